This design comes from an exercise in tuning for small area, a short achievable clock period and few clock cycles on the open sky130 flow, not from production work. RTL that was checked went through simulation tests only; none was proved equivalent to the original. Order is by start time. A run may have started before the one above it ended, and the first run may already hold edits. The series may have gaps, and a smaller design here may also do less where the tests do not look. For runs 4 to 7, 16, 20 to 22, 24, 27, 28 and 31, only the layout was checked, not whether the RTL still works. Power is estimated from default activity; no workload was simulated.

File: flow/run.sh
#!/bin/bash
# synth_recipe.tcl (not shown) runs the flow's synth.tcl, then flattens the netlist and writes it again
# the make line also repeats each setting of config.mk as NAME=value (left out here)
make -C /OpenROAD-flow-scripts/flow DESIGN_CONFIG=/design/flow/config.mk WORK_HOME=/design/flow/orfs CLKGATE_MAP_FILE= SYNTH_SCRIPT=/design/flow/synth_recipe.tcl finish
File: flow/design.v
module sdram_controller (
        input   clk,
        input   rst,
        output  sdram_cle,
        output  sdram_cs,
        output  sdram_cas,
        output  sdram_ras,
        output  sdram_we,
        output  sdram_dqm,
        output  [1:0]  sdram_ba,
        output  [12:0] sdram_a,
        input   [31:0] sdram_dqi,
        output  [31:0] sdram_dqo,
        input   [22:0] user_addr,
        input   rw,                  
        input   [31:0] data_in,
        output  [31:0] data_out,
        output  busy,
        input   in_valid,
        output  out_valid
    );
    localparam [9:0] REF_TH = 10'd780;
    localparam [2:0] C_NOP = 3'b111,
                     C_ACT = 3'b011,
                     C_RD  = 3'b101,
                     C_WR  = 3'b100,
                     C_PRE = 3'b010,
                     C_REF = 3'b001;
    reg  [2:0]  cmd_q;
    reg  [12:0] a_q;
    reg  [1:0]  ba_q;
    reg         req_valid;
    reg         req_rw;
    reg  [1:0]  req_b;
    reg  [12:0] req_row;
    reg  [5:0]  req_col;
    reg  [31:0] req_data;
    reg         req_hit;         
    reg  [12:0] row0, row1, row2, row3;
    reg  [3:0]  open;
    reg  [2:0]  v0, v1, v2, v3;
    reg         act_last;        
    reg  [1:0]  rd_v;            
    reg  [9:0]  rcnt;            
    reg  [1:0]  rdp;             
    assign sdram_cle = 1'b1;
    assign sdram_cs  = 1'b0;
    assign sdram_ras = cmd_q[2];
    assign sdram_cas = cmd_q[1];
    assign sdram_we  = cmd_q[0];
    assign sdram_dqm = 1'b0;
    assign sdram_ba  = ba_q;
    assign sdram_a   = a_q;
    assign sdram_dqo = req_data;
    assign out_valid = rdp[1];
    assign data_out  = sdram_dqi;
    wire col_q = cmd_q[2] & ~cmd_q[1];
    wire busy_w = req_valid & ~col_q;
    assign busy = busy_w;
    wire acc = in_valid & ~busy_w;
    wire [1:0]  in_b   = user_addr[9:8];
    wire [12:0] in_row = user_addr[22:10];
    wire [5:0]  in_col = user_addr[7:2];
    wire [3:0] zero  = {v3 == 3'd0, v2 == 3'd0, v1 == 3'd0, v0 == 3'd0};
    wire [3:0] colok = {v3 <= 3'd2, v2 <= 3'd2, v1 <= 3'd2, v0 <= 3'd2};
    wire [3:0] rmatch = {row3 == in_row, row2 == in_row, row1 == in_row, row0 == in_row};
    wire in_open  = open[in_b];
    wire in_hit   = in_open & rmatch[in_b];
    wire in_zero  = zero[in_b];
    wire        xv    = acc | busy_w;
    wire        x_rw  = acc ? rw     : req_rw;
    wire [1:0]  x_b   = acc ? in_b   : req_b;
    wire [12:0] x_row = acc ? in_row : req_row;
    wire [5:0]  x_col = acc ? in_col : req_col;
    wire        x_hit = acc ? in_hit : req_hit;
    wire        x_open  = open[x_b];
    wire        x_zero  = zero[x_b];
    wire        x_colok = colok[x_b];
    wire rp = (rcnt >= REF_TH);
    wire any_open = |open;
    wire all_zero = &zero;
    wire pre_ok_all = &(zero | ~open);
    wire do_col   = ~rp & xv & x_hit & x_colok & (~x_rw | (rd_v == 2'd0));
    wire do_pre_x = ~rp & xv & ~x_hit & x_open & x_zero;
    wire do_act_x = ~rp & xv & ~x_open & x_zero & ~act_last;
    wire x_any = do_col | do_pre_x | do_act_x;
    wire pk = ~rp & busy_w & in_valid & (in_b != req_b) & ~in_hit & ~x_any;
    wire do_pre_y = pk & in_open & in_zero;
    wire do_act_y = pk & ~in_open & in_zero & ~act_last;
    wire do_preall = rp & any_open & pre_ok_all;
    wire do_ref    = rp & ~any_open & all_zero;
    wire do_act = do_act_x | do_act_y;
    wire do_pre = do_pre_x | do_pre_y;
    wire tgt_y  = do_act_y | do_pre_y;
    wire [1:0]  t_b   = tgt_y ? in_b : x_b;
    wire [12:0] t_row = tgt_y ? in_row : x_row;
    reg [2:0]  cmd_d;
    reg [12:0] a_d;
    always @* begin
        cmd_d = C_NOP;
        a_d = 13'd0;
        if (do_col) begin
            cmd_d = x_rw ? C_WR : C_RD;
            a_d = {7'd0, x_col};
        end else if (do_act) begin
            cmd_d = C_ACT;
            a_d = t_row;
        end else if (do_pre) begin
            cmd_d = C_PRE;
        end else if (do_preall) begin
            cmd_d = C_PRE;
            a_d[10] = 1'b1;
        end else if (do_ref) begin
            cmd_d = C_REF;
        end
    end
    function [2:0] vnext;
        input [2:0] v;
        input act, pre, wr, rf;
        reg [2:0] dec;
        begin
            dec = (v == 3'd0) ? 3'd0 : v - 3'd1;
            if (act)
                vnext = 3'd4;
            else if (pre)
                vnext = 3'd2;
            else if (rf)
                vnext = 3'd6;
            else if (wr && dec == 3'd0)
                vnext = 3'd1;
            else
                vnext = dec;
        end
    endfunction
    wire [3:0] tsel = 4'b0001 << t_b;
    wire [3:0] act_k = {4{do_act}} & tsel;
    wire [3:0] pre_k = ({4{do_pre}} & tsel) | {4{do_preall}};
    wire [3:0] wr_k  = {4{do_col & x_rw}} & tsel;
    always @(posedge clk) begin
        if (rst) begin
            cmd_q <= C_NOP;
            req_valid <= 1'b0;
            open <= 4'd0;
            v0 <= 3'd0; v1 <= 3'd0; v2 <= 3'd0; v3 <= 3'd0;
            act_last <= 1'b0;
            rd_v <= 2'd0;
            rcnt <= 10'd0;
            rdp <= 2'd0;
        end else begin
            cmd_q <= cmd_d;
            req_valid <= xv;
            open <= (open | act_k) & ~pre_k;
            v0 <= vnext(v0, act_k[0], pre_k[0], wr_k[0], do_ref);
            v1 <= vnext(v1, act_k[1], pre_k[1], wr_k[1], do_ref);
            v2 <= vnext(v2, act_k[2], pre_k[2], wr_k[2], do_ref);
            v3 <= vnext(v3, act_k[3], pre_k[3], wr_k[3], do_ref);
            act_last <= do_act;
            rd_v <= (do_col & ~x_rw) ? 2'd2 : (rd_v == 2'd0) ? 2'd0 : rd_v - 2'd1;
            rcnt <= do_ref ? 10'd0 : rcnt + 10'd1;
            rdp <= {rdp[0], cmd_q == C_RD};
        end
        a_q <= a_d;
        ba_q <= t_b;
        req_hit <= (x_hit & ~do_preall) | do_act_x;
        if (acc) begin
            req_rw <= rw;
            req_b <= in_b;
            req_row <= in_row;
            req_col <= in_col;
            req_data <= data_in;
        end
        if (act_k[0]) row0 <= t_row;
        if (act_k[1]) row1 <= t_row;
        if (act_k[2]) row2 <= t_row;
        if (act_k[3]) row3 <= t_row;
    end
endmodule
File: flow/config.mk
export PLATFORM = sky130hd
export DESIGN_NAME = sdram_controller
export DESIGN_NICKNAME = sdram_controller
export VERILOG_FILES = /design/flow/design.v
export SDC_FILE = /design/flow/constraint.sdc
export NUM_CORES = 4
export LEC_CHECK = 0
export CAP_MARGIN = 20
export CORE_MARGIN = 2
export CORE_UTILIZATION = 40
export SLEW_MARGIN = 20
File: flow/constraint.sdc
create_clock -name core_clock -period 5.0 [get_ports {clk}]
set_input_delay 1.0000 -clock core_clock [delete_from_list [all_inputs] [get_ports {clk}]]
set_output_delay 1.0000 -clock core_clock [all_outputs]
set_load 0.01 [all_outputs]
==> impl_metrics.csv, run 1 <==
group,metric,value,unit
sta,timing.fmax,0.2222,GHz
synthesis,synthArstFlopShare,0,%
floorplanning,dieArea,18680,um2
flow_run,maxCapViolations,0,
sta,slew_headroom,46.73,%
synthesis,ys_types,67,
setup_path,crit_arrival,4610,ps
floorplanning,io_pins,178,
setup_path,critPathRequiredTime,5110,ps
setup_path,path_class,"input port to register",
drt,via_per_inst,5.187,
placed_design,port_buffers,108,
sta,rsz0062_at_grt,"no",
synthesis,synthFlopType,"edfxtp_1",
cts,ctsHoldBuffers,0,
finish,layout-drive-gt1-share,12.36,%
floorplanning,initial_core_util,40.85,%
sta,hold_violations,0,
synthesis,synth_top_family_by_area,"simple AND/OR/NAND/NOR gates",
cts,cts_root_buf,"clkbuf_16",
cts,clk_pin_slew,60,ps
worst_hold_path,hold_path_class,"register to register",
placed_design,gp_congestion,0.8705,
floorplanning,fp.dieH,136.7,um
setup_path,rr_startpoint,"open[3]",
synthesis,synth.area.mux_share,4.140,%
drt,ant_nets,0,
sta,finalClockSkew,7.701,ps
sta,setup_violations,0,
finish,ff_latch_area,3984,um2
drt,via_count,4777,
synthesis,synth_edf_count,84,
floorplanning,die_width,136.7,um
drt,routedWlPerCell,18.02,um
cts,cts_buffers,17,
sta,finalCritPeriodShare,90.01,%
power,powerDensity,471.0,nW/um2
setup_path,crit_slowest_cell,"a211oi_2",
drt,drt_iter0_markers,325,
sta,period_minus_slack,4500,ps
floorplanning,rows,48,
setup_path,slowest_delay,700,ps
setup_path,critPathBufInv,4,
sta,worst_pin_slew,797.5,ps
sta,finalMaxSlewViolations,0,
cts,cts_setup_buffers,0,
synthesis,synth_xor_xnor_area_share,7.711,%
cts,cts_tree,"done",
global_routing,track_usage,17.91,%
finish,fillers,1517,
global_routing,gr-total-overflow,0,
synthesis,yosys_register_bits,157,
setup_path,crit_chain,"clkdlybuf4s50_1 -> mux4_2 -> inv_1 -> a2111oi_4 -> a211oi_2 -> o21ai_4 -> o41ai_2 -> o21ai_1 -> inv_1 -> buf_4",
finish,multi_input_area,2541,um2
synthesis,syn_avg_cell_area,11.68,um2
finish,syn_to_final_growth,23.99,%
setup_path,worst_setup_path_start_kind,"input port",
synthesis,ys_seq_area_share,56.57,%
power,p_leak,3.347,nW
global_routing,grt_pass1_wl,25210,um
synthesis,synth_compound_area_share,10.63,%
drt,drc,0,
drt,drt-pass1-iter-count,5,
synthesis,yosys.area_share.simple,11.64,%
finish,finalNetCount,784,
setup_path,startpoint,"user_addr[8]",
sta,finalSetupTns,0,ps
floorplanning,coreArea,17240,um2
cts,clk_path_buf_depth,2,
placed_design,dp.cells,889,
cts,htreeDepth,4,
synthesis,synthAdderAreaFrac,1.777,%
cts,clock-sinks,157,
cts,ctsResizeCount,0,
finish,instances_no_fill,921,
setup_path,crit_fanout,13,
synthesis,yosys_warnings,1,
global_routing,grt_max_degree,39,
global_routing,grt_antenna_before_repair,0,
finish,antennaDiodeCount,0,
power,peakVddDrop,255.9,uV
placed_design,hpwlAfterDp,11770,um
worst_hold_path,min-delay-start,"rdp[0]",
setup_path,cp-end-kind,"register",
setup_path,crit_top_cell,"inv_1",
drt,wirelength,16600,um
synthesis,netlist_instances,603,
synthesis,syn-cell-area,7042,um2
global_routing,grt_pass1_vias,4855,
setup_path,cp_top_family,"compound AO/OA/AOI/OAI gates",
outcome,status,"finished clean",
cts,clock_latency,420,ps
sta,fin_hold_ws,443.0,ps
==> per-layer routing <==
metal  track usage, %  part of all wire (%)  vias up
li1                 -                     -     2261
met1            21.80                    42     2311
met2            30.42                    50      164
met3            5.037                   6.5       41
met4            6.192                   1.7        0
met5                0                     0        -
==> worst reg2reg max path: cells and delay by family (launching register included) <==
kind | cells | cell delay, ps
mux | 1 | 590
compound gates | 5 | 1860
flops | 1 | 340
buf+inv | 3 | 610
==> cells in the mapped netlist (all sizes together) (8+ instances only) <==
| master | instances | area [um2] |
|---|---|---|
| buf | 53 | 384.1 |
| nand2 | 80 | 300.3 |
| edfxtp | 84 | 2522 |
| dfxtp | 73 | 1461 |
| nor4 | 10 | 62.56 |
| xnor2 | 28 | 245.2 |
| o211ai | 8 | 65.06 |
| xor2 | 34 | 297.8 |
| o21ai | 22 | 125.1 |
| mux2 | 16 | 206.5 |
| nand4 | 8 | 50.05 |
| o22ai | 8 | 50.05 |
| clkbuf | 9 | 33.78 |
| nor2 | 25 | 93.84 |
| nor3 | 8 | 40.04 |
| ha | 10 | 125.1 |
| inv | 27 | 101.4 |
==> area by class of cell <==
cell class / instances / area share (%)
Timing Repair Buffer: 122 / 13.87
Clock inverter: 15 / 2.092
Tap cell: 225 / 3.224
Multi-Input combinational cell: 357 / 29.11
Sequential cell: 157 / 45.63
Inverter: 28 / 1.204
Clock buffer: 17 / 4.872
==> state kept, by name, indices dropped and copies added, names as in the netlist, 3 cells and up <==
name / count
cmd_q: 3
rcnt: 10
v2: 3
req_row: 13
row2: 13
open: 4
row3: 13
v0: 3
row1: 13
req_col: 6
v1: 3
v3: 3
a_q: 13
req_data: 32
row0: 13
==> power breakdown <==
part           internal [mW]  switching [mW]  leakage, nW
sequential              1.62          0.0857         1.39
combinational          0.465           0.597         1.66
clock                  0.794           0.546        0.300
total                   2.88            1.23         3.35
==> stage by stage <==
step	cell area, um2	setup WS, ps	power [mW]	util, %
after CTS	8728	482.1	4.140	50.64
final	8731	499.5	4.112	50.65
after detailed placement	8120	35.77	2.796	47.11
after floorplan	7046	1204	2.386	-
after global routing	8731	354.6	4.303	50.65
after global placement	8120	77.32	2.770	47.11
==> cells in the final DEF (no fill, tap or decap), types with 5 or more instances in the layout <==
| cell | Yosys | final |
|---|---|---|
| o31ai_1 | 5 | 5 |
| o21ai_0 | 16 | 16 |
| dfxtp_1 | 73 | 73 |
| nand3_1 | 5 | 5 |
| clkdlybuf4s50_1 | 0 | 108 |
| inv_1 | 25 | 25 |
| a211oi_1 | 6 | 6 |
| o22ai_1 | 8 | 8 |
| mux2_4 | 7 | 7 |
| xnor2_1 | 28 | 28 |
| mux2_2 | 9 | 9 |
| a22o_1 | 6 | 6 |
| nand2_1 | 80 | 80 |
| nor3_1 | 8 | 8 |
| a21oi_1 | 5 | 5 |
| and2_1 | 7 | 7 |
| clkbuf_16 | 0 | 17 |
| buf_4 | 36 | 12 |
| nor2_1 | 25 | 24 |
| nand4_1 | 8 | 8 |
| ha_1 | 10 | 10 |
| nor4_1 | 10 | 10 |
| o211ai_1 | 7 | 7 |
| xor2_1 | 34 | 34 |
| edfxtp_1 | 84 | 84 |
==> kinds of logic (layout without fill, tap and decap cells) <==
logic type / count (synthesis) / in the layout
xor gates and xnor gates: 62 / 62
buffers and inverters: 90 / 182
other: 2 / 3
DFF: 157 / 157
and+or+nand+nor: 169 / 169
muxes: 22 / 22
AOI/OAI and AO/OA: 91 / 91
adders and majority gates: 10 / 10
==> path summary, 6_finish.rpt <==
kind	endpoint	slack (ps)	depth (start not counted)
setup / recovery	row0[6]	500	10
hold / removal	rdp[1]	440	1
setup reg to reg	row0[6]	1270	9
hold reg to reg	rdp[1]	440	1
Testbench counts, summed over its fixed seeds: cycles 76,139.
==> run 2: changes to the inputs <==
--- a/flow/config.mk
+++ b/flow/config.mk
@@ -8,4 +8,5 @@
 export CAP_MARGIN = 20
 export CORE_MARGIN = 2
 export CORE_UTILIZATION = 40
+export SETUP_SLACK_MARGIN = 2.2
 export SLEW_MARGIN = 20
==> run 2 against run 1 <==
Critical path type unchanged. Total power up 13%. Final area up 15%. Largest power group unchanged. Synthesized area unchanged. Synthesized cell count unchanged. Clock skew up 0.84 ps. Combinational power up 58%. Clock power down 5%. Critical path depth up 4. Core utilization up 7.7 points. Via count up 9.8%. Still clean.
==> impl_metrics.csv, run 2 <==
group,metric,value,unit
finish,regMostFlops,"req_data",
sta,finalMaxSlewViolations,0,
placed_design,placed_area,8168,um2
cts,clk_path_buf_depth,2,
floorplanning,coreArea,17240,um2
synthesis,yosysMostFrequentCell,"edfxtp_1",
finish,final_common_cell,"clkdlybuf4s50_1",
finish,multi_input_area,3127,um2
cts,clock_latency,440,ps
global_routing,grt_max_degree,24,
sta,setup_violations,0,
global_routing,gr-total-overflow,0,
finish,syn_to_final_growth,42.84,%
placed_design,port_buffers,108,
sta,hold_violations,0,
worst_hold_path,hold_path_class,"register to register",
setup_path,crit_arrival,3830,ps
sta,worst_pin_slew,844.9,ps
placed_design,hpwlAfterDp,12060,um
floorplanning,io_pins,178,
global_routing,grt_pass1_wl,28170,um
power,p_leak,3.921,nW
setup_path,rr_startpoint,"rcnt[7]",
floorplanning,rows,48,
global_routing,grt_pass1_vias,5122,
synthesis,yosys_warnings,1,
synthesis,ys_seq_area_share,56.57,%
finish,largest_reg_flops,32,
sta,layout_setup_ws,1514,ps
placed_design,dpl_worst_slack,409.1,ps
setup_path,r2r_setup_slack,1680,ps
setup_path,crit_fanout,6,
synthesis,syn_avg_cell_area,11.68,um2
cts,htreeDepth,4,
worst_hold_path,min-delay-start,"rdp[0]",
floorplanning,dieArea,18680,um2
drt,wirelength,19630,um
sta,finalCritPeriodShare,69.72,%
sta,period_minus_slack,3486,ps
finish,fillers,1357,
synthesis,syn-cell-area,7042,um2
sta,finalClockSkew,8.539,ps
synthesis,netlist.area_leader.share,35.82,%
setup_path,path_class,"input port to register",
drt,drc,0,
power,peakVddDrop,287.7,uV
synthesis,yosys_register_bits,157,
cts,ctsHoldBuffers,0,
finish,fin_area,10060,um2
outcome,status,"finished clean",
sta,slew_headroom,43.50,%
setup_path,reg2reg_to,"v1[0]",
cts,clk_pin_slew,70,ps
setup_path,critPathRequiredTime,5340,ps
synthesis,netlist_instances,603,
worst_hold_path,holdPathStages,1,
synthesis,synth_commonest_cells,"84 x edfxtp_1, 80 x nand2_1, 73 x dfxtp_1",
setup_path,cp-end-kind,"register",
synthesis,synth_top_area_cell,"edfxtp_1",
drt,routedWlPerCell,19.80,um
drt,drt_iter0_markers,429,
floorplanning,fp.dieH,136.7,um
sta,timing.fmax,0.2869,GHz
setup_path,startpoint,"user_addr[14]",
placed_design,gp_congestion,0.8787,
cts,cts_root_buf,"clkbuf_16",
synthesis,ys_types,67,
flow_run,maxCapViolations,0,
finish,instances_no_fill,991,
worst_hold_path,whs_endpoint,"rdp[1]",
global_routing,grt_antenna_before_repair,0,
placed_design,dp.cells,884,
drt,drt-pass1-iter-count,4,
finish,ff_latch_area,3984,um2
sta,finalSetupTns,0,ps
drt,via_per_inst,5.293,
setup_path,reg2regPathDepth,9,
finish,fin_util,58.36,%
drt,via_count,5245,
finish,final_cell_mix,"92 x clkdlybuf4s50_1, 84 x edfxtp_1, 77 x nand2_1",
cts,cts_tree,"done",
synthesis,synthFlopType,"edfxtp_1",
synthesis,synthTopCellsByArea,"edfxtp_1 36%, dfxtp_1 21%, nand2_1 4.3%",
finish,finalNetCount,854,
setup_path,worst_setup_path_start_kind,"input port",
drt,ant_nets,0,
sta,rsz0062_at_grt,"yes",
power,powerDensity,463.9,nW/um2
synthesis,synthArstFlopShare,0,%
finish,layout-drive-gt1-share,31.20,%
floorplanning,initial_core_util,40.85,%
cts,clock-sinks,157,
cts,cts_buffers,17,
finish,antennaDiodeCount,0,
synthesis,synth_edf_count,84,
global_routing,track_usage,20.19,%
floorplanning,die_width,136.7,um
[run 2: cell counts after synthesis]
No cell type changed its count.
[run 2: power by group]
part           switching, mW  internal (mW)  total (mW)
logic                  0.863          0.811        1.67
registers             0.0975           1.62        1.72
clock network          0.601          0.670        1.27
[run 2: metal layers]
layer	track usage [%]	up-vias	part of all wire, %
met5	0	-	0
met4	8.912	0	3.1
met3	4.778	53	6.5
met2	33.53	223	50
met1	25.02	2568	40
li1	-	2401	-
[run 2: worst max path at each step]
| stage | end | slack [ps] | cells past startpoint |
|---|---|---|---|
| 6_report | v2[0] | 1510 | 14 |
| 5_1_grt | v2[0] | 1460 | 13 |
| 4_1_cts | a_q[5] | 1490 | 11 |
| 3_5_place_dp | a_q[3] | 410 | 10 |
| 3_3_place_gp | a_q[3] | 420 | 10 |
| 2_1_floorplan | row0[11] | 1390 | 11 |
[run 2: through the flow]
stage	hold WS (ps)	total power [mW]
2_1_floorplan	413.8	2.438
3_3_place_gp	427.6	2.805
3_5_place_dp	427.6	2.836
4_1_cts	447.8	4.456
5_1_grt	454.4	4.837
6_report	442.5	4.666
[run 2: kinds of logic (layout without fill, tap and decap cells)]
group           after synthesis  after routing  synth area share [%]
other cells                   2              3                0.1066
mux                          22             22                 4.140
xor+xnor                     62             62                 7.712
buf+inv                      90            251                 7.427
compound gates               91             91                 10.63
fa+ha+maj                    10             10                 1.777
simple gates                169            170                 11.64
flops                       157            157                 56.57
[run 2: timing repair]
| action | 4_1_cts | 5_1_grt |
|---|---|---|
| buffers inserted | 43 | 26 |
| cloned | 5 | 1 |
| hold endpoints to repair | 0 | 0 |
| endpoints found under the setup margin | 179 | 142 |
| gates resized for setup | 187 | 50 |
| pin swaps | 37 | 36 |
[run 2: final cells by class]
| type | count | share of cell area, % |
|---|---|---|
| sequential | 157 | 39.61 |
| clock buffer | 17 | 4.229 |
| tap | 225 | 2.799 |
| clock inverter | 15 | 1.567 |
| inverter | 28 | 1.468 |
| timing repair buffer | 187 | 18.77 |
| timing repair inverter | 4 | 0.4727 |
| multi-input combinational | 358 | 31.09 |
[run 2: critical path: stages]
cell and delay [ps]:
buf_12 110, buf_8 120, buf_4 130, xor2_1 160, nor4_1 430, nand4_1 220
a21oi_2 260, a211oi_4 110, buf_4 170, buf_6 120, nor3_4 220, nand2_2 140
o32a_1 350, nor4_4 280
==> run 3: changes to the inputs <==
--- a/flow/config.mk
+++ b/flow/config.mk
@@ -5,6 +5,7 @@
 export SDC_FILE = /design/flow/constraint.sdc
 export NUM_CORES = 4
 export LEC_CHECK = 0
+export ABC_CLOCK_PERIOD_IN_PS = 2800
 export CAP_MARGIN = 20
 export CORE_MARGIN = 2
 export CORE_UTILIZATION = 40
==> run 3 against run 2 <==
Clock power is essentially flat. Synthesized area unchanged. Die area stayed put. Combinational power is essentially flat. Worst hold slack did not move. Sequential power barely moved. Core utilization unchanged. Total power is the same. Critical path type unchanged. Critical endpoint unchanged. Largest power group unchanged.
==> impl_metrics.csv, run 3 <==
group,metric,value,unit
synthesis,synth_edf_count,84,
cts,htreeDepth,4,
cts,ctsHoldBuffers,0,
sta,finalClockSkew,8.539,ps
cts,clk_pin_slew,70,ps
global_routing,grt_max_degree,24,
setup_path,slowest_delay,430,ps
cts,cts_root_buf,"clkbuf_16",
sta,setup_violations,0,
power,peakVddDrop,287.7,uV
sta,layout_setup_ws,1514,ps
cts,cts_tree,"done",
synthesis,synthArstFlopShare,0,%
sta,hold_violations,0,
synthesis,ys_seq_area_share,56.57,%
floorplanning,dieArea,18680,um2
synthesis,synth_commonest_cells,"84 x edfxtp_1, 80 x nand2_1, 73 x dfxtp_1",
placed_design,port_buffers,108,
setup_path,crit_chain,"buf_12 -> buf_8 -> buf_4 -> xor2_1 -> nor4_1 -> nand4_1 -> a21oi_2 -> a211oi_4 -> buf_4 -> buf_6 -> nor3_4 -> nand2_2 -> o32a_1 -> nor4_4",
floorplanning,fp.dieH,136.7,um
global_routing,grt.busiest_layer,"met2",
setup_path,crit_arrival,3830,ps
setup_path,path_class,"input port to register",
global_routing,grt_pass1_wl,28170,um
drt,wirelength,19630,um
global_routing,grt_antenna_before_repair,0,
placed_design,placed_area,8168,um2
finish,layout-drive-gt1-share,31.20,%
setup_path,crit_top_cell,"buf_4",
global_routing,met1_usage,25.02,%
sta,slew_headroom,43.50,%
setup_path,cp-end-kind,"register",
synthesis,yosys_register_bits,157,
global_routing,grtUsageMet3,4.778,%
floorplanning,initial_core_util,40.85,%
sta,finalCritPeriodShare,69.72,%
finish,finalNetCount,854,
synthesis,netlist.area_leader.share,35.82,%
placed_design,gp_congestion,0.8787,
floorplanning,io_pins,178,
synthesis,synthTopCellsByArea,"edfxtp_1 36%, dfxtp_1 21%, nand2_1 4.3%",
power,finalPower,4.666,mW
synthesis,synth_top_area_cell,"edfxtp_1",
finish,fillers,1357,
synthesis,synthFlopType,"edfxtp_1",
finish,antennaDiodeCount,0,
drt,routedWlPerCell,19.80,um
drt,via_per_inst,5.293,
worst_hold_path,hold_path_class,"register to register",
global_routing,track_usage,20.19,%
sta,finalSetupTns,0,ps
setup_path,critPathRequiredTime,5340,ps
finish,regMostFlops,"req_data",
flow_run,maxCapViolations,0,
power,powerDensity,463.9,nW/um2
finish,final_common_cell,"clkdlybuf4s50_1",
finish,final_cell_mix,"92 x clkdlybuf4s50_1, 84 x edfxtp_1, 77 x nand2_1",
placed_design,hpwlAfterDp,12060,um
placed_design,dpl_worst_slack,409.1,ps
drt,ant_nets,0,
finish,syn_to_final_growth,42.84,%
global_routing,gr-total-overflow,0,
cts,clock-sinks,157,
drt,drt-pass1-iter-count,4,
sta,worst_pin_slew,844.9,ps
power,p_leak,3.921,nW
sta,rsz0062_at_grt,"yes",
global_routing,met2_usage,33.53,%
drt,via_count,5245,
cts,cts_buffers,17,
synthesis,yosys_warnings,1,
cts,clk_path_buf_depth,2,
floorplanning,die_width,136.7,um
cts,clock_latency,440,ps
floorplanning,coreArea,17240,um2
floorplanning,rows,48,
drt,drt_iter0_markers,429,
finish,fin_area,10060,um2
synthesis,yosysMostFrequentCell,"edfxtp_1",
global_routing,grt_pass1_vias,5122,
setup_path,crit_slowest_cell,"nor4_1",
drt,drc,0,
setup_path,crit_fanout,6,
synthesis,netlist_instances,603,
sta,finalMaxSlewViolations,0,
synthesis,syn-cell-area,7042,um2
sta,period_minus_slack,3486,ps
setup_path,r2r_setup_slack,1680,ps
outcome,status,"finished clean",
finish,largest_reg_flops,32,
sta,timing.fmax,0.2869,GHz
setup_path,worst_setup_path_start_kind,"input port",
synthesis,ys_types,67,
synthesis,syn_avg_cell_area,11.68,um2
[run 3: worst max-delay path, delay by kind of cell]
family	cells	cell delay, ps
XOR/XNOR	1	160
buffers and inverters	5	650
AND/OR/NAND/NOR	5	1290
AO/OA/AOI/OAI	3	720
[run 3: final timing paths]
check | cells past startpoint | startpoint | end
setup / recovery | 14 | user_addr[14] | v2[0]
hold / removal | 1 | rdp[0] | rdp[1]
setup reg to reg | 9 | rcnt[7] | v1[0]
hold reg to reg | 1 | rdp[0] | rdp[1]
[run 3: timing repair]
action                     4_1_cts  5_1_grt
cloned                           5        1
pin swaps                       37       36
setup endpoints to repair      179      142
gates resized for setup        187       50
hold endpoints to repair         0        0
buffers inserted                43       26
[run 3: metrics by stage]
step / hold WS [ps] / utilization [%] / cells
final: 442.5 / 58.36 / 991
after global routing: 454.4 / 58.36 / 991
after CTS: 447.8 / 55.95 / 964
after detailed placement: 427.6 / 47.39 / 884
after global placement: 427.6 / 47.39 / 884
after floorplan: 413.8 / - / 604
[run 3: layout make-up]
type	count	area, um2	share of cell area (%)
clock inverter	15	157.7	1.567
multi-input combinational	358	3127	31.09
inverter	28	147.6	1.468
sequential	157	3984	39.61
tap	225	281.5	2.799
clock buffer	17	425.4	4.229
timing repair buffer	187	1888	18.77
timing repair inverter	4	47.55	0.4727
[run 3: report_power, final]
part / internal [mW] / total, mW / switching, mW / leakage, nW
clock network: 0.670 / 1.27 / 0.601 / 0.285
registers: 1.62 / 1.72 / 0.0975 / 1.39
logic: 0.811 / 1.67 / 0.863 / 2.25
[run 3: cells by family (layout without fill, tap and decap cells)]
logic type	count (synthesis)	in the layout	share of synthesized area, %
and+or+nand+nor	169	170	11.64
DFF	157	157	56.57
AOI/OAI and AO/OA	91	91	10.63
buffers and inverters	90	251	7.427
xor gates and xnor gates	62	62	7.712
muxes	22	22	4.140
adders and majority gates	10	10	1.777
other	2	3	0.1066
[run 3: metal layers]
layer | wire, um | vias to the layer above | share of wire (%)
met4 | 610 | 0 | 3.1
met1 | 7885 | 2568 | 40
li1 | - | 2401 | -
met3 | 1268 | 53 | 6.5
met2 | 9861 | 223 | 50
met5 | 0 | - | 0
==> run 4: changes to the inputs <==
==> flow/design.v (replaced) <==
module sdram_controller (
        input   clk,
        input   rst,
        output  sdram_cle,
        output  sdram_cs,
        output  sdram_cas,
        output  sdram_ras,
        output  sdram_we,
        output  sdram_dqm,
        output  [1:0]  sdram_ba,
        output  [12:0] sdram_a,
        input   [31:0] sdram_dqi,
        output  [31:0] sdram_dqo,
        input   [22:0] user_addr,
        input   rw,                  
        input   [31:0] data_in,
        output  [31:0] data_out,
        output  busy,
        input   in_valid,
        output  out_valid
    );
    localparam [9:0] REF_TH = 10'd780;
    localparam [2:0] C_NOP = 3'b111,
                     C_RD  = 3'b101;
    reg  [2:0]  cmd_q;
    reg  [12:0] a_q;
    reg  [1:0]  ba_q;
    reg         req_valid;
    reg         req_rw;
    reg  [1:0]  req_b;
    reg  [12:0] req_row;
    reg  [5:0]  req_col;
    reg  [31:0] req_data;
    reg         req_hit;         
    reg  [12:0] row0, row1, row2, row3;
    reg  [3:0]  open;
    reg  [2:0]  v0, v1, v2, v3;
    reg         act_last;        
    reg  [1:0]  rd_v;            
    reg  [9:0]  rcnt;            
    reg         rp;              
    reg  [1:0]  rdp;             
    assign sdram_cle = 1'b1;
    assign sdram_cs  = 1'b0;
    assign sdram_ras = cmd_q[2];
    assign sdram_cas = cmd_q[1];
    assign sdram_we  = cmd_q[0];
    assign sdram_dqm = 1'b0;
    assign sdram_ba  = ba_q;
    assign sdram_a   = a_q;
    assign sdram_dqo = req_data;
    assign out_valid = rdp[1];
    assign data_out  = sdram_dqi;
    wire col_q  = cmd_q[2] & ~cmd_q[1];
    wire busy_w = req_valid & ~col_q;
    assign busy = busy_w;
    wire acc = in_valid & ~busy_w;
    wire [1:0]  in_b   = user_addr[9:8];
    wire [12:0] in_row = user_addr[22:10];
    wire [5:0]  in_col = user_addr[7:2];
    wire [3:0] zero  = {v3 == 3'd0, v2 == 3'd0, v1 == 3'd0, v0 == 3'd0};
    wire [3:0] colok = {v3 <= 3'd2, v2 <= 3'd2, v1 <= 3'd2, v0 <= 3'd2};
    wire [3:0] rmatch = {row3 == in_row, row2 == in_row, row1 == in_row, row0 == in_row};
    wire [3:0] in_sel = 4'b0001 << in_b;
    wire in_open  = open[in_b];
    wire in_zero  = zero[in_b];
    wire in_colok = colok[in_b];
    wire in_hit   = |(in_sel & open & rmatch);
    wire rdv0 = (rd_v == 2'd0);
    wire rq_open  = open[req_b];
    wire rq_zero  = zero[req_b];
    wire rq_colok = colok[req_b];
    wire b_col = busy_w & req_hit & rq_colok & (~req_rw | rdv0);
    wire b_pre = busy_w & ~req_hit & rq_open & rq_zero;
    wire b_act = busy_w & ~rq_open & rq_zero & ~act_last;
    wire b_any = b_col | b_pre | b_act;
    wire pe    = busy_w & ~b_any & in_valid & (in_b != req_b);
    wire y_act = pe & ~in_open & in_zero & ~act_last;
    wire a_act = ~in_open & in_zero & ~act_last;
    wire do_act_x = ~rp & (acc ? a_act : b_act);
    wire do_act   = ~rp & (acc ? a_act : (b_act | y_act));
    wire any_open   = |open;
    wire all_zero   = &zero;
    wire pre_ok_all = &(zero | ~open);
    wire do_preall  = rp & any_open & pre_ok_all;
    wire do_ref     = rp & ~any_open & all_zero;
    wire        sel_in = acc | ~b_any;
    wire [1:0]  t_b   = sel_in ? in_b   : req_b;
    wire [12:0] t_row = sel_in ? in_row : req_row;
    wire [5:0]  x_col = acc ? in_col : req_col;
    wire        x_rw  = acc ? rw : req_rw;
    wire        xv    = acc | busy_w;
    wire [3:0] tsel  = 4'b0001 << t_b;
    wire [3:0] act_k = {4{do_act}} & tsel;
    wire [12:0] a_d = do_act ? t_row : {2'b00, do_preall, 4'b0000, x_col};
    function [2:0] vnext;
        input [2:0] v;
        input act, pre, wr, rf;
        reg [2:0] dec;
        begin
            dec = (v == 3'd0) ? 3'd0 : v - 3'd1;
            if (act)
                vnext = 3'd4;
            else if (pre)
                vnext = 3'd2;
            else if (rf)
                vnext = 3'd6;
            else if (wr && dec == 3'd0)
                vnext = 3'd1;
            else
                vnext = dec;
        end
    endfunction
    wire [2:0]  n_cmd   [0:1];
    wire [3:0]  n_open  [0:1];
    wire [11:0] n_v     [0:1];
    wire [1:0]  n_rdv   [0:1];
    wire        n_rqhit [0:1];
    genvar h;
    generate
        for (h = 0; h < 2; h = h + 1) begin : hx
            wire hit = (h == 1);
            wire y_pre = pe & in_open & in_zero & ~hit;
            wire a_col = hit & in_colok & (~rw | rdv0);
            wire a_pre = ~hit & in_open & in_zero;
            wire do_col = ~rp & (acc ? a_col : b_col);
            wire do_pre = ~rp & (acc ? a_pre : (b_pre | y_pre));
            wire [3:0] pre_k = ({4{do_pre}} & tsel) | {4{do_preall}};
            wire [3:0] wr_k  = {4{do_col & x_rw}} & tsel;
            assign n_cmd[h] = {~(do_act | do_pre | do_preall | do_ref),
                               ~(do_col | do_ref),
                               ~((do_col & x_rw) | do_pre | do_preall)};
            assign n_open[h] = (open | act_k) & ~pre_k;
            assign n_v[h] = {vnext(v3, act_k[3], pre_k[3], wr_k[3], do_ref),
                             vnext(v2, act_k[2], pre_k[2], wr_k[2], do_ref),
                             vnext(v1, act_k[1], pre_k[1], wr_k[1], do_ref),
                             vnext(v0, act_k[0], pre_k[0], wr_k[0], do_ref)};
            assign n_rdv[h] = (do_col & ~x_rw) ? 2'd2 : rdv0 ? 2'd0 : rd_v - 2'd1;
            assign n_rqhit[h] = ((acc ? hit : req_hit) & ~do_preall) | do_act_x;
        end
    endgenerate
    wire hs = in_hit;
    always @(posedge clk) begin
        if (rst) begin
            cmd_q <= C_NOP;
            req_valid <= 1'b0;
            open <= 4'd0;
            v0 <= 3'd0; v1 <= 3'd0; v2 <= 3'd0; v3 <= 3'd0;
            act_last <= 1'b0;
            rd_v <= 2'd0;
            rcnt <= 10'd0;
            rp <= 1'b0;
            rdp <= 2'd0;
        end else begin
            cmd_q <= n_cmd[hs];
            req_valid <= xv;
            open <= n_open[hs];
            {v3, v2, v1, v0} <= n_v[hs];
            act_last <= do_act;
            rd_v <= n_rdv[hs];
            rcnt <= do_ref ? 10'd0 : rcnt + 10'd1;
            rp <= (rp & ~do_ref) | (rcnt == REF_TH);
            rdp <= {rdp[0], cmd_q == C_RD};
        end
        a_q <= a_d;
        ba_q <= t_b;
        req_hit <= n_rqhit[hs];
        if (acc) begin
            req_rw <= rw;
            req_b <= in_b;
            req_row <= in_row;
            req_col <= in_col;
            req_data <= data_in;
        end
        if (act_k[0]) row0 <= t_row;
        if (act_k[1]) row1 <= t_row;
        if (act_k[2]) row2 <= t_row;
        if (act_k[3]) row3 <= t_row;
    end
endmodule
--- a/flow/config.mk
+++ b/flow/config.mk
@@ -5,9 +5,8 @@
 export SDC_FILE = /design/flow/constraint.sdc
 export NUM_CORES = 4
 export LEC_CHECK = 0
-export ABC_CLOCK_PERIOD_IN_PS = 2800
 export CAP_MARGIN = 20
 export CORE_MARGIN = 2
 export CORE_UTILIZATION = 40
-export SETUP_SLACK_MARGIN = 2.2
+export SETUP_SLACK_MARGIN = 3.0
 export SLEW_MARGIN = 20
==> run 4 against run 3 <==
Still clean on timing, DRC and antenna. Via count shrank 6.6%. Critical endpoint is now v0[0]. Critical path depth shrank 7. Largest cell class unchanged. Flip-flop and latch count grew 1.
==> impl_metrics.csv, run 4 <==
group,metric,value,unit
outcome,status,"finished clean",
setup_path,cp-end-kind,"register",
setup_path,path_depth,7,
sta,fin_hold_ws,439.1,ps
floorplanning,fp.dieH,137.5,um
setup_path,worst_setup_path_start_kind,"input port",
global_routing,grt_antenna_before_repair,0,
synthesis,synth_top_area_cell,"edfxtp_1",
synthesis,synth_edf_count,99,
drt,drt-pass1-iter-count,4,
sta,finalMaxSlewViolations,0,
synthesis,yosys.area_share.simple,11.49,%
synthesis,ys_types,64,
sta,timing.fmax,0.3915,GHz
placed_design,hpwlAfterDp,11690,um
synthesis,synthFlopType,"edfxtp_1",
cts,clock_latency,430,ps
drt,via_per_inst,5.332,
setup_path,crit_arrival,2900,ps
setup_path,reg2regPathDepth,8,
synthesis,synth.area.mux_share,6.177,%
synthesis,syn-cell-area,7131,um2
sta,hold_violations,0,
sta,finalClockSkew,10.10,ps
setup_path,critPathBufInv,2,
drt,via_count,4900,
synthesis,synth_top_family_by_area,"simple AND/OR/NAND/NOR gates",
floorplanning,dieArea,18910,um2
floorplanning,initial_core_util,41.08,%
synthesis,yosysMostFrequentCell,"edfxtp_1",
cts,htreeDepth,4,
finish,regMostFlops,"req_data",
synthesis,syn_avg_cell_area,12.71,um2
floorplanning,die_width,137.5,um
sta,finalSetupTns,0,ps
finish,syn_to_final_growth,36.20,%
global_routing,track_usage,20.21,%
setup_path,crit_fanout,6,
drt,wirelength,18230,um
synthesis,synth_xor_xnor_area_share,7.615,%
synthesis,ys_seq_area_share,58.26,%
setup_path,cp-endpoint,"v0[0]",
worst_hold_path,holdPathStages,1,
sta,setup_violations,0,
placed_design,dpl_worst_slack,1055,ps
synthesis,synth_compound_area_share,8.317,%
synthesis,yosys_warnings,1,
finish,final_cell_mix,"99 x edfxtp_1, 55 x dfxtp_1, 45 x buf_4",
finish,instances_no_fill,919,
finish,antennaDiodeCount,0,
drt,ant_nets,0,
sta,slew_headroom,52.34,%
setup_path,critPathRequiredTime,5350,ps
setup_path,crit_chain,"buf_12 -> mux4_2 -> or4b_4 -> a41oi_4 -> buf_6 -> o2111ai_1 -> a211oi_1",
finish,finalNetCount,782,
sta,worst_pin_slew,709.6,ps
drt,drc,0,
cts,ctsHoldBuffers,0,
cts,cts_tree,"done",
floorplanning,coreArea,17360,um2
drt,drt_iter0_markers,409,
finish,layout-drive-gt1-share,42.80,%
placed_design,dp.cells,835,
placed_design,gp_congestion,0.9020,
floorplanning,io_pins,178,
setup_path,slowest_delay,550,ps
synthesis,netlist.area_leader.share,41.69,%
power,p_leak,3.656,nW
synthesis,synth_commonest_cells,"99 x edfxtp_1, 59 x dfxtp_1, 55 x xnor2_1",
global_routing,gr-total-overflow,0,
flow_run,maxCapViolations,0,
cts,clk_pin_slew,70,ps
finish,final_common_cell,"edfxtp_1",
cts,clk_path_buf_depth,2,
global_routing,grt_max_degree,21,
power,peakVddDrop,309.3,uV
setup_path,reg2reg_to,"open[3]",
drt,routedWlPerCell,19.84,um
synthesis,yosys_register_bits,158,
floorplanning,rows,48,
worst_hold_path,hold_path_class,"register to register",
placed_design,port_buffers,108,
setup_path,startpoint,"user_addr[8]",
synthesis,synthArstFlopShare,0,%
setup_path,r2r_setup_slack,2460,ps
power,powerDensity,458.1,nW/um2
finish,fillers,1411,
cts,cts_buffers,17,
synthesis,synthTopCellsByArea,"edfxtp_1 42%, dfxtp_1 17%, xnor2_1 6.8%",
sta,period_minus_slack,2554,ps
setup_path,path_class,"input port to register",
global_routing,grt_pass1_wl,28060,um
cts,cts_root_buf,"clkbuf_16",
setup_path,rr_startpoint,"v2[2]",
cts,clock-sinks,158,
sta,rsz0062_at_grt,"yes",
synthesis,netlist_instances,561,
global_routing,grt_pass1_vias,5030,
finish,largest_reg_flops,32,
sta,finalCritPeriodShare,51.08,%
setup_path,cp_top_family,"compound AO/OA/AOI/OAI gates",
synthesis,synthAdderAreaFrac,1.755,%
setup_path,crit_slowest_cell,"or4b_4",
sta,layout_setup_ws,2446,ps
-- run 4: changes by cell type in the layout (fill, tap and decap cells not counted), moves of 17 or more --
cell and change:
buf_2 +32, nand2_1 -70, dfxtp_1 -18, xor2_1 -26, clkdlybuf4s50_1 -53, mux2_2 +17, xnor2_2 +18
-- run 4: worst min path at each step --
stage / to / start
6_report: rdp[1] / rdp[0]
5_1_grt: rdp[1] / rdp[0]
4_1_cts: rdp[1] / rdp[0]
3_5_place_dp: rdp[1] / rdp[0]
3_3_place_gp: rdp[1] / rdp[0]
2_1_floorplan: rdp[1] / rdp[0]
-- run 4: what timing repair did --
action	CTS	global route
gates resized for setup	377	54
cloned	1	0
setup buffers	43	8
setup endpoints to repair	291	194
pin swaps	53	22
-- run 4: area by class of cell --
cell class                 instances  area, um2  share of cell area [%]
multi-input combinational        326       3202                   32.97
sequential                       158       4159                   42.82
tap                              225      281.5                   2.899
inverter                          15      67.56                  0.6957
timing repair buffer             162       1364                   14.04
timing repair inverter             1      6.256                 0.06442
clock buffer                      17      425.4                   4.380
clock inverter                    15      206.4                   2.126
-- run 4: routing by layer --
metal / up-vias / wire (um) / GRT usage, %
met5: - / 0 / 0
met1: 2377 / 7705 / 26.38
li1: 2264 / - / -
met4: 0 / 459 / 8.992
met2: 211 / 8639 / 32.06
met3: 48 / 1423 / 4.783
-- run 4: stage by stage --
| step | instance area [um2] | power [mW] | utilization, % |
|---|---|---|---|
| CTS | 9523 | 4.415 | 54.87 |
| global route | 9712 | 4.644 | 55.95 |
| global placement | 8158 | 2.770 | 47.00 |
| floorplan | 7323 | 2.419 | - |
| finish | 9712 | 4.449 | 55.95 |
| detailed placement | 8158 | 2.787 | 47.00 |
-- run 4: kinds of logic (layout without fill, tap and decap cells) --
| group | count (synthesis) | after routing |
|---|---|---|
| AOI/OAI and AO/OA | 74 | 74 |
| xor gates and xnor gates | 62 | 62 |
| adders and majority gates | 10 | 10 |
| buffers and inverters | 78 | 210 |
| DFF | 158 | 158 |
| muxes | 33 | 33 |
| other | 2 | 3 |
| and+or+nand+nor | 144 | 144 |
-- run 4: where the power goes --
part	switching, mW	internal (mW)
Sequential	0.115	1.64
Combinational	0.688	0.634
Clock	0.602	0.774
Total	1.41	3.04
-- run 4: worst register-to-register path: cells and delay by family (launching register included) --
family          cells  cell delay [ps]
fa+ha+maj           1              200
mux                 1              500
flops               1              410
buf+inv             1              110
simple gates        1              160
compound gates      4             1070
==> run 5: changes to the inputs <==
--- a/flow/design.v
+++ b/flow/design.v
@@ -32,6 +32,9 @@
     reg  [5:0]  req_col;
     reg  [31:0] req_data;
     reg         req_hit;         
+    reg         rq_open;         
+    reg         rq_zero;         
+    reg         rq_colok;        
     reg  [12:0] row0, row1, row2, row3;
     reg  [3:0]  open;
     reg  [2:0]  v0, v1, v2, v3;
@@ -67,9 +70,6 @@
     wire in_colok = colok[in_b];
     wire in_hit   = |(in_sel & open & rmatch);
     wire rdv0 = (rd_v == 2'd0);
-    wire rq_open  = open[req_b];
-    wire rq_zero  = zero[req_b];
-    wire rq_colok = colok[req_b];
     wire b_col = busy_w & req_hit & rq_colok & (~req_rw | rdv0);
     wire b_pre = busy_w & ~req_hit & rq_open & rq_zero;
     wire b_act = busy_w & ~rq_open & rq_zero & ~act_last;
@@ -89,10 +89,12 @@
     wire [12:0] t_row = sel_in ? in_row : req_row;
     wire [5:0]  x_col = acc ? in_col : req_col;
     wire        x_rw  = acc ? rw : req_rw;
+    wire [1:0]  x_b   = acc ? in_b : req_b;
     wire        xv    = acc | busy_w;
     wire [3:0] tsel  = 4'b0001 << t_b;
     wire [3:0] act_k = {4{do_act}} & tsel;
-    wire [12:0] a_d = do_act ? t_row : {2'b00, do_preall, 4'b0000, x_col};
+    wire t_open = |(open & tsel);
+    wire [12:0] a_d = (~t_open & ~rp) ? t_row : {2'b00, rp, 4'b0000, x_col};
     function [2:0] vnext;
         input [2:0] v;
         input act, pre, wr, rf;
@@ -113,6 +115,7 @@
     endfunction
     wire [2:0]  n_cmd   [0:1];
     wire [3:0]  n_open  [0:1];
+    wire [2:0]  n_xf    [0:1];
     wire [11:0] n_v     [0:1];
     wire [1:0]  n_rdv   [0:1];
     wire        n_rqhit [0:1];
@@ -137,6 +140,10 @@
                              vnext(v0, act_k[0], pre_k[0], wr_k[0], do_ref)};
             assign n_rdv[h] = (do_col & ~x_rw) ? 2'd2 : rdv0 ? 2'd0 : rd_v - 2'd1;
             assign n_rqhit[h] = ((acc ? hit : req_hit) & ~do_preall) | do_act_x;
+            wire [2:0] nv [0:3];
+            assign {nv[3], nv[2], nv[1], nv[0]} = n_v[h];
+            wire [2:0] nvx = nv[x_b];
+            assign n_xf[h] = {n_open[h][x_b], nvx == 3'd0, nvx <= 3'd2};
         end
     endgenerate
     wire hs = in_hit;
@@ -165,6 +172,7 @@
         a_q <= a_d;
         ba_q <= t_b;
         req_hit <= n_rqhit[hs];
+        {rq_open, rq_zero, rq_colok} <= n_xf[hs];
         if (acc) begin
             req_rw <= rw;
             req_b <= in_b;
@@ -172,9 +180,9 @@
             req_col <= in_col;
             req_data <= data_in;
         end
-        if (act_k[0]) row0 <= t_row;
-        if (act_k[1]) row1 <= t_row;
-        if (act_k[2]) row2 <= t_row;
-        if (act_k[3]) row3 <= t_row;
+        if (tsel[0] & ~open[0]) row0 <= t_row;
+        if (tsel[1] & ~open[1]) row1 <= t_row;
+        if (tsel[2] & ~open[2]) row2 <= t_row;
+        if (tsel[3] & ~open[3]) row3 <= t_row;
     end
 endmodule
==> run 5 against run 4 <==
Combinational power grew 8%. Highest routed layer unchanged. Global-route usage grew 0.39 points. Total power grew 2.8%. Critical path depth grew 3. Clock skew grew 1.0 ps. Critical endpoint is now rq_colok. Count of clock-buffer cells in the layout is the same. Synthesized cell count grew 15%. First-iteration DRC count shrank 5.9%.
==> impl_metrics.csv, run 5 <==
group,metric,value,unit
outcome,status,"finished clean",
worst_hold_path,hold_path_class,"register to register",
power,peakVddDrop,285.3,uV
synthesis,synthFlopType,"edfxtp_1",
synthesis,yosysMostFrequentCell,"edfxtp_1",
cts,clk_path_buf_depth,2,
synthesis,netlist.area_leader.share,38.83,%
synthesis,netlist_instances,643,
global_routing,grt_max_degree,28,
synthesis,syn_avg_cell_area,11.67,um2
floorplanning,coreArea,18580,um2
finish,syn_to_final_growth,36.41,%
cts,clock-sinks,161,
floorplanning,dieArea,19860,um2
floorplanning,rows,50,
cts,clk_pin_slew,60,ps
global_routing,gr-total-overflow,0,
setup_path,rr_startpoint,"v1[1]",
finish,final_cell_mix,"97 x edfxtp_1, 51 x dfxtp_1, 47 x nor2_1",
sta,setup_violations,0,
floorplanning,die_width,140.9,um
cts,clock_latency,430,ps
finish,antennaDiodeCount,0,
setup_path,startpoint,"user_addr[8]",
sta,rsz0062_at_grt,"yes",
sta,slew_headroom,46.74,%
cts,htreeDepth,4,
finish,largest_reg_flops,32,
synthesis,synth_top_area_cell,"edfxtp_1",
setup_path,path_class,"input port to register",
synthesis,ys_seq_area_share,55.91,%
setup_path,crit_fanout,8,
placed_design,gp_congestion,0.8906,
sta,finalClockSkew,11.10,ps
cts,cts_root_buf,"clkbuf_16",
sta,worst_pin_slew,792.7,ps
flow_run,maxCapViolations,0,
worst_hold_path,min-delay-start,"rdp[0]",
cts,cts_buffers,17,
sta,finalMaxSlewViolations,0,
floorplanning,fp.dieH,140.9,um
cts,ctsHoldBuffers,0,
placed_design,port_buffers,108,
global_routing,grt_antenna_before_repair,0,
drt,wirelength,20710,um
global_routing,grt_pass1_wl,30750,um
setup_path,crit_arrival,3130,ps
synthesis,synthArstFlopShare,0,%
setup_path,critPathRequiredTime,5340,ps
sta,finalCritPeriodShare,55.91,%
synthesis,syn-cell-area,7501,um2
setup_path,worst_setup_path_start_kind,"input port",
finish,regMostFlops,"req_data",
synthesis,synth_edf_count,97,
cts,cts_tree,"done",
drt,drc,0,
synthesis,synthTopCellsByArea,"edfxtp_1 39%, dfxtp_1 17%, mux2_2 4.5%",
floorplanning,io_pins,178,
drt,via_count,5532,
sta,period_minus_slack,2796,ps
power,p_leak,3.914,nW
drt,drt-pass1-iter-count,5,
setup_path,cp-end-kind,"register",
global_routing,grt_pass1_vias,5412,
finish,final_common_cell,"edfxtp_1",
finish,fin_util,55.07,%
sta,finalSetupTns,0,ps
global_routing,track_usage,20.60,%
synthesis,yosys_warnings,1,
synthesis,ys_types,83,
placed_design,hpwlAfterDp,13720,um
synthesis,yosys_register_bits,161,
drt,ant_nets,0,
synthesis,synth_commonest_cells,"97 x edfxtp_1, 64 x dfxtp_1, 58 x nor2_1",
finish,layout-drive-gt1-share,41.58,%
drt,drt_iter0_markers,385,
power,powerDensity,446.9,nW/um2
sta,timing.fmax,0.3577,GHz
drt,via_per_inst,5.371,
drt,routedWlPerCell,20.10,um
sta,hold_violations,0,
floorplanning,initial_core_util,40.37,%
finish,finalNetCount,880,
## run 5: metal layers
layer  share of wire (%)  track usage (%)  routed length (um)  vias up
met4                 2.3            8.105                 486        0
met1                  40            24.58                8294     2686
met2                  51            35.79               10570      244
li1                    -                -                   -     2568
met5                   0                0                   0        -
met3                 6.5            5.163                1356       34
## run 5: cell families after synthesis
kind of cell / after synthesis / share of synthesized area [%]
DFF: 161 / 55.91
buffers and inverters: 83 / 6.656
AOI/OAI and AO/OA: 102 / 9.325
and+or+nand+nor: 185 / 13.31
xor gates and xnor gates: 62 / 7.239
other: 2 / 0.1001
adders and majority gates: 6 / 1.001
muxes: 42 / 6.455
## run 5: path summary, 6_finish.rpt
kind	end	slack (ps)	cells past startpoint
worst max register to register	rq_colok	2220	10
worst min register to register	rdp[1]	430	1
worst min-delay path	rdp[1]	430	1
worst max-delay path	rq_colok	2200	10
## run 5: layout make-up
type                            count  area, um2
Clock inverter                     15      193.9
Sequential cell                   161       4218
Multi-Input combinational cell    402       3467
Fill cell                        1589       8348
Clock buffer                       17      425.4
Timing Repair Buffer              181       1540
Inverter                           19      87.58
Timing Repair inverter              1      7.507
Tap cell                          234      292.8
## run 5: what timing repair did
action | in CTS | in global routing
setup endpoints to repair | 294 | 204
gates cloned | 5 | 0
setup buffers | 36 | 29
pin swaps | 15 | 32
gates resized for setup | 318 | 120
## run 5: report_power, final
part | switching [mW] | internal, mW | total [mW]
registers | 0.133 | 1.66 | 1.79
logic | 0.739 | 0.689 | 1.43
clock network | 0.552 | 0.800 | 1.35
## run 5: through the flow
step	power (mW)	worst slack, ps	instance area (um2)	hold slack (ps)	cells
3_3_place_gp	2.815	853.1	8579	431.2	928
3_5_place_dp	2.824	886.8	8579	425.5	928
5_1_grt	4.763	2138	10230	470.3	1030
4_1_cts	4.396	2240	9799	440.2	1001
2_1_floorplan	2.480	1974	7731	413.8	644
6_report	4.572	2205	10230	434.7	1030
## run 5: critical path, stage by stage
cell	delay [ps]
buf_12	90
mux4_2	540
nor4_4	350
a21oi_4	180
buf_12	190
nor2_4	130
nor2_1	50
o21ai_0	140
nand3_2	160
a221oi_2	290
==> run 6: changes to the inputs <==
==> flow/design.v (replaced) <==
module sdram_controller (
        input   clk,
        input   rst,
        output  sdram_cle,
        output  sdram_cs,
        output  sdram_cas,
        output  sdram_ras,
        output  sdram_we,
        output  sdram_dqm,
        output  [1:0]  sdram_ba,
        output  [12:0] sdram_a,
        input   [31:0] sdram_dqi,
        output  [31:0] sdram_dqo,
        input   [22:0] user_addr,
        input   rw,                  
        input   [31:0] data_in,
        output  [31:0] data_out,
        output  busy,
        input   in_valid,
        output  out_valid
    );
    localparam [9:0] REF_ST = 10'd380;
    localparam [2:0] C_NOP = 3'b111,
                     C_RD  = 3'b101;
    reg  [2:0]  cmd_q;
    reg  [12:0] a_q;
    reg  [1:0]  ba_q;
    reg         req_valid;
    reg         req_rw;
    reg  [1:0]  req_b;
    reg  [12:0] req_row;
    reg  [5:0]  req_col;
    reg  [31:0] req_data;
    reg         req_hit;         
    reg  [12:0] row [0:3];
    reg  [3:0]  open;
    reg  [2:0]  v [0:3];
    reg         act_last;        
    reg  [1:0]  rd_v;            
    reg  [9:0]  rcnt;            
    reg         rp;              
    reg  [1:0]  rdp;             
    assign sdram_cle = 1'b1;
    assign sdram_cs  = 1'b0;
    assign sdram_ras = cmd_q[2];
    assign sdram_cas = cmd_q[1];
    assign sdram_we  = cmd_q[0];
    assign sdram_dqm = 1'b0;
    assign sdram_ba  = ba_q;
    assign sdram_a   = a_q;
    assign sdram_dqo = req_data;
    assign out_valid = rdp[1];
    assign data_out  = sdram_dqi;
    wire col_q  = cmd_q[2] & ~cmd_q[1];
    wire busy_w = req_valid & ~col_q;
    assign busy = busy_w;
    wire acc = in_valid & ~busy_w;
    wire [1:0]  in_b   = user_addr[9:8];
    wire [12:0] in_row = user_addr[22:10];
    wire [5:0]  in_col = user_addr[7:2];
    wire rdv0 = (rd_v == 2'd0);
    wire [3:0] in_k = 4'b0001 << in_b;
    wire [3:0] rq_k = 4'b0001 << req_b;
    wire [3:0] zero, colok, rmatch, canact;
    genvar k;
    generate
        for (k = 0; k < 4; k = k + 1) begin : bv
            assign zero[k]   = (v[k] == 3'd0);
            assign colok[k]  = (v[k] <= 3'd2);
            assign rmatch[k] = (row[k] == in_row);
            assign canact[k] = ~open[k] & zero[k] & ~act_last;
        end
    endgenerate
    wire rq_open  = |(rq_k & open);
    wire rq_zero  = |(rq_k & zero);
    wire rq_colok = |(rq_k & colok);
    wire rq_canact = |(rq_k & canact);
    wire b_col = busy_w & req_hit & rq_colok & (~req_rw | rdv0);
    wire b_pre = busy_w & ~req_hit & rq_open & rq_zero;
    wire b_act = busy_w & rq_canact;
    wire b_any = b_col | b_pre | b_act;
    wire pe = busy_w & ~b_any & in_valid;
    wire [3:0] in_act = ({4{acc}} | ({4{pe}} & ~rq_k)) & in_k;
    wire [3:0] rq_act = {4{b_any}} & rq_k;
    wire in_hit = |(in_k & open & rmatch);
    wire in_ok  = ~rw | rdv0;
    wire rq_ok  = ~req_rw | rdv0;
    wire [3:0] act_k, pre_k, col_k;
    generate
        for (k = 0; k < 4; k = k + 1) begin : bc
            assign act_k[k] = ~rp & canact[k] & (in_act[k] | rq_act[k]);
            assign pre_k[k] = ~rp & open[k] & zero[k] &
                              ((in_act[k] & ~rmatch[k]) | (rq_act[k] & ~req_hit));
            assign col_k[k] = ~rp & colok[k] &
                              ((acc & in_k[k] & open[k] & rmatch[k] & in_ok) |
                               (rq_act[k] & req_hit & rq_ok));
        end
    endgenerate
    wire do_act = |act_k;
    wire do_pre = |pre_k;
    wire do_col = |col_k;
    wire any_open   = |open;
    wire all_zero   = &zero;
    wire pre_ok_all = &(zero | ~open);
    wire do_preall  = rp & any_open & pre_ok_all;
    wire do_ref     = rp & ~any_open & all_zero;
    wire        sel_in = acc | ~b_any;
    wire [1:0]  t_b   = sel_in ? in_b   : req_b;
    wire [12:0] t_row = sel_in ? in_row : req_row;
    wire [5:0]  x_col = acc ? in_col : req_col;
    wire        x_rw  = acc ? rw : req_rw;
    wire        xv    = acc | busy_w;
    wire [3:0]  tsel  = sel_in ? in_k : rq_k;
    wire        t_open = |(open & tsel);
    wire [12:0] a_d = (~t_open & ~rp) ? t_row : {2'b00, rp, 4'b0000, x_col};
    wire [2:0] cmd_d = {~(do_act | do_pre | do_preall | do_ref),
                        ~(do_col | do_ref),
                        ~((do_col & x_rw) | do_pre | do_preall)};
    wire do_act_x = acc ? |(act_k & in_k) : |(act_k & rq_k & {4{b_any}});
    function [2:0] vnext;
        input [2:0] vv;
        input act, pre, wr, rf;
        reg [2:0] dec;
        begin
            dec = (vv == 3'd0) ? 3'd0 : vv - 3'd1;
            if (act)
                vnext = 3'd4;
            else if (pre)
                vnext = 3'd2;
            else if (rf)
                vnext = 3'd6;
            else if (wr && dec == 3'd0)
                vnext = 3'd1;
            else
                vnext = dec;
        end
    endfunction
    integer i;
    always @(posedge clk) begin
        if (rst) begin
            cmd_q <= C_NOP;
            req_valid <= 1'b0;
            open <= 4'd0;
            for (i = 0; i < 4; i = i + 1)
                v[i] <= 3'd0;
            act_last <= 1'b0;
            rd_v <= 2'd0;
            rcnt <= 10'd1;
            rp <= 1'b0;
            rdp <= 2'd0;
        end else begin
            cmd_q <= cmd_d;
            req_valid <= xv;
            open <= (open | act_k) & ~(pre_k | {4{do_preall}});
            for (i = 0; i < 4; i = i + 1)
                v[i] <= vnext(v[i], act_k[i], pre_k[i] | do_preall, col_k[i] & x_rw, do_ref);
            act_last <= do_act;
            rd_v <= (do_col & ~x_rw) ? 2'd2 : rdv0 ? 2'd0 : rd_v - 2'd1;
            rcnt <= do_ref ? 10'd1 : {rcnt[8:0], rcnt[9] ^ rcnt[6]};
            rp <= (rp & ~do_ref) | (rcnt == REF_ST);
            rdp <= {rdp[0], cmd_q == C_RD};
        end
        a_q <= a_d;
        ba_q <= t_b;
        req_hit <= ((acc ? in_hit : req_hit) & ~do_preall) | do_act_x;
        if (acc) begin
            req_rw <= rw;
            req_b <= in_b;
            req_row <= in_row;
            req_col <= in_col;
            req_data <= data_in;
        end
        for (i = 0; i < 4; i = i + 1)
            if (tsel[i] & ~open[i])
                row[i] <= t_row;
    end
endmodule
==> run 6 against run 5 <==
Still clean. Maximum frequency decreased by 7.9%. Final area shrank 6.3%. Core utilization increased by 0.77 points. Largest cell class unchanged. Largest power group unchanged.
==> impl_metrics.csv, run 6 <==
group,metric,value,unit
cts,cts_root_buf,"clkbuf_16",
sta,slew_headroom,52.57,%
floorplanning,initial_core_util,40.67,%
drt,ant_nets,0,
drt,via_count,4954,
global_routing,gr-total-overflow,0,
outcome,status,"finished clean",
sta,rsz0062_at_grt,"yes",
sta,fin_hold_ws,438.5,ps
setup_path,path_class,"register to register",
finish,fillers,1469,
sta,finalSetupTns,0,ps
synthesis,synthArstFlopShare,0,%
synthesis,synth_top_area_cell,"edfxtp_1",
drt,drt_iter0_markers,246,
finish,final_common_cell,"edfxtp_1",
drt,drc,0,
sta,hold_violations,0,
sta,finalMaxSlewViolations,0,
floorplanning,io_pins,178,
global_routing,track_usage,19.63,%
sta,finalCritPeriodShare,60.70,%
placed_design,hpwlAfterDp,11640,um
synthesis,synthFlopType,"edfxtp_1",
finish,final_cell_mix,"99 x edfxtp_1, 50 x dfxtp_1, 40 x clkdlybuf4s50_1",
drt,drt-pass1-iter-count,5,
power,peakVddDrop,263.5,uV
synthesis,yosys_register_bits,158,
sta,finalClockSkew,8.963,ps
synthesis,yosys_warnings,3,
cts,htreeDepth,4,
synthesis,synthTopCellsByArea,"edfxtp_1 43%, dfxtp_1 17%, xnor2_1 4.4%",
setup_path,rr_startpoint,"req_b[0]",
global_routing,grt_max_degree,48,
floorplanning,die_width,136.2,um
sta,timing.fmax,0.3295,GHz
sta,worst_pin_slew,710.5,ps
drt,via_per_inst,5.253,
finish,antennaDiodeCount,0,
setup_path,cp-end-kind,"register",
finish,top_regs,"row: 52 flops, req_data: 32 flops",
synthesis,ys_seq_area_share,59.47,%
setup_path,crit_chain,"buf_6 -> mux2_4 -> a32o_2 -> o31ai_4 -> buf_12 -> buf_4 -> buf_6 -> buf_12 -> a2bb2oi_4 -> nor2_4 -> mux4_2 -> o21a_1",
synthesis,netlist_instances,576,
cts,cts_buffers,17,
global_routing,grt_antenna_before_repair,0,
setup_path,worst_setup_path_start_kind,"register",
global_routing,grt_pass1_vias,5034,
drt,wirelength,17840,um
synthesis,yosysMostFrequentCell,"edfxtp_1",
finish,largest_reg_flops,52,
cts,clock_latency,420,ps
floorplanning,fp.dieH,136.2,um
synthesis,netlist.area_leader.share,42.56,%
cts,ctsHoldBuffers,0,
sta,period_minus_slack,3035,ps
placed_design,port_buffers,108,
power,powerDensity,380.3,nW/um2
global_routing,grt_pass1_wl,27460,um
setup_path,crit_slowest_cell,"edfxtp_1",
finish,finalNetCount,802,
cts,cts_tree,"done",
floorplanning,dieArea,18540,um2
setup_path,critPathRequiredTime,5310,ps
synthesis,syn-cell-area,6985,um2
floorplanning,rows,48,
synthesis,syn_avg_cell_area,12.13,um2
finish,regMostFlops,"row",
synthesis,synth_commonest_cells,"99 x edfxtp_1, 59 x dfxtp_1, 37 x nor2_1",
placed_design,gp_congestion,0.9276,
setup_path,slowest_delay,480,ps
drt,routedWlPerCell,18.92,um
flow_run,maxCapViolations,0,
power,p_leak,3.721,nW
worst_hold_path,min-delay-start,"rdp[0]",
synthesis,ys_types,65,
sta,setup_violations,0,
setup_path,startpoint,"req_b[0]",
setup_path,crit_fanout,7,
cts,clk_pin_slew,60,ps
cts,clock-sinks,158,
floorplanning,coreArea,17180,um2
setup_path,crit_arrival,3350,ps
cts,clk_path_buf_depth,2,
finish,layout-drive-gt1-share,38.86,%
synthesis,synth_edf_count,99,
worst_hold_path,hold_path_class,"register to register",
finish,fin_util,55.84,%
finish,syn_to_final_growth,37.31,%
-- run 6: final timing paths --
kind | end | slack [ps] | depth (start not counted)
min | rdp[1] | 440 | 1
max | req_hit | 1970 | 12
min reg2reg | rdp[1] | 440 | 1
max reg2reg | req_hit | 1970 | 12
-- run 6: cell type report --
type | instances | area, um2 | share of cell area, %
clock buffer | 19 | 442.9 | 4.618
tap | 225 | 281.5 | 2.935
inverter | 19 | 75.07 | 0.7827
clock inverter | 13 | 128.9 | 1.344
timing repair buffer | 171 | 1504 | 15.68
multi-input combinational | 338 | 2994 | 31.22
sequential | 158 | 4165 | 43.43
-- run 6: critical path, delay by kind of cell, from the launching register on --
family	cells	cell delay (ps)
AND/OR/NAND/NOR	1	80
flip-flops	1	480
AO/OA/AOI/OAI	4	940
multiplexers	2	750
buffers and inverters	5	680
-- run 6: cells by family (layout without fill, tap and decap cells) --
| kind of cell | count (synthesis) | count (layout) | share of synthesized area [%] |
|---|---|---|---|
| other cells | 2 | 3 | 0.1075 |
| fa+ha+maj | 6 | 6 | 1.075 |
| buf+inv | 81 | 222 | 6.466 |
| xor+xnor | 53 | 53 | 6.645 |
| simple gates | 166 | 166 | 12.48 |
| flops | 158 | 158 | 59.47 |
| compound gates | 77 | 77 | 8.132 |
| mux | 33 | 33 | 5.624 |
-- run 6: what timing repair did --
action	4_1_cts	5_1_grt
pin swaps	28	21
gates resized for setup	352	49
cloned	2	1
endpoints found under the hold margin	0	0
buffers inserted	43	11
endpoints found under the setup margin	285	199
-- run 6: per-stage QoR --
stage          setup WS (ps)  std cells  power [mW]  area [um2]
3_3_place_gp            1224        854       2.224        8167
4_1_cts                 1962        931       3.646        9442
2_1_floorplan           2168        577       2.031        7392
6_report                1965        943       3.648        9592
5_1_grt                 1902        943       3.809        9592
3_5_place_dp            1225        854       2.234        8167
-- run 6: per-layer routing --
layer / track usage, % / vias to the layer above / share of wire (%)
met5: 0 / - / 0
met4: 6.944 / 0 / 2.0
met3: 4.325 / 39 / 5.2
met2: 34.17 / 173 / 52
met1: 23.95 / 2455 / 41
li1: - / 2287 / -
-- run 6: power breakdown --
part	switching (mW)	internal [mW]	leakage [nW]
combinational	0.391	0.398	2.01
sequential	0.0698	1.54	1.42
clock	0.541	0.711	0.286
==> run 7: changes to the inputs <==
--- a/flow/design.v
+++ b/flow/design.v
@@ -104,15 +104,15 @@
     wire pre_ok_all = &(zero | ~open);
     wire do_preall  = rp & any_open & pre_ok_all;
     wire do_ref     = rp & ~any_open & all_zero;
-    wire        sel_in = acc | ~b_any;
-    wire [1:0]  t_b   = sel_in ? in_b   : req_b;
-    wire [12:0] t_row = sel_in ? in_row : req_row;
+    wire [1:0]  t_b   = b_any ? req_b : in_b;
     wire [5:0]  x_col = acc ? in_col : req_col;
     wire        x_rw  = acc ? rw : req_rw;
     wire        xv    = acc | busy_w;
-    wire [3:0]  tsel  = sel_in ? in_k : rq_k;
-    wire        t_open = |(open & tsel);
-    wire [12:0] a_d = (~t_open & ~rp) ? t_row : {2'b00, rp, 4'b0000, x_col};
+    wire        in_open = |(in_k & open);
+    wire [12:0] a_d = rp      ? 13'h0400 :
+                      b_act   ? req_row :
+                      b_any   ? {7'd0, req_col} :
+                      in_open ? {7'd0, in_col} : in_row;
     wire [2:0] cmd_d = {~(do_act | do_pre | do_preall | do_ref),
                         ~(do_col | do_ref),
                         ~((do_col & x_rw) | do_pre | do_preall)};
@@ -171,7 +171,7 @@
             req_data <= data_in;
         end
         for (i = 0; i < 4; i = i + 1)
-            if (tsel[i] & ~open[i])
-                row[i] <= t_row;
+            if (~open[i] & (b_act ? rq_k[i] : in_k[i]))
+                row[i] <= b_act ? req_row : in_row;
     end
 endmodule
==> run 7 against run 6 <==
Worst hold slack better by 3.6 ps. Global-route usage up 1.8 points. Maximum frequency up 19%. Synthesized area up 6.0%. Clock power about the same. Critical path type unchanged. Largest cell class unchanged.
==> impl_metrics.csv, run 7 <==
group,metric,value,unit
synthesis,netlist.area_leader.share,42.57,%
cts,clock_latency,430,ps
synthesis,synthTopCellsByArea,"edfxtp_1 43%, dfxtp_1 14%, xnor2_1 6.3%",
power,cellInternalPower,3.276,mW
floorplanning,coreArea,18090,um2
synthesis,synthFlopType,"edfxtp_1",
synthesis,yosys_register_bits,158,
setup_path,critPathRequiredTime,5180,ps
global_routing,track_usage,21.45,%
finish,syn_to_final_growth,44.33,%
floorplanning,initial_core_util,40.95,%
floorplanning,rows,49,
cts,cts_buffers,17,
drt,ant_nets,0,
sta,finalClockSkew,9.785,ps
drt,via_count,5614,
sta,hold_violations,0,
setup_path,reg2regPathDepth,11,
placed_design,port_buffers,108,
setup_path,r2r_setup_slack,2450,ps
floorplanning,die_width,140.1,um
power,clockPowerShare,24.9,%
power,p_comb_share,37.8,%
power,peakVddDrop,282.6,uV
setup_path,rr_startpoint,"v[3][1]",
setup_path,crit_fanout,13,
worst_hold_path,hold_path_class,"register to register",
setup_path,path_class,"register to register",
drt,wirelength,20750,um
sta,slew_headroom,50.36,%
finish,final_cell_mix,"105 x edfxtp_1, 67 x buf_4, 39 x clkdlybuf4s50_1",
finish,final_common_cell,"edfxtp_1",
setup_path,crit_arrival,2730,ps
finish,largest_reg_flops,52,
sta,rsz0062_at_grt,"yes",
power,finalPower,4.885,mW
worst_hold_path,min-delay-start,"rcnt[3]",
synthesis,yosysMostFrequentCell,"edfxtp_1",
worst_hold_path,whs_endpoint,"rcnt[4]",
placed_design,gp_congestion,0.9187,
setup_path,reg2reg_to,"row[1][7]",
drt,drt_iter0_markers,317,
worst_hold_path,holdPathStages,1,
power,netSwitchingFraction,32.94,%
floorplanning,io_pins,178,
sta,fin_hold_ws,442.1,ps
power,p_sw,1.609,mW
drt,drt-pass1-iter-count,30,
synthesis,ys_seq_area_share,56.90,%
power,p_leak,4.067,nW
floorplanning,dieArea,19620,um2
power,p_seq_share,37.2,%
drt,routedWlPerCell,20.45,um
synthesis,netlist_instances,625,
drt,via_per_inst,5.531,
setup_path,worst_setup_path_start_kind,"register",
global_routing,grt_antenna_before_repair,0,
finish,regMostFlops,"row",
setup_path,cp-end-kind,"register",
cts,ctsHoldBuffers,0,
finish,fillers,1452,
placed_design,hpwlAfterDp,13110,um
synthesis,syn_avg_cell_area,11.85,um2
synthesis,synth_commonest_cells,"105 x edfxtp_1, 53 x dfxtp_1, 53 x xnor2_1",
global_routing,gr-total-overflow,0,
floorplanning,fp.dieH,140.1,um
sta,setup_violations,0,
synthesis,syn-cell-area,7406,um2
synthesis,synth_top_area_cell,"edfxtp_1",
sta,worst_pin_slew,737.8,ps
finish,antennaDiodeCount,0,
synthesis,ys_types,65,
sta,timing.fmax,0.3924,GHz
synthesis,synthArstFlopShare,0,%
flow_run,maxCapViolations,0,
outcome,status,"finished clean",
global_routing,grt_max_degree,57,
synthesis,synth_edf_count,105,
cts,clock-sinks,158,
power,powerDensity,457.0,nW/um2
sta,finalCritPeriodShare,50.96,%
finish,ff_latch_area,4243,um2
sta,period_minus_slack,2548,ps
global_routing,grt_pass1_vias,5793,
drt,drc,0,
finish,top_regs,"row: 52 flops, req_data: 32 flops",
cts,cts_tree,"done",
cts,htreeDepth,4,
synthesis,yosys_warnings,3,
finish,layout-drive-gt1-share,45.29,%
finish,multi_input_area,3730,um2
cts,clk_path_buf_depth,2,
cts,clk_pin_slew,60,ps
global_routing,grt_pass1_wl,32260,um
cts,cts_root_buf,"clkbuf_16",
finish,finalNetCount,872,
sta,finalSetupTns,0,ps
sta,finalMaxSlewViolations,0,
-- run 7: cell count changes after synthesis, moves of 8 or more --
cell / previous run / this run
clkbuf_1: 17 / 30
nand3_1: 7 / 15
xor2_1: 18 / 0
a211o_1: 0 / 8
mux2_2: 24 / 9
mux2i_1: 4 / 13
a21oi_1: 10 / 22
xnor2_1: 35 / 53
-- run 7: power groups by stage --
stage | logic, mW | clock network (mW) | registers (mW)
6_report | 1.85 | 1.22 | 1.82
5_1_grt | 1.97 | 1.29 | 1.84
4_1_cts | 1.71 | 1.25 | 1.81
3_5_place_dp | 1.31 | 0 | 1.82
3_3_place_gp | 1.30 | 0 | 1.82
2_1_floorplan | 0.904 | 0 | 1.82
-- run 7: routing by layer --
layer  vias to the layer above  track usage [%]  routed length, um
li1                       2547                -                  -
met5                         -                0                  0
met1                      2812            24.96               8180
met3                        56            5.333                978
met2                       199            37.39              10860
met4                         0            9.995                738
-- run 7: worst max-delay path, cell delays in order (launching register included) --
cell	delay [ps]
dfxtp_2	340
nor2_4	130
ha_4	170
nand2b_4	70
mux4_2	570
buf_4	200
nor2_4	120
buf_12	160
buf_12	110
mux2i_4	220
nor2_4	50
buf_12	160
-- run 7: per-stage QoR --
stage	cells	utilization (%)	area (um2)	setup slack, ps
final	1015	59.10	10690	2452
after global routing	1015	59.10	10690	2396
after CTS	992	57.30	10360	2482
after detailed placement	897	48.62	8793	1255
after global placement	897	48.62	8793	1310
after floorplan	626	-	8142	2569
-- run 7: timing repair --
item | in CTS | in global routing
gates resized for setup | 397 | 49
pin swaps | 83 | 36
endpoints found under the setup margin | 291 | 200
cloned | 2 | 0
buffers inserted | 61 | 23
-- run 7: how the worst max path moves through the flow --
stage / slack (ps) / startpoint / end
floorplan: 2570 / user_addr[11] / cmd_q[2]
global placement: 1310 / user_addr[9] / v[2][0]
detailed placement: 1250 / user_addr[9] / v[2][0]
CTS: 2480 / v[1][1] / cmd_q[2]
global route: 2400 / v[2][0] / req_hit
finish: 2450 / v[3][1] / row[1][7]
-- run 7: cell families after synthesis --
kind of cell	after synthesis	share of synthesized area, %
flip-flops	158	56.90
adder cells (fa/ha/maj)	8	1.352
multiplexers	25	4.038
AND/OR/NAND/NOR	198	14.46
other	2	0.1014
XOR/XNOR	53	6.268
buffers and inverters	89	6.369
AO/OA/AOI/OAI	92	10.51
-- run 7: final cells by class --
class,instances,area share [%]
Timing Repair Buffer,198,16.82
Tap cell,229,2.681
Sequential cell,158,39.69
Clock inverter,12,1.065
Clock buffer,20,4.085
Inverter,19,0.7609
Multi-Input combinational cell,379,34.89
==> run 8: changes to the inputs <==
==> flow/design.v (replaced) <==
module sdram_controller (
        input   clk,
        input   rst,
        output  sdram_cle,
        output  sdram_cs,
        output  sdram_cas,
        output  sdram_ras,
        output  sdram_we,
        output  sdram_dqm,
        output  [1:0]  sdram_ba,
        output  [12:0] sdram_a,
        input   [31:0] sdram_dqi,
        output  [31:0] sdram_dqo,
        input   [22:0] user_addr,
        input   rw,                  
        input   [31:0] data_in,
        output  [31:0] data_out,
        output  busy,
        input   in_valid,
        output  out_valid
    );
    localparam [9:0] REF_ST = 10'd380;
    localparam [2:0] C_NOP = 3'b111,
                     C_RD  = 3'b101;
    reg  [2:0]  cmd_q;
    reg  [12:0] a_q;
    reg  [1:0]  ba_q;
    reg         req_valid;
    reg         req_rw;
    reg  [1:0]  req_b;
    reg  [12:0] req_row;
    reg  [5:0]  req_col;
    reg  [31:0] req_data;
    reg         req_hit;         
    reg  [12:0] row0, row1, row2, row3;
    reg  [3:0]  open;
    reg  [2:0]  v0, v1, v2, v3;
    reg         act_last;        
    reg  [1:0]  rd_v;            
    reg  [9:0]  rcnt;            
    reg         rp;              
    reg  [1:0]  rdp;             
    assign sdram_cle = 1'b1;
    assign sdram_cs  = 1'b0;
    assign sdram_ras = cmd_q[2];
    assign sdram_cas = cmd_q[1];
    assign sdram_we  = cmd_q[0];
    assign sdram_dqm = 1'b0;
    assign sdram_ba  = ba_q;
    assign sdram_a   = a_q;
    assign sdram_dqo = req_data;
    assign out_valid = rdp[1];
    assign data_out  = sdram_dqi;
    wire col_q  = cmd_q[2] & ~cmd_q[1];
    wire busy_w = req_valid & ~col_q;
    assign busy = busy_w;
    wire acc = in_valid & ~busy_w;
    wire [1:0]  in_b   = user_addr[9:8];
    wire [12:0] in_row = user_addr[22:10];
    wire [5:0]  in_col = user_addr[7:2];
    wire [3:0] zero  = {v3 == 3'd0, v2 == 3'd0, v1 == 3'd0, v0 == 3'd0};
    wire [3:0] colok = {v3 <= 3'd2, v2 <= 3'd2, v1 <= 3'd2, v0 <= 3'd2};
    wire [3:0] rmatch = {row3 == in_row, row2 == in_row, row1 == in_row, row0 == in_row};
    wire [3:0] in_sel = 4'b0001 << in_b;
    wire in_open  = open[in_b];
    wire in_zero  = zero[in_b];
    wire in_colok = colok[in_b];
    wire in_hit   = |(in_sel & open & rmatch);
    wire rdv0 = (rd_v == 2'd0);
    wire rq_open  = open[req_b];
    wire rq_zero  = zero[req_b];
    wire rq_colok = colok[req_b];
    wire b_col = busy_w & req_hit & rq_colok & (~req_rw | rdv0);
    wire b_pre = busy_w & ~req_hit & rq_open & rq_zero;
    wire b_act = busy_w & ~rq_open & rq_zero & ~act_last;
    wire b_any = b_col | b_pre | b_act;
    wire pe    = busy_w & ~b_any & in_valid & (in_b != req_b);
    wire y_act = pe & ~in_open & in_zero & ~act_last;
    wire a_act = ~in_open & in_zero & ~act_last;
    wire do_act_x = ~rp & (acc ? a_act : b_act);
    wire do_act   = ~rp & (acc ? a_act : (b_act | y_act));
    wire any_open   = |open;
    wire all_zero   = &zero;
    wire pre_ok_all = &(zero | ~open);
    wire do_preall  = rp & any_open & pre_ok_all;
    wire do_ref     = rp & ~any_open & all_zero;
    wire        sel_in = acc | ~b_any;
    wire [1:0]  t_b   = sel_in ? in_b   : req_b;
    wire [12:0] t_row = sel_in ? in_row : req_row;
    wire [5:0]  x_col = acc ? in_col : req_col;
    wire        x_rw  = acc ? rw : req_rw;
    wire        xv    = acc | busy_w;
    wire [3:0] tsel  = 4'b0001 << t_b;
    wire [3:0] act_k = {4{do_act}} & tsel;
    wire [12:0] a_d = do_act ? t_row : {2'b00, do_preall, 4'b0000, x_col};
    function [2:0] vnext;
        input [2:0] v;
        input act, pre, wr, rf;
        reg [2:0] dec;
        begin
            dec = (v == 3'd0) ? 3'd0 : v - 3'd1;
            if (act)
                vnext = 3'd4;
            else if (pre)
                vnext = 3'd2;
            else if (rf)
                vnext = 3'd6;
            else if (wr && dec == 3'd0)
                vnext = 3'd1;
            else
                vnext = dec;
        end
    endfunction
    wire [2:0]  n_cmd   [0:1];
    wire [3:0]  n_open  [0:1];
    wire [11:0] n_v     [0:1];
    wire [1:0]  n_rdv   [0:1];
    wire        n_rqhit [0:1];
    genvar h;
    generate
        for (h = 0; h < 2; h = h + 1) begin : hx
            wire hit = (h == 1);
            wire y_pre = pe & in_open & in_zero & ~hit;
            wire a_col = hit & in_colok & (~rw | rdv0);
            wire a_pre = ~hit & in_open & in_zero;
            wire do_col = ~rp & (acc ? a_col : b_col);
            wire do_pre = ~rp & (acc ? a_pre : (b_pre | y_pre));
            wire [3:0] pre_k = ({4{do_pre}} & tsel) | {4{do_preall}};
            wire [3:0] wr_k  = {4{do_col & x_rw}} & tsel;
            assign n_cmd[h] = {~(do_act | do_pre | do_preall | do_ref),
                               ~(do_col | do_ref),
                               ~((do_col & x_rw) | do_pre | do_preall)};
            assign n_open[h] = (open | act_k) & ~pre_k;
            assign n_v[h] = {vnext(v3, act_k[3], pre_k[3], wr_k[3], do_ref),
                             vnext(v2, act_k[2], pre_k[2], wr_k[2], do_ref),
                             vnext(v1, act_k[1], pre_k[1], wr_k[1], do_ref),
                             vnext(v0, act_k[0], pre_k[0], wr_k[0], do_ref)};
            assign n_rdv[h] = (do_col & ~x_rw) ? 2'd2 : rdv0 ? 2'd0 : rd_v - 2'd1;
            assign n_rqhit[h] = ((acc ? hit : req_hit) & ~do_preall) | do_act_x;
        end
    endgenerate
    wire hs = in_hit;
    always @(posedge clk) begin
        if (rst) begin
            cmd_q <= C_NOP;
            req_valid <= 1'b0;
            open <= 4'd0;
            v0 <= 3'd0; v1 <= 3'd0; v2 <= 3'd0; v3 <= 3'd0;
            act_last <= 1'b0;
            rd_v <= 2'd0;
            rcnt <= 10'd1;
            rp <= 1'b0;
            rdp <= 2'd0;
        end else begin
            cmd_q <= n_cmd[hs];
            req_valid <= xv;
            open <= n_open[hs];
            {v3, v2, v1, v0} <= n_v[hs];
            act_last <= do_act;
            rd_v <= n_rdv[hs];
            rcnt <= do_ref ? 10'd1 : {rcnt[8:0], rcnt[9] ^ rcnt[6]};
            rp <= (rp & ~do_ref) | (rcnt == REF_ST);
            rdp <= {rdp[0], cmd_q == C_RD};
        end
        a_q <= a_d;
        ba_q <= t_b;
        req_hit <= n_rqhit[hs];
        if (acc) begin
            req_rw <= rw;
            req_b <= in_b;
            req_row <= in_row;
            req_col <= in_col;
            req_data <= data_in;
        end
        if (act_k[0]) row0 <= t_row;
        if (act_k[1]) row1 <= t_row;
        if (act_k[2]) row2 <= t_row;
        if (act_k[3]) row3 <= t_row;
    end
endmodule
--- a/flow/config.mk
+++ b/flow/config.mk
@@ -7,6 +7,6 @@
 export LEC_CHECK = 0
 export CAP_MARGIN = 20
 export CORE_MARGIN = 2
-export CORE_UTILIZATION = 40
+export CORE_UTILIZATION = 50
 export SETUP_SLACK_MARGIN = 3.0
 export SLEW_MARGIN = 20
==> run 8 against run 7 <==
Via count shrank 22%. Synthesized area shrank 9.2%. Final area shrank 17%. Count of clock-buffer cells in the layout grew 3. Routed wire length shrank 24%. Still clean. Total power shrank 13%. Register-to-register slack lost 70 ps. Global-route usage grew 0.82 points. Critical path depth shrank 2. Core utilization grew 8.4 points. Non-clock buffer count shrank 40. Sequential power shrank 2%.
==> impl_metrics.csv, run 8 <==
group,metric,value,unit
finish,syn_to_final_growth,32.27,%
setup_path,slowest_delay,540,ps
floorplanning,coreArea,13190,um2
finish,regMostFlops,"req_data",
setup_path,cp-end-kind,"register",
worst_hold_path,hold_path_class,"register to register",
setup_path,crit_top_cell,"buf_6",
synthesis,synthFlopType,"edfxtp_1",
setup_path,crit_slowest_cell,"mux4_2",
cts,cts_tree,"done",
cts,clock-sinks,158,
sta,finalMaxSlewViolations,0,
finish,antennaDiodeCount,0,
drt,wirelength,15810,um
cts,cts_buffers,17,
power,p_leak,3.455,nW
sta,hold_violations,0,
setup_path,path_class,"input port to register",
floorplanning,io_pins,178,
setup_path,crit_fanout,6,
synthesis,synth_top_area_cell,"edfxtp_1",
floorplanning,die_width,120.0,um
sta,rsz0062_at_grt,"yes",
floorplanning,rows,42,
sta,period_minus_slack,2735,ps
floorplanning,initial_core_util,51.01,%
cts,clk_path_buf_depth,2,
synthesis,ys_types,48,
sta,finalClockSkew,4.939,ps
global_routing,gr-total-overflow,0,
setup_path,crit_arrival,2870,ps
global_routing,grt_pass1_vias,4340,
sta,fin_hold_ws,446.3,ps
sta,slew_headroom,54.23,%
global_routing,track_usage,22.27,%
cts,htreeDepth,4,
floorplanning,fp.dieH,120.0,um
setup_path,worst_setup_path_start_kind,"input port",
synthesis,yosys_warnings,1,
synthesis,synthArstFlopShare,0,%
finish,finalNetCount,727,
drt,drc,0,
finish,final_common_cell,"edfxtp_1",
synthesis,ys_seq_area_share,61.74,%
drt,drt_iter0_markers,325,
global_routing,grt_pass1_wl,23890,um
sta,finalSetupTns,0,ps
drt,ant_nets,0,
finish,fillers,956,
synthesis,synth_commonest_cells,"99 x edfxtp_1, 59 x dfxtp_1, 55 x xnor2_1",
setup_path,crit_chain,"buf_6 -> buf_6 -> mux4_2 -> nor4b_4 -> nand4_1 -> nand2_4 -> buf_12 -> nand2_8 -> inv_8",
synthesis,netlist.area_leader.share,44.19,%
synthesis,syn-cell-area,6728,um2
floorplanning,dieArea,14400,um2
cts,clock_latency,420,ps
placed_design,gp_congestion,0.8205,
cts,cts_root_buf,"clkbuf_16",
placed_design,port_buffers,108,
synthesis,yosysMostFrequentCell,"edfxtp_1",
drt,drt-pass1-iter-count,5,
sta,worst_pin_slew,686.6,ps
drt,via_count,4390,
global_routing,grt_max_degree,30,
finish,final_cell_mix,"99 x edfxtp_1, 50 x dfxtp_1, 48 x xnor2_1, 48 x buf_2, 39 x clkdlybuf4s50_1",
setup_path,critPathRequiredTime,5140,ps
drt,routedWlPerCell,19.35,um
flow_run,maxCapViolations,0,
synthesis,netlist_instances,506,
power,peakVddDrop,306.1,uV
synthesis,syn_avg_cell_area,13.30,um2
sta,setup_violations,0,
synthesis,synth_edf_count,99,
drt,via_per_inst,5.373,
synthesis,yosys_register_bits,158,
placed_design,hpwlAfterDp,9943,um
sta,timing.fmax,0.3657,GHz
cts,ctsHoldBuffers,0,
global_routing,grt_antenna_before_repair,0,
finish,layout-drive-gt1-share,40.25,%
outcome,status,"finished clean",
power,powerDensity,478.7,nW/um2
finish,largest_reg_flops,32,
synthesis,synthTopCellsByArea,"edfxtp_1 44%, dfxtp_1 18%, xnor2_1 7.2%",
cts,clk_pin_slew,60,ps
sta,finalCritPeriodShare,54.69,%
run 8: changes by cell type after synthesis, moves of 11 or more:
cell      change
a21oi_1      -13
buf_2        +12
clkbuf_1     -24
mux2_2       +18
nand2_1      -15
nor2_1       -30
nor4_1       -11
run 8: routing by layer:
layer | wire length, um | vias to the layer above | track usage (%) | share of wire [%]
met5 | 0 | - | 0 | 0
met4 | 323 | 0 | 9.265 | 2.0
met3 | 1186 | 31 | 5.941 | 7.5
met2 | 7473 | 219 | 34.34 | 47
met1 | 6823 | 2113 | 29.87 | 43
li1 | - | 2027 | - | -
run 8: kinds of logic (layout without fill, tap and decap cells):
kind of cell	count (synthesis)	count (layout)	share of synthesized area, %
adders and majority gates	8	8	1.488
and+or+nand+nor	105	107	8.983
buffers and inverters	83	215	7.179
xor gates and xnor gates	55	55	7.160
DFF	158	158	61.74
muxes	37	37	7.011
other	2	3	0.1116
AOI/OAI and AO/OA	58	58	6.324
run 8: per-stage QoR:
step / instances / worst slack, ps / power [mW] / util, % / instance area [um2]
after floorplan: 507 / 2164 / 2.470 / - / 7049
after global placement: 734 / 1022 / 2.783 / 58.95 / 7776
after detailed placement: 734 / 1000 / 2.806 / 58.95 / 7776
after CTS: 805 / 2402 / 4.181 / 65.74 / 8671
after global routing: 817 / 2246 / 4.439 / 67.46 / 8899
final: 817 / 2265 / 4.260 / 67.46 / 8899
run 8: repair_timing:
| item | 4_1_cts | 5_1_grt |
|---|---|---|
| resized for setup | 326 | 53 |
| cloned | 5 | 0 |
| pin swaps | 27 | 18 |
| endpoints found under the setup margin | 288 | 224 |
| setup buffers | 34 | 12 |
run 8: final timing paths:
kind | start | end | slack, ps | cells after the start
setup / recovery | user_addr[8] | row2[6] | 2270 | 9
hold reg to reg | rdp[0] | rdp[1] | 450 | 1
setup reg to reg | req_b[1] | row3[3] | 2380 | 8
hold / removal | rdp[0] | rdp[1] | 450 | 1
run 8: critical path: cells and delay by family:
kind	cells	cell delay, ps
simple gates	4	900
mux	1	540
buf+inv	4	420
run 8: area by class of cell:
cell class | count | area [um2] | share of cell area, %
clock buffers | 23 | 486.7 | 5.470
clock inverters | 9 | 60.06 | 0.6749
inverters | 22 | 126.4 | 1.420
multi-input cells | 268 | 2555 | 28.71
flip-flops and latches | 158 | 4165 | 46.81
well taps | 176 | 220.2 | 2.475
repair buffers | 158 | 1259 | 14.15
repair inverters | 3 | 26.28 | 0.2953
run 8: where the power goes:
group / switching, mW / internal (mW)
clock network: 0.494 / 0.687
logic: 0.666 / 0.634
registers: 0.109 / 1.67
total: 1.27 / 2.99
Testbench counts for the RTL of run 8, summed over its fixed seeds: cycles 76,097.
==> run 9: changes to the inputs <==
--- a/flow/config.mk
+++ b/flow/config.mk
@@ -8,5 +8,5 @@
 export CAP_MARGIN = 20
 export CORE_MARGIN = 2
 export CORE_UTILIZATION = 50
-export SETUP_SLACK_MARGIN = 3.0
+export SETUP_SLACK_MARGIN = 2.2
 export SLEW_MARGIN = 20
==> run 9 against run 8 <==
Still clean. Global-route usage down 1.6 points. Sequential share of layout area is 1.3 points higher. Synthesized area unchanged. Maximum frequency shrank 0.63%. Sequential power is essentially flat. Via count is 5.2% lower. Synthesized cell count stayed put. Non-clock buffer count fell by 30.
==> impl_metrics.csv, run 9 <==
group,metric,value,unit
sta,timing.fmax,0.3634,GHz
synthesis,synthFlopType,"edfxtp_1",
setup_path,critPathRequiredTime,5130,ps
synthesis,synthArstFlopShare,0,%
synthesis,syn_avg_cell_area,13.30,um2
drt,wirelength,14660,um
cts,htreeDepth,4,
global_routing,grt_pass1_vias,4163,
power,p_leak,3.166,nW
synthesis,ys_types,48,
setup_path,path_class,"input port to register",
synthesis,synth_top_family_by_area,"simple AND/OR/NAND/NOR gates",
drt,via_per_inst,5.303,
power,netSwitchingFraction,27.84,%
sta,slew_headroom,61.34,%
global_routing,grt_antenna_before_repair,0,
finish,fin_area,8626,um2
cts,ctsHoldBuffers,0,
floorplanning,die_width,120.0,um
floorplanning,io_pins,178,
global_routing,gr-total-overflow,0,
synthesis,syn-cell-area,6728,um2
floorplanning,rows,42,
synthesis,synth.area.mux_share,7.011,%
setup_path,rr_startpoint,"req_b[0]",
global_routing,grt_max_degree,34,
finish,largest_reg_flops,32,
synthesis,synthAdderAreaFrac,1.488,%
worst_hold_path,whs_endpoint,"rdp[1]",
sta,rsz0062_at_grt,"no",
synthesis,yosys_warnings,1,
setup_path,crit_slowest_cell,"mux4_2",
finish,layout-drive-gt1-share,23.48,%
drt,ant_nets,0,
setup_path,crit_arrival,2880,ps
cts,clk_pin_slew,60,ps
synthesis,synth_top_area_cell,"edfxtp_1",
sta,finalCritPeriodShare,55.04,%
power,cellInternalPower,3.003,mW
drt,drc,0,
sta,period_minus_slack,2752,ps
power,p_sw,1.159,mW
synthesis,synth_commonest_cells,"99 x edfxtp_1, 59 x dfxtp_1, 55 x xnor2_1",
worst_hold_path,hold_path_class,"register to register",
floorplanning,dieArea,14400,um2
sta,finalSetupTns,0,ps
power,powerDensity,482.5,nW/um2
power,clockPowerShare,30.4,%
finish,antennaDiodeCount,0,
finish,regMostFlops,"req_data",
sta,layout_setup_ws,2248,ps
cts,clock_latency,420,ps
finish,final_common_cell,"edfxtp_1",
placed_design,gp_congestion,0.8234,
floorplanning,initial_core_util,51.01,%
power,p_seq_share,42.6,%
synthesis,ys_seq_area_share,61.74,%
synthesis,netlist_instances,506,
cts,clk_path_buf_depth,2,
finish,final_cell_mix,"99 x edfxtp_1, 93 x clkdlybuf4s50_1, 59 x dfxtp_1",
placed_design,dpl_worst_slack,829.7,ps
drt,drt-pass1-iter-count,4,
outcome,status,"finished clean",
setup_path,r2r_setup_slack,2320,ps
flow_run,maxCapViolations,0,
synthesis,synth_edf_count,99,
synthesis,yosys.area_share.simple,8.983,%
placed_design,placed_area,7734,um2
setup_path,crit_fanout,13,
cts,cts_buffers,17,
floorplanning,fp.dieH,120.0,um
synthesis,netlist.area_leader.share,44.19,%
cts,cts_root_buf,"clkbuf_16",
synthesis,yosysMostFrequentCell,"edfxtp_1",
drt,routedWlPerCell,18.68,um
synthesis,synth_xor_xnor_area_share,7.160,%
worst_hold_path,holdPathStages,1,
sta,finalMaxSlewViolations,0,
power,finalPower,4.162,mW
worst_hold_path,min-delay-start,"rdp[0]",
sta,worst_pin_slew,579.2,ps
power,p_comb_share,27.1,%
synthesis,synthTopCellsByArea,"edfxtp_1 44%, dfxtp_1 18%, xnor2_1 7.2%",
cts,clock-sinks,158,
finish,syn_to_final_growth,28.21,%
setup_path,reg2regPathDepth,9,
placed_design,hpwlAfterDp,9971,um
placed_design,port_buffers,108,
synthesis,synth_compound_area_share,6.323,%
global_routing,track_usage,20.71,%
drt,drt_iter0_markers,219,
sta,finalClockSkew,6.237,ps
setup_path,reg2reg_to,"v1[1]",
setup_path,worst_setup_path_start_kind,"input port",
finish,finalNetCount,695,
setup_path,slowest_delay,560,ps
sta,setup_violations,0,
global_routing,grt_pass1_wl,22350,um
cts,cts_tree,"done",
drt,via_count,4163,
floorplanning,coreArea,13190,um2
setup_path,crit_top_cell,"buf_4",
power,peakVddDrop,320.0,uV
synthesis,yosys_register_bits,158,
finish,fillers,1002,
sta,hold_violations,0,
setup_path,crit_chain,"buf_4 -> mux4_2 -> nor4b_4 -> nand4_1 -> nand2_4 -> buf_4 -> nand2_8 -> inv_8",
finish,fin_util,65.40,%
setup_path,cp-end-kind,"register",
run 9: stage by stage:
step / cells / hold slack [ps]
after global routing: 785 / 464.9
after detailed placement: 733 / 442.9
after CTS: 777 / 462.1
after global placement: 733 / 423.1
after floorplan: 507 / 413.8
final: 785 / 451.6
run 9: how the worst max path moves through the flow:
stage | startpoint | to
after detailed placement | user_addr[8] | row0[8]
after global routing | user_addr[8] | a_q[4]
after floorplan | user_addr[8] | row1[0]
after global placement | user_addr[8] | row0[8]
final | user_addr[8] | row2[5]
after CTS | in_valid | v1[1]
run 9: layer usage:
| metal | wire, um | track usage (%) | part of all wire (%) | vias up |
|---|---|---|---|---|
| met1 | 6328 | 26.40 | 43 | 2029 |
| met5 | 0 | 0 | 0 | - |
| met3 | 927 | 5.276 | 6.3 | 20 |
| met4 | 201 | 8.456 | 1.4 | 0 |
| met2 | 7203 | 33.74 | 49 | 158 |
| li1 | - | - | - | 1956 |
run 9: layout make-up:
cell class | instances | area (um2) | area share [%]
Timing Repair Buffer | 128 | 1209 | 14.01
Clock buffer | 22 | 475.5 | 5.512
Sequential cell | 158 | 4154 | 48.16
Multi-Input combinational cell | 267 | 2338 | 27.11
Inverter | 22 | 102.6 | 1.189
Tap cell | 176 | 220.2 | 2.553
Clock inverter | 10 | 111.4 | 1.291
Timing Repair inverter | 2 | 15.01 | 0.1741
run 9: worst max-delay path: cells and delay by family:
kind	cells	cell delay [ps]
buffers and inverters	3	440
muxes	1	560
and+or+nand+nor	4	850
run 9: logic make-up after synthesis:
family,Yosys count
flip-flops,158
AND/OR/NAND/NOR,105
buffers and inverters,83
AO/OA/AOI/OAI,58
XOR/XNOR,55
multiplexers,37
adder cells (fa/ha/maj),8
other,2
run 9: power by group through the flow:
stage	Sequential [mW]	Combinational [mW]	Clock [mW]
4_1_cts	1.77	1.07	1.29
3_3_place_gp	1.79	0.983	0
6_report	1.77	1.13	1.26
2_1_floorplan	1.82	0.624	0
5_1_grt	1.79	1.21	1.35
3_5_place_dp	1.79	0.998	0
run 9: repair_timing:
action / in CTS / in global routing
gates resized for setup: 33 / 56
pin swaps: 3 / 8
setup endpoints to repair: 88 / 67
cloned: 3 / 1
buffers inserted: 9 / 7
==> run 10: changes to the inputs <==
--- a/flow/config.mk
+++ b/flow/config.mk
@@ -8,5 +8,5 @@
 export CAP_MARGIN = 20
 export CORE_MARGIN = 2
 export CORE_UTILIZATION = 50
-export SETUP_SLACK_MARGIN = 2.2
+export SETUP_SLACK_MARGIN = 1.5
 export SLEW_MARGIN = 20
==> run 10 against run 9 <==
Sequential share of layout area up 2.0 points. Synthesized cell count unchanged. Count of clock-buffer cells in the layout down 5.
==> impl_metrics.csv, run 10 <==
group,metric,value,unit
outcome,status,"finished clean",
global_routing,grt_antenna_before_repair,0,
drt,wirelength,13940,um
setup_path,crit_arrival,3710,ps
cts,cts_setup_buffers,0,
worst_hold_path,whs_endpoint,"rdp[1]",
power,clockPowerShare,31.2,%
sta,setup_violations,0,
cts,cts_root_buf,"clkbuf_16",
drt,drt-pass1-iter-count,5,
finish,final_cell_mix,"106 x clkdlybuf4s50_1, 99 x edfxtp_1, 59 x dfxtp_1",
power,p_sw,1.135,mW
synthesis,ys_types,48,
drt,dr_wl_met3,1164,um
cts,clk_pin_slew,60,ps
cts,htreeDepth,4,
floorplanning,io_pins,178,
sta,slew_headroom,60.21,%
synthesis,synth_top_area_cell,"edfxtp_1",
synthesis,synthTopCellsByArea,"edfxtp_1 44%, dfxtp_1 18%, xnor2_1 7.2%",
cts,clock-sinks,158,
synthesis,synthArstFlopShare,0,%
setup_path,critPathRequiredTime,5360,ps
power,p_leak,2.998,nW
drt,met1_length,6140,um
finish,multi_input_area,2112,um2
drt,via_per_inst,5.292,
cts,ctsHoldBuffers,0,
setup_path,r2r_setup_slack,1950,ps
sta,timing.fmax,0.2982,GHz
sta,layout_setup_ws,1647,ps
cts,clock_latency,420,ps
floorplanning,fp.dieH,120.0,um
synthesis,yosys_warnings,1,
synthesis,ys_seq_area_share,61.74,%
drt,routedWlPerCell,18.15,um
setup_path,crit_fanout,6,
finish,ff_latch_area,4154,um2
sta,finalClockSkew,12.13,ps
drt,via_count,4064,
synthesis,yosysMostFrequentCell,"edfxtp_1",
finish,fillers,1033,
floorplanning,dieArea,14400,um2
setup_path,reg2reg_to,"row1[9]",
sta,finalCritPeriodShare,67.06,%
flow_run,maxCapViolations,0,
synthesis,yosys_register_bits,158,
sta,finalMaxSlewViolations,0,
finish,layout-drive-gt1-share,13.51,%
synthesis,synthFlopType,"edfxtp_1",
synthesis,synth_commonest_cells,"99 x edfxtp_1, 59 x dfxtp_1, 55 x xnor2_1",
setup_path,reg2regPathDepth,7,
cts,cts_buffers,17,
synthesis,netlist_instances,506,
cts,cts_tree,"done",
power,cellInternalPower,2.840,mW
worst_hold_path,min-delay-start,"rdp[0]",
drt,drt_iter0_markers,316,
drt,ant_nets,0,
worst_hold_path,holdPathStages,1,
finish,regMostFlops,"req_data",
global_routing,grt_pass1_vias,4073,
sta,period_minus_slack,3353,ps
setup_path,cp-end-kind,"register",
setup_path,worst_setup_path_start_kind,"input port",
synthesis,synth_edf_count,99,
floorplanning,coreArea,13190,um2
finish,final_common_cell,"clkdlybuf4s50_1",
power,powerDensity,480.0,nW/um2
finish,syn_to_final_growth,23.10,%
setup_path,path_class,"input port to register",
sta,rsz0062_at_grt,"no",
setup_path,rr_startpoint,"req_b[1]",
floorplanning,rows,42,
synthesis,syn-cell-area,6728,um2
placed_design,port_buffers,108,
drt,wl_met2,6518,um
floorplanning,die_width,120.0,um
synthesis,netlist.area_leader.share,44.19,%
drt,dr.max_layer_used,"met4",
placed_design,hpwlAfterDp,9912,um
power,p_seq_share,44.4,%
cts,clk_path_buf_depth,2,
sta,hold_violations,0,
power,peakVddDrop,333.7,uV
global_routing,track_usage,20.13,%
finish,antennaDiodeCount,0,
finish,largest_reg_flops,32,
drt,drc,0,
floorplanning,initial_core_util,51.01,%
global_routing,grt_max_degree,37,
setup_path,startpoint,"user_addr[22]",
global_routing,gr-total-overflow,0,
synthesis,syn_avg_cell_area,13.30,um2
placed_design,dpl_worst_slack,748.0,ps
sta,worst_pin_slew,596.9,ps
power,netSwitchingFraction,28.55,%
power,p_comb_share,24.4,%
global_routing,grt_pass1_wl,21770,um
placed_design,gp_congestion,0.8241,
worst_hold_path,hold_path_class,"register to register",
sta,finalSetupTns,0,ps
finish,finalNetCount,678,
run 10: stage by stage:
| step | cells | hold WS [ps] | area [um2] | utilization [%] | power (mW) |
|---|---|---|---|---|---|
| final | 768 | 441.4 | 8282 | 62.79 | 3.976 |
| after global routing | 768 | 472.4 | 8282 | 62.79 | 4.172 |
| after CTS | 768 | 443.7 | 8277 | 62.75 | 4.011 |
| after detailed placement | 736 | 435.9 | 7689 | 58.29 | 2.761 |
| after global placement | 736 | 426.5 | 7689 | 58.29 | 2.733 |
| after floorplan | 507 | 413.8 | 6733 | - | 2.389 |
run 10: layer usage:
metal / vias up / GRT usage (%)
met5: - / 0
met4: 0 / 8.382
met3: 12 / 6.369
met2: 190 / 30.86
met1: 1935 / 26.50
li1: 1927 / -
run 10: cells by family (layout without fill, tap and decap cells):
group | Yosys count | in the layout | share of synthesized area [%]
adder cells (fa/ha/maj) | 8 | 8 | 1.488
XOR/XNOR | 55 | 55 | 7.160
AND/OR/NAND/NOR | 105 | 105 | 8.983
flip-flops | 158 | 158 | 61.74
multiplexers | 37 | 37 | 7.011
buffers and inverters | 83 | 168 | 7.179
AO/OA/AOI/OAI | 58 | 58 | 6.324
other | 2 | 3 | 0.1116
run 10: how the worst max path moves through the flow:
stage | cells past startpoint | to | slack [ps]
finish | 8 | v0[1] | 1650
global route | 8 | v0[1] | 1600
CTS | 8 | row0[10] | 1520
detailed placement | 7 | row1[8] | 750
global placement | 7 | row1[8] | 840
floorplan | 8 | row1[0] | 1750
run 10: final cells by class:
type | instances | share of cell area [%]
Multi-Input combinational cell | 266 | 25.50
Tap cell | 176 | 2.659
Clock inverter | 15 | 1.843
Clock buffer | 17 | 5.137
Inverter | 22 | 1.042
Sequential cell | 158 | 50.16
Timing Repair Buffer | 114 | 13.66
run 10: timing repair:
| action | in CTS | in global routing |
|---|---|---|
| gates cloned | 0 | 0 |
| setup endpoints to repair | 52 | 58 |
| pin swaps | 0 | 0 |
| gates resized for setup | 2 | 2 |
run 10: worst max-delay path, cell delays in order:
cell and delay, ps:
clkdlybuf4s50_1 670, xnor2_1 200, nand4_1 160, nor4_1 70, or4_1 620, o41ai_4 530
and2_1 270, o311a_1 180
run 10: power groups by stage:
stage | sequential [mW] | clock, mW | combinational, mW
after floorplan | 1.81 | 0 | 0.574
after global placement | 1.78 | 0 | 0.949
after detailed placement | 1.79 | 0 | 0.968
after CTS | 1.77 | 1.27 | 0.977
after global routing | 1.79 | 1.33 | 1.05
final | 1.76 | 1.24 | 0.970
==> run 11: changes to the inputs <==
--- a/flow/config.mk
+++ b/flow/config.mk
@@ -7,6 +7,6 @@
 export LEC_CHECK = 0
 export CAP_MARGIN = 20
 export CORE_MARGIN = 2
-export CORE_UTILIZATION = 50
-export SETUP_SLACK_MARGIN = 1.5
+export CORE_UTILIZATION = 55
+export SETUP_SLACK_MARGIN = 2.2
 export SLEW_MARGIN = 20
==> run 11 against run 10 <==
Combinational power rose by 12%. Worst hold slack improved by 1.8 ps. Global-route usage rose by 2.2 points. Core utilization rose by 7.8 points. Via count rose by 3.5%. Clock power barely moved. First-iteration DRC count rose by 20%. Final cell count fell by 2.1%. Largest cell class unchanged.
==> impl_metrics.csv, run 11 <==
group,metric,value,unit
setup_path,critPathRequiredTime,5310,ps
synthesis,synth_top_family_by_area,"simple AND/OR/NAND/NOR gates",
cts,cts_root_buf,"clkbuf_16",
cts,ctsHoldBuffers,0,
finish,antennaDiodeCount,0,
global_routing,gr-total-overflow,0,
drt,drt_iter0_markers,380,
global_routing,grt_pass1_wl,21970,um
synthesis,synthAdderAreaFrac,1.488,%
setup_path,path_class,"input port to register",
sta,rsz0062_at_grt,"no",
sta,setup_violations,0,
global_routing,grt_pass1_vias,4155,
finish,syn_to_final_growth,25.53,%
cts,clock-sinks,158,
sta,finalClockSkew,7.049,ps
global_routing,grt_antenna_before_repair,0,
setup_path,slowest_delay,520,ps
floorplanning,io_pins,178,
placed_design,gp_congestion,0.8561,
floorplanning,fp.dieH,114.6,um
cts,cts_buffers,17,
power,p_seq_share,42.8,%
setup_path,worst_setup_path_start_kind,"input port",
synthesis,netlist.area_leader.share,44.19,%
setup_path,crit_fanout,17,
synthesis,synthFlopType,"edfxtp_1",
synthesis,syn_avg_cell_area,13.30,um2
synthesis,synth.area.mux_share,7.011,%
setup_path,crit_slowest_cell,"clkdlybuf4s50_1",
floorplanning,dieArea,13130,um2
placed_design,hpwlAfterDp,10040,um
floorplanning,die_width,114.6,um
setup_path,reg2regPathDepth,7,
floorplanning,rows,40,
power,peakVddDrop,327.8,uV
synthesis,yosys.area_share.simple,8.983,%
placed_design,port_buffers,108,
placed_design,placed_area,7697,um2
worst_hold_path,holdPathStages,1,
drt,drc,0,
drt,ant_nets,0,
drt,drt-pass1-iter-count,5,
synthesis,yosysMostFrequentCell,"edfxtp_1",
finish,fin_area,8446,um2
sta,worst_pin_slew,597.1,ps
power,netSwitchingFraction,27.70,%
synthesis,synth_xor_xnor_area_share,7.160,%
finish,layout-drive-gt1-share,20.66,%
synthesis,ys_types,48,
sta,finalCritPeriodShare,54.93,%
synthesis,yosys_warnings,1,
drt,via_count,4207,
global_routing,grt_max_degree,34,
drt,routedWlPerCell,19.50,um
drt,wirelength,14660,um
power,p_comb_share,26.5,%
floorplanning,initial_core_util,56.24,%
synthesis,netlist_instances,506,
finish,finalNetCount,691,
flow_run,maxCapViolations,0,
synthesis,synthTopCellsByArea,"edfxtp_1 44%, dfxtp_1 18%, xnor2_1 7.2%",
finish,largest_reg_flops,32,
floorplanning,coreArea,11960,um2
synthesis,synth_top_area_cell,"edfxtp_1",
power,cellInternalPower,2.987,mW
worst_hold_path,hold_path_class,"register to register",
setup_path,crit_chain,"clkdlybuf4s50_1 -> a21boi_4 -> buf_12 -> mux2i_2 -> nor3_1 -> a21oi_2 -> nor4b_1 -> o211a_1",
synthesis,ys_seq_area_share,61.74,%
cts,clk_path_buf_depth,2,
drt,via_per_inst,5.594,
finish,fillers,890,
cts,htreeDepth,4,
finish,regMostFlops,"req_data",
synthesis,synth_commonest_cells,"99 x edfxtp_1, 59 x dfxtp_1, 55 x xnor2_1",
cts,cts_tree,"done",
setup_path,cp-end-kind,"register",
sta,timing.fmax,0.3641,GHz
synthesis,synth_compound_area_share,6.323,%
synthesis,synthArstFlopShare,0,%
power,p_leak,3.088,nW
sta,finalMaxSlewViolations,0,
cts,clk_pin_slew,60,ps
setup_path,r2r_setup_slack,2320,ps
setup_path,crit_arrival,3060,ps
sta,finalSetupTns,0,ps
power,p_sw,1.145,mW
cts,clock_latency,420,ps
finish,final_cell_mix,"99 x edfxtp_1, 93 x clkdlybuf4s50_1, 59 x dfxtp_1",
synthesis,yosys_register_bits,158,
synthesis,synth_edf_count,99,
sta,hold_violations,0,
synthesis,syn-cell-area,6728,um2
sta,slew_headroom,60.14,%
power,powerDensity,489.2,nW/um2
global_routing,track_usage,22.38,%
sta,period_minus_slack,2747,ps
finish,final_common_cell,"edfxtp_1",
outcome,status,"finished clean",
power,clockPowerShare,30.7,%
## run 11: layer usage
layer | wire (um) | global-route usage (%) | up-vias
met5 | 0 | 0 | -
met4 | 187 | 8.537 | 0
met3 | 1024 | 6.088 | 23
met2 | 7015 | 35.50 | 183
met1 | 6436 | 29.53 | 2049
li1 | - | - | 1952
## run 11: worst max-delay path, delay by kind of cell
family	cells	cell delay (ps)
AOI/OAI and AO/OA	3	820
muxes	1	300
and+or+nand+nor	2	210
buffers and inverters	2	720
## run 11: path summary, 6_finish.rpt
kind / start / to
worst max-delay path: in_valid / v1[0]
worst min-delay path: rdp[0] / rdp[1]
worst max register to register: req_b[1] / v0[1]
worst min register to register: rdp[0] / rdp[1]
## run 11: repair_timing
action | CTS | global route
pin swaps | 1 | 6
gates cloned | 3 | 1
endpoints found under the setup margin | 88 | 67
buffers inserted | 3 | 9
gates resized for setup | 31 | 47
## run 11: layout make-up
type | instances | area, um2 | area share (%)
sequential | 158 | 4154 | 49.19
timing repair inverter | 2 | 15.01 | 0.1778
multi-input combinational | 267 | 2223 | 26.33
tap | 147 | 183.9 | 2.178
timing repair buffer | 124 | 1184 | 14.01
clock inverter | 11 | 142.6 | 1.689
inverter | 22 | 102.6 | 1.215
clock buffer | 21 | 440.4 | 5.215
## run 11: logic make-up (layout without fill, tap and decap cells)
logic type                 Yosys count  after routing
adders and majority gates            8              8
and+or+nand+nor                    105            106
buffers and inverters               83            180
DFF                                158            158
AOI/OAI and AO/OA                   58             58
muxes                               37             37
xor gates and xnor gates            55             55
other                                2              3
## run 11: metrics by stage
| step | util [%] | total power, mW | hold slack [ps] | setup slack (ps) | std cells |
|---|---|---|---|---|---|
| final | 70.61 | 4.131 | 443.3 | 2253 | 752 |
| after global routing | 70.61 | 4.305 | 461.1 | 2195 | 752 |
| after CTS | 69.69 | 4.097 | 445.4 | 2187 | 742 |
| after detailed placement | 64.35 | 2.795 | 430.5 | 923.1 | 704 |
| after global placement | 64.35 | 2.761 | 429.6 | 1010 | 704 |
| after floorplan | - | 2.439 | 413.8 | 2164 | 507 |
## run 11: power by group through the flow
stage	clock (mW)	combinational [mW]	sequential, mW
2_1_floorplan	0	0.624	1.82
3_3_place_gp	0	0.977	1.78
3_5_place_dp	0	1.00	1.79
4_1_cts	1.29	1.04	1.77
5_1_grt	1.35	1.17	1.79
6_report	1.27	1.09	1.77
==> run 12: changes to the inputs <==
--- a/flow/config.mk
+++ b/flow/config.mk
@@ -7,6 +7,6 @@
 export LEC_CHECK = 0
 export CAP_MARGIN = 20
 export CORE_MARGIN = 2
-export CORE_UTILIZATION = 55
+export CORE_UTILIZATION = 60
 export SETUP_SLACK_MARGIN = 2.2
 export SLEW_MARGIN = 20
==> run 12 against run 11 <==
Register-to-register slack got worse by 70 ps. Final area fell by 0.92%. Critical endpoint is now v1[1]. Still clean on timing, DRC and antenna. Largest cell class unchanged. Critical path depth rose by 1.
==> impl_metrics.csv, run 12 <==
group,metric,value,unit
outcome,status,"finished clean",
synthesis,synth_top_area_cell,"edfxtp_1",
cts,cts_tree,"done",
global_routing,gr-total-overflow,0,
synthesis,yosys_register_bits,158,
cts,cts_buffers,17,
drt,via_per_inst,5.763,
floorplanning,rows,38,
setup_path,crit_fanout,11,
finish,layout-drive-gt1-share,17.03,%
global_routing,grt_antenna_before_repair,0,
cts,ctsHoldBuffers,0,
floorplanning,io_pins,178,
setup_path,reg2reg_to,"v1[1]",
cts,htreeDepth,4,
synthesis,synthFlopType,"edfxtp_1",
sta,hold_violations,0,
drt,wirelength,15070,um
cts,clk_path_buf_depth,2,
synthesis,yosysMostFrequentCell,"edfxtp_1",
finish,regMostFlops,"req_data",
worst_hold_path,min-delay-start,"rdp[0]",
global_routing,grt_pass1_vias,4293,
sta,fin_hold_ws,434.0,ps
drt,dr_wl_met3,1264,um
synthesis,synthArstFlopShare,0,%
setup_path,critPathRequiredTime,5420,ps
finish,finalNetCount,685,
drt,ant_nets,0,
finish,antennaDiodeCount,0,
drt,dr.max_layer_used,"met4",
worst_hold_path,holdPathStages,1,
floorplanning,initial_core_util,61.79,%
power,p_leak,3.063,nW
placed_design,placed_area,7689,um2
setup_path,worst_setup_path_start_kind,"register",
synthesis,ys_seq_area_share,61.74,%
setup_path,rr_startpoint,"v0[0]",
drt,drt_iter0_markers,307,
finish,fin_area,8368,um2
global_routing,grt_max_degree,29,
floorplanning,die_width,109.9,um
flow_run,maxCapViolations,0,
sta,rsz0062_at_grt,"no",
sta,setup_violations,0,
drt,routedWlPerCell,20.39,um
sta,period_minus_slack,2752,ps
sta,finalMaxSlewViolations,0,
drt,drt-pass1-iter-count,5,
worst_hold_path,hold_path_class,"register to register",
placed_design,dp.cells,697,
setup_path,r2r_setup_slack,2250,ps
finish,final_common_cell,"edfxtp_1",
setup_path,reg2regPathDepth,9,
setup_path,cp-end-kind,"register",
global_routing,track_usage,25.55,%
drt,drc,0,
finish,largest_reg_flops,32,
global_routing,grt_pass1_wl,22450,um
synthesis,synthTopCellsByArea,"edfxtp_1 44%, dfxtp_1 18%, xnor2_1 7.2%",
sta,timing.fmax,0.3634,GHz
finish,final_cell_mix,"99 x edfxtp_1, 92 x clkdlybuf4s50_1, 59 x dfxtp_1",
sta,worst_pin_slew,604.7,ps
cts,clock-sinks,158,
power,peakVddDrop,289.3,uV
sta,slew_headroom,59.63,%
drt,met1_length,6050,um
synthesis,syn_avg_cell_area,13.30,um2
cts,clk_pin_slew,60,ps
power,powerDensity,486.0,nW/um2
sta,finalCritPeriodShare,55.04,%
synthesis,syn-cell-area,6728,um2
cts,cts_root_buf,"clkbuf_8",
placed_design,hpwlAfterDp,10470,um
synthesis,netlist.area_leader.share,44.19,%
finish,syn_to_final_growth,24.38,%
synthesis,synth_edf_count,99,
synthesis,synth_commonest_cells,"99 x edfxtp_1, 59 x dfxtp_1, 55 x xnor2_1",
sta,finalClockSkew,12.00,ps
floorplanning,coreArea,10890,um2
cts,clock_latency,530,ps
setup_path,path_class,"register to register",
floorplanning,fp.dieH,109.9,um
synthesis,yosys_warnings,1,
placed_design,port_buffers,108,
floorplanning,dieArea,12080,um2
finish,fin_util,76.86,%
synthesis,ys_types,48,
worst_hold_path,whs_endpoint,"rdp[1]",
sta,finalSetupTns,0,ps
drt,wl_met2,7297,um
finish,instances_no_fill,739,
placed_design,gp_congestion,0.8827,
setup_path,crit_arrival,3170,ps
drt,via_count,4259,
synthesis,netlist_instances,506,
## run 12: cell types whose count changed in the layout (fill, tap and decap cells not counted), moves of 2 or more
cell / before / now
dlygate4sd2_1: 0 / 13
a32o_2: 3 / 1
a32o_1: 2 / 4
buf_4: 13 / 9
clkbuf_16: 18 / 16
clkbuf_2: 13 / 0
clkinv_4: 1 / 4
buf_12: 3 / 0
clkbuf_8: 0 / 3
clkinvlp_4: 6 / 3
## run 12: layout make-up
class,count,area [um2]
Sequential cell,158,4154
Fill cell,702,2520
Multi-Input combinational cell,267,2206
Timing Repair Buffer,118,1146
Clock buffer,23,456.7
Tap cell,140,175.2
Clock inverter,9,112.6
Inverter,22,102.6
Timing Repair inverter,2,15.01
## run 12: metal layers
layer  vias to the layer above  GRT usage [%]
met1                      2068          31.79
met2                       207          41.54
met3                        39          5.631
met5                         -              0
li1                       1945              -
met4                         0          13.92
## run 12: cells by family after synthesis
group / share of synthesized area (%)
flip-flops: 61.74
AND/OR/NAND/NOR: 8.983
buffers and inverters: 7.179
AO/OA/AOI/OAI: 6.324
XOR/XNOR: 7.160
multiplexers: 7.011
adder cells (fa/ha/maj): 1.488
other: 0.1116
## run 12: how the worst max path moves through the flow
| stage | start | to | slack, ps |
|---|---|---|---|
| 4_1_cts | user_addr[10] | v1[1] | 2200 |
| 5_1_grt | v0[0] | v1[1] | 2190 |
| 6_report | v0[0] | v1[1] | 2250 |
| 3_5_place_dp | user_addr[8] | row0[5] | 960 |
| 2_1_floorplan | user_addr[8] | row1[0] | 2160 |
| 3_3_place_gp | user_addr[8] | row0[5] | 1030 |
## run 12: where the power goes
part / switching, mW / total [mW] / internal, mW
clock network: 0.496 / 1.23 / 0.738
logic: 0.552 / 1.06 / 0.507
registers: 0.107 / 1.77 / 1.67
total: 1.16 / 4.07 / 2.91
## run 12: critical path, stage by stage (launching register included)
cell	delay, ps
dfxtp_1	330
nor2_1	180
ha_2	260
mux4_2	250
nand3_1	170
a211o_1	340
and2_4	240
a32o_2	310
and2_1	190
o311a_1	350
## run 12: what timing repair did
action	in CTS	in global routing
resized for setup	29	9
cloned	3	0
endpoints found under the setup margin	84	71
setup buffers	5	2
pin swaps	1	2
## run 12: stage by stage
stage	setup slack, ps	total power, mW
after CTS	2204	4.068
after floorplan	2164	2.439
final	2248	4.067
after detailed placement	964.5	2.797
after global routing	2187	4.231
after global placement	1032	2.758
==> run 13: changes to the inputs <==
--- a/flow/config.mk
+++ b/flow/config.mk
@@ -5,8 +5,9 @@
 export SDC_FILE = /design/flow/constraint.sdc
 export NUM_CORES = 4
 export LEC_CHECK = 0
+export ABC_AREA = 1
 export CAP_MARGIN = 20
 export CORE_MARGIN = 2
-export CORE_UTILIZATION = 60
+export CORE_UTILIZATION = 55
 export SETUP_SLACK_MARGIN = 2.2
 export SLEW_MARGIN = 20
==> run 13 against run 12 <==
Still clean on timing, DRC and antenna. Core utilization fell by 8.0 points. Non-clock buffer count down 2. Routed wire length grew 37%. First-iteration DRC count is 66% higher. Combinational power fell by 16%. Critical path type is now input port to register. Largest power group unchanged.
==> impl_metrics.csv, run 13 <==
group,metric,value,unit
floorplanning,coreArea,13720,um2
power,p_sw,1.125,mW
cts,clk_pin_slew,60,ps
floorplanning,dieArea,14850,um2
finish,final_cell_mix,"241 x nand2_1, 107 x nor2_1, 99 x edfxtp_1",
cts,clock_latency,420,ps
placed_design,gp_congestion,0.9363,
drt,drt-pass1-iter-count,5,
synthesis,synth_top_area_cell,"edfxtp_1",
sta,rsz0062_at_grt,"no",
worst_hold_path,whs_endpoint,"rdp[1]",
setup_path,slowest_delay,330,ps
setup_path,reg2reg_to,"row2[6]",
synthesis,yosysMostFrequentCell,"nand2_1",
placed_design,dp.cells,1121,
floorplanning,initial_core_util,55.67,%
setup_path,crit_top_cell,"nand2_1",
drt,routedWlPerCell,17.78,um
power,p_seq_share,42.7,%
worst_hold_path,holdPathStages,2,
finish,largest_reg_flops,32,
placed_design,hpwlAfterDp,14800,um
drt,drt_iter0_markers,511,
synthesis,ys_types,44,
outcome,status,"finished clean",
sta,finalSetupTns,0,ps
sta,period_minus_slack,2713,ps
sta,slew_headroom,18.85,%
floorplanning,die_width,121.8,um
flow_run,maxCapViolations,0,
power,clockPowerShare,34.4,%
power,p_leak,4.216,nW
drt,via_count,6291,
setup_path,r2r_setup_slack,2340,ps
finish,finalNetCount,1068,
setup_path,path_class,"input port to register",
synthesis,netlist.area_leader.share,38.93,%
sta,finalMaxSlewViolations,0,
power,netSwitchingFraction,29.06,%
sta,finalClockSkew,8.171,ps
cts,ctsHoldBuffers,0,
sta,setup_violations,0,
finish,instances_no_fill,1163,
setup_path,critPathRequiredTime,5130,ps
finish,final_common_cell,"nand2_1",
global_routing,grt_antenna_before_repair,1,
finish,layout-drive-gt1-share,11.20,%
drt,ant_nets,0,
cts,cts_root_buf,"clkbuf_16",
power,powerDensity,409.5,nW/um2
power,p_comb_share,22.9,%
worst_hold_path,hold_path_class,"register to register",
setup_path,worst_setup_path_start_kind,"input port",
global_routing,grt_pass1_vias,6147,
sta,finalCritPeriodShare,54.25,%
floorplanning,rows,43,
setup_path,crit_slowest_cell,"clkdlybuf4s15_2",
setup_path,rr_startpoint,"v0[0]",
cts,cts_buffers,17,
power,peakVddDrop,230.1,uV
synthesis,synth_edf_count,99,
synthesis,syn-cell-area,7637,um2
setup_path,crit_arrival,2850,ps
global_routing,track_usage,28.32,%
floorplanning,fp.dieH,121.8,um
cts,clk_path_buf_depth,2,
finish,syn_to_final_growth,23.72,%
global_routing,grt_max_degree,56,
sta,worst_pin_slew,1207,ps
synthesis,syn_avg_cell_area,8.689,um2
global_routing,gr-total-overflow,0,
synthesis,synthFlopType,"edfxtp_1",
drt,drc,0,
synthesis,netlist_instances,879,
setup_path,cp-end-kind,"register",
cts,htreeDepth,4,
synthesis,synthArstFlopShare,0,%
finish,regMostFlops,"req_data",
synthesis,yosys_register_bits,158,
placed_design,port_buffers,108,
sta,hold_violations,0,
floorplanning,io_pins,178,
worst_hold_path,min-delay-start,"rdp[0]",
drt,wirelength,20680,um
setup_path,crit_chain,"clkdlybuf4s15_2 -> nand2_1 -> nor2_1 -> inv_1 -> nand4_1 -> nand3b_1 -> nand2_2 -> nand2_4 -> nand2_8 -> nand2_1 -> clkinv_4",
synthesis,synth_commonest_cells,"246 x nand2_1, 109 x nor2_1, 99 x edfxtp_1",
global_routing,grt_pass1_wl,31510,um
sta,timing.fmax,0.3686,GHz
synthesis,ys_seq_area_share,54.39,%
synthesis,yosys_warnings,1,
cts,cts_tree,"done",
power,cellInternalPower,2.745,mW
finish,fillers,1102,
drt,via_per_inst,5.409,
synthesis,synthTopCellsByArea,"edfxtp_1 39%, dfxtp_1 15%, nand2_1 12%",
setup_path,reg2regPathDepth,12,
setup_path,crit_fanout,14,
cts,clock-sinks,158,
-- run 13: cell count changes after synthesis, moves of 17 or more --
cell	change
and2_1	-17
inv_1	+75
xnor2_1	-46
nand3_1	+32
nor2_1	+96
nand2_1	+228
mux2_2	-27
-- run 13: area by class of cell --
cell class / count / area [um2] / area share, %
clock inverter: 12 / 166.4 / 1.761
clock buffer: 20 / 436.7 / 4.621
inverter: 115 / 464.2 / 4.913
timing repair buffer: 116 / 1206 / 12.76
timing repair inverter: 1 / 6.256 / 0.06621
tap: 180 / 225.2 / 2.383
sequential: 158 / 4154 / 43.96
multi-input combinational: 560 / 2788 / 29.50
antenna: 1 / 2.502 / 0.02648
-- run 13: cells by family after synthesis --
group	count (synthesis)	share of synthesized area (%)
AO/OA/AOI/OAI	71	5.488
XOR/XNOR	12	1.376
adder cells (fa/ha/maj)	8	1.311
other	2	0.09833
AND/OR/NAND/NOR	465	27.00
flip-flops	158	54.39
buffers and inverters	163	10.34
-- run 13: through the flow --
stage / utilization, % / hold slack (ps) / setup slack, ps / power [mW] / area (um2)
2_1_floorplan: - / 388.3 / 2149 / 2.201 / 7691
3_3_place_gp: 63.05 / 396.5 / 1043 / 2.484 / 8650
3_5_place_dp: 63.05 / 398.9 / 1036 / 2.506 / 8650
4_1_cts: 68.11 / 412.5 / 2206 / 3.860 / 9344
5_1_grt: 68.87 / 432.5 / 2216 / 4.020 / 9449
6_report: 68.87 / 408.9 / 2287 / 3.870 / 9449
-- run 13: timing repair --
| item | 4_1_cts | 5_1_grt |
|---|---|---|
| gates cloned | 2 | 0 |
| pin swaps | 1 | 1 |
| gates resized for setup | 18 | 19 |
| setup buffers | 2 | 5 |
| setup endpoints to repair | 109 | 71 |
-- run 13: how the worst max path moves through the flow --
stage / start / slack [ps] / to / cells after the start
after floorplan: in_valid / 2150 / row1[0] / 9
after global placement: user_addr[8] / 1040 / row3[11] / 10
after detailed placement: user_addr[8] / 1040 / row3[5] / 10
after CTS: user_addr[19] / 2210 / v2[1] / 14
after global routing: user_addr[8] / 2220 / v1[0] / 15
final: user_addr[8] / 2290 / row2[6] / 11
-- run 13: power groups by stage --
stage	combinational (mW)	sequential, mW	clock [mW]
final	0.886	1.65	1.33
after floorplan	0.515	1.69	0
after global placement	0.812	1.67	0
after detailed placement	0.828	1.68	0
after CTS	0.862	1.65	1.35
after global routing	0.960	1.67	1.39
-- run 13: routing by layer --
metal / global-route usage (%) / vias to the layer above / routed length (um)
li1: - / 2978 / -
met1: 33.66 / 2974 / 7902
met2: 49.41 / 276 / 10630
met3: 4.822 / 63 / 1324
met4: 14.30 / 0 / 818
met5: 0 / - / 0
-- run 13: critical path, delay by kind of cell --
kind	cells	cell delay [ps]
buf+inv	3	670
simple gates	8	1150
==> run 14: changes to the inputs <==
--- a/flow/config.mk
+++ b/flow/config.mk
@@ -5,9 +5,8 @@
 export SDC_FILE = /design/flow/constraint.sdc
 export NUM_CORES = 4
 export LEC_CHECK = 0
-export ABC_AREA = 1
 export CAP_MARGIN = 20
 export CORE_MARGIN = 2
-export CORE_UTILIZATION = 55
+export CORE_UTILIZATION = 70
 export SETUP_SLACK_MARGIN = 2.2
 export SLEW_MARGIN = 20
==> run 14 against run 13 <==
Global-route usage is 7.5 points higher. Maximum frequency is 12% lower. Via count is 20% lower. Die area is 30% lower. Critical path depth is 1 lower. Sequential share of layout area is 5.3 points higher. Largest cell class unchanged. Highest routed layer unchanged.
==> impl_metrics.csv, run 14 <==
group,metric,value,unit
outcome,status,"finished clean",
synthesis,synth_top_area_cell,"edfxtp_1",
power,peakVddDrop,406.9,uV
floorplanning,dieArea,10410,um2
setup_path,path_class,"register to register",
synthesis,ys_types,48,
floorplanning,coreArea,9284,um2
cts,htreeDepth,4,
setup_path,crit_arrival,3330,ps
drt,via_per_inst,6.862,
global_routing,grt_pass1_vias,4827,
setup_path,worst_setup_path_start_kind,"register",
sta,finalCritPeriodShare,61.71,%
finish,layout-drive-gt1-share,19.74,%
global_routing,grt.busiest_layer,"met2",
drt,ant_nets,0,
synthesis,netlist_instances,506,
cts,clock-sinks,158,
finish,final_common_cell,"edfxtp_1",
finish,syn_to_final_growth,25.42,%
sta,rsz0062_at_grt,"no",
placed_design,gp_congestion,0.9078,
drt,via_count,5057,
sta,finalMaxSlewViolations,0,
synthesis,synth_commonest_cells,"99 x edfxtp_1, 59 x dfxtp_1, 55 x xnor2_1",
synthesis,ys_seq_area_share,61.74,%
global_routing,grt_antenna_before_repair,0,
synthesis,yosys_warnings,1,
finish,final_cell_mix,"99 x edfxtp_1, 92 x clkdlybuf4s50_1, 59 x dfxtp_1",
cts,ctsHoldBuffers,0,
finish,finalNetCount,694,
global_routing,grt_max_degree,31,
placed_design,dpl_worst_slack,1038,ps
sta,timing.fmax,0.3241,GHz
drt,wirelength,21100,um
placed_design,port_buffers,108,
sta,worst_pin_slew,795.6,ps
power,powerDensity,506.4,nW/um2
synthesis,yosysMostFrequentCell,"edfxtp_1",
setup_path,crit_slowest_cell,"nor4b_1",
global_routing,track_usage,35.77,%
drt,drt_iter0_markers,829,
cts,cts_root_buf,"clkbuf_8",
cts,cts_buffers,17,
setup_path,cp-end-kind,"register",
flow_run,maxCapViolations,0,
synthesis,yosys_register_bits,158,
sta,slew_headroom,46.47,%
synthesis,netlist.area_leader.share,44.19,%
setup_path,crit_chain,"nor2_1 -> ha_2 -> mux4_2 -> nand3_2 -> nor4b_1 -> a21oi_1 -> nand2_1 -> buf_12 -> nand2_4 -> clkinvlp_4",
sta,finalSetupTns,0,ps
floorplanning,fp.dieH,102.0,um
power,p_leak,3.126,nW
drt,drc,0,
setup_path,critPathRequiredTime,5240,ps
drt,routedWlPerCell,28.63,um
global_routing,met1_usage,40.07,%
placed_design,hpwlAfterDp,10800,um
global_routing,grt_pass1_wl,26720,um
finish,largest_reg_flops,32,
finish,antennaDiodeCount,0,
setup_path,slowest_delay,610,ps
cts,cts_tree,"done",
sta,period_minus_slack,3085,ps
synthesis,syn-cell-area,6728,um2
synthesis,synthFlopType,"edfxtp_1",
finish,regMostFlops,"req_data",
floorplanning,initial_core_util,72.47,%
synthesis,synth_edf_count,99,
floorplanning,io_pins,178,
drt,drt-pass1-iter-count,8,
cts,clk_path_buf_depth,2,
sta,layout_setup_ws,1915,ps
sta,setup_violations,0,
synthesis,syn_avg_cell_area,13.30,um2
floorplanning,rows,35,
floorplanning,die_width,102.0,um
sta,hold_violations,0,
synthesis,synthTopCellsByArea,"edfxtp_1 44%, dfxtp_1 18%, xnor2_1 7.2%",
synthesis,synthArstFlopShare,0,%
worst_hold_path,hold_path_class,"register to register",
global_routing,grtUsageMet3,12.45,%
global_routing,gr-total-overflow,0,
finish,fillers,351,
sta,finalClockSkew,13.24,ps
global_routing,met2_usage,58.81,%
cts,clk_pin_slew,70,ps
cts,clock_latency,540,ps
setup_path,crit_fanout,12,
[run 14: cell type report]
type / count / area (um2) / share of cell area (%)
Clock buffer: 18 / 427.9 / 5.071
Clock inverter: 14 / 118.9 / 1.409
Inverter: 22 / 105.1 / 1.246
Multi-Input combinational cell: 268 / 2242 / 26.57
Sequential cell: 158 / 4154 / 49.23
Tap cell: 129 / 161.4 / 1.913
Timing Repair Buffer: 126 / 1217 / 14.43
Timing Repair inverter: 2 / 11.26 / 0.1335
[run 14: critical path, delay by kind of cell (launching register included)]
kind / cells / cell delay [ps]
mux: 1 / 280
fa+ha+maj: 1 / 320
simple gates: 5 / 1260
buf+inv: 2 / 390
compound gates: 1 / 180
flops: 1 / 350
[run 14: timing repair]
action | in CTS | in global routing
cloned | 3 | 1
buffers inserted | 6 | 9
pin swaps | 2 | 3
setup endpoints to repair | 84 | 80
resized for setup | 34 | 11
[run 14: kinds of logic after synthesis]
kind of cell | count (synthesis) | share of synthesized area, %
buffers and inverters | 83 | 7.179
other | 2 | 0.1116
AOI/OAI and AO/OA | 58 | 6.324
DFF | 158 | 61.74
adders and majority gates | 8 | 1.488
and+or+nand+nor | 105 | 8.983
xor gates and xnor gates | 55 | 7.160
muxes | 37 | 7.011
[run 14: per-stage QoR]
| step | power [mW] | instance area (um2) | util, % | hold WS, ps | std cells |
|---|---|---|---|---|---|
| after detailed placement | 2.795 | 7675 | 82.67 | 444.3 | 686 |
| after CTS | 4.071 | 8322 | 89.64 | 462.3 | 727 |
| after global placement | 2.742 | 7675 | 82.67 | 424.6 | 686 |
| after global routing | 4.376 | 8438 | 90.89 | 470.1 | 737 |
| after floorplan | 2.439 | 6817 | - | 413.8 | 507 |
| final | 4.273 | 8438 | 90.89 | 458.7 | 737 |
[run 14: final timing paths]
path	end	from	depth (start not counted)	slack, ps
hold / removal	rcnt[5]	rcnt[4]	1	460
setup / recovery	row3[9]	v2[0]	10	1910
setup reg to reg	row3[9]	v2[0]	10	1910
hold reg to reg	rcnt[5]	rcnt[4]	1	460
[run 14: report_power, final]
group	leakage [nW]	switching (mW)	internal, mW	total (mW)
logic	1.44	0.692	0.559	1.25
clock network	0.278	0.583	0.644	1.23
registers	1.41	0.129	1.67	1.80
total	3.13	1.40	2.87	4.27
[run 14: per-layer routing]
layer  wire length, um  vias to the layer above
met1              6676                     2372
met3              2541                      194
met2             10300                      533
li1                  -                     1958
met5                 0                        -
met4              1579                        0
==> run 15: changes to the inputs <==
--- a/flow/config.mk
+++ b/flow/config.mk
@@ -7,6 +7,8 @@
 export LEC_CHECK = 0
 export CAP_MARGIN = 20
 export CORE_MARGIN = 2
-export CORE_UTILIZATION = 70
+export CORE_UTILIZATION = 60
+export CTS_BUF_LIST = sky130_fd_sc_hd__clkbuf_4 sky130_fd_sc_hd__clkbuf_8
+export CTS_CLUSTER_SIZE = 40
 export SETUP_SLACK_MARGIN = 2.2
 export SLEW_MARGIN = 20
==> run 15 against run 14 <==
Final cell count is 0.95% higher. Count of clock-buffer cells in the layout grew 5. Via count fell by 17%. Flip-flop and latch count unchanged. Total power decreased by 11%. Setup slack better by 320 ps. Non-clock buffer count down 3. Worst hold slack worse by 21 ps. First-iteration DRC count fell by 66%. Global-route usage decreased by 10 points. Maximum frequency increased by 11%. Still clean.
==> impl_metrics.csv, run 15 <==
group,metric,value,unit
setup_path,crit_arrival,2920,ps
drt,via_per_inst,5.647,
setup_path,crit_fanout,10,
cts,cts_root_buf,"clkbuf_8",
synthesis,yosys.area_share.simple,8.983,%
drt,dr_wl_met3,1169,um
cts,clk_pin_slew,80,ps
setup_path,crit_slowest_cell,"mux4_2",
placed_design,hpwlAfterDp,10470,um
synthesis,synth_commonest_cells,"99 x edfxtp_1, 59 x dfxtp_1, 55 x xnor2_1",
global_routing,grt_antenna_before_repair,0,
synthesis,yosys_warnings,1,
sta,rsz0062_at_grt,"no",
drt,dr.max_layer_used,"met4",
synthesis,synth_compound_area_share,6.323,%
synthesis,synthFlopType,"edfxtp_1",
sta,slew_headroom,60.45,%
sta,layout_setup_ws,2230,ps
synthesis,synth_top_family_by_area,"simple AND/OR/NAND/NOR gates",
cts,cts_tree,"done",
cts,clock-sinks,158,
global_routing,gr-total-overflow,0,
placed_design,port_buffers,108,
setup_path,path_class,"input port to register",
finish,syn_to_final_growth,22.67,%
sta,finalMaxSlewViolations,0,
setup_path,slowest_delay,570,ps
finish,fin_area,8253,um2
floorplanning,initial_core_util,61.79,%
finish,antennaDiodeCount,0,
sta,finalClockSkew,12.06,ps
worst_hold_path,hold_path_class,"register to register",
synthesis,yosysMostFrequentCell,"edfxtp_1",
synthesis,synthAdderAreaFrac,1.488,%
placed_design,dp.cells,697,
drt,drt_iter0_markers,286,
synthesis,synth_xor_xnor_area_share,7.160,%
drt,wirelength,14940,um
sta,finalSetupTns,0,ps
global_routing,grt_max_degree,29,
sta,period_minus_slack,2770,ps
power,peakVddDrop,298.8,uV
finish,largest_reg_flops,32,
synthesis,syn-cell-area,6728,um2
finish,regMostFlops,"req_data",
global_routing,grt_pass1_vias,4247,
finish,final_common_cell,"edfxtp_1",
flow_run,maxCapViolations,0,
finish,finalNetCount,690,
power,powerDensity,461.6,nW/um2
drt,wl_met2,7236,um
synthesis,yosys_register_bits,158,
drt,routedWlPerCell,20.08,um
global_routing,grt_pass1_wl,22340,um
drt,drt-pass1-iter-count,5,
synthesis,synth_edf_count,99,
setup_path,critPathRequiredTime,5150,ps
drt,drc,0,
floorplanning,die_width,109.9,um
finish,final_cell_mix,"99 x edfxtp_1, 93 x clkdlybuf4s50_1, 59 x dfxtp_1",
drt,ant_nets,0,
drt,met1_length,6090,um
synthesis,synth.area.mux_share,7.011,%
synthesis,netlist.area_leader.share,44.19,%
placed_design,placed_area,7689,um2
cts,clk_path_buf_depth,2,
sta,finalCritPeriodShare,55.41,%
synthesis,ys_seq_area_share,61.74,%
floorplanning,rows,38,
setup_path,cp-end-kind,"register",
finish,instances_no_fill,744,
global_routing,track_usage,25.48,%
setup_path,crit_chain,"clkbuf_4 -> mux4_2 -> nor4b_4 -> nand4_1 -> nand2_2 -> buf_12 -> nand2_4 -> clkinvlp_4",
finish,layout-drive-gt1-share,18.38,%
synthesis,synthArstFlopShare,0,%
finish,fin_util,75.80,%
floorplanning,dieArea,12080,um2
cts,clock_latency,450,ps
synthesis,netlist_instances,506,
power,p_leak,3.012,nW
cts,cts_buffers,17,
sta,timing.fmax,0.3610,GHz
sta,fin_hold_ws,437.4,ps
setup_path,r2r_setup_slack,2270,ps
floorplanning,io_pins,178,
floorplanning,coreArea,10890,um2
synthesis,syn_avg_cell_area,13.30,um2
floorplanning,fp.dieH,109.9,um
outcome,status,"finished clean",
placed_design,gp_congestion,0.8827,
synthesis,ys_types,48,
power,finalPower,3.809,mW
cts,htreeDepth,4,
drt,via_count,4201,
sta,worst_pin_slew,592.5,ps
synthesis,synth_top_area_cell,"edfxtp_1",
sta,setup_violations,0,
sta,hold_violations,0,
synthesis,synthTopCellsByArea,"edfxtp_1 44%, dfxtp_1 18%, xnor2_1 7.2%",
setup_path,worst_setup_path_start_kind,"input port",
placed_design,dpl_worst_slack,964.5,ps
[run 15: cell type report]
| class | count | area [um2] |
|---|---|---|
| clock inverter | 9 | 112.6 |
| timing repair buffer | 123 | 1200 |
| tap | 140 | 175.2 |
| clock buffer | 23 | 291.5 |
| sequential | 158 | 4154 |
| multi-input combinational | 267 | 2202 |
| fill | 718 | 2635 |
| inverter | 22 | 102.6 |
| timing repair inverter | 2 | 15.01 |
[run 15: final timing paths]
path	startpoint	endpoint	cells past startpoint
max	user_addr[8]	row3[7]	8
min	rdp[0]	rdp[1]	1
max reg2reg	v0[0]	v1[1]	9
min reg2reg	rdp[0]	rdp[1]	1
[run 15: per-layer routing]
layer,up-vias,global-route usage [%]
li1,1949,-
met1,2024,31.92
met2,198,41.28
met3,30,5.631
met4,0,13.65
met5,-,0
[run 15: logic make-up (layout without fill, tap and decap cells)]
kind of cell | count (synthesis) | in the layout
other | 2 | 3
flip-flops | 158 | 158
buffers and inverters | 83 | 179
AO/OA/AOI/OAI | 58 | 58
XOR/XNOR | 55 | 55
adder cells (fa/ha/maj) | 8 | 8
multiplexers | 37 | 37
AND/OR/NAND/NOR | 105 | 106
[run 15: critical path: cells and delay by family]
kind / cells / cell delay [ps]
buffers and inverters: 3 / 530
muxes: 1 / 570
and+or+nand+nor: 4 / 830
[run 15: report_power, final]
| group | internal [mW] | switching (mW) |
|---|---|---|
| Clock | 0.493 | 0.454 |
| Combinational | 0.537 | 0.557 |
| Sequential | 1.66 | 0.105 |
[run 15: timing repair]
action	in CTS	in global routing
setup buffers	6	6
setup endpoints to repair	89	61
hold buffers	0	0
pin swaps	2	5
gates cloned	3	0
gates resized for setup	29	11
==> run 16: changes to the inputs <==
--- a/flow/design.v
+++ b/flow/design.v
@@ -92,7 +92,8 @@
     wire        xv    = acc | busy_w;
     wire [3:0] tsel  = 4'b0001 << t_b;
     wire [3:0] act_k = {4{do_act}} & tsel;
-    wire [12:0] a_d = do_act ? t_row : {2'b00, do_preall, 4'b0000, x_col};
+    wire t_open = |(open & tsel);
+    wire [12:0] a_d = (~t_open & ~rp) ? t_row : {2'b00, rp, 4'b0000, x_col};
     function [2:0] vnext;
         input [2:0] v;
         input act, pre, wr, rf;
@@ -172,9 +173,9 @@
             req_col <= in_col;
             req_data <= data_in;
         end
-        if (act_k[0]) row0 <= t_row;
-        if (act_k[1]) row1 <= t_row;
-        if (act_k[2]) row2 <= t_row;
-        if (act_k[3]) row3 <= t_row;
+        if (tsel[0] & ~open[0]) row0 <= t_row;
+        if (tsel[1] & ~open[1]) row1 <= t_row;
+        if (tsel[2] & ~open[2]) row2 <= t_row;
+        if (tsel[3] & ~open[3]) row3 <= t_row;
     end
 endmodule
==> run 16 against run 15 <==
Still clean on timing, DRC and antenna. Synthesized area grew 1.6%. Routed wire length grew 14%. Setup slack lost 180 ps. Critical path type is now register to register. Largest power group unchanged.
==> impl_metrics.csv, run 16 <==
group,metric,value,unit
outcome,status,"finished clean",
finish,syn_to_final_growth,32.70,%
floorplanning,dieArea,12260,um2
synthesis,synth_edf_count,99,
placed_design,gp_congestion,0.9151,
power,p_comb_share,32.3,%
floorplanning,fp.dieH,110.7,um
synthesis,netlist_instances,524,
drt,drt_iter0_markers,592,
power,peakVddDrop,355.6,uV
sta,finalClockSkew,15.22,ps
global_routing,gr-total-overflow,0,
setup_path,critPathRequiredTime,5340,ps
synthesis,synthFlopType,"edfxtp_1",
finish,antennaDiodeCount,0,
synthesis,yosys_warnings,1,
setup_path,worst_setup_path_start_kind,"register",
setup_path,cp-end-kind,"register",
setup_path,crit_fanout,11,
cts,cts_buffers,17,
power,p_leak,3.366,nW
drt,ant_nets,0,
finish,final_common_cell,"edfxtp_1",
setup_path,path_class,"register to register",
floorplanning,coreArea,10980,um2
drt,wirelength,17080,um
global_routing,met2_usage,42.66,%
power,powerDensity,448.1,nW/um2
power,p_sw,1.167,mW
sta,setup_violations,0,
sta,slew_headroom,36.55,%
power,cellInternalPower,2.898,mW
cts,clk_pin_slew,80,ps
setup_path,rr_startpoint,"req_b[0]",
global_routing,met1_usage,35.26,%
cts,cts_tree,"done",
sta,finalSetupTns,0,ps
sta,fin_hold_ws,451.2,ps
sta,rsz0062_at_grt,"yes",
synthesis,synthArstFlopShare,0,%
synthesis,synth_commonest_cells,"99 x edfxtp_1, 59 x dfxtp_1, 54 x xnor2_1",
setup_path,reg2reg_to,"v1[0]",
synthesis,synth_top_area_cell,"edfxtp_1",
power,netSwitchingFraction,28.71,%
sta,period_minus_slack,2953,ps
sta,finalCritPeriodShare,59.06,%
synthesis,syn_avg_cell_area,13.05,um2
worst_hold_path,whs_endpoint,"rdp[1]",
global_routing,track_usage,26.70,%
cts,htreeDepth,4,
cts,ctsHoldBuffers,0,
synthesis,ys_types,58,
setup_path,r2r_setup_slack,2050,ps
global_routing,grt_antenna_before_repair,0,
drt,drc,0,
worst_hold_path,min-delay-start,"rdp[0]",
setup_path,crit_arrival,3290,ps
drt,via_count,4668,
setup_path,startpoint,"req_b[0]",
floorplanning,io_pins,178,
global_routing,grt.busiest_layer,"met2",
finish,regMostFlops,"req_data",
drt,drt-pass1-iter-count,5,
drt,routedWlPerCell,21.35,um
cts,clk_path_buf_depth,2,
global_routing,grt_max_degree,35,
placed_design,port_buffers,108,
global_routing,grtUsageMet3,8.201,%
sta,finalMaxSlewViolations,0,
flow_run,maxCapViolations,0,
synthesis,synthTopCellsByArea,"edfxtp_1 43%, dfxtp_1 17%, xnor2_1 6.9%",
sta,hold_violations,0,
sta,timing.fmax,0.3386,GHz
finish,largest_reg_flops,32,
synthesis,ys_seq_area_share,60.76,%
power,p_seq_share,42.9,%
global_routing,grt_pass1_vias,4430,
finish,final_cell_mix,"99 x edfxtp_1, 92 x clkdlybuf4s50_1, 49 x xnor2_1",
cts,cts_root_buf,"clkbuf_8",
synthesis,yosys_register_bits,158,
sta,worst_pin_slew,948.8,ps
placed_design,hpwlAfterDp,10520,um
worst_hold_path,holdPathStages,1,
power,clockPowerShare,24.8,%
synthesis,yosysMostFrequentCell,"edfxtp_1",
global_routing,grt_pass1_wl,25020,um
drt,via_per_inst,5.835,
finish,layout-drive-gt1-share,29.39,%
setup_path,reg2regPathDepth,10,
cts,clock_latency,460,ps
synthesis,syn-cell-area,6837,um2
floorplanning,rows,38,
floorplanning,initial_core_util,62.25,%
synthesis,netlist.area_leader.share,43.48,%
finish,finalNetCount,746,
floorplanning,die_width,110.7,um
worst_hold_path,hold_path_class,"register to register",
cts,clock-sinks,158,
-- run 16: layer usage --
metal | part of all wire (%) | routed length, um
met5 | 0 | 0
met4 | 2.4 | 416
met3 | 8.1 | 1386
met2 | 50 | 8482
met1 | 40 | 6793
-- run 16: how the worst max path moves through the flow --
stage	endpoint	slack [ps]
2_1_floorplan	open[2]	2180
3_3_place_gp	v3[1]	1160
3_5_place_dp	v0[1]	1130
4_1_cts	a_q[2]	2200
5_1_grt	v1[0]	1970
6_report	v1[0]	2050
-- run 16: cells by family after synthesis --
group | share of synthesized area, %
compound gates | 5.783
xor+xnor | 7.046
fa+ha+maj | 1.464
buf+inv | 6.717
flops | 60.76
mux | 7.943
other cells | 0.1099
simple gates | 10.18
-- run 16: power groups by stage --
stage / Sequential, mW / Clock [mW] / Combinational (mW)
floorplan: 1.78 / 0 / 0.578
detailed placement: 1.76 / 0 / 0.911
CTS: 1.73 / 1.02 / 1.12
finish: 1.74 / 1.01 / 1.31
global placement: 1.75 / 0 / 0.888
global route: 1.76 / 1.09 / 1.38
-- run 16: layout make-up --
| type | instances | area [um2] |
|---|---|---|
| tap | 140 | 175.2 |
| fill | 591 | 1911 |
| inverter | 19 | 71.32 |
| multi-input combinational | 287 | 2594 |
| sequential | 158 | 4169 |
| clock inverter | 12 | 168.9 |
| timing repair buffer | 164 | 1638 |
| clock buffer | 20 | 256.5 |
-- run 16: critical path: stages, from the launching register on --
cell and delay (ps):
edfxtp_1 460, mux4_2 580, mux2i_2 250, a22oi_2 110, buf_4 140, buf_4 140
buf_16 150, a221oi_4 410, clkbuf_16 220, nor2_1 50, nor4bb_2 320
-- run 16: what timing repair did --
item	4_1_cts	5_1_grt
pin swaps	13	19
gates cloned	2	4
buffers inserted	29	14
setup endpoints to repair	86	68
gates resized for setup	64	45
-- run 16: metrics by stage --
| stage | cells | cell area [um2] | setup WS, ps | power (mW) | utilization (%) |
|---|---|---|---|---|---|
| finish | 800 | 9072 | 2047 | 4.065 | 82.60 |
| global placement | 719 | 7825 | 1162 | 2.641 | 71.25 |
| floorplan | 525 | 6920 | 2178 | 2.353 | - |
| CTS | 782 | 8727 | 2195 | 3.873 | 79.46 |
| detailed placement | 719 | 7825 | 1130 | 2.674 | 71.25 |
| global route | 800 | 9072 | 1971 | 4.226 | 82.60 |
==> run 17: changes to the inputs <==
--- a/flow/design.v
+++ b/flow/design.v
@@ -92,8 +92,7 @@
     wire        xv    = acc | busy_w;
     wire [3:0] tsel  = 4'b0001 << t_b;
     wire [3:0] act_k = {4{do_act}} & tsel;
-    wire t_open = |(open & tsel);
-    wire [12:0] a_d = (~t_open & ~rp) ? t_row : {2'b00, rp, 4'b0000, x_col};
+    wire [12:0] a_d = do_act ? t_row : {2'b00, do_preall, 4'b0000, x_col};
     function [2:0] vnext;
         input [2:0] v;
         input act, pre, wr, rf;
@@ -173,9 +172,9 @@
             req_col <= in_col;
             req_data <= data_in;
         end
-        if (tsel[0] & ~open[0]) row0 <= t_row;
-        if (tsel[1] & ~open[1]) row1 <= t_row;
-        if (tsel[2] & ~open[2]) row2 <= t_row;
-        if (tsel[3] & ~open[3]) row3 <= t_row;
+        if (act_k[0]) row0 <= t_row;
+        if (act_k[1]) row1 <= t_row;
+        if (act_k[2]) row2 <= t_row;
+        if (act_k[3]) row3 <= t_row;
     end
 endmodule
==> flow/flow/run.sh (new file) <==
#!/bin/bash
# The standard layout (standard.sh, all ORFS steps unchanged), except that the
# buffers ORFS puts on every input and output port are sky130_fd_sc_hd__buf_1 cells.
set -euo pipefail
export BUFFER_PORTS_ARGS="-buffer_cell sky130_fd_sc_hd__buf_1"
bash standard.sh > standard.log 2>&1
==> flow/standard.sh (new file) <==
#!/bin/bash
# synth_recipe.tcl (not shown) runs the flow's synth.tcl, then flattens the netlist and writes it again
# the make line also repeats each setting of config.mk as NAME=value (left out here)
make -C /OpenROAD-flow-scripts/flow DESIGN_CONFIG=/design/flow/config.mk WORK_HOME=/design/flow/orfs CLKGATE_MAP_FILE= SYNTH_SCRIPT=/design/flow/synth_recipe.tcl "${@:-finish}"
removed: flow/run.sh
==> run 17 against run 16 <==
Combinational power down 26%. Die area shrank 1.5%. Still clean on timing, DRC and antenna. Final cell count down 7.0%. Total power decreased by 9.1%. Critical path depth fell by 1. Largest cell class unchanged. Highest routed layer unchanged. Global-route usage is 2.7 points lower. Worst hold slack worse by 20 ps. Largest power group unchanged. Final area shrank 16%.
==> impl_metrics.csv, run 17 <==
group,metric,value,unit
outcome,status,"finished clean",
finish,layout-drive-gt1-share,20.20,%
cts,ctsHoldBuffers,0,
setup_path,reg2regPathDepth,10,
setup_path,path_class,"input port to register",
power,netSwitchingFraction,30.05,%
finish,finalNetCount,692,
synthesis,yosysMostFrequentCell,"edfxtp_1",
power,p_seq_share,47.7,%
synthesis,ys_seq_area_share,61.74,%
synthesis,syn_avg_cell_area,13.30,um2
setup_path,crit_arrival,3110,ps
synthesis,synth_top_area_cell,"edfxtp_1",
setup_path,cp-end-kind,"register",
drt,drt-pass1-iter-count,9,
power,p_comb_share,26.3,%
setup_path,crit_slowest_cell,"or4_1",
power,p_sw,1.111,mW
power,cellInternalPower,2.585,mW
synthesis,synth_edf_count,99,
floorplanning,die_width,109.9,um
finish,final_common_cell,"edfxtp_1",
cts,clk_pin_slew,80,ps
finish,syn_to_final_growth,13.41,%
power,peakVddDrop,295.4,uV
cts,cts_root_buf,"clkbuf_8",
setup_path,slowest_delay,370,ps
power,finalPower,3.695,mW
setup_path,reg2reg_to,"v0[1]",
synthesis,synthTopCellsByArea,"edfxtp_1 44%, dfxtp_1 18%, xnor2_1 7.2%",
sta,timing.fmax,0.3617,GHz
placed_design,port_buffers,108,
finish,fillers,780,
drt,ant_nets,0,
cts,cts_buffers,17,
floorplanning,rows,38,
sta,worst_pin_slew,625.7,ps
floorplanning,fp.dieH,109.9,um
cts,cts_tree,"done",
global_routing,grt_antenna_before_repair,0,
setup_path,r2r_setup_slack,2320,ps
setup_path,startpoint,"user_addr[13]",
placed_design,hpwlAfterDp,10120,um
cts,clk_path_buf_depth,2,
power,p_leak,2.749,nW
sta,rsz0062_at_grt,"no",
drt,drc,0,
setup_path,worst_setup_path_start_kind,"input port",
sta,finalClockSkew,7.285,ps
setup_path,crit_chain,"clkbuf_2 -> xnor2_1 -> nand4_1 -> nor4_1 -> or4_1 -> o41ai_4 -> buf_4 -> and2_1 -> o311a_1",
setup_path,cp-endpoint,"v0[1]",
cts,clock-sinks,158,
cts,htreeDepth,4,
sta,finalMaxSlewViolations,0,
power,powerDensity,484.3,nW/um2
drt,via_count,4199,
synthesis,yosys_warnings,1,
drt,routedWlPerCell,19.45,um
setup_path,critPathBufInv,2,
synthesis,synthArstFlopShare,0,%
finish,antennaDiodeCount,0,
sta,setup_violations,0,
setup_path,rr_startpoint,"v1[1]",
worst_hold_path,hold_path_class,"register to register",
floorplanning,io_pins,178,
sta,slew_headroom,58.29,%
synthesis,netlist.area_leader.share,44.19,%
floorplanning,initial_core_util,61.79,%
global_routing,gr-total-overflow,0,
synthesis,synthFlopType,"edfxtp_1",
worst_hold_path,min-delay-start,"rdp[0]",
cts,clock_latency,450,ps
sta,finalSetupTns,0,ps
drt,via_per_inst,5.644,
synthesis,netlist_instances,506,
drt,drt_iter0_markers,306,
setup_path,path_depth,9,
synthesis,ys_types,48,
synthesis,synth_commonest_cells,"99 x edfxtp_1, 59 x dfxtp_1, 55 x xnor2_1",
finish,largest_reg_flops,32,
synthesis,yosys_register_bits,158,
floorplanning,coreArea,10890,um2
global_routing,track_usage,24.04,%
power,clockPowerShare,26.0,%
finish,regMostFlops,"req_data",
placed_design,gp_congestion,0.8138,
setup_path,cp_top_family,"simple AND/OR/NAND/NOR gates",
drt,wirelength,14470,um
global_routing,grt_pass1_vias,4068,
synthesis,syn-cell-area,6728,um2
sta,hold_violations,0,
worst_hold_path,holdPathStages,1,
floorplanning,dieArea,12080,um2
sta,period_minus_slack,2764,ps
setup_path,critPathRequiredTime,5340,ps
finish,final_cell_mix,"99 x edfxtp_1, 93 x buf_1, 59 x dfxtp_1",
flow_run,maxCapViolations,0,
global_routing,grt_max_degree,35,
sta,finalCritPeriodShare,55.29,%
setup_path,crit_fanout,6,
global_routing,grt_pass1_wl,21160,um
[run 17: changes by cell type after synthesis, moves of 4 or more]
cell,previous run,this run
nor4b_1,2,8
and2_1,10,17
or3_1,4,0
o211a_1,0,4
o21ai_0,9,17
mux2i_1,10,4
clkbuf_1,18,6
nor2_1,27,13
a211oi_1,12,8
buf_2,4,17
nand4_1,18,14
[run 17: worst min-delay path by stage]
stage	end	slack [ps]
final	rdp[1]	430
after global routing	rdp[1]	450
after global placement	rdp[1]	430
after CTS	rdp[1]	440
after floorplan	rdp[1]	410
after detailed placement	rdp[1]	420
[run 17: power groups by stage]
| stage | combinational, mW | clock (mW) | sequential (mW) |
|---|---|---|---|
| finish | 0.970 | 0.961 | 1.76 |
| global route | 1.05 | 1.03 | 1.78 |
| CTS | 0.904 | 0.974 | 1.76 |
| detailed placement | 0.863 | 0 | 1.79 |
| global placement | 0.845 | 0 | 1.79 |
| floorplan | 0.624 | 0 | 1.82 |
[run 17: kinds of logic (layout without fill, tap and decap cells)]
family          Yosys count  after routing  share of synthesized area (%)
flops                   158            158                          61.74
simple gates            105            106                          8.983
buf+inv                  83            179                          7.179
compound gates           58             58                          6.324
xor+xnor                 55             55                          7.160
mux                      37             37                          7.011
fa+ha+maj                 8              8                          1.488
other cells               2              3                         0.1116
[run 17: area by class of cell]
cell class / count / area [um2] / area share (%)
Clock buffer: 19 / 255.2 / 3.345
Clock inverter: 11 / 142.6 / 1.869
Inverter: 22 / 102.6 / 1.345
Multi-Input combinational cell: 267 / 2211 / 28.98
Sequential cell: 158 / 4154 / 54.44
Tap cell: 140 / 175.2 / 2.296
Timing Repair Buffer: 125 / 574.3 / 7.527
Timing Repair inverter: 2 / 15.01 / 0.1968
[run 17: layer usage]
metal	wire length, um	GRT usage [%]	share of wire [%]	up-vias
met5	0	0	0	-
met4	448	11.84	3.1	0
met3	1299	7.410	9.0	35
met2	6794	37.38	47	202
met1	5930	30.55	41	2011
li1	-	-	-	1951
[run 17: repair_timing]
action,4_1_cts,5_1_grt
resized for setup,9,22
setup buffers,4,10
pin swaps,1,6
gates cloned,3,0
setup endpoints to repair,75,60
[run 17: stage by stage]
stage | util [%] | hold WS (ps) | worst slack (ps) | cell area (um2) | std cells
6_report | 70.08 | 431.4 | 2236 | 7630 | 744
3_5_place_dp | 64.41 | 423.1 | 1303 | 7013 | 697
4_1_cts | 68.79 | 435.8 | 2197 | 7490 | 734
2_1_floorplan | - | 413.8 | 2164 | 6817 | 507
3_3_place_gp | 64.41 | 430.5 | 1353 | 7013 | 697
5_1_grt | 70.08 | 450.9 | 2202 | 7630 | 744
Testbench counts for the RTL of run 17, summed over its fixed seeds: cycles 76,097.
==> run 18: changes to the inputs <==
==> flow/flow/run.sh (replaced) <==
#!/bin/bash
# The standard layout (standard.sh, all ORFS steps unchanged), except that the
# buffers ORFS puts on every input and output port are sky130_fd_sc_hd__buf_2 cells.
set -euo pipefail
export BUFFER_PORTS_ARGS="-buffer_cell sky130_fd_sc_hd__buf_2"
bash standard.sh > standard.log 2>&1
==> run 18 against run 17 <==
Die area unchanged. Core utilization increased by 0.081 points. Final area increased by 0.11%. Setup slack improved by 45 ps. Flip-flop and latch count unchanged. Critical path depth unchanged. First-iteration DRC count decreased by 15%. Combinational power decreased by 0.4%. Global-route usage decreased by 0.50 points. Worst hold slack improved by 20 ps. Count of clock-buffer cells in the layout decreased by 1. Sequential power about the same. Critical path type unchanged. Largest cell class unchanged. Highest routed layer unchanged.
==> impl_metrics.csv, run 18 <==
group,metric,value,unit
outcome,status,"finished clean",
finish,multi_input_area,2201,um2
setup_path,r2r_setup_slack,2320,ps
global_routing,track_usage,23.54,%
cts,clock_latency,450,ps
cts,cts_root_buf,"clkbuf_8",
drt,ant_nets,0,
sta,finalClockSkew,6.519,ps
sta,rsz0062_at_grt,"no",
cts,ctsHoldBuffers,0,
finish,fillers,768,
finish,largest_reg_flops,32,
synthesis,synthFlopType,"edfxtp_1",
cts,cts_tree,"done",
drt,drt-pass1-iter-count,5,
synthesis,yosysMostFrequentCell,"edfxtp_1",
synthesis,syn-cell-area,6728,um2
cts,clock-sinks,158,
floorplanning,fp.dieH,109.9,um
floorplanning,initial_core_util,61.79,%
placed_design,hpwlAfterDp,10090,um
finish,final_cell_mix,"107 x buf_2, 99 x edfxtp_1, 59 x dfxtp_1",
global_routing,grt_pass1_vias,3985,
finish,layout-drive-gt1-share,35.44,%
setup_path,critPathRequiredTime,5400,ps
synthesis,synth_commonest_cells,"99 x edfxtp_1, 59 x dfxtp_1, 55 x xnor2_1",
floorplanning,die_width,109.9,um
floorplanning,dieArea,12080,um2
drt,wirelength,14100,um
power,netSwitchingFraction,31.46,%
synthesis,synth_edf_count,99,
cts,clk_pin_slew,80,ps
worst_hold_path,whs_endpoint,"rdp[1]",
sta,period_minus_slack,2719,ps
power,p_leak,2.957,nW
setup_path,rr_startpoint,"v2[0]",
finish,finalNetCount,687,
synthesis,yosys_warnings,1,
power,p_sw,1.123,mW
cts,htreeDepth,4,
finish,regMostFlops,"req_data",
sta,finalMaxSlewViolations,0,
cts,cts_buffers,17,
power,powerDensity,467.3,nW/um2
sta,setup_violations,0,
sta,layout_setup_ws,2281,ps
drt,drc,0,
global_routing,gr-total-overflow,0,
finish,antennaDiodeCount,0,
synthesis,netlist_instances,506,
sta,timing.fmax,0.3677,GHz
setup_path,crit_arrival,3120,ps
floorplanning,rows,38,
floorplanning,coreArea,10890,um2
sta,hold_violations,0,
sta,slew_headroom,61.63,%
placed_design,gp_congestion,0.7964,
drt,routedWlPerCell,19.03,um
power,peakVddDrop,264.0,uV
drt,via_count,4182,
power,cellInternalPower,2.446,mW
setup_path,reg2reg_to,"v1[1]",
global_routing,grt_max_degree,36,
synthesis,synthTopCellsByArea,"edfxtp_1 44%, dfxtp_1 18%, xnor2_1 7.2%",
worst_hold_path,hold_path_class,"register to register",
finish,fin_util,70.16,%
synthesis,netlist.area_leader.share,44.19,%
flow_run,maxCapViolations,0,
synthesis,yosys_register_bits,158,
synthesis,ys_types,48,
sta,finalCritPeriodShare,54.39,%
drt,drt_iter0_markers,260,
worst_hold_path,holdPathStages,1,
global_routing,grt_pass1_wl,20620,um
setup_path,worst_setup_path_start_kind,"input port",
setup_path,reg2regPathDepth,9,
floorplanning,io_pins,178,
finish,syn_to_final_growth,13.54,%
drt,via_per_inst,5.644,
synthesis,synthArstFlopShare,0,%
power,p_seq_share,49.3,%
worst_hold_path,min-delay-start,"rdp[0]",
cts,clk_path_buf_depth,2,
power,clockPowerShare,23.6,%
sta,finalSetupTns,0,ps
synthesis,ys_seq_area_share,61.74,%
placed_design,port_buffers,108,
synthesis,synth_top_area_cell,"edfxtp_1",
finish,ff_latch_area,4154,um2
setup_path,path_class,"input port to register",
global_routing,grt_antenna_before_repair,0,
synthesis,syn_avg_cell_area,13.30,um2
setup_path,crit_fanout,10,
setup_path,cp-end-kind,"register",
placed_design,dpl_worst_slack,1098,ps
power,p_comb_share,27.1,%
sta,worst_pin_slew,574.8,ps
finish,final_common_cell,"buf_2",
## run 18: critical path: stages
cell and delay [ps]:
clkbuf_4 180, nor2b_1 170, nand3_1 130, nor4_1 70, or4_1 680, o41ai_4 320
buf_4 190, and2_1 180, o311a_1 180
## run 18: per-stage QoR
step | hold slack (ps) | power [mW] | cell area, um2 | instances
after floorplan | 413.8 | 2.439 | 6817 | 507
after detailed placement | 438.1 | 2.674 | 7141 | 696
final | 451.7 | 3.569 | 7639 | 741
after global routing | 466.1 | 3.742 | 7639 | 741
after CTS | 459.7 | 3.549 | 7555 | 735
after global placement | 423.3 | 2.650 | 7141 | 696
## run 18: kinds of logic (layout without fill, tap and decap cells)
group	count (synthesis)	count (layout)	synth area share (%)
compound gates	58	58	6.324
xor+xnor	55	55	7.160
fa+ha+maj	8	8	1.488
simple gates	105	106	8.983
buf+inv	83	176	7.179
other cells	2	3	0.1116
flops	158	158	61.74
mux	37	37	7.011
## run 18: per-layer routing
layer / vias up / global-route usage (%) / part of all wire [%]
li1: 1936 / - / -
met3: 32 / 7.172 / 9.3
met4: 0 / 10.67 / 2.8
met5: - / 0 / 0
met2: 222 / 36.20 / 47
met1: 1992 / 30.76 / 41
## run 18: what timing repair did
action	CTS	global route
hold endpoints to repair	0	0
endpoints found under the setup margin	75	73
cloned	1	2
setup buffers	6	4
gates resized for setup	2	16
pin swaps	1	6
## run 18: final cells by class
type,count,area share (%)
Clock inverter,14,1.474
Timing Repair inverter,2,0.1310
Multi-Input combinational cell,267,28.81
Tap cell,140,2.293
Timing Repair Buffer,120,8.337
Inverter,22,1.409
Sequential cell,158,54.38
Clock buffer,18,3.161
## run 18: worst max path at each step
stage | slack (ps) | cells past startpoint | endpoint | start
2_1_floorplan | 2160 | 8 | row1[0] | user_addr[8]
3_3_place_gp | 1150 | 7 | row0[5] | user_addr[8]
3_5_place_dp | 1100 | 7 | row0[5] | user_addr[8]
4_1_cts | 2200 | 9 | row0[2] | v1[0]
5_1_grt | 2200 | 9 | v1[1] | v2[0]
6_report | 2280 | 9 | v0[1] | user_addr[8]
## run 18: power by group through the flow
stage | clock network (mW) | logic, mW | registers [mW]
5_1_grt | 0.915 | 1.04 | 1.78
4_1_cts | 0.864 | 0.924 | 1.76
3_5_place_dp | 0 | 0.883 | 1.79
6_report | 0.843 | 0.966 | 1.76
3_3_place_gp | 0 | 0.867 | 1.78
2_1_floorplan | 0 | 0.624 | 1.82
==> run 19: changes to the inputs <==
--- a/flow/config.mk
+++ b/flow/config.mk
@@ -10,5 +10,5 @@
 export CORE_UTILIZATION = 60
 export CTS_BUF_LIST = sky130_fd_sc_hd__clkbuf_4 sky130_fd_sc_hd__clkbuf_8
 export CTS_CLUSTER_SIZE = 40
-export SETUP_SLACK_MARGIN = 2.2
+export SETUP_SLACK_MARGIN = 2.5
 export SLEW_MARGIN = 20
==> run 19 against run 18 <==
Flip-flop and latch count unchanged. Final cell count up 3.1%. Total power rose by 10%.
==> impl_metrics.csv, run 19 <==
group,metric,value,unit
placed_design,dp.cells,697,
sta,finalMaxSlewViolations,0,
cts,cts_tree,"done",
sta,timing.fmax,0.3931,GHz
synthesis,synthFlopType,"edfxtp_1",
floorplanning,io_pins,178,
synthesis,syn_avg_cell_area,13.30,um2
synthesis,synthAdderAreaFrac,1.488,%
synthesis,syn-cell-area,6728,um2
drt,routedWlPerCell,20.90,um
sta,finalCritPeriodShare,50.88,%
outcome,status,"finished clean",
setup_path,critPathRequiredTime,5340,ps
sta,slew_headroom,60.08,%
setup_path,startpoint,"req_b[1]",
drt,via_count,4353,
floorplanning,coreArea,10890,um2
cts,clk_path_buf_depth,2,
synthesis,synth.area.mux_share,7.011,%
synthesis,synth_xor_xnor_area_share,7.160,%
finish,largest_reg_flops,32,
sta,setup_violations,0,
synthesis,synth_top_family_by_area,"simple AND/OR/NAND/NOR gates",
cts,cts_root_buf,"clkbuf_8",
floorplanning,rows,38,
synthesis,yosys_register_bits,158,
cts,cts_buffers,17,
drt,wirelength,15970,um
synthesis,yosys_warnings,1,
power,powerDensity,480.8,nW/um2
placed_design,port_buffers,108,
synthesis,synth_compound_area_share,6.323,%
synthesis,synthTopCellsByArea,"edfxtp_1 44%, dfxtp_1 18%, xnor2_1 7.2%",
drt,drc,0,
setup_path,cp-end-kind,"register",
setup_path,r2r_setup_slack,2460,ps
flow_run,maxCapViolations,0,
setup_path,worst_setup_path_start_kind,"register",
floorplanning,fp.dieH,109.9,um
global_routing,grt_pass1_vias,4254,
power,p_leak,3.238,nW
setup_path,rr_startpoint,"req_b[1]",
finish,antennaDiodeCount,0,
global_routing,grt_pass1_wl,23230,um
finish,fin_util,75.25,%
synthesis,yosysMostFrequentCell,"edfxtp_1",
global_routing,grt_antenna_before_repair,0,
sta,rsz0062_at_grt,"yes",
floorplanning,initial_core_util,61.79,%
placed_design,hpwlAfterDp,10300,um
synthesis,netlist_instances,506,
sta,fin_hold_ws,450.1,ps
power,peakVddDrop,295.9,uV
finish,instances_no_fill,764,
finish,fin_area,8193,um2
finish,final_cell_mix,"102 x buf_2, 99 x edfxtp_1, 50 x xnor2_1, 50 x dfxtp_1, 28 x buf_4",
synthesis,synthArstFlopShare,0,%
placed_design,placed_area,7166,um2
cts,clk_pin_slew,90,ps
setup_path,crit_arrival,2880,ps
synthesis,yosys.area_share.simple,8.983,%
synthesis,ys_seq_area_share,61.74,%
finish,finalNetCount,711,
cts,clock-sinks,158,
sta,finalSetupTns,0,ps
setup_path,crit_fanout,5,
sta,hold_violations,0,
cts,htreeDepth,4,
setup_path,path_class,"register to register",
synthesis,synth_top_area_cell,"edfxtp_1",
drt,via_per_inst,5.698,
worst_hold_path,min-delay-start,"rdp[0]",
sta,finalClockSkew,13.40,ps
synthesis,synth_commonest_cells,"99 x edfxtp_1, 59 x dfxtp_1, 55 x xnor2_1",
finish,final_common_cell,"buf_2",
drt,ant_nets,0,
global_routing,grt_max_degree,33,
synthesis,ys_types,48,
sta,worst_pin_slew,598.0,ps
cts,clock_latency,460,ps
finish,fillers,704,
finish,layout-drive-gt1-share,43.27,%
sta,period_minus_slack,2544,ps
global_routing,track_usage,26.49,%
floorplanning,dieArea,12080,um2
floorplanning,die_width,109.9,um
global_routing,gr-total-overflow,0,
worst_hold_path,hold_path_class,"register to register",
placed_design,gp_congestion,0.8819,
drt,drt_iter0_markers,293,
synthesis,netlist.area_leader.share,44.19,%
drt,drt-pass1-iter-count,5,
synthesis,synth_edf_count,99,
finish,regMostFlops,"req_data",
finish,syn_to_final_growth,21.78,%
[run 19: cell counts after synthesis]
No cell type changed its count.
[run 19: cells by family (layout without fill, tap and decap cells)]
logic type               count (synthesis)  in the layout
AO/OA/AOI/OAI                           58             58
XOR/XNOR                                55             55
adder cells (fa/ha/maj)                  8              8
buffers and inverters                   83            199
flip-flops                             158            158
multiplexers                            37             37
other                                    2              3
AND/OR/NAND/NOR                        105            106
[run 19: final cells by class]
type                            count  area (um2)  area share [%]
Tap cell                          140       175.2           2.138
Timing Repair Buffer              142       908.4           11.09
Timing Repair inverter              4       47.55          0.5803
Clock inverter                     14       160.2           1.955
Clock buffer                       17       234.0           2.856
Inverter                           22       112.6           1.374
Multi-Input combinational cell    267        2390           29.17
Sequential cell                   158        4165           50.84
[run 19: power by group]
part           switching, mW  leakage, nW  internal (mW)
sequential             0.111         1.42           1.67
combinational          0.628         1.63          0.586
clock                  0.497        0.191          0.451
total                   1.24         3.24           2.70
[run 19: worst paths after layout]
path	endpoint	depth (start not counted)
max	v3[1]	7
max reg2reg	v3[1]	7
min reg2reg	rdp[1]	1
min	rdp[1]	1
[run 19: metal layers]
layer  up-vias  track usage (%)  wire, um  share of wire [%]
li1       1996                -         -                  -
met1      2098            33.72      6475                 41
met2       201            41.67      7603                 48
met3        58            7.113      1333                8.3
met4         0            13.56       557                3.5
met5         -                0         0                  0
[run 19: stage by stage]
stage / power [mW] / setup WS [ps]
after floorplan: 2.446 / 2164
after global placement: 2.657 / 1596
after detailed placement: 2.688 / 1574
after CTS: 3.789 / 2502
after global routing: 4.095 / 2376
final: 3.939 / 2456
[run 19: worst max-delay path, stage by stage, from the launching register on]
cell and delay, ps:
edfxtp_1 450, mux2i_2 290, mux2_4 340, a211o_4 370, and2_4 200, a32o_2 270, and2_4 160, o311a_1 350
[run 19: repair_timing]
action | CTS | global route
cloned | 3 | 2
pin swaps | 21 | 12
gates resized for setup | 46 | 37
setup buffers | 19 | 12
hold buffers | 0 | 0
setup endpoints to repair | 134 | 109
==> run 20: changes to the inputs <==
--- a/flow/design.v
+++ b/flow/design.v
@@ -28,7 +28,6 @@
     reg         req_valid;
     reg         req_rw;
     reg  [1:0]  req_b;
-    reg  [12:0] req_row;
     reg  [5:0]  req_col;
     reg  [31:0] req_data;
     reg         req_hit;         
@@ -86,7 +85,9 @@
     wire do_ref     = rp & ~any_open & all_zero;
     wire        sel_in = acc | ~b_any;
     wire [1:0]  t_b   = sel_in ? in_b   : req_b;
-    wire [12:0] t_row = sel_in ? in_row : req_row;
+    wire [12:0] rq_row = (req_b == 2'd0) ? row0 : (req_b == 2'd1) ? row1 :
+                         (req_b == 2'd2) ? row2 : row3;
+    wire [12:0] t_row = sel_in ? in_row : rq_row;
     wire [5:0]  x_col = acc ? in_col : req_col;
     wire        x_rw  = acc ? rw : req_rw;
     wire        xv    = acc | busy_w;
@@ -140,6 +141,8 @@
         end
     endgenerate
     wire hs = in_hit;
+    wire [3:0] rq_sel = 4'b0001 << req_b;
+    wire [3:0] row_en = in_sel & ({4{acc}} | (~open & ~({4{busy_w}} & rq_sel)));
     always @(posedge clk) begin
         if (rst) begin
             cmd_q <= C_NOP;
@@ -168,13 +171,12 @@
         if (acc) begin
             req_rw <= rw;
             req_b <= in_b;
-            req_row <= in_row;
             req_col <= in_col;
             req_data <= data_in;
         end
-        if (act_k[0]) row0 <= t_row;
-        if (act_k[1]) row1 <= t_row;
-        if (act_k[2]) row2 <= t_row;
-        if (act_k[3]) row3 <= t_row;
+        if (row_en[0]) row0 <= in_row;
+        if (row_en[1]) row1 <= in_row;
+        if (row_en[2]) row2 <= in_row;
+        if (row_en[3]) row3 <= in_row;
     end
 endmodule
--- a/flow/config.mk
+++ b/flow/config.mk
@@ -10,5 +10,5 @@
 export CORE_UTILIZATION = 60
 export CTS_BUF_LIST = sky130_fd_sc_hd__clkbuf_4 sky130_fd_sc_hd__clkbuf_8
 export CTS_CLUSTER_SIZE = 40
-export SETUP_SLACK_MARGIN = 2.5
+export SETUP_SLACK_MARGIN = 2.2
 export SLEW_MARGIN = 20
==> run 20 against run 19 <==
Synthesized area down 0.63%. Final cell count up 3.1%. Core utilization down 4.1 points. Register-to-register slack worse by 350 ps. Clock power down 5.7%. Non-clock buffer count down 17. Global-route usage down 0.43 points. Combinational power down 38%. Synthesized cell count up 9.3%. Final area down 5.9%. Worst hold slack about the same. Critical endpoint is now v2[0]. Largest cell class unchanged. Highest routed layer unchanged.
==> impl_metrics.csv, run 20 <==
group,metric,value,unit
floorplanning,rows,38,
synthesis,yosys_register_bits,145,
synthesis,synthArstFlopShare,0,%
synthesis,synth_commonest_cells,"86 x edfxtp_1, 59 x dfxtp_1, 51 x xnor2_1",
cts,cts_buffers,17,
cts,cts_root_buf,"clkbuf_8",
sta,finalClockSkew,10.37,ps
drt,ant_nets,0,
finish,syn_to_final_growth,15.37,%
sta,hold_violations,0,
synthesis,netlist.area_leader.share,38.63,%
finish,finalNetCount,734,
sta,period_minus_slack,2895,ps
floorplanning,die_width,109.6,um
power,finalPower,3.123,mW
drt,via_per_inst,5.607,
finish,final_common_cell,"buf_2",
worst_hold_path,hold_path_class,"register to register",
synthesis,ys_seq_area_share,56.30,%
setup_path,path_class,"register to register",
sta,rsz0062_at_grt,"yes",
setup_path,crit_fanout,3,
synthesis,synthFlopType,"edfxtp_1",
sta,finalCritPeriodShare,57.90,%
drt,drc,0,
finish,instances_no_fill,788,
floorplanning,dieArea,12000,um2
floorplanning,io_pins,178,
synthesis,syn-cell-area,6685,um2
synthesis,synth_top_area_cell,"edfxtp_1",
cts,clk_path_buf_depth,2,
setup_path,crit_arrival,3270,ps
sta,finalMaxSlewViolations,0,
global_routing,track_usage,26.06,%
sta,finalSetupTns,0,ps
placed_design,port_buffers,108,
outcome,status,"finished clean",
setup_path,critPathRequiredTime,5380,ps
finish,largest_reg_flops,32,
drt,drt_iter0_markers,260,
power,p_sw,0.9261,mW
finish,final_cell_mix,"108 x buf_2, 86 x edfxtp_1, 59 x dfxtp_1",
global_routing,grt_max_degree,43,
finish,layout-drive-gt1-share,31.17,%
global_routing,grt_pass1_vias,4446,
finish,regMostFlops,"req_data",
finish,antennaDiodeCount,0,
floorplanning,fp.dieH,109.6,um
synthesis,syn_avg_cell_area,12.09,um2
power,p_seq_share,47.3,%
sta,setup_violations,0,
placed_design,gp_congestion,0.8644,
power,clockPowerShare,28.6,%
global_routing,grt_pass1_wl,22740,um
setup_path,cp-end-kind,"register",
power,p_leak,3.015,nW
synthesis,yosysMostFrequentCell,"edfxtp_1",
drt,routedWlPerCell,18.59,um
cts,clock_latency,450,ps
global_routing,grt_antenna_before_repair,0,
placed_design,hpwlAfterDp,10050,um
sta,timing.fmax,0.3454,GHz
drt,drt-pass1-iter-count,5,
global_routing,gr-total-overflow,0,
cts,cts_tree,"done",
synthesis,ys_types,57,
sta,worst_pin_slew,990.5,ps
drt,via_count,4418,
cts,htreeDepth,4,
power,peakVddDrop,387.3,uV
synthesis,synth_edf_count,86,
drt,wirelength,14650,um
placed_design,dp.cells,742,
synthesis,netlist_instances,553,
cts,ctsHoldBuffers,0,
floorplanning,initial_core_util,61.67,%
power,p_comb_share,24.1,%
cts,clock-sinks,145,
flow_run,maxCapViolations,0,
cts,clk_pin_slew,80,ps
power,netSwitchingFraction,29.65,%
sta,slew_headroom,33.96,%
synthesis,yosys_warnings,1,
setup_path,worst_setup_path_start_kind,"register",
floorplanning,coreArea,10840,um2
synthesis,synthTopCellsByArea,"edfxtp_1 39%, dfxtp_1 18%, xnor2_1 6.7%",
power,powerDensity,405.0,nW/um2
power,cellInternalPower,2.197,mW
[run 20: changes by cell type in the layout (fill, tap and decap cells not counted), moves of 12 or more]
cell | before | now
buf_4 | 28 | 13
nor2_1 | 11 | 33
mux4_2 | 5 | 17
mux2i_1 | 2 | 15
edfxtp_1 | 99 | 86
nand2_1 | 13 | 37
[run 20: power by group through the flow]
stage	clock network [mW]	logic (mW)	registers, mW
finish	0.894	0.751	1.48
global route	0.961	0.809	1.49
CTS	0.912	0.712	1.48
detailed placement	0	0.663	1.50
global placement	0	0.657	1.50
floorplan	0	0.435	1.52
[run 20: area by class of cell]
| class | instances | area, um2 |
|---|---|---|
| tap | 140 | 175.2 |
| multi-input combinational | 329 | 2597 |
| fill | 800 | 3128 |
| timing repair buffer | 125 | 721.9 |
| clock buffer | 19 | 249.0 |
| sequential | 145 | 3764 |
| inverter | 17 | 68.82 |
| clock inverter | 13 | 136.4 |
[run 20: final timing paths]
| kind | startpoint | to | slack (ps) | cells after the start |
|---|---|---|---|---|
| max | req_b[0] | v2[0] | 2100 | 8 |
| min | rcnt[5] | rcnt[6] | 450 | 1 |
| max reg2reg | req_b[0] | v2[0] | 2100 | 8 |
| min reg2reg | rcnt[5] | rcnt[6] | 450 | 1 |
[run 20: cells by family after synthesis]
family	share of synthesized area (%)
and+or+nand+nor	11.79
xor gates and xnor gates	7.206
muxes	9.339
other	0.1123
AOI/OAI and AO/OA	7.244
buffers and inverters	6.513
DFF	56.30
adders and majority gates	1.497
[run 20: worst max-delay path: stages, from the launching register on]
cell and delay [ps]:
edfxtp_1 410, buf_12 120, mux4_2 540, mux2_4 350, a2bb2oi_4 190, mux2i_4 210, or3b_1 400, or4_4 420
a211oi_2 210
[run 20: timing repair]
item                                    CTS  global route
endpoints found under the setup margin   32            19
endpoints found under the hold margin     0             0
cloned                                    1             0
pin swaps                                 3             5
resized for setup                        13            13
buffers inserted                          9             4
[run 20: routing by layer]
layer | GRT usage [%] | wire length (um)
met5 | 0 | 0
met4 | 12.03 | 308
met3 | 8.121 | 865
met2 | 44.44 | 7698
met1 | 30.01 | 5780
[run 20: per-stage QoR]
stage | area, um2 | util (%) | hold slack, ps | worst slack [ps]
floorplan | 6723 | - | 413.8 | 2200
global placement | 7077 | 65.28 | 430.6 | 1556
detailed placement | 7077 | 65.28 | 428.8 | 1519
CTS | 7616 | 70.26 | 449.7 | 2119
global route | 7712 | 71.15 | 473.2 | 2006
finish | 7712 | 71.15 | 450.1 | 2105
==> run 21: changes to the inputs <==
--- a/flow/config.mk
+++ b/flow/config.mk
@@ -10,5 +10,5 @@
 export CORE_UTILIZATION = 60
 export CTS_BUF_LIST = sky130_fd_sc_hd__clkbuf_4 sky130_fd_sc_hd__clkbuf_8
 export CTS_CLUSTER_SIZE = 40
-export SETUP_SLACK_MARGIN = 2.2
+export SETUP_SLACK_MARGIN = 2.5
 export SLEW_MARGIN = 20
==> run 21 against run 20 <==
Still clean on timing, DRC and antenna. Final area grew 5.4%. Worst hold slack worse by 3.9 ps. Non-clock buffer count up 9. Combinational power increased by 29%. Critical endpoint unchanged.
==> impl_metrics.csv, run 21 <==
group,metric,value,unit
synthesis,ys_types,57,
setup_path,crit_fanout,3,
synthesis,syn_avg_cell_area,12.09,um2
synthesis,synth.area.mux_share,9.339,%
power,powerDensity,425.5,nW/um2
floorplanning,io_pins,178,
cts,clk_pin_slew,80,ps
sta,slew_headroom,36.31,%
global_routing,grt_max_degree,41,
cts,cts_tree,"done",
drt,wirelength,17100,um
global_routing,gr-total-overflow,0,
sta,finalCritPeriodShare,56.58,%
finish,layout-drive-gt1-share,37.29,%
synthesis,synthAdderAreaFrac,1.497,%
floorplanning,die_width,109.6,um
floorplanning,initial_core_util,61.67,%
setup_path,critPathRequiredTime,5380,ps
setup_path,crit_arrival,3210,ps
sta,worst_pin_slew,955.4,ps
sta,finalSetupTns,0,ps
synthesis,syn-cell-area,6685,um2
power,p_leak,3.189,nW
synthesis,synth_top_area_cell,"edfxtp_1",
floorplanning,fp.dieH,109.6,um
synthesis,netlist_instances,553,
global_routing,grt_pass1_vias,4566,
synthesis,synthFlopType,"edfxtp_1",
global_routing,track_usage,29.44,%
finish,finalNetCount,743,
sta,period_minus_slack,2829,ps
synthesis,yosys_warnings,1,
cts,clock-sinks,145,
floorplanning,dieArea,12000,um2
drt,drc,0,
synthesis,synth_commonest_cells,"86 x edfxtp_1, 59 x dfxtp_1, 51 x xnor2_1",
setup_path,reg2regPathDepth,8,
synthesis,synth_compound_area_share,7.243,%
sta,rsz0062_at_grt,"yes",
finish,multi_input_area,2766,um2
synthesis,synth_edf_count,86,
flow_run,maxCapViolations,0,
cts,clock_latency,460,ps
worst_hold_path,hold_path_class,"register to register",
drt,via_count,4653,
cts,cts_root_buf,"clkbuf_8",
setup_path,slowest_delay,540,ps
synthesis,yosys.area_share.simple,11.79,%
global_routing,grt_pass1_wl,25010,um
setup_path,cp-end-kind,"register",
finish,ff_latch_area,3772,um2
setup_path,path_class,"register to register",
synthesis,netlist.area_leader.share,38.63,%
finish,largest_reg_flops,32,
synthesis,synthTopCellsByArea,"edfxtp_1 39%, dfxtp_1 18%, xnor2_1 6.7%",
placed_design,hpwlAfterDp,11810,um
sta,hold_violations,0,
floorplanning,rows,38,
synthesis,yosysMostFrequentCell,"edfxtp_1",
cts,ctsHoldBuffers,0,
setup_path,worst_setup_path_start_kind,"register",
drt,routedWlPerCell,21.43,um
cts,clk_path_buf_depth,2,
global_routing,grt_antenna_before_repair,1,
sta,setup_violations,0,
synthesis,yosys_register_bits,145,
worst_hold_path,holdPathStages,1,
placed_design,gp_congestion,0.8965,
synthesis,synthArstFlopShare,0,%
finish,fillers,720,
outcome,status,"finished clean",
setup_path,crit_chain,"buf_12 -> mux4_2 -> mux2_4 -> a2bb2oi_4 -> mux2i_4 -> or3b_1 -> or4_4 -> a211oi_2",
drt,via_per_inst,5.831,
sta,finalMaxSlewViolations,0,
cts,cts_buffers,17,
setup_path,crit_slowest_cell,"mux4_2",
floorplanning,coreArea,10840,um2
finish,syn_to_final_growth,21.60,%
synthesis,ys_seq_area_share,56.30,%
finish,regMostFlops,"req_data",
placed_design,port_buffers,108,
synthesis,synth_top_family_by_area,"simple AND/OR/NAND/NOR gates",
synthesis,synth_xor_xnor_area_share,7.206,%
power,peakVddDrop,301.2,uV
cts,htreeDepth,4,
finish,final_cell_mix,"107 x buf_2, 86 x edfxtp_1, 52 x dfxtp_1",
finish,final_common_cell,"buf_2",
sta,finalClockSkew,9.804,ps
drt,ant_nets,0,
finish,fin_util,74.99,%
drt,drt-pass1-iter-count,5,
drt,drt_iter0_markers,413,
sta,timing.fmax,0.3535,GHz
## run 21: cell counts after synthesis
Identical to the previous run, type by type.
## run 21: worst max-delay path, delay by kind of cell, from the launching register on
family	cells	cell delay (ps)
flip-flops	1	410
buffers and inverters	1	120
AO/OA/AOI/OAI	2	350
multiplexers	3	1090
AND/OR/NAND/NOR	2	800
## run 21: what timing repair did
item                       4_1_cts  5_1_grt
cloned                           2        2
setup buffers                   14        3
pin swaps                        9       13
setup endpoints to repair       32       33
gates resized for setup         57       32
## run 21: area by class of cell
| cell class | instances | area share, % |
|---|---|---|
| flip-flops and latches | 145 | 46.41 |
| multi-input cells | 329 | 34.03 |
| repair buffers | 134 | 11.25 |
| clock buffers | 21 | 3.325 |
| well taps | 140 | 2.155 |
| clock inverters | 11 | 2.001 |
| inverters | 17 | 0.8004 |
| diodes | 1 | 0.03078 |
## run 21: layer usage
metal  global-route usage (%)  up-vias  part of all wire, %
met5                        0        -                    0
met4                    17.09        0                  4.9
met3                    8.536       45                  7.0
met2                    46.30      183                   48
met1                    36.30     2297                   40
li1                         -     2128                    -
## run 21: final timing paths
| check | endpoint | startpoint | slack [ps] |
|---|---|---|---|
| max reg2reg | v2[0] | req_b[0] | 2170 |
| min | rdp[1] | rdp[0] | 450 |
| min reg2reg | rdp[1] | rdp[0] | 450 |
| max | v2[0] | req_b[0] | 2170 |
## run 21: metrics by stage
stage / hold WS (ps) / total power, mW / cells / instance area [um2] / setup slack (ps)
after floorplan: 413.8 / 1.979 / 554 / 6869 / 2234
after global placement: 416.1 / 2.161 / 744 / 7122 / 1790
after detailed placement: 432.4 / 2.176 / 744 / 7122 / 1819
after CTS: 449.9 / 3.368 / 792 / 7943 / 2102
after global routing: 464.3 / 3.602 / 798 / 8129 / 2104
final: 446.2 / 3.459 / 798 / 8129 / 2171
## run 21: report_power, final
group,switching [mW],internal [mW],leakage [nW]
sequential,0.0739,1.41,1.30
clock,0.434,0.570,0.228
combinational,0.487,0.485,1.66
## run 21: cell families after synthesis
| family | count (synthesis) |
|---|---|
| simple gates | 151 |
| flops | 145 |
| buf+inv | 80 |
| mux | 40 |
| xor+xnor | 55 |
| compound gates | 72 |
| fa+ha+maj | 8 |
| other cells | 2 |
==> run 22: changes to the inputs <==
--- a/flow/design.v
+++ b/flow/design.v
@@ -27,7 +27,7 @@
     reg  [1:0]  ba_q;
     reg         req_valid;
     reg         req_rw;
-    reg  [1:0]  req_b;
+    reg  [3:0]  rq_sel;          
     reg  [5:0]  req_col;
     reg  [31:0] req_data;
     reg         req_hit;         
@@ -66,14 +66,15 @@
     wire in_colok = colok[in_b];
     wire in_hit   = |(in_sel & open & rmatch);
     wire rdv0 = (rd_v == 2'd0);
-    wire rq_open  = open[req_b];
-    wire rq_zero  = zero[req_b];
-    wire rq_colok = colok[req_b];
+    wire [1:0] req_b = {rq_sel[3] | rq_sel[2], rq_sel[3] | rq_sel[1]};
+    wire rq_open  = |(rq_sel & open);
+    wire rq_zero  = |(rq_sel & zero);
+    wire rq_colok = |(rq_sel & colok);
     wire b_col = busy_w & req_hit & rq_colok & (~req_rw | rdv0);
     wire b_pre = busy_w & ~req_hit & rq_open & rq_zero;
     wire b_act = busy_w & ~rq_open & rq_zero & ~act_last;
     wire b_any = b_col | b_pre | b_act;
-    wire pe    = busy_w & ~b_any & in_valid & (in_b != req_b);
+    wire pe    = busy_w & ~b_any & in_valid & ~|(in_sel & rq_sel);
     wire y_act = pe & ~in_open & in_zero & ~act_last;
     wire a_act = ~in_open & in_zero & ~act_last;
     wire do_act_x = ~rp & (acc ? a_act : b_act);
@@ -85,8 +86,8 @@
     wire do_ref     = rp & ~any_open & all_zero;
     wire        sel_in = acc | ~b_any;
     wire [1:0]  t_b   = sel_in ? in_b   : req_b;
-    wire [12:0] rq_row = (req_b == 2'd0) ? row0 : (req_b == 2'd1) ? row1 :
-                         (req_b == 2'd2) ? row2 : row3;
+    wire [12:0] rq_row = ({13{rq_sel[0]}} & row0) | ({13{rq_sel[1]}} & row1) |
+                         ({13{rq_sel[2]}} & row2) | ({13{rq_sel[3]}} & row3);
     wire [12:0] t_row = sel_in ? in_row : rq_row;
     wire [5:0]  x_col = acc ? in_col : req_col;
     wire        x_rw  = acc ? rw : req_rw;
@@ -141,7 +142,6 @@
         end
     endgenerate
     wire hs = in_hit;
-    wire [3:0] rq_sel = 4'b0001 << req_b;
     wire [3:0] row_en = in_sel & ({4{acc}} | (~open & ~({4{busy_w}} & rq_sel)));
     always @(posedge clk) begin
         if (rst) begin
@@ -170,7 +170,7 @@
         req_hit <= n_rqhit[hs];
         if (acc) begin
             req_rw <= rw;
-            req_b <= in_b;
+            rq_sel <= in_sel;
             req_col <= in_col;
             req_data <= data_in;
         end
--- a/flow/config.mk
+++ b/flow/config.mk
@@ -10,5 +10,5 @@
 export CORE_UTILIZATION = 60
 export CTS_BUF_LIST = sky130_fd_sc_hd__clkbuf_4 sky130_fd_sc_hd__clkbuf_8
 export CTS_CLUSTER_SIZE = 40
-export SETUP_SLACK_MARGIN = 2.5
+export SETUP_SLACK_MARGIN = 2.2
 export SLEW_MARGIN = 20
==> run 22 against run 21 <==
Still clean. Die area is 1.8% higher. Maximum frequency is 0.76% higher. Via count grew 9.2%. Routed wire length grew 0.74%. Worst hold slack gained 6.3 ps. Count of clock-buffer cells in the layout is the same. Critical path type is now input port to register. Critical endpoint is now v1[2]. Largest cell class unchanged.
==> impl_metrics.csv, run 22 <==
group,metric,value,unit
outcome,status,"finished clean",
floorplanning,io_pins,178,
power,clockPowerShare,28.8,%
floorplanning,rows,38,
setup_path,crit_arrival,3140,ps
drt,wirelength,17230,um
drt,drt_iter0_markers,546,
power,p_sw,0.9300,mW
synthesis,synth_edf_count,88,
placed_design,dpl_worst_slack,1369,ps
finish,antennaDiodeCount,0,
synthesis,yosys_warnings,1,
power,powerDensity,393.1,nW/um2
synthesis,ys_types,71,
drt,via_count,5083,
global_routing,grt_max_degree,34,
setup_path,r2r_setup_slack,2220,ps
drt,via_per_inst,6.044,
setup_path,startpoint,"user_addr[8]",
floorplanning,coreArea,10980,um2
global_routing,track_usage,28.39,%
setup_path,reg2reg_to,"v0[1]",
power,p_leak,3.025,nW
finish,instances_no_fill,841,
synthesis,synth_xor_xnor_area_share,6.814,%
cts,cts_tree,"done",
drt,ant_nets,0,
synthesis,synthFlopType,"edfxtp_1",
synthesis,synthArstFlopShare,0,%
global_routing,grt_antenna_before_repair,0,
synthesis,synthAdderAreaFrac,1.469,%
sta,setup_violations,0,
synthesis,syn-cell-area,6813,um2
finish,syn_to_final_growth,15.08,%
sta,worst_pin_slew,862.7,ps
synthesis,synth_top_family_by_area,"simple AND/OR/NAND/NOR gates",
setup_path,cp-end-kind,"register",
power,p_seq_share,48.1,%
finish,fin_area,7840,um2
synthesis,synth_commonest_cells,"88 x edfxtp_1, 59 x dfxtp_1, 53 x xnor2_1",
finish,finalNetCount,787,
sta,finalSetupTns,0,ps
floorplanning,initial_core_util,62.03,%
synthesis,synth_compound_area_share,12.49,%
power,cellInternalPower,2.152,mW
floorplanning,fp.dieH,110.6,um
finish,largest_reg_flops,32,
synthesis,ys_seq_area_share,56.12,%
placed_design,gp_congestion,0.9302,
sta,slew_headroom,42.42,%
drt,drt-pass1-iter-count,5,
power,p_comb_share,23.1,%
sta,hold_violations,0,
sta,layout_setup_ws,2192,ps
setup_path,reg2regPathDepth,9,
sta,finalCritPeriodShare,56.16,%
cts,cts_root_buf,"clkbuf_8",
cts,clk_path_buf_depth,2,
worst_hold_path,hold_path_class,"register to register",
cts,cts_buffers,17,
sta,rsz0062_at_grt,"yes",
sta,period_minus_slack,2808,ps
placed_design,placed_area,7126,um2
synthesis,yosys.area_share.simple,12.75,%
global_routing,grt_pass1_wl,26700,um
synthesis,synth.area.mux_share,2.461,%
setup_path,crit_fanout,11,
synthesis,netlist.area_leader.share,38.79,%
placed_design,port_buffers,108,
finish,layout-drive-gt1-share,30.67,%
synthesis,yosys_register_bits,147,
sta,finalMaxSlewViolations,0,
setup_path,path_class,"input port to register",
power,netSwitchingFraction,30.18,%
global_routing,gr-total-overflow,0,
global_routing,grt_pass1_vias,4820,
sta,finalClockSkew,12.46,ps
finish,final_cell_mix,"107 x buf_2, 88 x edfxtp_1, 58 x dfxtp_1",
floorplanning,dieArea,12220,um2
finish,final_common_cell,"buf_2",
sta,timing.fmax,0.3561,GHz
synthesis,synthTopCellsByArea,"edfxtp_1 39%, dfxtp_1 17%, xnor2_1 6.8%",
cts,htreeDepth,4,
cts,clock-sinks,147,
drt,drc,0,
synthesis,netlist_instances,602,
setup_path,critPathRequiredTime,5340,ps
flow_run,maxCapViolations,0,
finish,regMostFlops,"req_data",
floorplanning,die_width,110.6,um
cts,clock_latency,460,ps
cts,clk_pin_slew,80,ps
synthesis,synth_top_area_cell,"edfxtp_1",
synthesis,syn_avg_cell_area,11.32,um2
drt,routedWlPerCell,20.49,um
synthesis,yosysMostFrequentCell,"edfxtp_1",
setup_path,worst_setup_path_start_kind,"input port",
power,peakVddDrop,223.3,uV
setup_path,rr_startpoint,"v2[0]",
placed_design,dp.cells,782,
placed_design,hpwlAfterDp,11540,um
setup_path,cp-endpoint,"v1[2]",
==> run 22: changes by cell type after synthesis, sizes merged, moves of 6 or more <==
cell | before | now
a21oi | 14 | 23
a22oi | 0 | 31
a311oi | 0 | 6
buf | 39 | 57
clkbuf | 24 | 16
mux2i | 17 | 5
mux4 | 17 | 3
nand2 | 37 | 50
nand3 | 5 | 13
==> run 22: repair_timing <==
action	in CTS	in global routing
hold buffers	0	0
setup endpoints to repair	33	23
pin swaps	2	7
buffers inserted	9	17
resized for setup	10	18
cloned	1	0
==> run 22: power by group through the flow <==
| stage | Combinational [mW] | Clock, mW | Sequential (mW) |
|---|---|---|---|
| finish | 0.711 | 0.889 | 1.48 |
| global route | 0.770 | 0.958 | 1.49 |
| CTS | 0.643 | 0.898 | 1.48 |
| detailed placement | 0.587 | 0 | 1.51 |
| global placement | 0.572 | 0 | 1.51 |
| floorplan | 0.406 | 0 | 1.53 |
==> run 22: per-stage QoR <==
step	hold WS, ps	util, %	total power, mW
detailed placement	437.1	64.88	2.101
global route	458.9	71.38	3.222
CTS	454.9	69.55	3.022
global placement	419.3	64.88	2.082
finish	452.5	71.38	3.082
floorplan	413.8	-	1.932
==> run 22: cell families (layout without fill, tap and decap cells) <==
logic type / count (synthesis) / in the layout
AOI/OAI and AO/OA: 120 / 120
xor gates and xnor gates: 53 / 53
adders and majority gates: 8 / 8
buffers and inverters: 95 / 192
DFF: 147 / 147
muxes: 11 / 11
other: 2 / 3
and+or+nand+nor: 166 / 167
==> run 22: worst min path at each step <==
stage / start / to / slack, ps / cells past startpoint
finish: req_col[5] / req_col[5] / 450 / 2
global route: rdp[0] / rdp[1] / 460 / 1
CTS: req_col[2] / req_col[2] / 450 / 2
detailed placement: req_col[3] / req_col[3] / 440 / 2
global placement: rdp[0] / rdp[1] / 420 / 1
floorplan: rdp[0] / rdp[1] / 410 / 1
==> run 22: worst max-delay path, stage by stage <==
cell	delay (ps)
clkbuf_4	190
or2b_2	260
inv_2	50
nand3_1	100
nor4_2	60
nor4_1	670
o211ai_2	360
a21boi_2	330
o32ai_1	130
==> run 22: area by class of cell <==
cell class	count	area, um2
clock buffer	21	282.8
clock inverter	11	102.6
fill	827	3143
inverter	22	82.58
multi-input combinational	362	2600
sequential	147	3825
tap	140	175.2
timing repair buffer	138	772.0
==> run 22: routing by layer <==
metal  global-route usage (%)  vias up  share of wire [%]  wire (um)
li1                         -     2307                  -          -
met5                        0        -                  0          0
met4                    10.42        0                2.0        341
met1                    37.97     2474                 41       7073
met2                    44.74      261                 49       8393
met3                    7.684       41                8.2       1421
==> run 23: changes to the inputs <==
==> flow/design.v: back to that of run 8 <==
--- a/flow/config.mk
+++ b/flow/config.mk
@@ -10,5 +10,6 @@
 export CORE_UTILIZATION = 60
 export CTS_BUF_LIST = sky130_fd_sc_hd__clkbuf_4 sky130_fd_sc_hd__clkbuf_8
 export CTS_CLUSTER_SIZE = 40
+export PLACE_DENSITY = 0.75
 export SETUP_SLACK_MARGIN = 2.2
 export SLEW_MARGIN = 20
==> run 23 against run 22 <==
Still clean on timing, DRC and antenna. Count of clock-buffer cells in the layout down 2. Setup slack improved by 22 ps. Maximum frequency grew 0.80%. Global-route usage fell by 3.0 points. Synthesized cell count is 16% lower. Non-clock buffer count decreased by 13. Synthesized area fell by 1.2%. Critical endpoint is now v1[1]. Largest cell class unchanged. Largest power group unchanged.
==> impl_metrics.csv, run 23 <==
group,metric,value,unit
outcome,status,"finished clean",
power,p_comb_share,26.3,%
drt,ant_nets,0,
sta,worst_pin_slew,572.8,ps
global_routing,grt_pass1_vias,4230,
finish,finalNetCount,691,
drt,drt_iter0_markers,396,
floorplanning,io_pins,178,
global_routing,grt_pass1_wl,22380,um
floorplanning,fp.dieH,109.9,um
synthesis,netlist.area_leader.share,44.19,%
finish,largest_reg_flops,32,
worst_hold_path,hold_path_class,"register to register",
sta,finalClockSkew,9.667,ps
synthesis,synthTopCellsByArea,"edfxtp_1 44%, dfxtp_1 18%, xnor2_1 7.2%",
synthesis,synthFlopType,"edfxtp_1",
setup_path,critPathRequiredTime,5340,ps
flow_run,maxCapViolations,0,
floorplanning,rows,38,
power,p_seq_share,47.2,%
setup_path,crit_fanout,11,
power,peakVddDrop,273.1,uV
cts,clk_path_buf_depth,2,
global_routing,grt_max_degree,31,
cts,clk_pin_slew,80,ps
synthesis,yosys_register_bits,158,
drt,drt-pass1-iter-count,7,
floorplanning,die_width,109.9,um
sta,finalCritPeriodShare,55.71,%
placed_design,gp_congestion,0.9045,
setup_path,crit_arrival,3120,ps
cts,cts_tree,"done",
drt,routedWlPerCell,20.01,um
synthesis,netlist_instances,506,
power,cellInternalPower,2.608,mW
setup_path,cp-end-kind,"register",
global_routing,track_usage,25.42,%
sta,setup_violations,0,
finish,syn_to_final_growth,14.95,%
floorplanning,initial_core_util,61.79,%
synthesis,yosysMostFrequentCell,"edfxtp_1",
power,finalPower,3.743,mW
sta,hold_violations,0,
cts,cts_buffers,17,
synthesis,syn_avg_cell_area,13.30,um2
finish,final_common_cell,"buf_2",
drt,via_count,4201,
cts,clock_latency,450,ps
power,p_leak,3.000,nW
placed_design,dpl_worst_slack,1104,ps
global_routing,grt_antenna_before_repair,0,
synthesis,synth_commonest_cells,"99 x edfxtp_1, 59 x dfxtp_1, 55 x xnor2_1",
finish,final_cell_mix,"108 x buf_2, 99 x edfxtp_1, 59 x dfxtp_1",
synthesis,synthArstFlopShare,0,%
global_routing,gr-total-overflow,0,
floorplanning,coreArea,10890,um2
synthesis,ys_types,48,
finish,layout-drive-gt1-share,35.70,%
sta,timing.fmax,0.3590,GHz
synthesis,ys_seq_area_share,61.74,%
drt,via_per_inst,5.639,
setup_path,worst_setup_path_start_kind,"register",
sta,layout_setup_ws,2215,ps
synthesis,syn-cell-area,6728,um2
cts,ctsHoldBuffers,0,
placed_design,hpwlAfterDp,10380,um
setup_path,path_class,"register to register",
finish,antennaDiodeCount,0,
sta,finalSetupTns,0,ps
sta,finalMaxSlewViolations,0,
synthesis,yosys_warnings,1,
power,p_sw,1.134,mW
synthesis,synth_edf_count,99,
power,netSwitchingFraction,30.31,%
placed_design,port_buffers,108,
drt,wirelength,14910,um
finish,fin_util,71.03,%
sta,rsz0062_at_grt,"yes",
drt,drc,0,
cts,htreeDepth,4,
power,powerDensity,483.9,nW/um2
cts,cts_root_buf,"clkbuf_8",
cts,clock-sinks,158,
finish,regMostFlops,"req_data",
sta,period_minus_slack,2785,ps
synthesis,synth_top_area_cell,"edfxtp_1",
sta,slew_headroom,61.76,%
power,clockPowerShare,26.5,%
floorplanning,dieArea,12080,um2
-- run 23: critical path, cell delays in order (launching register included) --
cell     delay, ps
dfxtp_1        340
nor2_1         170
ha_2           260
mux4_2         260
nand3_2        140
a211o_1        380
and2_4         250
a32o_2         310
and2_1         200
o311a_1        360
-- run 23: timing repair --
item,CTS,global route
cloned,2,0
resized for setup,5,10
endpoints found under the setup margin,75,61
buffers inserted,6,9
pin swaps,1,4
-- run 23: area by class of cell --
| cell class | instances | area [um2] |
|---|---|---|
| fill | 743 | 3154 |
| timing repair inverter | 1 | 7.507 |
| inverter | 22 | 105.1 |
| timing repair buffer | 125 | 671.9 |
| multi-input combinational | 267 | 2203 |
| tap | 140 | 175.2 |
| clock inverter | 13 | 161.4 |
| sequential | 158 | 4154 |
| clock buffer | 19 | 255.2 |
-- run 23: final timing paths --
| check | slack, ps | endpoint | cells after the start | from |
|---|---|---|---|---|
| worst max-delay path | 2210 | v1[1] | 9 | v1[1] |
| worst min-delay path | 440 | rdp[1] | 1 | rdp[0] |
| worst max register to register | 2210 | v1[1] | 9 | v1[1] |
| worst min register to register | 440 | rdp[1] | 1 | rdp[0] |
-- run 23: power by group through the flow --
stage / logic, mW / clock network (mW) / registers (mW)
final: 0.986 / 0.991 / 1.77
after global routing: 1.06 / 1.06 / 1.79
after CTS: 0.937 / 1.00 / 1.77
after detailed placement: 0.885 / 0 / 1.79
after global placement: 0.862 / 0 / 1.78
after floorplan: 0.624 / 0 / 1.82
-- run 23: metal layers --
layer	global-route usage [%]	up-vias	part of all wire [%]
met5	0	-	0
met4	10.49	0	2.3
met3	7.943	33	7.8
met2	43.34	187	50
met1	29.67	2031	40
li1	-	1950	-
-- run 23: logic make-up (layout without fill, tap and decap cells) --
family | after synthesis | after routing | synth area share [%]
AO/OA/AOI/OAI | 58 | 58 | 6.324
adder cells (fa/ha/maj) | 8 | 8 | 1.488
XOR/XNOR | 55 | 55 | 7.160
other | 2 | 3 | 0.1116
buffers and inverters | 83 | 180 | 7.179
flip-flops | 158 | 158 | 61.74
AND/OR/NAND/NOR | 105 | 106 | 8.983
multiplexers | 37 | 37 | 7.011
-- run 23: stage by stage --
step	hold slack [ps]	cells	cell area (um2)
2_1_floorplan	413.8	507	6817
3_3_place_gp	417.7	696	7141
5_1_grt	467.9	745	7734
4_1_cts	452.3	736	7635
6_report	442.2	745	7734
3_5_place_dp	433.5	696	7141
Testbench counts for the RTL of run 23, summed over its fixed seeds: cycles 76,097.
==> run 24: changes to the inputs <==
==> flow/design.v: back to that of run 6 <==
--- a/flow/config.mk
+++ b/flow/config.mk
@@ -10,6 +10,5 @@
 export CORE_UTILIZATION = 60
 export CTS_BUF_LIST = sky130_fd_sc_hd__clkbuf_4 sky130_fd_sc_hd__clkbuf_8
 export CTS_CLUSTER_SIZE = 40
-export PLACE_DENSITY = 0.75
 export SETUP_SLACK_MARGIN = 2.2
 export SLEW_MARGIN = 20
==> run 24 against run 23 <==
Register-to-register slack got worse by 210 ps. Clock skew increased by 6.7 ps. Final area up 8.6%. Flip-flop and latch count stayed put. Die area grew 3.7%. Largest cell class unchanged. Sequential power down 9.6%. Global-route usage is 1.6 points higher. Sequential share of layout area decreased by 4.0 points. Still clean. Routed wire length is 11% higher. Core utilization increased by 2.8 points. Highest routed layer unchanged. Via count is 16% higher.
==> impl_metrics.csv, run 24 <==
group,metric,value,unit
sta,period_minus_slack,2995,ps
finish,syn_to_final_growth,20.24,%
drt,drc,0,
global_routing,grtUsageMet3,7.839,%
synthesis,synth.area.mux_share,5.624,%
sta,rsz0062_at_grt,"yes",
finish,finalNetCount,782,
power,p_leak,3.292,nW
finish,layout-drive-gt1-share,38.25,%
synthesis,synth_edf_count,99,
sta,finalSetupTns,0,ps
synthesis,yosys_warnings,3,
cts,clk_pin_slew,90,ps
floorplanning,io_pins,178,
global_routing,met1_usage,35.67,%
floorplanning,die_width,111.9,um
synthesis,synthFlopType,"edfxtp_1",
cts,clock-sinks,158,
global_routing,grt.busiest_layer,"met2",
cts,cts_tree,"done",
setup_path,reg2reg_to,"a_q[2]",
placed_design,port_buffers,108,
synthesis,netlist.area_leader.share,42.56,%
finish,instances_no_fill,841,
synthesis,synthArstFlopShare,0,%
sta,finalCritPeriodShare,59.90,%
drt,drt_iter0_markers,371,
global_routing,grt_pass1_wl,25890,um
placed_design,dpl_worst_slack,1217,ps
global_routing,grt_antenna_before_repair,0,
synthesis,yosys.area_share.simple,12.48,%
floorplanning,fp.dieH,111.9,um
setup_path,reg2regPathDepth,9,
setup_path,startpoint,"req_b[1]",
sta,worst_pin_slew,1016,ps
sta,fin_hold_ws,452.0,ps
synthesis,synth_top_family_by_area,"simple AND/OR/NAND/NOR gates",
cts,clk_path_buf_depth,2,
global_routing,gr-total-overflow,0,
finish,final_cell_mix,"108 x buf_2, 99 x edfxtp_1, 48 x dfxtp_1",
cts,htreeDepth,4,
setup_path,r2r_setup_slack,2010,ps
global_routing,track_usage,26.99,%
drt,via_per_inst,5.795,
floorplanning,dieArea,12520,um2
synthesis,synthTopCellsByArea,"edfxtp_1 43%, dfxtp_1 17%, xnor2_1 4.4%",
finish,largest_reg_flops,52,
sta,finalClockSkew,16.36,ps
power,powerDensity,379.4,nW/um2
drt,via_count,4874,
drt,ant_nets,0,
finish,final_common_cell,"buf_2",
sta,hold_violations,0,
finish,regMostFlops,"row",
finish,top_regs,"row: 52 flops, req_data: 32 flops",
setup_path,critPathRequiredTime,5350,ps
synthesis,synth_commonest_cells,"99 x edfxtp_1, 59 x dfxtp_1, 37 x nor2_1",
global_routing,met2_usage,41.90,%
setup_path,cp-endpoint,"a_q[2]",
setup_path,path_class,"register to register",
synthesis,ys_types,65,
setup_path,crit_fanout,7,
outcome,status,"finished clean",
finish,antennaDiodeCount,0,
setup_path,crit_arrival,3340,ps
global_routing,grt_max_degree,48,
floorplanning,initial_core_util,61.44,%
drt,drt-pass1-iter-count,5,
synthesis,synth_top_area_cell,"edfxtp_1",
cts,cts_buffers,17,
synthesis,yosys_register_bits,158,
synthesis,netlist_instances,576,
synthesis,yosysMostFrequentCell,"edfxtp_1",
setup_path,worst_setup_path_start_kind,"register",
sta,setup_violations,0,
synthesis,synth_compound_area_share,8.132,%
sta,timing.fmax,0.3339,GHz
synthesis,syn_avg_cell_area,12.13,um2
synthesis,synth_xor_xnor_area_share,6.645,%
drt,wirelength,16490,um
placed_design,hpwlAfterDp,11040,um
cts,clock_latency,450,ps
sta,layout_setup_ws,2005,ps
sta,slew_headroom,32.14,%
setup_path,rr_startpoint,"req_b[1]",
placed_design,dp.cells,773,
synthesis,synthAdderAreaFrac,1.075,%
placed_design,gp_congestion,0.9466,
floorplanning,rows,39,
setup_path,cp-end-kind,"register",
power,peakVddDrop,294.8,uV
sta,finalMaxSlewViolations,0,
synthesis,ys_seq_area_share,59.47,%
flow_run,maxCapViolations,0,
cts,cts_root_buf,"clkbuf_8",
worst_hold_path,hold_path_class,"register to register",
drt,routedWlPerCell,19.60,um
global_routing,grt_pass1_vias,4872,
synthesis,syn-cell-area,6985,um2
floorplanning,coreArea,11370,um2
-- run 24: changes by cell type in the layout (fill, tap and decap cells not counted), sizes merged, moves of 7 or more --
cell / before / now
nand2: 18 / 31
nor3: 3 / 14
xor2: 0 / 18
buf: 125 / 149
nor2b: 9 / 16
nor4b: 8 / 1
nor2: 13 / 38
xnor2: 55 / 35
-- run 24: worst min-delay path by stage --
stage,startpoint,to,slack [ps],depth (start not counted)
6_report,rcnt[5],rcnt[6],450,1
5_1_grt,rdp[0],rdp[1],460,1
4_1_cts,rcnt[5],rcnt[6],450,1
3_5_place_dp,rcnt[5],rcnt[6],440,1
3_3_place_gp,rcnt[4],rcnt[5],430,1
2_1_floorplan,rdp[0],rdp[1],410,1
-- run 24: worst max-delay path: stages (launching register included) --
cell	delay (ps)
edfxtp_1	560
and2_4	230
a221oi_4	310
a21oi_4	110
o31ai_4	230
buf_6	180
mux2i_4	270
nor2_4	70
a2111o_2	590
mux2_4	330
-- run 24: metrics by stage --
step           total power [mW]  util, %  instance area [um2]
2_1_floorplan             2.001        -                 7066
3_3_place_gp              2.144    65.53                 7451
3_5_place_dp              2.155    65.53                 7451
4_1_cts                   3.138    71.67                 8149
5_1_grt                   3.317    73.87                 8399
6_report                  3.187    73.87                 8399
-- run 24: what timing repair did --
| action | in CTS | in global routing |
|---|---|---|
| setup buffers | 21 | 13 |
| resized for setup | 36 | 29 |
| endpoints found under the setup margin | 154 | 36 |
| hold buffers | 0 | 0 |
| cloned | 1 | 1 |
| pin swaps | 7 | 3 |
-- run 24: metal layers --
metal	wire, um	share of wire (%)
met1	6963	42
met2	8007	49
met3	1182	7.2
met4	332	2.0
met5	0	0
-- run 24: area by class of cell --
class	instances	area (um2)
clock buffers	20	275.3
clock inverters	12	122.6
fillers	795	2970
inverters	19	71.32
multi-input cells	339	2658
flip-flops and latches	158	4178
well taps	143	178.9
repair buffers	150	915.9
-- run 24: cells by family after synthesis --
group	after synthesis
adders and majority gates	6
xor gates and xnor gates	53
and+or+nand+nor	166
muxes	33
DFF	158
buffers and inverters	81
other	2
AOI/OAI and AO/OA	77
-- run 24: report_power, final --
group          switching, mW  internal (mW)
Combinational          0.358          0.303
Clock                  0.483          0.445
Sequential            0.0629           1.54
==> run 25: changes to the inputs <==
==> flow/design.v: back to that of run 8 <==
--- a/flow/config.mk
+++ b/flow/config.mk
@@ -8,7 +8,8 @@
 export CAP_MARGIN = 20
 export CORE_MARGIN = 2
 export CORE_UTILIZATION = 60
-export CTS_BUF_LIST = sky130_fd_sc_hd__clkbuf_4 sky130_fd_sc_hd__clkbuf_8
-export CTS_CLUSTER_SIZE = 40
+export CTS_BUF_LIST = sky130_fd_sc_hd__clkbuf_8 sky130_fd_sc_hd__clkbuf_16
+export CTS_CLUSTER_DIAMETER = 150
+export CTS_CLUSTER_SIZE = 100
 export SETUP_SLACK_MARGIN = 2.2
 export SLEW_MARGIN = 20
==> run 25 against run 24 <==
Register-to-register slack better by 300 ps. Core utilization shrank 2.3 points. Final area shrank 7.2%. Global-route usage shrank 3.2 points. Critical path depth is 1 lower. Setup slack improved by 280 ps. Combinational power up 45%. Flip-flop and latch count unchanged. Largest power group unchanged.
==> impl_metrics.csv, run 25 <==
group,metric,value,unit
sta,finalMaxSlewViolations,0,
finish,fillers,744,
global_routing,grt_antenna_before_repair,0,
power,peakVddDrop,304.5,uV
floorplanning,die_width,109.9,um
worst_hold_path,min-delay-start,"rdp[0]",
synthesis,syn_avg_cell_area,13.30,um2
floorplanning,rows,38,
finish,fin_area,7796,um2
finish,final_common_cell,"buf_2",
global_routing,gr-total-overflow,0,
sta,fin_hold_ws,450.0,ps
floorplanning,fp.dieH,109.9,um
flow_run,maxCapViolations,0,
setup_path,critPathRequiredTime,5480,ps
cts,cts_root_buf,"clkbuf_8",
synthesis,synth_top_area_cell,"edfxtp_1",
finish,largest_reg_flops,32,
sta,period_minus_slack,2716,ps
placed_design,hpwlAfterDp,10090,um
setup_path,cp-end-kind,"register",
setup_path,path_class,"input port to register",
power,finalPower,3.867,mW
drt,via_per_inst,5.621,
floorplanning,dieArea,12080,um2
drt,ant_nets,0,
sta,finalSetupTns,0,ps
global_routing,grt_pass1_vias,3961,
cts,clock-sinks,158,
setup_path,crit_slowest_cell,"or4_1",
synthesis,synthTopCellsByArea,"edfxtp_1 44%, dfxtp_1 18%, xnor2_1 7.2%",
cts,clk_pin_slew,60,ps
cts,clock_latency,540,ps
drt,via_count,4154,
setup_path,worst_setup_path_start_kind,"input port",
drt,wirelength,14150,um
placed_design,dp.cells,696,
synthesis,netlist.area_leader.share,44.19,%
cts,cts_tree,"done",
sta,finalClockSkew,5.966,ps
finish,final_cell_mix,"107 x buf_2, 99 x edfxtp_1, 59 x dfxtp_1",
finish,instances_no_fill,739,
floorplanning,io_pins,178,
finish,ff_latch_area,4154,um2
floorplanning,initial_core_util,61.79,%
placed_design,placed_area,7141,um2
floorplanning,coreArea,10890,um2
synthesis,synthArstFlopShare,0,%
power,powerDensity,496.0,nW/um2
cts,htreeDepth,4,
finish,antennaDiodeCount,0,
outcome,status,"finished clean",
worst_hold_path,hold_path_class,"register to register",
sta,setup_violations,0,
setup_path,crit_arrival,3190,ps
synthesis,synthFlopType,"edfxtp_1",
placed_design,gp_congestion,0.7964,
drt,routedWlPerCell,19.15,um
sta,hold_violations,0,
finish,syn_to_final_growth,15.88,%
global_routing,grt_pass1_wl,20850,um
drt,drt-pass1-iter-count,5,
cts,clk_path_buf_depth,2,
setup_path,crit_chain,"clkbuf_4 -> nor2b_1 -> nand3_1 -> nor4_1 -> or4_1 -> o41ai_4 -> and2_1 -> o311a_1",
cts,cts_buffers,17,
synthesis,ys_seq_area_share,61.74,%
sta,finalCritPeriodShare,54.31,%
global_routing,grt_max_degree,36,
setup_path,rr_startpoint,"v2[1]",
finish,layout-drive-gt1-share,34.72,%
setup_path,startpoint,"user_addr[8]",
synthesis,syn-cell-area,6728,um2
synthesis,synth_edf_count,99,
synthesis,ys_types,48,
synthesis,yosysMostFrequentCell,"edfxtp_1",
finish,regMostFlops,"req_data",
setup_path,crit_fanout,10,
synthesis,yosys_warnings,1,
finish,finalNetCount,685,
global_routing,track_usage,23.76,%
cts,ctsHoldBuffers,0,
synthesis,yosys_register_bits,158,
setup_path,slowest_delay,670,ps
finish,multi_input_area,2201,um2
sta,worst_pin_slew,582.8,ps
sta,rsz0062_at_grt,"no",
drt,drc,0,
sta,slew_headroom,61.15,%
synthesis,synth_commonest_cells,"99 x edfxtp_1, 59 x dfxtp_1, 55 x xnor2_1",
power,p_leak,3.032,nW
drt,drt_iter0_markers,381,
sta,timing.fmax,0.3682,GHz
synthesis,netlist_instances,506,
placed_design,port_buffers,108,
## run 25: timing repair
| action | CTS | global route |
|---|---|---|
| pin swaps | 1 | 4 |
| setup endpoints to repair | 73 | 66 |
| cloned | 3 | 0 |
| buffers inserted | 6 | 2 |
| gates resized for setup | 7 | 7 |
## run 25: final timing paths
path,endpoint,slack [ps],depth (start not counted)
min reg2reg,rdp[1],450,1
min,rdp[1],450,1
max,v0[1],2280,8
max reg2reg,v0[1],2310,9
## run 25: worst max-delay path: cells and delay by family
kind                   cells  cell delay (ps)
and+or+nand+nor            5             1280
AOI/OAI and AO/OA          2              720
buffers and inverters      1              180
## run 25: where the power goes
group | internal (mW) | total (mW) | switching [mW]
Combinational | 0.417 | 0.959 | 0.543
Sequential | 1.67 | 1.76 | 0.0978
Clock | 0.618 | 1.14 | 0.527
## run 25: logic make-up (layout without fill, tap and decap cells)
family,Yosys count,count (layout),synth area share (%)
multiplexers,37,37,7.011
flip-flops,158,158,61.74
buffers and inverters,83,174,7.179
XOR/XNOR,55,55,7.160
other,2,3,0.1116
AND/OR/NAND/NOR,105,106,8.983
adder cells (fa/ha/maj),8,8,1.488
AO/OA/AOI/OAI,58,58,6.324
## run 25: metal layers
layer | share of wire [%] | global-route usage, % | wire, um | up-vias
li1 | - | - | - | 1938
met1 | 42 | 31.14 | 5926 | 1987
met2 | 47 | 36.68 | 6634 | 193
met3 | 8.3 | 6.817 | 1178 | 36
met4 | 2.9 | 10.94 | 410 | 0
met5 | 0 | 0 | 0 | -
## run 25: through the flow
step	utilization [%]	worst slack, ps
floorplan	-	2164
global placement	65.58	1146
detailed placement	65.58	1098
CTS	71.26	2218
global route	71.60	2201
finish	71.60	2284
## run 25: final cells by class
cell class | instances | area share, %
Timing Repair inverter | 2 | 0.1926
Multi-Input combinational cell | 267 | 28.23
Clock buffer | 17 | 5.312
Clock inverter | 15 | 1.493
Tap cell | 140 | 2.247
Timing Repair Buffer | 118 | 7.928
Sequential cell | 158 | 53.28
Inverter | 22 | 1.316
Testbench counts for the RTL of run 25, summed over its fixed seeds: cycles 76,097.
==> run 26: changes to the inputs <==
--- a/flow/config.mk
+++ b/flow/config.mk
@@ -8,8 +8,8 @@
 export CAP_MARGIN = 20
 export CORE_MARGIN = 2
 export CORE_UTILIZATION = 60
-export CTS_BUF_LIST = sky130_fd_sc_hd__clkbuf_8 sky130_fd_sc_hd__clkbuf_16
-export CTS_CLUSTER_DIAMETER = 150
-export CTS_CLUSTER_SIZE = 100
+export CTS_BUF_LIST = sky130_fd_sc_hd__clkbuf_4 sky130_fd_sc_hd__clkbuf_8
+export CTS_CLUSTER_SIZE = 40
+export GPL_TIMING_DRIVEN = 0
 export SETUP_SLACK_MARGIN = 2.2
 export SLEW_MARGIN = 20
==> run 26 against run 25 <==
Still clean. Routed wire length is 7.6% higher. Non-clock buffer count rose by 92. Sequential power is essentially flat. Total power shrank 1.6%. Sequential share of layout area is 2.9 points lower. Clock power down 12%. Critical path type is now register to register.
==> impl_metrics.csv, run 26 <==
group,metric,value,unit
global_routing,grt_pass1_wl,22630,um
sta,rsz0062_at_grt,"yes",
floorplanning,fp.dieH,109.9,um
outcome,status,"finished clean",
finish,fin_util,75.74,%
floorplanning,die_width,109.9,um
synthesis,ys_types,48,
floorplanning,rows,38,
cts,cts_root_buf,"clkbuf_8",
worst_hold_path,holdPathStages,1,
sta,worst_pin_slew,717.8,ps
synthesis,synthArstFlopShare,0,%
drt,via_count,4549,
power,powerDensity,461.2,nW/um2
setup_path,critPathRequiredTime,5190,ps
cts,ctsHoldBuffers,0,
finish,largest_reg_flops,32,
global_routing,gr-total-overflow,0,
synthesis,netlist_instances,506,
setup_path,crit_fanout,10,
cts,clock_latency,460,ps
flow_run,maxCapViolations,0,
synthesis,syn-cell-area,6728,um2
drt,drt_iter0_markers,282,
cts,cts_tree,"done",
finish,final_common_cell,"buf_2",
sta,hold_violations,0,
synthesis,yosysMostFrequentCell,"edfxtp_1",
setup_path,cp-end-kind,"register",
sta,setup_violations,0,
synthesis,ys_seq_area_share,61.74,%
finish,final_cell_mix,"155 x buf_2, 99 x edfxtp_1, 57 x dfxtp_1",
cts,clock-sinks,158,
finish,antennaDiodeCount,0,
finish,regMostFlops,"req_data",
placed_design,port_buffers,140,
cts,clk_pin_slew,80,ps
placed_design,hpwlAfterDp,11020,um
synthesis,syn_avg_cell_area,13.30,um2
synthesis,synthTopCellsByArea,"edfxtp_1 44%, dfxtp_1 18%, xnor2_1 7.2%",
synthesis,netlist.area_leader.share,44.19,%
cts,htreeDepth,4,
drt,routedWlPerCell,18.36,um
sta,finalSetupTns,0,ps
sta,finalCritPeriodShare,54.58,%
floorplanning,coreArea,10890,um2
floorplanning,initial_core_util,61.79,%
finish,finalNetCount,775,
floorplanning,dieArea,12080,um2
sta,period_minus_slack,2729,ps
synthesis,synth_top_area_cell,"edfxtp_1",
sta,timing.fmax,0.3664,GHz
global_routing,track_usage,25.60,%
setup_path,crit_arrival,2910,ps
cts,clk_path_buf_depth,2,
finish,layout-drive-gt1-share,43.69,%
floorplanning,io_pins,178,
synthesis,synth_edf_count,99,
finish,syn_to_final_growth,22.58,%
global_routing,grt_pass1_vias,4430,
placed_design,gp_congestion,0.8549,
synthesis,yosys_register_bits,158,
synthesis,synthFlopType,"edfxtp_1",
drt,wirelength,15220,um
global_routing,grt_max_degree,57,
sta,finalMaxSlewViolations,0,
power,p_leak,3.355,nW
synthesis,synth_commonest_cells,"99 x edfxtp_1, 59 x dfxtp_1, 55 x xnor2_1",
worst_hold_path,hold_path_class,"register to register",
sta,finalClockSkew,13.05,ps
setup_path,path_class,"register to register",
drt,drt-pass1-iter-count,6,
setup_path,reg2regPathDepth,9,
sta,slew_headroom,52.15,%
finish,fillers,731,
power,peakVddDrop,279.3,uV
setup_path,worst_setup_path_start_kind,"register",
drt,drc,0,
synthesis,yosys_warnings,1,
drt,ant_nets,0,
drt,via_per_inst,5.487,
global_routing,grt_antenna_before_repair,0,
cts,cts_buffers,17,
## run 26: changes by cell type in the layout (fill, tap and decap cells not counted), moves of 3 or more
| cell | previous run | this run |
|---|---|---|
| clkbuf_1 | 0 | 5 |
| clkbuf_8 | 1 | 18 |
| nor2_1 | 13 | 9 |
| nor2_2 | 0 | 4 |
| bufinv_16 | 0 | 3 |
| clkbuf_16 | 16 | 0 |
| buf_2 | 107 | 155 |
| buf_4 | 10 | 45 |
## run 26: final cells by class
class	instances	area, um2	area share, %
inverter	22	107.6	1.305
timing repair buffer	149	768.2	9.316
buffer	61	424.2	5.143
timing repair inverter	1	7.507	0.09103
clock inverter	12	160.2	1.942
clock buffer	20	262.8	3.186
tap	140	175.2	2.124
multi-input combinational	266	2185	26.49
sequential	158	4156	50.40
## run 26: path summary, 6_finish.rpt
check	endpoint	slack, ps	start
worst min-delay path	rdp[1]	450	rdp[0]
worst max register to register	row1[7]	2270	v3[1]
worst min register to register	rdp[1]	450	rdp[0]
worst max-delay path	row1[7]	2270	v3[1]
## run 26: worst max-delay path: stages, from the launching register on
cell and delay [ps]:
dfxtp_1 380, nor2_2 70, ha_2 210, mux4_2 480, nand3_1 190, a211o_1 170, and2_4 170, buf_6 160
clkbuf_4 230, mux2_2 400
## run 26: timing repair
| action | 4_1_cts | 5_1_grt |
|---|---|---|
| pin swaps | 1 | 7 |
| cloned | 1 | 0 |
| setup buffers | 3 | 6 |
| setup endpoints to repair | 53 | 102 |
| gates resized for setup | 3 | 20 |
## run 26: routing by layer
metal	GRT usage, %	share of wire (%)	vias up
met2	42.33	49	238
met5	0	0	-
met1	33.37	40	2165
li1	-	-	2119
met3	6.046	9.4	27
met4	8.318	1.8	0
## run 26: through the flow
stage / worst slack [ps] / hold slack (ps) / cell area, um2 / std cells / total power [mW]
6_report: 2271 / 446.9 / 8247 / 829 / 3.804
4_1_cts: 2210 / 447.9 / 8155 / 823 / 3.763
5_1_grt: 2173 / 456.0 / 8247 / 829 / 3.970
3_5_place_dp: 1646 / 425.8 / 7692 / 787 / 2.756
3_3_place_gp: 1685 / 427.8 / 7692 / 787 / 2.718
2_1_floorplan: 2164 / 413.8 / 6817 / 507 / 2.439
## run 26: report_power, final
group          internal, mW  total (mW)  switching (mW)
Sequential             1.66        1.77           0.101
Clock                 0.523        1.00           0.477
Combinational         0.467        1.04           0.571
Total                  2.65        3.80            1.15
## run 26: cells by family (layout without fill, tap and decap cells)
kind of cell | after synthesis | in the layout | synth area share [%]
flip-flops | 158 | 158 | 61.74
multiplexers | 37 | 37 | 7.011
XOR/XNOR | 55 | 55 | 7.160
other | 2 | 3 | 0.1116
AO/OA/AOI/OAI | 58 | 58 | 6.324
buffers and inverters | 83 | 265 | 7.179
adder cells (fa/ha/maj) | 8 | 8 | 1.488
AND/OR/NAND/NOR | 105 | 105 | 8.983
==> run 27: changes to the inputs <==
--- a/flow/design.v
+++ b/flow/design.v
@@ -21,7 +21,11 @@
     );
     localparam [9:0] REF_ST = 10'd380;
     localparam [2:0] C_NOP = 3'b111,
-                     C_RD  = 3'b101;
+                     C_ACT = 3'b011,
+                     C_RD  = 3'b101,
+                     C_WR  = 3'b100,
+                     C_PRE = 3'b010,
+                     C_REF = 3'b001;
     reg  [2:0]  cmd_q;
     reg  [12:0] a_q;
     reg  [1:0]  ba_q;
@@ -51,7 +55,7 @@
     assign sdram_dqo = req_data;
     assign out_valid = rdp[1];
     assign data_out  = sdram_dqi;
-    wire col_q  = cmd_q[2] & ~cmd_q[1];
+    wire col_q = cmd_q[2] & ~cmd_q[1];
     wire busy_w = req_valid & ~col_q;
     assign busy = busy_w;
     wire acc = in_valid & ~busy_w;
@@ -61,11 +65,9 @@
     wire [3:0] zero  = {v3 == 3'd0, v2 == 3'd0, v1 == 3'd0, v0 == 3'd0};
     wire [3:0] colok = {v3 <= 3'd2, v2 <= 3'd2, v1 <= 3'd2, v0 <= 3'd2};
     wire [3:0] rmatch = {row3 == in_row, row2 == in_row, row1 == in_row, row0 == in_row};
-    wire [3:0] in_sel = 4'b0001 << in_b;
     wire in_open  = open[in_b];
+    wire in_hit   = in_open & rmatch[in_b];
     wire in_zero  = zero[in_b];
-    wire in_colok = colok[in_b];
-    wire in_hit   = |(in_sel & open & rmatch);
     wire rdv0 = (rd_v == 2'd0);
     wire rq_open  = open[req_b];
     wire rq_zero  = zero[req_b];
@@ -76,22 +78,30 @@
     wire b_any = b_col | b_pre | b_act;
     wire pe    = busy_w & ~b_any & in_valid & (in_b != req_b);
     wire y_act = pe & ~in_open & in_zero & ~act_last;
+    wire y_pre = pe & in_open & in_zero & ~in_hit;
+    wire a_col = in_hit & colok[in_b] & (~rw | rdv0);
+    wire a_pre = ~in_hit & in_open & in_zero;
     wire a_act = ~in_open & in_zero & ~act_last;
+    wire do_col   = ~rp & (acc ? a_col : b_col);
     wire do_act_x = ~rp & (acc ? a_act : b_act);
     wire do_act   = ~rp & (acc ? a_act : (b_act | y_act));
-    wire any_open   = |open;
-    wire all_zero   = &zero;
+    wire do_pre   = ~rp & (acc ? a_pre : (b_pre | y_pre));
+    wire any_open = |open;
+    wire all_zero = &zero;
     wire pre_ok_all = &(zero | ~open);
-    wire do_preall  = rp & any_open & pre_ok_all;
-    wire do_ref     = rp & ~any_open & all_zero;
+    wire do_preall = rp & any_open & pre_ok_all;
+    wire do_ref    = rp & ~any_open & all_zero;
     wire        sel_in = acc | ~b_any;
     wire [1:0]  t_b   = sel_in ? in_b   : req_b;
     wire [12:0] t_row = sel_in ? in_row : req_row;
     wire [5:0]  x_col = acc ? in_col : req_col;
     wire        x_rw  = acc ? rw : req_rw;
+    wire        x_hit = acc ? in_hit : req_hit;
     wire        xv    = acc | busy_w;
-    wire [3:0] tsel  = 4'b0001 << t_b;
-    wire [3:0] act_k = {4{do_act}} & tsel;
+    wire [2:0] cmd_d;
+    assign cmd_d[2] = ~(do_act | do_pre | do_preall | do_ref);
+    assign cmd_d[1] = ~(do_col | do_ref);
+    assign cmd_d[0] = ~((do_col & x_rw) | do_pre | do_preall);
     wire [12:0] a_d = do_act ? t_row : {2'b00, do_preall, 4'b0000, x_col};
     function [2:0] vnext;
         input [2:0] v;
@@ -111,35 +121,10 @@
                 vnext = dec;
         end
     endfunction
-    wire [2:0]  n_cmd   [0:1];
-    wire [3:0]  n_open  [0:1];
-    wire [11:0] n_v     [0:1];
-    wire [1:0]  n_rdv   [0:1];
-    wire        n_rqhit [0:1];
-    genvar h;
-    generate
-        for (h = 0; h < 2; h = h + 1) begin : hx
-            wire hit = (h == 1);
-            wire y_pre = pe & in_open & in_zero & ~hit;
-            wire a_col = hit & in_colok & (~rw | rdv0);
-            wire a_pre = ~hit & in_open & in_zero;
-            wire do_col = ~rp & (acc ? a_col : b_col);
-            wire do_pre = ~rp & (acc ? a_pre : (b_pre | y_pre));
-            wire [3:0] pre_k = ({4{do_pre}} & tsel) | {4{do_preall}};
-            wire [3:0] wr_k  = {4{do_col & x_rw}} & tsel;
-            assign n_cmd[h] = {~(do_act | do_pre | do_preall | do_ref),
-                               ~(do_col | do_ref),
-                               ~((do_col & x_rw) | do_pre | do_preall)};
-            assign n_open[h] = (open | act_k) & ~pre_k;
-            assign n_v[h] = {vnext(v3, act_k[3], pre_k[3], wr_k[3], do_ref),
-                             vnext(v2, act_k[2], pre_k[2], wr_k[2], do_ref),
-                             vnext(v1, act_k[1], pre_k[1], wr_k[1], do_ref),
-                             vnext(v0, act_k[0], pre_k[0], wr_k[0], do_ref)};
-            assign n_rdv[h] = (do_col & ~x_rw) ? 2'd2 : rdv0 ? 2'd0 : rd_v - 2'd1;
-            assign n_rqhit[h] = ((acc ? hit : req_hit) & ~do_preall) | do_act_x;
-        end
-    endgenerate
-    wire hs = in_hit;
+    wire [3:0] tsel = 4'b0001 << t_b;
+    wire [3:0] act_k = {4{do_act}} & tsel;
+    wire [3:0] pre_k = ({4{do_pre}} & tsel) | {4{do_preall}};
+    wire [3:0] wr_k  = {4{do_col & x_rw}} & tsel;
     always @(posedge clk) begin
         if (rst) begin
             cmd_q <= C_NOP;
@@ -152,19 +137,22 @@
             rp <= 1'b0;
             rdp <= 2'd0;
         end else begin
-            cmd_q <= n_cmd[hs];
+            cmd_q <= cmd_d;
             req_valid <= xv;
-            open <= n_open[hs];
-            {v3, v2, v1, v0} <= n_v[hs];
+            open <= (open | act_k) & ~pre_k;
+            v0 <= vnext(v0, act_k[0], pre_k[0], wr_k[0], do_ref);
+            v1 <= vnext(v1, act_k[1], pre_k[1], wr_k[1], do_ref);
+            v2 <= vnext(v2, act_k[2], pre_k[2], wr_k[2], do_ref);
+            v3 <= vnext(v3, act_k[3], pre_k[3], wr_k[3], do_ref);
             act_last <= do_act;
-            rd_v <= n_rdv[hs];
+            rd_v <= (do_col & ~x_rw) ? 2'd2 : (rd_v == 2'd0) ? 2'd0 : rd_v - 2'd1;
             rcnt <= do_ref ? 10'd1 : {rcnt[8:0], rcnt[9] ^ rcnt[6]};
             rp <= (rp & ~do_ref) | (rcnt == REF_ST);
             rdp <= {rdp[0], cmd_q == C_RD};
         end
         a_q <= a_d;
         ba_q <= t_b;
-        req_hit <= n_rqhit[hs];
+        req_hit <= (x_hit & ~do_preall) | do_act_x;
         if (acc) begin
             req_rw <= rw;
             req_b <= in_b;
--- a/flow/config.mk
+++ b/flow/config.mk
@@ -10,6 +10,5 @@
 export CORE_UTILIZATION = 60
 export CTS_BUF_LIST = sky130_fd_sc_hd__clkbuf_4 sky130_fd_sc_hd__clkbuf_8
 export CTS_CLUSTER_SIZE = 40
-export GPL_TIMING_DRIVEN = 0
 export SETUP_SLACK_MARGIN = 2.2
 export SLEW_MARGIN = 20
==> run 27 against run 26 <==
Still clean. Via count decreased by 3.2%. Critical path type is now input port to register. Largest power group unchanged. Sequential power fell by 5%. Highest routed layer unchanged. Global-route usage shrank 1.2 points. Critical endpoint is now v0[1].
==> impl_metrics.csv, run 27 <==
group,metric,value,unit
finish,finalNetCount,733,
drt,ant_nets,0,
setup_path,cp-end-kind,"register",
synthesis,yosys.area_share.simple,9.824,%
synthesis,netlist_instances,537,
floorplanning,io_pins,178,
placed_design,gp_congestion,0.8580,
finish,syn_to_final_growth,17.10,%
synthesis,ys_seq_area_share,60.85,%
setup_path,crit_slowest_cell,"o311a_1",
synthesis,synth.area.mux_share,6.928,%
finish,largest_reg_flops,32,
floorplanning,initial_core_util,62.16,%
sta,fin_hold_ws,445.2,ps
power,peakVddDrop,230.2,uV
global_routing,gr-total-overflow,0,
power,p_seq_share,49.2,%
placed_design,placed_area,7243,um2
setup_path,path_class,"input port to register",
sta,finalCritPeriodShare,54.90,%
synthesis,synth_top_area_cell,"edfxtp_1",
setup_path,crit_fanout,11,
synthesis,yosysMostFrequentCell,"edfxtp_1",
outcome,status,"finished clean",
floorplanning,dieArea,12250,um2
cts,cts_tree,"done",
drt,wirelength,14820,um
cts,cts_buffers,17,
finish,antennaDiodeCount,0,
synthesis,ys_types,56,
finish,ff_latch_area,4163,um2
cts,ctsHoldBuffers,0,
flow_run,maxCapViolations,0,
setup_path,slowest_delay,450,ps
setup_path,crit_arrival,3070,ps
cts,clock-sinks,158,
setup_path,critPathRequiredTime,5330,ps
synthesis,synthArstFlopShare,0,%
placed_design,dpl_worst_slack,1261,ps
placed_design,hpwlAfterDp,9623,um
synthesis,synth_commonest_cells,"99 x edfxtp_1, 59 x dfxtp_1, 37 x buf_4",
power,netSwitchingFraction,29.70,%
global_routing,grtUsageMet3,6.780,%
drt,drc,0,
floorplanning,rows,38,
placed_design,port_buffers,108,
placed_design,dp.cells,727,
synthesis,yosys_warnings,1,
power,powerDensity,426.8,nW/um2
power,p_sw,1.013,mW
finish,instances_no_fill,787,
global_routing,track_usage,24.40,%
sta,finalMaxSlewViolations,0,
synthesis,synth_edf_count,99,
drt,drt-pass1-iter-count,5,
global_routing,grt_antenna_before_repair,0,
drt,drt_iter0_markers,222,
finish,final_cell_mix,"107 x buf_2, 99 x edfxtp_1, 52 x dfxtp_1",
drt,routedWlPerCell,18.83,um
floorplanning,die_width,110.7,um
drt,via_per_inst,5.597,
synthesis,synthTopCellsByArea,"edfxtp_1 44%, dfxtp_1 17%, xnor2_1 4.5%",
power,cellInternalPower,2.399,mW
synthesis,netlist.area_leader.share,43.55,%
global_routing,met2_usage,41.39,%
sta,period_minus_slack,2745,ps
setup_path,r2r_setup_slack,2280,ps
synthesis,syn_avg_cell_area,12.71,um2
cts,clock_latency,430,ps
global_routing,grt.busiest_layer,"met2",
sta,worst_pin_slew,911.1,ps
sta,setup_violations,0,
cts,clk_pin_slew,80,ps
floorplanning,coreArea,10980,um2
finish,regMostFlops,"req_data",
finish,layout-drive-gt1-share,36.17,%
drt,via_count,4405,
global_routing,met1_usage,29.41,%
power,p_comb_share,26.7,%
global_routing,grt_pass1_vias,4554,
cts,cts_root_buf,"clkbuf_8",
sta,finalClockSkew,12.07,ps
floorplanning,fp.dieH,110.7,um
finish,fillers,756,
setup_path,crit_chain,"buf_2 -> xor2_1 -> nor4_2 -> nand3_1 -> o311a_1 -> o221ai_4 -> a21oi_4 -> buf_12 -> a31o_2",
sta,hold_violations,0,
synthesis,synthFlopType,"edfxtp_1",
sta,layout_setup_ws,2255,ps
finish,multi_input_area,2356,um2
synthesis,synthAdderAreaFrac,1.466,%
synthesis,synth_top_family_by_area,"simple AND/OR/NAND/NOR gates",
finish,final_common_cell,"buf_2",
global_routing,grt_max_degree,55,
power,p_leak,3.109,nW
sta,slew_headroom,38.89,%
setup_path,worst_setup_path_start_kind,"input port",
synthesis,yosys_register_bits,158,
sta,finalSetupTns,0,ps
sta,timing.fmax,0.3643,GHz
global_routing,grt_pass1_wl,23280,um
cts,htreeDepth,4,
synthesis,synth_xor_xnor_area_share,7.056,%
cts,clk_path_buf_depth,2,
worst_hold_path,hold_path_class,"register to register",
synthesis,synth_compound_area_share,6.928,%
synthesis,syn-cell-area,6827,um2
power,clockPowerShare,24.1,%
finish,fin_area,7994,um2
sta,rsz0062_at_grt,"no",
-- run 27: cell count changes in the layout (fill, tap and decap cells not counted), moves of 7 or more --
| cell | previous run | this run |
|---|---|---|
| xnor2_1 | 55 | 35 |
| nand2_1 | 13 | 30 |
| nor2_1 | 9 | 27 |
| buf_2 | 155 | 107 |
| nor3_1 | 3 | 10 |
| xor2_1 | 0 | 20 |
| a21oi_1 | 8 | 16 |
| buf_4 | 45 | 17 |
-- run 27: stage by stage --
stage | power (mW) | util [%]
2_1_floorplan | 2.251 | -
3_3_place_gp | 2.431 | 65.95
3_5_place_dp | 2.454 | 65.95
4_1_cts | 3.374 | 71.53
5_1_grt | 3.567 | 72.78
6_report | 3.412 | 72.78
-- run 27: cells by family after synthesis --
kind of cell	Yosys count
flip-flops	158
AND/OR/NAND/NOR	132
buffers and inverters	82
AO/OA/AOI/OAI	64
XOR/XNOR	55
multiplexers	36
adder cells (fa/ha/maj)	8
other	2
-- run 27: metal layers --
layer	vias to the layer above	part of all wire, %
met2	170	51
met3	60	6.1
met1	2111	40
li1	2064	-
met4	0	2.8
met5	-	0
-- run 27: final timing paths --
kind,from,endpoint,depth (start not counted)
worst max-delay path,user_addr[15],v0[1],9
worst min-delay path,req_col[1],req_col[1],2
worst max register to register,req_b[1],v0[1],9
worst min register to register,req_col[1],req_col[1],2
-- run 27: power groups by stage --
| stage | Clock, mW | Combinational (mW) | Sequential, mW |
|---|---|---|---|
| 5_1_grt | 0.893 | 0.978 | 1.70 |
| 6_report | 0.822 | 0.911 | 1.68 |
| 3_5_place_dp | 0 | 0.747 | 1.71 |
| 2_1_floorplan | 0 | 0.524 | 1.73 |
| 3_3_place_gp | 0 | 0.731 | 1.70 |
| 4_1_cts | 0.841 | 0.858 | 1.68 |
-- run 27: area by class of cell --
class	count	area share [%]
inverter	20	0.9391
multi-input combinational	299	29.47
timing repair buffer	138	11.02
clock inverter	11	0.8452
clock buffer	21	3.459
tap	140	2.191
sequential	158	52.07
-- run 27: worst max-delay path, delay by kind of cell --
family          cells  cell delay, ps
xor+xnor            1             180
compound gates      4            1090
simple gates        2             460
buf+inv             2             320
-- run 27: timing repair --
item / in CTS / in global routing
pin swaps: 5 / 4
gates resized for setup: 7 / 24
endpoints found under the setup margin: 139 / 76
endpoints found under the hold margin: 0 / 0
setup buffers: 22 / 5
cloned: 1 / 0
==> run 28: changes to the inputs <==
--- a/flow/config.mk
+++ b/flow/config.mk
@@ -10,5 +10,5 @@
 export CORE_UTILIZATION = 60
 export CTS_BUF_LIST = sky130_fd_sc_hd__clkbuf_4 sky130_fd_sc_hd__clkbuf_8
 export CTS_CLUSTER_SIZE = 40
-export SETUP_SLACK_MARGIN = 2.2
+export SETUP_SLACK_MARGIN = 2.5
 export SLEW_MARGIN = 20
==> run 28 against run 27 <==
Critical path type is now register to register. Largest cell class unchanged. Final cell count grew 4.4%. Synthesized cell count is the same. Sequential power is essentially flat. Clock power grew 14%. Still clean. Combinational power grew 37%. Flip-flop and latch count is the same. Count of clock-buffer cells in the layout is the same.
==> impl_metrics.csv, run 28 <==
group,metric,value,unit
outcome,status,"finished clean",
floorplanning,rows,38,
sta,layout_setup_ws,2165,ps
cts,clk_pin_slew,80,ps
finish,instances_no_fill,822,
synthesis,synthArstFlopShare,0,%
cts,ctsHoldBuffers,0,
sta,finalMaxSlewViolations,0,
finish,multi_input_area,2579,um2
drt,via_count,4661,
setup_path,crit_arrival,3190,ps
sta,rsz0062_at_grt,"yes",
cts,clock_latency,460,ps
drt,drc,0,
setup_path,startpoint,"req_b[1]",
cts,htreeDepth,4,
synthesis,synthTopCellsByArea,"edfxtp_1 44%, dfxtp_1 17%, xnor2_1 4.5%",
finish,fillers,670,
synthesis,netlist_instances,537,
placed_design,dp.cells,728,
global_routing,grt_antenna_before_repair,0,
synthesis,yosysMostFrequentCell,"edfxtp_1",
placed_design,placed_area,7253,um2
finish,largest_reg_flops,32,
global_routing,track_usage,25.74,%
setup_path,cp_top_family,"multiplexers",
floorplanning,fp.dieH,110.7,um
drt,drt-pass1-iter-count,6,
finish,final_common_cell,"buf_2",
drt,ant_nets,0,
power,p_seq_share,43.4,%
setup_path,slowest_delay,590,ps
setup_path,path_class,"register to register",
drt,wirelength,15990,um
placed_design,port_buffers,108,
flow_run,maxCapViolations,0,
setup_path,cp-end-kind,"register",
setup_path,rr_startpoint,"req_b[1]",
drt,dr.max_layer_used,"met4",
synthesis,ys_seq_area_share,60.85,%
worst_hold_path,hold_path_class,"register to register",
sta,finalClockSkew,15.04,ps
synthesis,synth_top_area_cell,"edfxtp_1",
drt,met1_length,6355,um
global_routing,grt_pass1_vias,4637,
cts,clk_path_buf_depth,2,
setup_path,crit_fanout,11,
floorplanning,io_pins,178,
finish,fin_util,79.48,%
power,peakVddDrop,273.4,uV
sta,setup_violations,0,
worst_hold_path,min-delay-start,"rdp[0]",
setup_path,critPathBufInv,4,
power,p_leak,3.501,nW
cts,cts_tree,"done",
power,p_comb_share,32.4,%
setup_path,crit_slowest_cell,"mux4_2",
finish,regMostFlops,"req_data",
synthesis,yosys_warnings,1,
sta,finalCritPeriodShare,56.71,%
sta,worst_pin_slew,766.2,ps
floorplanning,initial_core_util,62.16,%
synthesis,netlist.area_leader.share,43.55,%
floorplanning,coreArea,10980,um2
drt,routedWlPerCell,19.45,um
finish,ff_latch_area,4169,um2
sta,slew_headroom,48.85,%
setup_path,worst_setup_path_start_kind,"register",
placed_design,dpl_worst_slack,1330,ps
cts,cts_buffers,17,
sta,timing.fmax,0.3527,GHz
drt,drt_iter0_markers,324,
setup_path,critPathRequiredTime,5350,ps
finish,syn_to_final_growth,27.88,%
power,netSwitchingFraction,29.16,%
synthesis,ys_types,56,
synthesis,syn_avg_cell_area,12.71,um2
finish,layout-drive-gt1-share,43.26,%
power,p_sw,1.129,mW
setup_path,crit_chain,"mux4_2 -> mux2i_2 -> a32oi_4 -> buf_6 -> buf_6 -> buf_12 -> o2111a_2 -> o221ai_4 -> a21oi_4 -> buf_12 -> a31o_2",
power,clockPowerShare,24.1,%
drt,dr_wl_met3,974,um
floorplanning,die_width,110.7,um
cts,cts_root_buf,"clkbuf_8",
sta,period_minus_slack,2835,ps
finish,finalNetCount,768,
finish,fin_area,8730,um2
synthesis,synth_edf_count,99,
drt,wl_met2,8076,um
synthesis,synthFlopType,"edfxtp_1",
global_routing,grt_max_degree,54,
global_routing,gr-total-overflow,0,
finish,final_cell_mix,"103 x buf_2, 99 x edfxtp_1, 47 x dfxtp_1",
global_routing,grt_pass1_wl,24180,um
power,cellInternalPower,2.741,mW
floorplanning,dieArea,12250,um2
drt,via_per_inst,5.670,
sta,finalSetupTns,0,ps
synthesis,synth_commonest_cells,"99 x edfxtp_1, 59 x dfxtp_1, 37 x buf_4",
cts,clock-sinks,158,
synthesis,yosys_register_bits,158,
placed_design,gp_congestion,0.9162,
finish,antennaDiodeCount,0,
placed_design,hpwlAfterDp,9639,um
power,powerDensity,443.3,nW/um2
synthesis,syn-cell-area,6827,um2
sta,hold_violations,0,
## run 28: changes by cell type in the layout (fill, tap and decap cells not counted), moves of 5 or more
cell	change
mux2_2	-20
mux2_4	+20
buf_6	+15
buf_4	+12
buf_12	+6
dfxtp_1	-5
dfxtp_2	+5
## run 28: logic make-up after synthesis
group | Yosys count | share of synthesized area (%)
other | 2 | 0.1100
muxes | 36 | 6.928
adders and majority gates | 8 | 1.466
xor gates and xnor gates | 55 | 7.056
and+or+nand+nor | 132 | 9.824
buffers and inverters | 82 | 6.836
AOI/OAI and AO/OA | 64 | 6.928
DFF | 158 | 60.85
## run 28: layout make-up
cell class / instances / area share (%)
flip-flops and latches: 158 / 47.76
multi-input cells: 300 / 29.54
repair buffers: 172 / 15.35
clock buffers: 21 / 3.168
well taps: 140 / 2.007
clock inverters: 11 / 1.319
inverters: 20 / 0.8600
## run 28: path summary, 6_finish.rpt
path / endpoint / slack, ps / cells after the start
setup / recovery: v0[1] / 2160 / 11
hold / removal: rdp[1] / 450 / 1
setup reg to reg: v0[1] / 2160 / 11
hold reg to reg: rdp[1] / 450 / 1
## run 28: what timing repair did
| item | in CTS | in global routing |
|---|---|---|
| pin swaps | 19 | 15 |
| setup buffers | 39 | 19 |
| resized for setup | 72 | 44 |
| cloned | 4 | 0 |
| endpoints found under the setup margin | 188 | 194 |
## run 28: power groups by stage
stage	logic, mW	registers, mW	clock network [mW]
after global routing	1.32	1.70	1.00
after floorplan	0.528	1.73	0
final	1.25	1.68	0.934
after global placement	0.729	1.70	0
after detailed placement	0.741	1.71	0
after CTS	1.08	1.68	0.945
## run 28: stage by stage
stage | hold slack (ps) | power [mW]
3_5_place_dp | 431.9 | 2.446
3_3_place_gp | 423.7 | 2.428
6_report | 452.4 | 3.870
5_1_grt | 467.9 | 4.022
4_1_cts | 455.8 | 3.707
2_1_floorplan | 413.4 | 2.255
## run 28: per-layer routing
layer,vias up,GRT usage (%)
met2,173,42.86
li1,2125,-
met1,2283,32.42
met4,0,10.92
met3,80,6.124
met5,-,0
==> run 29: changes to the inputs <==
==> flow/design.v: back to that of run 8 <==
==> flow/config.mk (replaced) <==
export PLATFORM = sky130hd
export DESIGN_NAME = sdram_controller
export DESIGN_NICKNAME = sdram_controller
export VERILOG_FILES = /design/flow/design.v
export SDC_FILE = /design/flow/constraint.sdc
export NUM_CORES = 4
export LEC_CHECK = 0
export CAP_MARGIN = 0
export CORE_MARGIN = 2
export CORE_UTILIZATION = 60
export CTS_BUF_LIST = sky130_fd_sc_hd__clkbuf_4 sky130_fd_sc_hd__clkbuf_8
export CTS_CLUSTER_SIZE = 40
export SETUP_SLACK_MARGIN = 2.2
export SLEW_MARGIN = 0
==> run 29 against run 28 <==
Synthesized area fell by 1.4%. Largest power group unchanged. Critical endpoint unchanged. Worst hold slack got worse by 0.72 ps. Global-route usage fell by 2.2 points. Non-clock buffer count fell by 52. Clock power fell by 9.7%. Register-to-register slack improved by 160 ps. Sequential share of layout area rose by 6.6 points. Critical path type is now input port to register. Clock skew fell by 8.5 ps.
==> impl_metrics.csv, run 29 <==
group,metric,value,unit
cts,htreeDepth,4,
drt,drt_iter0_markers,260,
floorplanning,coreArea,10890,um2
cts,ctsHoldBuffers,0,
placed_design,placed_area,7141,um2
floorplanning,fp.dieH,109.9,um
drt,routedWlPerCell,19.03,um
power,powerDensity,467.3,nW/um2
synthesis,syn-cell-area,6728,um2
floorplanning,io_pins,178,
sta,finalClockSkew,6.519,ps
cts,cts_buffers,17,
sta,finalSetupTns,0,ps
synthesis,synth_edf_count,99,
finish,ff_latch_area,4154,um2
power,p_comb_share,27.1,%
drt,wirelength,14100,um
global_routing,track_usage,23.54,%
cts,clock_latency,450,ps
synthesis,synthArstFlopShare,0,%
synthesis,synth_top_area_cell,"edfxtp_1",
floorplanning,die_width,109.9,um
placed_design,gp_congestion,0.7964,
finish,largest_reg_flops,32,
cts,clock-sinks,158,
drt,drt-pass1-iter-count,5,
drt,ant_nets,0,
sta,hold_violations,0,
floorplanning,dieArea,12080,um2
worst_hold_path,hold_path_class,"register to register",
synthesis,netlist.area_leader.share,44.19,%
sta,fin_hold_ws,451.7,ps
sta,finalMaxSlewViolations,0,
sta,finalCritPeriodShare,54.39,%
finish,antennaDiodeCount,0,
floorplanning,initial_core_util,61.79,%
synthesis,synthTopCellsByArea,"edfxtp_1 44%, dfxtp_1 18%, xnor2_1 7.2%",
placed_design,hpwlAfterDp,10090,um
global_routing,grt_max_degree,36,
finish,syn_to_final_growth,13.54,%
sta,setup_violations,0,
synthesis,yosys_register_bits,158,
sta,timing.fmax,0.3677,GHz
setup_path,crit_arrival,3120,ps
global_routing,grt_antenna_before_repair,0,
power,peakVddDrop,264.0,uV
sta,slew_headroom,61.63,%
synthesis,ys_types,48,
setup_path,path_class,"input port to register",
global_routing,grt_pass1_vias,3985,
placed_design,port_buffers,108,
finish,final_common_cell,"buf_2",
cts,cts_root_buf,"clkbuf_8",
finish,multi_input_area,2201,um2
power,p_leak,2.957,nW
power,clockPowerShare,23.6,%
finish,fin_area,7639,um2
sta,rsz0062_at_grt,"no",
power,p_seq_share,49.3,%
placed_design,dpl_worst_slack,1098,ps
power,cellInternalPower,2.446,mW
floorplanning,rows,38,
setup_path,critPathRequiredTime,5400,ps
sta,period_minus_slack,2719,ps
synthesis,netlist_instances,506,
finish,finalNetCount,687,
cts,cts_tree,"done",
flow_run,maxCapViolations,0,
power,netSwitchingFraction,31.46,%
drt,drc,0,
synthesis,ys_seq_area_share,61.74,%
global_routing,grt_pass1_wl,20620,um
synthesis,yosys_warnings,1,
global_routing,gr-total-overflow,0,
power,p_sw,1.123,mW
synthesis,synthFlopType,"edfxtp_1",
setup_path,crit_fanout,10,
sta,layout_setup_ws,2281,ps
sta,worst_pin_slew,574.8,ps
finish,regMostFlops,"req_data",
outcome,status,"finished clean",
cts,clk_path_buf_depth,2,
drt,via_count,4182,
setup_path,worst_setup_path_start_kind,"input port",
finish,layout-drive-gt1-share,35.44,%
cts,clk_pin_slew,80,ps
synthesis,synth_commonest_cells,"99 x edfxtp_1, 59 x dfxtp_1, 55 x xnor2_1",
finish,final_cell_mix,"107 x buf_2, 99 x edfxtp_1, 59 x dfxtp_1",
synthesis,yosysMostFrequentCell,"edfxtp_1",
synthesis,syn_avg_cell_area,13.30,um2
setup_path,cp-end-kind,"register",
finish,fillers,768,
drt,via_per_inst,5.644,
==> run 29: changes by cell type after synthesis, moves of 6 or more <==
cell,change
buf_2,+14
a21oi_1,-7
and2_1,+6
nor4b_1,+7
clkbuf_1,-12
nor3_1,-12
nor2_1,-17
xnor2_1,+20
a211oi_1,+6
nand2b_1,-6
nand2_1,-12
xor2_1,-20
==> run 29: path summary, 6_finish.rpt <==
| check | cells after the start | slack, ps | to | startpoint |
|---|---|---|---|---|
| hold reg to reg | 1 | 450 | rdp[1] | rdp[0] |
| setup reg to reg | 9 | 2320 | v1[1] | v2[0] |
| setup / recovery | 9 | 2280 | v0[1] | user_addr[8] |
| hold / removal | 1 | 450 | rdp[1] | rdp[0] |
==> run 29: critical path, cell delays in order <==
cell	delay, ps
clkbuf_4	180
nor2b_1	170
nand3_1	130
nor4_1	70
or4_1	680
o41ai_4	320
buf_4	190
and2_1	180
o311a_1	180
==> run 29: power groups by stage <==
stage	clock network, mW	registers [mW]	logic [mW]
2_1_floorplan	0	1.82	0.624
3_3_place_gp	0	1.78	0.867
3_5_place_dp	0	1.79	0.883
4_1_cts	0.864	1.76	0.924
5_1_grt	0.915	1.78	1.04
6_report	0.843	1.76	0.966
==> run 29: layout make-up <==
cell class	instances	share of cell area, %
sequential	158	54.38
multi-input combinational	267	28.81
timing repair buffer	120	8.337
clock buffer	18	3.161
tap	140	2.293
clock inverter	14	1.474
inverter	22	1.409
timing repair inverter	2	0.1310
==> run 29: metal layers <==
metal	global-route usage [%]	wire length [um]	vias up
met2	36.20	6577	222
met4	10.67	388	0
met5	0	0	-
met1	30.76	5830	1992
met3	7.172	1305	32
li1	-	-	1936
==> run 29: repair_timing <==
action	4_1_cts	5_1_grt
pin swaps	1	6
gates resized for setup	2	16
gates cloned	1	2
hold endpoints to repair	0	0
setup endpoints to repair	75	73
buffers inserted	6	4
==> run 29: cell families (layout without fill, tap and decap cells) <==
kind of cell    count (synthesis)  count (layout)  share of synthesized area [%]
fa+ha+maj                       8               8                          1.488
mux                            37              37                          7.011
flops                         158             158                          61.74
compound gates                 58              58                          6.324
simple gates                  105             106                          8.983
xor+xnor                       55              55                          7.160
other cells                     2               3                         0.1116
buf+inv                        83             176                          7.179
==> run 29: stage by stage <==
| step | power (mW) | std cells | utilization (%) |
|---|---|---|---|
| finish | 3.569 | 741 | 70.16 |
| floorplan | 2.439 | 507 | - |
| global route | 3.742 | 741 | 70.16 |
| detailed placement | 2.674 | 696 | 65.58 |
| CTS | 3.549 | 735 | 69.39 |
| global placement | 2.650 | 696 | 65.58 |
Testbench counts for the RTL of run 29, summed over its fixed seeds: cycles 76,097.
==> run 30: changes to the inputs <==
--- a/flow/config.mk
+++ b/flow/config.mk
@@ -5,10 +5,10 @@
 export SDC_FILE = /design/flow/constraint.sdc
 export NUM_CORES = 4
 export LEC_CHECK = 0
-export CAP_MARGIN = 0
+export CAP_MARGIN = 20
 export CORE_MARGIN = 2
-export CORE_UTILIZATION = 60
+export CORE_UTILIZATION = 65
 export CTS_BUF_LIST = sky130_fd_sc_hd__clkbuf_4 sky130_fd_sc_hd__clkbuf_8
 export CTS_CLUSTER_SIZE = 40
 export SETUP_SLACK_MARGIN = 2.2
-export SLEW_MARGIN = 0
+export SLEW_MARGIN = 20
==> run 30 against run 29 <==
Synthesized area is the same. Core utilization grew 5.5 points. Routed wire length is 0.86% lower. Final area grew 0.85%. Non-clock buffer count up 5. Setup slack worse by 79 ps. Sequential share of layout area shrank 0.46 points. Global-route usage grew 1.8 points. Worst hold slack improved by 1.6 ps. First-iteration DRC count grew 12%. Critical path type unchanged. Largest cell class unchanged. Highest routed layer unchanged.
==> impl_metrics.csv, run 30 <==
group,metric,value,unit
setup_path,critPathBufInv,3,
placed_design,port_buffers,108,
floorplanning,initial_core_util,66.06,%
synthesis,synthArstFlopShare,0,%
cts,clock-sinks,158,
synthesis,synth_top_area_cell,"edfxtp_1",
finish,layout-drive-gt1-share,36.24,%
synthesis,netlist_instances,506,
synthesis,synth_edf_count,99,
cts,cts_root_buf,"clkbuf_8",
finish,final_cell_mix,"107 x buf_2, 99 x edfxtp_1, 59 x dfxtp_1",
drt,drc,0,
drt,wirelength,13980,um
sta,setup_violations,0,
finish,finalNetCount,693,
global_routing,gr-total-overflow,0,
global_routing,grt_pass1_wl,21220,um
synthesis,synthAdderAreaFrac,1.488,%
synthesis,yosys.area_share.simple,8.983,%
synthesis,ys_types,48,
setup_path,critPathRequiredTime,5160,ps
finish,multi_input_area,2217,um2
flow_run,maxCapViolations,0,
synthesis,synth_commonest_cells,"99 x edfxtp_1, 59 x dfxtp_1, 55 x xnor2_1",
placed_design,hpwlAfterDp,9516,um
drt,drt_iter0_markers,292,
sta,timing.fmax,0.3574,GHz
power,powerDensity,473.2,nW/um2
global_routing,grt_max_degree,33,
placed_design,dp.cells,693,
floorplanning,dieArea,11180,um2
setup_path,cp-end-kind,"register",
cts,htreeDepth,4,
synthesis,netlist.area_leader.share,44.19,%
sta,rsz0062_at_grt,"no",
finish,final_common_cell,"buf_2",
synthesis,ys_seq_area_share,61.74,%
sta,finalSetupTns,0,ps
drt,via_per_inst,5.721,
drt,drt-pass1-iter-count,5,
setup_path,crit_chain,"clkbuf_4 -> mux4_2 -> nor4b_4 -> nand4_1 -> nand2_1 -> buf_6 -> nand2_4 -> clkinvlp_4",
global_routing,grt_antenna_before_repair,0,
global_routing,grt_pass1_vias,4097,
synthesis,syn_avg_cell_area,13.30,um2
sta,finalClockSkew,8.145,ps
setup_path,worst_setup_path_start_kind,"input port",
synthesis,yosysMostFrequentCell,"edfxtp_1",
synthesis,syn-cell-area,6728,um2
sta,worst_pin_slew,596.5,ps
cts,cts_buffers,17,
setup_path,path_class,"input port to register",
setup_path,crit_arrival,2960,ps
finish,syn_to_final_growth,14.51,%
sta,period_minus_slack,2798,ps
synthesis,yosys_register_bits,158,
finish,antennaDiodeCount,0,
setup_path,slowest_delay,560,ps
placed_design,placed_area,7143,um2
cts,clock_latency,450,ps
sta,fin_hold_ws,453.3,ps
finish,ff_latch_area,4154,um2
floorplanning,die_width,105.7,um
outcome,status,"finished clean",
cts,clk_pin_slew,80,ps
finish,regMostFlops,"req_data",
setup_path,crit_slowest_cell,"mux4_2",
power,peakVddDrop,322.8,uV
drt,via_count,4251,
setup_path,crit_fanout,12,
setup_path,cp_top_family,"simple AND/OR/NAND/NOR gates",
global_routing,track_usage,25.33,%
floorplanning,coreArea,10180,um2
finish,fin_util,75.64,%
finish,fillers,694,
sta,slew_headroom,60.18,%
cts,clk_path_buf_depth,2,
sta,hold_violations,0,
synthesis,synth_top_family_by_area,"simple AND/OR/NAND/NOR gates",
drt,ant_nets,0,
cts,cts_tree,"done",
worst_hold_path,hold_path_class,"register to register",
finish,instances_no_fill,743,
sta,finalMaxSlewViolations,0,
synthesis,synthTopCellsByArea,"edfxtp_1 44%, dfxtp_1 18%, xnor2_1 7.2%",
synthesis,synth.area.mux_share,7.011,%
sta,finalCritPeriodShare,55.96,%
floorplanning,io_pins,178,
floorplanning,rows,37,
power,p_leak,3.000,nW
synthesis,synth_compound_area_share,6.323,%
drt,routedWlPerCell,18.82,um
finish,fin_area,7704,um2
finish,largest_reg_flops,32,
synthesis,yosys_warnings,1,
synthesis,synth_xor_xnor_area_share,7.160,%
synthesis,synthFlopType,"edfxtp_1",
floorplanning,fp.dieH,105.7,um
placed_design,gp_congestion,0.8899,
## run 30: cell counts after synthesis
No cell type changed its count.
## run 30: through the flow
step           total power [mW]  setup WS (ps)
4_1_cts                   3.584           2204
5_1_grt                   3.814           2135
3_3_place_gp              2.641           1610
2_1_floorplan             2.439           2164
3_5_place_dp              2.680           1554
6_report                  3.645           2202
## run 30: worst reg2reg max path: cells and delay by family (launching register included)
| kind | cells | cell delay, ps |
|---|---|---|
| flops | 1 | 570 |
| simple gates | 2 | 420 |
| compound gates | 3 | 990 |
| mux | 2 | 640 |
## run 30: layer usage
| layer | up-vias | GRT usage [%] | part of all wire, % |
|---|---|---|---|
| met5 | - | 0 | 0 |
| met4 | 0 | 9.117 | 2.1 |
| met3 | 25 | 9.400 | 9.7 |
| met2 | 245 | 38.85 | 47 |
| met1 | 2025 | 33.35 | 42 |
| li1 | 1956 | - | - |
## run 30: path summary, 6_finish.rpt
| path | slack, ps | endpoint | start | cells after the start |
|---|---|---|---|---|
| setup reg to reg | 2260 | v2[1] | req_b[1] | 7 |
| setup / recovery | 2200 | row0[1] | user_addr[8] | 8 |
| hold reg to reg | 450 | rdp[1] | rdp[0] | 1 |
| hold / removal | 450 | rdp[1] | rdp[0] | 1 |
## run 30: repair_timing
| item | 4_1_cts | 5_1_grt |
|---|---|---|
| hold buffers | 0 | 0 |
| gates resized for setup | 5 | 11 |
| gates cloned | 3 | 1 |
| endpoints found under the setup margin | 28 | 67 |
| pin swaps | 0 | 4 |
| setup buffers | 0 | 14 |
## run 30: cell families (layout without fill, tap and decap cells)
group	Yosys count	in the layout
adder cells (fa/ha/maj)	8	8
AND/OR/NAND/NOR	105	107
AO/OA/AOI/OAI	58	58
flip-flops	158	158
multiplexers	37	37
buffers and inverters	83	181
other	2	3
XOR/XNOR	55	55
## run 30: power by group
group,internal (mW),leakage [nW],switching [mW]
sequential,1.66,1.41,0.103
clock,0.435,0.198,0.450
combinational,0.438,1.39,0.557
total,2.54,3.00,1.11
## run 30: cell type report
cell class,instances,area share (%)
Tap cell,136,2.209
Timing Repair Buffer,125,8.754
Multi-Input combinational cell,268,28.78
Sequential cell,158,53.92
Inverter,22,1.332
Clock buffer,22,3.687
Clock inverter,10,1.121
Timing Repair inverter,2,0.1949
==> run 31: changes to the inputs <==
--- a/flow/design.v
+++ b/flow/design.v
@@ -90,8 +90,9 @@
     wire [5:0]  x_col = acc ? in_col : req_col;
     wire        x_rw  = acc ? rw : req_rw;
     wire        xv    = acc | busy_w;
-    wire [3:0] tsel  = 4'b0001 << t_b;
-    wire [3:0] act_k = {4{do_act}} & tsel;
+    wire [3:0] rq_sel = 4'b0001 << req_b;
+    wire [3:0] act_k = {4{~rp}} & (acc ? {4{a_act}} & in_sel
+                                       : ({4{b_act}} & rq_sel) | ({4{y_act}} & in_sel));
     wire [12:0] a_d = do_act ? t_row : {2'b00, do_preall, 4'b0000, x_col};
     function [2:0] vnext;
         input [2:0] v;
@@ -125,8 +126,11 @@
             wire a_pre = ~hit & in_open & in_zero;
             wire do_col = ~rp & (acc ? a_col : b_col);
             wire do_pre = ~rp & (acc ? a_pre : (b_pre | y_pre));
-            wire [3:0] pre_k = ({4{do_pre}} & tsel) | {4{do_preall}};
-            wire [3:0] wr_k  = {4{do_col & x_rw}} & tsel;
+            wire [3:0] pre_k = ({4{~rp}} & (acc ? {4{a_pre}} & in_sel
+                                                : ({4{b_pre}} & rq_sel) | ({4{y_pre}} & in_sel)))
+                               | {4{do_preall}};
+            wire [3:0] wr_k  = {4{~rp}} & (acc ? {4{a_col & rw}} & in_sel
+                                               : {4{b_col & req_rw}} & rq_sel);
             assign n_cmd[h] = {~(do_act | do_pre | do_preall | do_ref),
                                ~(do_col | do_ref),
                                ~((do_col & x_rw) | do_pre | do_preall)};
--- a/flow/config.mk
+++ b/flow/config.mk
@@ -7,7 +7,7 @@
 export LEC_CHECK = 0
 export CAP_MARGIN = 20
 export CORE_MARGIN = 2
-export CORE_UTILIZATION = 65
+export CORE_UTILIZATION = 60
 export CTS_BUF_LIST = sky130_fd_sc_hd__clkbuf_4 sky130_fd_sc_hd__clkbuf_8
 export CTS_CLUSTER_SIZE = 40
 export SETUP_SLACK_MARGIN = 2.2
==> run 31 against run 30 <==
Setup slack improved by 26 ps. Synthesized area up 2.3%. Maximum frequency rose by 0.93%. Synthesized cell count grew 7.7%. Core utilization fell by 5.1 points. Clock skew increased by 4.9 ps. Sequential share of layout area fell by 1.8 points. Final area rose by 3.7%. Total power decreased by 12%. Global-route usage up 1.1 points. Routed wire length up 14%. Clock power is 15% higher.
==> impl_metrics.csv, run 31 <==
group,metric,value,unit
outcome,status,"finished clean",
power,cellInternalPower,2.344,mW
floorplanning,dieArea,12350,um2
placed_design,port_buffers,108,
synthesis,synthFlopType,"edfxtp_1",
placed_design,gp_congestion,0.9242,
sta,timing.fmax,0.3607,GHz
floorplanning,rows,39,
finish,instances_no_fill,789,
cts,clk_path_buf_depth,2,
synthesis,synth_top_area_cell,"edfxtp_1",
finish,syn_to_final_growth,16.01,%
placed_design,hpwlAfterDp,10820,um
global_routing,grt_antenna_before_repair,0,
synthesis,yosys_register_bits,158,
power,p_seq_share,49.9,%
sta,worst_pin_slew,613.6,ps
setup_path,critPathBufInv,2,
drt,routedWlPerCell,20.18,um
setup_path,slowest_delay,640,ps
synthesis,ys_seq_area_share,60.33,%
floorplanning,initial_core_util,60.82,%
finish,layout-drive-gt1-share,35.60,%
global_routing,grt_max_degree,41,
floorplanning,io_pins,178,
setup_path,cp-end-kind,"register",
sta,period_minus_slack,2772,ps
placed_design,placed_area,7316,um2
drt,via_per_inst,5.819,
cts,cts_root_buf,"clkbuf_8",
global_routing,grt_pass1_vias,4660,
synthesis,synthArstFlopShare,0,%
global_routing,grt_pass1_wl,24810,um
drt,drc,0,
synthesis,ys_types,59,
drt,wirelength,15920,um
drt,via_count,4591,
power,powerDensity,399.4,nW/um2
sta,slew_headroom,58.04,%
finish,final_common_cell,"buf_2",
cts,cts_tree,"done",
finish,finalNetCount,732,
synthesis,synth_edf_count,99,
synthesis,yosysMostFrequentCell,"edfxtp_1",
setup_path,crit_chain,"buf_2 -> mux4_2 -> and3_4 -> nand2_4 -> a31o_2 -> clkinvlp_4 -> nor4_1",
setup_path,crit_fanout,14,
cts,ctsHoldBuffers,0,
setup_path,critPathRequiredTime,5340,ps
synthesis,netlist.area_leader.share,43.18,%
power,p_comb_share,18.1,%
setup_path,cp_top_family,"buffers and inverters",
sta,finalClockSkew,13.09,ps
sta,finalCritPeriodShare,55.45,%
sta,hold_violations,0,
power,p_leak,3.195,nW
floorplanning,fp.dieH,111.1,um
power,clockPowerShare,32.0,%
synthesis,netlist_instances,545,
floorplanning,die_width,111.1,um
cts,clock-sinks,158,
global_routing,gr-total-overflow,0,
finish,fillers,825,
setup_path,crit_arrival,3120,ps
power,netSwitchingFraction,26.54,%
cts,clock_latency,450,ps
drt,drt_iter0_markers,403,
cts,cts_buffers,17,
cts,htreeDepth,4,
drt,ant_nets,0,
floorplanning,coreArea,11320,um2
finish,regMostFlops,"req_data",
drt,drt-pass1-iter-count,5,
sta,rsz0062_at_grt,"no",
setup_path,crit_slowest_cell,"mux4_2",
synthesis,synth_commonest_cells,"99 x edfxtp_1, 59 x dfxtp_1, 54 x xor2_1",
finish,largest_reg_flops,32,
placed_design,dp.cells,739,
finish,final_cell_mix,"107 x buf_2, 99 x edfxtp_1, 54 x xor2_1",
worst_hold_path,hold_path_class,"register to register",
sta,finalMaxSlewViolations,0,
power,peakVddDrop,247.8,uV
sta,setup_violations,0,
synthesis,yosys_warnings,1,
synthesis,synthTopCellsByArea,"edfxtp_1 43%, dfxtp_1 17%, xor2_1 6.9%",
setup_path,worst_setup_path_start_kind,"input port",
synthesis,syn_avg_cell_area,12.63,um2
cts,clk_pin_slew,80,ps
power,p_sw,0.8469,mW
finish,fin_area,7988,um2
setup_path,path_class,"input port to register",
global_routing,track_usage,26.45,%
finish,antennaDiodeCount,0,
synthesis,syn-cell-area,6885,um2
sta,finalSetupTns,0,ps
flow_run,maxCapViolations,0,
-- run 31: final cells by class --
class | count | area (um2) | area share [%]
repair buffers | 130 | 749.5 | 9.383
well taps | 143 | 178.9 | 2.240
flip-flops and latches | 158 | 4167 | 52.16
clock inverters | 9 | 131.4 | 1.645
inverters | 23 | 100.1 | 1.253
clock buffers | 23 | 304.0 | 3.806
multi-input cells | 303 | 2357 | 29.51
-- run 31: metrics by stage --
| stage | util [%] | power [mW] | worst slack (ps) | hold WS (ps) |
|---|---|---|---|---|
| global route | 70.56 | 3.313 | 2186 | 470.6 |
| floorplan | - | 1.994 | 2025 | 413.4 |
| detailed placement | 64.62 | 2.150 | 1486 | 431.9 |
| CTS | 69.75 | 3.186 | 2209 | 450.0 |
| global placement | 64.62 | 2.138 | 1457 | 423.5 |
| finish | 70.56 | 3.191 | 2228 | 445.9 |
-- run 31: per-layer routing --
metal	global-route usage (%)	routed length, um	up-vias
li1	-	-	2108
met1	36.91	6862	2202
met2	38.20	7104	239
met3	7.600	1490	42
met4	13.09	467	0
met5	0	0	-
-- run 31: final timing paths --
kind | to | slack [ps] | depth (start not counted) | startpoint
hold reg to reg | req_col[4] | 450 | 2 | req_col[4]
setup / recovery | v0[0] | 2230 | 7 | user_addr[9]
hold / removal | req_col[4] | 450 | 2 | req_col[4]
setup reg to reg | v2[1] | 2260 | 9 | v1[0]
-- run 31: worst reg2reg max path, stage by stage, from the launching register on --
cell     delay (ps)
dfxtp_2         370
nor2_1           80
ha_2            220
mux4_2          470
and3_4          230
a22oi_4         290
a21oi_4         130
buf_4           180
o41ai_2         500
o311a_1         200
-- run 31: power groups by stage --
stage	clock network, mW	logic (mW)	registers, mW
final	1.02	0.577	1.59
after global routing	1.09	0.623	1.61
after CTS	1.04	0.559	1.59
after detailed placement	0	0.528	1.62
after global placement	0	0.519	1.62
after floorplan	0	0.353	1.64
-- run 31: cell families after synthesis --
logic type / after synthesis / share of synthesized area (%)
mux: 30 / 5.815
buf+inv: 85 / 6.705
simple gates: 137 / 10.47
compound gates: 70 / 8.123
xor+xnor: 55 / 6.996
flops: 158 / 60.33
other cells: 2 / 0.1091
fa+ha+maj: 8 / 1.454
-- run 31: repair_timing --
action	in CTS	in global routing
setup endpoints to repair	136	56
resized for setup	7	17
setup buffers	13	5
pin swaps	2	4
==> run 32: changes to the inputs <==
--- a/flow/design.v
+++ b/flow/design.v
@@ -90,9 +90,8 @@
     wire [5:0]  x_col = acc ? in_col : req_col;
     wire        x_rw  = acc ? rw : req_rw;
     wire        xv    = acc | busy_w;
-    wire [3:0] rq_sel = 4'b0001 << req_b;
-    wire [3:0] act_k = {4{~rp}} & (acc ? {4{a_act}} & in_sel
-                                       : ({4{b_act}} & rq_sel) | ({4{y_act}} & in_sel));
+    wire [3:0] tsel  = 4'b0001 << t_b;
+    wire [3:0] act_k = {4{do_act}} & tsel;
     wire [12:0] a_d = do_act ? t_row : {2'b00, do_preall, 4'b0000, x_col};
     function [2:0] vnext;
         input [2:0] v;
@@ -126,11 +125,8 @@
             wire a_pre = ~hit & in_open & in_zero;
             wire do_col = ~rp & (acc ? a_col : b_col);
             wire do_pre = ~rp & (acc ? a_pre : (b_pre | y_pre));
-            wire [3:0] pre_k = ({4{~rp}} & (acc ? {4{a_pre}} & in_sel
-                                                : ({4{b_pre}} & rq_sel) | ({4{y_pre}} & in_sel)))
-                               | {4{do_preall}};
-            wire [3:0] wr_k  = {4{~rp}} & (acc ? {4{a_col & rw}} & in_sel
-                                               : {4{b_col & req_rw}} & rq_sel);
+            wire [3:0] pre_k = ({4{do_pre}} & tsel) | {4{do_preall}};
+            wire [3:0] wr_k  = {4{do_col & x_rw}} & tsel;
             assign n_cmd[h] = {~(do_act | do_pre | do_preall | do_ref),
                                ~(do_col | do_ref),
                                ~((do_col & x_rw) | do_pre | do_preall)};
--- a/flow/config.mk
+++ b/flow/config.mk
@@ -10,5 +10,5 @@
 export CORE_UTILIZATION = 60
 export CTS_BUF_LIST = sky130_fd_sc_hd__clkbuf_4 sky130_fd_sc_hd__clkbuf_8
 export CTS_CLUSTER_SIZE = 40
-export SETUP_SLACK_MARGIN = 2.2
+export SETUP_SLACK_MARGIN = 2.0
 export SLEW_MARGIN = 20
==> run 32 against run 31 <==
Synthesized cell count is 7.2% lower. Still clean on timing, DRC and antenna. Worst hold slack better by 7.5 ps. Core utilization fell by 0.72 points. Count of clock-buffer cells in the layout down 1. First-iteration DRC count shrank 39%.
==> impl_metrics.csv, run 32 <==
group,metric,value,unit
synthesis,yosysMostFrequentCell,"edfxtp_1",
floorplanning,die_width,109.9,um
global_routing,grt_max_degree,60,
setup_path,crit_chain,"inv_2 -> mux4_2 -> nand4_1 -> o21ai_0 -> a32o_1 -> nand2_1 -> clkinvlp_4 -> buf_12",
synthesis,ys_seq_area_share,61.74,%
sta,worst_pin_slew,576.7,ps
sta,slew_headroom,61.55,%
power,finalPower,3.640,mW
placed_design,port_buffers,108,
floorplanning,dieArea,12080,um2
sta,finalClockSkew,11.35,ps
global_routing,gr-total-overflow,0,
power,peakVddDrop,262.5,uV
cts,clk_pin_slew,80,ps
global_routing,grt_antenna_before_repair,0,
global_routing,grt_pass1_vias,4170,
placed_design,dpl_worst_slack,1149,ps
synthesis,synth_top_area_cell,"edfxtp_1",
finish,largest_reg_flops,32,
cts,ctsHoldBuffers,0,
synthesis,syn_avg_cell_area,13.30,um2
finish,final_cell_mix,"108 x buf_2, 99 x edfxtp_1, 59 x dfxtp_1",
finish,finalNetCount,683,
cts,cts_buffers,17,
cts,cts_root_buf,"clkbuf_8",
cts,cts_tree,"done",
global_routing,track_usage,23.91,%
sta,fin_hold_ws,453.3,ps
power,p_leak,2.931,nW
synthesis,netlist.area_leader.share,44.19,%
sta,finalSetupTns,0,ps
synthesis,yosys_register_bits,158,
drt,drt-pass1-iter-count,5,
synthesis,synth_commonest_cells,"99 x edfxtp_1, 59 x dfxtp_1, 55 x xnor2_1",
finish,layout-drive-gt1-share,32.83,%
cts,clk_path_buf_depth,2,
drt,via_count,4143,
sta,period_minus_slack,2908,ps
synthesis,synthTopCellsByArea,"edfxtp_1 44%, dfxtp_1 18%, xnor2_1 7.2%",
global_routing,grt_pass1_wl,21260,um
finish,regMostFlops,"req_data",
setup_path,crit_slowest_cell,"edfxtp_1",
synthesis,ys_types,48,
synthesis,syn-cell-area,6728,um2
drt,drt_iter0_markers,246,
power,powerDensity,478.7,nW/um2
floorplanning,coreArea,10890,um2
synthesis,synthArstFlopShare,0,%
setup_path,slowest_delay,540,ps
setup_path,crit_arrival,3110,ps
finish,final_common_cell,"buf_2",
drt,drc,0,
sta,hold_violations,0,
finish,antennaDiodeCount,0,
setup_path,worst_setup_path_start_kind,"register",
cts,htreeDepth,4,
synthesis,yosys_warnings,1,
placed_design,gp_congestion,0.8314,
outcome,status,"finished clean",
cts,clock-sinks,158,
sta,setup_violations,0,
cts,clock_latency,440,ps
worst_hold_path,hold_path_class,"register to register",
floorplanning,fp.dieH,109.9,um
drt,routedWlPerCell,18.83,um
drt,via_per_inst,5.621,
setup_path,critPathRequiredTime,5200,ps
setup_path,cp-end-kind,"register",
synthesis,synth_edf_count,99,
synthesis,synthFlopType,"edfxtp_1",
floorplanning,io_pins,178,
sta,finalMaxSlewViolations,0,
drt,wirelength,13880,um
synthesis,netlist_instances,506,
setup_path,crit_fanout,13,
flow_run,maxCapViolations,0,
sta,timing.fmax,0.3439,GHz
setup_path,path_class,"register to register",
placed_design,hpwlAfterDp,9708,um
finish,syn_to_final_growth,13.02,%
floorplanning,rows,38,
drt,ant_nets,0,
sta,layout_setup_ws,2092,ps
sta,rsz0062_at_grt,"no",
floorplanning,initial_core_util,61.79,%
sta,finalCritPeriodShare,58.16,%
run 32: changes by cell type in the layout (fill, tap and decap cells not counted), moves of 11 or more:
cell | before | now
nand2_1 | 28 | 17
buf_4 | 19 | 8
xnor2_1 | 1 | 55
nor4_1 | 19 | 5
xor2_1 | 54 | 0
run 32: worst paths after layout:
check                           depth (start not counted)  endpoint  slack [ps]      from
worst max-delay path                                    8   row0[8]        2090  req_b[0]
worst min-delay path                                    1   rcnt[6]         450   rcnt[5]
worst max register to register                          8   row0[8]        2090  req_b[0]
worst min register to register                          1   rcnt[6]         450   rcnt[5]
run 32: what timing repair did:
action                                  in CTS  in global routing
cloned                                       0                  1
endpoints found under the setup margin      52                 53
buffers inserted                             3                  6
gates resized for setup                      3                  3
endpoints found under the hold margin        0                  0
pin swaps                                    0                  1
run 32: cells by family (layout without fill, tap and decap cells):
family	Yosys count	count (layout)	share of synthesized area [%]
AO/OA/AOI/OAI	58	58	6.324
multiplexers	37	37	7.011
XOR/XNOR	55	55	7.160
flip-flops	158	158	61.74
adder cells (fa/ha/maj)	8	8	1.488
AND/OR/NAND/NOR	105	106	8.983
buffers and inverters	83	172	7.179
other	2	3	0.1116
run 32: power by group:
part           leakage [nW]  switching [mW]  internal [mW]
combinational          1.31           0.507          0.391
sequential             1.41          0.0977           1.66
clock                 0.209           0.451          0.530
total                  2.93            1.06           2.58
run 32: layer usage:
layer  routed length (um)  vias to the layer above  track usage, %
met4                  240                        0           9.222
met3                 1137                       26           6.758
met5                    0                        -               0
met2                 6523                      196           38.04
li1                     -                     1930               -
met1                 5978                     1991           31.17
run 32: critical path: cells and delay by family (launching register included):
family / cells / cell delay, ps
buf+inv: 3 / 520
flops: 1 / 540
simple gates: 2 / 500
compound gates: 2 / 580
mux: 1 / 530
run 32: area by class of cell:
| cell class | instances | area (um2) |
|---|---|---|
| clock buffers | 22 | 277.8 |
| clock inverters | 10 | 140.1 |
| fillers | 806 | 3284 |
| inverters | 22 | 97.59 |
| multi-input cells | 267 | 2127 |
| flip-flops and latches | 158 | 4154 |
| well taps | 140 | 175.2 |
| repair buffers | 118 | 631.9 |
run 32: through the flow:
| step | util [%] | instances | area [um2] |
|---|---|---|---|
| 2_1_floorplan | - | 507 | 6744 |
| 3_3_place_gp | 65.00 | 695 | 7077 |
| 3_5_place_dp | 65.00 | 695 | 7077 |
| 4_1_cts | 69.25 | 730 | 7540 |
| 5_1_grt | 69.83 | 737 | 7604 |
| 6_report | 69.83 | 737 | 7604 |
Testbench counts for the RTL of run 32, summed over its fixed seeds: cycles 76,097.
==> run 33: changes to the inputs <==
--- a/flow/config.mk
+++ b/flow/config.mk
@@ -10,5 +10,5 @@
 export CORE_UTILIZATION = 60
 export CTS_BUF_LIST = sky130_fd_sc_hd__clkbuf_4 sky130_fd_sc_hd__clkbuf_8
 export CTS_CLUSTER_SIZE = 40
-export SETUP_SLACK_MARGIN = 2.0
+export SETUP_SLACK_MARGIN = 2.35
 export SLEW_MARGIN = 20
==> run 33 against run 32 <==
Still clean on timing, DRC and antenna. Global-route usage grew 1.3 points. Count of clock-buffer cells in the layout shrank 4. Register-to-register slack gained 310 ps. Clock power shrank 8.9%. Critical path type is now input port to register. Critical endpoint is now v1[1]. Largest cell class unchanged.
==> impl_metrics.csv, run 33 <==
group,metric,value,unit
drt,drt-pass1-iter-count,7,
drt,via_per_inst,5.645,
synthesis,ys_seq_area_share,61.74,%
synthesis,synthFlopType,"edfxtp_1",
setup_path,crit_arrival,3020,ps
setup_path,cp-end-kind,"register",
synthesis,ys_types,48,
setup_path,crit_slowest_cell,"or4_4",
sta,finalCritPeriodShare,52.61,%
setup_path,crit_chain,"buf_2 -> xnor2_1 -> nand4_1 -> nor4_1 -> or4_4 -> o41ai_4 -> buf_4 -> and2_1 -> o311a_1",
finish,antennaDiodeCount,0,
cts,clock-sinks,158,
sta,setup_violations,0,
setup_path,worst_setup_path_start_kind,"input port",
finish,finalNetCount,693,
synthesis,yosys_register_bits,158,
flow_run,maxCapViolations,0,
finish,layout-drive-gt1-share,38.06,%
sta,finalClockSkew,15.14,ps
sta,hold_violations,0,
sta,fin_hold_ws,459.4,ps
synthesis,synth_edf_count,99,
power,p_leak,3.013,nW
sta,rsz0062_at_grt,"yes",
setup_path,crit_fanout,6,
sta,slew_headroom,62.70,%
drt,routedWlPerCell,20.17,um
global_routing,grt_antenna_before_repair,0,
floorplanning,rows,38,
floorplanning,initial_core_util,61.79,%
drt,ant_nets,0,
setup_path,cp_top_family,"simple AND/OR/NAND/NOR gates",
setup_path,startpoint,"user_addr[20]",
floorplanning,fp.dieH,109.9,um
worst_hold_path,min-delay-start,"rdp[0]",
finish,syn_to_final_growth,16.11,%
finish,largest_reg_flops,32,
cts,clk_path_buf_depth,2,
synthesis,synth_top_area_cell,"edfxtp_1",
floorplanning,die_width,109.9,um
synthesis,syn-cell-area,6728,um2
setup_path,critPathRequiredTime,5390,ps
sta,period_minus_slack,2630,ps
synthesis,netlist_instances,506,
worst_hold_path,hold_path_class,"register to register",
drt,drc,0,
floorplanning,dieArea,12080,um2
cts,cts_root_buf,"clkbuf_8",
synthesis,synthTopCellsByArea,"edfxtp_1 44%, dfxtp_1 18%, xnor2_1 7.2%",
synthesis,synth_commonest_cells,"99 x edfxtp_1, 59 x dfxtp_1, 55 x xnor2_1",
cts,cts_buffers,17,
power,powerDensity,476.6,nW/um2
setup_path,path_class,"input port to register",
synthesis,yosysMostFrequentCell,"edfxtp_1",
setup_path,slowest_delay,590,ps
placed_design,hpwlAfterDp,10380,um
cts,ctsHoldBuffers,0,
global_routing,gr-total-overflow,0,
global_routing,grt_max_degree,33,
finish,regMostFlops,"req_data",
global_routing,grt_pass1_vias,4077,
synthesis,netlist.area_leader.share,44.19,%
floorplanning,io_pins,178,
sta,worst_pin_slew,557.5,ps
synthesis,yosys_warnings,1,
sta,timing.fmax,0.3802,GHz
finish,final_cell_mix,"107 x buf_2, 99 x edfxtp_1, 58 x dfxtp_1",
global_routing,track_usage,25.22,%
cts,htreeDepth,4,
drt,wirelength,15070,um
global_routing,grt_pass1_wl,21940,um
finish,final_common_cell,"buf_2",
power,peakVddDrop,269.9,uV
sta,finalSetupTns,0,ps
sta,finalMaxSlewViolations,0,
cts,clk_pin_slew,90,ps
drt,via_count,4217,
cts,cts_tree,"done",
setup_path,critPathBufInv,2,
placed_design,gp_congestion,0.8676,
floorplanning,coreArea,10890,um2
outcome,status,"finished clean",
synthesis,synthArstFlopShare,0,%
setup_path,rr_startpoint,"req_b[1]",
synthesis,syn_avg_cell_area,13.30,um2
drt,drt_iter0_markers,277,
cts,clock_latency,450,ps
placed_design,port_buffers,108,
## run 33: cell counts after synthesis
Identical to the previous run, type by type.
## run 33: power by group
part | leakage (nW) | internal (mW) | switching [mW] | total [mW]
clock network | 0.182 | 0.407 | 0.487 | 0.894
registers | 1.41 | 1.66 | 0.102 | 1.76
logic | 1.42 | 0.478 | 0.586 | 1.06
total | 3.01 | 2.55 | 1.17 | 3.72
## run 33: area by class of cell
cell class	instances	area [um2]
tap	140	175.2
inverter	22	102.6
clock inverter	14	133.9
multi-input combinational	268	2280
clock buffer	18	241.5
timing repair buffer	125	708.2
timing repair inverter	2	15.01
fill	773	3077
sequential	158	4155
## run 33: routing by layer
| layer | global-route usage (%) | part of all wire, % | vias up |
|---|---|---|---|
| met5 | 0 | 0 | - |
| met1 | 31.38 | 40 | 2029 |
| li1 | - | - | 1957 |
| met3 | 7.765 | 9.4 | 26 |
| met4 | 9.403 | 1.6 | 0 |
| met2 | 41.41 | 49 | 205 |
## run 33: what timing repair did
action	in CTS	in global routing
pin swaps	7	7
setup buffers	11	3
resized for setup	16	19
cloned	3	1
setup endpoints to repair	75	102
## run 33: cells by family (layout without fill, tap and decap cells)
logic type | after synthesis | after routing | synth area share (%)
multiplexers | 37 | 37 | 7.011
flip-flops | 158 | 158 | 61.74
adder cells (fa/ha/maj) | 8 | 8 | 1.488
AND/OR/NAND/NOR | 105 | 107 | 8.983
AO/OA/AOI/OAI | 58 | 58 | 6.324
buffers and inverters | 83 | 181 | 7.179
XOR/XNOR | 55 | 55 | 7.160
other | 2 | 3 | 0.1116
## run 33: stage by stage
stage	area, um2	total power, mW	setup slack (ps)	std cells	utilization [%]
finish	7811	3.723	2370	747	71.74
global route	7811	3.885	2288	747	71.74
CTS	7690	3.665	2361	743	70.63
detailed placement	7154	2.686	1538	697	65.71
global placement	7154	2.654	1579	697	65.71
floorplan	6878	2.445	2164	507	-
## run 33: path summary, 6_finish.rpt
path / endpoint / slack, ps / cells after the start
setup reg to reg: v1[1] / 2400 / 8
hold reg to reg: rdp[1] / 460 / 1
hold / removal: rdp[1] / 460 / 1
setup / recovery: v1[1] / 2370 / 9

==> what the ideal ports hide <==
How much do the figures lean on ideal ports? The routed layouts below were timed once more, with nothing changed but the port constraints.
Step 1 assumes that a clkbuf_16 drives the clock port and a buf_2 every other input.
Step 2 moves the port delays by t, midway between the first and last clock arrival at a register: inputs arrive t later, outputs are due t later. That takes back most of the time a late clock gives input paths.
Three values: ideal ports, drivers, drivers and shift; two values: the first two.
run	t, ns	setup WS [ns]	clock arrival spread, ns
run 1	0.460	0.500 / 0.514 / 0.054	0.009 / 0.008
run 2	0.472	1.514 / 1.506 / 1.034	0.009 / 0.008
run 3	0.472	1.514 / 1.506 / 1.034	0.009 / 0.008
run 4	0.472	2.446 / 2.426 / 1.954	0.010 / 0.010
run 5	0.464	2.205 / 2.182 / 1.719	0.013 / 0.013
run 6	0.456	1.965 / 1.965 / 1.965	0.009 / 0.009
run 7	0.463	2.452 / 2.452 / 2.012	0.011 / 0.011
run 8	0.461	2.265 / 2.270 / 1.809	0.006 / 0.007
run 9	0.452	2.248 / 2.258 / 1.806	0.007 / 0.007
run 10	0.455	1.647 / 1.662 / 1.207	0.012 / 0.012
run 11	0.454	2.253 / 2.266 / 1.813	0.007 / 0.007
run 12	0.568	2.248 / 2.248 / 1.745	0.013 / 0.013
run 13	0.463	2.287 / 2.310 / 1.847	0.008 / 0.008
run 14	0.573	1.915 / 1.915 / 1.390	0.014 / 0.015
run 15	0.481	2.230 / 2.225 / 1.744	0.013 / 0.013
run 16	0.481	2.047 / 2.047 / 1.665	0.016 / 0.015
run 17	0.484	2.236 / 2.243 / 1.758	0.007 / 0.007
run 18	0.485	2.281 / 2.293 / 1.808	0.006 / 0.007
run 19	0.487	2.456 / 2.456 / 1.970	0.015 / 0.016
run 20	0.479	2.105 / 2.105 / 1.708	0.010 / 0.011
run 21	0.489	2.171 / 2.171 / 1.796	0.010 / 0.010
run 22	0.493	2.192 / 2.193 / 1.700	0.015 / 0.014
run 23	0.484	2.215 / 2.215 / 1.767	0.010 / 0.010
run 24	0.486	2.005 / 2.005 / 1.857	0.016 / 0.016
run 25	0.569	2.284 / 2.295 / 1.727	0.007 / 0.007
run 26	0.482	2.271 / 2.271 / 1.812	0.013 / 0.013
run 27	0.455	2.255 / 2.268 / 1.814	0.013 / 0.013
run 28	0.486	2.165 / 2.165 / 1.726	0.015 / 0.015
run 29	0.485	2.281 / 2.293 / 1.808	0.006 / 0.007
run 30	0.473	2.202 / 2.208 / 1.734	0.010 / 0.009
run 31	0.479	2.228 / 2.228 / 1.749	0.013 / 0.013
run 32	0.474	2.092 / 2.092 / 1.666	0.013 / 0.013
run 33	0.475	2.370 / 2.366 / 1.891	0.015 / 0.015
After both steps setup and hold are still met in every run listed. The setup slack of run 25, which loses most, moves by +0.011 ns with the drivers and by -0.557 ns with both steps.
